Background: an optimization exercise with open tools, aiming at small area and a short achievable clock period. Do not read the settings as production practice. Where RTL was checked, it was by simulation tests only, not by an equivalence proof against the original. Runs are listed by start time; runs that overlapped did not see each other's results, and the first one shown may already differ from the original design. Not every run is shown, and edits may drop behaviour that the tests do not exercise. For runs 6 to 8, 10, 11, 13 to 15 and 19 to 22, only the layout was checked, not whether the RTL still works. Power is estimated from default activity; no workload was simulated.

`config.mk`:
```
export PLATFORM = sky130hd
export DESIGN_NAME = cpu
export DESIGN_NICKNAME = cpu
export VERILOG_FILES = /design/flow/design.v
export SDC_FILE = /design/flow/constraint.sdc
export NUM_CORES = 4
export LEC_CHECK = 0
export CAP_MARGIN = 20
export CORE_MARGIN = 2
export CORE_UTILIZATION = 40
export SETUP_SLACK_MARGIN = 0.2
export SLEW_MARGIN = 20
```
`design.v`:
```
module signExtend(S, Q);
input [5:0] S;
output [7:0] Q;
assign Q = {S[5], S[5], S[5:0]};
endmodule
module two_to_one_mux(S0, S1, Q, select);
input [7:0] S0;
input [7:0] S1;
input select;
output [7:0] Q;
assign Q = (select == 0) ? S0 : S1;
endmodule
module control(OP, BSEL, CISEL, OSEL, SHIFT_LA, SHIFT_LR, LOGICAL_OP);  
input [2:0] OP;
output BSEL;
output CISEL;
output [1:0] OSEL;
output SHIFT_LA;
output SHIFT_LR;
output LOGICAL_OP;
wire q = (OP==3'b000 | OP ==3'b001);
wire w = (OP==3'b010 | OP==3'b011 | OP ==3'b100);
wire e = (OP==3'b101 | OP ==3'b110);
assign BSEL = OP[0];
assign CISEL = OP[0];
assign OSEL = (q ? 2'b00 : w ? 2'b01 : e ? 2'b10: q);
assign SHIFT_LA = (OP==3'b010);
assign SHIFT_LR = OP[1];
assign LOGICAL_OP = OP[0];
endmodule
module adder(A, B, CI, Y, C, V); 
  input [7:0] A;
  input [7:0] B;
  input CI;
  output  reg [7:0] Y;
  output reg C;
  output reg V;
  reg CI1;
  reg CI2;
  reg CI3;
  reg CI4;
  reg CI5;
  reg CI6;
  reg CI7;
  reg CI8;
always @(*)
	begin
		Y[0] = CI ^ A[0] ^ B[0];
		CI1 = (CI & A[0])|(CI & B[0])|(A[0] & B[0]);
		Y[1] = CI1^ A[1] ^ B[1];
		CI2 =(CI1 & A[1])|(CI1 & B[1])|(A[1] & B[1]);
		Y[2] =CI2 ^ A[2] ^ B[2];
		CI3 = (CI2 & A[2])|(CI2 & B[2])|(A[2] & B[2]);
		Y[3] = CI3 ^ A[3] ^ B[3];
		CI4 = (CI3 & A[3])|(CI3 & B[3])|(A[3] & B[3]);
		Y[4] = CI4 ^ A[4] ^ B[4];
		CI5 = (CI4 & A[4])|(CI4 & B[4])|(A[4] & B[4]);
		Y[5] = CI5 ^ A[5] ^ B[5];
		CI6 = (CI5 & A[5])|(CI5 & B[5])|(A[5] & B[5]);
		Y[6] = CI6 ^ A[6] ^ B[6];
		CI7 = (CI6 & A[6])|(CI6 & B[6])|(A[6] & B[6]);
		Y[7] = CI7 ^ A[7] ^ B[7];
		C = (CI7 & A[7])|(CI7 & B[7])|(A[7] & B[7]);
		V = (CI7==C) ? 0:1;
end
endmodule
module shifter(A, LA, LR, Y, C);
input [7:0] A;
input LA, LR;
output reg [7:0] Y;
output reg C;
   always @(*)
	begin
		if (LA==0 & LR==1)
			begin
			Y = {1'b0, A[7:1]};
			C = A[0];
			end
	else if (LA==0 & LR==0)
		begin
		Y = {A[6:0], 1'b0};
		C = A[7];
		end
	else
		begin
		Y = {A[7], A[7:1]};
		C = A[0];
		end
	end
endmodule
module logical(A, B, OP, Y);  
	input [7:0] A;
	input [7:0] B;
	input OP;
	output [7:0] Y;
	assign Y[0] = (~OP&(A[0]|B[0]))|(OP&(A[0]&B[0]));
	assign Y[1] = (~OP&(A[1]|B[1]))|(OP&(A[1]&B[1]));
	assign Y[2] = (~OP&(A[2]|B[2]))|(OP&(A[2]&B[2]));
	assign Y[3] = (~OP&(A[3]|B[3]))|(OP&(A[3]&B[3]));
	assign Y[4] = (~OP&(A[4]|B[4]))|(OP&(A[4]&B[4]));
	assign Y[5] = (~OP&(A[5]|B[5]))|(OP&(A[5]&B[5]));
	assign Y[6] = (~OP&(A[6]|B[6]))|(OP&(A[6]&B[6]));
	assign Y[7] = (~OP&(A[7]|B[7]))|(OP&(A[7]&B[7]));
endmodule
module alu(A, B, OP, Y, C, V, N, Z, BSEL, CSEL, OSEL, SHIFT_LA, SHIFT_LR, LOGICAL_OP, Y_ADD, Y_SHIFT, Y_LOG, C_ADD, C_SHIFT);
  input  [7:0]  A;
  input  [7:0]  B;
  input  [2:0]  OP;
  output [7:0]  Y;
  output [7:0]  Y_ADD;
  output [7:0]  Y_SHIFT;
  output [7:0]  Y_LOG;
  output        C;
  output C_ADD;
  output C_SHIFT;
  output        V;
  output        N;
  output        Z;
  output BSEL;
  output CSEL; 
  output [1:0] OSEL;
  output SHIFT_LA;
  output SHIFT_LR;
  output LOGICAL_OP;
adder add (
.A(A),
.B((BSEL) ? ~B : B),
.CI(CISEL),
.Y(Y_ADD),
.C(C_ADD),
.V(V)
);
shifter shift (
.A(A),
.LA(SHIFT_LA),
.LR(SHIFT_LR),
.Y(Y_SHIFT),
.C(C_SHIFT)
);
logical log (
.A(A),
.B(B),
.OP(LOGICAL_OP),
.Y(Y_LOG)
);
control con (
.OP(OP),
.BSEL(BSEL),
.CISEL(CISEL),
.OSEL(OSEL),
.SHIFT_LA(SHIFT_LA),
.SHIFT_LR(SHIFT_LR),
.LOGICAL_OP(LOGICAL_OP)
);
wire q = (OSEL == 2'b00);
wire w = (OSEL == 2'b01);
wire e = (OSEL == 2'b10);
assign Y = (q ? Y_ADD : w ? Y_SHIFT : e ? Y_LOG: Y_LOG);
assign C = (OSEL == 2'b00) ? C_ADD : (OSEL == 2'b01) ? C_SHIFT : 2'b0;
assign N = (Y[7:4] > 4'b0111);
assign Z = (Y[7:0]==8'b00000000);
endmodule
module registerFile(CLK, SA, SB, LD, DR, D_in, DataA, DataB, RESET);
input CLK;
input RESET;
input [2:0] SA;
input [2:0] SB;
input LD;
input [2:0] DR;
input [7:0] D_in;
output [7:0] DataA;
output [7:0] DataB;
reg [7:0] reg0, reg1, reg2, reg3, reg4, reg5, reg6, reg7;
assign DataA = (SA == 3'b0) ? reg0 :
					(SA == 3'b001) ? reg1 :
					(SA == 3'b010) ? reg2 :
					(SA == 3'b011) ? reg3 :
					(SA == 3'b100) ? reg4 :
					(SA == 3'b101) ? reg5 :
					(SA == 3'b110) ? reg6 :
					(SA == 3'b111) ? reg7 : 0;
assign DataB = (SB == 3'b0) ? reg0 :
					(SB == 3'b001) ? reg1 :
					(SB == 3'b010) ? reg2 :
					(SB == 3'b011) ? reg3 :
					(SB == 3'b100) ? reg4 :
					(SB == 3'b101) ? reg5 :
					(SB == 3'b110) ? reg6 :
					(SB == 3'b111) ? reg7 : 0;
always @(posedge CLK) begin
if(RESET) begin
reg0<=8'b0;
reg1<=8'b0;
reg2<=8'b0;
reg3<=8'b0;
reg4<=8'b0;
reg5<=8'b0;
reg6<=8'b0;
reg7<=8'b0;
end
else if(LD) begin
	case(DR)
		3'b000: reg0<=D_in;
		3'b001: reg1<=D_in;
		3'b010: reg2<=D_in;
		3'b011: reg3<=D_in;
		3'b100: reg4<=D_in;
		3'b101: reg5<=D_in;
		3'b110: reg6<=D_in;
		3'b111: reg7<=D_in;
	endcase
end
end
endmodule
module decoder(INST, DR, SA, SB, IMM, MB, FS, MD, LD, MW, BS, OFF, HALT);
input [15:0] INST;
output reg [2:0] DR;
output reg [2:0] SA;
output reg [2:0] SB;
output reg [5:0] IMM;
output reg [3:0] FS;
output reg [3:0] BS;
output reg [5:0] OFF;
output reg HALT;
output reg MB;
output reg MD;
output reg LD;
output reg MW;
always @(INST) begin
if(INST[15:12] == 4'b0000)begin
if(INST[2:0] == 3'b000)begin
	DR <= 3'b0;
	SA <= 3'b0;
	SB <= 3'b0;
	IMM <= 6'b0;
	FS <= 3'b0;
	MB <= 1'b0;
	OFF <= 6'b0;
	LD <= 1'b0;
	MW <= 1'b0;
	MD <= 1'b0;
	HALT<=1'b0;
	BS <= 3'b100;
end
else if(INST[2:0] == 3'b001)begin
	HALT <= 1'b1;
	DR <= 3'b0;
	SA <= 3'b0;
	SB <= 3'b0;
	OFF <= 6'b0;
	IMM <= 6'b0;
	FS <= 3'b0;
	MB <= 1'b0;
	LD <= 1'b0;
	MW <= 1'b0;
	MD <= 1'b0;
	BS <= 3'b100;
end
else begin
	DR <= 3'b0;
	SA <= 3'b0;
	SB <= 3'b0;
	OFF <= 6'b0;
	IMM <= 6'b0;
	FS <= 3'b0;
	MB <= 1'b0;
	LD <= 1'b0;
	MW <= 1'b0;
	MD <= 1'b0;
	BS <= 3'b100;
	HALT<=1'b0;
end
end	
else if(INST[15] == 0 && INST[14:12] != 3'b000)begin  
if(INST[15:12] == 4'b0010) begin
	IMM <= {INST[5:0]};
	DR <= 	INST[8:6];
	SA <= INST[11:9];
	SB <= 3'b0;
	MB <= 1'b1;
	LD <= 1'b1;
	MW <= 1'b0;
	BS <= 3'b100;
	OFF <= 6'b0;
	FS <= 3'b0;
	MD <= 1'b1;
	HALT<=1'b0;
end
else if(INST[15:12] == 4'b0100) begin
	IMM <= {INST[5:0]};
	DR <= 3'b0;
	SA <= INST[11:9];
	SB <= INST[8:6];
	MB <= 1'b1;
	OFF <= 6'b0;
	LD <= 1'b0;
	MW <= 1'b1;
	FS <= 3'b0;
	MD <= 1'b0;	
	BS <= 3'b100;
	HALT<=1'b0;
end
else if(INST[15:12] == 4'b0101) begin
	IMM <= INST[5:0];
	DR <= INST[8:6];
	SA <= INST[11:9];
	SB <= 3'b0;
	MB <= 1'b1;
	LD <= 1'b1;
	MW <= 1'b0;
	FS <= 3'b0;
	OFF <= 6'b0;
	BS <= 3'b100;
	HALT<=1'b0;
	MD <= 1'b0;
end
else if(INST[15:12] == 4'b0110) begin
	IMM <= {INST[5:0]};
	DR <= INST[8:6];
	SA <= INST[11:9];
	SB <= 3'b0;
	MB <= 1'b1;
	OFF <= 6'b0;
	LD <= 1'b1;
	MW <= 1'b0;
	FS <= 3'b101;
	MD <= 1'b0;
	BS <= 3'b100;
	HALT<=1'b0;
end
else if(INST[15:12] == 4'b0111) begin
	IMM <= {INST[5:0]};
	DR <= INST[8:6];
	SA <= INST[11:9];
	SB <= 3'b0;
	MB <= 1'b1;
	OFF <= 6'b0;
	LD <= 1'b1;
	MW <= 1'b0;
	FS <= 3'b110;
	MD <= 1'b0;
	BS <= 3'b100;
	HALT<=1'b0;
end	
else begin
	DR <= 3'b0;
	SA <= 3'b0;
	SB <= 3'b0;
	IMM <= 6'b0;
	FS <= 3'b0;
	MB <= 1'b0;
	OFF <= 6'b0;
	BS <= 3'b100;
	LD <= 1'b0;
	MW <= 1'b0;
	MD <= 1'b0;
	HALT<=1'b0;
end
end  
else if(INST[15:12] == 4'b1111) begin  
if(INST[2:0] == 3'b0)begin
	FS <= 3'b0;
	IMM <= 6'b0;
	DR <= INST[5:3];
	SA <= INST[11:9];
	SB <= INST[8:6];
	MB <= 1'b0;
	BS <= 3'b100;
	LD <= 1'b1;
	HALT<=1'b0;
	OFF <= 6'b0;
	MW <= 1'b0;
	MD <= 1'b0;
end
else if(INST[2:0] == 3'b001) begin
	FS <= 3'b001;
	IMM <= 6'b0;
	DR <= INST[5:3];
	SA <= INST[11:9];
	SB <= INST[8:6];
	MB <= 1'b0;
	OFF <= 6'b0;
	BS <= 3'b100;
	LD <= 1'b1;
	MW <= 1'b0;	
	MD <= 1'b0;
	HALT<=1'b0;
end
else if(INST[2:0] == 3'b010) begin
	FS <= 3'b010;
	IMM <= 6'b0;
	DR <= INST[5:3];
	SA <= INST[11:9];
	SB <= 3'b0;
	MB <= 1'b0;
	LD <= 1'b1;
	HALT<=1'b0;
	OFF <= 6'b0;
	MW <= 1'b0;
	BS <= 3'b100;
	MD <= 1'b0;
end
else if(INST[2:0] == 3'b011) begin
	FS <= 3'b011;
	IMM <= 6'b0;
	DR <= INST[5:3];
	SA <= INST[11:9];
	SB <= 3'b0;
	OFF <= 6'b0;
	MB <= 1'b0;
	BS <= 3'b100;
	LD <= 1'b1;
	HALT<=1'b0;
	MW <= 1'b0;
	MD <= 1'b0;
end
else if(INST[2:0] == 3'b100) begin
	FS <= 3'b100;
	IMM <= 6'b0;
	DR <= INST[5:3];
	SA <= INST[11:9];
	SB <= 3'b0;
	MB <= 1'b0;
	LD <= 1'b1;
	MW <= 1'b0;
	OFF <= 6'b0;
	HALT<=1'b0;
	BS <= 3'b100;
	MD <= 1'b0;
end
else if(INST[2:0] == 3'b101) begin
	FS <= 3'b101;
	DR <= INST[5:3];
	SA <= INST[11:9];
	SB <= INST[8:6];
	IMM <= 6'b0;
	OFF <= 6'b0;
	MB <= 1'b0;
	LD <= 1'b1;
	MW <= 1'b0;
	MD <= 1'b0;
	BS <= 3'b100;
	HALT<=1'b0;
end
else if(INST[2:0] == 3'b110) begin
	FS <= 3'b110;
	DR <= INST[5:3];
	SA <= INST[11:9];
	SB <= INST[8:6];
	IMM <= 6'b0;
	OFF <= 6'b0;
	MB <= 1'b0;
	LD <= 1'b1;
	MW <= 1'b0;
	MD <= 1'b0;
	BS <= 3'b100;
	HALT<=1'b0;
end
else begin
	DR <= 3'b0;
	SA <= 3'b0;
	SB <= 3'b0;
	IMM <= 6'b0;
	FS <= 3'b0;
	MB <= 1'b0;
	LD <= 1'b0;
	BS <= 3'b100;
	MW <= 1'b0;
	HALT<=1'b0;
	MD <= 1'b0;
	OFF <= 6'b0;
end
end  
else if(INST[15:14] == 2'b10) begin
if(INST[15:12] == 4'b1000) begin
	DR <= 3'b0;
	SA <= INST[11:9];
	SB <= INST[8:6];
	IMM <= 6'b0;
	FS<=3'b001;
	BS<=3'b0;
	HALT<=1'b0;
	MB<=1'b0;
	LD = 1'b0;
	MW = 1'b0;
	MD = 1'b0;
	OFF <= INST[5:0];
end
else if (INST[15:12] == 4'b1001) begin
	DR <= 3'b0;
	SA <= INST[11:9];
	SB <= INST[8:6];
	IMM <= 6'b0;
	FS<=3'b001;
	BS<=3'b001;
	HALT<=1'b0;
	MB<=1'b0;
	LD = 1'b0;
	MW = 1'b0;
	MD = 1'b0;
	OFF <= INST[5:0];
end
else if(INST[15:12] == 4'b1010) begin
	DR <= 3'b0;
	SA <= INST[11:9];
	SB <= 3'b0;
	IMM <= 6'b0;
	FS<=3'b001;
	BS<=3'b010;  
	HALT<=1'b0;
	MB<=1'b1;
	LD = 1'b0;
	MW = 1'b0;
	MD = 1'b0;
	OFF <= INST[5:0];
end
else if(INST[15:12] == 4'b1011) begin
	DR <= 3'b0;
	SA <= INST[11:9];
	SB <= 3'b0;
	IMM <= 6'b0;
	FS<=3'b001;
	BS<=3'b011;
	HALT<=1'b0;
	MB <=1'b1;
	LD = 1'b0;
	MW = 1'b0;
	MD = 1'b0;
	OFF <= INST[5:0];
end
else begin
	DR <= 3'b0;
	SA <= 3'b0;
	SB <= 3'b0;
	IMM <= 6'b0;
	FS <= 3'b0;
	BS <= 3'b0;
	HALT<=1'b0;
	MB <= 1'b0;
	LD <= 1'b0;
	MW <= 1'b0;
	MD <= 1'b0;
	OFF <= 6'b0;
end
end  
else begin
	DR <= 3'b0;
	SA <= 3'b0;
	SB <= 3'b0;
	IMM <= 6'b0;
	FS <= 3'b0;
	BS <= 3'b0;
	HALT<=1'b0;
	MB <= 1'b0;
	LD <= 1'b0;
	MW <= 1'b0;
	MD <= 1'b0;
	OFF <= 6'b0;
end
end 
endmodule
module cpu(CLK, RESET, EN_L, Iin, Din, PC, NextPC, DataA, DataB, DataC, DataD, MW);
  input         CLK;
  input         RESET;
  input         EN_L;
  input  [15:0] Iin;
  input  [7:0]  Din;
  output [7:0]  PC;
  output [7:0]  NextPC;
  output [7:0]  DataA;
  output [7:0]  DataB;
  output [7:0]  DataC;
  output [7:0]  DataD;
  output        MW;
  reg [7:0] PC;
  wire MW;
  wire [2:0] DR;
  wire [2:0] SA;
  wire [2:0] SB;
  wire [5:0] IMM;
  wire [8:0] IMMext;
  wire [2:0] FS;
  wire [2:0] BS;
  wire HALT, MB, MD, LD, H, Z, N, MP;  
  reg EN_LPrev;
  wire [5:0] OFF;
  wire [7:0] OFFext;
  wire [7:0] OFFshift;
  assign OFFshift = {OFFext[6:0], 1'b0};
  wire [7:0] MBResult;
  wire HaltCondition;
  assign HaltCondition = HALT & (!EN_L & EN_LPrev);
  assign MP = (BS == 3'b000) ? Z : (BS == 3'b001) ? ~Z : (BS == 3'b010) ? ~N : (BS == 3'b011) ? N : (BS == 3'b100) ? 1'b0:1'b0;
  always @(posedge CLK) begin
  EN_LPrev <= EN_L;
  if(RESET) PC <= 8'b0;
  else PC <= NextPC;
  end
  assign NextPC = (HaltCondition) ? PC : ((MP) ? (PC+2+OFFshift) : (PC+2));
	decoder decoder (
	.INST(Iin),
	.DR(DR),
	.SA(SA),
	.SB(SB),
	.IMM(IMM),
	.FS(FS),
	.BS(BS),
	.OFF(OFF),
	.HALT(HALT),
	.MB(MB),
	.MD(MD),
	.LD(LD),
	.MW(MW)
	);
	registerFile regFile (
	.CLK(CLK),
	.SA(SA),
	.SB(SB),
	.LD(LD),
	.DR(DR),
	.D_in(DataC),
	.DataA(DataA),
	.DataB(DataB),
	.RESET(RESET)
	);
	signExtend IMMExtend (
	.S(IMM),
	.Q(IMMext)
	);
	signExtend OFFextend(
	.S(OFF),
	.Q(OFFext)
	);
	two_to_one_mux MBMux(
	.S0(DataB),
	.S1(IMMext),
	.select(MB),
	.Q(MBResult)
	);
	alu alu(	
	.A(DataA),
	.B(MBResult),
	.OP(FS),
	.Y(DataD),
	.Z(Z),
	.N(N)
	);	
	two_to_one_mux MDmux (
	.S0(DataD),
	.S1(Din),
	.select(MD),
	.Q(DataC)
	);
endmodule
```
`run.sh`:
```
#!/bin/bash
# synth_recipe.tcl (not shown) runs the flow's synth.tcl, then flattens the netlist and writes it again
# the make line also repeats each setting of config.mk as NAME=value (left out here)
make -C /OpenROAD-flow-scripts/flow DESIGN_CONFIG=/design/flow/config.mk WORK_HOME=/design/flow/orfs CLKGATE_MAP_FILE= SYNTH_SCRIPT=/design/flow/synth_recipe.tcl finish
```
`constraint.sdc`:
```
create_clock -name core_clock -period 11.5 [get_ports {CLK}]
set_input_delay 2.3000 -clock core_clock [delete_from_list [all_inputs] [get_ports {CLK}]]
set_output_delay 2.3000 -clock core_clock [all_outputs]
set_load 0.01 [all_outputs]
```
==> results of run 1 <==
sequential cells by signal (all words and copies together), names as in the netlist:
register,flops
EN_LPrev,1
PC,7
regFile.reg0,8
regFile.reg1,8
regFile.reg2,8
regFile.reg3,8
regFile.reg4,8
regFile.reg5,8
regFile.reg6,8
regFile.reg7,8
per-stage QoR:
stage / worst slack [ps] / instance area, um2
floorplan: 544 / 5990
global placement: -213 / 7510
detailed placement: -298 / 7510
CTS: 99.7 / 7880
global route: 209 / 7960
finish: 505 / 7960
Yosys cell counts, types with 4 or more instances:
| library cell | number |
|---|---|
| nand3_1 | 16 |
| a21o_1 | 8 |
| o221ai_1 | 4 |
| dfxtp_1 | 72 |
| a22oi_1 | 8 |
| o32ai_1 | 4 |
| nor2b_1 | 14 |
| and2_1 | 16 |
| o31ai_1 | 4 |
| nand2b_1 | 12 |
| a221oi_1 | 6 |
| a31oi_1 | 14 |
| o2bb2ai_1 | 6 |
| mux2i_1 | 47 |
| o21a_1 | 7 |
| o22ai_1 | 13 |
| o21ai_0 | 27 |
| mux2_2 | 8 |
| a32oi_1 | 4 |
| o2111ai_1 | 4 |
| a21boi_0 | 5 |
| o32a_1 | 4 |
| ha_1 | 7 |
| a2bb2oi_1 | 4 |
| buf_1 | 8 |
| a211o_1 | 5 |
| inv_1 | 28 |
| clkbuf_1 | 32 |
| nor2_1 | 111 |
| o211ai_1 | 12 |
| fa_1 | 7 |
| buf_6 | 5 |
| a21oi_1 | 45 |
| and3_1 | 8 |
| a211oi_1 | 34 |
| buf_2 | 8 |
| nand2_1 | 58 |
| xnor2_1 | 17 |
| nor3_1 | 15 |
| or2_2 | 5 |
worst max-delay path, delay by kind of cell:
kind                     cells  cell delay [ps]
adder cells (fa/ha/maj)      6             2250
AO/OA/AOI/OAI                6             1430
buffers and inverters        5             1290
XOR/XNOR                     4              580
AND/OR/NAND/NOR              2              530
multiplexers                 1              290
final cells by class:
| cell class | count | share of cell area (%) |
|---|---|---|
| inverter | 30 | 1.41 |
| tap | 184 | 2.89 |
| clock buffer | 9 | 2.83 |
| multi-input combinational | 621 | 53.6 |
| clock inverter | 6 | 0.849 |
| sequential | 72 | 18.1 |
| timing repair buffer | 189 | 20.3 |
cell families after synthesis:
logic type	after synthesis	share of synthesized area, %
simple gates	279	22.7
compound gates	248	30.0
buf+inv	87	6.46
flops	72	24.1
mux	56	9.62
xor+xnor	20	2.93
fa+ha+maj	16	4.16
other cells	1	0.0627
repair_timing:
item                                    CTS  global route
hold buffers                              0             0
endpoints found under the setup margin    7             7
gates cloned                              0             0
pin swaps                                 7             4
resized for setup                        21            19
endpoints found under the hold margin     0             0
setup buffers                             3             3
how the worst max path moves through the flow:
| stage | from | end | slack (ps) | depth (start not counted) |
|---|---|---|---|---|
| global placement | Iin[15] | NextPC[3] | -210 | 26 |
| CTS | Iin[15] | NextPC[2] | 100 | 26 |
| global route | Iin[15] | NextPC[1] | 210 | 26 |
| detailed placement | Iin[14] | NextPC[2] | -300 | 27 |
| floorplan | Iin[13] | NextPC[4] | 540 | 25 |
| finish | Iin[7] | NextPC[3] | 510 | 24 |
routing by layer:
layer,up-vias,wire length [um],GRT usage (%)
li1,3139,-,-
met1,3225,10300,39.2
met2,262,11200,48.9
met3,42,1610,5.23
met4,0,675,10.9
met5,-,0,0
power groups by stage:
| stage | combinational [mW] | clock (mW) | sequential (mW) |
|---|---|---|---|
| floorplan | 0.220 | 0 | 0.274 |
| global placement | 0.412 | 0 | 0.276 |
| detailed placement | 0.415 | 0 | 0.276 |
| CTS | 0.418 | 0.291 | 0.271 |
| global route | 0.459 | 0.304 | 0.272 |
| finish | 0.431 | 0.288 | 0.271 |
==> run notes, run 1 <==
- Tmin final: 10,990 ps
- Total of max-cap violations: 0
- Synth Cell Area: 0.00598 mm2
- Post-synthesis instance total: 779
- Crit start category: primary input
- WS Path Type: in2out
- Hold Slack: 475 ps
- Setup_tns: 0 ps
- Design Power: 990 uW
- Non-Filler Instances: 1,111
- Final core utilization: 54.6%
- Warnings, synthesis: 10
- # fillers: 1,400
- # DRC: 0
- R2R Path End: PC[7]
- Combinational fraction of design power: 43.5%
- Vias per inst: 6.00
- Diodes inserted: 0
- Crit path cell chain: clkdlybuf4s50_1, buf_4, nor2b_1, buf_4, a221oi_1, o32a_1, o211ai_1, xnor2_1, fa_2, fa_2, fa_2, fa_2, fa_2, fa_2, xnor2_2, xnor2_1, xnor2_1, o211ai_1, nor4b_4, a22oi_1, o221a_2, buf_4, mux2_4, dlygate4sd2_1
- Slew headroom: 25.7%
- DRT Pass-1 Iters: 5
- H-tree Lvls: 3
- Commonest non-fill, non-tap cell in the layout: buf_4
- Die ar.: 0.0159 mm2
- Flop pwr share: 27.4%
- Tot GR Track Use: 29.8%
- Slowest Stage Delay on Critical Path: 470 ps
- WP data required: 9200 ps
- Multi-input logic area: 0.00426 mm2
- Chip Width: 126 um
- Fmax: 0.0910 GHz
- Crit-path max FO: 9
- Clk buf depth: 2
- Largest net degree at the start of global routing: 73
- Critical Path End Type: output pin
- Final nets: 964
- Post-DRT Antenna Nets: 0
- Int Pwr: 627 uW
- Clk_skew: 8.76 ps
- Max rail drop VDD: 0.0649 mV
- Reg2Reg Depth: 23
- Register Area: 0.00144 mm2
- CTS Buf Count: 9
- Vias: 6,668
- Placed Cells: 1,089
- First-pass GRT wire length: 37.0 mm
- DRT Wirelength: 23.8 mm
- # IOs: 76
- Worst hold path class: reg2reg
- Synth Register Bits: 72
- Arr. time, crit path: 8690 ps
- Worst reg-to-reg setup slack: 5530 ps
- Hold Crit Depth: 2
- Hold_sp: regFile.reg5[5]
- Worst skew pair latency: 350 ps
- RSZ-0062 raised after global routing: false
- # rows: 44
- Post-synth top area cell: dfxtp_1
- Clk pin slew, worst setup/hold paths: 60 ps
- P_sw: 363 uW
- RR Startpoint: regFile.reg5[1]
- Routed len/inst: 21.4 um
- Syn Area/Cell: 7.68 um2
- Synth cell types: 86
- CTS tree: done
- Power share of the clock group: 29.1%
- Crit share post-route: 95.6%
- HPWL Detailed: 18.6 mm
- Number of synthesized flops with an enable pin: 0
- Fin. max-slew vios: 0
- Share of cells above drive strength 1: 20.6%
- Core area: 0.0146 mm2
- Top cell by count, worst path: fa_2
- Vias in the first global route: 6,426
- Layout area overhead: 33.0%
- Synth async-reset ratio: 0%
- Switching Fraction: 36.7%
- Register area share after synthesis: 24.1%
- Top area cells in the synthesized netlist: dfxtp_1, mux2i_1, nor2_1
- PD cells: 124 mW/mm2
- Initial Utilization: 41.0%
- Clk sinks: 72
- Die height: 126 um
- Status: timing/DRC/antenna clean
- Worst slew pin tran: 1110 ps
- Initial antenna violation count: 0
- Leak Pwr: 3.10 nW
- Slowest-stage cell, CP: clkdlybuf4s50_1
- Hold Crit Endpoint: regFile.reg5[5]
- Final Setup Violations: 0
- Root buf cell: clkbuf_16
- Final GP Congestion: 0.963
- Most frequent cells in the layout: buf_4, nor2_1, dfxtp_1
- Port Buf Inserts: 73
- Final Hold Viols: 0
- Synth Flop Type: dfxtp_1
- DR iter-0 viols: 555
- Grt total ovfl: 0
- Synth top area share: 24.1%
==> run 2: changes to the inputs <==
--- a/design.v
+++ b/design.v
@@ -573,82 +573,80 @@
   output [7:0]  DataD;
   output        MW;
-  reg [7:0] PC;
-  wire MW;
-  wire [2:0] DR;
-  wire [2:0] SA;
-  wire [2:0] SB;
-  wire [5:0] IMM;
-  wire [8:0] IMMext;
-  wire [2:0] FS;
-  wire [2:0] BS;
-  wire HALT, MB, MD, LD, H, Z, N, MP;  
-  reg EN_LPrev;
-  wire [5:0] OFF;
-  wire [7:0] OFFext;
-  wire [7:0] OFFshift;
-  assign OFFshift = {OFFext[6:0], 1'b0};
-  wire [7:0] MBResult;
-  wire HaltCondition;
-  assign HaltCondition = HALT & (!EN_L & EN_LPrev);
-  assign MP = (BS == 3'b000) ? Z : (BS == 3'b001) ? ~Z : (BS == 3'b010) ? ~N : (BS == 3'b011) ? N : (BS == 3'b100) ? 1'b0:1'b0;
+  reg  [7:1] pc_q;
+  reg        EN_LPrev;
+  reg  [7:0] r0, r1, r2, r3, r4, r5, r6, r7;
+  wire [3:0] op = Iin[15:12];
+  wire [2:0] rs = Iin[11:9];
+  wire [2:0] rt = Iin[8:6];
+  wire [2:0] rd = Iin[5:3];
+  wire [2:0] fn = Iin[2:0];
+  wire [7:0] imm = {{2{Iin[5]}}, Iin[5:0]};
+  wire isR    = (op == 4'b1111) & (fn != 3'b111);
+  wire isLB   = (op == 4'b0010);
+  wire isSB   = (op == 4'b0100);
+  wire isIALU = (op[3:2] == 2'b01) & (op[1:0] != 2'b00);    
+  wire isBr   = (op[3:2] == 2'b10);
+  wire isHALT = (op == 4'b0000) & (fn == 3'b001);
+  wire useA   = isR | isLB | isSB | isIALU | isBr;          
+  wire [2:0] sa = useA ? rs : 3'b000;
+  reg  [7:0] A, B;
+  always @(*) begin
+    case (sa)
+      3'd0: A = r0; 3'd1: A = r1; 3'd2: A = r2; 3'd3: A = r3;
+      3'd4: A = r4; 3'd5: A = r5; 3'd6: A = r6; default: A = r7;
+    endcase
+    case (rt)
+      3'd0: B = r0; 3'd1: B = r1; 3'd2: B = r2; 3'd3: B = r3;
+      3'd4: B = r4; 3'd5: B = r5; 3'd6: B = r6; default: B = r7;
+    endcase
+  end
+  assign DataA = A;
+  assign DataB = B;
+  wire useImm = ~op[3];                        
+  wire [7:0] opB = useImm ? imm : B;
+  wire doSub  = isBr ? ~op[1] : (isR & (fn == 3'b001));    
+  wire [7:0] sum = A + (doSub ? ~opB : opB) + {7'b0, doSub};
+  wire doAnd  = isR ? (fn == 3'b101) : (op == 4'b0110);
+  wire doOr   = isR ? (fn == 3'b110) : (op == 4'b0111);
+  wire doSra  = isR & (fn == 3'b010);
+  wire doSrl  = isR & (fn == 3'b011);
+  wire doPass = isBr & op[1];                  
+  wire doAdd  = isLB | isSB | (op == 4'b0101) | (isR & fn[2:1] == 2'b00) | (isBr & ~op[1]);
+  reg [7:0] Y;
+  always @(*) begin
+    if (doAdd)       Y = sum;
+    else if (doAnd)  Y = A & opB;
+    else if (doOr)   Y = A | opB;
+    else if (doSra)  Y = {A[7], A[7:1]};
+    else if (doSrl)  Y = {1'b0, A[7:1]};
+    else if (doPass) Y = A;
+    else             Y = {A[6:0], 1'b0};
+  end
+  assign DataD = Y;
+  assign DataC = isLB ? Din : Y;
+  assign MW = isSB;
+  wire eq = (A == B);
+  wire taken = isBr & (op[1] ? (A[7] ^ ~op[0]) : (eq ^ op[0]));
+  wire halt = isHALT & ~EN_L & EN_LPrev;
+  wire [7:1] pc_inc = pc_q + 7'd1;
+  wire [7:1] pc_br  = pc_q + 7'd1 + {Iin[5], Iin[5:0]};
+  wire [7:1] npc = halt ? pc_q : (taken ? pc_br : pc_inc);
+  assign NextPC = {npc, 1'b0};
+  assign PC = {pc_q, 1'b0};
+  wire LD = isR | isLB | isIALU;
+  wire [2:0] DR = isR ? rd : rt;
   always @(posedge CLK) begin
-  EN_LPrev <= EN_L;
-  if(RESET) PC <= 8'b0;
-  else PC <= NextPC;
+    EN_LPrev <= EN_L;
+    if (RESET) pc_q <= 7'd0;
+    else       pc_q <= npc;
+    if (RESET) begin
+      r0 <= 8'd0; r1 <= 8'd0; r2 <= 8'd0; r3 <= 8'd0;
+      r4 <= 8'd0; r5 <= 8'd0; r6 <= 8'd0; r7 <= 8'd0;
+    end else if (LD) begin
+      case (DR)
+        3'd0: r0 <= DataC; 3'd1: r1 <= DataC; 3'd2: r2 <= DataC; 3'd3: r3 <= DataC;
+        3'd4: r4 <= DataC; 3'd5: r5 <= DataC; 3'd6: r6 <= DataC; default: r7 <= DataC;
+      endcase
+    end
   end
-  assign NextPC = (HaltCondition) ? PC : ((MP) ? (PC+2+OFFshift) : (PC+2));
-	decoder decoder (
-	.INST(Iin),
-	.DR(DR),
-	.SA(SA),
-	.SB(SB),
-	.IMM(IMM),
-	.FS(FS),
-	.BS(BS),
-	.OFF(OFF),
-	.HALT(HALT),
-	.MB(MB),
-	.MD(MD),
-	.LD(LD),
-	.MW(MW)
-	);
-	registerFile regFile (
-	.CLK(CLK),
-	.SA(SA),
-	.SB(SB),
-	.LD(LD),
-	.DR(DR),
-	.D_in(DataC),
-	.DataA(DataA),
-	.DataB(DataB),
-	.RESET(RESET)
-	);
-	signExtend IMMExtend (
-	.S(IMM),
-	.Q(IMMext)
-	);
-	signExtend OFFextend(
-	.S(OFF),
-	.Q(OFFext)
-	);
-	two_to_one_mux MBMux(
-	.S0(DataB),
-	.S1(IMMext),
-	.select(MB),
-	.Q(MBResult)
-	);
-	alu alu(	
-	.A(DataA),
-	.B(MBResult),
-	.OP(FS),
-	.Y(DataD),
-	.Z(Z),
-	.N(N)
-	);	
-	two_to_one_mux MDmux (
-	.S0(DataD),
-	.S1(Din),
-	.select(MD),
-	.Q(DataC)
-	);
 endmodule
==> run 2 against run 1 <==
Clock power rose by 6%. Cell area fell by 11%. Critical path type unchanged. Sequential share of layout area rose by 2.3 points. Setup slack improved by 990 ps. Via count fell by 12%. Clock skew fell by 1.5 ps. Global-route usage fell by 5.1 points. Synthesized cell count fell by 4.5%. Highest routed layer unchanged. Count of clock-buffer cells in the layout rose by 2. Critical path depth fell by 8. Hold slack improved by 18 ps.
==> run notes, run 2 <==
- Status: timing/DRC/antenna clean (unchanged)
- Final nets: 832 (was 964)
- Synth Register Bits: 72 (unchanged)
- Synth cell types: 84 (was 86)
- DRT Pass-1 Iters: 5 (unchanged)
- Syn Area/Cell: 8.02 um2 (was 7.68 um2)
- WS Path Type: in2out (unchanged)
- Number of synthesized flops with an enable pin: 0 (unchanged)
- Hold Buf Count CTS: 0 (unchanged)
- Most frequent cells after synthesis: nor2_1, dfxtp_1, mux2i_1 (was nor2_1, dfxtp_1, nand2_1)
- Die height: 126 um (about the same)
- Setup_tns: 0 ps (unchanged)
- Post-DRT Antenna Nets: 0 (unchanged)
- First-pass GRT wire length: 31.0 mm (was 37.0 mm)
- Crit-path max FO: 14 (was 9)
- DRT Wirelength: 19.9 mm (was 23.8 mm)
- Most common cell in the netlist: nor2_1 (unchanged)
- H-tree Lvls: 3 (unchanged)
- WP data required: 9200 ps (about the same)
- Top area cells in the synthesized netlist: dfxtp_1, mux2i_1, nor2_1 (unchanged)
- Slowest Stage Delay on Critical Path: 760 ps (was 470 ps)
- RSZ-0062 raised after global routing: false (unchanged)
- Port Buf Inserts: 73 (unchanged)
- Root buf cell: clkbuf_16 (unchanged)
- Die ar.: 0.0159 mm2 (about the same)
- Grt total ovfl: 0 (unchanged)
- Clk sinks: 72 (unchanged)
- Post-synthesis instance total: 744 (was 779)
- Tot GR Track Use: 24.6% (was 29.8%)
- Clk_skew: 7.31 ps (was 8.76 ps)
- Initial Utilization: 41.1% (was 41.0%)
- Final Setup Violations: 0 (unchanged)
- Critical Path End Type: output pin (unchanged)
- Core area: 0.0145 mm2 (was 0.0146 mm2)
- Slew headroom: 26.6% (was 25.7%)
- Leak Pwr: 2.60 nW (was 3.10 nW)
- Synth async-reset ratio: 0% (unchanged)
- Vias per inst: 5.98 (was 6.00)
- Share of cells above drive strength 1: 8.43% (was 20.6%)
- Synth top area share: 24.2% (was 24.1%)
- Vias: 5,850 (was 6,668)
- Post-CTS Resized: 0 (was 21)
- Crit start category: primary input (unchanged)
- CTS tree: done (unchanged)
- Initial antenna violation count: 0 (unchanged)
- CTS Buf Count: 9 (unchanged)
- Design Power: 816 uW (was 990 uW)
- Worst skew pair latency: 350 ps (about the same)
- Crit path cell chain: clkdlybuf4s50_1, nand4_1, nor2b_1, o22ai_4, a221oi_1, nor2_1, ha_1, a21o_1, a21o_1, a21o_1, a21oi_1, xnor2_1, and3_1, a21oi_1, o21ai_1, clkdlybuf4s50_1 (was clkdlybuf4s50_1, buf_4, nor2b_1, buf_4, a221oi_1, o32a_1, o211ai_1, xnor2_1, fa_2, fa_2, fa_2, fa_2, fa_2, fa_2, xnor2_2, xnor2_1, xnor2_1, o211ai_1, nor4b_4, a22oi_1, o221a_2, buf_4, mux2_4, dlygate4sd2_1)
- Total of max-cap violations: 0 (unchanged)
- Post-synth top area cell: dfxtp_1 (unchanged)
- Fmax: 0.100 GHz (was 0.0910 GHz)
- Synth Flop Type: dfxtp_1 (unchanged)
- Slowest-stage cell, CP: nor2b_1 (was clkdlybuf4s50_1)
- Most frequent cells in the layout: nor2_1, dfxtp_1, clkdlybuf4s50_1 (was buf_4, nor2_1, dfxtp_1)
- Max rail drop VDD: 0.0958 mV (was 0.0649 mV)
- Clk pin slew, worst setup/hold paths: 50 ps (was 60 ps)
- Tmin final: 10,000 ps (was 10,990 ps)
- # DRC: 0 (unchanged)
- Arr. time, crit path: 7700 ps (was 8690 ps)
- Worst reg-to-reg setup slack: 7320 ps (was 5530 ps)
- # fillers: 1,386 (was 1,400)
- Worst hold path class: reg2reg (unchanged)
- Synth Cell Area: 0.00597 mm2 (was 0.00598 mm2)
- Final Hold Viols: 0 (unchanged)
- Vias in the first global route: 5,505 (was 6,426)
- Crit share post-route: 87.0% (was 95.6%)
- Layout area overhead: 18.5% (was 33.0%)
- Final GP Congestion: 0.926 (was 0.963)
- Top cell by count, worst path: a21o_1 (was fa_2)
- # rows: 44 (unchanged)
- DR iter-0 viols: 587 (was 555)
- Clk buf depth: 2 (unchanged)
- Register area share after synthesis: 24.2% (was 24.1%)
- Fin. max-slew vios: 0 (unchanged)
- Post-CTS setup buffer count: 0 (was 3)
- Diodes inserted: 0 (unchanged)
- Worst slew pin tran: 1100 ps (was 1110 ps)
- PD cells: 115 mW/mm2 (was 124 mW/mm2)
- Commonest non-fill, non-tap cell in the layout: nor2_1 (was buf_4)
- Warnings, synthesis: 1 (was 10)
- Chip Width: 126 um (about the same)
- HPWL Detailed: 15.2 mm (was 18.6 mm)
- Largest net degree at the start of global routing: 75 (was 73)
- Routed len/inst: 20.3 um (was 21.4 um)
- # IOs: 76 (unchanged)
-- run 2: cell count changes after synthesis, sizes merged, moves of 9 or more --
cell | previous run | this run
a211oi | 34 | 24
clkbuf | 33 | 23
inv | 29 | 20
mux2i | 47 | 61
nand2b | 12 | 25
nor2 | 112 | 87
o21ai | 30 | 42
-- run 2: logic make-up after synthesis --
logic type                 count (synthesis)  share of synthesized area, %
adders and majority gates                 15                          3.40
DFF                                       72                          24.2
AOI/OAI and AO/OA                        225                          27.1
xor gates and xnor gates                  23                          3.61
muxes                                     77                          14.4
buffers and inverters                     65                          4.93
other                                      1                        0.0628
and+or+nand+nor                          266                          22.3
-- run 2: power breakdown --
part / switching (mW) / leakage (nW) / internal [mW]
Combinational: 0.139 / 1.87 / 0.108
Sequential: 0.00859 / 0.582 / 0.257
Clock: 0.109 / 0.152 / 0.195
-- run 2: worst paths after layout --
path,start,end,cells after the start
max,Iin[14],DataC[6],16
min,r2[5],r2[5],2
max reg2reg,r7[2],r3[5],14
min reg2reg,r2[5],r2[5],2
-- run 2: cell type report --
class	instances	area (um2)	area share, %
multi-input cells	608	4240	59.9
flip-flops and latches	72	1440	20.4
repair buffers	79	766	10.8
clock buffers	11	243	3.43
well taps	184	230	3.26
clock inverters	5	80.1	1.13
inverters	20	75.1	1.06
-- run 2: critical path, delay by kind of cell --
family                   cells  cell delay [ps]
buffers and inverters        2             1390
AO/OA/AOI/OAI                8             2140
XOR/XNOR                     1              140
adder cells (fa/ha/maj)      1              400
AND/OR/NAND/NOR              4             1320
-- run 2: per-layer routing --
layer | global-route usage (%) | vias up | part of all wire (%)
met1 | 34.3 | 2774 | 47
met3 | 3.99 | 18 | 5.0
met5 | 0 | - | 0
met4 | 6.72 | 0 | 1.3
met2 | 39.7 | 213 | 46
li1 | - | 2845 | -
-- run 2: per-stage QoR --
stage	std cells	hold WS [ps]	area, um2	setup WS [ps]	utilization (%)
detailed placement	963	485	6750	1610	46.5
finish	979	493	7070	1500	48.6
CTS	979	494	7080	1580	48.7
floorplan	745	452	5970	3630	-
global placement	963	481	6750	1730	46.5
global route	979	518	7070	1090	48.6
==> run 3: changes to the inputs <==
--- a/design.v
+++ b/design.v
@@ -589,43 +589,32 @@
   wire isHALT = (op == 4'b0000) & (fn == 3'b001);
   wire useA   = isR | isLB | isSB | isIALU | isBr;          
-  wire [2:0] sa = useA ? rs : 3'b000;
-  reg  [7:0] A, B;
-  always @(*) begin
-    case (sa)
-      3'd0: A = r0; 3'd1: A = r1; 3'd2: A = r2; 3'd3: A = r3;
-      3'd4: A = r4; 3'd5: A = r5; 3'd6: A = r6; default: A = r7;
-    endcase
-    case (rt)
-      3'd0: B = r0; 3'd1: B = r1; 3'd2: B = r2; 3'd3: B = r3;
-      3'd4: B = r4; 3'd5: B = r5; 3'd6: B = r6; default: B = r7;
-    endcase
-  end
-  assign DataA = A;
-  assign DataB = B;
+  wire [7:0] sa_oh = 8'd1 << rs;
+  wire [7:0] sb_oh = 8'd1 << rt;
+  wire [7:0] a = ({8{sa_oh[0]}} & r0) | ({8{sa_oh[1]}} & r1) | ({8{sa_oh[2]}} & r2) | ({8{sa_oh[3]}} & r3) |
+                 ({8{sa_oh[4]}} & r4) | ({8{sa_oh[5]}} & r5) | ({8{sa_oh[6]}} & r6) | ({8{sa_oh[7]}} & r7);
+  wire [7:0] b = ({8{sb_oh[0]}} & r0) | ({8{sb_oh[1]}} & r1) | ({8{sb_oh[2]}} & r2) | ({8{sb_oh[3]}} & r3) |
+                 ({8{sb_oh[4]}} & r4) | ({8{sb_oh[5]}} & r5) | ({8{sb_oh[6]}} & r6) | ({8{sb_oh[7]}} & r7);
+  assign DataA = useA ? a : r0;
+  assign DataB = b;
   wire useImm = ~op[3];                        
-  wire [7:0] opB = useImm ? imm : B;
+  wire [7:0] opB = useImm ? imm : b;
   wire doSub  = isBr ? ~op[1] : (isR & (fn == 3'b001));    
-  wire [7:0] sum = A + (doSub ? ~opB : opB) + {7'b0, doSub};
+  wire [7:0] sum = a + (doSub ? ~opB : opB) + {7'b0, doSub};
+  wire doAdd  = isLB | isSB | (op == 4'b0101) | (isR & fn[2:1] == 2'b00) | (isBr & ~op[1]);
   wire doAnd  = isR ? (fn == 3'b101) : (op == 4'b0110);
   wire doOr   = isR ? (fn == 3'b110) : (op == 4'b0111);
   wire doSra  = isR & (fn == 3'b010);
   wire doSrl  = isR & (fn == 3'b011);
+  wire doSll  = isR & (fn == 3'b100);
   wire doPass = isBr & op[1];                  
-  wire doAdd  = isLB | isSB | (op == 4'b0101) | (isR & fn[2:1] == 2'b00) | (isBr & ~op[1]);
-  reg [7:0] Y;
-  always @(*) begin
-    if (doAdd)       Y = sum;
-    else if (doAnd)  Y = A & opB;
-    else if (doOr)   Y = A | opB;
-    else if (doSra)  Y = {A[7], A[7:1]};
-    else if (doSrl)  Y = {1'b0, A[7:1]};
-    else if (doPass) Y = A;
-    else             Y = {A[6:0], 1'b0};
-  end
+  wire [7:0] Y = ({8{doAdd}} & sum) | ({8{doAnd}} & (a & opB)) | ({8{doOr}} & (a | opB)) |
+                 ({8{doSra}} & {a[7], a[7:1]}) | ({8{doSrl}} & {1'b0, a[7:1]}) |
+                 ({8{doSll}} & {a[6:0], 1'b0}) | ({8{doPass}} & a) |
+                 ({8{~useA}} & {r0[6:0], 1'b0});
   assign DataD = Y;
   assign DataC = isLB ? Din : Y;
   assign MW = isSB;
-  wire eq = (A == B);
-  wire taken = isBr & (op[1] ? (A[7] ^ ~op[0]) : (eq ^ op[0]));
+  wire eq = (a == b);
+  wire taken = isBr & (op[1] ? (a[7] ^ ~op[0]) : (eq ^ op[0]));
   wire halt = isHALT & ~EN_L & EN_LPrev;
   wire [7:1] pc_inc = pc_q + 7'd1;
@@ -636,17 +625,18 @@
   wire LD = isR | isLB | isIALU;
   wire [2:0] DR = isR ? rd : rt;
+  wire [7:0] wd = RESET ? 8'd0 : DataC;
+  wire [7:0] we = {8{RESET}} | ({8{LD}} & (8'd1 << DR));
   always @(posedge CLK) begin
     EN_LPrev <= EN_L;
     if (RESET) pc_q <= 7'd0;
     else       pc_q <= npc;
-    if (RESET) begin
-      r0 <= 8'd0; r1 <= 8'd0; r2 <= 8'd0; r3 <= 8'd0;
-      r4 <= 8'd0; r5 <= 8'd0; r6 <= 8'd0; r7 <= 8'd0;
-    end else if (LD) begin
-      case (DR)
-        3'd0: r0 <= DataC; 3'd1: r1 <= DataC; 3'd2: r2 <= DataC; 3'd3: r3 <= DataC;
-        3'd4: r4 <= DataC; 3'd5: r5 <= DataC; 3'd6: r6 <= DataC; default: r7 <= DataC;
-      endcase
-    end
+    if (we[0]) r0 <= wd;
+    if (we[1]) r1 <= wd;
+    if (we[2]) r2 <= wd;
+    if (we[3]) r3 <= wd;
+    if (we[4]) r4 <= wd;
+    if (we[5]) r5 <= wd;
+    if (we[6]) r6 <= wd;
+    if (we[7]) r7 <= wd;
   end
 endmodule
--- a/config.mk
+++ b/config.mk
@@ -9,4 +9,4 @@
 export CORE_MARGIN = 2
 export CORE_UTILIZATION = 40
-export SETUP_SLACK_MARGIN = 0.2
+export SETUP_SLACK_MARGIN = 3.5
 export SLEW_MARGIN = 20
==> run 3 against run 2 <==
Register-to-register slack gained 410 ps. Utilization grew 4.8 points. Area after synthesis shrank 13%. Critical endpoint is now DataC[1].
==> run notes, run 3 <==
- Diodes inserted: 0 (unchanged)
- Most common cell in the netlist: edfxtp_1 (was nor2_1)
- CTS tree: done (unchanged)
- Final instance area: 0.00678 mm2 (was 0.00707 mm2)
- Vias per inst: 5.75 (was 5.98)
- Combinational fraction of design power: 42.8% (was 30.2%)
- Placed Cells: 679 (was 963)
- Worst skew pair latency: 340 ps (was 350 ps)
- # IOs: 76 (unchanged)
- Syn Area/Cell: 11.5 um2 (was 8.02 um2)
- Clk_skew: 11.5 ps (was 7.31 ps)
- Share of cells above drive strength 1: 23.2% (was 8.43%)
- Slowest Stage Delay on Critical Path: 670 ps (was 760 ps)
- Synth cell types: 60 (was 84)
- Final GP Congestion: 0.908 (was 0.926)
- # rows: 41 (was 44)
- Final nets: 581 (was 832)
- Post-Synth XOR/XNOR Area: 4.70% (was 3.61%)
- Total of max-cap violations: 0 (unchanged)
- Setup_tns: 0 ps (unchanged)
- First-pass GRT wire length: 22.6 mm (was 31.0 mm)
- Tot GR Track Use: 21.2% (was 24.6%)
- Warnings, synthesis: 1 (unchanged)
- Register area share after synthesis: 39.9% (was 24.2%)
- Switching Fraction: 33.1% (was 31.4%)
- Multiplexer share of the synthesized area: 21.8% (was 14.4%)
- Crit path cell chain: buf_2, bufbuf_16, mux4_2, mux2i_4, a21oi_4, mux2i_4, fa_2, o22ai_1, a2111oi_1, a21oi_1, clkdlybuf4s50_1 (was clkdlybuf4s50_1, nand4_1, nor2b_1, o22ai_4, a221oi_1, nor2_1, ha_1, a21o_1, a21o_1, a21o_1, a21oi_1, xnor2_1, and3_1, a21oi_1, o21ai_1, clkdlybuf4s50_1)
- Initial antenna violation count: 0 (unchanged)
- Largest net degree at the start of global routing: 24 (was 75)
- Tmin final: 7980 ps (was 10,000 ps)
- Post-DRT Antenna Nets: 0 (unchanged)
- Layout area overhead: 29.8% (was 18.5%)
- P_sw: 373 uW (was 256 uW)
- Post-synth top area cell: edfxtp_1 (was dfxtp_1)
- Critical Path End Type: output pin (unchanged)
- Worst slew pin tran: 1080 ps (was 1100 ps)
- WS Path Type: in2out (unchanged)
- Fin. max-slew vios: 0 (unchanged)
- # DRC: 0 (unchanged)
- Int Pwr: 755 uW (was 560 uW)
- Synth Cell Area: 0.00522 mm2 (was 0.00597 mm2)
- Non-Filler Instances: 716 (was 979)
- Slowest-stage cell, CP: a2111oi_1 (was nor2b_1)
- Port Buf Inserts: 73 (unchanged)
- Most frequent cells after synthesis: edfxtp_1, nor2_1, mux4_2, o21ai_0 (was nor2_1, dfxtp_1, mux2i_1)
- HPWL Detailed: 10.6 mm (was 15.2 mm)
- Power share of the clock group: 24.8% (was 37.3%)
- Die ar.: 0.0140 mm2 (was 0.0159 mm2)
- Initial Utilization: 41.2% (was 41.1%)
- Leak Pwr: 2.61 nW (was 2.60 nW)
- Final Setup Violations: 0 (unchanged)
- Most frequent cells in the layout: edfxtp_1, clkdlybuf4s50_1, nor2_1 (was nor2_1, dfxtp_1, clkdlybuf4s50_1)
- Post-synthesis instance total: 455 (was 744)
- DR iter-0 viols: 368 (was 587)
- Vias in the first global route: 3,931 (was 5,505)
- Post-Synth Adder-Cell Area: 3.88% (was 3.40%)
- CTS Buf Count: 9 (unchanged)
- DRT Pass-1 Iters: 5 (unchanged)
- Root buf cell: clkbuf_16 (unchanged)
- Number of synthesized flops with an enable pin: 64 (was 0)
- Final Hold Viols: 0 (unchanged)
- Post-synthesis simple-gate area fraction: 10.8% (was 22.3%)
- PD cells: 166 mW/mm2 (was 115 mW/mm2)
- Commonest non-fill, non-tap cell in the layout: edfxtp_1 (was nor2_1)
- Chip Width: 118 um (was 126 um)
- Vias: 4,116 (was 5,850)
- Core area: 0.0127 mm2 (was 0.0145 mm2)
- WP data required: 9200 ps (about the same)
- Slew headroom: 27.6% (was 26.6%)
- Fmax: 0.125 GHz (was 0.100 GHz)
- Crit start category: primary input (unchanged)
- Cell area after placement: 0.00604 mm2 (was 0.00675 mm2)
- Synth Register Bits: 72 (unchanged)
- Crit-path max FO: 6 (was 14)
- Flop pwr share: 32.4% (was 32.5%)
- Grt total ovfl: 0 (unchanged)
- Synth top area share: 36.8% (was 24.2%)
- Synth Flop Type: edfxtp_1 (was dfxtp_1)
- Arr. time, crit path: 5680 ps (was 7700 ps)
- Routed len/inst: 20.7 um (was 20.3 um)
- Clk pin slew, worst setup/hold paths: 50 ps (about the same)
- Die height: 118 um (was 126 um)
- Clk sinks: 72 (unchanged)
- RSZ-0062 raised after global routing: true (was false)
- Top cell by count, worst path: mux2i_4 (was a21o_1)
- Top area cells in the synthesized netlist: edfxtp_1, mux4_2, xnor2_1 (was dfxtp_1, mux2i_1, nor2_1)
- Worst hold path class: reg2reg (unchanged)
- Synth async-reset ratio: 0% (unchanged)
- Max rail drop VDD: 0.0835 mV (was 0.0958 mV)
- Status: timing/DRC/antenna clean (unchanged)
- Crit share post-route: 69.4% (was 87.0%)
- DRT Wirelength: 14.8 mm (was 19.9 mm)
- H-tree Lvls: 3 (unchanged)
- Post-synthesis compound-gate area fraction: 14.0% (was 27.1%)
- Clk buf depth: 2 (unchanged)
- Largest family of logic cells by synthesized area: multiplexers (was compound AO/OA/AOI/OAI gates)
[run 3: cells by family after synthesis]
group,after synthesis
adders and majority gates,15
DFF,72
muxes,65
AOI/OAI and AO/OA,110
and+or+nand+nor,113
other,1
xor gates and xnor gates,28
buffers and inverters,51
[run 3: final timing paths]
check	startpoint	endpoint	slack, ps	cells past startpoint
hold reg to reg	pc_q[7]	pc_q[7]	510	2
setup reg to reg	r0[2]	r7[6]	7730	15
hold / removal	pc_q[7]	pc_q[7]	510	2
setup / recovery	Iin[8]	DataC[1]	3520	11
[run 3: per-stage QoR]
step / hold slack, ps / worst slack (ps) / power, mW / util (%)
finish: 511 / 3520 / 1.13 / 53.5
global route: 536 / 3390 / 1.18 / 53.5
CTS: 512 / 3500 / 1.12 / 52.7
detailed placement: 504 / 2150 / 0.806 / 47.7
global placement: 502 / 2170 / 0.803 / 47.7
floorplan: 531 / 3660 / 0.633 / -
[run 3: critical path: cells and delay by family]
kind,cells,cell delay [ps]
compound gates,4,1070
fa+ha+maj,1,560
buf+inv,3,980
mux,3,770
[run 3: power by group through the flow]
| stage | combinational [mW] | sequential (mW) | clock (mW) |
|---|---|---|---|
| after floorplan | 0.273 | 0.361 | 0 |
| after global placement | 0.435 | 0.368 | 0 |
| after detailed placement | 0.437 | 0.369 | 0 |
| after CTS | 0.468 | 0.364 | 0.283 |
| after global routing | 0.516 | 0.369 | 0.298 |
| final | 0.483 | 0.365 | 0.280 |
[run 3: repair_timing]
| item | 4_1_cts | 5_1_grt |
|---|---|---|
| gates resized for setup | 82 | 20 |
| hold buffers | 0 | 0 |
| buffers inserted | 13 | 5 |
| endpoints found under the setup margin | 22 | 14 |
| pin swaps | 5 | 4 |
| gates cloned | 2 | 0 |
[run 3: layout make-up]
cell class	instances	area (um2)
Inverter	25	93.8
Tap cell	172	215
Timing Repair Buffer	98	995
Fill cell	1095	5890
Multi-Input combinational cell	333	3090
Sequential cell	72	2080
Clock inverter	7	78.8
Clock buffer	9	225
[run 3: per-layer routing]
| layer | GRT usage (%) | routed length, um |
|---|---|---|
| met1 | 28.9 | 6570 |
| met3 | 3.67 | 755 |
| met4 | 6.17 | 337 |
| met5 | 0 | 0 |
| met2 | 34.6 | 7130 |
==> run 4: changes to the inputs <==
--- a/config.mk
+++ b/config.mk
@@ -9,4 +9,5 @@
 export CORE_MARGIN = 2
 export CORE_UTILIZATION = 40
-export SETUP_SLACK_MARGIN = 3.5
+export GPL_TIMING_DRIVEN = 0
+export SETUP_SLACK_MARGIN = 0.2
 export SLEW_MARGIN = 20
==> run 4 against run 3 <==
Utilization fell by 2.8 points. Synthesized cell count unchanged. Combinational power is 7.7% lower. Register-to-register slack got worse by 540 ps. Via count decreased by 0.61%. Area after synthesis stayed put. Sequential power barely moved. Maximum frequency shrank 12%. Critical path depth rose by 5. Hold slack gained 10 ps. Largest power group unchanged. Highest routed layer unchanged.
==> run notes, run 4 <==
- Initial antenna violation count: 0 (unchanged)
- RSZ-0062 raised after global routing: false (was true)
- Post-route setup slack: 2390 ps (was 3520 ps)
- Register Area: 0.00208 mm2 (unchanged)
- Int Pwr: 726 uW (was 755 uW)
- # IOs: 76 (unchanged)
- Post-CTS Resized: 0 (was 82)
- Hold_sp: pc_q[7] (unchanged)
- # rows: 41 (unchanged)
- Syn Area/Cell: 11.5 um2 (unchanged)
- Die height: 118 um (unchanged)
- Combinational fraction of design power: 41.4% (was 42.8%)
- Largest net degree at the start of global routing: 13 (was 24)
- Clk pin slew, worst setup/hold paths: 50 ps (about the same)
- Diodes inserted: 0 (unchanged)
- Post-place setup slack: 2350 ps (was 2150 ps)
- Power share of the clock group: 25.0% (was 24.8%)
- Fmax: 0.110 GHz (was 0.125 GHz)
- Worst skew pair latency: 330 ps (was 340 ps)
- Vias per inst: 5.75 (about the same)
- PD cells: 168 mW/mm2 (was 166 mW/mm2)
- Synth Flop Type: edfxtp_1 (unchanged)
- Clk_skew: 6.93 ps (was 11.5 ps)
- Clk buf depth: 2 (unchanged)
- Final core utilization: 50.7% (was 53.5%)
- DRT Pass-1 Iters: 6 (was 5)
- # DRC: 0 (unchanged)
- Synth Cell Area: 0.00522 mm2 (unchanged)
- Met1 wire length: 6.61 mm (was 6.57 mm)
- Synth top area share: 36.8% (unchanged)
- Layout area overhead: 23.0% (was 29.8%)
- Post-synthesis instance total: 455 (unchanged)
- Crit-path max FO: 9 (was 6)
- Hold Buf Count CTS: 0 (unchanged)
- H-tree Lvls: 3 (unchanged)
- Post-DRT Antenna Nets: 0 (unchanged)
- Hold Crit Endpoint: pc_q[7] (unchanged)
- Met2 WL: 7.00 mm (was 7.13 mm)
- Worst hold path class: reg2reg (unchanged)
- Grt total ovfl: 0 (unchanged)
- Post-CTS setup buffer count: 0 (was 13)
- Vias: 4,091 (was 4,116)
- Synth Register Bits: 72 (unchanged)
- Top area cells in the synthesized netlist: edfxtp_1, mux4_2, xnor2_1 (unchanged)
- Port Buf Inserts: 69 (was 73)
- Final nets: 578 (was 581)
- Commonest non-fill, non-tap cell in the layout: clkdlybuf4s50_1 (was edfxtp_1)
- CTS tree: done (unchanged)
- Fin. max-slew vios: 0 (unchanged)
- Hold Crit Depth: 2 (unchanged)
- Final Hold Viols: 0 (unchanged)
- Clk sinks: 72 (unchanged)
- Tot GR Track Use: 21.6% (was 21.2%)
- Core area: 0.0127 mm2 (unchanged)
- RR Startpoint: r0[4] (was r0[2])
- Setup_tns: 0 ps (unchanged)
- Slew headroom: 25.5% (was 27.6%)
- Warnings, synthesis: 1 (unchanged)
- Routed len/inst: 20.6 um (was 20.7 um)
- Most frequent cells in the layout: clkdlybuf4s50_1, edfxtp_1, nor2_1 (was edfxtp_1, clkdlybuf4s50_1, nor2_1)
- Status: timing/DRC/antenna clean (unchanged)
- Post-synth top area cell: edfxtp_1 (unchanged)
- Crit start category: primary input (unchanged)
- Most common cell in the netlist: edfxtp_1 (unchanged)
- Cell area after placement: 0.00613 mm2 (was 0.00604 mm2)
- Arr. time, crit path: 6810 ps (was 5680 ps)
- Met3 WL: 837 um (was 755 um)
- Final GP Congestion: 0.957 (was 0.908)
- Worst reg-to-reg setup slack: 7190 ps (was 7730 ps)
- Design Power: 1.08 mW (was 1.13 mW)
- Crit share post-route: 79.2% (was 69.4%)
- Leak Pwr: 2.44 nW (was 2.61 nW)
- HPWL Detailed: 11.1 mm (was 10.6 mm)
- DRT Wirelength: 14.6 mm (was 14.8 mm)
- Flop pwr share: 33.7% (was 32.4%)
- Die ar.: 0.0140 mm2 (unchanged)
- Synth cell types: 60 (unchanged)
- Most frequent cells after synthesis: edfxtp_1, nor2_1, mux4_2, o21ai_0 (unchanged)
- Synth async-reset ratio: 0% (unchanged)
- Multi-input logic area: 0.00289 mm2 (was 0.00309 mm2)
- Highest metal used: met4 (unchanged)
- Final instance area: 0.00642 mm2 (was 0.00678 mm2)
- Total of max-cap violations: 0 (unchanged)
- First-pass GRT wire length: 23.1 mm (was 22.6 mm)
- CTS Buf Count: 9 (unchanged)
- Non-Filler Instances: 712 (was 716)
- Hold Slack: 522 ps (was 511 ps)
- Max rail drop VDD: 0.107 mV (was 0.0835 mV)
- Reg2Reg Depth: 12 (was 15)
- Slowest Stage Delay on Critical Path: 660 ps (was 670 ps)
- Vias in the first global route: 4,067 (was 3,931)
- Initial Utilization: 41.2% (unchanged)
- Chip Width: 118 um (unchanged)
- Switching Fraction: 32.7% (was 33.1%)
- WP data required: 9200 ps (about the same)
- Crit path cell chain: clkdlybuf4s50_1, clkbuf_1, nor3b_1, a22o_1, clkbuf_1, xnor2_1, inv_1, fa_1, nor2b_1, o21ai_0, nand2b_1, xnor2_1, o22ai_1, a2111oi_0, a21oi_1, clkdlybuf4s50_1 (was buf_2, bufbuf_16, mux4_2, mux2i_4, a21oi_4, mux2i_4, fa_2, o22ai_1, a2111oi_1, a21oi_1, clkdlybuf4s50_1)
- Number of synthesized flops with an enable pin: 64 (unchanged)
- P_sw: 353 uW (was 373 uW)
- R2R Path End: r1[7] (was r7[6])
- Register area share after synthesis: 39.9% (unchanged)
- Share of cells above drive strength 1: 15.6% (was 23.2%)
- Placed Cells: 697 (was 679)
- Root buf cell: clkbuf_16 (unchanged)
- Tmin final: 9110 ps (was 7980 ps)
- Critical Path End Type: output pin (unchanged)
- Slowest-stage cell, CP: a2111oi_0 (was a2111oi_1)
- WS Path Type: in2out (unchanged)
- Final Setup Violations: 0 (unchanged)
- DR iter-0 viols: 462 (was 368)
- Worst slew pin tran: 1120 ps (was 1080 ps)
- # fillers: 1,155 (was 1,095)
-- run 4: cell counts after synthesis --
No cell type changed its count.
-- run 4: metal layers --
| layer | vias up | GRT usage [%] |
|---|---|---|
| li1 | 1894 | - |
| met1 | 2020 | 30.2 |
| met2 | 162 | 34.5 |
| met3 | 15 | 4.39 |
| met4 | 0 | 4.89 |
| met5 | - | 0 |
-- run 4: logic make-up after synthesis --
kind of cell | Yosys count | synth area share (%)
AO/OA/AOI/OAI | 110 | 14.0
buffers and inverters | 51 | 4.84
adder cells (fa/ha/maj) | 15 | 3.88
flip-flops | 72 | 39.9
other | 1 | 0.0718
multiplexers | 65 | 21.8
XOR/XNOR | 28 | 4.70
AND/OR/NAND/NOR | 113 | 10.8
-- run 4: power by group through the flow --
stage	Sequential [mW]	Clock, mW	Combinational, mW
floorplan	0.361	0	0.273
global placement	0.365	0	0.442
detailed placement	0.368	0	0.445
CTS	0.363	0.276	0.448
global route	0.369	0.285	0.484
finish	0.364	0.269	0.446
-- run 4: worst max path at each step --
stage / startpoint / endpoint / slack, ps / cells past startpoint
6_report: Iin[1] / DataC[4] / 2390 / 16
5_1_grt: Iin[1] / DataC[4] / 2010 / 16
3_5_place_dp: Iin[1] / DataC[4] / 2350 / 16
3_3_place_gp: Iin[1] / DataC[4] / 2370 / 16
2_1_floorplan: Iin[7] / DataC[6] / 3660 / 17
4_1_cts: Iin[1] / DataC[4] / 2320 / 16
-- run 4: critical path, delay by kind of cell --
family          cells  cell delay, ps
simple gates        3             660
xor+xnor            2             360
compound gates      5            1280
buf+inv             5            1790
fa+ha+maj           1             430
-- run 4: final cells by class --
class	instances	area share, %
Clock buffer	9	3.51
Clock inverter	6	0.955
Buffer	26	2.48
Multi-Input combinational cell	333	45.1
Inverter	25	1.46
Sequential cell	72	32.4
Tap cell	172	3.35
Timing Repair Buffer	69	10.8
==> run 5: changes to the inputs <==
--- a/config.mk
+++ b/config.mk
@@ -8,6 +8,6 @@
 export CAP_MARGIN = 20
 export CORE_MARGIN = 2
-export CORE_UTILIZATION = 40
-export GPL_TIMING_DRIVEN = 0
-export SETUP_SLACK_MARGIN = 0.2
+export CORE_UTILIZATION = 60
+export CTS_BUF_LIST = sky130_fd_sc_hd__clkbuf_4
+export SETUP_SLACK_MARGIN = 3.5
 export SLEW_MARGIN = 20
==> run 5 against run 4 <==
Still clean. Maximum frequency increased by 15%. Clock skew increased by 8.5 ps. First-iteration DRC count decreased by 37%. Sequential share of layout area decreased by 0.87 points. Cell area increased by 2.8%. Critical path type unchanged. Highest routed layer unchanged.
==> run notes, run 5 <==
- Synth Flop Type: edfxtp_1 (unchanged)
- Post-place setup slack: 2230 ps (was 2350 ps)
- Post-synthesis instance total: 455 (unchanged)
- Root buf cell: clkbuf_4 (was clkbuf_16)
- DRT Wirelength: 15.0 mm (was 14.6 mm)
- Int Pwr: 674 uW (was 726 uW)
- Total of max-cap violations: 0 (unchanged)
- Register area share after synthesis: 39.9% (unchanged)
- Max rail drop VDD: 0.130 mV (was 0.107 mV)
- Chip Width: 97.3 um (was 118 um)
- Clk sinks: 72 (unchanged)
- Most frequent cells in the layout: edfxtp_1, clkdlybuf4s50_1, nor2_1 (was clkdlybuf4s50_1, edfxtp_1, nor2_1)
- # IOs: 76 (unchanged)
- Final nets: 585 (was 578)
- H-tree Lvls: 3 (unchanged)
- Switching Fraction: 35.0% (was 32.7%)
- Number of synthesized flops with an enable pin: 64 (unchanged)
- Diodes inserted: 0 (unchanged)
- CTS tree: done (unchanged)
- Tmin final: 7900 ps (was 9110 ps)
- Commonest non-fill, non-tap cell in the layout: edfxtp_1 (was clkdlybuf4s50_1)
- Hold Slack: 537 ps (was 522 ps)
- Share of cells above drive strength 1: 24.7% (was 15.6%)
- Setup_tns: 0 ps (unchanged)
- Highest metal used: met4 (unchanged)
- Largest net degree at the start of global routing: 32 (was 13)
- Core area: 0.00859 mm2 (was 0.0127 mm2)
- Crit share post-route: 68.7% (was 79.2%)
- Post-DRT Antenna Nets: 0 (unchanged)
- First-pass GRT wire length: 23.3 mm (was 23.1 mm)
- Clk buf depth: 2 (unchanged)
- Most frequent cells after synthesis: edfxtp_1, nor2_1, mux4_2, o21ai_0 (unchanged)
- Die height: 97.3 um (was 118 um)
- Tot GR Track Use: 32.3% (was 21.6%)
- Initial antenna violation count: 0 (unchanged)
- Final Setup Violations: 0 (unchanged)
- Synth async-reset ratio: 0% (unchanged)
- Slew headroom: 27.9% (was 25.5%)
- WS Path Type: in2out (unchanged)
- Grt total ovfl: 0 (unchanged)
- # DRC: 0 (unchanged)
- Flop pwr share: 35.4% (was 33.7%)
- Met3 WL: 1.48 mm (was 837 um)
- Met1 wire length: 5.90 mm (was 6.61 mm)
- Synth Register Bits: 72 (unchanged)
- Synth cell types: 60 (unchanged)
- PD cells: 157 mW/mm2 (was 168 mW/mm2)
- Status: timing/DRC/antenna clean (unchanged)
- Synth Cell Area: 0.00522 mm2 (unchanged)
- Post-synth top area cell: edfxtp_1 (unchanged)
- Leak Pwr: 2.67 nW (was 2.44 nW)
- Arr. time, crit path: 5600 ps (was 6810 ps)
- Fin. max-slew vios: 0 (unchanged)
- Syn Area/Cell: 11.5 um2 (unchanged)
- Layout area overhead: 26.4% (was 23.0%)
- Final Hold Viols: 0 (unchanged)
- DR iter-0 viols: 292 (was 462)
- Top area cells in the synthesized netlist: edfxtp_1, mux4_2, xnor2_1 (unchanged)
- Most common cell in the netlist: edfxtp_1 (unchanged)
- Fmax: 0.127 GHz (was 0.110 GHz)
- Critical Path End Type: output pin (unchanged)
- Worst slew pin tran: 1080 ps (was 1120 ps)
- HPWL Detailed: 10.3 mm (was 11.1 mm)
- Initial Utilization: 60.7% (was 41.2%)
- # rows: 34 (was 41)
- Clk_skew: 15.4 ps (was 6.93 ps)
- Crit-path max FO: 5 (was 9)
- P_sw: 363 uW (was 353 uW)
- Vias in the first global route: 4,259 (was 4,067)
- Routed len/inst: 22.8 um (was 20.6 um)
- Combinational fraction of design power: 47.5% (was 41.4%)
- WP data required: 9200 ps (about the same)
- Post-route setup slack: 3600 ps (was 2390 ps)
- Met2 WL: 7.19 mm (was 7.00 mm)
- Port Buf Inserts: 73 (was 69)
- Hold Buf Count CTS: 0 (unchanged)
- Crit start category: primary input (unchanged)
- CTS Buf Count: 9 (unchanged)
- Vias per inst: 6.57 (was 5.75)
- DRT Pass-1 Iters: 5 (was 6)
- Worst hold path class: reg2reg (unchanged)
- Final core utilization: 76.8% (was 50.7%)
- Die ar.: 0.00946 mm2 (was 0.0140 mm2)
- Power share of the clock group: 17.1% (was 25.0%)
- Vias: 4,306 (was 4,091)
- Warnings, synthesis: 1 (unchanged)
- Synth top area share: 36.8% (unchanged)
- Worst skew pair latency: 410 ps (was 330 ps)
- Clk pin slew, worst setup/hold paths: 110 ps (was 50 ps)
- Final GP Congestion: 0.923 (was 0.957)
- RSZ-0062 raised after global routing: true (was false)
[run 5: power groups by stage]
stage | registers [mW] | clock network [mW] | logic (mW)
CTS | 0.364 | 0.178 | 0.475
detailed placement | 0.370 | 0 | 0.433
floorplan | 0.361 | 0 | 0.273
global route | 0.371 | 0.190 | 0.525
global placement | 0.365 | 0 | 0.427
finish | 0.367 | 0.177 | 0.493
[run 5: final timing paths]
check / slack (ps) / to / cells past startpoint / from
hold reg to reg: 540 / pc_q[7] / 2 / pc_q[7]
hold / removal: 540 / pc_q[7] / 2 / pc_q[7]
setup reg to reg: 7690 / r3[6] / 14 / r0[0]
setup / recovery: 3600 / DataD[5] / 14 / Iin[7]
[run 5: logic make-up after synthesis]
kind of cell    count (synthesis)  synth area share (%)
simple gates                  113                  10.8
compound gates                110                  14.0
flops                          72                  39.9
mux                            65                  21.8
buf+inv                        51                  4.84
xor+xnor                       28                  4.70
fa+ha+maj                      15                  3.88
other cells                     1                0.0718
[run 5: repair_timing]
| action | in CTS | in global routing |
|---|---|---|
| buffers inserted | 21 | 3 |
| gates resized for setup | 88 | 29 |
| cloned | 2 | 0 |
| endpoints found under the hold margin | 0 | 0 |
| endpoints found under the setup margin | 22 | 17 |
| pin swaps | 9 | 10 |
[run 5: final cells by class]
cell class | instances | area (um2)
Fill cell | 575 | 2000
Multi-Input combinational cell | 333 | 3120
Timing Repair Buffer | 102 | 1020
Inverter | 25 | 93.8
Sequential cell | 72 | 2080
Tap cell | 108 | 135
Clock buffer | 9 | 67.6
Clock inverter | 6 | 85.1
[run 5: metrics by stage]
stage	total power, mW	std cells	instance area (um2)
CTS	1.02	652	6490
global placement	0.792	614	5950
detailed placement	0.803	614	5950
global route	1.09	655	6600
finish	1.04	655	6600
floorplan	0.633	456	5220
[run 5: critical path, stage by stage]
cell             delay (ps)
buf_2                   130
bufbuf_16               280
buf_6                   130
mux4_2                  510
mux2_4                  330
a21oi_4                 180
xnor2_1                  90
ha_1                    360
buf_4                   160
buf_4                   120
nor2_1                  120
mux2i_1                  90
o2111ai_1               220
clkdlybuf4s50_1         580
[run 5: layer usage]
layer	GRT usage [%]	vias up
met3	6.76	37
met4	10.8	0
met1	43.7	2084
li1	-	1911
met2	52.7	274
met5	0	-
==> run 6: changes to the inputs <==
--- a/design.v
+++ b/design.v
@@ -608,10 +608,10 @@
   wire doSll  = isR & (fn == 3'b100);
   wire doPass = isBr & op[1];                  
-  wire [7:0] Y = ({8{doAdd}} & sum) | ({8{doAnd}} & (a & opB)) | ({8{doOr}} & (a | opB)) |
-                 ({8{doSra}} & {a[7], a[7:1]}) | ({8{doSrl}} & {1'b0, a[7:1]}) |
-                 ({8{doSll}} & {a[6:0], 1'b0}) | ({8{doPass}} & a) |
-                 ({8{~useA}} & {r0[6:0], 1'b0});
-  assign DataD = Y;
-  assign DataC = isLB ? Din : Y;
+  wire [7:0] other = ({8{doAnd}} & (a & opB)) | ({8{doOr}} & (a | opB)) |
+                     ({8{doSra}} & {a[7], a[7:1]}) | ({8{doSrl}} & {1'b0, a[7:1]}) |
+                     ({8{doSll}} & {a[6:0], 1'b0}) | ({8{doPass}} & a) |
+                     ({8{~useA}} & {r0[6:0], 1'b0});
+  assign DataD = doAdd ? sum : other;
+  assign DataC = (doAdd & ~isLB) ? sum : (isLB ? Din : other);
   assign MW = isSB;
   wire eq = (a == b);
==> flow/run.sh (new file) <==
#!/bin/bash
# The standard layout (standard.sh), with the input and output ports buffered by
# sky130_fd_sc_hd__buf_2 instead of the cell buffer_ports picks by default.
set -euo pipefail
export BUFFER_PORTS_ARGS="-buffer_cell sky130_fd_sc_hd__buf_2"
bash standard.sh > flow_make.log 2>&1
==> standard.sh (new file) <==
#!/bin/bash
# synth_recipe.tcl (not shown) runs the flow's synth.tcl, then flattens the netlist and writes it again
# the make line also repeats each setting of config.mk as NAME=value (left out here)
make -C /OpenROAD-flow-scripts/flow DESIGN_CONFIG=/design/flow/config.mk WORK_HOME=/design/flow/orfs CLKGATE_MAP_FILE= SYNTH_SCRIPT=/design/flow/synth_recipe.tcl "${@:-finish}"
--- a/config.mk
+++ b/config.mk
@@ -9,5 +9,5 @@
 export CORE_MARGIN = 2
 export CORE_UTILIZATION = 60
-export CTS_BUF_LIST = sky130_fd_sc_hd__clkbuf_4
-export SETUP_SLACK_MARGIN = 3.5
+export CTS_BUF_LIST = sky130_fd_sc_hd__clkbuf_8
+export SETUP_SLACK_MARGIN = 4.0
 export SLEW_MARGIN = 20
removed: run.sh
==> run 6 against run 5 <==
Hold slack better by 43 ps. Setup slack better by 180 ps. Wire length down 5.1%. Combinational power down 28%. Global-route usage down 2.2 points. Flip-flop and latch count unchanged. Via count down 0.72%. Sequential power down 5%. Cell area down 4.9%. Clock skew down 4.1 ps. Die area up 1.1%. Critical endpoint is now DataC[7].
==> run notes, run 6 <==
- Fin. max-slew vios: 0 (unchanged)
- Most frequent cells in the layout: buf_2, edfxtp_1, nand2_1 (was edfxtp_1, clkdlybuf4s50_1, nor2_1)
- Final Hold Viols: 0 (unchanged)
- Final core utilization: 72.6% (was 76.8%)
- Final Setup Violations: 0 (unchanged)
- Synth async-reset ratio: 0% (unchanged)
- Clk sinks: 72 (unchanged)
- PD cells: 148 mW/mm2 (was 157 mW/mm2)
- Top area cells in the synthesized netlist: edfxtp_1, mux4_2, mux4_1 (was edfxtp_1, mux4_2, xnor2_1)
- Reg2Reg Depth: 14 (unchanged)
- Vias: 4,275 (was 4,306)
- Hold Crit Depth: 2 (unchanged)
- Largest net degree at the start of global routing: 25 (was 32)
- Arr. time, crit path: 5430 ps (was 5600 ps)
- Synth cell types: 69 (was 60)
- Syn Area/Cell: 10.9 um2 (was 11.5 um2)
- Grt total ovfl: 0 (unchanged)
- Clk_skew: 11.3 ps (was 15.4 ps)
- # DRC: 0 (unchanged)
- Non-Filler Instances: 671 (was 655)
- Vias per inst: 6.37 (was 6.57)
- Most frequent cells after synthesis: edfxtp_1, nand2_1, nor2_1 (was edfxtp_1, nor2_1, mux4_2, o21ai_0)
- Crit start category: primary input (unchanged)
- RR Startpoint: r0[4] (was r0[0])
- Routed len/inst: 21.2 um (was 22.8 um)
- Post-synthesis instance total: 482 (was 455)
- Worst slew pin tran: 1080 ps (about the same)
- Post-synth top area cell: edfxtp_1 (unchanged)
- Fmax: 0.129 GHz (was 0.127 GHz)
- H-tree Lvls: 3 (unchanged)
- DRT Pass-1 Iters: 6 (was 5)
- Hold_sp: pc_q[5] (was pc_q[7])
- Final nets: 600 (was 585)
- Synth top area share: 36.4% (was 36.8%)
- Die height: 97.8 um (was 97.3 um)
- WS Path Type: in2out (unchanged)
- Synth Cell Area: 0.00528 mm2 (was 0.00522 mm2)
- # IOs: 76 (unchanged)
- Number of synthesized flops with an enable pin: 64 (unchanged)
- Chip Width: 97.8 um (was 97.3 um)
- Max rail drop VDD: 0.109 mV (was 0.130 mV)
- Warnings, synthesis: 1 (unchanged)
- Die ar.: 0.00956 mm2 (was 0.00946 mm2)
- CTS Buf Count: 9 (unchanged)
- R2R Path End: r1[7] (was r3[6])
- Worst reg-to-reg setup slack: 7300 ps (was 7690 ps)
- Worst skew pair latency: 350 ps (was 410 ps)
- Critical Path End Type: output pin (unchanged)
- Initial Utilization: 61.1% (was 60.7%)
- Clk pin slew, worst setup/hold paths: 80 ps (was 110 ps)
- Initial antenna violation count: 0 (unchanged)
- Synth Flop Type: edfxtp_1 (unchanged)
- Synth Register Bits: 72 (unchanged)
- Status: timing/DRC/antenna clean (unchanged)
- Leak Pwr: 2.61 nW (was 2.67 nW)
- Root buf cell: clkbuf_8 (was clkbuf_4)
- Diodes inserted: 0 (unchanged)
- CTS tree: done (unchanged)
- Port Buf Inserts: 73 (unchanged)
- Hold Crit Endpoint: pc_q[5] (was pc_q[7])
- Commonest non-fill, non-tap cell in the layout: buf_2 (was edfxtp_1)
- Slew headroom: 28.2% (was 27.9%)
- Layout area overhead: 18.9% (was 26.4%)
- Crit-path max FO: 8 (was 5)
- Placed Cells: 635 (was 614)
- First-pass GRT wire length: 22.3 mm (was 23.3 mm)
- Hold Buf Count CTS: 0 (unchanged)
- Tmin final: 7730 ps (was 7900 ps)
- Post-DRT Antenna Nets: 0 (unchanged)
- RSZ-0062 raised after global routing: true (unchanged)
- Vias in the first global route: 4,157 (was 4,259)
- Core area: 0.00864 mm2 (was 0.00859 mm2)
- Final GP Congestion: 0.893 (was 0.923)
- Worst hold path class: reg2reg (unchanged)
- Setup_tns: 0 ps (unchanged)
- HPWL Detailed: 10.2 mm (was 10.3 mm)
- Register area share after synthesis: 39.4% (was 39.9%)
- WP data required: 9200 ps (about the same)
- Share of cells above drive strength 1: 32.7% (was 24.7%)
- DRT Wirelength: 14.2 mm (was 15.0 mm)
- DR iter-0 viols: 249 (was 292)
- Tot GR Track Use: 30.1% (was 32.3%)
- Crit share post-route: 67.2% (was 68.7%)
- Most common cell in the netlist: edfxtp_1 (unchanged)
- Total of max-cap violations: 0 (unchanged)
- Clk buf depth: 2 (unchanged)
- # rows: 34 (unchanged)
==> run 6: layout make-up <==
class | count | area (um2)
multi-input cells | 361 | 3120
fillers | 657 | 2360
flip-flops and latches | 72 | 2080
repair buffers | 95 | 648
well taps | 108 | 135
clock buffers | 9 | 124
clock inverters | 6 | 93.8
inverters | 20 | 75.1
==> run 6: worst max-delay path, stage by stage <==
cell and delay [ps]:
buf_16 110, mux4_4 650, nand2b_4 110, nand2_4 50
mux2i_4 170, xor2_1 90, ha_1 340, o21a_1 130
nor2_1 50, a31oi_2 200, a21oi_2 90, maj3_2 340
xnor2_2 150, a221oi_4 360, a21oi_2 100, buf_2 160
==> run 6: worst max path at each step <==
| stage | from | end | slack (ps) |
|---|---|---|---|
| 2_1_floorplan | Iin[7] | DataC[6] | 4000 |
| 3_3_place_gp | Iin[7] | DataC[7] | 3190 |
| 3_5_place_dp | Iin[7] | DataC[7] | 3160 |
| 4_1_cts | Iin[7] | DataC[7] | 3790 |
| 5_1_grt | Iin[7] | DataC[7] | 3640 |
| 6_report | Iin[7] | DataC[7] | 3770 |
==> run 6: logic make-up (layout without fill, tap and decap cells) <==
family	after synthesis	in the layout	synth area share [%]
adders and majority gates	15	15	3.79
buffers and inverters	50	130	5.10
xor gates and xnor gates	31	31	5.14
DFF	72	72	39.4
other	1	2	0.0711
muxes	55	55	19.0
AOI/OAI and AO/OA	98	98	12.1
and+or+nand+nor	160	160	15.3
==> run 6: metrics by stage <==
stage	worst slack, ps	power [mW]	area, um2	hold WS (ps)
floorplan	4000	0.568	5310	563
finish	3770	0.929	6270	581
detailed placement	3160	0.658	5620	570
global placement	3190	0.652	5620	559
CTS	3790	0.904	6110	581
global route	3640	0.973	6270	599
==> run 6: what timing repair did <==
action | 4_1_cts | 5_1_grt
resized for setup | 27 | 26
pin swaps | 15 | 17
buffers inserted | 12 | 8
setup endpoints to repair | 16 | 13
gates cloned | 1 | 0
==> run 6: layer usage <==
layer | global-route usage (%) | wire, um | vias to the layer above
met1 | 41.1 | 5950 | 2082
met2 | 48.9 | 6930 | 212
met3 | 4.51 | 986 | 32
met5 | 0 | 0 | -
met4 | 12.3 | 337 | 0
li1 | - | - | 1949
==> run 6: report_power, final <==
part	internal, mW	switching [mW]	total, mW
clock network	0.122	0.101	0.223
registers	0.328	0.0211	0.349
logic	0.165	0.191	0.356
==> run 7: changes to the inputs <==
--- a/config.mk
+++ b/config.mk
@@ -10,4 +10,4 @@
 export CORE_UTILIZATION = 60
 export CTS_BUF_LIST = sky130_fd_sc_hd__clkbuf_8
-export SETUP_SLACK_MARGIN = 4.0
+export SETUP_SLACK_MARGIN = 3.0
 export SLEW_MARGIN = 20
==> run 7 against run 6 <==
Still clean. Final cell count down 3.0%. Via count down 3.8%. Area after synthesis unchanged. Flip-flop and latch count unchanged. Wire length down 4.5%. Sequential power about the same. Setup slack worse by 590 ps. Synthesized cell count unchanged. Critical path depth down 2. Critical endpoint unchanged. Largest power group is now registers.
==> run notes, run 7 <==
- Status: timing/DRC/antenna clean (unchanged)
- # rows: 34 (unchanged)
- Largest net degree at the start of global routing: 25 (unchanged)
- Slowest-stage cell, CP: o32a_1 (was mux4_4)
- Post-synthesis compound-gate area fraction: 12.1% (unchanged)
- Port Buf Inserts: 73 (unchanged)
- Initial Utilization: 61.1% (unchanged)
- DRT Pass-1 Iters: 4 (was 6)
- Most frequent cells in the layout: buf_2, edfxtp_1, nand2_1 (unchanged)
- Chip Width: 97.8 um (unchanged)
- Vias: 4,112 (was 4,275)
- Synth Flop Type: edfxtp_1 (unchanged)
- Fin. max-slew vios: 0 (unchanged)
- Most frequent cells after synthesis: edfxtp_1, nand2_1, nor2_1 (unchanged)
- Post-CTS setup buffer count: 0 (was 12)
- Routed len/inst: 20.8 um (was 21.2 um)
- Post-Synth Adder-Cell Area: 3.79% (unchanged)
- CTS tree: done (unchanged)
- Die ar.: 0.00956 mm2 (unchanged)
- P_sw: 294 uW (was 313 uW)
- Total of max-cap violations: 0 (unchanged)
- Vias in the first global route: 4,035 (was 4,157)
- Flop pwr share: 39.8% (was 37.6%)
- WS Path Type: in2out (unchanged)
- Clk sinks: 72 (unchanged)
- Grt total ovfl: 0 (unchanged)
- # IOs: 76 (unchanged)
- Register area share after synthesis: 39.4% (unchanged)
- Final Setup Violations: 0 (unchanged)
- Worst slew pin tran: 1100 ps (was 1080 ps)
- Final GP Congestion: 0.887 (was 0.893)
- Post-synthesis instance total: 482 (unchanged)
- Warnings, synthesis: 1 (unchanged)
- Fmax: 0.120 GHz (was 0.129 GHz)
- Final instance area: 0.00583 mm2 (was 0.00627 mm2)
- Placed Cells: 635 (unchanged)
- Synth cell types: 69 (unchanged)
- Slowest Stage Delay on Critical Path: 600 ps (was 650 ps)
- CTS Buf Count: 9 (unchanged)
- Syn Area/Cell: 10.9 um2 (unchanged)
- Max rail drop VDD: 0.117 mV (was 0.109 mV)
- Core area: 0.00864 mm2 (unchanged)
- Hold Slack: 592 ps (was 581 ps)
- RSZ-0062 raised after global routing: true (unchanged)
- Switching Fraction: 33.5% (was 33.7%)
- Most common cell in the netlist: edfxtp_1 (unchanged)
- H-tree Lvls: 3 (unchanged)
- Synth Register Bits: 72 (unchanged)
- Post-DRT Antenna Nets: 0 (unchanged)
- Non-Filler Instances: 651 (was 671)
- Post-CTS Resized: 0 (was 27)
- Tmin final: 8320 ps (was 7730 ps)
- Synth Cell Area: 0.00528 mm2 (unchanged)
- Diodes inserted: 0 (unchanged)
- Critical Path End Type: output pin (unchanged)
- Largest family of logic cells by synthesized area: multiplexers (unchanged)
- WP data required: 9200 ps (about the same)
- Crit start category: primary input (unchanged)
- Final nets: 579 (was 600)
- Clk buf depth: 2 (unchanged)
- Arr. time, crit path: 6020 ps (was 5430 ps)
- Synth async-reset ratio: 0% (unchanged)
- Worst hold path class: reg2reg (unchanged)
- Commonest non-fill, non-tap cell in the layout: buf_2 (unchanged)
- Crit share post-route: 72.3% (was 67.2%)
- Die height: 97.8 um (unchanged)
- Multiplexer share of the synthesized area: 19.0% (unchanged)
- DRT Wirelength: 13.6 mm (was 14.2 mm)
- Combinational fraction of design power: 34.5% (was 38.4%)
- Power share of the clock group: 25.7% (was 24.0%)
- Post-Synth XOR/XNOR Area: 5.14% (unchanged)
- PD cells: 150 mW/mm2 (was 148 mW/mm2)
- Final Hold Viols: 0 (unchanged)
- Root buf cell: clkbuf_8 (unchanged)
- Layout area overhead: 10.5% (was 18.9%)
- Synth top area share: 36.4% (unchanged)
- DR iter-0 viols: 206 (was 249)
- Slew headroom: 26.3% (was 28.2%)
- Post-synthesis simple-gate area fraction: 15.3% (unchanged)
- Initial antenna violation count: 0 (unchanged)
- Crit path cell chain: buf_2, nand4_1, o32a_1, xor2_1, ha_1, o21a_1, nor2_1, a31oi_1, a21oi_1, maj3_1, xnor2_1, a221oi_1, a21oi_1, buf_2 (was buf_16, mux4_4, nand2b_4, nand2_4, mux2i_4, xor2_1, ha_1, o21a_1, nor2_1, a31oi_2, a21oi_2, maj3_2, xnor2_2, a221oi_4, a21oi_2, buf_2)
- Crit-path max FO: 23 (was 8)
- Share of cells above drive strength 1: 24.9% (was 32.7%)
- Clk pin slew, worst setup/hold paths: 80 ps (about the same)
- Post-synth top area cell: edfxtp_1 (unchanged)
- Setup_tns: 0 ps (unchanged)
- Top area cells in the synthesized netlist: edfxtp_1, mux4_2, mux4_1 (unchanged)
- Leak Pwr: 2.44 nW (was 2.61 nW)
- Tot GR Track Use: 29.1% (was 30.1%)
- First-pass GRT wire length: 21.4 mm (was 22.3 mm)
- Hold Buf Count CTS: 0 (unchanged)
- HPWL Detailed: 9.91 mm (was 10.2 mm)
- # DRC: 0 (unchanged)
- Int Pwr: 583 uW (was 616 uW)
- Clk_skew: 10.5 ps (was 11.3 ps)
- Worst skew pair latency: 350 ps (about the same)
- Vias per inst: 6.32 (was 6.37)
- Cell area after placement: 0.00560 mm2 (was 0.00562 mm2)
- Number of synthesized flops with an enable pin: 64 (unchanged)
## run 7: cell counts after synthesis
Identical to the previous run, type by type.
## run 7: final cells by class
type                            instances  area (um2)
Fill cell                             695        2800
Tap cell                              108         135
Sequential cell                        72        2080
Inverter                               20        75.1
Clock buffer                            9         124
Multi-Input combinational cell        361        2950
Clock inverter                          7        96.3
Timing Repair Buffer                   74         375
## run 7: worst paths after layout
path              startpoint       end  slack, ps  cells past startpoint
setup / recovery     Iin[15]  DataC[7]       3180                     14
setup reg to reg       r0[4]     r3[7]       7080                     14
hold / removal       pc_q[5]   pc_q[5]        590                      2
hold reg to reg      pc_q[5]   pc_q[5]        590                      2
## run 7: critical path, delay by kind of cell
family	cells	cell delay, ps
buf+inv	2	540
xor+xnor	2	380
compound gates	6	1710
fa+ha+maj	2	740
simple gates	2	340
## run 7: power groups by stage
stage                     combinational [mW]  sequential (mW)  clock (mW)
after floorplan                        0.218            0.346           0
after global placement                 0.295            0.350           0
after detailed placement               0.298            0.354           0
after CTS                              0.300            0.349       0.230
after global routing                   0.332            0.353       0.237
final                                  0.302            0.349       0.225
## run 7: routing by layer
layer | share of wire [%] | up-vias | global-route usage, %
met1 | 42 | 1993 | 40.0
met3 | 7.2 | 30 | 4.29
met2 | 48 | 175 | 47.9
met5 | 0 | - | 0
met4 | 2.5 | 0 | 10.6
li1 | - | 1914 | -
## run 7: cells by family (layout without fill, tap and decap cells)
kind of cell / after synthesis / count (layout)
AO/OA/AOI/OAI: 98 / 98
buffers and inverters: 50 / 110
other: 1 / 2
adder cells (fa/ha/maj): 15 / 15
flip-flops: 72 / 72
XOR/XNOR: 31 / 31
multiplexers: 55 / 55
AND/OR/NAND/NOR: 160 / 160
## run 7: per-stage QoR
step           util [%]  setup slack, ps  total power, mW
2_1_floorplan         -             3850            0.564
4_1_cts            67.3             3030            0.878
3_5_place_dp       64.8             3050            0.653
6_report           67.5             3180            0.877
3_3_place_gp       64.8             3080            0.645
5_1_grt            67.5             2970            0.922
==> run 8: changes to the inputs <==
--- a/config.mk
+++ b/config.mk
@@ -10,4 +10,4 @@
 export CORE_UTILIZATION = 60
 export CTS_BUF_LIST = sky130_fd_sc_hd__clkbuf_8
-export SETUP_SLACK_MARGIN = 3.0
+export SETUP_SLACK_MARGIN = 3.5
 export SLEW_MARGIN = 20
==> run 8 against run 7 <==
Via count is 2.1% higher. Non-clock buffer count up 11. Area after synthesis did not move. Die area did not move. Final cell count increased by 1.7%. Sequential share of layout area decreased by 1.2 points. Flip-flop and latch count unchanged. Setup slack better by 430 ps. Clock skew grew 3.6 ps. Maximum frequency increased by 5.4%.
==> run notes, run 8 <==
- H-tree Lvls: 3 (unchanged)
- HPWL Detailed: 9.91 mm (unchanged)
- Post-synthesis instance total: 482 (unchanged)
- Port Buf Inserts: 73 (unchanged)
- Warnings, synthesis: 1 (unchanged)
- Root buf cell: clkbuf_8 (unchanged)
- Die ar.: 0.00956 mm2 (unchanged)
- WP data required: 9200 ps (about the same)
- PD cells: 148 mW/mm2 (was 150 mW/mm2)
- Critical Path End Type: output pin (unchanged)
- Reg2Reg Depth: 14 (unchanged)
- Most frequent cells in the layout: buf_2, edfxtp_1, nand2_1 (unchanged)
- Synth Register Bits: 72 (unchanged)
- Worst skew pair latency: 350 ps (about the same)
- CTS tree: done (unchanged)
- Largest net degree at the start of global routing: 25 (unchanged)
- Crit start category: primary input (unchanged)
- # DRC: 0 (unchanged)
- Top area cells in the synthesized netlist: edfxtp_1, mux4_2, mux4_1 (unchanged)
- Crit path cell chain: buf_4, nand4_1, o32a_4, xor2_2, buf_4, ha_1, o211ai_1, a31oi_1, a21oi_1, maj3_1, xnor2_1, a221oi_2, a21oi_1, buf_2 (was buf_2, nand4_1, o32a_1, xor2_1, ha_1, o21a_1, nor2_1, a31oi_1, a21oi_1, maj3_1, xnor2_1, a221oi_1, a21oi_1, buf_2)
- Vias: 4,200 (was 4,112)
- Vias in the first global route: 4,053 (was 4,035)
- Worst slew pin tran: 1140 ps (was 1100 ps)
- WS Path Type: in2out (unchanged)
- Crit-path max FO: 23 (unchanged)
- Arr. time, crit path: 5590 ps (was 6020 ps)
- Setup_tns: 0 ps (unchanged)
- # fillers: 668 (was 695)
- # IOs: 76 (unchanged)
- Vias per inst: 6.34 (was 6.32)
- Slew headroom: 24.2% (was 26.3%)
- CTS Buf Count: 9 (unchanged)
- Synth top area share: 36.4% (unchanged)
- Grt total ovfl: 0 (unchanged)
- Synth Flop Type: edfxtp_1 (unchanged)
- Final Hold Viols: 0 (unchanged)
- Status: timing/DRC/antenna clean (unchanged)
- Clk_skew: 14.2 ps (was 10.5 ps)
- Core area: 0.00864 mm2 (unchanged)
- Worst hold path class: reg2reg (unchanged)
- Clk sinks: 72 (unchanged)
- Final nets: 590 (was 579)
- Tmin final: 7890 ps (was 8320 ps)
- Synth cell types: 69 (unchanged)
- Tot GR Track Use: 29.2% (was 29.1%)
- Placed Cells: 635 (unchanged)
- Register area share after synthesis: 39.4% (unchanged)
- Slowest Stage Delay on Critical Path: 490 ps (was 600 ps)
- Fin. max-slew vios: 0 (unchanged)
- Final core utilization: 70.0% (was 67.5%)
- Non-Filler Instances: 662 (was 651)
- Max rail drop VDD: 0.117 mV (about the same)
- Syn Area/Cell: 10.9 um2 (unchanged)
- Chip Width: 97.8 um (unchanged)
- Post-synth top area cell: edfxtp_1 (unchanged)
- Total of max-cap violations: 0 (unchanged)
- Layout area overhead: 14.5% (was 10.5%)
- Commonest non-fill, non-tap cell in the layout: buf_2 (unchanged)
- Most common cell in the netlist: edfxtp_1 (unchanged)
- Final Setup Violations: 0 (unchanged)
- Hold Crit Depth: 2 (unchanged)
- Synth async-reset ratio: 0% (unchanged)
- DR iter-0 viols: 231 (was 206)
- Routed len/inst: 20.9 um (was 20.8 um)
- Fmax: 0.127 GHz (was 0.120 GHz)
- DRT Wirelength: 13.9 mm (was 13.6 mm)
- Initial Utilization: 61.1% (unchanged)
- Slowest-stage cell, CP: o32a_4 (was o32a_1)
- Final GP Congestion: 0.887 (unchanged)
- # rows: 34 (unchanged)
- Post-DRT Antenna Nets: 0 (unchanged)
- Leak Pwr: 2.51 nW (was 2.44 nW)
- Most frequent cells after synthesis: edfxtp_1, nand2_1, nor2_1 (unchanged)
- RSZ-0062 raised after global routing: false (was true)
- Share of cells above drive strength 1: 28.7% (was 24.9%)
- Clk pin slew, worst setup/hold paths: 80 ps (about the same)
- Synth Cell Area: 0.00528 mm2 (unchanged)
- Clk buf depth: 2 (unchanged)
- Diodes inserted: 0 (unchanged)
- Crit share post-route: 68.6% (was 72.3%)
- Number of synthesized flops with an enable pin: 64 (unchanged)
- Initial antenna violation count: 0 (unchanged)
- DRT Pass-1 Iters: 4 (unchanged)
- Design Power: 893 uW (was 877 uW)
- Die height: 97.8 um (unchanged)
- First-pass GRT wire length: 21.5 mm (was 21.4 mm)
==> run 8: cell counts after synthesis <==
No cell type changed its count.
==> run 8: timing repair <==
action                                  4_1_cts  5_1_grt
endpoints found under the setup margin       12        7
pin swaps                                     1        9
buffers inserted                              5        5
gates cloned                                  0        1
hold buffers                                  0        0
gates resized for setup                       9       21
==> run 8: worst max-delay path: cells and delay by family <==
kind                       cells  cell delay, ps
AOI/OAI and AO/OA              6            1490
adders and majority gates      2             650
buffers and inverters          3             580
xor gates and xnor gates       2             360
and+or+nand+nor                1             210
==> run 8: layer usage <==
layer | GRT usage [%] | wire [um] | vias to the layer above
met2 | 47.7 | 6850 | 167
li1 | - | - | 1937
met1 | 40.3 | 5850 | 2072
met3 | 4.29 | 881 | 24
met4 | 10.7 | 276 | 0
met5 | 0 | 0 | -
==> run 8: power by group <==
part           internal, mW  total, mW  switching (mW)
Combinational         0.144      0.320           0.176
Sequential            0.328      0.350          0.0216
Clock                 0.122      0.224           0.101
==> run 8: path summary, 6_finish.rpt <==
path                 from       end  slack (ps)
setup reg to reg    r0[4]     r3[7]        7210
setup / recovery  Iin[15]  DataC[7]        3610
hold / removal    pc_q[5]   pc_q[5]         590
hold reg to reg   pc_q[5]   pc_q[5]         590
==> run 8: kinds of logic after synthesis <==
group,synth area share [%]
buffers and inverters,5.10
and+or+nand+nor,15.3
muxes,19.0
AOI/OAI and AO/OA,12.1
xor gates and xnor gates,5.14
other,0.0711
DFF,39.4
adders and majority gates,3.79
==> run 8: metrics by stage <==
stage	setup slack (ps)	hold WS, ps	instance area [um2]
4_1_cts	3440	590	5880
5_1_grt	3470	634	6040
2_1_floorplan	3850	563	5280
6_report	3610	589	6040
3_3_place_gp	3080	562	5600
3_5_place_dp	3050	580	5600
==> run 8: cell type report <==
type / count / area, um2 / area share (%)
multi-input cells: 361 / 3020 / 49.9
inverters: 20 / 75.1 / 1.24
clock buffers: 9 / 124 / 2.05
clock inverters: 7 / 96.3 / 1.59
repair buffers: 85 / 513 / 8.49
flip-flops and latches: 72 / 2080 / 34.5
well taps: 108 / 135 / 2.24
==> run 9: changes to the inputs <==
--- a/design.v
+++ b/design.v
@@ -608,10 +608,10 @@
   wire doSll  = isR & (fn == 3'b100);
   wire doPass = isBr & op[1];                  
-  wire [7:0] other = ({8{doAnd}} & (a & opB)) | ({8{doOr}} & (a | opB)) |
-                     ({8{doSra}} & {a[7], a[7:1]}) | ({8{doSrl}} & {1'b0, a[7:1]}) |
-                     ({8{doSll}} & {a[6:0], 1'b0}) | ({8{doPass}} & a) |
-                     ({8{~useA}} & {r0[6:0], 1'b0});
-  assign DataD = doAdd ? sum : other;
-  assign DataC = (doAdd & ~isLB) ? sum : (isLB ? Din : other);
+  wire [7:0] Y = ({8{doAdd}} & sum) | ({8{doAnd}} & (a & opB)) | ({8{doOr}} & (a | opB)) |
+                 ({8{doSra}} & {a[7], a[7:1]}) | ({8{doSrl}} & {1'b0, a[7:1]}) |
+                 ({8{doSll}} & {a[6:0], 1'b0}) | ({8{doPass}} & a) |
+                 ({8{~useA}} & {r0[6:0], 1'b0});
+  assign DataD = Y;
+  assign DataC = isLB ? Din : Y;
   assign MW = isSB;
   wire eq = (a == b);
==> run 9 against run 8 <==
Largest power group is now combinational logic. Critical path type unchanged. Cell area decreased by 1.9%. Area after synthesis decreased by 1.1%. Via count decreased by 4.8%.
==> run notes, run 9 <==
- Most frequent cells in the layout: buf_2, edfxtp_1, nor2_1 (was buf_2, edfxtp_1, nand2_1)
- Switching Fraction: 35.7% (was 33.5%)
- RR Startpoint: r0[3] (was r0[4])
- Met2 WL: 6.38 mm (was 6.85 mm)
- Met1 wire length: 5.76 mm (was 5.85 mm)
- RSZ-0062 raised after global routing: false (unchanged)
- Hold Crit Endpoint: pc_q[7] (was pc_q[5])
- Layout area overhead: 13.5% (was 14.5%)
- Tmin final: 7830 ps (was 7890 ps)
- Combinational fraction of design power: 41.9% (was 35.8%)
- WS Path Type: in2out (unchanged)
- Most frequent cells after synthesis: edfxtp_1, nor2_1, mux4_2, o21ai_0 (was edfxtp_1, nand2_1, nor2_1)
- WP data required: 9200 ps (about the same)
- Most common cell in the netlist: edfxtp_1 (unchanged)
- Post-DRT Antenna Nets: 0 (unchanged)
- Top area cells in the synthesized netlist: edfxtp_1, mux4_2, xnor2_1 (was edfxtp_1, mux4_2, mux4_1)
- Synth Flop Type: edfxtp_1 (unchanged)
- Arr. time, crit path: 5530 ps (was 5590 ps)
- CTS tree: done (unchanged)
- R2R Path End: r7[6] (was r3[7])
- Slew headroom: 29.9% (was 24.2%)
- Max rail drop VDD: 0.114 mV (was 0.117 mV)
- Grt total ovfl: 0 (unchanged)
- Synth cell types: 60 (was 69)
- Clk_skew: 12.8 ps (was 14.2 ps)
- # IOs: 76 (unchanged)
- Synth Register Bits: 72 (unchanged)
- HPWL Detailed: 9.90 mm (was 9.91 mm)
- P_sw: 345 uW (was 299 uW)
- Die ar.: 0.00946 mm2 (was 0.00956 mm2)
- Reg2Reg Depth: 14 (unchanged)
- Core area: 0.00859 mm2 (was 0.00864 mm2)
- H-tree Lvls: 3 (unchanged)
- Crit start category: primary input (unchanged)
- First-pass GRT wire length: 20.6 mm (was 21.5 mm)
- # DRC: 0 (unchanged)
- Post-synthesis instance total: 455 (was 482)
- Clk pin slew, worst setup/hold paths: 80 ps (about the same)
- DRT Wirelength: 13.2 mm (was 13.9 mm)
- Hold Crit Depth: 2 (unchanged)
- Hold_sp: pc_q[7] (was pc_q[5])
- Crit share post-route: 68.1% (was 68.6%)
- Largest net degree at the start of global routing: 32 (was 25)
- Clk buf depth: 2 (unchanged)
- Worst skew pair latency: 340 ps (was 350 ps)
- Crit-path max FO: 18 (was 23)
- Chip Width: 97.3 um (was 97.8 um)
- Final nets: 559 (was 590)
- Worst slew pin tran: 1050 ps (was 1140 ps)
- Worst reg-to-reg setup slack: 7630 ps (was 7210 ps)
- Number of synthesized flops with an enable pin: 64 (unchanged)
- Highest metal used: met4 (unchanged)
- Leak Pwr: 2.40 nW (was 2.51 nW)
- Fin. max-slew vios: 0 (unchanged)
- Register Area: 0.00208 mm2 (unchanged)
- Commonest non-fill, non-tap cell in the layout: buf_2 (unchanged)
- Worst hold path class: reg2reg (unchanged)
- Total of max-cap violations: 0 (unchanged)
- # rows: 34 (unchanged)
- Multi-input logic area: 0.00298 mm2 (was 0.00302 mm2)
- Initial antenna violation count: 0 (unchanged)
- Met3 WL: 938 um (was 881 um)
- Routed len/inst: 21.0 um (was 20.9 um)
- Clk sinks: 72 (unchanged)
- DR iter-0 viols: 234 (was 231)
- Final GP Congestion: 0.905 (was 0.887)
- # fillers: 696 (was 668)
- Critical Path End Type: output pin (unchanged)
- Hold Slack: 520 ps (was 589 ps)
- Initial Utilization: 60.7% (was 61.1%)
- Final Hold Viols: 0 (unchanged)
- Synth top area share: 36.8% (was 36.4%)
- Int Pwr: 621 uW (was 594 uW)
- DRT Pass-1 Iters: 5 (was 4)
- Hold Buf Count CTS: 0 (unchanged)
- Share of cells above drive strength 1: 30.3% (was 28.7%)
- Diodes inserted: 0 (unchanged)
- CTS Buf Count: 9 (unchanged)
- Power share of the clock group: 20.5% (was 25.0%)
- Port Buf Inserts: 73 (unchanged)
- Warnings, synthesis: 1 (unchanged)
- Final Setup Violations: 0 (unchanged)
- Setup_tns: 0 ps (unchanged)
- Post-synth top area cell: edfxtp_1 (unchanged)
- Die height: 97.3 um (was 97.8 um)
- Vias in the first global route: 3,735 (was 4,053)
- PD cells: 163 mW/mm2 (was 148 mW/mm2)
- Synth Cell Area: 0.00522 mm2 (was 0.00528 mm2)
- Vias: 3,997 (was 4,200)
- Vias per inst: 6.34 (about the same)
- Flop pwr share: 37.6% (was 39.2%)
- Root buf cell: clkbuf_8 (unchanged)
- Syn Area/Cell: 11.5 um2 (was 10.9 um2)
- Fmax: 0.128 GHz (was 0.127 GHz)
- Register area share after synthesis: 39.9% (was 39.4%)
- Status: timing/DRC/antenna clean (unchanged)
- Synth async-reset ratio: 0% (unchanged)
- Tot GR Track Use: 28.0% (was 29.2%)
run 9: cell types whose count changed in the layout (fill, tap and decap cells not counted), sizes merged, moves of 5 or more:
cell / before / now
nand2b: 15 / 7
o22ai: 1 / 9
xor2: 21 / 9
mux2i: 11 / 22
inv: 20 / 27
nor2b: 15 / 10
nand2: 48 / 25
o21ai: 19 / 29
xnor2: 10 / 19
buf: 83 / 74
nor2: 39 / 34
run 9: kinds of logic (layout without fill, tap and decap cells):
group           after synthesis  after routing  synth area share [%]
simple gates                113            113                  10.8
compound gates              110            110                  14.0
flops                        72             72                  39.9
mux                          65             65                  21.8
buf+inv                      51            117                  4.84
xor+xnor                     28             28                  4.70
fa+ha+maj                    15             15                  3.88
other cells                   1              2                0.0718
run 9: worst max-delay path: stages:
cell and delay, ps:
buf_4 240, mux2_2 380, o22ai_1 310, nor2_1 190, mux2i_2 270, fa_2 270, nor2b_1 50, o21ai_1 110
nand2b_1 100, a21o_1 200, a21oi_2 150, xnor2_1 80, a2111o_1 420, mux2_2 290, buf_2 140
run 9: final cells by class:
cell class,count,share of cell area (%)
clock inverters,7,1.22
well taps,108,2.28
repair buffers,76,7.37
inverters,25,1.58
multi-input cells,333,50.3
flip-flops and latches,72,35.1
clock buffers,9,2.09
run 9: timing repair:
action	4_1_cts	5_1_grt
pin swaps	0	1
gates cloned	0	0
gates resized for setup	13	24
setup buffers	0	3
endpoints found under the setup margin	13	7
run 9: layer usage:
| metal | GRT usage (%) | up-vias |
|---|---|---|
| met5 | 0 | - |
| met4 | 5.13 | 0 |
| met3 | 4.96 | 10 |
| met2 | 45.7 | 148 |
| met1 | 40.6 | 1984 |
| li1 | - | 1855 |
run 9: how the worst max path moves through the flow:
stage / start / to / slack (ps) / cells after the start
global placement: Iin[7] / DataC[4] / 3110 / 16
detailed placement: Iin[7] / DataC[4] / 3070 / 16
CTS: Iin[7] / DataC[6] / 3500 / 16
floorplan: Iin[7] / DataC[6] / 3660 / 17
finish: Iin[11] / DataC[6] / 3670 / 15
global route: Iin[7] / DataC[6] / 3520 / 17
run 9: stage by stage:
| step | setup slack [ps] | util (%) | cell area [um2] | cells | total power, mW |
|---|---|---|---|---|---|
| CTS | 3500 | 67.5 | 5800 | 627 | 0.952 |
| detailed placement | 3070 | 64.8 | 5570 | 611 | 0.748 |
| finish | 3670 | 69.0 | 5930 | 630 | 0.967 |
| floorplan | 3660 | - | 5220 | 456 | 0.633 |
| global placement | 3110 | 64.8 | 5570 | 611 | 0.740 |
| global route | 3520 | 69.0 | 5930 | 630 | 1.02 |
run 9: power groups by stage:
stage / sequential (mW) / combinational (mW) / clock, mW
6_report: 0.364 / 0.405 / 0.198
5_1_grt: 0.368 / 0.440 / 0.213
4_1_cts: 0.363 / 0.386 / 0.204
3_5_place_dp: 0.369 / 0.380 / 0
3_3_place_gp: 0.364 / 0.376 / 0
2_1_floorplan: 0.361 / 0.273 / 0
==> run 10: changes to the inputs <==
--- a/design.v
+++ b/design.v
@@ -576,53 +576,27 @@
   reg        EN_LPrev;
   reg  [7:0] r0, r1, r2, r3, r4, r5, r6, r7;
-  wire [3:0] op = Iin[15:12];
-  wire [2:0] rs = Iin[11:9];
-  wire [2:0] rt = Iin[8:6];
-  wire [2:0] rd = Iin[5:3];
-  wire [2:0] fn = Iin[2:0];
-  wire [7:0] imm = {{2{Iin[5]}}, Iin[5:0]};
-  wire isR    = (op == 4'b1111) & (fn != 3'b111);
-  wire isLB   = (op == 4'b0010);
-  wire isSB   = (op == 4'b0100);
-  wire isIALU = (op[3:2] == 2'b01) & (op[1:0] != 2'b00);    
-  wire isBr   = (op[3:2] == 2'b10);
-  wire isHALT = (op == 4'b0000) & (fn == 3'b001);
-  wire useA   = isR | isLB | isSB | isIALU | isBr;          
-  wire [7:0] sa_oh = 8'd1 << rs;
-  wire [7:0] sb_oh = 8'd1 << rt;
-  wire [7:0] a = ({8{sa_oh[0]}} & r0) | ({8{sa_oh[1]}} & r1) | ({8{sa_oh[2]}} & r2) | ({8{sa_oh[3]}} & r3) |
-                 ({8{sa_oh[4]}} & r4) | ({8{sa_oh[5]}} & r5) | ({8{sa_oh[6]}} & r6) | ({8{sa_oh[7]}} & r7);
-  wire [7:0] b = ({8{sb_oh[0]}} & r0) | ({8{sb_oh[1]}} & r1) | ({8{sb_oh[2]}} & r2) | ({8{sb_oh[3]}} & r3) |
-                 ({8{sb_oh[4]}} & r4) | ({8{sb_oh[5]}} & r5) | ({8{sb_oh[6]}} & r6) | ({8{sb_oh[7]}} & r7);
+  wire useA, useImm, doSub, doAdd, doAnd, doOr, doSra, doSrl, doSll, doPass, isLB, isSB;
+  wire isBr, isHALT, LD;
+  wire [2:0] DR;
+  cpu_ctrl ctrl (.I(Iin), .useA(useA), .useImm(useImm), .doSub(doSub), .doAdd(doAdd), .doAnd(doAnd),
+             .doOr(doOr), .doSra(doSra), .doSrl(doSrl), .doSll(doSll), .doPass(doPass), .isLB(isLB),
+             .isSB(isSB), .isBr(isBr), .isHALT(isHALT), .LD(LD), .DR(DR));
+  wire [7:0] sa_oh, sb_oh;
+  wire [7:0] a, b;
+  cpu_dec3 dec_a (.s(Iin[11:9]), .y(sa_oh));
+  cpu_dec3 dec_b (.s(Iin[8:6]), .y(sb_oh));
+  cpu_rdport port_a (.sel(sa_oh), .r0(r0), .r1(r1), .r2(r2), .r3(r3), .r4(r4), .r5(r5), .r6(r6), .r7(r7), .y(a));
+  cpu_rdport port_b (.sel(sb_oh), .r0(r0), .r1(r1), .r2(r2), .r3(r3), .r4(r4), .r5(r5), .r6(r6), .r7(r7), .y(b));
   assign DataA = useA ? a : r0;
   assign DataB = b;
-  wire useImm = ~op[3];                        
-  wire [7:0] opB = useImm ? imm : b;
-  wire doSub  = isBr ? ~op[1] : (isR & (fn == 3'b001));    
-  wire [7:0] sum = a + (doSub ? ~opB : opB) + {7'b0, doSub};
-  wire doAdd  = isLB | isSB | (op == 4'b0101) | (isR & fn[2:1] == 2'b00) | (isBr & ~op[1]);
-  wire doAnd  = isR ? (fn == 3'b101) : (op == 4'b0110);
-  wire doOr   = isR ? (fn == 3'b110) : (op == 4'b0111);
-  wire doSra  = isR & (fn == 3'b010);
-  wire doSrl  = isR & (fn == 3'b011);
-  wire doSll  = isR & (fn == 3'b100);
-  wire doPass = isBr & op[1];                  
-  wire [7:0] Y = ({8{doAdd}} & sum) | ({8{doAnd}} & (a & opB)) | ({8{doOr}} & (a | opB)) |
-                 ({8{doSra}} & {a[7], a[7:1]}) | ({8{doSrl}} & {1'b0, a[7:1]}) |
-                 ({8{doSll}} & {a[6:0], 1'b0}) | ({8{doPass}} & a) |
-                 ({8{~useA}} & {r0[6:0], 1'b0});
-  assign DataD = Y;
-  assign DataC = isLB ? Din : Y;
+  cpu_alu alu (.a(a), .b(b), .imm(Iin[5:0]), .r0(r0), .Din(Din), .useA(useA), .useImm(useImm),
+           .doSub(doSub), .doAdd(doAdd), .doAnd(doAnd), .doOr(doOr), .doSra(doSra), .doSrl(doSrl),
+           .doSll(doSll), .doPass(doPass), .isLB(isLB), .D(DataD), .C(DataC));
   assign MW = isSB;
-  wire eq = (a == b);
-  wire taken = isBr & (op[1] ? (a[7] ^ ~op[0]) : (eq ^ op[0]));
   wire halt = isHALT & ~EN_L & EN_LPrev;
-  wire [7:1] pc_inc = pc_q + 7'd1;
-  wire [7:1] pc_br  = pc_q + 7'd1 + {Iin[5], Iin[5:0]};
-  wire [7:1] npc = halt ? pc_q : (taken ? pc_br : pc_inc);
+  wire [7:1] npc;
+  cpu_pc pcu (.pc(pc_q), .a(a), .b(b), .op(Iin[13:12]), .isBr(isBr), .halt(halt), .off(Iin[5:0]), .npc(npc));
   assign NextPC = {npc, 1'b0};
   assign PC = {pc_q, 1'b0};
-  wire LD = isR | isLB | isIALU;
-  wire [2:0] DR = isR ? rd : rt;
   wire [7:0] wd = RESET ? 8'd0 : DataC;
   wire [7:0] we = {8{RESET}} | ({8{LD}} & (8'd1 << DR));
@@ -641,2 +615,69 @@
   end
 endmodule
+module cpu_ctrl(I, useA, useImm, doSub, doAdd, doAnd, doOr, doSra, doSrl, doSll, doPass, isLB, isSB,
+            isBr, isHALT, LD, DR);
+  input  [15:0] I;
+  output useA, useImm, doSub, doAdd, doAnd, doOr, doSra, doSrl, doSll, doPass, isLB, isSB;
+  output isBr, isHALT, LD;
+  output [2:0] DR;
+  wire [3:0] op = I[15:12];
+  wire [2:0] fn = I[2:0];
+  wire isR    = (op == 4'b1111) & (fn != 3'b111);
+  assign isLB = (op == 4'b0010);
+  assign isSB = (op == 4'b0100);
+  wire isIALU = (op[3:2] == 2'b01) & (op[1:0] != 2'b00);    
+  assign isBr = (op[3:2] == 2'b10);
+  assign isHALT = (op == 4'b0000) & (fn == 3'b001);
+  assign useA   = isR | isLB | isSB | isIALU | isBr;        
+  assign useImm = ~op[3];                                   
+  assign doSub  = isBr ? ~op[1] : (isR & (fn == 3'b001));   
+  assign doAdd  = isLB | isSB | (op == 4'b0101) | (isR & fn[2:1] == 2'b00) | (isBr & ~op[1]);
+  assign doAnd  = isR ? (fn == 3'b101) : (op == 4'b0110);
+  assign doOr   = isR ? (fn == 3'b110) : (op == 4'b0111);
+  assign doSra  = isR & (fn == 3'b010);
+  assign doSrl  = isR & (fn == 3'b011);
+  assign doSll  = isR & (fn == 3'b100);
+  assign doPass = isBr & op[1];                             
+  assign LD = isR | isLB | isIALU;
+  assign DR = isR ? I[5:3] : I[8:6];
+endmodule
+module cpu_alu(a, b, imm, r0, Din, useA, useImm, doSub, doAdd, doAnd, doOr, doSra, doSrl, doSll, doPass,
+           isLB, D, C);
+  input  [7:0] a, b, r0, Din;
+  input  [5:0] imm;
+  input  useA, useImm, doSub, doAdd, doAnd, doOr, doSra, doSrl, doSll, doPass, isLB;
+  output [7:0] D, C;
+  wire [7:0] opB = useImm ? {{2{imm[5]}}, imm} : b;
+  wire [7:0] sum = a + (doSub ? ~opB : opB) + {7'b0, doSub};
+  wire [7:0] other = ({8{doAnd}} & (a & opB)) | ({8{doOr}} & (a | opB)) |
+                     ({8{doSra}} & {a[7], a[7:1]}) | ({8{doSrl}} & {1'b0, a[7:1]}) |
+                     ({8{doSll}} & {a[6:0], 1'b0}) | ({8{doPass}} & a) |
+                     ({8{~useA}} & {r0[6:0], 1'b0});
+  assign D = doAdd ? sum : other;
+  assign C = (doAdd & ~isLB) ? sum : (isLB ? Din : other);
+endmodule
+module cpu_pc(pc, a, b, op, isBr, halt, off, npc);
+  input  [7:1] pc;
+  input  [7:0] a, b;
+  input  [1:0] op;
+  input  isBr, halt;
+  input  [5:0] off;
+  output [7:1] npc;
+  wire eq = (a == b);
+  wire taken = isBr & (op[1] ? (a[7] ^ ~op[0]) : (eq ^ op[0]));
+  wire [7:1] pc_inc = pc + 7'd1;
+  wire [7:1] pc_br  = pc + 7'd1 + {off[5], off};
+  assign npc = halt ? pc : (taken ? pc_br : pc_inc);
+endmodule
+module cpu_dec3(s, y);
+  input  [2:0] s;
+  output [7:0] y;
+  assign y = 8'd1 << s;
+endmodule
+module cpu_rdport(sel, r0, r1, r2, r3, r4, r5, r6, r7, y);
+  input  [7:0] sel;
+  input  [7:0] r0, r1, r2, r3, r4, r5, r6, r7;
+  output [7:0] y;
+  assign y = ({8{sel[0]}} & r0) | ({8{sel[1]}} & r1) | ({8{sel[2]}} & r2) | ({8{sel[3]}} & r3) |
+             ({8{sel[4]}} & r4) | ({8{sel[5]}} & r5) | ({8{sel[6]}} & r6) | ({8{sel[7]}} & r7);
+endmodule
--- a/config.mk
+++ b/config.mk
@@ -12,2 +12,3 @@
 export SETUP_SLACK_MARGIN = 3.5
 export SLEW_MARGIN = 20
+export SYNTH_HIERARCHICAL = 1
==> run 10 against run 9 <==
Still clean on timing, DRC and antenna. Register-to-register slack worse by 120 ps. Synthesized cell count rose by 10%. Clock skew is 1.7 ps lower. Clock power rose by 15%. First-iteration DRC count grew 63%. Total power decreased by 6.9%. Sequential power shrank 3%. Critical path type unchanged.
==> run notes, run 10 <==
- Status: timing/DRC/antenna clean (unchanged)
- Layout area overhead: 12.1% (was 13.5%)
- WS Path Type: in2out (unchanged)
- Largest net degree at the start of global routing: 24 (was 32)
- Final core utilization: 69.1% (was 69.0%)
- CTS tree: done (unchanged)
- Clk sinks: 72 (unchanged)
- PD cells: 149 mW/mm2 (was 163 mW/mm2)
- Post-Synth Adder-Cell Area: 4.24% (was 3.88%)
- Fmax: 0.126 GHz (was 0.128 GHz)
- RR Startpoint: r0[4] (was r0[3])
- # IOs: 76 (unchanged)
- Post-DRT Antenna Nets: 0 (unchanged)
- H-tree Lvls: 3 (unchanged)
- Slew headroom: 26.9% (was 29.9%)
- Chip Width: 98.6 um (was 97.3 um)
- Synth async-reset ratio: 0% (unchanged)
- Launch point of the worst path: Iin[8] (was Iin[11])
- Hold Slack: 622 ps (was 520 ps)
- Tot GR Track Use: 31.2% (was 28.0%)
- Most frequent cells after synthesis: a22oi_1, edfxtp_1, a21oi_1 (was edfxtp_1, nor2_1, mux4_2, o21ai_0)
- Hold Crit Depth: 3 (was 2)
- Top cell by count, worst path: buf_2 (was mux2_2)
- Synth Register Bits: 72 (unchanged)
- Max rail drop VDD: 0.0824 mV (was 0.114 mV)
- # DRC: 0 (unchanged)
- Synth cell types: 77 (was 60)
- Tmin final: 7930 ps (was 7830 ps)
- # rows: 34 (unchanged)
- Reg2Reg Depth: 11 (was 14)
- Arr. time, crit path: 5630 ps (was 5530 ps)
- HPWL Detailed: 11.1 mm (was 9.90 mm)
- Die height: 98.6 um (was 97.3 um)
- Critical Path End Type: output pin (unchanged)
- Crit start category: primary input (unchanged)
- Multi-input logic area: 0.00304 mm2 (was 0.00298 mm2)
- Crit path cell chain: buf_2, and3b_2, a22oi_1, nand4_1, mux2i_4, o21ai_0, fa_1, a21o_1, a21oi_1, nor3b_1, a2111oi_2, mux2_2, buf_2 (was buf_4, mux2_2, o22ai_1, nor2_1, mux2i_2, fa_2, nor2b_1, o21ai_1, nand2b_1, a21o_1, a21oi_2, xnor2_1, a2111o_1, mux2_2, buf_2)
- Vias per inst: 6.73 (was 6.34)
- Synth Flop Type: edfxtp_1 (unchanged)
- Hold Buf Count CTS: 0 (unchanged)
- Post-synthesis instance total: 502 (was 455)
- First-pass GRT wire length: 23.7 mm (was 20.6 mm)
- Leak Pwr: 2.39 nW (was 2.40 nW)
- Slowest Stage Delay on Critical Path: 440 ps (was 420 ps)
- Multiplexer share of the synthesized area: 7.22% (was 21.8%)
- Core area: 0.00872 mm2 (was 0.00859 mm2)
- Hold_sp: pc_q[2] (was pc_q[7])
- Slowest-stage cell, CP: fa_1 (was a2111o_1)
- Setup_tns: 0 ps (unchanged)
- CTS Buf Count: 9 (unchanged)
- WP data required: 9200 ps (about the same)
- Routed len/inst: 22.2 um (was 21.0 um)
- Register Area: 0.00208 mm2 (unchanged)
- Clk_skew: 11.2 ps (was 12.8 ps)
- Fin. max-slew vios: 0 (unchanged)
- Top area cells in the synthesized netlist: edfxtp_1, a22oi_1, ha_1 (was edfxtp_1, mux4_2, xnor2_1)
- Port Buf Inserts: 73 (unchanged)
- DRT Pass-1 Iters: 6 (was 5)
- Register area share after synthesis: 38.7% (was 39.9%)
- Root buf cell: clkbuf_8 (unchanged)
- Share of cells above drive strength 1: 28.1% (was 30.3%)
- Design Power: 900 uW (was 967 uW)
- Grt total ovfl: 0 (unchanged)
- Die ar.: 0.00973 mm2 (was 0.00946 mm2)
- Initial Utilization: 61.6% (was 60.7%)
- Worst hold path class: reg2reg (unchanged)
- Synth top area share: 35.8% (was 36.8%)
- Clk buf depth: 2 (unchanged)
- Worst slew pin tran: 1080 ps (was 1050 ps)
- # fillers: 667 (was 696)
- Final GP Congestion: 0.907 (was 0.905)
- Worst skew pair latency: 340 ps (about the same)
- Total of max-cap violations: 0 (unchanged)
- Final nets: 604 (was 559)
- Post-Synth XOR/XNOR Area: 4.24% (was 4.70%)
- Commonest non-fill, non-tap cell in the layout: buf_2 (unchanged)
- Vias in the first global route: 4,395 (was 3,735)
- Synth Cell Area: 0.00537 mm2 (was 0.00522 mm2)
- Most common cell in the netlist: a22oi_1 (was edfxtp_1)
- Initial antenna violation count: 0 (unchanged)
- Warnings, synthesis: 7 (was 1)
- Diodes inserted: 0 (unchanged)
- Final Setup Violations: 0 (unchanged)
- Number of synthesized flops with an enable pin: 64 (unchanged)
- Largest family of logic cells by synthesized area: compound AO/OA/AOI/OAI gates (was multiplexers)
- Most frequent cells in the layout: buf_2, a22oi_1, edfxtp_1 (was buf_2, edfxtp_1, nor2_1)
- Post-synth top area cell: edfxtp_1 (unchanged)
- DRT Wirelength: 14.9 mm (was 13.2 mm)
- Vias: 4,526 (was 3,997)
- Final Hold Viols: 0 (unchanged)
- Crit-path max FO: 9 (was 18)
- Post-synthesis compound-gate area fraction: 22.3% (was 14.0%)
- DR iter-0 viols: 381 (was 234)
- Crit share post-route: 68.9% (was 68.1%)
- Post-synthesis simple-gate area fraction: 16.7% (was 10.8%)
- RSZ-0062 raised after global routing: true (was false)
- Clk pin slew, worst setup/hold paths: 90 ps (was 80 ps)
- Syn Area/Cell: 10.7 um2 (was 11.5 um2)
## run 10: metrics by stage
stage / setup slack (ps) / cells / cell area, um2
5_1_grt: 3340 / 673 / 6030
6_report: 3570 / 673 / 6030
2_1_floorplan: 4110 / 503 / 5380
4_1_cts: 3490 / 666 / 5890
3_5_place_dp: 3240 / 650 / 5640
3_3_place_gp: 3240 / 650 / 5630
## run 10: modules after synthesis (local to each module, per instance)
module,flip-flops and latches,times used
cpu,72,1
cpu_ctrl,0,1
cpu_dec3,0,2
cpu_pc,0,1
cpu_rdport,0,2
cpu_alu,0,1
## run 10: metal layers
metal	GRT usage, %	wire (um)	up-vias
li1	-	-	2088
met4	8.96	166	0
met5	0	0	-
met2	48.9	7140	239
met3	5.39	1290	12
met1	45.1	6320	2187
## run 10: path summary, 6_finish.rpt
| check | slack [ps] | endpoint |
|---|---|---|
| setup / recovery | 3570 | DataC[6] |
| hold / removal | 620 | pc_q[2] |
| setup reg to reg | 7510 | r1[7] |
| hold reg to reg | 620 | pc_q[2] |
## run 10: final cells by class
cell class / instances / share of cell area [%]
sequential: 72 / 34.6
timing repair buffer: 84 / 7.93
inverter: 18 / 1.12
clock inverter: 7 / 1.70
tap: 108 / 2.24
multi-input combinational: 375 / 50.4
clock buffer: 9 / 2.06
## run 10: where the power goes
group / leakage (nW) / internal [mW] / switching [mW] / total (mW)
sequential: 0.724 / 0.329 / 0.0231 / 0.352
clock: 0.110 / 0.124 / 0.104 / 0.228
combinational: 1.56 / 0.132 / 0.187 / 0.319
## run 10: critical path, delay by kind of cell
kind                       cells  cell delay (ps)
and+or+nand+nor                3              710
buffers and inverters          2              370
muxes                          2              570
adders and majority gates      1              440
AOI/OAI and AO/OA              5             1230
## run 10: timing repair
action	4_1_cts	5_1_grt
pin swaps	0	3
setup endpoints to repair	13	13
setup buffers	0	7
gates resized for setup	6	11
## run 10: cell families (layout without fill, tap and decap cells)
family / Yosys count / count (layout)
fa+ha+maj: 17 / 17
compound gates: 156 / 156
simple gates: 143 / 143
mux: 31 / 31
buf+inv: 56 / 118
flops: 72 / 72
xor+xnor: 26 / 26
other cells: 1 / 2
==> run 11: changes to the inputs <==
--- a/design.v
+++ b/design.v
@@ -576,25 +576,60 @@
   reg        EN_LPrev;
   reg  [7:0] r0, r1, r2, r3, r4, r5, r6, r7;
-  wire useA, useImm, doSub, doAdd, doAnd, doOr, doSra, doSrl, doSll, doPass, isLB, isSB;
-  wire isBr, isHALT, LD;
+  wire useA, useImm, doSub, doAdd, selC, isLB, isBr, isHALT, LD;
+  wire doAnd, doOr, doSra, doSrl, doSll, doPass;
   wire [2:0] DR;
-  cpu_ctrl ctrl (.I(Iin), .useA(useA), .useImm(useImm), .doSub(doSub), .doAdd(doAdd), .doAnd(doAnd),
-             .doOr(doOr), .doSra(doSra), .doSrl(doSrl), .doSll(doSll), .doPass(doPass), .isLB(isLB),
-             .isSB(isSB), .isBr(isBr), .isHALT(isHALT), .LD(LD), .DR(DR));
-  wire [7:0] sa_oh, sb_oh;
-  wire [7:0] a, b;
-  cpu_dec3 dec_a (.s(Iin[11:9]), .y(sa_oh));
-  cpu_dec3 dec_b (.s(Iin[8:6]), .y(sb_oh));
-  cpu_rdport port_a (.sel(sa_oh), .r0(r0), .r1(r1), .r2(r2), .r3(r3), .r4(r4), .r5(r5), .r6(r6), .r7(r7), .y(a));
-  cpu_rdport port_b (.sel(sb_oh), .r0(r0), .r1(r1), .r2(r2), .r3(r3), .r4(r4), .r5(r5), .r6(r6), .r7(r7), .y(b));
-  assign DataA = useA ? a : r0;
+  cpu_ctrl ctrl (.I(Iin), .useA(useA), .useImm(useImm), .doSub(doSub), .doAdd(doAdd), .selC(selC),
+                 .doAnd(doAnd), .doOr(doOr), .doSra(doSra), .doSrl(doSrl), .doSll(doSll),
+                 .doPass(doPass), .isLB(isLB), .isSB(MW), .isBr(isBr), .isHALT(isHALT), .LD(LD), .DR(DR));
+  wire [7:0] sa, sb, a, b, bm;
+  cpu_dec3 dec_a (.s(Iin[11:9]), .y(sa));
+  cpu_dec3 dec_b (.s(Iin[8:6]), .y(sb));
+  genvar i;
+  generate
+    for (i = 0; i < 8; i = i + 1) begin : rd
+      wire ta0, ta1, ta2, ta3, tb0, tb1, tb2, tb3;
+      g_a22oi pa0 (.a1(sa[0]), .a2(r0[i]), .b1(sa[1]), .b2(r1[i]), .y(ta0));
+      g_a22oi pa1 (.a1(sa[2]), .a2(r2[i]), .b1(sa[3]), .b2(r3[i]), .y(ta1));
+      g_a22oi pa2 (.a1(sa[4]), .a2(r4[i]), .b1(sa[5]), .b2(r5[i]), .y(ta2));
+      g_a22oi pa3 (.a1(sa[6]), .a2(r6[i]), .b1(sa[7]), .b2(r7[i]), .y(ta3));
+      g_nand4 na (.a(ta0), .b(ta1), .c(ta2), .d(ta3), .y(a[i]));
+      g_a22oi pb0 (.a1(sb[0]), .a2(r0[i]), .b1(sb[1]), .b2(r1[i]), .y(tb0));
+      g_a22oi pb1 (.a1(sb[2]), .a2(r2[i]), .b1(sb[3]), .b2(r3[i]), .y(tb1));
+      g_a22oi pb2 (.a1(sb[4]), .a2(r4[i]), .b1(sb[5]), .b2(r5[i]), .y(tb2));
+      g_a22oi pb3 (.a1(sb[6]), .a2(r6[i]), .b1(sb[7]), .b2(r7[i]), .y(tb3));
+      g_nand4 nb (.a(tb0), .b(tb1), .c(tb2), .d(tb3), .y(b[i]));
+      g_a41oi mb (.a1(tb0), .a2(tb1), .a3(tb2), .a4(tb3), .b1(useImm), .y(bm[i]));
+    end
+  endgenerate
   assign DataB = b;
-  cpu_alu alu (.a(a), .b(b), .imm(Iin[5:0]), .r0(r0), .Din(Din), .useA(useA), .useImm(useImm),
-           .doSub(doSub), .doAdd(doAdd), .doAnd(doAnd), .doOr(doOr), .doSra(doSra), .doSrl(doSrl),
-           .doSll(doSll), .doPass(doPass), .isLB(isLB), .D(DataD), .C(DataC));
-  assign MW = isSB;
+  cpu_mux8 amux (.s(useA), .d1(a), .d0(r0), .y(DataA));
+  wire [7:0] k, bx;
+  cpu_opk opk (.imm(Iin[5:0]), .useImm(useImm), .sub(doSub), .k(k));
+  generate
+    for (i = 0; i < 8; i = i + 1) begin : opb
+      g_xor2 x (.a(bm[i]), .b(k[i]), .y(bx[i]));
+    end
+  endgenerate
+  wire [7:0] sum;
+  cpu_add8 add (.a(a), .b(bx), .ci(doSub), .s(sum));
+  wire [7:0] nother, notherC;
+  cpu_other oth (.a(a), .b(bx), .r0(r0), .Din(Din), .useA(useA), .isLB(isLB), .doAnd(doAnd),
+                 .doOr(doOr), .doSra(doSra), .doSrl(doSrl), .doSll(doSll), .doPass(doPass),
+                 .nD(nother), .nC(notherC));
+  generate
+    for (i = 0; i < 8; i = i + 1) begin : res
+      wire sd, sc;
+      g_nand2 d0 (.a(sum[i]), .b(doAdd), .y(sd));
+      g_nand2 d1 (.a(sd), .b(nother[i]), .y(DataD[i]));
+      g_nand2 c0 (.a(sum[i]), .b(selC), .y(sc));
+      g_nand2 c1 (.a(sc), .b(notherC[i]), .y(DataC[i]));
+    end
+  endgenerate
   wire halt = isHALT & ~EN_L & EN_LPrev;
-  wire [7:1] npc;
-  cpu_pc pcu (.pc(pc_q), .a(a), .b(b), .op(Iin[13:12]), .isBr(isBr), .halt(halt), .off(Iin[5:0]), .npc(npc));
+  wire taken;
+  wire [7:1] pc_inc, pc_br, npc;
+  cpu_taken tk (.a(a), .b(b), .op(Iin[13:12]), .isBr(isBr), .taken(taken));
+  cpu_pcadd pa (.pc(pc_q), .off(Iin[5:0]), .inc(pc_inc), .br(pc_br));
+  cpu_pcsel ps (.pc(pc_q), .inc(pc_inc), .br(pc_br), .taken(taken), .halt(halt), .npc(npc));
   assign NextPC = {npc, 1'b0};
   assign PC = {pc_q, 1'b0};
@@ -615,9 +650,9 @@
   end
 endmodule
-module cpu_ctrl(I, useA, useImm, doSub, doAdd, doAnd, doOr, doSra, doSrl, doSll, doPass, isLB, isSB,
-            isBr, isHALT, LD, DR);
+module cpu_ctrl(I, useA, useImm, doSub, doAdd, selC, doAnd, doOr, doSra, doSrl, doSll, doPass,
+                isLB, isSB, isBr, isHALT, LD, DR);
   input  [15:0] I;
-  output useA, useImm, doSub, doAdd, doAnd, doOr, doSra, doSrl, doSll, doPass, isLB, isSB;
-  output isBr, isHALT, LD;
+  output useA, useImm, doSub, doAdd, selC, doAnd, doOr, doSra, doSrl, doSll, doPass;
+  output isLB, isSB, isBr, isHALT, LD;
   output [2:0] DR;
   wire [3:0] op = I[15:12];
@@ -633,4 +668,5 @@
   assign doSub  = isBr ? ~op[1] : (isR & (fn == 3'b001));   
   assign doAdd  = isLB | isSB | (op == 4'b0101) | (isR & fn[2:1] == 2'b00) | (isBr & ~op[1]);
+  assign selC   = doAdd & ~isLB;
   assign doAnd  = isR ? (fn == 3'b101) : (op == 4'b0110);
   assign doOr   = isR ? (fn == 3'b110) : (op == 4'b0111);
@@ -642,42 +678,84 @@
   assign DR = isR ? I[5:3] : I[8:6];
 endmodule
-module cpu_alu(a, b, imm, r0, Din, useA, useImm, doSub, doAdd, doAnd, doOr, doSra, doSrl, doSll, doPass,
-           isLB, D, C);
-  input  [7:0] a, b, r0, Din;
+module cpu_dec3(s, y);
+  input  [2:0] s;
+  output [7:0] y;
+  assign y = 8'd1 << s;
+endmodule
+module cpu_mux8(s, d1, d0, y);
+  input s;
+  input [7:0] d1, d0;
+  output [7:0] y;
+  assign y = s ? d1 : d0;
+endmodule
+module cpu_opk(imm, useImm, sub, k);
   input  [5:0] imm;
-  input  useA, useImm, doSub, doAdd, doAnd, doOr, doSra, doSrl, doSll, doPass, isLB;
-  output [7:0] D, C;
-  wire [7:0] opB = useImm ? {{2{imm[5]}}, imm} : b;
-  wire [7:0] sum = a + (doSub ? ~opB : opB) + {7'b0, doSub};
-  wire [7:0] other = ({8{doAnd}} & (a & opB)) | ({8{doOr}} & (a | opB)) |
-                     ({8{doSra}} & {a[7], a[7:1]}) | ({8{doSrl}} & {1'b0, a[7:1]}) |
-                     ({8{doSll}} & {a[6:0], 1'b0}) | ({8{doPass}} & a) |
-                     ({8{~useA}} & {r0[6:0], 1'b0});
-  assign D = doAdd ? sum : other;
-  assign C = (doAdd & ~isLB) ? sum : (isLB ? Din : other);
+  input  useImm, sub;
+  output [7:0] k;
+  assign k = useImm ? {{2{imm[5]}}, imm} : {8{sub}};
 endmodule
-module cpu_pc(pc, a, b, op, isBr, halt, off, npc);
-  input  [7:1] pc;
+module cpu_add8(a, b, ci, s);
+  input  [7:0] a, b;
+  input  ci;
+  output [7:0] s;
+  wire [8:0] t = {a, 1'b1} + {b, ci};
+  assign s = t[8:1];
+endmodule
+module cpu_other(a, b, r0, Din, useA, isLB, doAnd, doOr, doSra, doSrl, doSll, doPass, nD, nC);
+  input  [7:0] a, b, r0, Din;
+  input  useA, isLB, doAnd, doOr, doSra, doSrl, doSll, doPass;
+  output [7:0] nD, nC;
+  wire [7:0] o = ({8{doAnd}} & (a & b)) | ({8{doOr}} & (a | b)) |
+                 ({8{doSra}} & {a[7], a[7:1]}) | ({8{doSrl}} & {1'b0, a[7:1]}) |
+                 ({8{doSll}} & {a[6:0], 1'b0}) | ({8{doPass}} & a) |
+                 ({8{~useA}} & {r0[6:0], 1'b0});
+  assign nD = ~o;
+  assign nC = ~(isLB ? Din : o);
+endmodule
+module cpu_taken(a, b, op, isBr, taken);
   input  [7:0] a, b;
   input  [1:0] op;
-  input  isBr, halt;
-  input  [5:0] off;
-  output [7:1] npc;
+  input  isBr;
+  output taken;
   wire eq = (a == b);
-  wire taken = isBr & (op[1] ? (a[7] ^ ~op[0]) : (eq ^ op[0]));
-  wire [7:1] pc_inc = pc + 7'd1;
-  wire [7:1] pc_br  = pc + 7'd1 + {off[5], off};
-  assign npc = halt ? pc : (taken ? pc_br : pc_inc);
+  assign taken = isBr & (op[1] ? (a[7] ^ ~op[0]) : (eq ^ op[0]));
 endmodule
-module cpu_dec3(s, y);
-  input  [2:0] s;
-  output [7:0] y;
-  assign y = 8'd1 << s;
+module cpu_pcadd(pc, off, inc, br);
+  input  [7:1] pc;
+  input  [5:0] off;
+  output [7:1] inc, br;
+  assign inc = pc + 7'd1;
+  wire [7:0] t = {pc, 1'b1} + {off[5], off, 1'b1};
+  assign br = t[7:1];
+endmodule
+module cpu_pcsel(pc, inc, br, taken, halt, npc);
+  input  [7:1] pc, inc, br;
+  input  taken, halt;
+  output [7:1] npc;
+  assign npc = halt ? pc : (taken ? br : inc);
 endmodule
-module cpu_rdport(sel, r0, r1, r2, r3, r4, r5, r6, r7, y);
-  input  [7:0] sel;
-  input  [7:0] r0, r1, r2, r3, r4, r5, r6, r7;
-  output [7:0] y;
-  assign y = ({8{sel[0]}} & r0) | ({8{sel[1]}} & r1) | ({8{sel[2]}} & r2) | ({8{sel[3]}} & r3) |
-             ({8{sel[4]}} & r4) | ({8{sel[5]}} & r5) | ({8{sel[6]}} & r6) | ({8{sel[7]}} & r7);
+module g_nand2(a, b, y);
+  input a, b;
+  output y;
+  assign y = ~(a & b);
+endmodule
+module g_nand4(a, b, c, d, y);
+  input a, b, c, d;
+  output y;
+  assign y = ~(a & b & c & d);
+endmodule
+module g_xor2(a, b, y);
+  input a, b;
+  output y;
+  assign y = a ^ b;
+endmodule
+module g_a22oi(a1, a2, b1, b2, y);
+  input a1, a2, b1, b2;
+  output y;
+  assign y = ~((a1 & a2) | (b1 & b2));
+endmodule
+module g_a41oi(a1, a2, a3, a4, b1, y);
+  input a1, a2, a3, a4, b1;
+  output y;
+  assign y = ~((a1 & a2 & a3 & a4) | b1);
 endmodule
==> run 11 against run 10 <==
Flip-flop and latch count did not move. Total power rose by 6.4%. Die area rose by 7.2%. Area after synthesis rose by 7.5%. Final cell count rose by 11%. Synthesized cell count rose by 5.8%. Maximum frequency rose by 3.2%. Non-clock buffer count fell by 1. Sequential share of layout area fell by 2.6 points. Setup slack improved by 250 ps. Hold slack improved by 27 ps.
==> run notes, run 11 <==
- Leak Pwr: 2.48 nW (was 2.39 nW)
- Worst skew pair latency: 350 ps (was 340 ps)
- Tmin final: 7680 ps (was 7930 ps)
- Grt total ovfl: 0 (unchanged)
- Final GP Congestion: 0.916 (was 0.907)
- CP delay by family, top: compound AO/OA/AOI/OAI gates (unchanged)
- Crit-path max FO: 11 (was 9)
- Die ar.: 0.0104 mm2 (was 0.00973 mm2)
- Synth async-reset ratio: 0% (unchanged)
- First-pass GRT wire length: 24.7 mm (was 23.7 mm)
- CTS tree: done (unchanged)
- Number of synthesized flops with an enable pin: 64 (unchanged)
- Max rail drop VDD: 0.0927 mV (was 0.0824 mV)
- Crit start category: primary input (unchanged)
- Share of cells above drive strength 1: 36.6% (was 28.1%)
- Clk pin slew, worst setup/hold paths: 90 ps (about the same)
- Status: timing/DRC/antenna clean (unchanged)
- Most frequent cells in the layout: buf_2, a22oi_2, edfxtp_1 (was buf_2, a22oi_1, edfxtp_1)
- Chip Width: 102 um (was 98.6 um)
- Final nets: 653 (was 604)
- Vias per inst: 6.49 (was 6.73)
- Clk buf depth: 2 (unchanged)
- Post-synth top area cell: edfxtp_1 (unchanged)
- Fmax: 0.130 GHz (was 0.126 GHz)
- Syn Area/Cell: 10.9 um2 (was 10.7 um2)
- Final Setup Violations: 0 (unchanged)
- DRT Pass-1 Iters: 5 (was 6)
- Slowest-stage cell, CP: fa_1 (unchanged)
- Diodes inserted: 0 (unchanged)
- Vias: 4,825 (was 4,526)
- Clk sinks: 72 (unchanged)
- Synth Flop Type: edfxtp_1 (unchanged)
- Synth top area share: 33.3% (was 35.8%)
- Synth cell types: 71 (was 77)
- Crit path cell chain: buf_2, clkinvlp_4, nor2_1, o2bb2ai_1, mux2_4, xor2_1, fa_1, a21o_2, a21oi_2, o21ai_0, xor2_1, nand2_1, nand2_1, buf_2 (was buf_2, and3b_2, a22oi_1, nand4_1, mux2i_4, o21ai_0, fa_1, a21o_1, a21oi_1, nor3b_1, a2111oi_2, mux2_2, buf_2)
- H-tree Lvls: 3 (unchanged)
- # rows: 35 (was 34)
- RR Startpoint: r0[0] (was r0[4])
- Final Hold Viols: 0 (unchanged)
- Synth Register Bits: 72 (unchanged)
- Crit share post-route: 66.8% (was 68.9%)
- Tot GR Track Use: 31.4% (was 31.2%)
- CTS Buf Count: 9 (unchanged)
- Commonest non-fill, non-tap cell in the layout: buf_2 (unchanged)
- Post-DRT Antenna Nets: 0 (unchanged)
- Setup_tns: 0 ps (unchanged)
- DR iter-0 viols: 327 (was 381)
- # DRC: 0 (unchanged)
- Design Power: 957 uW (was 900 uW)
- CP Buf/Inv Count: 3 (was 2)
- Worst reg-to-reg setup slack: 7830 ps (was 7510 ps)
- Slew headroom: 30.2% (was 26.9%)
- Die height: 102 um (was 98.6 um)
- Layout area overhead: 12.6% (was 12.1%)
- Register area share after synthesis: 36.0% (was 38.7%)
- Critical Path End Type: output pin (unchanged)
- Arr. time, crit path: 5380 ps (was 5630 ps)
- Routed len/inst: 21.6 um (was 22.2 um)
- Slowest Stage Delay on Critical Path: 460 ps (was 440 ps)
- Total of max-cap violations: 0 (unchanged)
- Port Buf Inserts: 73 (unchanged)
- Worst slew pin tran: 1040 ps (was 1080 ps)
- Root buf cell: clkbuf_8 (unchanged)
- # IOs: 76 (unchanged)
- Hold_sp: pc_q[5] (was pc_q[2])
- Clk_skew: 16.5 ps (was 11.2 ps)
- RSZ-0062 raised after global routing: false (was true)
- DRT Wirelength: 16.1 mm (was 14.9 mm)
- Hold Buf Count CTS: 0 (unchanged)
- HPWL Detailed: 12.3 mm (was 11.1 mm)
- Initial antenna violation count: 0 (unchanged)
- Top area cells in the synthesized netlist: edfxtp_1, a22oi_2, nand2_1 (was edfxtp_1, a22oi_1, ha_1)
- WP data required: 9200 ps (about the same)
- Core area: 0.00928 mm2 (was 0.00872 mm2)
- Placed Cells: 727 (was 650)
- Post-synthesis instance total: 531 (was 502)
- Largest net degree at the start of global routing: 24 (unchanged)
- Worst hold path class: reg2reg (unchanged)
- WS Path Type: in2out (unchanged)
- Warnings, synthesis: 7 (unchanged)
- Fin. max-slew vios: 0 (unchanged)
- Vias in the first global route: 4,653 (was 4,395)
- Initial Utilization: 62.3% (was 61.6%)
- PD cells: 147 mW/mm2 (was 149 mW/mm2)
- Hold Slack: 648 ps (was 622 ps)
- Synth Cell Area: 0.00578 mm2 (was 0.00537 mm2)
- Most frequent cells after synthesis: a22oi_2, edfxtp_1, nand2_1 (was a22oi_1, edfxtp_1, a21oi_1)
- Launch point of the worst path: Iin[15] (was Iin[8])
- Non-Filler Instances: 744 (was 673)
run 11: final timing paths:
check	endpoint	cells after the start
worst min-delay path	pc_q[5]	3
worst max register to register	r1[7]	10
worst max-delay path	DataC[5]	14
worst min register to register	pc_q[5]	3
run 11: layout make-up:
type                    count  area (um2)
fillers                   730        2780
multi-input cells         430        3540
well taps                 129         161
repair buffers             83         440
inverters                  14        56.3
clock buffers               9         124
flip-flops and latches     72        2080
clock inverters             7         101
run 11: timing repair:
item	in CTS	in global routing
setup endpoints to repair	8	0
hold endpoints to repair	0	0
gates resized for setup	1	0
buffers inserted	1	0
run 11: where the power goes:
| group | total [mW] | switching, mW | internal [mW] | leakage, nW |
|---|---|---|---|---|
| combinational | 0.354 | 0.210 | 0.145 | 1.65 |
| clock | 0.232 | 0.108 | 0.124 | 0.107 |
| sequential | 0.370 | 0.0355 | 0.335 | 0.724 |
| total | 0.957 | 0.353 | 0.604 | 2.48 |
run 11: kinds of logic (layout without fill, tap and decap cells):
| family | count (synthesis) | after routing | synth area share (%) |
|---|---|---|---|
| DFF | 72 | 72 | 36.0 |
| muxes | 26 | 26 | 5.78 |
| and+or+nand+nor | 205 | 205 | 20.6 |
| xor gates and xnor gates | 29 | 29 | 4.52 |
| other | 1 | 2 | 0.0649 |
| AOI/OAI and AO/OA | 152 | 152 | 26.3 |
| adders and majority gates | 16 | 16 | 3.72 |
| buffers and inverters | 30 | 113 | 2.99 |
run 11: metal layers:
metal	GRT usage [%]	vias up	routed length, um
met2	51.9	237	7600
met3	6.70	40	1310
met1	40.9	2326	6650
met4	11.8	0	513
met5	0	-	0
li1	-	2222	-
run 11: per-module statistics from Yosys (local to each module, per instance), a selection:
module / cell area [um2] / cells / flip-flops and latches / times used
g_a22oi: 12.5 / 1 / 0 / 64
g_a41oi: 16.3 / 1 / 0 / 8
cpu_taken: 195 / 24 / 0 / 1
cpu_add8: 333 / 40 / 0 / 1
cpu: 2320 / 106 / 72 / 1
cpu_ctrl: 287 / 44 / 0 / 1
g_nand4: 6.26 / 1 / 0 / 16
cpu_other: 522 / 81 / 0 / 1
g_xor2: 8.76 / 1 / 0 / 8
cpu_pcsel: 150 / 23 / 0 / 1
cpu_opk: 116 / 9 / 0 / 1
cpu_mux8: 131 / 9 / 0 / 1
run 11: metrics by stage:
| stage | setup WS (ps) | utilization (%) | area, um2 |
|---|---|---|---|
| after floorplan | 4110 | - | 5780 |
| after global placement | 3360 | 67.5 | 6260 |
| after detailed placement | 3320 | 67.5 | 6270 |
| after CTS | 3840 | 70.0 | 6500 |
| after global routing | 3600 | 70.1 | 6510 |
| final | 3820 | 70.1 | 6510 |
run 11: worst min-delay path, cell delays in order, from the launching register on:
cell and delay, ps:
dfxtp_1 360, nand2_1 70, o21ai_1 60, nor2b_1 120
==> run 12: changes to the inputs <==
==> design.v: back to that of run 3 <==
==> flow/run.sh (replaced) <==
#!/bin/bash
# The standard layout (standard.sh), with the input and output ports buffered by
# sky130_fd_sc_hd__buf_1 instead of the cell buffer_ports picks by default.
set -euo pipefail
export BUFFER_PORTS_ARGS="-buffer_cell sky130_fd_sc_hd__buf_1"
bash standard.sh > flow_make.log 2>&1
--- a/config.mk
+++ b/config.mk
@@ -12,3 +12,2 @@
 export SETUP_SLACK_MARGIN = 3.5
 export SLEW_MARGIN = 20
-export SYNTH_HIERARCHICAL = 1
==> run 12 against run 11 <==
Setup slack got worse by 230 ps. Critical path type unchanged. Clock power decreased by 4%. Critical path depth increased by 4. Non-clock buffer count increased by 13.
==> run notes, run 12 <==
- Vias: 4,148 (was 4,825)
- Top area cells in the synthesized netlist: edfxtp_1, mux4_2, xnor2_1 (was edfxtp_1, a22oi_2, nand2_1)
- Final instance area: 0.00600 mm2 (was 0.00651 mm2)
- CTS Buf Count: 9 (unchanged)
- Die height: 97.3 um (was 102 um)
- Clk_skew: 14.1 ps (was 16.5 ps)
- Clk buf depth: 2 (unchanged)
- Synth Cell Area: 0.00522 mm2 (was 0.00578 mm2)
- Critical Path End Type: output pin (unchanged)
- Worst skew pair latency: 350 ps (about the same)
- Status: timing/DRC/antenna clean (unchanged)
- First-pass GRT wire length: 20.9 mm (was 24.7 mm)
- Die ar.: 0.00946 mm2 (was 0.0104 mm2)
- RSZ-0062 raised after global routing: true (was false)
- HPWL Detailed: 9.93 mm (was 12.3 mm)
- Worst hold path class: reg2reg (unchanged)
- Post-synthesis instance total: 455 (was 531)
- Warnings, synthesis: 1 (was 7)
- Max rail drop VDD: 0.129 mV (was 0.0927 mV)
- DRT Wirelength: 13.9 mm (was 16.1 mm)
- Total of max-cap violations: 0 (unchanged)
- Final Hold Viols: 0 (unchanged)
- Most frequent cells after synthesis: edfxtp_1, nor2_1, mux4_2, o21ai_0 (was a22oi_2, edfxtp_1, nand2_1)
- Synth cell types: 60 (was 71)
- Fin. max-slew vios: 0 (unchanged)
- Synth Register Bits: 72 (unchanged)
- Register area share after synthesis: 39.9% (was 36.0%)
- # fillers: 644 (was 730)
- Worst reg-to-reg setup slack: 7620 ps (was 7830 ps)
- Share of cells above drive strength 1: 20.0% (was 36.6%)
- R2R Path End: r2[7] (was r1[7])
- PD cells: 165 mW/mm2 (was 147 mW/mm2)
- Cell area after placement: 0.00553 mm2 (was 0.00627 mm2)
- Number of synthesized flops with an enable pin: 64 (unchanged)
- WS Path Type: in2out (unchanged)
- Synth async-reset ratio: 0% (unchanged)
- Hold Crit Endpoint: pc_q[7] (was pc_q[5])
- Hold Crit Depth: 2 (was 3)
- Diodes inserted: 0 (unchanged)
- CTS tree: done (unchanged)
- Largest net degree at the start of global routing: 32 (was 24)
- H-tree Lvls: 3 (unchanged)
- Final Setup Violations: 0 (unchanged)
- WP data required: 9200 ps (about the same)
- # IOs: 76 (unchanged)
- Crit start category: primary input (unchanged)
- Syn Area/Cell: 11.5 um2 (was 10.9 um2)
- Reg2Reg Depth: 12 (was 10)
- Initial antenna violation count: 0 (unchanged)
- Root buf cell: clkbuf_8 (unchanged)
- Commonest non-fill, non-tap cell in the layout: buf_1 (was buf_2)
- Post-DRT Antenna Nets: 0 (unchanged)
- Arr. time, crit path: 5610 ps (was 5380 ps)
- Slew headroom: 27.1% (was 30.2%)
- Routed len/inst: 21.4 um (was 21.6 um)
- Post-synth top area cell: edfxtp_1 (unchanged)
- DRT Pass-1 Iters: 5 (unchanged)
- Hold Buf Count CTS: 0 (unchanged)
- Final nets: 579 (was 653)
- Most frequent cells in the layout: buf_1, edfxtp_1, nor2_1 (was buf_2, a22oi_2, edfxtp_1)
- Final core utilization: 69.8% (was 70.1%)
- Layout area overhead: 15.0% (was 12.6%)
- Tot GR Track Use: 28.7% (was 31.4%)
- Vias in the first global route: 3,837 (was 4,653)
- Chip Width: 97.3 um (was 102 um)
- Vias per inst: 6.39 (was 6.49)
- Hold_sp: pc_q[7] (was pc_q[5])
- Core area: 0.00859 mm2 (was 0.00928 mm2)
- # rows: 34 (was 35)
- Port Buf Inserts: 73 (unchanged)
- Clk pin slew, worst setup/hold paths: 80 ps (was 90 ps)
- Tmin final: 7910 ps (was 7680 ps)
- Synth Flop Type: edfxtp_1 (unchanged)
- # DRC: 0 (unchanged)
- Crit-path max FO: 7 (was 11)
- Fmax: 0.126 GHz (was 0.130 GHz)
- Final GP Congestion: 0.867 (was 0.916)
- Most common cell in the netlist: edfxtp_1
- DR iter-0 viols: 297 (was 327)
- Crit share post-route: 68.8% (was 66.8%)
- Setup_tns: 0 ps (unchanged)
- RR Startpoint: r0[4] (was r0[0])
- Worst slew pin tran: 1090 ps (was 1040 ps)
- Clk sinks: 72 (unchanged)
- Synth top area share: 36.8% (was 33.3%)
- Grt total ovfl: 0 (unchanged)
- Initial Utilization: 60.7% (was 62.3%)
- Leak Pwr: 2.29 nW (was 2.48 nW)
==> run 12: cell count changes after synthesis, sizes merged, moves of 13 or more <==
cell / before / now
nor2b: 34 / 10
nand4: 19 / 4
a22oi: 64 / 3
nand2: 62 / 25
nor2: 12 / 34
mux4: 0 / 30
mux2i: 9 / 22
==> run 12: final cells by class <==
type,instances,area (um2),share of cell area (%)
clock inverters,6,93.8,1.56
well taps,108,135,2.25
flip-flops and latches,72,2080,34.7
repair buffers,96,485,8.09
inverters,25,93.8,1.56
clock buffers,9,124,2.06
multi-input cells,333,2990,49.8
==> run 12: logic make-up after synthesis <==
logic type	count (synthesis)	synth area share (%)
adder cells (fa/ha/maj)	15	3.88
AND/OR/NAND/NOR	113	10.8
XOR/XNOR	28	4.70
AO/OA/AOI/OAI	110	14.0
buffers and inverters	51	4.84
other	1	0.0718
multiplexers	65	21.8
flip-flops	72	39.9
==> run 12: repair_timing <==
item	in CTS	in global routing
resized for setup	11	18
pin swaps	0	1
buffers inserted	4	11
gates cloned	0	1
setup endpoints to repair	10	11
==> run 12: critical path, cell delays in order <==
cell and delay [ps]:
clkbuf_2 150, buf_12 150, mux4_2 550, mux2i_4 210, nand2_1 90, o21ai_2 110
xnor2_2 150, inv_1 80, fa_2 370, nor2b_1 120, o21ai_1 60, nand2b_1 110
a21o_1 140, a21oi_2 60, xnor2_1 120, a2111o_1 420, mux2_2 290, buf_1 130
==> run 12: layer usage <==
metal | GRT usage [%] | vias up | wire length (um)
met5 | 0 | - | 0
met4 | 8.44 | 0 | 406
met3 | 4.68 | 28 | 1320
met2 | 46.2 | 239 | 6560
met1 | 40.8 | 1980 | 5630
li1 | - | 1901 | -
==> run 12: per-stage QoR <==
| step | worst slack [ps] | power, mW | std cells | hold WS (ps) |
|---|---|---|---|---|
| 6_report | 3590 | 0.991 | 649 | 527 |
| 5_1_grt | 3420 | 1.04 | 649 | 550 |
| 4_1_cts | 3470 | 0.970 | 637 | 532 |
| 3_5_place_dp | 3170 | 0.740 | 618 | 518 |
| 3_3_place_gp | 3210 | 0.733 | 618 | 502 |
| 2_1_floorplan | 3660 | 0.633 | 456 | 531 |
==> run 12: worst max-delay path by stage <==
stage	startpoint	endpoint
3_3_place_gp	Iin[6]	DataC[6]
4_1_cts	Iin[7]	DataC[6]
5_1_grt	Iin[7]	DataC[6]
6_report	Iin[7]	DataC[6]
2_1_floorplan	Iin[7]	DataC[6]
3_5_place_dp	Iin[6]	DataC[6]
==> run 12: power by group <==
group / internal [mW] / leakage, nW / switching (mW) / total [mW]
logic: 0.174 / 1.46 / 0.227 / 0.402
clock network: 0.122 / 0.106 / 0.101 / 0.223
registers: 0.340 / 0.723 / 0.0253 / 0.366
==> run 13: changes to the inputs <==
--- a/design.v
+++ b/design.v
@@ -576,53 +576,56 @@
   reg        EN_LPrev;
   reg  [7:0] r0, r1, r2, r3, r4, r5, r6, r7;
-  wire [3:0] op = Iin[15:12];
-  wire [2:0] rs = Iin[11:9];
-  wire [2:0] rt = Iin[8:6];
-  wire [2:0] rd = Iin[5:3];
-  wire [2:0] fn = Iin[2:0];
-  wire [7:0] imm = {{2{Iin[5]}}, Iin[5:0]};
-  wire isR    = (op == 4'b1111) & (fn != 3'b111);
-  wire isLB   = (op == 4'b0010);
-  wire isSB   = (op == 4'b0100);
-  wire isIALU = (op[3:2] == 2'b01) & (op[1:0] != 2'b00);    
-  wire isBr   = (op[3:2] == 2'b10);
-  wire isHALT = (op == 4'b0000) & (fn == 3'b001);
-  wire useA   = isR | isLB | isSB | isIALU | isBr;          
-  wire [7:0] sa_oh = 8'd1 << rs;
-  wire [7:0] sb_oh = 8'd1 << rt;
-  wire [7:0] a = ({8{sa_oh[0]}} & r0) | ({8{sa_oh[1]}} & r1) | ({8{sa_oh[2]}} & r2) | ({8{sa_oh[3]}} & r3) |
-                 ({8{sa_oh[4]}} & r4) | ({8{sa_oh[5]}} & r5) | ({8{sa_oh[6]}} & r6) | ({8{sa_oh[7]}} & r7);
-  wire [7:0] b = ({8{sb_oh[0]}} & r0) | ({8{sb_oh[1]}} & r1) | ({8{sb_oh[2]}} & r2) | ({8{sb_oh[3]}} & r3) |
-                 ({8{sb_oh[4]}} & r4) | ({8{sb_oh[5]}} & r5) | ({8{sb_oh[6]}} & r6) | ({8{sb_oh[7]}} & r7);
-  assign DataA = useA ? a : r0;
+  wire useA, useImm, doSub, doAdd, selC, isLB, isBr, isHALT, LD;
+  wire doAnd, doOr, doRsh, doSra, doSll, doPass;
+  wire [2:0] DR;
+  wire [7:0] k;
+  cpu_ctrl ctrl (.I(Iin), .useA(useA), .useImm(useImm), .doSub(doSub), .doAdd(doAdd), .selC(selC),
+                 .doAnd(doAnd), .doOr(doOr), .doRsh(doRsh), .doSra(doSra), .doSll(doSll),
+                 .doPass(doPass), .isLB(isLB), .isSB(MW), .isBr(isBr), .isHALT(isHALT), .LD(LD),
+                 .DR(DR), .k(k));
+  wire [7:0] sa, sb, sm, a, b, bm;
+  cpu_dec3 dec_a (.s(Iin[11:9]), .y(sa));
+  cpu_dec3 dec_b (.s(Iin[8:6]), .y(sb));
+  cpu_dec3 dec_m (.s(Iin[8:6]), .y(sm));
+  genvar i;
+  generate
+    for (i = 0; i < 8; i = i + 1) begin : rd
+      wire [7:0] ri = {r7[i], r6[i], r5[i], r4[i], r3[i], r2[i], r1[i], r0[i]};
+      cpu_rd8  pa (.s(sa), .r(ri), .y(a[i]));
+      cpu_rd8  pb (.s(sb), .r(ri), .y(b[i]));
+      cpu_rd8m pm (.s(sm), .r(ri), .u(useImm), .y(bm[i]));
+    end
+  endgenerate
   assign DataB = b;
-  wire useImm = ~op[3];                        
-  wire [7:0] opB = useImm ? imm : b;
-  wire doSub  = isBr ? ~op[1] : (isR & (fn == 3'b001));    
-  wire [7:0] sum = a + (doSub ? ~opB : opB) + {7'b0, doSub};
-  wire doAdd  = isLB | isSB | (op == 4'b0101) | (isR & fn[2:1] == 2'b00) | (isBr & ~op[1]);
-  wire doAnd  = isR ? (fn == 3'b101) : (op == 4'b0110);
-  wire doOr   = isR ? (fn == 3'b110) : (op == 4'b0111);
-  wire doSra  = isR & (fn == 3'b010);
-  wire doSrl  = isR & (fn == 3'b011);
-  wire doSll  = isR & (fn == 3'b100);
-  wire doPass = isBr & op[1];                  
-  wire [7:0] Y = ({8{doAdd}} & sum) | ({8{doAnd}} & (a & opB)) | ({8{doOr}} & (a | opB)) |
-                 ({8{doSra}} & {a[7], a[7:1]}) | ({8{doSrl}} & {1'b0, a[7:1]}) |
-                 ({8{doSll}} & {a[6:0], 1'b0}) | ({8{doPass}} & a) |
-                 ({8{~useA}} & {r0[6:0], 1'b0});
-  assign DataD = Y;
-  assign DataC = isLB ? Din : Y;
-  assign MW = isSB;
-  wire eq = (a == b);
-  wire taken = isBr & (op[1] ? (a[7] ^ ~op[0]) : (eq ^ op[0]));
+  cpu_mux8 amux (.s(useA), .d1(a), .d0(r0), .y(DataA));
+  wire [7:0] sum;
+  cpu_add8 add (.a(a), .bm(bm), .k(k), .ci(doSub), .s(sum));
+  wire [7:0] nother, notherC;
+  generate
+    for (i = 0; i < 8; i = i + 1) begin : oth
+      cpu_oth1 o (.a(a[i]), .bm(bm[i]), .k(k[i]), .al(i > 0 ? a[i-1] : 1'b0),
+                  .ar(i < 7 ? a[i+1] : a[7]), .r0l(i > 0 ? r0[i-1] : 1'b0), .din(Din[i]),
+                  .useA(useA), .isLB(isLB), .doAnd(doAnd), .doOr(doOr),
+                  .doRsh(i < 7 ? doRsh : doSra), .doSll(doSll), .doPass(doPass),
+                  .nD(nother[i]), .nC(notherC[i]));
+    end
+  endgenerate
+  generate
+    for (i = 0; i < 8; i = i + 1) begin : res
+      wire sd, sc;
+      g_nand2 d0 (.a(sum[i]), .b(doAdd), .y(sd));
+      g_nand2 d1 (.a(sd), .b(nother[i]), .y(DataD[i]));
+      g_nand2 c0 (.a(sum[i]), .b(selC), .y(sc));
+      g_nand2 c1 (.a(sc), .b(notherC[i]), .y(DataC[i]));
+    end
+  endgenerate
   wire halt = isHALT & ~EN_L & EN_LPrev;
-  wire [7:1] pc_inc = pc_q + 7'd1;
-  wire [7:1] pc_br  = pc_q + 7'd1 + {Iin[5], Iin[5:0]};
-  wire [7:1] npc = halt ? pc_q : (taken ? pc_br : pc_inc);
+  wire taken;
+  wire [7:1] pc_inc, pc_br, npc;
+  cpu_taken tk (.a(a), .b(bm), .op(Iin[13:12]), .isBr(isBr), .taken(taken));
+  cpu_pcadd pa (.pc(pc_q), .off(Iin[5:0]), .inc(pc_inc), .br(pc_br));
+  cpu_pcsel ps (.pc(pc_q), .inc(pc_inc), .br(pc_br), .taken(taken), .halt(halt), .npc(npc));
   assign NextPC = {npc, 1'b0};
   assign PC = {pc_q, 1'b0};
-  wire LD = isR | isLB | isIALU;
-  wire [2:0] DR = isR ? rd : rt;
   wire [7:0] wd = RESET ? 8'd0 : DataC;
   wire [7:0] we = {8{RESET}} | ({8{LD}} & (8'd1 << DR));
@@ -641,2 +644,199 @@
   end
 endmodule
+module cpu_ctrl(I, useA, useImm, doSub, doAdd, selC, doAnd, doOr, doRsh, doSra, doSll, doPass,
+                isLB, isSB, isBr, isHALT, LD, DR, k);
+  input  [15:0] I;
+  output useA, useImm, doSub, doAdd, selC, doAnd, doOr, doRsh, doSra, doSll, doPass;
+  output isLB, isSB, isBr, isHALT, LD;
+  output [2:0] DR;
+  output [7:0] k;
+  wire [3:0] op = I[15:12];
+  wire [2:0] fn = I[2:0];
+  wire isR    = (op == 4'b1111) & (fn != 3'b111);
+  assign isLB = (op == 4'b0010);
+  assign isSB = (op == 4'b0100);
+  wire isIALU = (op[3:2] == 2'b01) & (op[1:0] != 2'b00);    
+  assign isBr = (op[3:2] == 2'b10);
+  assign isHALT = (op == 4'b0000) & (fn == 3'b001);
+  assign useA   = isR | isLB | isSB | isIALU | isBr;        
+  assign useImm = ~op[3];                                   
+  assign doSub  = (op[3:1] == 3'b100) | ((op == 4'b1111) & (fn == 3'b001));   
+  assign doAdd  = isLB | isSB | (op == 4'b0101) | (isR & fn[2:1] == 2'b00) | (isBr & ~op[1]);
+  assign selC   = doAdd & ~isLB;
+  assign doAnd  = isR ? (fn == 3'b101) : (op == 4'b0110);
+  assign doOr   = isR ? (fn == 3'b110) : (op == 4'b0111);
+  assign doSra  = isR & (fn == 3'b010);
+  assign doRsh  = isR & (fn[2:1] == 2'b01);                 
+  assign doSll  = isR & (fn == 3'b100);
+  assign doPass = isBr & op[1];                             
+  assign LD = isR | isLB | isIALU;
+  assign DR = isR ? I[5:3] : I[8:6];
+  assign k = ({8{useImm}} & {{2{I[5]}}, I[5:0]}) | {8{doSub}};
+endmodule
+module cpu_dec3(s, y);
+  input  [2:0] s;
+  output [7:0] y;
+  assign y = 8'd1 << s;
+endmodule
+module cpu_rd8(s, r, y);
+  input  [7:0] s, r;
+  output y;
+  assign y = |(s & r);
+endmodule
+module cpu_rd8m(s, r, u, y);
+  input  [7:0] s, r;
+  input  u;
+  output y;
+  assign y = |(s & r) & ~u;
+endmodule
+module cpu_mux8(s, d1, d0, y);
+  input s;
+  input [7:0] d1, d0;
+  output [7:0] y;
+  assign y = s ? d1 : d0;
+endmodule
+module cpu_oth1(a, bm, k, al, ar, r0l, din, useA, isLB, doAnd, doOr, doRsh, doSll, doPass, nD, nC);
+  input  a, bm, k, al, ar, r0l, din;
+  input  useA, isLB, doAnd, doOr, doRsh, doSll, doPass;
+  output nD, nC;
+  wire b = bm | k;                   
+  wire o = (doAnd & a & b) | (doOr & (a | b)) | (doRsh & ar) | (doSll & al) | (doPass & a) |
+           (~useA & r0l);
+  assign nD = ~o;
+  assign nC = ~(isLB ? din : o);
+endmodule
+module cpu_add8(a, bm, k, ci, s);
+  input  [7:0] a, bm, k;
+  input  ci;
+  output [7:0] s;
+  wire [7:0] b;
+  genvar j;
+  generate
+    for (j = 0; j < 8; j = j + 1) begin : ox
+      g_xor2 x (.a(bm[j]), .b(k[j]), .y(b[j]));
+    end
+  endgenerate
+  wire [6:0] ng, nt;
+  wire [7:0] p;
+  genvar i;
+  generate
+    for (i = 0; i < 7; i = i + 1) begin : l0
+      g_nand2 gg (.a(a[i]), .b(b[i]), .y(ng[i]));
+      g_nor2  gt (.a(a[i]), .b(b[i]), .y(nt[i]));
+    end
+    for (i = 0; i < 8; i = i + 1) begin : lp
+      g_xor2  gp (.a(a[i]), .b(b[i]), .y(p[i]));
+    end
+  endgenerate
+  wire nci;
+  g_inv  i_ci (.a(ci), .y(nci));
+  wire c1, G21, T21, G43, T43, G65, T65;
+  g_o21ai l1a (.a1(nt[0]), .a2(nci), .b1(ng[0]), .y(c1));
+  g_o21ai l1b (.a1(nt[2]), .a2(ng[1]), .b1(ng[2]), .y(G21));
+  g_nor2  l1c (.a(nt[2]), .b(nt[1]), .y(T21));
+  g_o21ai l1d (.a1(nt[4]), .a2(ng[3]), .b1(ng[4]), .y(G43));
+  g_nor2  l1e (.a(nt[4]), .b(nt[3]), .y(T43));
+  g_o21ai l1f (.a1(nt[6]), .a2(ng[5]), .b1(ng[6]), .y(G65));
+  g_nor2  l1g (.a(nt[6]), .b(nt[5]), .y(T65));
+  wire g1, t1, g5, t5;
+  g_inv i_g1 (.a(ng[1]), .y(g1));
+  g_inv i_t1 (.a(nt[1]), .y(t1));
+  g_inv i_g5 (.a(ng[5]), .y(g5));
+  g_inv i_t5 (.a(nt[5]), .y(t5));
+  wire nc2, nc3, nG53, nT53, nG63, nT63;
+  g_a21oi l2a (.a1(t1), .a2(c1), .b1(g1), .y(nc2));
+  g_a21oi l2b (.a1(T21), .a2(c1), .b1(G21), .y(nc3));
+  g_a21oi l2c (.a1(t5), .a2(G43), .b1(g5), .y(nG53));
+  g_nand2 l2d (.a(t5), .b(T43), .y(nT53));
+  g_a21oi l2e (.a1(T65), .a2(G43), .b1(G65), .y(nG63));
+  g_nand2 l2f (.a(T65), .b(T43), .y(nT63));
+  wire nG43, nT43;
+  g_inv i_G43 (.a(G43), .y(nG43));
+  g_inv i_T43 (.a(T43), .y(nT43));
+  wire c4, c5, c6, c7;
+  g_o21ai l3a (.a1(nt[3]), .a2(nc3), .b1(ng[3]), .y(c4));
+  g_o21ai l3b (.a1(nT43), .a2(nc3), .b1(nG43), .y(c5));
+  g_o21ai l3c (.a1(nT53), .a2(nc3), .b1(nG53), .y(c6));
+  g_o21ai l3d (.a1(nT63), .a2(nc3), .b1(nG63), .y(c7));
+  g_xor2  s0 (.a(p[0]), .b(ci), .y(s[0]));
+  g_xor2  s1 (.a(p[1]), .b(c1), .y(s[1]));
+  g_xnor2 s2 (.a(p[2]), .b(nc2), .y(s[2]));
+  g_xnor2 s3 (.a(p[3]), .b(nc3), .y(s[3]));
+  g_xor2  s4 (.a(p[4]), .b(c4), .y(s[4]));
+  g_xor2  s5 (.a(p[5]), .b(c5), .y(s[5]));
+  g_xor2  s6 (.a(p[6]), .b(c6), .y(s[6]));
+  g_xor2  s7 (.a(p[7]), .b(c7), .y(s[7]));
+endmodule
+module cpu_taken(a, b, op, isBr, taken);
+  input  [7:0] a, b;
+  input  [1:0] op;
+  input  isBr;
+  output taken;
+  wire eq = (a == b);
+  assign taken = isBr & (op[1] ? (a[7] ^ ~op[0]) : (eq ^ op[0]));
+endmodule
+module cpu_pcadd(pc, off, inc, br);
+  input  [7:1] pc;
+  input  [5:0] off;
+  output [7:1] inc, br;
+  assign inc = pc + 7'd1;
+  wire [7:0] t = {pc, 1'b1} + {off[5], off, 1'b1};
+  assign br = t[7:1];
+endmodule
+module cpu_pcsel(pc, inc, br, taken, halt, npc);
+  input  [7:1] pc, inc, br;
+  input  taken, halt;
+  output [7:1] npc;
+  wire [7:1] nt = halt ? pc : inc;
+  assign npc = taken ? br : nt;
+endmodule
+module g_nand2(a, b, y);
+  input a, b;
+  output y;
+  assign y = ~(a & b);
+endmodule
+module g_nand4(a, b, c, d, y);
+  input a, b, c, d;
+  output y;
+  assign y = ~(a & b & c & d);
+endmodule
+module g_xor2(a, b, y);
+  input a, b;
+  output y;
+  assign y = a ^ b;
+endmodule
+module g_a22oi(a1, a2, b1, b2, y);
+  input a1, a2, b1, b2;
+  output y;
+  assign y = ~((a1 & a2) | (b1 & b2));
+endmodule
+module g_a41oi(a1, a2, a3, a4, b1, y);
+  input a1, a2, a3, a4, b1;
+  output y;
+  assign y = ~((a1 & a2 & a3 & a4) | b1);
+endmodule
+module g_nor2(a, b, y);
+  input a, b;
+  output y;
+  assign y = ~(a | b);
+endmodule
+module g_inv(a, y);
+  input a;
+  output y;
+  assign y = ~a;
+endmodule
+module g_xnor2(a, b, y);
+  input a, b;
+  output y;
+  assign y = ~(a ^ b);
+endmodule
+module g_o21ai(a1, a2, b1, y);
+  input a1, a2, b1;
+  output y;
+  assign y = ~((a1 | a2) & b1);
+endmodule
+module g_a21oi(a1, a2, b1, y);
+  input a1, a2, b1;
+  output y;
+  assign y = ~((a1 & a2) | b1);
+endmodule
==> flow/run.sh (replaced) <==
#!/bin/bash
# The standard layout (standard.sh), with the input and output ports buffered by
# sky130_fd_sc_hd__buf_2 instead of the cell buffer_ports picks by default.
set -euo pipefail
export BUFFER_PORTS_ARGS="-buffer_cell sky130_fd_sc_hd__buf_2"
bash standard.sh > flow_make.log 2>&1
--- a/config.mk
+++ b/config.mk
@@ -10,4 +10,5 @@
 export CORE_UTILIZATION = 60
 export CTS_BUF_LIST = sky130_fd_sc_hd__clkbuf_8
-export SETUP_SLACK_MARGIN = 3.5
+export SETUP_SLACK_MARGIN = 4.0
 export SLEW_MARGIN = 20
+export SYNTH_HIERARCHICAL = 1
==> run 13 against run 12 <==
Highest routed layer unchanged. Register-to-register slack improved by 560 ps. Via count increased by 29%. Final cell count increased by 19%. Sequential power decreased by 2%. Combinational power decreased by about 20%. Clock skew decreased by 2.7 ps. Count of clock-buffer cells in the layout unchanged. First-iteration DRC count increased by 110%. Largest cell class unchanged. Clock power decreased by 9.9%. Utilization increased by 0.90 points.
==> run notes, run 13 <==
- Hold_sp: pc_q[1] (was pc_q[7])
- Chip Width: 100 um (was 97.3 um)
- # fillers: 719 (was 644)
- Crit-path max FO: 17 (was 7)
- Final Hold Viols: 0 (unchanged)
- RR Startpoint: r3[1] (was r0[4])
- DR iter-0 viols: 638 (was 297)
- Vias in the first global route: 4,863 (was 3,837)
- Tmin final: 7360 ps (was 7910 ps)
- Die ar.: 0.0101 mm2 (was 0.00946 mm2)
- Synth async-reset ratio: 0% (unchanged)
- PD cells: 137 mW/mm2 (was 165 mW/mm2)
- Arr. time, crit path: 5060 ps (was 5610 ps)
- DRT Pass-1 Iters: 6 (was 5)
- Layout area overhead: 15.8% (was 15.0%)
- Post-route setup slack: 4140 ps (was 3590 ps)
- Core area: 0.00911 mm2 (was 0.00859 mm2)
- Fmax: 0.136 GHz (was 0.126 GHz)
- # IOs: 76 (unchanged)
- Worst slew pin tran: 1130 ps (was 1090 ps)
- Fin. max-slew vios: 0 (unchanged)
- Post-DRT Antenna Nets: 0 (unchanged)
- Clk pin slew, worst setup/hold paths: 90 ps (was 80 ps)
- WP data required: 9200 ps (about the same)
- Multiplexer share of the synthesized area: 5.83% (was 21.8%)
- Root buf cell: clkbuf_8 (unchanged)
- Setup_tns: 0 ps (unchanged)
- Clk_skew: 11.4 ps (was 14.1 ps)
- Warnings, synthesis: 7 (was 1)
- Tot GR Track Use: 35.0% (was 28.7%)
- Most frequent cells after synthesis: a22oi_1, edfxtp_1, nand2_1 (was edfxtp_1, nor2_1, mux4_2, o21ai_0)
- Largest family of logic cells by synthesized area: compound AO/OA/AOI/OAI gates (was multiplexers)
- H-tree Lvls: 3 (unchanged)
- Clk sinks: 72 (unchanged)
- RSZ-0062 raised after global routing: true (unchanged)
- Total of max-cap violations: 0 (unchanged)
- Most frequent cells in the layout: a22oi_1, buf_2, edfxtp_1 (was buf_1, edfxtp_1, nor2_1)
- Slew headroom: 24.4% (was 27.1%)
- Most common cell in the netlist: a22oi_1 (was edfxtp_1)
- Vias per inst: 6.94 (was 6.39)
- Grt total ovfl: 0 (unchanged)
- Final Setup Violations: 0 (unchanged)
- Launch point of the worst path: Iin[6] (was Iin[7])
- Synth cell types: 68 (was 60)
- Max rail drop VDD: 0.117 mV (was 0.129 mV)
- Vias: 5,359 (was 4,148)
- Final core utilization: 70.7% (was 69.8%)
- Synth top area share: 34.5% (was 36.8%)
- Number of synthesized flops with an enable pin: 64 (unchanged)
- Initial antenna violation count: 0 (unchanged)
- Post-synth top area cell: edfxtp_1 (unchanged)
- Met1 wire length: 6.96 mm (was 5.63 mm)
- # rows: 35 (was 34)
- # DRC: 0 (unchanged)
- Register area share after synthesis: 37.4% (was 39.9%)
- Syn Area/Cell: 9.71 um2 (was 11.5 um2)
- Diodes inserted: 0 (unchanged)
- HPWL Detailed: 12.8 mm (was 9.93 mm)
- Synth Cell Area: 0.00556 mm2 (was 0.00522 mm2)
- Final nets: 691 (was 579)
- First-pass GRT wire length: 26.7 mm (was 20.9 mm)
- Critical Path End Type: output pin (unchanged)
- WS Path Type: in2out (unchanged)
- Highest metal used: met4 (unchanged)
- CTS tree: done (unchanged)
- Post-synthesis compound-gate area fraction: 25.3% (was 14.0%)
- Post-Synth XOR/XNOR Area: 6.12% (was 4.70%)
- Crit start category: primary input (unchanged)
- Cell area after placement: 0.00601 mm2 (was 0.00553 mm2)
- Commonest non-fill, non-tap cell in the layout: a22oi_1 (was buf_1)
- Synth Register Bits: 72 (unchanged)
- CTS Buf Count: 9 (unchanged)
- DRT Wirelength: 17.6 mm (was 13.9 mm)
- Routed len/inst: 22.9 um (was 21.4 um)
- Met2 WL: 8.08 mm (was 6.56 mm)
- Status: timing/DRC/antenna clean (unchanged)
- Die height: 100 um (was 97.3 um)
- Met3 WL: 2.05 mm (was 1.32 mm)
- Port Buf Inserts: 73 (unchanged)
- Worst hold path class: reg2reg (unchanged)
- Leak Pwr: 2.52 nW (was 2.29 nW)
- Post-synthesis simple-gate area fraction: 19.5% (was 10.8%)
- Post-synthesis instance total: 573 (was 455)
- Post-place setup slack: 3310 ps (was 3170 ps)
- Post-Synth Adder-Cell Area: 1.93% (was 3.88%)
- Worst skew pair latency: 360 ps (was 350 ps)
- Hold Slack: 746 ps (was 527 ps)
- Top area cells in the synthesized netlist: edfxtp_1, a22oi_1, xor2_1 (was edfxtp_1, mux4_2, xnor2_1)
- Final instance area: 0.00644 mm2 (was 0.00600 mm2)
- Final GP Congestion: 0.930 (was 0.867)
- Largest net degree at the start of global routing: 24 (was 32)
- Synth Flop Type: edfxtp_1 (unchanged)
- Clk buf depth: 2 (unchanged)
- Initial Utilization: 61.1% (was 60.7%)
- Crit share post-route: 64.0% (was 68.8%)
- Share of cells above drive strength 1: 25.4% (was 20.0%)
## run 13: kinds of logic (layout without fill, tap and decap cells)
kind of cell    after synthesis  after routing
compound gates              194            194
flops                        72             72
mux                          27             27
other cells                   1              4
buf+inv                      44            129
xor+xnor                     38             38
simple gates                189            189
fa+ha+maj                     8              8
## run 13: what timing repair did
| action | in CTS | in global routing |
|---|---|---|
| resized for setup | 13 | 15 |
| setup buffers | 4 | 0 |
| setup endpoints to repair | 21 | 15 |
| hold buffers | 0 | 0 |
## run 13: per-stage QoR
step / instances / total power [mW]
6_report: 772 / 0.880
3_3_place_gp: 751 / 0.663
4_1_cts: 772 / 0.867
5_1_grt: 772 / 0.916
3_5_place_dp: 752 / 0.669
2_1_floorplan: 576 / 0.563
## run 13: area by class of cell
class	instances	area (um2)	area share [%]
clock inverter	7	61.3	0.952
multi-input combinational	460	3450	53.5
inverter	32	120	1.86
clock buffer	9	124	1.92
tap	111	139	2.16
timing repair buffer	81	468	7.26
sequential	72	2080	32.3
## run 13: path summary, 6_finish.rpt
kind	to	slack (ps)	depth (start not counted)
worst min-delay path	pc_q[1]	750	3
worst min register to register	pc_q[1]	750	3
worst max register to register	r4[7]	8180	10
worst max-delay path	DataC[7]	4140	13
## run 13: layer usage
layer,up-vias,track usage (%)
met4,0,12.8
met2,376,54.4
met5,-,0
li1,2404,-
met3,52,6.82
met1,2527,48.9
## run 13: report_power, final
part	internal (mW)	switching [mW]	leakage, nW	total [mW]
registers	0.326	0.0330	0.726	0.359
logic	0.124	0.196	1.70	0.320
clock network	0.0829	0.118	0.0892	0.201
## run 13: worst max-delay path, stage by stage
cell,delay (ps)
clkbuf_4,210
nor3_4,450
a22oi_1,190
a41oi_2,260
xor2_1,320
nor2_1,100
o21ai_2,230
a21oi_2,140
o21ai_1,200
xor2_1,220
nand2_1,90
nand2_1,190
buf_2,160
## run 13: Yosys stat by module (local to each module, per instance), a selection
module	cell area, um2	flops+latches	cells	copies in the design
g_inv	3.75	0	1	7
cpu_oth1	53.8	0	8	8
cpu_rd8	36.3	0	5	16
cpu_pcadd	382	0	53	1
cpu_pcsel	150	0	23	1
g_nand2	3.75	0	1	41
g_xnor2	8.76	0	1	2
cpu_ctrl	369	0	56	1
g_nor2	3.75	0	1	10
g_xor2	8.76	0	1	22
==> run 14: changes to the inputs <==
--- a/config.mk
+++ b/config.mk
@@ -10,5 +10,5 @@
 export CORE_UTILIZATION = 60
 export CTS_BUF_LIST = sky130_fd_sc_hd__clkbuf_8
-export SETUP_SLACK_MARGIN = 4.0
+export SETUP_SLACK_MARGIN = 4.5
 export SLEW_MARGIN = 20
 export SYNTH_HIERARCHICAL = 1
==> run 14 against run 13 <==
Global-route usage is 1.9 points higher. Via count grew 8.7%. Clock skew about the same. Critical path type unchanged. Largest cell class unchanged. Largest power group is now combinational logic.
==> run notes, run 14 <==
- H-tree Lvls: 3 (unchanged)
- # DRC: 0 (unchanged)
- # rows: 35 (unchanged)
- Max rail drop VDD: 0.121 mV (was 0.117 mV)
- DRT Pass-1 Iters: 8 (was 6)
- Fin. max-slew vios: 0 (unchanged)
- Die ar.: 0.0101 mm2 (unchanged)
- Commonest non-fill, non-tap cell in the layout: a22oi_1 (unchanged)
- Layout area overhead: 31.2% (was 15.8%)
- Total of max-cap violations: 0 (unchanged)
- Share of cells above drive strength 1: 38.0% (was 25.4%)
- CTS tree: done (unchanged)
- # IOs: 76 (unchanged)
- Register area share after synthesis: 37.4% (unchanged)
- Synth cell types: 68 (unchanged)
- Final core utilization: 80.1% (was 70.7%)
- HPWL Detailed: 12.8 mm (unchanged)
- Number of synthesized flops with an enable pin: 64 (unchanged)
- Clk_skew: 11.6 ps (was 11.4 ps)
- PD cells: 131 mW/mm2 (was 137 mW/mm2)
- Final GP Congestion: 0.930 (unchanged)
- Vias in the first global route: 5,217 (was 4,863)
- Core area: 0.00911 mm2 (unchanged)
- Setup_tns: 0 ps (unchanged)
- Post-route setup slack: 4300 ps (was 4140 ps)
- Routed len/inst: 23.8 um (was 22.9 um)
- Initial Utilization: 61.1% (unchanged)
- Most common cell in the netlist: a22oi_1 (unchanged)
- Final nets: 744 (was 691)
- Post-DRT Antenna Nets: 0 (unchanged)
- Worst hold path class: reg2reg (unchanged)
- Vias per inst: 7.06 (was 6.94)
- Placed Cells: 752 (unchanged)
- Non-Filler Instances: 825 (was 772)
- Synth Flop Type: edfxtp_1 (unchanged)
- Synth async-reset ratio: 0% (unchanged)
- Reg2Reg Depth: 12 (was 10)
- Clk pin slew, worst setup/hold paths: 90 ps (about the same)
- Worst skew pair latency: 360 ps (about the same)
- Largest net degree at the start of global routing: 24 (unchanged)
- Crit start category: primary input (unchanged)
- Status: timing/DRC/antenna clean (unchanged)
- Post-place setup slack: 3310 ps (unchanged)
- Tot GR Track Use: 36.9% (was 35.0%)
- Die height: 100 um (unchanged)
- Final instance area: 0.00730 mm2 (was 0.00644 mm2)
- Chip Width: 100 um (unchanged)
- Cell area after placement: 0.00601 mm2 (unchanged)
- Crit-path max FO: 8 (was 17)
- RSZ-0062 raised after global routing: true (unchanged)
- Final Setup Violations: 0 (unchanged)
- Post-synthesis instance total: 573 (unchanged)
- WP data required: 9200 ps (about the same)
- Synth Register Bits: 72 (unchanged)
- DRT Wirelength: 19.7 mm (was 17.6 mm)
- Most frequent cells in the layout: a22oi_1, edfxtp_1, buf_2 (was a22oi_1, buf_2, edfxtp_1)
- Final Hold Viols: 0 (unchanged)
- Syn Area/Cell: 9.71 um2 (unchanged)
- Warnings, synthesis: 7 (unchanged)
- First-pass GRT wire length: 28.1 mm (was 26.7 mm)
- Vias: 5,827 (was 5,359)
- Diodes inserted: 0 (unchanged)
- Top area cells in the synthesized netlist: edfxtp_1, a22oi_1, xor2_1 (unchanged)
- Clk buf depth: 2 (unchanged)
- Fmax: 0.139 GHz (was 0.136 GHz)
- Grt total ovfl: 0 (unchanged)
- Post-synth top area cell: edfxtp_1 (unchanged)
- Root buf cell: clkbuf_8 (unchanged)
- Initial antenna violation count: 0 (unchanged)
- Leak Pwr: 2.89 nW (was 2.52 nW)
- Synth Cell Area: 0.00556 mm2 (unchanged)
- Slew headroom: 12.2% (was 24.4%)
- Synth top area share: 34.5% (unchanged)
- Crit share post-route: 62.6% (was 64.0%)
- Arr. time, crit path: 4900 ps (was 5060 ps)
- Most frequent cells after synthesis: a22oi_1, edfxtp_1, nand2_1 (unchanged)
- DR iter-0 viols: 740 (was 638)
- Tmin final: 7200 ps (was 7360 ps)
- Critical Path End Type: output pin (unchanged)
- # fillers: 567 (was 719)
- WS Path Type: in2out (unchanged)
- Port Buf Inserts: 73 (unchanged)
- Worst slew pin tran: 1310 ps (was 1130 ps)
- CTS Buf Count: 9 (unchanged)
- Clk sinks: 72 (unchanged)
- Hold Crit Depth: 3 (unchanged)
[run 14: cell counts after synthesis]
Identical to the previous run, type by type.
[run 14: metrics by stage]
step                hold slack [ps]  power [mW]
floorplan                       797       0.563
global placement                724       0.663
detailed placement              736       0.669
CTS                             765       0.903
global route                    836       0.991
finish                          785       0.956
[run 14: what timing repair did]
| item | 4_1_cts | 5_1_grt |
|---|---|---|
| pin swaps | 23 | 37 |
| setup endpoints to repair | 23 | 17 |
| setup buffers | 35 | 19 |
| gates cloned | 1 | 2 |
| gates resized for setup | 65 | 58 |
| hold buffers | 0 | 0 |
[run 14: logic make-up (layout without fill, tap and decap cells)]
family | after synthesis | after routing | share of synthesized area [%]
AO/OA/AOI/OAI | 194 | 194 | 25.3
flip-flops | 72 | 72 | 37.4
AND/OR/NAND/NOR | 189 | 189 | 19.5
buffers and inverters | 44 | 182 | 3.80
XOR/XNOR | 38 | 38 | 6.12
other | 1 | 4 | 0.0674
multiplexers | 27 | 27 | 5.83
adder cells (fa/ha/maj) | 8 | 8 | 1.93
[run 14: path summary, 6_finish.rpt]
path                              start        end  slack [ps]
worst max register to register    r0[2]      r4[7]        8300
worst min register to register  pc_q[1]    pc_q[1]         790
worst min-delay path            pc_q[1]    pc_q[1]         790
worst max-delay path             Iin[8]  NextPC[5]        4300
[run 14: metal layers]
layer | vias to the layer above | share of wire (%) | global-route usage [%]
li1 | 2512 | - | -
met1 | 2726 | 37 | 49.9
met2 | 462 | 46 | 57.7
met3 | 127 | 11 | 7.73
met4 | 0 | 5.8 | 15.4
met5 | - | 0 | 0
[run 14: cell type report]
class	count	area [um2]	share of cell area, %
multi-input cells	460	3770	51.7
clock inverters	7	61.3	0.840
inverters	32	123	1.68
flip-flops and latches	72	2080	28.5
clock buffers	9	124	1.70
repair buffers	134	996	13.7
well taps	111	139	1.90
[run 14: worst max-delay path, stage by stage]
cell	delay (ps)
buf_12	120
and3b_2	390
a22oi_2	140
a41oi_2	310
buf_4	200
xor2_4	80
nor4_4	360
a21oi_1	130
nand4b_1	330
buf_6	250
o21ai_2	140
buf_2	150
[run 14: where the power goes]
group          internal [mW]  switching (mW)  leakage [nW]
Combinational          0.169           0.228          2.08
Clock                 0.0829           0.114        0.0892
Sequential             0.326          0.0352         0.726
Total                  0.578           0.378          2.89
[run 14: Yosys stat by module, one instance, submodules excluded, excerpt]
module	flops+latches	times used	area [um2]
cpu_mux8	0	1	131
cpu_pcadd	0	1	382
g_xor2	0	22	8.76
cpu_pcsel	0	1	150
cpu_oth1	0	8	53.8
g_o21ai	0	8	5.00
cpu_rd8	0	16	36.3
cpu_dec3	0	3	65.1
g_nor2	0	10	3.75
cpu_ctrl	0	1	369
==> run 15: changes to the inputs <==
--- a/design.v
+++ b/design.v
@@ -577,15 +577,14 @@
   reg  [7:0] r0, r1, r2, r3, r4, r5, r6, r7;
   wire useA, useImm, doSub, doAdd, selC, isLB, isBr, isHALT, LD;
-  wire doAnd, doOr, doRsh, doSra, doSll, doPass;
+  wire doAnd, doOr, doRsh, doSra, doSll, doOP;
   wire [2:0] DR;
   wire [7:0] k;
   cpu_ctrl ctrl (.I(Iin), .useA(useA), .useImm(useImm), .doSub(doSub), .doAdd(doAdd), .selC(selC),
                  .doAnd(doAnd), .doOr(doOr), .doRsh(doRsh), .doSra(doSra), .doSll(doSll),
-                 .doPass(doPass), .isLB(isLB), .isSB(MW), .isBr(isBr), .isHALT(isHALT), .LD(LD),
+                 .doOP(doOP), .isLB(isLB), .isSB(MW), .isBr(isBr), .isHALT(isHALT), .LD(LD),
                  .DR(DR), .k(k));
-  wire [7:0] sa, sb, sm, a, b, bm;
+  wire [7:0] sa, sb, a, b, bm;
   cpu_dec3 dec_a (.s(Iin[11:9]), .y(sa));
   cpu_dec3 dec_b (.s(Iin[8:6]), .y(sb));
-  cpu_dec3 dec_m (.s(Iin[8:6]), .y(sm));
   genvar i;
   generate
@@ -593,19 +592,27 @@
       wire [7:0] ri = {r7[i], r6[i], r5[i], r4[i], r3[i], r2[i], r1[i], r0[i]};
       cpu_rd8  pa (.s(sa), .r(ri), .y(a[i]));
-      cpu_rd8  pb (.s(sb), .r(ri), .y(b[i]));
-      cpu_rd8m pm (.s(sm), .r(ri), .u(useImm), .y(bm[i]));
+      cpu_rd8m pb (.s(sb), .r(ri), .u(useImm), .y(b[i]), .ym(bm[i]));
     end
   endgenerate
   assign DataB = b;
-  cpu_mux8 amux (.s(useA), .d1(a), .d0(r0), .y(DataA));
-  wire [7:0] sum;
-  cpu_add8 add (.a(a), .bm(bm), .k(k), .ci(doSub), .s(sum));
+  wire nuseA;
+  g_inv iua (.a(useA), .y(nuseA));
+  generate
+    for (i = 0; i < 8; i = i + 1) begin : am
+      wire m1, m0;
+      g_nand2 n1 (.a(useA), .b(a[i]), .y(m1));
+      g_nand2 n0 (.a(nuseA), .b(r0[i]), .y(m0));
+      g_nand2 n2 (.a(m1), .b(m0), .y(DataA[i]));
+    end
+  endgenerate
+  wire [7:0] sum, bx;
+  cpu_add8 add (.a(a), .bm(bm), .k(k), .ci(doSub), .s(sum), .bx(bx));
   wire [7:0] nother, notherC;
   generate
     for (i = 0; i < 8; i = i + 1) begin : oth
-      cpu_oth1 o (.a(a[i]), .bm(bm[i]), .k(k[i]), .al(i > 0 ? a[i-1] : 1'b0),
+      cpu_oth1 o (.a(a[i]), .b(bx[i]), .al(i > 0 ? a[i-1] : 1'b0),
                   .ar(i < 7 ? a[i+1] : a[7]), .r0l(i > 0 ? r0[i-1] : 1'b0), .din(Din[i]),
-                  .useA(useA), .isLB(isLB), .doAnd(doAnd), .doOr(doOr),
-                  .doRsh(i < 7 ? doRsh : doSra), .doSll(doSll), .doPass(doPass),
+                  .nuseA(nuseA), .isLB(isLB), .doAnd(doAnd), .doOr(doOr), .doOP(doOP),
+                  .doRsh(i < 7 ? doRsh : doSra), .doSll(doSll),
                   .nD(nother[i]), .nC(notherC[i]));
     end
@@ -621,9 +628,26 @@
   endgenerate
   wire halt = isHALT & ~EN_L & EN_LPrev;
-  wire taken;
+  wire taken, ntaken;
   wire [7:1] pc_inc, pc_br, npc;
-  cpu_taken tk (.a(a), .b(bm), .op(Iin[13:12]), .isBr(isBr), .taken(taken));
-  cpu_pcadd pa (.pc(pc_q), .off(Iin[5:0]), .inc(pc_inc), .br(pc_br));
-  cpu_pcsel ps (.pc(pc_q), .inc(pc_inc), .br(pc_br), .taken(taken), .halt(halt), .npc(npc));
+  wire [7:0] eqb;
+  wire eq0, eq1;
+  generate
+    for (i = 0; i < 8; i = i + 1) begin : cmp
+      g_xnor2 x (.a(a[i]), .b(bm[i]), .y(eqb[i]));
+    end
+  endgenerate
+  g_nand4 e0 (.a(eqb[0]), .b(eqb[1]), .c(eqb[2]), .d(eqb[3]), .y(eq0));
+  g_nand4 e1 (.a(eqb[4]), .b(eqb[5]), .c(eqb[6]), .d(eqb[7]), .y(eq1));
+  cpu_taken tk (.neq0(eq0), .neq1(eq1), .a7(a[7]), .op(Iin[13:12]), .isBr(isBr), .taken(taken), .ntaken(ntaken));
+  cpu_pcinc pi (.pc(pc_q), .halt(halt), .inc(pc_inc));
+  cpu_pcbr  pb (.pc(pc_q), .off(Iin[5:0]), .br(pc_br));
+  generate
+    for (i = 1; i < 8; i = i + 1) begin : ps
+      wire m1, m0;
+      g_nand2 n1 (.a(taken), .b(pc_br[i]), .y(m1));
+      g_nand2 n0 (.a(ntaken), .b(pc_inc[i]), .y(m0));
+      g_nand2 n2 (.a(m1), .b(m0), .y(npc[i]));
+    end
+  endgenerate
   assign NextPC = {npc, 1'b0};
   assign PC = {pc_q, 1'b0};
@@ -644,8 +668,8 @@
   end
 endmodule
-module cpu_ctrl(I, useA, useImm, doSub, doAdd, selC, doAnd, doOr, doRsh, doSra, doSll, doPass,
+module cpu_ctrl(I, useA, useImm, doSub, doAdd, selC, doAnd, doOr, doRsh, doSra, doSll, doOP,
                 isLB, isSB, isBr, isHALT, LD, DR, k);
   input  [15:0] I;
-  output useA, useImm, doSub, doAdd, selC, doAnd, doOr, doRsh, doSra, doSll, doPass;
+  output useA, useImm, doSub, doAdd, selC, doAnd, doOr, doRsh, doSra, doSll, doOP;
   output isLB, isSB, isBr, isHALT, LD;
   output [2:0] DR;
@@ -669,5 +693,6 @@
   assign doRsh  = isR & (fn[2:1] == 2'b01);                 
   assign doSll  = isR & (fn == 3'b100);
-  assign doPass = isBr & op[1];                             
+  wire doPass   = isBr & op[1];                             
+  assign doOP   = doOr | doPass;
   assign LD = isR | isLB | isIALU;
   assign DR = isR ? I[5:3] : I[8:6];
@@ -684,31 +709,27 @@
   assign y = |(s & r);
 endmodule
-module cpu_rd8m(s, r, u, y);
+module cpu_rd8m(s, r, u, y, ym);
   input  [7:0] s, r;
   input  u;
-  output y;
-  assign y = |(s & r) & ~u;
-endmodule
-module cpu_mux8(s, d1, d0, y);
-  input s;
-  input [7:0] d1, d0;
-  output [7:0] y;
-  assign y = s ? d1 : d0;
-endmodule
-module cpu_oth1(a, bm, k, al, ar, r0l, din, useA, isLB, doAnd, doOr, doRsh, doSll, doPass, nD, nC);
-  input  a, bm, k, al, ar, r0l, din;
-  input  useA, isLB, doAnd, doOr, doRsh, doSll, doPass;
+  output y, ym;
+  wire t = |(s & r);
+  assign y = t;
+  assign ym = t & ~u;
+endmodule
+module cpu_oth1(a, b, al, ar, r0l, din, nuseA, isLB, doAnd, doOr, doOP, doRsh, doSll, nD, nC);
+  input  a, b, al, ar, r0l, din;
+  input  nuseA, isLB, doAnd, doOr, doOP, doRsh, doSll;
   output nD, nC;
-  wire b = bm | k;                   
-  wire o = (doAnd & a & b) | (doOr & (a | b)) | (doRsh & ar) | (doSll & al) | (doPass & a) |
-           (~useA & r0l);
+  wire x = (doAnd & b) | doOP;
+  wire o = (a & x) | (doOr & b) | (doRsh & ar) | (doSll & al) | (nuseA & r0l);
   assign nD = ~o;
-  assign nC = ~(isLB ? din : o);
+  assign nC = ~o & ~(isLB & din);
 endmodule
-module cpu_add8(a, bm, k, ci, s);
+module cpu_add8(a, bm, k, ci, s, bx);
   input  [7:0] a, bm, k;
   input  ci;
-  output [7:0] s;
+  output [7:0] s, bx;
   wire [7:0] b;
+  assign bx = b;
   genvar j;
   generate
@@ -768,26 +789,58 @@
   g_xor2  s7 (.a(p[7]), .b(c7), .y(s[7]));
 endmodule
-module cpu_taken(a, b, op, isBr, taken);
-  input  [7:0] a, b;
+module cpu_taken(neq0, neq1, a7, op, isBr, taken, ntaken);
+  input  neq0, neq1, a7;
   input  [1:0] op;
   input  isBr;
-  output taken;
-  wire eq = (a == b);
-  assign taken = isBr & (op[1] ? (a[7] ^ ~op[0]) : (eq ^ op[0]));
+  output taken, ntaken;
+  wire eq = ~(neq0 | neq1);
+  assign taken = isBr & (op[1] ? (a7 ^ ~op[0]) : (eq ^ op[0]));
+  assign ntaken = ~taken;
 endmodule
-module cpu_pcadd(pc, off, inc, br);
+module cpu_pcinc(pc, halt, inc);
+  input  [7:1] pc;
+  input  halt;
+  output [7:1] inc;
+  assign inc = pc + {6'd0, ~halt};
+endmodule
+module cpu_pcbr(pc, off, br);
   input  [7:1] pc;
   input  [5:0] off;
-  output [7:1] inc, br;
-  assign inc = pc + 7'd1;
-  wire [7:0] t = {pc, 1'b1} + {off[5], off, 1'b1};
-  assign br = t[7:1];
-endmodule
-module cpu_pcsel(pc, inc, br, taken, halt, npc);
-  input  [7:1] pc, inc, br;
-  input  taken, halt;
-  output [7:1] npc;
-  wire [7:1] nt = halt ? pc : inc;
-  assign npc = taken ? br : nt;
+  output [7:1] br;
+  wire [6:0] x = pc;
+  wire [6:0] y = {off[5], off};
+  wire [6:0] p;
+  wire [6:1] s;
+  genvar i;
+  generate
+    for (i = 1; i < 7; i = i + 1) begin : lp
+      g_xor2 gp (.a(x[i]), .b(y[i]), .y(p[i]));
+    end
+  endgenerate
+  g_xnor2 s0 (.a(x[0]), .b(y[0]), .y(br[1]));
+  wire nc1, ng1, nt1, ng3, nt3, ng5, nt5, g2, t2, g4, t4;
+  g_nor2  t0n (.a(x[0]), .b(y[0]), .y(nc1));    
+  g_nand2 g1n (.a(x[1]), .b(y[1]), .y(ng1));
+  g_nor2  t1n (.a(x[1]), .b(y[1]), .y(nt1));
+  g_and2  g2p (.a(x[2]), .b(y[2]), .y(g2));
+  g_or2   t2p (.a(x[2]), .b(y[2]), .y(t2));
+  g_nand2 g3n (.a(x[3]), .b(y[3]), .y(ng3));
+  g_nor2  t3n (.a(x[3]), .b(y[3]), .y(nt3));
+  g_and2  g4p (.a(x[4]), .b(y[4]), .y(g4));
+  g_or2   t4p (.a(x[4]), .b(y[4]), .y(t4));
+  g_nand2 g5n (.a(x[5]), .b(y[5]), .y(ng5));
+  g_nor2  t5n (.a(x[5]), .b(y[5]), .y(nt5));
+  wire c2, nc3, c4, nc5, c6;
+  g_o21ai k2 (.a1(nt1), .a2(nc1), .b1(ng1), .y(c2));
+  g_a21oi k3 (.a1(t2), .a2(c2), .b1(g2), .y(nc3));
+  g_o21ai k4 (.a1(nt3), .a2(nc3), .b1(ng3), .y(c4));
+  g_a21oi k5 (.a1(t4), .a2(c4), .b1(g4), .y(nc5));
+  g_o21ai k6 (.a1(nt5), .a2(nc5), .b1(ng5), .y(c6));
+  g_xnor2 s1 (.a(p[1]), .b(nc1), .y(br[2]));
+  g_xor2  s2 (.a(p[2]), .b(c2), .y(br[3]));
+  g_xnor2 s3 (.a(p[3]), .b(nc3), .y(br[4]));
+  g_xor2  s4 (.a(p[4]), .b(c4), .y(br[5]));
+  g_xnor2 s5 (.a(p[5]), .b(nc5), .y(br[6]));
+  g_xor2  s6 (.a(p[6]), .b(c6), .y(br[7]));
 endmodule
 module g_nand2(a, b, y);
@@ -841,2 +894,12 @@
   assign y = ~((a1 & a2) | b1);
 endmodule
+module g_and2(a, b, y);
+  input a, b;
+  output y;
+  assign y = a & b;
+endmodule
+module g_or2(a, b, y);
+  input a, b;
+  output y;
+  assign y = a | b;
+endmodule
--- a/config.mk
+++ b/config.mk
@@ -10,5 +10,5 @@
 export CORE_UTILIZATION = 60
 export CTS_BUF_LIST = sky130_fd_sc_hd__clkbuf_8
-export SETUP_SLACK_MARGIN = 4.5
+export SETUP_SLACK_MARGIN = 4.0
 export SLEW_MARGIN = 20
 export SYNTH_HIERARCHICAL = 1
==> run 15 against run 14 <==
Combinational power is about 20% lower. Die area is 5.1% lower. Synthesized cell count is 9.1% lower. Final cell count is 12% lower. Hold slack worse by 78 ps. Wire length is 27% lower. Maximum frequency is 0.95% lower. Global-route usage is 7.2 points lower. Sequential power hardly changed. Count of clock-buffer cells in the layout stayed put. Cell area is 16% lower.
==> run notes, run 15 <==
- Crit path cell chain: buf_2, nor3b_2, a22oi_1, nand4_1, xnor2_1, nand4_1, nor3_2, a21oi_2, mux2i_2, nand2_1, nand2_1, buf_2 (was buf_12, and3b_2, a22oi_2, a41oi_2, buf_4, xor2_4, nor4_4, a21oi_1, nand4b_1, buf_6, o21ai_2, buf_2)
- Worst reg-to-reg setup slack: 8310 ps (was 8300 ps)
- Grt total ovfl: 0 (unchanged)
- DRT Pass-1 Iters: 6 (was 8)
- Switching Fraction: 38.4% (was 39.5%)
- Synth cell types: 53 (was 68)
- Root buf cell: clkbuf_8 (unchanged)
- Met1 Use GR: 44.4% (was 49.9%)
- Grt met3 use: 4.82% (was 7.73%)
- RR Startpoint: r0[0] (was r0[2])
- Vias per inst: 6.35 (was 7.06)
- Register area share after synthesis: 39.5% (was 37.4%)
- Worst hold path class: reg2reg (unchanged)
- HPWL Detailed: 10.7 mm (was 12.8 mm)
- Vias in the first global route: 4,166 (was 5,217)
- Slowest Stage Delay on Critical Path: 540 ps (was 390 ps)
- Layout area overhead: 16.2% (was 31.2%)
- Final Setup Violations: 0 (unchanged)
- Fin. max-slew vios: 0 (unchanged)
- # DRC: 0 (unchanged)
- Leak Pwr: 2.50 nW (was 2.89 nW)
- Setup_tns: 0 ps (unchanged)
- Synth async-reset ratio: 0% (unchanged)
- Share of cells above drive strength 1: 34.9% (was 38.0%)
- Final Hold Viols: 0 (unchanged)
- Met2 Use GR: 44.9% (was 57.7%)
- Tmin final: 7270 ps (was 7200 ps)
- Warnings, synthesis: 7 (unchanged)
- Top area cells in the synthesized netlist: edfxtp_1, a22oi_2, nand2_1 (was edfxtp_1, a22oi_1, xor2_1)
- Tot GR Track Use: 29.6% (was 36.9%)
- Post-route setup slack: 4230 ps (was 4300 ps)
- # IOs: 76 (unchanged)
- Post-place setup slack: 3860 ps (was 3310 ps)
- First-pass GRT wire length: 22.4 mm (was 28.1 mm)
- Number of synthesized flops with an enable pin: 64 (unchanged)
- Clk_skew: 12.5 ps (was 11.6 ps)
- Vias: 4,617 (was 5,827)
- Most common cell in the netlist: nand2_1 (was a22oi_1)
- Hold_sp: pc_q[7] (was pc_q[1])
- Port Buf Inserts: 73 (unchanged)
- Final nets: 643 (was 744)
- Diodes inserted: 0 (unchanged)
- WP data required: 9200 ps (about the same)
- H-tree Lvls: 3 (unchanged)
- Placed Cells: 699 (was 752)
- Crit start category: primary input (unchanged)
- Initial Utilization: 61.0% (was 61.1%)
- PD cells: 143 mW/mm2 (was 131 mW/mm2)
- Gr busiest metal: met2 (unchanged)
- Launch point of the worst path: Iin[10] (was Iin[8])
- Status: timing/DRC/antenna clean (unchanged)
- Total of max-cap violations: 0 (unchanged)
- Chip Width: 97.7 um (was 100 um)
- Clk sinks: 72 (unchanged)
- Flop pwr share: 41.3% (was 37.8%)
- Worst slew pin tran: 1140 ps (was 1310 ps)
- DR iter-0 viols: 469 (was 740)
- Syn Area/Cell: 10.1 um2 (was 9.71 um2)
- CTS tree: done (unchanged)
- WS Path Type: in2out (unchanged)
- Crit share post-route: 63.2% (was 62.6%)
- Clk buf depth: 2 (unchanged)
- CTS Buf Count: 9 (unchanged)
- Non-Filler Instances: 727 (was 825)
- Synth Flop Type: edfxtp_1 (unchanged)
- Die height: 97.7 um (was 100 um)
- Initial antenna violation count: 0 (unchanged)
- Synth Cell Area: 0.00527 mm2 (was 0.00556 mm2)
- Clk pin slew, worst setup/hold paths: 90 ps (about the same)
- Max rail drop VDD: 0.124 mV (was 0.121 mV)
- Slew headroom: 23.8% (was 12.2%)
- Final GP Congestion: 0.925 (was 0.930)
- Most frequent cells after synthesis: nand2_1, edfxtp_1, a22oi_1, a22oi_2, xor2_1 (was a22oi_1, edfxtp_1, nand2_1)
- Routed len/inst: 19.7 um (was 23.8 um)
- Post-synth top area cell: edfxtp_1 (unchanged)
- RSZ-0062 raised after global routing: false (was true)
- Power share of the clock group: 22.5% (was 20.7%)
- Commonest non-fill, non-tap cell in the layout: nand2_1 (was a22oi_1)
- Largest net degree at the start of global routing: 24 (unchanged)
- # rows: 34 (was 35)
- Slowest-stage cell, CP: nor3b_2 (was and3b_2)
- Post-DRT Antenna Nets: 0 (unchanged)
- Fmax: 0.138 GHz (was 0.139 GHz)
- Post-synthesis instance total: 521 (was 573)
- Critical Path End Type: output pin (unchanged)
- Worst skew pair latency: 360 ps (about the same)
- Synth Register Bits: 72 (unchanged)
- Combinational fraction of design power: 36.2% (was 41.5%)
- Crit-path max FO: 9 (was 8)
- Most frequent cells in the layout: nand2_1, buf_2, edfxtp_1 (was a22oi_1, edfxtp_1, buf_2)
- Int Pwr: 538 uW (was 578 uW)
- DRT Wirelength: 14.3 mm (was 19.7 mm)
- P_sw: 335 uW (was 378 uW)
- Die ar.: 0.00954 mm2 (was 0.0101 mm2)
- Arr. time, crit path: 4970 ps (was 4900 ps)
- Synth top area share: 36.5% (was 34.5%)
- Core area: 0.00864 mm2 (was 0.00911 mm2)
## run 15: changes by cell type after synthesis, sizes merged, moves of 7 or more
cell,before,now
a221oi,0,8
nand2b,11,1
inv,32,14
mux2,19,4
nand2,56,108
xnor2,7,17
o2111a,8,0
a21o,2,9
nor3,14,6
a22oi,104,80
o21ai,34,19
## run 15: stage by stage
step	power, mW	hold slack, ps	instance area, um2	utilization, %
2_1_floorplan	0.564	792	5280	-
3_3_place_gp	0.653	696	5750	66.6
3_5_place_dp	0.660	698	5750	66.6
4_1_cts	0.856	717	5960	69.1
5_1_grt	0.920	770	6120	70.9
6_report	0.874	707	6120	70.9
## run 15: layout make-up
class	count	area [um2]
multi-input combinational	423	3130
fill	687	2510
sequential	72	2080
timing repair buffer	94	528
tap	108	135
clock buffer	9	124
clock inverter	7	70.1
inverter	14	52.6
## run 15: modules after synthesis, one instance, submodules excluded, excerpt
| module | times used | area (um2) | cells inside |
|---|---|---|---|
| g_nand2 | 89 | 3.75 | 1 |
| cpu_rd8m | 8 | 72.6 | 6 |
| cpu_dec3 | 2 | 65.1 | 8 |
| cpu_pcinc | 1 | 96.3 | 12 |
| g_or2 | 2 | 6.26 | 1 |
| g_and2 | 2 | 6.26 | 1 |
| cpu_ctrl | 1 | 418 | 65 |
| cpu_taken | 1 | 60.1 | 7 |
| g_xor2 | 31 | 8.76 | 1 |
| g_xnor2 | 14 | 8.76 | 1 |
| cpu | 1 | 2320 | 106 |
| cpu_oth1 | 8 | 52.6 | 6 |
## run 15: kinds of logic after synthesis
logic type                 after synthesis  synth area share [%]
AOI/OAI and AO/OA                      155                  27.8
DFF                                     72                  39.5
buffers and inverters                   29                  2.83
adders and majority gates                2                 0.475
other                                    1                0.0712
muxes                                    6                  1.31
xor gates and xnor gates                51                  8.48
and+or+nand+nor                        205                  19.5
## run 15: power by group through the flow
stage          clock network [mW]  logic (mW)  registers, mW
5_1_grt                     0.210       0.346          0.364
4_1_cts                     0.199       0.297          0.360
3_3_place_gp                    0       0.288          0.365
6_report                    0.197       0.316          0.361
2_1_floorplan                   0       0.208          0.356
3_5_place_dp                    0       0.295          0.365
## run 15: metal layers
layer  wire (um)  share of wire [%]  vias up
met5           0                  0        -
met4         194                1.4        0
met3        1000                7.0       20
met2        6600                 46      238
met1        6530                 46     2198
li1            -                  -     2161
## run 15: what timing repair did
item / CTS / global route
pin swaps: 0 / 6
hold buffers: 0 / 0
buffers inserted: 0 / 12
endpoints found under the hold margin: 0 / 0
gates resized for setup: 4 / 13
setup endpoints to repair: 9 / 17
## run 15: critical path: cells and delay by family
kind            cells  cell delay (ps)
xor+xnor            1              180
buf+inv             2              300
simple gates        6             1510
compound gates      2              260
mux                 1              420
## run 15: worst paths after layout
kind	endpoint	depth (start not counted)
worst min register to register	pc_q[7]	4
worst max-delay path	NextPC[2]	12
worst max register to register	r6[5]	10
worst min-delay path	pc_q[7]	4
==> run 16: changes to the inputs <==
--- a/design.v
+++ b/design.v
@@ -576,11 +576,11 @@
   reg        EN_LPrev;
   reg  [7:0] r0, r1, r2, r3, r4, r5, r6, r7;
-  wire useA, useImm, doSub, doAdd, selC, isLB, isBr, isHALT, LD;
-  wire doAnd, doOr, doRsh, doSra, doSll, doOP;
+  wire useA, zB, doSub, doAdd, selC, isLB, isBr, isHALT, LD;
+  wire doAnd, doOr, doRsh, doSra, doSll;
   wire [2:0] DR;
   wire [7:0] k;
-  cpu_ctrl ctrl (.I(Iin), .useA(useA), .useImm(useImm), .doSub(doSub), .doAdd(doAdd), .selC(selC),
+  cpu_ctrl ctrl (.I(Iin), .useA(useA), .zB(zB), .doSub(doSub), .doAdd(doAdd), .selC(selC),
                  .doAnd(doAnd), .doOr(doOr), .doRsh(doRsh), .doSra(doSra), .doSll(doSll),
-                 .doOP(doOP), .isLB(isLB), .isSB(MW), .isBr(isBr), .isHALT(isHALT), .LD(LD),
+                 .isLB(isLB), .isSB(MW), .isBr(isBr), .isHALT(isHALT), .LD(LD),
                  .DR(DR), .k(k));
   wire [7:0] sa, sb, a, b, bm;
@@ -592,5 +592,5 @@
       wire [7:0] ri = {r7[i], r6[i], r5[i], r4[i], r3[i], r2[i], r1[i], r0[i]};
       cpu_rd8  pa (.s(sa), .r(ri), .y(a[i]));
-      cpu_rd8m pb (.s(sb), .r(ri), .u(useImm), .y(b[i]), .ym(bm[i]));
+      cpu_rd8m pb (.s(sb), .r(ri), .u(zB), .y(b[i]), .ym(bm[i]));
     end
   endgenerate
@@ -606,12 +606,12 @@
     end
   endgenerate
-  wire [7:0] sum, bx;
-  cpu_add8 add (.a(a), .bm(bm), .k(k), .ci(doSub), .s(sum), .bx(bx));
+  wire [7:0] sum, ang, ant;
+  cpu_add8 add (.a(a), .bm(bm), .k(k), .ci(doSub), .s(sum), .ng(ang), .nt(ant));
   wire [7:0] nother, notherC;
   generate
     for (i = 0; i < 8; i = i + 1) begin : oth
-      cpu_oth1 o (.a(a[i]), .b(bx[i]), .al(i > 0 ? a[i-1] : 1'b0),
+      cpu_oth1 o (.ng(ang[i]), .nt(ant[i]), .al(i > 0 ? a[i-1] : 1'b0),
                   .ar(i < 7 ? a[i+1] : a[7]), .r0l(i > 0 ? r0[i-1] : 1'b0), .din(Din[i]),
-                  .nuseA(nuseA), .isLB(isLB), .doAnd(doAnd), .doOr(doOr), .doOP(doOP),
+                  .nuseA(nuseA), .isLB(isLB), .doAnd(doAnd), .doOr(doOr),
                   .doRsh(i < 7 ? doRsh : doSra), .doSll(doSll),
                   .nD(nother[i]), .nC(notherC[i]));
@@ -668,8 +668,8 @@
   end
 endmodule
-module cpu_ctrl(I, useA, useImm, doSub, doAdd, selC, doAnd, doOr, doRsh, doSra, doSll, doOP,
+module cpu_ctrl(I, useA, zB, doSub, doAdd, selC, doAnd, doOr, doRsh, doSra, doSll,
                 isLB, isSB, isBr, isHALT, LD, DR, k);
   input  [15:0] I;
-  output useA, useImm, doSub, doAdd, selC, doAnd, doOr, doRsh, doSra, doSll, doOP;
+  output useA, zB, doSub, doAdd, selC, doAnd, doOr, doRsh, doSra, doSll;
   output isLB, isSB, isBr, isHALT, LD;
   output [2:0] DR;
@@ -684,7 +684,7 @@
   assign isHALT = (op == 4'b0000) & (fn == 3'b001);
   assign useA   = isR | isLB | isSB | isIALU | isBr;        
-  assign useImm = ~op[3];                                   
+  wire useImm   = ~op[3];                                   
   assign doSub  = (op[3:1] == 3'b100) | ((op == 4'b1111) & (fn == 3'b001));   
-  assign doAdd  = isLB | isSB | (op == 4'b0101) | (isR & fn[2:1] == 2'b00) | (isBr & ~op[1]);
+  assign doAdd  = isLB | isSB | (op == 4'b0101) | (isR & fn[2:1] == 2'b00) | isBr;
   assign selC   = doAdd & ~isLB;
   assign doAnd  = isR ? (fn == 3'b101) : (op == 4'b0110);
@@ -693,6 +693,5 @@
   assign doRsh  = isR & (fn[2:1] == 2'b01);                 
   assign doSll  = isR & (fn == 3'b100);
-  wire doPass   = isBr & op[1];                             
-  assign doOP   = doOr | doPass;
+  assign zB     = useImm | (isBr & op[1]);
   assign LD = isR | isLB | isIALU;
   assign DR = isR ? I[5:3] : I[8:6];
@@ -717,19 +716,17 @@
   assign ym = t & ~u;
 endmodule
-module cpu_oth1(a, b, al, ar, r0l, din, nuseA, isLB, doAnd, doOr, doOP, doRsh, doSll, nD, nC);
-  input  a, b, al, ar, r0l, din;
-  input  nuseA, isLB, doAnd, doOr, doOP, doRsh, doSll;
+module cpu_oth1(ng, nt, al, ar, r0l, din, nuseA, isLB, doAnd, doOr, doRsh, doSll, nD, nC);
+  input  ng, nt, al, ar, r0l, din;
+  input  nuseA, isLB, doAnd, doOr, doRsh, doSll;
   output nD, nC;
-  wire x = (doAnd & b) | doOP;
-  wire o = (a & x) | (doOr & b) | (doRsh & ar) | (doSll & al) | (nuseA & r0l);
+  wire o = (doAnd & ~ng) | (doOr & ~nt) | (doRsh & ar) | (doSll & al) | (nuseA & r0l);
   assign nD = ~o;
   assign nC = ~o & ~(isLB & din);
 endmodule
-module cpu_add8(a, bm, k, ci, s, bx);
+module cpu_add8(a, bm, k, ci, s, ng, nt);
   input  [7:0] a, bm, k;
   input  ci;
-  output [7:0] s, bx;
+  output [7:0] s, ng, nt;
   wire [7:0] b;
-  assign bx = b;
   genvar j;
   generate
@@ -738,9 +735,8 @@
     end
   endgenerate
-  wire [6:0] ng, nt;
   wire [7:0] p;
   genvar i;
   generate
-    for (i = 0; i < 7; i = i + 1) begin : l0
+    for (i = 0; i < 8; i = i + 1) begin : l0
       g_nand2 gg (.a(a[i]), .b(b[i]), .y(ng[i]));
       g_nor2  gt (.a(a[i]), .b(b[i]), .y(nt[i]));
--- a/config.mk
+++ b/config.mk
@@ -10,5 +10,5 @@
 export CORE_UTILIZATION = 60
 export CTS_BUF_LIST = sky130_fd_sc_hd__clkbuf_8
-export SETUP_SLACK_MARGIN = 4.0
+export SETUP_SLACK_MARGIN = 3.7
 export SLEW_MARGIN = 20
 export SYNTH_HIERARCHICAL = 1
==> run 16 against run 15 <==
Critical endpoint is now NextPC[7]. Cell area shrank 3.2%. Highest routed layer unchanged. Wire length rose by 0.75%. Clock power increased by 9%. Maximum frequency shrank 1.6%. Register-to-register slack got worse by 60 ps. Critical path depth unchanged. Sequential power barely moved. Combinational power fell by 11%. Global-route usage is 0.99 points higher.
==> run notes, run 16 <==
- Clk buf depth: 2 (unchanged)
- Setup_tns: 0 ps (unchanged)
- Post-DRT Antenna Nets: 0 (unchanged)
- Max rail drop VDD: 0.133 mV (was 0.124 mV)
- RR Startpoint: r0[1] (was r0[0])
- Register area share after synthesis: 39.9% (was 39.5%)
- Routed len/inst: 20.0 um (was 19.7 um)
- Tmin final: 7390 ps (was 7270 ps)
- DR iter-0 viols: 482 (was 469)
- Hold Crit Depth: 4 (unchanged)
- Slew headroom: 35.5% (was 23.8%)
- Post-synthesis instance total: 529 (was 521)
- Worst reg-to-reg setup slack: 8250 ps (was 8310 ps)
- Vias: 4,622 (was 4,617)
- R2R Path End: r3[6] (was r6[5])
- Tot GR Track Use: 30.6% (was 29.6%)
- Synth async-reset ratio: 0% (unchanged)
- Layout area overhead: 13.7% (was 16.2%)
- Fmax: 0.135 GHz (was 0.138 GHz)
- Final nets: 639 (was 643)
- Status: timing/DRC/antenna clean (unchanged)
- Final Setup Violations: 0 (unchanged)
- Most frequent cells after synthesis: nand2_1, edfxtp_1, inv_1 (was nand2_1, edfxtp_1, a22oi_1, a22oi_2, xor2_1)
- Largest net degree at the start of global routing: 24 (unchanged)
- Arr. time, crit path: 5090 ps (was 4970 ps)
- Post-synth top area cell: edfxtp_1 (unchanged)
- HPWL Detailed: 10.9 mm (was 10.7 mm)
- Die height: 97.2 um (was 97.7 um)
- Top area cells in the synthesized netlist: edfxtp_1, a22oi_2, nand2_1 (unchanged)
- Clk pin slew, worst setup/hold paths: 80 ps (was 90 ps)
- WS Path Type: in2out (unchanged)
- Final instance area: 0.00593 mm2 (was 0.00612 mm2)
- Final Hold Viols: 0 (unchanged)
- Chip Width: 97.2 um (was 97.7 um)
- Vias per inst: 6.39 (was 6.35)
- Core area: 0.00855 mm2 (was 0.00864 mm2)
- Hold_sp: pc_q[7] (unchanged)
- Initial Utilization: 61.0% (about the same)
- Synth Cell Area: 0.00521 mm2 (was 0.00527 mm2)
- Most frequent cells in the layout: nand2_1, buf_2, edfxtp_1 (unchanged)
- Number of synthesized flops with an enable pin: 64 (unchanged)
- Clk sinks: 72 (unchanged)
- Cell area after placement: 0.00570 mm2 (was 0.00575 mm2)
- Syn Area/Cell: 9.85 um2 (was 10.1 um2)
- # IOs: 76 (unchanged)
- Initial antenna violation count: 0 (unchanged)
- Hold Crit Endpoint: pc_q[7] (unchanged)
- Crit share post-route: 64.2% (was 63.2%)
- CTS Buf Count: 9 (unchanged)
- Crit-path max FO: 10 (was 9)
- Synth top area share: 36.9% (was 36.5%)
- WP data required: 9200 ps (about the same)
- First-pass GRT wire length: 22.8 mm (was 22.4 mm)
- RSZ-0062 raised after global routing: false (unchanged)
- Post-CTS setup buffer count: 0 (unchanged)
- Worst hold path class: reg2reg (unchanged)
- Fin. max-slew vios: 0 (unchanged)
- Grt total ovfl: 0 (unchanged)
- Root buf cell: clkbuf_8 (unchanged)
- Clk_skew: 17.4 ps (was 12.5 ps)
- H-tree Lvls: 3 (unchanged)
- # fillers: 673 (was 687)
- CTS tree: done (unchanged)
- PD cells: 145 mW/mm2 (was 143 mW/mm2)
- Diodes inserted: 0 (unchanged)
- Crit start category: primary input (unchanged)
- Warnings, synthesis: 7 (unchanged)
- Synth Register Bits: 72 (unchanged)
- DRT Wirelength: 14.4 mm (was 14.3 mm)
- Total of max-cap violations: 0 (unchanged)
- Synth cell types: 57 (was 53)
- Hold Slack: 723 ps (was 707 ps)
- Most common cell in the netlist: nand2_1 (unchanged)
- Share of cells above drive strength 1: 27.8% (was 34.9%)
- Die ar.: 0.00945 mm2 (was 0.00954 mm2)
- Worst slew pin tran: 960 ps (was 1140 ps)
- Reg2Reg Depth: 10 (unchanged)
- Vias in the first global route: 4,262 (was 4,166)
- DRT Pass-1 Iters: 5 (was 6)
- Worst skew pair latency: 360 ps (about the same)
- Commonest non-fill, non-tap cell in the layout: nand2_1 (unchanged)
- Critical Path End Type: output pin (unchanged)
- Synth Flop Type: edfxtp_1 (unchanged)
- Port Buf Inserts: 73 (unchanged)
- Leak Pwr: 2.38 nW (was 2.50 nW)
- # rows: 34 (unchanged)
- Final GP Congestion: 0.983 (was 0.925)
- # DRC: 0 (unchanged)
## run 16: worst max-delay path, stage by stage
cell and delay, ps:
buf_2 140, nor3_2 550, a22oi_1 190, nand4_1 420
xnor2_1 180, nand4_1 170, nor3_2 220, a21oi_2 70
mux2i_1 510, nand2_1 120, nand2_1 90, buf_2 120
## run 16: kinds of logic (layout without fill, tap and decap cells)
kind of cell | count (synthesis) | after routing | share of synthesized area, %
simple gates | 212 | 212 | 20.6
compound gates | 138 | 138 | 25.2
flops | 72 | 72 | 39.9
xor+xnor | 50 | 50 | 8.40
buf+inv | 49 | 131 | 4.15
mux | 5 | 5 | 1.13
fa+ha+maj | 2 | 2 | 0.480
other cells | 1 | 5 | 0.0719
## run 16: how the worst max path moves through the flow
stage / from / to / slack [ps] / depth (start not counted)
after floorplan: Iin[6] / DataC[4] / 4260 / 11
after global placement: Iin[9] / NextPC[6] / 3940 / 12
after CTS: Iin[11] / NextPC[7] / 3870 / 12
after global routing: Iin[11] / NextPC[7] / 3830 / 12
after detailed placement: Iin[9] / NextPC[7] / 3860 / 12
final: Iin[9] / NextPC[7] / 4110 / 12
## run 16: Yosys stat by module (local to each module, per instance), a selection
module	flops+latches	cells inside	area, um2
cpu_dec3	0	8	65.1
cpu_pcinc	0	12	96.3
g_or2	0	1	6.26
g_xnor2	0	1	8.76
g_o21ai	0	1	5.00
g_nor2	0	1	3.75
cpu	72	106	2320
## run 16: area by class of cell
| class | instances | area, um2 | area share (%) |
|---|---|---|---|
| multi-input cells | 412 | 2960 | 49.9 |
| flip-flops and latches | 72 | 2080 | 35.1 |
| repair buffers | 79 | 410 | 6.92 |
| inverters | 36 | 135 | 2.28 |
| well taps | 108 | 135 | 2.28 |
| clock buffers | 9 | 124 | 2.09 |
| clock inverters | 7 | 86.3 | 1.46 |
## run 16: routing by layer
layer	GRT usage, %	wire length, um	share of wire [%]
met3	7.63	1310	9.0
met5	0	0	0
met4	10.8	301	2.1
met2	46.0	6460	45
met1	43.4	6370	44
## run 16: power breakdown
part           total (mW)  internal [mW]  switching, mW  leakage [nW]
clock               0.215          0.105          0.110         0.104
combinational       0.282          0.106          0.176          1.55
sequential          0.362          0.330         0.0318         0.724
total               0.859          0.541          0.318          2.38
## run 16: stage by stage
step / instances / utilization [%] / total power [mW] / setup slack (ps)
2_1_floorplan: 533 / - / 0.550 / 4260
3_3_place_gp: 707 / 66.6 / 0.637 / 3940
3_5_place_dp: 707 / 66.6 / 0.643 / 3860
4_1_cts: 723 / 69.1 / 0.857 / 3870
5_1_grt: 723 / 69.3 / 0.901 / 3830
6_report: 723 / 69.3 / 0.859 / 4110
## run 16: timing repair
item | 4_1_cts | 5_1_grt
resized for setup | 0 | 3
hold buffers | 0 | 0
endpoints found under the setup margin | 0 | 7
==> run 17: changes to the inputs <==
--- a/config.mk
+++ b/config.mk
@@ -10,5 +10,5 @@
 export CORE_UTILIZATION = 60
 export CTS_BUF_LIST = sky130_fd_sc_hd__clkbuf_8
-export SETUP_SLACK_MARGIN = 3.7
+export SETUP_SLACK_MARGIN = 4.0
 export SLEW_MARGIN = 20
 export SYNTH_HIERARCHICAL = 1
==> run 17 against run 16 <==
Largest power group unchanged. Utilization rose by 0.073 points. Final cell count did not move. Combinational power barely moved. Count of clock-buffer cells in the layout did not move. First-iteration DRC count fell by 1.0%. Clock skew barely moved. Sequential power barely moved. Clock power barely moved.
==> run notes, run 17 <==
- Worst hold path class: reg2reg (unchanged)
- Number of synthesized flops with an enable pin: 64 (unchanged)
- Slowest Stage Delay on Critical Path: 570 ps (was 550 ps)
- Routed len/inst: 19.9 um (was 20.0 um)
- H-tree Lvls: 3 (unchanged)
- Final Hold Viols: 0 (unchanged)
- Crit-path max FO: 10 (unchanged)
- Vias per inst: 6.38 (was 6.39)
- Critical Path End Type: output pin (unchanged)
- Slew headroom: 36.7% (was 35.5%)
- RSZ-0062 raised after global routing: true (was false)
- HPWL Detailed: 10.9 mm (unchanged)
- Crit start category: primary input (unchanged)
- Clk buf depth: 2 (unchanged)
- Syn Area/Cell: 9.85 um2 (unchanged)
- Tmin final: 7280 ps (was 7390 ps)
- Die ar.: 0.00945 mm2 (unchanged)
- Synth async-reset ratio: 0% (unchanged)
- Multi-input logic area: 0.00296 mm2 (about the same)
- Share of cells above drive strength 1: 28.1% (was 27.8%)
- Synth top area share: 36.9% (unchanged)
- Port Buf Inserts: 73 (unchanged)
- Initial antenna violation count: 0 (unchanged)
- Max rail drop VDD: 0.133 mV (about the same)
- Initial Utilization: 61.0% (unchanged)
- # IOs: 76 (unchanged)
- Synth Cell Area: 0.00521 mm2 (unchanged)
- Post-synthesis instance total: 529 (unchanged)
- Chip Width: 97.2 um (unchanged)
- PD cells: 145 mW/mm2 (about the same)
- Total of max-cap violations: 0 (unchanged)
- Grt total ovfl: 0 (unchanged)
- Diodes inserted: 0 (unchanged)
- Die height: 97.2 um (unchanged)
- Setup_tns: 0 ps (unchanged)
- # DRC: 0 (unchanged)
- Commonest non-fill, non-tap cell in the layout: nand2_1 (unchanged)
- Cell area after placement: 0.00570 mm2 (unchanged)
- Leak Pwr: 2.37 nW (was 2.38 nW)
- Synth cell types: 57 (unchanged)
- Layout area overhead: 13.9% (was 13.7%)
- Worst slew pin tran: 943 ps (was 960 ps)
- Final nets: 639 (unchanged)
- Register area share after synthesis: 39.9% (unchanged)
- Design Power: 859 uW (about the same)
- Synth Register Bits: 72 (unchanged)
- Largest net degree at the start of global routing: 24 (unchanged)
- Clk pin slew, worst setup/hold paths: 80 ps (about the same)
- Crit share post-route: 63.3% (was 64.2%)
- WS Path Type: in2out (unchanged)
- Tot GR Track Use: 30.5% (was 30.6%)
- Final GP Congestion: 0.983 (unchanged)
- Post-synth top area cell: edfxtp_1 (unchanged)
- Final Setup Violations: 0 (unchanged)
- Most frequent cells after synthesis: nand2_1, edfxtp_1, inv_1 (unchanged)
- Slowest-stage cell, CP: nor3b_2 (was nor3_2)
- Most common cell in the netlist: nand2_1 (unchanged)
- # fillers: 671 (was 673)
- Register Area: 0.00208 mm2 (unchanged)
- Worst skew pair latency: 360 ps (about the same)
- Top area cells in the synthesized netlist: edfxtp_1, a22oi_2, nand2_1 (unchanged)
- Final instance area: 0.00593 mm2 (about the same)
- Fin. max-slew vios: 0 (unchanged)
- Most frequent cells in the layout: nand2_1, buf_2, edfxtp_1 (unchanged)
- WP data required: 9200 ps (about the same)
- Fmax: 0.137 GHz (was 0.135 GHz)
- Vias: 4,616 (was 4,622)
- Post-DRT Antenna Nets: 0 (unchanged)
- CP Buf/Inv Count: 2 (unchanged)
- Root buf cell: clkbuf_8 (unchanged)
- Clk_skew: 17.9 ps (was 17.4 ps)
- First-pass GRT wire length: 22.8 mm (about the same)
- DR iter-0 viols: 477 (was 482)
- Final core utilization: 69.4% (was 69.3%)
- Crit path cell chain: buf_2, nor3b_2, a22oi_1, nand4_1, xnor2_1, nand4_1, nor3_2, a21oi_2, mux2i_2, nand2_1, nand2_1, buf_2 (was buf_2, nor3_2, a22oi_1, nand4_1, xnor2_1, nand4_1, nor3_2, a21oi_2, mux2i_1, nand2_1, nand2_1, buf_2)
- Hold Buf Count CTS: 0 (unchanged)
- Arr. time, crit path: 4980 ps (was 5090 ps)
- DRT Pass-1 Iters: 5 (unchanged)
- Vias in the first global route: 4,249 (was 4,262)
- Warnings, synthesis: 7 (unchanged)
- CTS tree: done (unchanged)
- DRT Wirelength: 14.4 mm (about the same)
- Clk sinks: 72 (unchanged)
- # rows: 34 (unchanged)
- Core area: 0.00855 mm2 (unchanged)
- CP delay by family, top: simple AND/OR/NAND/NOR gates (unchanged)
- CTS Buf Count: 9 (unchanged)
- Synth Flop Type: edfxtp_1 (unchanged)
- Status: timing/DRC/antenna clean (unchanged)
==> run 17: final cells by class <==
class | instances | area share, %
Clock buffer | 9 | 2.09
Clock inverter | 7 | 1.45
Inverter | 36 | 2.28
Multi-Input combinational cell | 412 | 49.9
Sequential cell | 72 | 35.1
Tap cell | 108 | 2.28
Timing Repair Buffer | 79 | 6.92
==> run 17: stage by stage <==
step / hold slack [ps] / worst slack [ps] / instances
after CTS: 730 / 4190 / 723
after global routing: 796 / 3980 / 723
final: 723 / 4220 / 723
after global placement: 698 / 3940 / 707
after floorplan: 792 / 4260 / 533
after detailed placement: 713 / 3860 / 707
==> run 17: tightest hold or removal path, cell delays in order, from the launching register on <==
cell and delay [ps]:
dfxtp_1 380, xnor2_1 80, nand2_1 50, nand2_1 50, nor2b_1 120
==> run 17: timing repair <==
item | 4_1_cts | 5_1_grt
cloned | 0 | 0
resized for setup | 4 | 2
setup endpoints to repair | 7 | 9
setup buffers | 0 | 0
==> run 17: final timing paths <==
check | from | to | slack, ps | cells past startpoint
worst min-delay path | pc_q[7] | pc_q[7] | 720 | 4
worst min register to register | pc_q[7] | pc_q[7] | 720 | 4
worst max-delay path | Iin[11] | NextPC[7] | 4220 | 12
worst max register to register | r0[1] | r1[7] | 8270 | 10
==> run 17: logic make-up (layout without fill, tap and decap cells) <==
| group | Yosys count | count (layout) | synth area share, % |
|---|---|---|---|
| AOI/OAI and AO/OA | 138 | 138 | 25.2 |
| xor gates and xnor gates | 50 | 50 | 8.40 |
| adders and majority gates | 2 | 2 | 0.480 |
| buffers and inverters | 49 | 131 | 4.15 |
| DFF | 72 | 72 | 39.9 |
| muxes | 5 | 5 | 1.13 |
| other | 1 | 5 | 0.0719 |
| and+or+nand+nor | 212 | 212 | 20.6 |
==> run 17: where the power goes <==
| part | switching [mW] | leakage (nW) | internal, mW | total (mW) |
|---|---|---|---|---|
| Clock | 0.110 | 0.104 | 0.105 | 0.215 |
| Sequential | 0.0316 | 0.724 | 0.330 | 0.362 |
| Combinational | 0.176 | 1.55 | 0.106 | 0.282 |
==> run 17: metal layers <==
| layer | GRT usage [%] | share of wire, % | vias up |
|---|---|---|---|
| met5 | 0 | 0 | - |
| met4 | 10.8 | 1.8 | 0 |
| met3 | 6.91 | 9.3 | 28 |
| met2 | 46.0 | 45 | 260 |
| met1 | 43.6 | 44 | 2173 |
| li1 | - | - | 2155 |
==> run 17: Yosys stat by module (local to each module, per instance), excerpt <==
module / area (um2) / cells inside
cpu: 2320 / 106
cpu_rd8m: 72.6 / 6
g_xor2: 8.76 / 1
g_nand4: 6.26 / 1
g_o21ai: 5.00 / 1
g_nor2: 3.75 / 1
g_nand2: 3.75 / 1
==> run 18: changes to the inputs <==
--- a/config.mk
+++ b/config.mk
@@ -10,5 +10,5 @@
 export CORE_UTILIZATION = 60
 export CTS_BUF_LIST = sky130_fd_sc_hd__clkbuf_8
-export SETUP_SLACK_MARGIN = 4.0
+export SETUP_SLACK_MARGIN = 4.3
 export SLEW_MARGIN = 20
 export SYNTH_HIERARCHICAL = 1
==> run 18 against run 17 <==
Still clean on timing, DRC and antenna. Synthesized cell count is the same. Global-route usage is essentially flat. Sequential power about the same. Total power increased by 3.8%. Die area is the same. Cell area is 6.4% higher. Critical path type unchanged.
==> run notes, run 18 <==
- Post-DRT Antenna Nets: 0 (unchanged)
- Status: timing/DRC/antenna clean (unchanged)
- Layout area overhead: 21.2% (was 13.9%)
- Switching Fraction: 37.0% (was 36.9%)
- H-tree Lvls: 3 (unchanged)
- Register area share after synthesis: 39.9% (unchanged)
- Final Setup Violations: 0 (unchanged)
- Fmax: 0.140 GHz (was 0.137 GHz)
- Register Area: 0.00208 mm2 (unchanged)
- Int Pwr: 562 uW (was 542 uW)
- Setup_tns: 0 ps (unchanged)
- Clk pin slew, worst setup/hold paths: 80 ps (about the same)
- Crit path cell chain: clkbuf_4, and3b_4, buf_12, a22oi_2, a41oi_4, xor2_2, nor2_1, nor2_2, a21oi_4, o21ai_1, xor2_1, nand2_1, nand2_1, buf_2 (was buf_2, nor3b_2, a22oi_1, nand4_1, xnor2_1, nand4_1, nor3_2, a21oi_2, mux2i_2, nand2_1, nand2_1, buf_2)
- Post-synthesis compound-gate area fraction: 25.2% (unchanged)
- Post-synthesis simple-gate area fraction: 20.6% (unchanged)
- Arr. time, crit path: 4830 ps (was 4980 ps)
- Post-synth top area cell: edfxtp_1 (unchanged)
- Initial antenna violation count: 0 (unchanged)
- Die height: 97.2 um (unchanged)
- Clk sinks: 72 (unchanged)
- Commonest non-fill, non-tap cell in the layout: nand2_1 (unchanged)
- WS Path Type: in2out (unchanged)
- First-pass GRT wire length: 22.7 mm (was 22.8 mm)
- Final instance area: 0.00632 mm2 (was 0.00593 mm2)
- Synth Flop Type: edfxtp_1 (unchanged)
- Syn Area/Cell: 9.85 um2 (unchanged)
- DRT Wirelength: 15.2 mm (was 14.4 mm)
- DR iter-0 viols: 567 (was 477)
- Synth Cell Area: 0.00521 mm2 (unchanged)
- WP data required: 9200 ps (about the same)
- Root buf cell: clkbuf_8 (unchanged)
- Leak Pwr: 2.56 nW (was 2.37 nW)
- Final nets: 667 (was 639)
- Port Buf Inserts: 73 (unchanged)
- Crit-path max FO: 9 (was 10)
- Crit share post-route: 62.0% (was 63.3%)
- P_sw: 330 uW (was 317 uW)
- Final GP Congestion: 0.980 (was 0.983)
- Clk_skew: 10.2 ps (was 17.9 ps)
- Vias: 4,876 (was 4,616)
- # rows: 34 (unchanged)
- Die ar.: 0.00945 mm2 (unchanged)
- Multi-input logic area: 0.00312 mm2 (was 0.00296 mm2)
- Crit start category: primary input (unchanged)
- Power share of the clock group: 24.1% (was 25.0%)
- Post-synthesis instance total: 529 (unchanged)
- Tot GR Track Use: 30.6% (was 30.5%)
- Slowest Stage Delay on Critical Path: 270 ps (was 570 ps)
- Chip Width: 97.2 um (unchanged)
- Diodes inserted: 0 (unchanged)
- Cell area after placement: 0.00570 mm2 (about the same)
- Most common cell in the netlist: nand2_1 (unchanged)
- Tmin final: 7130 ps (was 7280 ps)
- Synth async-reset ratio: 0% (unchanged)
- Routed len/inst: 20.2 um (was 19.9 um)
- # fillers: 649 (was 671)
- Hold Slack: 730 ps (was 723 ps)
- Initial Utilization: 61.0% (unchanged)
- Multiplexer share of the synthesized area: 1.13% (unchanged)
- Largest family of logic cells by synthesized area: compound AO/OA/AOI/OAI gates (unchanged)
- Synth Register Bits: 72 (unchanged)
- CTS tree: done (unchanged)
- Placed Cells: 706 (was 707)
- # DRC: 0 (unchanged)
- Core area: 0.00855 mm2 (unchanged)
- Post-Synth Adder-Cell Area: 0.480% (unchanged)
- Worst slew pin tran: 1040 ps (was 943 ps)
- Flop pwr share: 40.6% (was 42.1%)
- Vias in the first global route: 4,206 (was 4,249)
- Final Hold Viols: 0 (unchanged)
- Combinational fraction of design power: 35.3% (was 32.8%)
- CTS Buf Count: 9 (unchanged)
- Most frequent cells after synthesis: nand2_1, edfxtp_1, inv_1 (unchanged)
- DRT Pass-1 Iters: 6 (was 5)
- CP delay by family, top: compound AO/OA/AOI/OAI gates (was simple AND/OR/NAND/NOR gates)
- Share of cells above drive strength 1: 33.4% (was 28.1%)
- HPWL Detailed: 10.8 mm (was 10.9 mm)
- Slew headroom: 30.1% (was 36.7%)
- Synth top area share: 36.9% (unchanged)
- Warnings, synthesis: 7 (unchanged)
- Top cell by count, worst path: nand2_1
- Grt total ovfl: 0 (unchanged)
- Largest net degree at the start of global routing: 24 (unchanged)
- Most frequent cells in the layout: nand2_1, buf_2, edfxtp_1 (unchanged)
- Critical Path End Type: output pin (unchanged)
- CP Buf/Inv Count: 3 (was 2)
- Slowest-stage cell, CP: nor2_1 (was nor3b_2)
- Non-Filler Instances: 751 (was 723)
- Synth cell types: 57 (unchanged)
- Number of synthesized flops with an enable pin: 64 (unchanged)
- # IOs: 76 (unchanged)
- Worst hold path class: reg2reg (unchanged)
- Worst skew pair latency: 360 ps (about the same)
- PD cells: 141 mW/mm2 (was 145 mW/mm2)
- Post-Synth XOR/XNOR Area: 8.40% (unchanged)
- RSZ-0062 raised after global routing: false (was true)
- Max rail drop VDD: 0.106 mV (was 0.133 mV)
- Hold Buf Count CTS: 0 (unchanged)
- Total of max-cap violations: 0 (unchanged)
- Fin. max-slew vios: 0 (unchanged)
- Clk buf depth: 2 (unchanged)
- Vias per inst: 6.49 (was 6.38)
- Top area cells in the synthesized netlist: edfxtp_1, a22oi_2, nand2_1 (unchanged)
-- run 18: routing by layer --
metal / part of all wire [%] / global-route usage [%]
met1: 42 / 45.1
met2: 45 / 44.9
met3: 9.7 / 5.04
met4: 3.4 / 12.7
met5: 0 / 0
-- run 18: worst paths after layout --
check,from,depth (start not counted),slack [ps],to
max,Iin[8],14,4370,DataC[6]
min,pc_q[7],4,730,pc_q[7]
max reg2reg,r0[2],11,8320,r2[7]
min reg2reg,pc_q[7],4,730,pc_q[7]
-- run 18: area by class of cell --
class                   count  area share, %
clock inverters             7           1.35
clock buffers               9           1.96
well taps                 108           2.14
flip-flops and latches     72           33.0
multi-input cells         412           49.3
inverters                  36           2.14
repair buffers            107           10.1
-- run 18: kinds of logic (layout without fill, tap and decap cells) --
logic type      after synthesis  in the layout
flops                        72             72
fa+ha+maj                     2              2
mux                           5              5
compound gates              138            138
buf+inv                      49            159
xor+xnor                     50             50
simple gates                212            212
other cells                   1              5
-- run 18: per-stage QoR --
stage / power (mW) / util [%] / setup WS [ps]
after floorplan: 0.550 / - / 4340
after global placement: 0.638 / 66.6 / 3880
after detailed placement: 0.643 / 66.6 / 3800
after CTS: 0.859 / 69.8 / 4300
after global routing: 0.932 / 73.9 / 4240
final: 0.892 / 73.9 / 4370
-- run 18: power by group through the flow --
stage	Combinational, mW	Sequential [mW]	Clock, mW
floorplan	0.193	0.357	0
global placement	0.273	0.365	0
detailed placement	0.278	0.366	0
CTS	0.282	0.360	0.216
global route	0.341	0.365	0.226
finish	0.314	0.362	0.215
-- run 18: repair_timing --
action                                  in CTS  in global routing
endpoints found under the setup margin      21                 16
gates resized for setup                      9                 24
endpoints found under the hold margin        0                  0
pin swaps                                    1                 18
setup buffers                                3                 26
-- run 18: modules after synthesis, one instance, submodules excluded, a selection --
module / area [um2] / flops+latches / times used
g_nor2: 3.75 / 0 / 15
cpu_rd8: 36.3 / 0 / 8
cpu: 2320 / 72 / 1
cpu_dec3: 65.1 / 0 / 2
g_xor2: 8.76 / 0 / 31
cpu_pcinc: 96.3 / 0 / 1
-- run 18: tightest hold or removal path: stages, from the launching register on --
cell and delay, ps:
dfxtp_1 380, xnor2_1 90, nand2_1 50, nand2_1 50, nor2b_1 130
==> run 19: changes to the inputs <==
--- a/design.v
+++ b/design.v
@@ -592,5 +592,6 @@
       wire [7:0] ri = {r7[i], r6[i], r5[i], r4[i], r3[i], r2[i], r1[i], r0[i]};
       cpu_rd8  pa (.s(sa), .r(ri), .y(a[i]));
-      cpu_rd8m pb (.s(sb), .r(ri), .u(zB), .y(b[i]), .ym(bm[i]));
+      cpu_rd8  pb (.s(sb), .r(ri), .y(b[i]));
+      g_and2b  mb (.a_n(zB), .b(b[i]), .y(bm[i]));
     end
   endgenerate
@@ -634,5 +635,5 @@
   generate
     for (i = 0; i < 8; i = i + 1) begin : cmp
-      g_xnor2 x (.a(a[i]), .b(bm[i]), .y(eqb[i]));
+      g_xnor2 x (.a(a[i]), .b(b[i]), .y(eqb[i]));
     end
   endgenerate
@@ -708,12 +709,4 @@
   assign y = |(s & r);
 endmodule
-module cpu_rd8m(s, r, u, y, ym);
-  input  [7:0] s, r;
-  input  u;
-  output y, ym;
-  wire t = |(s & r);
-  assign y = t;
-  assign ym = t & ~u;
-endmodule
 module cpu_oth1(ng, nt, al, ar, r0l, din, nuseA, isLB, doAnd, doOr, doRsh, doSll, nD, nC);
   input  ng, nt, al, ar, r0l, din;
@@ -900,2 +893,7 @@
   assign y = a | b;
 endmodule
+module g_and2b(a_n, b, y);
+  input a_n, b;
+  output y;
+  assign y = ~a_n & b;
+endmodule
--- a/config.mk
+++ b/config.mk
@@ -10,5 +10,5 @@
 export CORE_UTILIZATION = 60
 export CTS_BUF_LIST = sky130_fd_sc_hd__clkbuf_8
-export SETUP_SLACK_MARGIN = 4.3
+export SETUP_SLACK_MARGIN = 4.0
 export SLEW_MARGIN = 20
 export SYNTH_HIERARCHICAL = 1
==> run 19 against run 18 <==
Final cell count down 3.7%. Clock skew up 1.0 ps. Hold slack worse by 3.3 ps. Cell area down 7.3%. Combinational power down 6.7%. Global-route usage up 0.38 points. Total power down 5.4%. Critical endpoint is now DataC[7]. Largest cell class unchanged. Highest routed layer unchanged.
==> run notes, run 19 <==
- Status: timing/DRC/antenna clean (unchanged)
- Core area: 0.00818 mm2 (was 0.00855 mm2)
- Crit start category: primary input (unchanged)
- Most common cell in the netlist: nand2_1 (unchanged)
- Largest net degree at the start of global routing: 24 (unchanged)
- Vias per inst: 6.24 (was 6.49)
- Clk sinks: 72 (unchanged)
- DRT Pass-1 Iters: 6 (unchanged)
- Post-synthesis instance total: 529 (unchanged)
- Leak Pwr: 2.43 nW (was 2.56 nW)
- Routed len/inst: 18.9 um (was 20.2 um)
- Synth async-reset ratio: 0% (unchanged)
- Diodes inserted: 0 (unchanged)
- Post-Synth XOR/XNOR Area: 8.70% (was 8.40%)
- Chip Width: 95.6 um (was 97.2 um)
- Total of max-cap violations: 0 (unchanged)
- Clk pin slew, worst setup/hold paths: 80 ps (about the same)
- Die height: 95.6 um (was 97.2 um)
- Synth Flop Type: edfxtp_1 (unchanged)
- Post-place setup slack: 3680 ps (was 3800 ps)
- Slowest Stage Delay on Critical Path: 330 ps (was 270 ps)
- Hold Slack: 727 ps (was 730 ps)
- Commonest non-fill, non-tap cell in the layout: nand2_1 (unchanged)
- Port Buf Inserts: 73 (unchanged)
- Tmin final: 7360 ps (was 7130 ps)
- Vias in the first global route: 4,048 (was 4,206)
- Fmax: 0.136 GHz (was 0.140 GHz)
- Vias: 4,509 (was 4,876)
- Worst skew pair latency: 350 ps (was 360 ps)
- Slowest-stage cell, CP: and3b_2 (was nor2_1)
- Post-route setup slack: 4140 ps (was 4370 ps)
- Layout area overhead: 16.4% (was 21.2%)
- CTS Buf Count: 9 (unchanged)
- First-pass GRT wire length: 21.3 mm (was 22.7 mm)
- RSZ-0062 raised after global routing: false (unchanged)
- Post-synthesis compound-gate area fraction: 20.3% (was 25.2%)
- Worst slew pin tran: 896 ps (was 1040 ps)
- Hold Buf Count CTS: 0 (unchanged)
- Initial antenna violation count: 0 (unchanged)
- Synth cell types: 55 (was 57)
- Initial Utilization: 61.6% (was 61.0%)
- Cell area after placement: 0.00548 mm2 (was 0.00570 mm2)
- Final nets: 642 (was 667)
- # rows: 33 (was 34)
- Share of cells above drive strength 1: 24.6% (was 33.4%)
- CTS tree: done (unchanged)
- Setup_tns: 0 ps (unchanged)
- H-tree Lvls: 3 (unchanged)
- Multiplexer share of the synthesized area: 1.17% (was 1.13%)
- Final Setup Violations: 0 (unchanged)
- Crit share post-route: 64.0% (was 62.0%)
- HPWL Detailed: 10.2 mm (was 10.8 mm)
- Final instance area: 0.00586 mm2 (was 0.00632 mm2)
- Synth top area share: 38.2% (was 36.9%)
- Grt total ovfl: 0 (unchanged)
- Warnings, synthesis: 7 (unchanged)
- Max rail drop VDD: 0.132 mV (was 0.106 mV)
- PD cells: 144 mW/mm2 (was 141 mW/mm2)
- Critical Path End Type: output pin (unchanged)
- Number of synthesized flops with an enable pin: 64 (unchanged)
- Post-DRT Antenna Nets: 0 (unchanged)
- # DRC: 0 (unchanged)
- Top area cells in the synthesized netlist: edfxtp_1, a22oi_1, nand2_1 (was edfxtp_1, a22oi_2, nand2_1)
- Clk_skew: 11.2 ps (was 10.2 ps)
- Fin. max-slew vios: 0 (unchanged)
- DR iter-0 viols: 417 (was 567)
- Synth Cell Area: 0.00503 mm2 (was 0.00521 mm2)
- Arr. time, crit path: 5060 ps (was 4830 ps)
- Crit path cell chain: buf_2, and3b_2, a22oi_1, nand4_1, nor2b_4, xor2_1, nor2_1, o21ai_1, a21oi_4, o21ai_1, xor2_1, nand2_1, nand2_1, buf_2 (was clkbuf_4, and3b_4, buf_12, a22oi_2, a41oi_4, xor2_2, nor2_1, nor2_2, a21oi_4, o21ai_1, xor2_1, nand2_1, nand2_1, buf_2)
- Most frequent cells in the layout: nand2_1, buf_2, edfxtp_1 (unchanged)
- Post-synthesis simple-gate area fraction: 23.5% (was 20.6%)
- WP data required: 9200 ps (about the same)
- Final core utilization: 71.7% (was 73.9%)
- Largest family of logic cells by synthesized area: simple AND/OR/NAND/NOR gates (was compound AO/OA/AOI/OAI gates)
- Post-synth top area cell: edfxtp_1 (unchanged)
- Tot GR Track Use: 31.0% (was 30.6%)
- Post-Synth Adder-Cell Area: 0.497% (was 0.480%)
- Worst hold path class: reg2reg (unchanged)
- Syn Area/Cell: 9.51 um2 (was 9.85 um2)
- Root buf cell: clkbuf_8 (unchanged)
- Most frequent cells after synthesis: nand2_1, a22oi_1, edfxtp_1 (was nand2_1, edfxtp_1, inv_1)
- Register area share after synthesis: 41.4% (was 39.9%)
- # IOs: 76 (unchanged)
- Die ar.: 0.00914 mm2 (was 0.00945 mm2)
- Final GP Congestion: 0.974 (was 0.980)
- WS Path Type: in2out (unchanged)
- Final Hold Viols: 0 (unchanged)
- Slew headroom: 39.8% (was 30.1%)
- Crit-path max FO: 9 (unchanged)
- Clk buf depth: 2 (unchanged)
- DRT Wirelength: 13.7 mm (was 15.2 mm)
- Synth Register Bits: 72 (unchanged)
run 19: cell types whose count changed after synthesis:
cell	previous run	this run
a22oi_2	32	0
a41oi_2	8	0
a22oi_1	32	64
nor2b_4	1	9
run 19: what timing repair did:
action | 4_1_cts | 5_1_grt
endpoints found under the setup margin | 19 | 18
pin swaps | 0 | 7
buffers inserted | 0 | 7
resized for setup | 8 | 15
run 19: area by class of cell:
cell class / count / area [um2]
Timing Repair Buffer: 82 / 435
Clock buffer: 9 / 124
Fill cell: 625 / 2320
Multi-Input combinational cell: 412 / 2880
Tap cell: 105 / 131
Sequential cell: 72 / 2080
Clock inverter: 7 / 71.3
Inverter: 36 / 135
run 19: critical path: cells and delay by family:
| family | cells | cell delay [ps] |
|---|---|---|
| xor gates and xnor gates | 2 | 460 |
| AOI/OAI and AO/OA | 4 | 770 |
| and+or+nand+nor | 6 | 1130 |
| buffers and inverters | 2 | 390 |
run 19: cells by family (layout without fill, tap and decap cells):
| group | Yosys count | in the layout |
|---|---|---|
| AND/OR/NAND/NOR | 220 | 220 |
| AO/OA/AOI/OAI | 130 | 130 |
| flip-flops | 72 | 72 |
| XOR/XNOR | 50 | 50 |
| buffers and inverters | 49 | 134 |
| multiplexers | 5 | 5 |
| adder cells (fa/ha/maj) | 2 | 2 |
| other | 1 | 5 |
run 19: per-layer routing:
layer / vias to the layer above / wire, um / global-route usage [%]
met5: - / 0 / 0
met1: 2127 / 5960 / 43.8
li1: 2127 / - / -
met3: 22 / 1090 / 4.90
met2: 233 / 6410 / 49.1
met4: 0 / 195 / 9.40
run 19: modules after synthesis, one instance, submodules excluded, a selection:
module     area (um2)  cells
cpu              2320    106
cpu_ctrl          405     63
cpu_pcinc        96.3     12
cpu_dec3         65.1      8
cpu_oth1         46.3      7
cpu_rd8          36.3      5
g_a21oi          8.76      1
g_xor2           8.76      1
g_xnor2          8.76      1
g_or2            6.26      1
g_and2           6.26      1
g_nand4          6.26      1
g_inv            3.75      1
run 19: power breakdown:
| part | leakage (nW) | total, mW | internal, mW | switching (mW) |
|---|---|---|---|---|
| Sequential | 0.724 | 0.352 | 0.330 | 0.0227 |
| Clock | 0.0970 | 0.198 | 0.100 | 0.0979 |
| Combinational | 1.61 | 0.293 | 0.114 | 0.180 |
run 19: final timing paths:
kind	startpoint	end	slack, ps	cells past startpoint
setup reg to reg	r0[2]	r3[7]	8190	12
hold / removal	pc_q[1]	pc_q[1]	730	4
setup / recovery	Iin[8]	DataC[7]	4140	14
hold reg to reg	pc_q[1]	pc_q[1]	730	4
run 19: stage by stage:
| step | cells | power, mW |
|---|---|---|
| after floorplan | 533 | 0.544 |
| after global placement | 700 | 0.625 |
| after detailed placement | 700 | 0.633 |
| after CTS | 716 | 0.830 |
| after global routing | 723 | 0.889 |
| final | 723 | 0.844 |
==> run 20: changes to the inputs <==
--- a/config.mk
+++ b/config.mk
@@ -9,5 +9,5 @@
 export CORE_MARGIN = 2
 export CORE_UTILIZATION = 60
-export CTS_BUF_LIST = sky130_fd_sc_hd__clkbuf_8
+export CTS_BUF_LIST = sky130_fd_sc_hd__clkbuf_4 sky130_fd_sc_hd__clkbuf_8
 export SETUP_SLACK_MARGIN = 4.0
 export SLEW_MARGIN = 20
==> run 20 against run 19 <==
Hold slack improved by 3.4 ps. Critical path depth stayed put. Wire length decreased by 1.0%. Global-route usage decreased by 0.32 points. Register-to-register slack is essentially flat. Count of clock-buffer cells in the layout is 1 higher. Synthesized cell count unchanged. Die area unchanged. Maximum frequency up 0.12%. Critical endpoint unchanged. Largest cell class unchanged. Largest power group unchanged. Highest routed layer unchanged.
==> run notes, run 20 <==
- Flop pwr share: 41.7% (was 41.8%)
- Hold_sp: pc_q[1] (unchanged)
- # IOs: 76 (unchanged)
- Die height: 95.6 um (unchanged)
- CTS Buf Count: 9 (unchanged)
- RSZ-0062 raised after global routing: false (unchanged)
- Highest metal used: met4 (unchanged)
- Critical Path End Type: output pin (unchanged)
- Tmin final: 7350 ps (was 7360 ps)
- Syn Area/Cell: 9.51 um2 (unchanged)
- WS Path Type: in2out (unchanged)
- DRT Pass-1 Iters: 6 (unchanged)
- Post-place setup slack: 3680 ps (unchanged)
- Status: timing/DRC/antenna clean (unchanged)
- Crit start category: primary input (unchanged)
- Worst skew pair latency: 350 ps (about the same)
- Vias in the first global route: 4,072 (was 4,048)
- Non-Filler Instances: 724 (was 723)
- Grt total ovfl: 0 (unchanged)
- Power share of the clock group: 23.6% (was 23.5%)
- Met3 WL: 1.05 mm (was 1.09 mm)
- Register Area: 0.00208 mm2 (unchanged)
- Cell area after placement: 0.00548 mm2 (unchanged)
- Arr. time, crit path: 5050 ps (was 5060 ps)
- Most frequent cells after synthesis: nand2_1, a22oi_1, edfxtp_1 (unchanged)
- Clk buf depth: 2 (unchanged)
- Clk_skew: 7.30 ps (was 11.2 ps)
- Worst slew pin tran: 909 ps (was 896 ps)
- Placed Cells: 700 (unchanged)
- Layout area overhead: 16.1% (was 16.4%)
- Final nets: 643 (was 642)
- Post-synth top area cell: edfxtp_1 (unchanged)
- CTS tree: done (unchanged)
- Launch point of the worst path: Iin[8] (unchanged)
- PD cells: 145 mW/mm2 (was 144 mW/mm2)
- Post-DRT Antenna Nets: 0 (unchanged)
- Fin. max-slew vios: 0 (unchanged)
- Most common cell in the netlist: nand2_1 (unchanged)
- Max rail drop VDD: 0.132 mV (about the same)
- Hold Slack: 730 ps (was 727 ps)
- DR iter-0 viols: 402 (was 417)
- Routed len/inst: 18.7 um (was 18.9 um)
- Vias per inst: 6.23 (was 6.24)
- Chip Width: 95.6 um (unchanged)
- Share of cells above drive strength 1: 24.4% (was 24.6%)
- Worst reg-to-reg setup slack: 8190 ps (about the same)
- Hold Crit Endpoint: pc_q[1] (unchanged)
- Crit share post-route: 64.0% (about the same)
- Final Hold Viols: 0 (unchanged)
- Port Buf Inserts: 73 (unchanged)
- R2R Path End: r3[7] (unchanged)
- Post-synthesis instance total: 529 (unchanged)
- Setup_tns: 0 ps (unchanged)
- Final core utilization: 71.4% (was 71.7%)
- RR Startpoint: r0[2] (unchanged)
- Initial antenna violation count: 0 (unchanged)
- Design Power: 844 uW (about the same)
- Fmax: 0.136 GHz (about the same)
- Int Pwr: 547 uW (was 543 uW)
- Final instance area: 0.00584 mm2 (was 0.00586 mm2)
- Met1 wire length: 5.95 mm (was 5.96 mm)
- Post-route setup slack: 4150 ps (was 4140 ps)
- # DRC: 0 (unchanged)
- Most frequent cells in the layout: nand2_1, buf_2, a22oi_1, edfxtp_1, inv_1 (was nand2_1, buf_2, edfxtp_1)
- Die ar.: 0.00914 mm2 (unchanged)
- Multi-input logic area: 0.00285 mm2 (was 0.00288 mm2)
- Total of max-cap violations: 0 (unchanged)
- Reg2Reg Depth: 12 (unchanged)
- Worst hold path class: reg2reg (unchanged)
- DRT Wirelength: 13.5 mm (was 13.7 mm)
- HPWL Detailed: 10.2 mm (unchanged)
- Synth top area share: 38.2% (unchanged)
- H-tree Lvls: 3 (unchanged)
- Hold Crit Depth: 4 (unchanged)
- Leak Pwr: 2.43 nW (about the same)
- WP data required: 9200 ps (about the same)
- Clk pin slew, worst setup/hold paths: 80 ps (about the same)
- P_sw: 298 uW (was 300 uW)
- Synth Register Bits: 72 (unchanged)
- # rows: 33 (unchanged)
- Number of synthesized flops with an enable pin: 64 (unchanged)
- Top area cells in the synthesized netlist: edfxtp_1, a22oi_1, nand2_1 (unchanged)
- Largest net degree at the start of global routing: 24 (unchanged)
- Root buf cell: clkbuf_8 (unchanged)
- Synth async-reset ratio: 0% (unchanged)
- Vias: 4,508 (was 4,509)
- Final Setup Violations: 0 (unchanged)
- Synth cell types: 55 (unchanged)
- Commonest non-fill, non-tap cell in the layout: nand2_1 (unchanged)
- Clk sinks: 72 (unchanged)
- # fillers: 634 (was 625)
- Core area: 0.00818 mm2 (unchanged)
- Warnings, synthesis: 7 (unchanged)
- Switching Fraction: 35.3% (was 35.6%)
- Final GP Congestion: 0.974 (unchanged)
- Crit-path max FO: 9 (unchanged)
- Tot GR Track Use: 30.6% (was 31.0%)
- First-pass GRT wire length: 21.2 mm (was 21.3 mm)
- Slew headroom: 38.9% (was 39.8%)
- Register area share after synthesis: 41.4% (unchanged)
- Met2 WL: 6.30 mm (was 6.41 mm)
- Combinational fraction of design power: 34.7% (was 34.8%)
- Initial Utilization: 61.6% (unchanged)
- Synth Flop Type: edfxtp_1 (unchanged)
- Synth Cell Area: 0.00503 mm2 (unchanged)
- Diodes inserted: 0 (unchanged)
-- run 20: worst max-delay path by stage --
stage | to | cells after the start | slack, ps
global route | DataD[6] | 14 | 3980
finish | DataC[7] | 14 | 4150
floorplan | DataC[4] | 12 | 4570
global placement | DataC[7] | 14 | 3870
CTS | DataC[7] | 14 | 4010
detailed placement | DataC[7] | 14 | 3680
-- run 20: final cells by class --
class / instances / area share [%]
Sequential cell: 72 / 35.6
Timing Repair Buffer: 83 / 7.54
Multi-Input combinational cell: 412 / 48.8
Inverter: 36 / 2.31
Clock inverter: 6 / 1.16
Clock buffer: 10 / 2.25
Tap cell: 105 / 2.25
-- run 20: modules after synthesis (local to each module, per instance), excerpt --
module | flops+latches | cells | copies in the design | cell area [um2]
cpu_ctrl | 0 | 63 | 1 | 405
cpu_dec3 | 0 | 8 | 2 | 65.1
cpu_taken | 0 | 7 | 1 | 60.1
cpu_oth1 | 0 | 7 | 8 | 46.3
g_and2b | 0 | 1 | 8 | 13.8
g_nand4 | 0 | 1 | 2 | 6.26
g_o21ai | 0 | 1 | 11 | 5.00
-- run 20: power groups by stage --
| stage | Combinational [mW] | Sequential (mW) | Clock, mW |
|---|---|---|---|
| finish | 0.293 | 0.352 | 0.199 |
| global route | 0.322 | 0.356 | 0.213 |
| CTS | 0.278 | 0.351 | 0.202 |
| detailed placement | 0.276 | 0.357 | 0 |
| global placement | 0.270 | 0.355 | 0 |
| floorplan | 0.193 | 0.351 | 0 |
-- run 20: timing repair --
item	in CTS	in global routing
pin swaps	0	5
hold buffers	0	0
setup endpoints to repair	19	18
gates resized for setup	8	10
hold endpoints to repair	0	0
buffers inserted	0	8
-- run 20: kinds of logic (layout without fill, tap and decap cells) --
family / Yosys count / count (layout) / share of synthesized area (%)
xor+xnor: 50 / 50 / 8.70
buf+inv: 49 / 135 / 4.30
compound gates: 130 / 130 / 20.3
fa+ha+maj: 2 / 2 / 0.497
simple gates: 220 / 220 / 23.5
flops: 72 / 72 / 41.4
mux: 5 / 5 / 1.17
other cells: 1 / 5 / 0.0745
-- run 20: worst max-delay path, stage by stage --
cell and delay, ps:
buf_2 240, and3b_2 320, a22oi_1 260, nand4_1 290
nor2b_4 220, xor2_1 280, nor2_1 130, nor2_1 250
nand2_1 80, o21ai_1 150, xor2_1 220, nand2_1 90
nand2_1 100, buf_2 130
-- run 20: per-layer routing --
metal	up-vias	GRT usage [%]
met5	-	0
met4	0	8.45
met3	32	4.43
met2	232	48.9
met1	2113	43.8
li1	2131	-
==> run 21: changes to the inputs <==
--- a/design.v
+++ b/design.v
@@ -576,9 +576,9 @@
   reg        EN_LPrev;
   reg  [7:0] r0, r1, r2, r3, r4, r5, r6, r7;
-  wire useA, zB, doSub, doAdd, selC, isLB, isBr, isHALT, LD;
+  wire useA, zB, doSub, doAdd, selC, isLB, isLBc, isBr, isHALT, LD;
   wire doAnd, doOr, doRsh, doSra, doSll;
   wire [2:0] DR;
   wire [7:0] k;
-  cpu_ctrl ctrl (.I(Iin), .useA(useA), .zB(zB), .doSub(doSub), .doAdd(doAdd), .selC(selC),
+  cpu_ctrl ctrl (.I(Iin), .RESET(RESET), .isLBc(isLBc), .useA(useA), .zB(zB), .doSub(doSub), .doAdd(doAdd), .selC(selC),
                  .doAnd(doAnd), .doOr(doOr), .doRsh(doRsh), .doSra(doSra), .doSll(doSll),
                  .isLB(isLB), .isSB(MW), .isBr(isBr), .isHALT(isHALT), .LD(LD),
@@ -612,7 +612,7 @@
   generate
     for (i = 0; i < 8; i = i + 1) begin : oth
-      cpu_oth1 o (.ng(ang[i]), .nt(ant[i]), .al(i > 0 ? a[i-1] : 1'b0),
-                  .ar(i < 7 ? a[i+1] : a[7]), .r0l(i > 0 ? r0[i-1] : 1'b0), .din(Din[i]),
-                  .nuseA(nuseA), .isLB(isLB), .doAnd(doAnd), .doOr(doOr),
+      cpu_oth1 o (.ng(ang[i]), .nt(ant[i]), .al(i > 0 ? DataA[i-1] : 1'b0),
+                  .ar(i < 7 ? DataA[i+1] : DataA[7]), .din(Din[i]),
+                  .isLB(isLBc), .doAnd(doAnd), .doOr(doOr),
                   .doRsh(i < 7 ? doRsh : doSra), .doSll(doSll),
                   .nD(nother[i]), .nC(notherC[i]));
@@ -640,5 +640,5 @@
   g_nand4 e0 (.a(eqb[0]), .b(eqb[1]), .c(eqb[2]), .d(eqb[3]), .y(eq0));
   g_nand4 e1 (.a(eqb[4]), .b(eqb[5]), .c(eqb[6]), .d(eqb[7]), .y(eq1));
-  cpu_taken tk (.neq0(eq0), .neq1(eq1), .a7(a[7]), .op(Iin[13:12]), .isBr(isBr), .taken(taken), .ntaken(ntaken));
+  cpu_taken tk (.neq0(eq0), .neq1(eq1), .a7(a[7]), .op(Iin[13:12]), .isBr(isBr), .RESET(RESET), .taken(taken), .ntaken(ntaken));
   cpu_pcinc pi (.pc(pc_q), .halt(halt), .inc(pc_inc));
   cpu_pcbr  pb (.pc(pc_q), .off(Iin[5:0]), .br(pc_br));
@@ -653,23 +653,23 @@
   assign NextPC = {npc, 1'b0};
   assign PC = {pc_q, 1'b0};
-  wire [7:0] wd = RESET ? 8'd0 : DataC;
   wire [7:0] we = {8{RESET}} | ({8{LD}} & (8'd1 << DR));
   always @(posedge CLK) begin
     EN_LPrev <= EN_L;
-    if (RESET) pc_q <= 7'd0;
-    else       pc_q <= npc;
-    if (we[0]) r0 <= wd;
-    if (we[1]) r1 <= wd;
-    if (we[2]) r2 <= wd;
-    if (we[3]) r3 <= wd;
-    if (we[4]) r4 <= wd;
-    if (we[5]) r5 <= wd;
-    if (we[6]) r6 <= wd;
-    if (we[7]) r7 <= wd;
+    pc_q <= npc;                   
+    if (we[0]) r0 <= DataC;
+    if (we[1]) r1 <= DataC;
+    if (we[2]) r2 <= DataC;
+    if (we[3]) r3 <= DataC;
+    if (we[4]) r4 <= DataC;
+    if (we[5]) r5 <= DataC;
+    if (we[6]) r6 <= DataC;
+    if (we[7]) r7 <= DataC;
   end
 endmodule
-module cpu_ctrl(I, useA, zB, doSub, doAdd, selC, doAnd, doOr, doRsh, doSra, doSll,
+module cpu_ctrl(I, RESET, isLBc, useA, zB, doSub, doAdd, selC, doAnd, doOr, doRsh, doSra, doSll,
                 isLB, isSB, isBr, isHALT, LD, DR, k);
   input  [15:0] I;
+  input  RESET;
+  output isLBc;
   output useA, zB, doSub, doAdd, selC, doAnd, doOr, doRsh, doSra, doSll;
   output isLB, isSB, isBr, isHALT, LD;
@@ -688,10 +688,12 @@
   assign doSub  = (op[3:1] == 3'b100) | ((op == 4'b1111) & (fn == 3'b001));   
   assign doAdd  = isLB | isSB | (op == 4'b0101) | (isR & fn[2:1] == 2'b00) | isBr;
-  assign selC   = doAdd & ~isLB;
-  assign doAnd  = isR ? (fn == 3'b101) : (op == 4'b0110);
-  assign doOr   = isR ? (fn == 3'b110) : (op == 4'b0111);
-  assign doSra  = isR & (fn == 3'b010);
-  assign doRsh  = isR & (fn[2:1] == 2'b01);                 
-  assign doSll  = isR & (fn == 3'b100);
+  wire run = ~RESET;
+  assign selC   = doAdd & ~isLB & run;
+  assign isLBc  = isLB & run;
+  assign doAnd  = (isR ? (fn == 3'b101) : (op == 4'b0110)) & run;
+  assign doOr   = (isR ? (fn == 3'b110) : (op == 4'b0111)) & run;
+  assign doSra  = isR & (fn == 3'b010) & run;
+  assign doRsh  = isR & (fn[2:1] == 2'b01) & run;           
+  assign doSll  = ((isR & (fn == 3'b100)) | ~useA) & run;   
   assign zB     = useImm | (isBr & op[1]);
   assign LD = isR | isLB | isIALU;
@@ -709,9 +711,9 @@
   assign y = |(s & r);
 endmodule
-module cpu_oth1(ng, nt, al, ar, r0l, din, nuseA, isLB, doAnd, doOr, doRsh, doSll, nD, nC);
-  input  ng, nt, al, ar, r0l, din;
-  input  nuseA, isLB, doAnd, doOr, doRsh, doSll;
+module cpu_oth1(ng, nt, al, ar, din, isLB, doAnd, doOr, doRsh, doSll, nD, nC);
+  input  ng, nt, al, ar, din;
+  input  isLB, doAnd, doOr, doRsh, doSll;
   output nD, nC;
-  wire o = (doAnd & ~ng) | (doOr & ~nt) | (doRsh & ar) | (doSll & al) | (nuseA & r0l);
+  wire o = (doAnd & ~ng) | (doOr & ~nt) | (doRsh & ar) | (doSll & al);
   assign nD = ~o;
   assign nC = ~o & ~(isLB & din);
@@ -778,12 +780,13 @@
   g_xor2  s7 (.a(p[7]), .b(c7), .y(s[7]));
 endmodule
-module cpu_taken(neq0, neq1, a7, op, isBr, taken, ntaken);
+module cpu_taken(neq0, neq1, a7, op, isBr, RESET, taken, ntaken);
   input  neq0, neq1, a7;
   input  [1:0] op;
-  input  isBr;
+  input  isBr, RESET;
   output taken, ntaken;
   wire eq = ~(neq0 | neq1);
-  assign taken = isBr & (op[1] ? (a7 ^ ~op[0]) : (eq ^ op[0]));
-  assign ntaken = ~taken;
+  wire t = isBr & (op[1] ? (a7 ^ ~op[0]) : (eq ^ op[0]));
+  assign taken = t & ~RESET;
+  assign ntaken = ~t & ~RESET;
 endmodule
 module cpu_pcinc(pc, halt, inc);
--- a/config.mk
+++ b/config.mk
@@ -9,5 +9,5 @@
 export CORE_MARGIN = 2
 export CORE_UTILIZATION = 60
-export CTS_BUF_LIST = sky130_fd_sc_hd__clkbuf_4 sky130_fd_sc_hd__clkbuf_8
+export CTS_BUF_LIST = sky130_fd_sc_hd__clkbuf_8
 export SETUP_SLACK_MARGIN = 4.0
 export SLEW_MARGIN = 20
==> run 21 against run 20 <==
Wire length is 5.8% higher. Maximum frequency is 0.35% lower. Sequential share of layout area is 0.80 points lower. Critical path depth is 1 higher. Die area is 1.8% lower. Final cell count is 2.9% lower. Clock power is 15% higher. Highest routed layer unchanged.
==> run notes, run 21 <==
- CTS Buf Count: 9 (unchanged)
- Synth Flop Type: edfxtp_1 (unchanged)
- # IOs: 76 (unchanged)
- Slowest-stage cell, CP: nor3_1 (was and3b_2)
- Crit-path max FO: 9 (unchanged)
- Synth Cell Area: 0.00494 mm2 (was 0.00503 mm2)
- Crit path cell chain: buf_2, nor3b_4, buf_4, a22oi_1, nand4_1, buf_4, xnor2_1, nand4_1, nor3_1, o21ai_0, a31oi_2, buf_4, nand2_1, nand2_1, buf_2 (was buf_2, and3b_2, a22oi_1, nand4_1, nor2b_4, xor2_1, nor2_1, nor2_1, nand2_1, o21ai_1, xor2_1, nand2_1, nand2_1, buf_2)
- Worst reg-to-reg setup slack: 8770 ps (was 8190 ps)
- Diodes inserted: 0 (unchanged)
- Flop pwr share: 41.0% (was 41.7%)
- Post-DRT Antenna Nets: 0 (unchanged)
- Commonest non-fill, non-tap cell in the layout: nand2_1 (unchanged)
- Crit share post-route: 64.2% (was 64.0%)
- Critical Path End Type: output pin (unchanged)
- Total of max-cap violations: 0 (unchanged)
- P_sw: 320 uW (was 298 uW)
- Warnings, synthesis: 7 (unchanged)
- Clk_skew: 19.0 ps (was 7.30 ps)
- Post-synth top area cell: edfxtp_1 (unchanged)
- Worst hold path class: reg2reg (unchanged)
- Final nets: 622 (was 643)
- Top area cells in the synthesized netlist: edfxtp_1, a22oi_1, nand2_1 (unchanged)
- Die ar.: 0.00897 mm2 (was 0.00914 mm2)
- Power share of the clock group: 25.4% (was 23.6%)
- CP delay by family, top: simple AND/OR/NAND/NOR gates (unchanged)
- Synth Register Bits: 72 (unchanged)
- Combinational fraction of design power: 33.6% (was 34.7%)
- HPWL Detailed: 10.1 mm (was 10.2 mm)
- Root buf cell: clkbuf_8 (unchanged)
- Core area: 0.00809 mm2 (was 0.00818 mm2)
- Most common cell in the netlist: nand2_1 (unchanged)
- # rows: 33 (unchanged)
- Share of cells above drive strength 1: 29.9% (was 24.4%)
- Top cell by count, worst path: buf_4 (was nand2_1)
- Routed len/inst: 20.3 um (was 18.7 um)
- Post-synthesis instance total: 498 (was 529)
- Int Pwr: 580 uW (was 547 uW)
- Vias: 4,511 (was 4,508)
- Tmin final: 7380 ps (was 7350 ps)
- Final core utilization: 73.8% (was 71.4%)
- Initial antenna violation count: 0 (unchanged)
- Max rail drop VDD: 0.0904 mV (was 0.132 mV)
- Register area share after synthesis: 42.1% (was 41.4%)
- # DRC: 0 (unchanged)
- Port Buf Inserts: 73 (unchanged)
- DRT Pass-1 Iters: 5 (was 6)
- DR iter-0 viols: 460 (was 402)
- Switching Fraction: 35.5% (was 35.3%)
- CP Buf/Inv Count: 5 (was 2)
- First-pass GRT wire length: 21.6 mm (was 21.2 mm)
- Design Power: 899 uW (was 844 uW)
- Synth async-reset ratio: 0% (unchanged)
- Number of synthesized flops with an enable pin: 64 (unchanged)
- RSZ-0062 raised after global routing: false (unchanged)
- Tot GR Track Use: 31.8% (was 30.6%)
- Grt total ovfl: 0 (unchanged)
- WS Path Type: in2out (unchanged)
- Die height: 94.7 um (was 95.6 um)
- Vias in the first global route: 4,186 (was 4,072)
- Layout area overhead: 20.9% (was 16.1%)
- Final Hold Viols: 0 (unchanged)
- Vias per inst: 6.42 (was 6.23)
- Largest net degree at the start of global routing: 17 (was 24)
- Crit start category: primary input (unchanged)
- Most frequent cells in the layout: nand2_1, buf_2, a22oi_1, edfxtp_1, xor2_1 (was nand2_1, buf_2, a22oi_1, edfxtp_1, inv_1)
- Synth top area share: 38.9% (was 38.2%)
- Clk sinks: 72 (unchanged)
- Synth cell types: 49 (was 55)
- WP data required: 9200 ps (about the same)
- Slew headroom: 38.2% (was 38.9%)
- Slowest Stage Delay on Critical Path: 340 ps (was 320 ps)
- Clk pin slew, worst setup/hold paths: 90 ps (was 80 ps)
- Status: timing/DRC/antenna clean (unchanged)
- PD cells: 151 mW/mm2 (was 145 mW/mm2)
- Most frequent cells after synthesis: nand2_1, a22oi_1, edfxtp_1 (unchanged)
- CTS tree: done (unchanged)
- Worst skew pair latency: 350 ps (about the same)
- Fmax: 0.135 GHz (was 0.136 GHz)
- Clk buf depth: 2 (unchanged)
- H-tree Lvls: 3 (unchanged)
- Final GP Congestion: 0.947 (was 0.974)
- Hold Slack: 624 ps (was 730 ps)
- Syn Area/Cell: 9.92 um2 (was 9.51 um2)
- Setup_tns: 0 ps (unchanged)
- Chip Width: 94.7 um (was 95.6 um)
- Fin. max-slew vios: 0 (unchanged)
- Worst slew pin tran: 919 ps (was 909 ps)
- Final Setup Violations: 0 (unchanged)
- DRT Wirelength: 14.3 mm (was 13.5 mm)
- Initial Utilization: 61.0% (was 61.6%)
- Arr. time, crit path: 5080 ps (was 5050 ps)
- Leak Pwr: 2.51 nW (was 2.43 nW)
[run 21: worst paths after layout]
kind	startpoint	endpoint	cells after the start
min	pc_q[7]	pc_q[7]	3
max	Iin[8]	NextPC[7]	15
min reg2reg	pc_q[7]	pc_q[7]	3
max reg2reg	r0[1]	r7[7]	11
[run 21: worst register-to-register path, stage by stage (launching register included)]
cell and delay [ps]:
edfxtp_1 440, a22oi_1 270, nand4_1 270, nor2b_4 220
xor2_2 210, nand2_1 150, o21ai_2 210, a21oi_4 60
o21ai_1 180, xor2_1 230, nand2_1 120, nand2_4 190
[run 21: cell families after synthesis]
group	share of synthesized area (%)
buf+inv	2.68
compound gates	22.1
simple gates	23.6
fa+ha+maj	0.507
xor+xnor	8.87
flops	42.1
other cells	0.0759
[run 21: per-layer routing]
metal  wire length, um  vias up  global-route usage, %
li1                  -     2051                      -
met1              5510     2122                   41.9
met2              6890      284                   52.3
met3              1320       54                   5.03
met4               581        0                   13.2
met5                 0        -                      0
[run 21: final cells by class]
cell class,count,area (um2)
clock buffer,9,124
clock inverter,7,101
fill,589,2120
inverter,19,71.3
multi-input combinational,400,2960
sequential,72,2080
tap,105,131
timing repair buffer,91,503
[run 21: metrics by stage]
| stage | setup slack [ps] | area (um2) | instances |
|---|---|---|---|
| global route | 3940 | 5970 | 703 |
| finish | 4120 | 5970 | 703 |
| floorplan | 4270 | 4950 | 500 |
| global placement | 3530 | 5410 | 672 |
| CTS | 3940 | 5770 | 695 |
| detailed placement | 3420 | 5410 | 672 |
[run 21: power by group through the flow]
stage | Clock, mW | Combinational [mW] | Sequential (mW)
floorplan | 0 | 0.187 | 0.364
global placement | 0 | 0.267 | 0.370
detailed placement | 0 | 0.272 | 0.371
CTS | 0.228 | 0.277 | 0.366
global route | 0.239 | 0.328 | 0.372
finish | 0.228 | 0.302 | 0.369
[run 21: repair_timing]
item,CTS,global route
endpoints found under the setup margin,21,18
gates cloned,0,0
gates resized for setup,16,29
buffers inserted,7,8
pin swaps,0,8
hold buffers,0,0
[run 21: per-module statistics from Yosys, one instance, submodules excluded, a selection]
module     flops+latches  cells
g_and2b                0      1
g_o21ai                0      1
cpu_rd8                0      5
g_or2                  0      1
g_inv                  0      1
g_nor2                 0      1
g_nand4                0      1
cpu                   72     90
cpu_taken              0      6
cpu_ctrl               0     65
g_and2                 0      1
==> run 22: changes to the inputs <==
==> design.v: back to that of run 19 <==
--- a/config.mk
+++ b/config.mk
@@ -8,5 +8,5 @@
 export CAP_MARGIN = 20
 export CORE_MARGIN = 2
-export CORE_UTILIZATION = 60
+export CORE_UTILIZATION = 70
 export CTS_BUF_LIST = sky130_fd_sc_hd__clkbuf_8
 export SETUP_SLACK_MARGIN = 4.0
==> run 22 against run 21 <==
Maximum frequency is 0.40% lower. Flip-flop and latch count stayed put. Synthesized cell count is 6.2% higher. Sequential share of layout area is 0.18 points higher. Critical path depth stayed put. Register-to-register slack worse by 800 ps. Cell area is 0.52% lower. Final cell count is 3.7% higher. Area after synthesis is 1.9% higher. Sequential power is 4% lower. Hold slack better by 130 ps. Critical endpoint is now DataC[7].
==> run notes, run 22 <==
- Layout area overhead: 18.1% (was 20.9%)
- Vias in the first global route: 4,331 (was 4,186)
- Status: timing/DRC/antenna clean (unchanged)
- Setup_tns: 0 ps (unchanged)
- Warnings, synthesis: 7 (unchanged)
- Total of max-cap violations: 0 (unchanged)
- Root buf cell: clkbuf_8 (unchanged)
- First-pass GRT wire length: 22.3 mm (was 21.6 mm)
- CP Depth: 15 (unchanged)
- Crit share post-route: 64.4% (was 64.2%)
- Commonest non-fill, non-tap cell in the layout: nand2_1 (unchanged)
- CP Buf/Inv Count: 3 (was 5)
- Synth cell types: 55 (was 49)
- DRT Pass-1 Iters: 8 (was 5)
- Worst hold path class: reg2reg (unchanged)
- Synth Flop Type: edfxtp_1 (unchanged)
- CTS Buf Count: 9 (unchanged)
- Synth async-reset ratio: 0% (unchanged)
- Register area share after synthesis: 41.4% (was 42.1%)
- HPWL Detailed: 10.2 mm (was 10.1 mm)
- # IOs: 76 (unchanged)
- Die ar.: 0.00788 mm2 (was 0.00897 mm2)
- Routed len/inst: 21.6 um (was 20.3 um)
- Worst skew pair latency: 350 ps (about the same)
- Placed Cells: 691 (was 672)
- Top area cells in the synthesized netlist: edfxtp_1, a22oi_1, nand2_1 (unchanged)
- Syn Area/Cell: 9.51 um2 (was 9.92 um2)
- CP delay by family, top: simple AND/OR/NAND/NOR gates (unchanged)
- Clk buf depth: 2 (unchanged)
- H-tree Lvls: 3 (unchanged)
- Fmax: 0.135 GHz (about the same)
- Slowest-stage cell, CP: and3b_2 (was nor3_1)
- Hold Crit Depth: 4 (was 3)
- Clk_skew: 8.26 ps (was 19.0 ps)
- Non-Filler Instances: 729 (was 703)
- Core area: 0.00687 mm2 (was 0.00809 mm2)
- Initial Utilization: 73.3% (was 61.0%)
- Post-place setup slack: 3710 ps (was 3420 ps)
- Tmin final: 7410 ps (was 7380 ps)
- # DRC: 0 (unchanged)
- Largest net degree at the start of global routing: 24 (was 17)
- Diodes inserted: 0 (unchanged)
- Most common cell in the netlist: nand2_1 (unchanged)
- WP data required: 9200 ps (about the same)
- RSZ-0062 raised after global routing: false (unchanged)
- Synth Cell Area: 0.00503 mm2 (was 0.00494 mm2)
- Leak Pwr: 2.49 nW (was 2.51 nW)
- Die height: 88.8 um (was 94.7 um)
- Clk pin slew, worst setup/hold paths: 80 ps (was 90 ps)
- Port Buf Inserts: 73 (unchanged)
- Final Setup Violations: 0 (unchanged)
- Post-DRT Antenna Nets: 0 (unchanged)
- Max rail drop VDD: 0.134 mV (was 0.0904 mV)
- Post-synthesis instance total: 529 (was 498)
- Synth Register Bits: 72 (unchanged)
- # rows: 30 (was 33)
- Chip Width: 88.8 um (was 94.7 um)
- Final core utilization: 86.5% (was 73.8%)
- Initial antenna violation count: 0 (unchanged)
- Slew headroom: 33.8% (was 38.2%)
- Crit path cell chain: buf_2, and3b_2, a22oi_1, nand4_1, nor2b_4, xor2_2, nor2_1, o21ai_2, a21oi_2, buf_4, o21ai_1, xor2_1, nand2_1, nand2_1, buf_2 (was buf_2, nor3b_4, buf_4, a22oi_1, nand4_1, buf_4, xnor2_1, nand4_1, nor3_1, o21ai_0, a31oi_2, buf_4, nand2_1, nand2_1, buf_2)
- Critical Path End Type: output pin (unchanged)
- Fin. max-slew vios: 0 (unchanged)
- Grt total ovfl: 0 (unchanged)
- Synth top area share: 38.2% (was 38.9%)
- Most frequent cells after synthesis: nand2_1, a22oi_1, edfxtp_1 (unchanged)
- Arr. time, crit path: 5110 ps (was 5080 ps)
- Vias per inst: 6.90 (was 6.42)
- DR iter-0 viols: 659 (was 460)
- Slowest Stage Delay on Critical Path: 320 ps (was 340 ps)
- Final GP Congestion: 0.917 (was 0.947)
- Crit-path max FO: 9 (unchanged)
- Share of cells above drive strength 1: 26.5% (was 29.9%)
- DRT Wirelength: 15.7 mm (was 14.3 mm)
- CTS tree: done (unchanged)
- Post-route setup slack: 4090 ps (was 4120 ps)
- Post-synth top area cell: edfxtp_1 (unchanged)
- PD cells: 145 mW/mm2 (was 151 mW/mm2)
- Worst slew pin tran: 985 ps (was 919 ps)
- Clk sinks: 72 (unchanged)
- Reg2Reg Depth: 13 (was 11)
- Tot GR Track Use: 37.8% (was 31.8%)
- Hold Buf Count CTS: 0 (unchanged)
- Crit start category: primary input (unchanged)
- Most frequent cells in the layout: nand2_1, buf_2, a22oi_1, edfxtp_1, inv_1 (was nand2_1, buf_2, a22oi_1, edfxtp_1, xor2_1)
- Number of synthesized flops with an enable pin: 64 (unchanged)
- WS Path Type: in2out (unchanged)
- Vias: 5,032 (was 4,511)
- Final Hold Viols: 0 (unchanged)
- Final nets: 657 (was 622)
run 22: final timing paths:
kind	startpoint	endpoint	slack, ps
max	Iin[8]	DataC[7]	4090
min	pc_q[7]	pc_q[7]	750
max reg2reg	r0[1]	r6[5]	7970
min reg2reg	pc_q[7]	pc_q[7]	750
run 22: per-stage QoR:
stage          hold slack (ps)  instance area [um2]  total power [mW]
6_report                   754                 5940             0.863
5_1_grt                    818                 5940             0.898
4_1_cts                    754                 5700             0.819
3_5_place_dp               707                 5470             0.633
3_3_place_gp               698                 5470             0.622
2_1_floorplan              792                 5050             0.544
run 22: logic make-up (layout without fill, tap and decap cells):
kind of cell	after synthesis	in the layout	synth area share, %
AOI/OAI and AO/OA	130	130	20.3
muxes	5	5	1.17
xor gates and xnor gates	50	50	8.70
adders and majority gates	2	2	0.497
DFF	72	72	41.4
other	1	5	0.0745
and+or+nand+nor	220	220	23.5
buffers and inverters	49	149	4.30
run 22: routing by layer:
layer / GRT usage [%] / share of wire [%] / vias up
met4: 16.9 / 5.6 / 0
met5: 0 / 0 / -
li1: - / - / 2174
met2: 60.3 / 47 / 459
met1: 51.7 / 36 / 2291
met3: 5.04 / 12 / 108
run 22: layout make-up:
| class | instances | area (um2) |
|---|---|---|
| clock buffer | 9 | 124 |
| clock inverter | 7 | 60.1 |
| fill | 378 | 926 |
| inverter | 36 | 135 |
| multi-input combinational | 412 | 2880 |
| sequential | 72 | 2080 |
| tap | 96 | 120 |
| timing repair buffer | 97 | 546 |
run 22: tightest hold or removal path: stages (launching register included):
cell and delay, ps:
dfxtp_1 350, xnor2_1 140, nand2_1 60, nand2_1 50
nor2b_1 120
run 22: report_power, final:
part | internal (mW) | switching (mW) | total (mW)
sequential | 0.330 | 0.0262 | 0.356
clock | 0.0819 | 0.107 | 0.189
combinational | 0.123 | 0.194 | 0.317
total | 0.535 | 0.328 | 0.863
run 22: per-module statistics from Yosys (local to each module, per instance), a selection:
module | copies in the design | cell area, um2 | flops+latches
g_and2b | 8 | 13.8 | 0
g_nand4 | 2 | 6.26 | 0
g_inv | 8 | 3.75 | 0
cpu_taken | 1 | 60.1 | 0
g_a21oi | 6 | 8.76 | 0
cpu_rd8 | 16 | 36.3 | 0
cpu | 1 | 2320 | 72
g_o21ai | 11 | 5.00 | 0
g_and2 | 2 | 6.26 | 0
g_nand2 | 90 | 3.75 | 0
g_xor2 | 31 | 8.76 | 0
g_or2 | 2 | 6.26 | 0
cpu_dec3 | 2 | 65.1 | 0
cpu_oth1 | 8 | 46.3 | 0
g_nor2 | 15 | 3.75 | 0
run 22: what timing repair did:
action                                  4_1_cts  5_1_grt
gates resized for setup                       9       12
endpoints found under the setup margin       19       17
pin swaps                                     0       11
setup buffers                                 0       22
==> run 23: changes to the inputs <==
--- a/design.v
+++ b/design.v
@@ -576,13 +576,13 @@
   reg        EN_LPrev;
   reg  [7:0] r0, r1, r2, r3, r4, r5, r6, r7;
-  wire useA, zB, doSub, doAdd, selC, isLB, isBr, isHALT, LD;
-  wire doAnd, doOr, doRsh, doSra, doSll;
+  wire useA, useB, doSub, doAdd, selC, isLB, isLBc, isBr, isHALT, LD;
+  wire ndoAnd, ndoOr, doRsh, doSra, doSll;
   wire [2:0] DR;
   wire [7:0] k;
-  cpu_ctrl ctrl (.I(Iin), .useA(useA), .zB(zB), .doSub(doSub), .doAdd(doAdd), .selC(selC),
-                 .doAnd(doAnd), .doOr(doOr), .doRsh(doRsh), .doSra(doSra), .doSll(doSll),
+  cpu_ctrl ctrl (.I(Iin), .RESET(RESET), .isLBc(isLBc), .useA(useA), .useB(useB), .doSub(doSub), .doAdd(doAdd), .selC(selC),
+                 .ndoAnd(ndoAnd), .ndoOr(ndoOr), .doRsh(doRsh), .doSra(doSra), .doSll(doSll),
                  .isLB(isLB), .isSB(MW), .isBr(isBr), .isHALT(isHALT), .LD(LD),
                  .DR(DR), .k(k));
-  wire [7:0] sa, sb, a, b, bm;
+  wire [7:0] sa, sb, a, b;
   cpu_dec3 dec_a (.s(Iin[11:9]), .y(sa));
   cpu_dec3 dec_b (.s(Iin[8:6]), .y(sb));
@@ -593,5 +593,4 @@
       cpu_rd8  pa (.s(sa), .r(ri), .y(a[i]));
       cpu_rd8  pb (.s(sb), .r(ri), .y(b[i]));
-      g_and2b  mb (.a_n(zB), .b(b[i]), .y(bm[i]));
     end
   endgenerate
@@ -608,11 +607,12 @@
   endgenerate
   wire [7:0] sum, ang, ant;
-  cpu_add8 add (.a(a), .bm(bm), .k(k), .ci(doSub), .s(sum), .ng(ang), .nt(ant));
+  wire [7:0] ap;
+  cpu_add8 add (.a(a), .b(b), .useB(useB), .k(k), .ci(doSub), .s(sum), .ng(ang), .nt(ant), .p(ap));
   wire [7:0] nother, notherC;
   generate
     for (i = 0; i < 8; i = i + 1) begin : oth
-      cpu_oth1 o (.ng(ang[i]), .nt(ant[i]), .al(i > 0 ? a[i-1] : 1'b0),
-                  .ar(i < 7 ? a[i+1] : a[7]), .r0l(i > 0 ? r0[i-1] : 1'b0), .din(Din[i]),
-                  .nuseA(nuseA), .isLB(isLB), .doAnd(doAnd), .doOr(doOr),
+      cpu_oth1 o (.ng(ang[i]), .nt(ant[i]), .al(i > 0 ? DataA[i-1] : 1'b0),
+                  .ar(i < 7 ? DataA[i+1] : DataA[7]), .din(Din[i]),
+                  .isLB(isLBc), .ndoAnd(ndoAnd), .ndoOr(ndoOr),
                   .doRsh(i < 7 ? doRsh : doSra), .doSll(doSll),
                   .nD(nother[i]), .nC(notherC[i]));
@@ -631,14 +631,8 @@
   wire taken, ntaken;
   wire [7:1] pc_inc, pc_br, npc;
-  wire [7:0] eqb;
   wire eq0, eq1;
-  generate
-    for (i = 0; i < 8; i = i + 1) begin : cmp
-      g_xnor2 x (.a(a[i]), .b(b[i]), .y(eqb[i]));
-    end
-  endgenerate
-  g_nand4 e0 (.a(eqb[0]), .b(eqb[1]), .c(eqb[2]), .d(eqb[3]), .y(eq0));
-  g_nand4 e1 (.a(eqb[4]), .b(eqb[5]), .c(eqb[6]), .d(eqb[7]), .y(eq1));
-  cpu_taken tk (.neq0(eq0), .neq1(eq1), .a7(a[7]), .op(Iin[13:12]), .isBr(isBr), .taken(taken), .ntaken(ntaken));
+  g_nand4 e0 (.a(ap[0]), .b(ap[1]), .c(ap[2]), .d(ap[3]), .y(eq0));
+  g_nand4 e1 (.a(ap[4]), .b(ap[5]), .c(ap[6]), .d(ap[7]), .y(eq1));
+  cpu_taken tk (.neq0(eq0), .neq1(eq1), .a7(a[7]), .op(Iin[13:12]), .isBr(isBr), .RESET(RESET), .taken(taken), .ntaken(ntaken));
   cpu_pcinc pi (.pc(pc_q), .halt(halt), .inc(pc_inc));
   cpu_pcbr  pb (.pc(pc_q), .off(Iin[5:0]), .br(pc_br));
@@ -653,24 +647,24 @@
   assign NextPC = {npc, 1'b0};
   assign PC = {pc_q, 1'b0};
-  wire [7:0] wd = RESET ? 8'd0 : DataC;
   wire [7:0] we = {8{RESET}} | ({8{LD}} & (8'd1 << DR));
   always @(posedge CLK) begin
     EN_LPrev <= EN_L;
-    if (RESET) pc_q <= 7'd0;
-    else       pc_q <= npc;
-    if (we[0]) r0 <= wd;
-    if (we[1]) r1 <= wd;
-    if (we[2]) r2 <= wd;
-    if (we[3]) r3 <= wd;
-    if (we[4]) r4 <= wd;
-    if (we[5]) r5 <= wd;
-    if (we[6]) r6 <= wd;
-    if (we[7]) r7 <= wd;
+    pc_q <= npc;                   
+    if (we[0]) r0 <= DataC;
+    if (we[1]) r1 <= DataC;
+    if (we[2]) r2 <= DataC;
+    if (we[3]) r3 <= DataC;
+    if (we[4]) r4 <= DataC;
+    if (we[5]) r5 <= DataC;
+    if (we[6]) r6 <= DataC;
+    if (we[7]) r7 <= DataC;
   end
 endmodule
-module cpu_ctrl(I, useA, zB, doSub, doAdd, selC, doAnd, doOr, doRsh, doSra, doSll,
+module cpu_ctrl(I, RESET, isLBc, useA, useB, doSub, doAdd, selC, ndoAnd, ndoOr, doRsh, doSra, doSll,
                 isLB, isSB, isBr, isHALT, LD, DR, k);
   input  [15:0] I;
-  output useA, zB, doSub, doAdd, selC, doAnd, doOr, doRsh, doSra, doSll;
+  input  RESET;
+  output isLBc;
+  output useA, useB, doSub, doAdd, selC, ndoAnd, ndoOr, doRsh, doSra, doSll;
   output isLB, isSB, isBr, isHALT, LD;
   output [2:0] DR;
@@ -688,11 +682,13 @@
   assign doSub  = (op[3:1] == 3'b100) | ((op == 4'b1111) & (fn == 3'b001));   
   assign doAdd  = isLB | isSB | (op == 4'b0101) | (isR & fn[2:1] == 2'b00) | isBr;
-  assign selC   = doAdd & ~isLB;
-  assign doAnd  = isR ? (fn == 3'b101) : (op == 4'b0110);
-  assign doOr   = isR ? (fn == 3'b110) : (op == 4'b0111);
-  assign doSra  = isR & (fn == 3'b010);
-  assign doRsh  = isR & (fn[2:1] == 2'b01);                 
-  assign doSll  = isR & (fn == 3'b100);
-  assign zB     = useImm | (isBr & op[1]);
+  wire run = ~RESET;
+  assign selC   = doAdd & ~isLB & run;
+  assign isLBc  = isLB & run;
+  assign ndoAnd = ~((isR ? (fn == 3'b101) : (op == 4'b0110)) & run);
+  assign ndoOr  = ~((isR ? (fn == 3'b110) : (op == 4'b0111)) & run);
+  assign doSra  = isR & (fn == 3'b010) & run;
+  assign doRsh  = isR & (fn[2:1] == 2'b01) & run;           
+  assign doSll  = ((isR & (fn == 3'b100)) | ~useA) & run;   
+  assign useB   = ~(useImm | (isBr & op[1]));
   assign LD = isR | isLB | isIALU;
   assign DR = isR ? I[5:3] : I[8:6];
@@ -709,32 +705,33 @@
   assign y = |(s & r);
 endmodule
-module cpu_oth1(ng, nt, al, ar, r0l, din, nuseA, isLB, doAnd, doOr, doRsh, doSll, nD, nC);
-  input  ng, nt, al, ar, r0l, din;
-  input  nuseA, isLB, doAnd, doOr, doRsh, doSll;
+module cpu_oth1(ng, nt, al, ar, din, isLB, ndoAnd, ndoOr, doRsh, doSll, nD, nC);
+  input  ng, nt, al, ar, din;
+  input  isLB, ndoAnd, ndoOr, doRsh, doSll;
   output nD, nC;
-  wire o = (doAnd & ~ng) | (doOr & ~nt) | (doRsh & ar) | (doSll & al) | (nuseA & r0l);
-  assign nD = ~o;
-  assign nC = ~o & ~(isLB & din);
-endmodule
-module cpu_add8(a, bm, k, ci, s, ng, nt);
-  input  [7:0] a, bm, k;
-  input  ci;
-  output [7:0] s, ng, nt;
-  wire [7:0] b;
+  wire no = (ng | ndoAnd) & (nt | ndoOr) & ~((doRsh & ar) | (doSll & al));
+  assign nD = no;
+  assign nC = no & ~(isLB & din);
+endmodule
+module cpu_add8(a, b, useB, k, ci, s, ng, nt, p);
+  input  [7:0] a, b, k;
+  input  useB, ci;
+  output [7:0] s, ng, nt, p;
+  wire [7:0] bx;
   genvar j;
   generate
     for (j = 0; j < 8; j = j + 1) begin : ox
-      g_xor2 x (.a(bm[j]), .b(k[j]), .y(b[j]));
+      wire nbm;
+      g_nand2 m (.a(b[j]), .b(useB), .y(nbm));
+      g_xnor2 x (.a(nbm), .b(k[j]), .y(bx[j]));
     end
   endgenerate
-  wire [7:0] p;
   genvar i;
   generate
     for (i = 0; i < 8; i = i + 1) begin : l0
-      g_nand2 gg (.a(a[i]), .b(b[i]), .y(ng[i]));
-      g_nor2  gt (.a(a[i]), .b(b[i]), .y(nt[i]));
+      g_nand2 gg (.a(a[i]), .b(bx[i]), .y(ng[i]));
+      g_nor2  gt (.a(a[i]), .b(bx[i]), .y(nt[i]));
     end
     for (i = 0; i < 8; i = i + 1) begin : lp
-      g_xor2  gp (.a(a[i]), .b(b[i]), .y(p[i]));
+      g_xor2  gp (.a(a[i]), .b(bx[i]), .y(p[i]));
     end
   endgenerate
@@ -778,12 +775,13 @@
   g_xor2  s7 (.a(p[7]), .b(c7), .y(s[7]));
 endmodule
-module cpu_taken(neq0, neq1, a7, op, isBr, taken, ntaken);
+module cpu_taken(neq0, neq1, a7, op, isBr, RESET, taken, ntaken);
   input  neq0, neq1, a7;
   input  [1:0] op;
-  input  isBr;
+  input  isBr, RESET;
   output taken, ntaken;
   wire eq = ~(neq0 | neq1);
-  assign taken = isBr & (op[1] ? (a7 ^ ~op[0]) : (eq ^ op[0]));
-  assign ntaken = ~taken;
+  wire t = isBr & (op[1] ? (a7 ^ ~op[0]) : (eq ^ op[0]));
+  assign taken = t & ~RESET;
+  assign ntaken = ~t & ~RESET;
 endmodule
 module cpu_pcinc(pc, halt, inc);
--- a/config.mk
+++ b/config.mk
@@ -8,7 +8,7 @@
 export CAP_MARGIN = 20
 export CORE_MARGIN = 2
-export CORE_UTILIZATION = 70
+export CORE_UTILIZATION = 60
 export CTS_BUF_LIST = sky130_fd_sc_hd__clkbuf_8
-export SETUP_SLACK_MARGIN = 4.0
+export SETUP_SLACK_MARGIN = 4.2
 export SLEW_MARGIN = 20
 export SYNTH_HIERARCHICAL = 1
==> run 23 against run 22 <==
Still clean. Register-to-register slack improved by 870 ps. Global-route usage decreased by 5.1 points. First-iteration DRC count shrank 6.8%. Sequential share of layout area rose by 0.081 points. Sequential power up 4%. Cell area decreased by 0.23%. Critical endpoint is now NextPC[5].
==> run notes, run 23 <==
- Post-DRT Antenna Nets: 0 (unchanged)
- # rows: 31 (was 30)
- Crit share post-route: 63.5% (was 64.4%)
- # IOs: 76 (unchanged)
- Root buf cell: clkbuf_8 (unchanged)
- First-pass GRT wire length: 21.2 mm (was 22.3 mm)
- Total of max-cap violations: 0 (unchanged)
- Worst skew pair latency: 360 ps (was 350 ps)
- Most frequent cells after synthesis: nand2_1, a22oi_1, edfxtp_1 (unchanged)
- Most common cell in the netlist: nand2_1 (unchanged)
- HPWL Detailed: 9.76 mm (was 10.2 mm)
- DRT Wirelength: 15.0 mm (was 15.7 mm)
- Layout area overhead: 28.6% (was 18.1%)
- Synth Register Bits: 72 (unchanged)
- Chip Width: 91.7 um (was 88.8 um)
- Die height: 91.7 um (was 88.8 um)
- Fin. max-slew vios: 0 (unchanged)
- RSZ-0062 raised after global routing: true (was false)
- WS Path Type: in2out (unchanged)
- Hold Slack: 622 ps (was 754 ps)
- H-tree Lvls: 3 (unchanged)
- CP Buf/Inv Count: 3 (unchanged)
- Power share of the clock group: 24.7% (was 21.9%)
- Clk pin slew, worst setup/hold paths: 80 ps (about the same)
- CTS Buf Count: 9 (unchanged)
- Switching Fraction: 35.6% (was 38.0%)
- DRT Pass-1 Iters: 16 (was 8)
- Crit-path max FO: 10 (was 9)
- Flop pwr share: 40.7% (was 41.3%)
- Diodes inserted: 0 (unchanged)
- Warnings, synthesis: 7 (unchanged)
- CTS tree: done (unchanged)
- P_sw: 326 uW (was 328 uW)
- Register area share after synthesis: 45.2% (was 41.4%)
- Final Hold Viols: 0 (unchanged)
- Arr. time, crit path: 5010 ps (was 5110 ps)
- Top cell by count, worst path: nand2_1
- Final Setup Violations: 0 (unchanged)
- Clk buf depth: 2 (unchanged)
- Final GP Congestion: 0.945 (was 0.917)
- Slowest-stage cell, CP: a21oi_2 (was and3b_2)
- Synth Cell Area: 0.00461 mm2 (was 0.00503 mm2)
- Int Pwr: 590 uW (was 535 uW)
- Leak Pwr: 2.55 nW (was 2.49 nW)
- Final nets: 626 (was 657)
- Vias in the first global route: 4,203 (was 4,331)
- Critical Path End Type: output pin (unchanged)
- Core area: 0.00733 mm2 (was 0.00687 mm2)
- Worst slew pin tran: 966 ps (was 985 ps)
- Clk sinks: 72 (unchanged)
- Slew headroom: 35.1% (was 33.8%)
- Share of cells above drive strength 1: 33.2% (was 26.5%)
- Initial Utilization: 62.9% (was 73.3%)
- Tmin final: 7310 ps (was 7410 ps)
- Most frequent cells in the layout: nand2_1, buf_2, edfxtp_1 (was nand2_1, buf_2, a22oi_1, edfxtp_1, inv_1)
- Commonest non-fill, non-tap cell in the layout: nand2_1 (unchanged)
- Synth Flop Type: edfxtp_1 (unchanged)
- Syn Area/Cell: 9.47 um2 (was 9.51 um2)
- # DRC: 0 (unchanged)
- WP data required: 9200 ps (about the same)
- CP delay by family, top: simple AND/OR/NAND/NOR gates (unchanged)
- Highest metal used: met4 (unchanged)
- Vias: 4,717 (was 5,032)
- Post-synthesis instance total: 487 (was 529)
- Die ar.: 0.00840 mm2 (was 0.00788 mm2)
- Initial antenna violation count: 0 (unchanged)
- Top area cells in the synthesized netlist: edfxtp_1, a22oi_1, nand2_1 (unchanged)
- Number of synthesized flops with an enable pin: 64 (unchanged)
- Routed len/inst: 21.4 um (was 21.6 um)
- Setup_tns: 0 ps (unchanged)
- Port Buf Inserts: 73 (unchanged)
- Crit start category: primary input (unchanged)
- Met2 WL: 7.30 mm (was 7.34 mm)
- Worst hold path class: reg2reg (unchanged)
- Synth top area share: 41.7% (was 38.2%)
- Tot GR Track Use: 32.6% (was 37.8%)
- PD cells: 154 mW/mm2 (was 145 mW/mm2)
- Clk_skew: 15.0 ps (was 8.26 ps)
- Grt total ovfl: 0 (unchanged)
- Vias per inst: 6.73 (was 6.90)
- Largest net degree at the start of global routing: 16 (was 24)
- Synth async-reset ratio: 0% (unchanged)
- Combinational fraction of design power: 34.6% (was 36.8%)
- Synth cell types: 48 (was 55)
- Max rail drop VDD: 0.115 mV (was 0.134 mV)
- Met3 WL: 1.64 mm (was 1.83 mm)
- Fmax: 0.137 GHz (was 0.135 GHz)
- DR iter-0 viols: 614 (was 659)
- Status: timing/DRC/antenna clean (unchanged)
- Crit path cell chain: clkbuf_4, inv_1, a21oi_2, nand2_1, xnor2_2, xor2_2, nand4_1, nor3_2, or3_4, and4b_2, nand2_1, nand2_1, buf_2 (was buf_2, and3b_2, a22oi_1, nand4_1, nor2b_4, xor2_2, nor2_1, o21ai_2, a21oi_2, buf_4, o21ai_1, xor2_1, nand2_1, nand2_1, buf_2)
- Post-synth top area cell: edfxtp_1 (unchanged)
- Met1 wire length: 5.36 mm (was 5.67 mm)
- Slowest Stage Delay on Critical Path: 440 ps (was 320 ps)
run 23: repair_timing:
action                                  4_1_cts  5_1_grt
hold buffers                                  0        0
buffers inserted                             10       20
cloned                                        0        1
resized for setup                            25       61
endpoints found under the setup margin       22       18
pin swaps                                     6       30
run 23: modules after synthesis (local to each module, per instance), excerpt:
module,area [um2],flip-flops and latches,times used,cells
cpu_dec3,65.1,0,2,8
cpu_oth1,31.3,0,8,4
g_a21oi,8.76,0,6,1
g_or2,6.26,0,2,1
g_inv,3.75,0,8,1
g_nand2,3.75,0,98,1
run 23: path summary, 6_finish.rpt:
check | depth (start not counted) | slack (ps) | startpoint | endpoint
worst min-delay path | 3 | 620 | pc_q[1] | pc_q[1]
worst max register to register | 11 | 8840 | r0[7] | pc_q[5]
worst min register to register | 3 | 620 | pc_q[1] | pc_q[1]
worst max-delay path | 13 | 4190 | Iin[14] | NextPC[5]
run 23: tightest hold or removal path: stages (launching register included):
cell and delay, ps:
dfxtp_1 390, xnor2_1 80, nand2_1 50, nand2_1 60
run 23: final cells by class:
class / instances / area, um2
Fill cell: 434 / 1400
Clock inverter: 7 / 95.1
Multi-Input combinational cell: 388 / 2730
Timing Repair Buffer: 106 / 704
Clock buffer: 9 / 124
Tap cell: 99 / 124
Sequential cell: 72 / 2080
Inverter: 20 / 75.1
run 23: layer usage:
layer / GRT usage [%] / vias up
li1: - / 2051
met1: 41.3 / 2166
met2: 55.8 / 410
met3: 5.26 / 90
met4: 13.4 / 0
met5: 0 / -
run 23: cell families (layout without fill, tap and decap cells):
kind of cell    after synthesis  in the layout  synth area share, %
other cells                   1              3               0.0813
buf+inv                      29            142                 2.99
xor+xnor                     42             42                 7.98
simple gates                205            205                 21.4
fa+ha+maj                     2              2                0.543
flops                        72             72                 45.2
compound gates              136            136                 21.8
run 23: stage by stage:
step	std cells	power, mW	setup WS, ps	util (%)	instance area [um2]
after global routing	701	0.951	4080	80.9	5930
after global placement	654	0.614	3470	69.0	5060
final	701	0.915	4190	80.9	5930
after detailed placement	654	0.621	3340	69.0	5060
after floorplan	489	0.531	4470	-	4620
after CTS	680	0.856	4210	74.7	5480
run 23: power by group through the flow:
stage          logic [mW]  clock network, mW  registers [mW]
3_3_place_gp        0.243                  0           0.371
3_5_place_dp        0.248                  0           0.373
2_1_floorplan       0.167                  0           0.364
6_report            0.317              0.226           0.372
4_1_cts             0.265              0.224           0.367
5_1_grt             0.339              0.237           0.375
==> run 24: changes to the inputs <==
--- a/config.mk
+++ b/config.mk
@@ -10,5 +10,5 @@
 export CORE_UTILIZATION = 60
 export CTS_BUF_LIST = sky130_fd_sc_hd__clkbuf_8
-export SETUP_SLACK_MARGIN = 4.2
+export SETUP_SLACK_MARGIN = 4.0
 export SLEW_MARGIN = 20
 export SYNTH_HIERARCHICAL = 1
==> run 24 against run 23 <==
Still clean on timing, DRC and antenna. Total power fell by 4.9%. Synthesized cell count did not move. Hold slack improved by 0.51 ps. Count of clock-buffer cells in the layout did not move. Critical path type unchanged.
==> run notes, run 24 <==
- Status: timing/DRC/antenna clean (unchanged)
- RR Startpoint: r0[0] (was r0[7])
- Tot GR Track Use: 32.6% (about the same)
- Non-Filler Instances: 679 (was 701)
- Post-Synth Adder-Cell Area: 0.543% (unchanged)
- Die height: 91.7 um (unchanged)
- DRT Pass-1 Iters: 6 (was 16)
- Initial Utilization: 62.9% (unchanged)
- Multiplexer share of the synthesized area: 0% (unchanged)
- # IOs: 76 (unchanged)
- # DRC: 0 (unchanged)
- Post-synthesis simple-gate area fraction: 21.4% (unchanged)
- Largest family of logic cells by synthesized area: compound AO/OA/AOI/OAI gates (unchanged)
- Register area share after synthesis: 45.2% (unchanged)
- Final nets: 604 (was 626)
- # rows: 31 (unchanged)
- Syn Area/Cell: 9.47 um2 (unchanged)
- Leak Pwr: 2.40 nW (was 2.55 nW)
- Post-place setup slack: 3340 ps (unchanged)
- DR iter-0 viols: 427 (was 614)
- Worst hold path class: reg2reg (unchanged)
- Synth top area share: 41.7% (unchanged)
- Fmax: 0.136 GHz (was 0.137 GHz)
- Post-DRT Antenna Nets: 0 (unchanged)
- Arr. time, crit path: 5060 ps (was 5010 ps)
- Post-route setup slack: 4140 ps (was 4190 ps)
- Share of cells above drive strength 1: 27.1% (was 33.2%)
- Crit-path max FO: 9 (was 10)
- Diodes inserted: 0 (unchanged)
- CTS Buf Count: 9 (unchanged)
- Chip Width: 91.7 um (unchanged)
- Commonest non-fill, non-tap cell in the layout: nand2_1 (unchanged)
- CP delay by family, top: simple AND/OR/NAND/NOR gates (unchanged)
- Hold_sp: pc_q[1] (unchanged)
- Grt total ovfl: 0 (unchanged)
- Clk_skew: 15.8 ps (was 15.0 ps)
- Final Hold Viols: 0 (unchanged)
- RSZ-0062 raised after global routing: false (was true)
- Vias: 4,517 (was 4,717)
- Worst skew pair latency: 360 ps (about the same)
- Layout area overhead: 21.5% (was 28.6%)
- Launch point of the worst path: Iin[8] (was Iin[14])
- Root buf cell: clkbuf_8 (unchanged)
- Final Setup Violations: 0 (unchanged)
- Post-Synth XOR/XNOR Area: 7.98% (unchanged)
- Warnings, synthesis: 7 (unchanged)
- CTS tree: done (unchanged)
- Number of synthesized flops with an enable pin: 64 (unchanged)
- Post-synthesis instance total: 487 (unchanged)
- Final GP Congestion: 0.945 (unchanged)
- Slowest-stage cell, CP: and3b_2 (was a21oi_2)
- Multi-input logic area: 0.00261 mm2 (was 0.00273 mm2)
- Tmin final: 7360 ps (was 7310 ps)
- Clk buf depth: 2 (unchanged)
- Clk pin slew, worst setup/hold paths: 80 ps (about the same)
- Synth cell types: 48 (unchanged)
- Synth Cell Area: 0.00461 mm2 (unchanged)
- Slowest Stage Delay on Critical Path: 310 ps (was 440 ps)
- Core area: 0.00733 mm2 (unchanged)
- Hold Buf Count CTS: 0 (unchanged)
- Crit share post-route: 64.0% (was 63.5%)
- Total of max-cap violations: 0 (unchanged)
- First-pass GRT wire length: 21.2 mm (about the same)
- Placed Cells: 654 (unchanged)
- H-tree Lvls: 3 (unchanged)
- Post-synthesis compound-gate area fraction: 21.8% (unchanged)
- Top area cells in the synthesized netlist: edfxtp_1, a22oi_1, nand2_1 (unchanged)
- WS Path Type: in2out (unchanged)
- Synth Register Bits: 72 (unchanged)
- Crit start category: primary input (unchanged)
- Vias in the first global route: 4,195 (was 4,203)
- Register Area: 0.00208 mm2 (unchanged)
- CP Buf/Inv Count: 3 (unchanged)
- Max rail drop VDD: 0.103 mV (was 0.115 mV)
- PD cells: 155 mW/mm2 (was 154 mW/mm2)
- Die ar.: 0.00840 mm2 (unchanged)
- Critical Path End Type: output pin (unchanged)
- Top cell by count, worst path: nand2_1 (unchanged)
- Most frequent cells after synthesis: nand2_1, a22oi_1, edfxtp_1 (unchanged)
- Setup_tns: 0 ps (unchanged)
- Worst slew pin tran: 1010 ps (was 966 ps)
- Most common cell in the netlist: nand2_1 (unchanged)
- Synth async-reset ratio: 0% (unchanged)
- # fillers: 489 (was 434)
- DRT Wirelength: 14.0 mm (was 15.0 mm)
- Vias per inst: 6.65 (was 6.73)
- Port Buf Inserts: 73 (unchanged)
- Slew headroom: 32.3% (was 35.1%)
- Clk sinks: 72 (unchanged)
- Synth Flop Type: edfxtp_1 (unchanged)
- Fin. max-slew vios: 0 (unchanged)
- Largest net degree at the start of global routing: 16 (unchanged)
- Crit path cell chain: clkbuf_4, and3b_2, a22oi_1, nand4_1, nand2_1, xnor2_2, xor2_1, nand4_1, nor3_2, o21ai_0, a31oi_2, buf_4, nand2_1, nand2_1, buf_2 (was clkbuf_4, inv_1, a21oi_2, nand2_1, xnor2_2, xor2_2, nand4_1, nor3_2, or3_4, and4b_2, nand2_1, nand2_1, buf_2)
- HPWL Detailed: 9.76 mm (unchanged)
- Design Power: 870 uW (was 915 uW)
- Initial antenna violation count: 0 (unchanged)
- Most frequent cells in the layout: nand2_1, buf_2, edfxtp_1 (unchanged)
- WP data required: 9200 ps (about the same)
- Post-synth top area cell: edfxtp_1 (unchanged)
- Routed len/inst: 20.6 um (was 21.4 um)
==> run 24: cell counts after synthesis <==
No cell type changed its count.
==> run 24: cell families (layout without fill, tap and decap cells) <==
group	Yosys count	count (layout)
simple gates	205	205
buf+inv	29	120
flops	72	72
compound gates	136	136
xor+xnor	42	42
other cells	1	3
fa+ha+maj	2	2
==> run 24: per-stage QoR <==
stage          utilization, %  instance area, um2  hold slack, ps
6_report                 76.4                5600             623
3_5_place_dp             69.0                5060             609
3_3_place_gp             69.0                5060             594
5_1_grt                  76.4                5600             658
2_1_floorplan               -                4620             679
4_1_cts                  73.5                5390             627
==> run 24: worst register-to-register path, delay by kind of cell, from the launching register on <==
| kind | cells | cell delay [ps] |
|---|---|---|
| DFF | 1 | 440 |
| xor gates and xnor gates | 2 | 390 |
| AOI/OAI and AO/OA | 4 | 780 |
| and+or+nand+nor | 5 | 830 |
==> run 24: power breakdown <==
group	internal, mW	switching [mW]
sequential	0.340	0.0298
combinational	0.100	0.175
clock	0.123	0.102
total	0.563	0.307
==> run 24: layout make-up <==
| cell class | instances | share of cell area [%] |
|---|---|---|
| Clock buffer | 9 | 2.21 |
| Clock inverter | 7 | 1.70 |
| Timing Repair Buffer | 84 | 8.89 |
| Inverter | 20 | 1.34 |
| Sequential cell | 72 | 37.2 |
| Tap cell | 99 | 2.21 |
| Multi-Input combinational cell | 388 | 46.5 |
==> run 24: final timing paths <==
kind	end	slack, ps	cells past startpoint
setup / recovery	NextPC[5]	4140	15
hold / removal	pc_q[1]	620	3
setup reg to reg	r6[4]	8850	11
hold reg to reg	pc_q[1]	620	3
==> run 24: timing repair <==
action,in CTS,in global routing
setup endpoints to repair,19,13
resized for setup,18,29
buffers inserted,1,8
pin swaps,2,10
==> run 24: layer usage <==
layer	track usage (%)	wire length [um]	vias to the layer above
li1	-	-	2004
met2	55.5	6780	336
met1	40.9	5220	2118
met4	14.4	555	0
met5	0	0	-
met3	5.42	1430	59
==> run 24: modules after synthesis (local to each module, per instance), a selection <==
module | flip-flops and latches | cells | area, um2 | copies in the design
g_xor2 | 0 | 1 | 8.76 | 23
g_xnor2 | 0 | 1 | 8.76 | 14
g_o21ai | 0 | 1 | 5.00 | 11
g_nand4 | 0 | 1 | 6.26 | 2
cpu_oth1 | 0 | 4 | 31.3 | 8
cpu_taken | 0 | 6 | 46.3 | 1
cpu_rd8 | 0 | 5 | 36.3 | 16
g_nand2 | 0 | 1 | 3.75 | 98
g_nor2 | 0 | 1 | 3.75 | 15
==> run 25: changes to the inputs <==
--- a/config.mk
+++ b/config.mk
@@ -10,5 +10,5 @@
 export CORE_UTILIZATION = 60
 export CTS_BUF_LIST = sky130_fd_sc_hd__clkbuf_8
-export SETUP_SLACK_MARGIN = 4.0
+export SETUP_SLACK_MARGIN = 3.7
 export SLEW_MARGIN = 20
 export SYNTH_HIERARCHICAL = 1
==> run 25 against run 24 <==
Synthesized cell count stayed put. Combinational power is 6% lower. Sequential share of layout area is 1.4 points higher. Area after synthesis stayed put. Register-to-register slack worse by 140 ps. Clock power hardly changed. Hold slack worse by 3.1 ps. Critical path depth is 1 lower.
==> run notes, run 25 <==
- Synth Flop Type: edfxtp_1 (unchanged)
- Die height: 91.7 um (unchanged)
- Register Area: 0.00208 mm2 (unchanged)
- Most frequent cells in the layout: nand2_1, buf_2, a22oi_1, edfxtp_1, nor2_1 (was nand2_1, buf_2, edfxtp_1)
- Synth Cell Area: 0.00461 mm2 (unchanged)
- CTS tree: done (unchanged)
- Non-Filler Instances: 674 (was 679)
- RSZ-0062 raised after global routing: false (unchanged)
- Vias in the first global route: 4,114 (was 4,195)
- Final GP Congestion: 0.945 (unchanged)
- Multi-input logic area: 0.00248 mm2 (was 0.00261 mm2)
- Synth top area share: 41.7% (unchanged)
- Max rail drop VDD: 0.102 mV (was 0.103 mV)
- Largest family of logic cells by synthesized area: compound AO/OA/AOI/OAI gates (unchanged)
- Worst Setup EP: NextPC[5] (unchanged)
- Power share of the clock group: 26.4% (was 25.8%)
- Port Buf Inserts: 73 (unchanged)
- Post-Synth XOR/XNOR Area: 7.98% (unchanged)
- Critical Path End Type: output pin (unchanged)
- Fmax: 0.131 GHz (was 0.136 GHz)
- Final core utilization: 73.7% (was 76.4%)
- First-pass GRT wire length: 20.6 mm (was 21.2 mm)
- Top area cells in the synthesized netlist: edfxtp_1, a22oi_1, nand2_1 (unchanged)
- Post-synth top area cell: edfxtp_1 (unchanged)
- R2R Path End: pc_q[5] (was r6[4])
- Vias: 4,470 (was 4,517)
- Worst hold path class: reg2reg (unchanged)
- Worst slew pin tran: 978 ps (was 1010 ps)
- Die ar.: 0.00840 mm2 (unchanged)
- DRT Pass-1 Iters: 6 (unchanged)
- # rows: 31 (unchanged)
- Most common cell in the netlist: nand2_1 (unchanged)
- Post-Synth Adder-Cell Area: 0.543% (unchanged)
- Final Hold Viols: 0 (unchanged)
- WS Path Type: in2out (unchanged)
- Root buf cell: clkbuf_8 (unchanged)
- Tmin final: 7620 ps (was 7360 ps)
- Initial antenna violation count: 0 (unchanged)
- Fin. max-slew vios: 0 (unchanged)
- Design Power: 851 uW (was 870 uW)
- Synth cell types: 48 (unchanged)
- Share of cells above drive strength 1: 23.8% (was 27.1%)
- Warnings, synthesis: 7 (unchanged)
- Total of max-cap violations: 0 (unchanged)
- P_sw: 298 uW (was 307 uW)
- Final nets: 599 (was 604)
- Syn Area/Cell: 9.47 um2 (unchanged)
- Core area: 0.00733 mm2 (unchanged)
- Switching Fraction: 35.0% (was 35.3%)
- Number of synthesized flops with an enable pin: 64 (unchanged)
- Leak Pwr: 2.30 nW (was 2.40 nW)
- Slew headroom: 34.3% (was 32.3%)
- Crit share post-route: 66.2% (was 64.0%)
- Chip Width: 91.7 um (unchanged)
- Synth Register Bits: 72 (unchanged)
- Worst reg-to-reg setup slack: 8710 ps (was 8850 ps)
- # IOs: 76 (unchanged)
- DR iter-0 viols: 427 (unchanged)
- Worst skew pair latency: 360 ps (about the same)
- Layout area overhead: 17.2% (was 21.5%)
- Clk pin slew, worst setup/hold paths: 80 ps (about the same)
- DRT Wirelength: 13.4 mm (was 14.0 mm)
- Post-DRT Antenna Nets: 0 (unchanged)
- Setup_tns: 0 ps (unchanged)
- Diodes inserted: 0 (unchanged)
- CTS Buf Count: 9 (unchanged)
- Tot GR Track Use: 31.5% (was 32.6%)
- Crit start category: primary input (unchanged)
- Combinational fraction of design power: 30.3% (was 31.6%)
- Clk buf depth: 2 (unchanged)
- Arr. time, crit path: 5320 ps (was 5060 ps)
- # DRC: 0 (unchanged)
- PD cells: 157 mW/mm2 (was 155 mW/mm2)
- Int Pwr: 553 uW (was 563 uW)
- Multiplexer share of the synthesized area: 0% (unchanged)
- Commonest non-fill, non-tap cell in the layout: nand2_1 (unchanged)
- WP data required: 9200 ps (about the same)
- Largest net degree at the start of global routing: 16 (unchanged)
- H-tree Lvls: 3 (unchanged)
- Post-synthesis instance total: 487 (unchanged)
- Vias per inst: 6.63 (was 6.65)
- Final Setup Violations: 0 (unchanged)
- Clk sinks: 72 (unchanged)
- Routed len/inst: 19.8 um (was 20.6 um)
- Status: timing/DRC/antenna clean (unchanged)
- Initial Utilization: 62.9% (unchanged)
- Most frequent cells after synthesis: nand2_1, a22oi_1, edfxtp_1 (unchanged)
- Clk_skew: 14.8 ps (was 15.8 ps)
- Register area share after synthesis: 45.2% (unchanged)
- Flop pwr share: 43.4% (was 42.5%)
- Crit-path max FO: 9 (unchanged)
- # fillers: 534 (was 489)
- Post-synthesis simple-gate area fraction: 21.4% (unchanged)
- Launch point of the worst path: Iin[8] (unchanged)
- Placed Cells: 654 (unchanged)
- HPWL Detailed: 9.76 mm (unchanged)
- Reg2Reg Depth: 9 (was 11)
- Post-synthesis compound-gate area fraction: 21.8% (unchanged)
- Synth async-reset ratio: 0% (unchanged)
- RR Startpoint: r0[7] (was r0[0])
- Grt total ovfl: 0 (unchanged)
==> run 25: cell counts after synthesis <==
No cell type changed its count.
==> run 25: metal layers <==
metal / vias to the layer above / wire (um) / global-route usage (%) / share of wire (%)
li1: 1996 / - / - / -
met1: 2096 / 5140 / 40.3 / 38
met2: 318 / 6360 / 54.0 / 48
met3: 60 / 1310 / 4.19 / 9.8
met4: 0 / 561 / 13.3 / 4.2
met5: - / 0 / 0 / 0
==> run 25: stage by stage <==
stage / cell area (um2) / setup slack, ps / hold WS, ps
final: 5400 / 3880 / 620
after global routing: 5400 / 3710 / 658
after CTS: 5330 / 3810 / 627
after detailed placement: 5060 / 3340 / 609
after global placement: 5060 / 3470 / 594
after floorplan: 4620 / 4470 / 679
==> run 25: kinds of logic (layout without fill, tap and decap cells) <==
| family | Yosys count | in the layout |
|---|---|---|
| AOI/OAI and AO/OA | 136 | 136 |
| xor gates and xnor gates | 42 | 42 |
| adders and majority gates | 2 | 2 |
| buffers and inverters | 29 | 115 |
| DFF | 72 | 72 |
| other | 1 | 3 |
| and+or+nand+nor | 205 | 205 |
==> run 25: how the worst min path moves through the flow <==
stage	endpoint	depth (start not counted)	slack, ps	startpoint
2_1_floorplan	pc_q[1]	3	680	pc_q[1]
3_3_place_gp	pc_q[7]	3	590	pc_q[7]
3_5_place_dp	pc_q[1]	3	610	pc_q[1]
4_1_cts	pc_q[7]	3	630	pc_q[7]
5_1_grt	pc_q[1]	3	660	pc_q[1]
6_report	pc_q[1]	3	620	pc_q[1]
==> run 25: power groups by stage <==
stage	combinational [mW]	clock (mW)	sequential [mW]
after floorplan	0.167	0	0.364
after global placement	0.243	0	0.371
after detailed placement	0.248	0	0.373
after CTS	0.251	0.224	0.367
after global routing	0.282	0.235	0.373
final	0.258	0.224	0.369
==> run 25: worst max-delay path: stages <==
cell	delay [ps]
buf_2	230
and3b_2	320
a22oi_1	290
nand4_1	200
nand2_1	130
xnor2_1	180
xor2_1	280
nand4_1	170
nor3_1	320
or3_1	190
and4b_1	370
nand2_1	100
nand2_1	90
buf_2	130
==> run 25: per-module statistics from Yosys, one instance, submodules excluded, excerpt <==
module,times used,flip-flops and latches,cells
g_xor2,23,0,1
g_xnor2,14,0,1
g_or2,2,0,1
cpu_rd8,16,0,5
g_a21oi,6,0,1
g_nand4,2,0,1
g_nand2,98,0,1
cpu_dec3,2,0,8
cpu_pcinc,1,0,12
cpu_oth1,8,0,4
g_inv,8,0,1
==> run 25: what timing repair did <==
action | in CTS | in global routing
buffers inserted | 0 | 4
gates resized for setup | 9 | 8
hold endpoints to repair | 0 | 0
pin swaps | 0 | 1
hold buffers | 0 | 0
cloned | 0 | 0
endpoints found under the setup margin | 11 | 11
==> run 25: area by class of cell <==
class,count,area share [%]
clock buffer,9,2.29
clock inverter,7,1.76
inverter,20,1.39
multi-input combinational,388,45.9
sequential,72,38.5
tap,99,2.29
timing repair buffer,79,7.83
==> run 26: changes to the inputs <==
==> flow/run.sh (replaced) <==
#!/bin/bash
# The standard layout (standard.sh), with two changes: the input and output ports are
# buffered by sky130_fd_sc_hd__buf_2 instead of the cell buffer_ports picks by default, and
# clock tree synthesis inserts no dummy loads and clusters up to 24 sinks per buffer.
set -euo pipefail
export BUFFER_PORTS_ARGS="-buffer_cell sky130_fd_sc_hd__buf_2"
export CTS_ARGS="-sink_clustering_enable -repair_clock_nets -buf_list sky130_fd_sc_hd__clkbuf_8 -dont_use_dummy_load -sink_clustering_size 24 -sink_clustering_max_diameter 100"
bash standard.sh > flow_make.log 2>&1
--- a/config.mk
+++ b/config.mk
@@ -10,5 +10,5 @@
 export CORE_UTILIZATION = 60
 export CTS_BUF_LIST = sky130_fd_sc_hd__clkbuf_8
-export SETUP_SLACK_MARGIN = 3.7
+export SETUP_SLACK_MARGIN = 4.0
 export SLEW_MARGIN = 20
 export SYNTH_HIERARCHICAL = 1
==> run 26 against run 25 <==
Still clean. Sequential share of layout area shrank 0.51 points. Utilization grew 0.99 points. Global-route usage about the same. Register-to-register slack better by 150 ps. Combinational power grew 7%. Via count decreased by 0.76%. Clock power shrank 32%. Sequential power about the same. Count of clock-buffer cells in the layout unchanged. Critical path depth stayed put. Critical path type unchanged. Largest cell class unchanged. Largest power group unchanged.
==> run notes, run 26 <==
- RR Startpoint: r0[2] (was r0[7])
- Chip Width: 91.7 um (unchanged)
- Setup_tns: 0 ps (unchanged)
- Worst skew pair latency: 360 ps (about the same)
- DRT Wirelength: 13.5 mm (was 13.4 mm)
- Most frequent cells in the layout: nand2_1, buf_2, a22oi_1, edfxtp_1, nor2_1 (unchanged)
- Non-Filler Instances: 674 (unchanged)
- Grt total ovfl: 0 (unchanged)
- Arr. time, crit path: 5040 ps (was 5320 ps)
- Multiplexer share of the synthesized area: 0% (unchanged)
- Port Buf Inserts: 73 (unchanged)
- Slew headroom: 33.5% (was 34.3%)
- Commonest non-fill, non-tap cell in the layout: nand2_1 (unchanged)
- HPWL Detailed: 9.76 mm (unchanged)
- CTS Buf Count: 9 (unchanged)
- # DRC: 0 (unchanged)
- Post-synthesis instance total: 487 (unchanged)
- Synth top area share: 41.7% (unchanged)
- Diodes inserted: 0 (unchanged)
- Synth Flop Type: edfxtp_1 (unchanged)
- DR iter-0 viols: 490 (was 427)
- Synth Register Bits: 72 (unchanged)
- Final nets: 606 (was 599)
- Hold Crit Depth: 3 (unchanged)
- Warnings, synthesis: 7 (unchanged)
- WS Path Type: in2out (unchanged)
- Largest net degree at the start of global routing: 16 (unchanged)
- H-tree Lvls: 3 (unchanged)
- Core area: 0.00733 mm2 (unchanged)
- Crit share post-route: 63.8% (was 66.2%)
- Final GP Congestion: 0.945 (unchanged)
- Routed len/inst: 20.0 um (was 19.8 um)
- Status: timing/DRC/antenna clean (unchanged)
- Fmax: 0.136 GHz (was 0.131 GHz)
- Final Hold Viols: 0 (unchanged)
- Post-place setup slack: 3340 ps (unchanged)
- Tmin final: 7340 ps (was 7620 ps)
- Die ar.: 0.00840 mm2 (unchanged)
- Tot GR Track Use: 31.5% (about the same)
- # IOs: 76 (unchanged)
- Post-synthesis simple-gate area fraction: 21.4% (unchanged)
- Root buf cell: clkbuf_8 (unchanged)
- CTS tree: done (unchanged)
- Hold Buf Count CTS: 0 (unchanged)
- Vias in the first global route: 4,163 (was 4,114)
- Layout area overhead: 18.8% (was 17.2%)
- Clk buf depth: 2 (unchanged)
- Synth cell types: 48 (unchanged)
- Post-Synth Adder-Cell Area: 0.543% (unchanged)
- Clk pin slew, worst setup/hold paths: 50 ps (was 80 ps)
- R2R Path End: r2[4] (was pc_q[5])
- Slowest Stage Delay on Critical Path: 330 ps (was 370 ps)
- # rows: 31 (unchanged)
- Crit start category: primary input (unchanged)
- Placed Cells: 654 (unchanged)
- CP Buf/Inv Count: 2 (unchanged)
- Largest family of logic cells by synthesized area: compound AO/OA/AOI/OAI gates (unchanged)
- Worst slew pin tran: 990 ps (was 978 ps)
- Die height: 91.7 um (unchanged)
- Post-synthesis compound-gate area fraction: 21.8% (unchanged)
- Register area share after synthesis: 45.2% (unchanged)
- Initial antenna violation count: 0 (unchanged)
- Total of max-cap violations: 0 (unchanged)
- Slowest-stage cell, CP: and4b_2 (was and4b_1)
- Crit path cell chain: clkbuf_4, and3b_2, a22oi_1, nand4_1, nand2_1, xnor2_2, xor2_1, nand4_1, nor3_2, or3_1, and4b_2, nand2_1, nand2_1, buf_2 (was buf_2, and3b_2, a22oi_1, nand4_1, nand2_1, xnor2_1, xor2_1, nand4_1, nor3_1, or3_1, and4b_1, nand2_1, nand2_1, buf_2)
- Vias per inst: 6.58 (was 6.63)
- Final Setup Violations: 0 (unchanged)
- Hold Crit Endpoint: pc_q[1] (unchanged)
- Reg2Reg Depth: 11 (was 9)
- Top area cells in the synthesized netlist: edfxtp_1, a22oi_1, nand2_1 (unchanged)
- Number of synthesized flops with an enable pin: 64 (unchanged)
- Synth Cell Area: 0.00461 mm2 (unchanged)
- CP delay by family, top: simple AND/OR/NAND/NOR gates (unchanged)
- Clk_skew: 26.1 ps (was 14.8 ps)
- Clk sinks: 72 (unchanged)
- RSZ-0062 raised after global routing: true (was false)
- Syn Area/Cell: 9.47 um2 (unchanged)
- Share of cells above drive strength 1: 26.3% (was 23.8%)
- Most frequent cells after synthesis: nand2_1, a22oi_1, edfxtp_1 (unchanged)
- Design Power: 796 uW (was 851 uW)
- First-pass GRT wire length: 20.7 mm (was 20.6 mm)
- Initial Utilization: 62.9% (unchanged)
- Post-Synth XOR/XNOR Area: 7.98% (unchanged)
- Worst reg-to-reg setup slack: 8860 ps (was 8710 ps)
- Leak Pwr: 2.35 nW (was 2.30 nW)
- Post-route setup slack: 4160 ps (was 3880 ps)
- Most common cell in the netlist: nand2_1 (unchanged)
- Fin. max-slew vios: 0 (unchanged)
- Crit-path max FO: 9 (unchanged)
- Post-DRT Antenna Nets: 0 (unchanged)
- Synth async-reset ratio: 0% (unchanged)
- Post-synth top area cell: edfxtp_1 (unchanged)
- CP Depth: 14 (unchanged)
- Top cell by count, worst path: nand2_1 (unchanged)
- Vias: 4,436 (was 4,470)
- PD cells: 145 mW/mm2 (was 157 mW/mm2)
- Critical Path End Type: output pin (unchanged)
- Max rail drop VDD: 0.0891 mV (was 0.102 mV)
- Hold_sp: pc_q[1] (unchanged)
- DRT Pass-1 Iters: 8 (was 6)
- Worst hold path class: reg2reg (unchanged)
- WP data required: 9200 ps (about the same)
[run 26: per-stage QoR]
stage / area, um2 / hold WS, ps / util (%)
final: 5480 / 619 / 74.7
after global routing: 5480 / 655 / 74.7
after CTS: 5290 / 624 / 72.2
after detailed placement: 5060 / 609 / 69.0
after global placement: 5060 / 594 / 69.0
after floorplan: 4620 / 679 / -
[run 26: final cells by class]
class	count	area [um2]
Clock buffer	9	124
Fill cell	516	1850
Inverter	20	75.1
Multi-Input combinational cell	388	2580
Sequential cell	72	2080
Tap cell	99	124
Timing Repair Buffer	86	495
[run 26: repair_timing]
action                     4_1_cts  5_1_grt
gates resized for setup         18       19
pin swaps                        2        7
setup endpoints to repair       19       13
setup buffers                    1       10
[run 26: modules after synthesis (local to each module, per instance), a selection]
| module | cells inside | area [um2] | copies in the design |
|---|---|---|---|
| cpu | 90 | 2210 | 1 |
| cpu_pcinc | 12 | 96.3 | 1 |
| cpu_dec3 | 8 | 65.1 | 2 |
| cpu_taken | 6 | 46.3 | 1 |
| cpu_rd8 | 5 | 36.3 | 16 |
| cpu_oth1 | 4 | 31.3 | 8 |
| g_xnor2 | 1 | 8.76 | 14 |
| g_xor2 | 1 | 8.76 | 23 |
| g_a21oi | 1 | 8.76 | 6 |
| g_and2 | 1 | 6.26 | 2 |
| g_nand4 | 1 | 6.26 | 2 |
| g_o21ai | 1 | 5.00 | 11 |
| g_nor2 | 1 | 3.75 | 15 |
| g_nand2 | 1 | 3.75 | 98 |
| g_inv | 1 | 3.75 | 8 |
[run 26: worst max-delay path by stage]
stage,slack (ps),to,start
6_report,4160,NextPC[5],Iin[8]
5_1_grt,3920,NextPC[7],Iin[6]
4_1_cts,4030,NextPC[6],Iin[8]
3_5_place_dp,3340,NextPC[5],Iin[7]
3_3_place_gp,3470,NextPC[1],Iin[7]
2_1_floorplan,4470,NextPC[1],Iin[6]
[run 26: logic make-up after synthesis]
logic type / count (synthesis)
and+or+nand+nor: 205
AOI/OAI and AO/OA: 136
DFF: 72
xor gates and xnor gates: 42
buffers and inverters: 29
adders and majority gates: 2
other: 1
[run 26: power by group]
group / total [mW] / switching (mW) / internal (mW)
logic: 0.275 / 0.174 / 0.100
registers: 0.369 / 0.0283 / 0.341
clock network: 0.152 / 0.0826 / 0.0698
total: 0.796 / 0.285 / 0.511
[run 26: tightest hold or removal path, cell delays in order, from the launching register on]
cell	delay, ps
dfxtp_1	380
xnor2_1	80
nand2_1	50
nand2_1	60
[run 26: layer usage]
layer	GRT usage [%]	wire [um]	vias to the layer above	part of all wire, %
li1	-	-	2004	-
met1	40.2	5280	2081	39
met2	52.6	6600	310	49
met3	4.77	1210	41	9.0
met4	15.5	381	0	2.8
met5	0	0	-	0
==> run 27: changes to the inputs <==
==> flow/run.sh (replaced) <==
#!/bin/bash
# The standard layout (standard.sh), with two changes: the input and output ports are
# buffered by sky130_fd_sc_hd__buf_2 instead of the cell buffer_ports picks by default, and
# clock tree synthesis inserts no dummy loads.
set -euo pipefail
export BUFFER_PORTS_ARGS="-buffer_cell sky130_fd_sc_hd__buf_2"
export CTS_ARGS="-sink_clustering_enable -repair_clock_nets -buf_list sky130_fd_sc_hd__clkbuf_8 -dont_use_dummy_load"
bash standard.sh > flow_make.log 2>&1
==> run 27 against run 26 <==
Still clean on timing, DRC and antenna. Sequential power barely moved. Maximum frequency did not move. Area after synthesis did not move. Clock skew did not move. Register-to-register slack barely moved. Critical path type unchanged. Largest power group unchanged.
==> run notes, run 27 <==
- Hold Slack: 619 ps (unchanged)
- Fmax: 0.136 GHz (unchanged)
- Crit share post-route: 63.8% (unchanged)
- Synth cell types: 48 (unchanged)
- DRT Wirelength: 13.5 mm (unchanged)
- Warnings, synthesis: 7 (unchanged)
- Most frequent cells in the layout: nand2_1, buf_2, a22oi_1, edfxtp_1, nor2_1 (unchanged)
- Worst slew pin tran: 990 ps (unchanged)
- Synth Cell Area: 0.00461 mm2 (unchanged)
- Commonest non-fill, non-tap cell in the layout: nand2_1 (unchanged)
- Multi-input logic area: 0.00258 mm2 (unchanged)
- Layout area overhead: 18.8% (unchanged)
- # rows: 31 (unchanged)
- Number of synthesized flops with an enable pin: 64 (unchanged)
- Critical Path End Type: output pin (unchanged)
- Vias: 4,436 (unchanged)
- Synth Flop Type: edfxtp_1 (unchanged)
- Register area share after synthesis: 45.2% (unchanged)
- Vias per inst: 6.58 (unchanged)
- Post-DRT Antenna Nets: 0 (unchanged)
- WS Path Type: in2out (unchanged)
- Slew headroom: 33.5% (unchanged)
- Core area: 0.00733 mm2 (unchanged)
- Syn Area/Cell: 9.47 um2 (unchanged)
- WP data required: 9200 ps (about the same)
- Post-synth top area cell: edfxtp_1 (unchanged)
- DRT Pass-1 Iters: 8 (unchanged)
- Most common cell in the netlist: nand2_1 (unchanged)
- Grt total ovfl: 0 (unchanged)
- Root buf cell: clkbuf_8 (unchanged)
- Vias in the first global route: 4,163 (unchanged)
- Largest net degree at the start of global routing: 16 (unchanged)
- Most frequent cells after synthesis: nand2_1, a22oi_1, edfxtp_1 (unchanged)
- # fillers: 516 (unchanged)
- Final Hold Viols: 0 (unchanged)
- First-pass GRT wire length: 20.7 mm (unchanged)
- PD cells: 145 mW/mm2 (unchanged)
- Max rail drop VDD: 0.0891 mV (unchanged)
- Worst skew pair latency: 360 ps (about the same)
- Setup_tns: 0 ps (unchanged)
- Final Setup Violations: 0 (unchanged)
- Crit start category: primary input (unchanged)
- Synth async-reset ratio: 0% (unchanged)
- Post-synthesis instance total: 487 (unchanged)
- CTS tree: done (unchanged)
- Hold Buf Count CTS: 0 (unchanged)
- RSZ-0062 raised after global routing: true (unchanged)
- Final core utilization: 74.7% (unchanged)
- # IOs: 76 (unchanged)
- Final nets: 606 (unchanged)
- Crit-path max FO: 9 (unchanged)
- DR iter-0 viols: 490 (unchanged)
- Leak Pwr: 2.35 nW (unchanged)
- Chip Width: 91.7 um (unchanged)
- Cell area after placement: 0.00506 mm2 (unchanged)
- Port Buf Inserts: 73 (unchanged)
- Initial Utilization: 62.9% (unchanged)
- Diodes inserted: 0 (unchanged)
- Fin. max-slew vios: 0 (unchanged)
- Final instance area: 0.00548 mm2 (unchanged)
- CTS Buf Count: 9 (unchanged)
- Total of max-cap violations: 0 (unchanged)
- Non-Filler Instances: 674 (unchanged)
- Die height: 91.7 um (unchanged)
- Clk buf depth: 2 (unchanged)
- Worst hold path class: reg2reg (unchanged)
- Routed len/inst: 20.0 um (unchanged)
- Status: timing/DRC/antenna clean (unchanged)
- Final GP Congestion: 0.945 (unchanged)
- Placed Cells: 654 (unchanged)
- Clk_skew: 26.1 ps (unchanged)
- Tot GR Track Use: 31.5% (unchanged)
- Share of cells above drive strength 1: 26.3% (unchanged)
- Synth top area share: 41.7% (unchanged)
- HPWL Detailed: 9.76 mm (unchanged)
- Register Area: 0.00208 mm2 (unchanged)
- H-tree Lvls: 3 (unchanged)
- Clk pin slew, worst setup/hold paths: 50 ps (about the same)
- Synth Register Bits: 72 (unchanged)
- Clk sinks: 72 (unchanged)
- # DRC: 0 (unchanged)
- Arr. time, crit path: 5040 ps (about the same)
- Initial antenna violation count: 0 (unchanged)
- Tmin final: 7340 ps (unchanged)
- Die ar.: 0.00840 mm2 (unchanged)
- Top area cells in the synthesized netlist: edfxtp_1, a22oi_1, nand2_1 (unchanged)
run 27: cell counts after synthesis:
Identical to the previous run, type by type.
run 27: metal layers:
| metal | wire length [um] | track usage [%] | up-vias |
|---|---|---|---|
| li1 | - | - | 2004 |
| met2 | 6600 | 52.6 | 310 |
| met1 | 5280 | 40.2 | 2081 |
| met5 | 0 | 0 | - |
| met4 | 381 | 15.5 | 0 |
| met3 | 1210 | 4.77 | 41 |
run 27: where the power goes:
group / internal [mW] / switching (mW)
clock network: 0.0698 / 0.0826
registers: 0.341 / 0.0283
logic: 0.100 / 0.174
total: 0.511 / 0.285
run 27: final cells by class:
class / count / share of cell area [%]
multi-input cells: 388 / 47.0
inverters: 20 / 1.37
clock buffers: 9 / 2.26
repair buffers: 86 / 9.05
well taps: 99 / 2.26
flip-flops and latches: 72 / 38.0
run 27: Yosys stat by module, one instance, submodules excluded, a selection:
| module | cells inside | area, um2 | flip-flops and latches |
|---|---|---|---|
| g_nand2 | 1 | 3.75 | 0 |
| g_or2 | 1 | 6.26 | 0 |
| cpu_ctrl | 70 | 370 | 0 |
| cpu_rd8 | 5 | 36.3 | 0 |
| g_inv | 1 | 3.75 | 0 |
| cpu_taken | 6 | 46.3 | 0 |
run 27: worst paths after layout:
check	endpoint	from	cells after the start	slack (ps)
setup / recovery	NextPC[5]	Iin[8]	14	4160
hold / removal	pc_q[1]	pc_q[1]	3	620
setup reg to reg	r2[4]	r0[2]	11	8860
hold reg to reg	pc_q[1]	pc_q[1]	3	620
run 27: what timing repair did:
action                     4_1_cts  5_1_grt
resized for setup               18       19
buffers inserted                 1       10
setup endpoints to repair       19       13
gates cloned                     0        0
pin swaps                        2        7
run 27: metrics by stage:
step	total power [mW]	setup slack [ps]
floorplan	0.531	4470
global placement	0.614	3470
detailed placement	0.621	3340
CTS	0.772	4030
global route	0.834	3920
finish	0.796	4160
run 27: worst max-delay path, stage by stage:
cell	delay, ps
clkbuf_4	200
and3b_2	310
a22oi_1	320
nand4_1	190
nand2_1	140
xnor2_2	140
xor2_1	260
nand4_1	160
nor3_2	210
or3_1	170
and4b_2	330
nand2_1	80
nand2_1	90
buf_2	130
run 27: kinds of logic after synthesis:
kind of cell               count (synthesis)  share of synthesized area (%)
and+or+nand+nor                          205                           21.4
adders and majority gates                  2                          0.543
xor gates and xnor gates                  42                           7.98
DFF                                       72                           45.2
other                                      1                         0.0813
buffers and inverters                     29                           2.99
AOI/OAI and AO/OA                        136                           21.8
==> run 28: changes to the inputs <==
==> flow/run.sh (replaced) <==
#!/bin/bash
# The standard layout (standard.sh), with two changes: the input and output ports are
# buffered by
# clock tree synthesis inserts no dummy loads.
set -euo pipefail
export BUFFER_PORTS_ARGS="-buffer_cell sky130_fd_sc_hd__buf_1"
export CTS_ARGS="-sink_clustering_enable -repair_clock_nets -buf_list sky130_fd_sc_hd__clkbuf_8 -dont_use_dummy_load"
bash standard.sh > flow_make.log 2>&1
==> run 28 against run 27 <==
Count of clock-buffer cells in the layout did not move. Largest power group unchanged. Wire length rose by 2.6%. Critical path type unchanged. Largest cell class unchanged. Highest routed layer unchanged. Clock power barely moved. Sequential share of layout area fell by 0.74 points. Critical path depth did not move. Critical endpoint is now NextPC[2].
==> run notes, run 28 <==
- Slew headroom: 28.4% (was 33.5%)
- Fmax: 0.135 GHz (was 0.136 GHz)
- R2R Path End: pc_q[2] (was r2[4])
- CP delay by family, top: simple AND/OR/NAND/NOR gates (unchanged)
- Total of max-cap violations: 0 (unchanged)
- Warnings, synthesis: 7 (unchanged)
- Most frequent cells in the layout: nand2_1, edfxtp_1, a22oi_1 (was nand2_1, buf_2, a22oi_1, edfxtp_1, nor2_1)
- Vias in the first global route: 4,101 (was 4,163)
- Top cell by count, worst path: nand2_1 (unchanged)
- Synth cell types: 48 (unchanged)
- Reg2Reg Depth: 11 (unchanged)
- Final Hold Viols: 0 (unchanged)
- Critical Path End Type: output pin (unchanged)
- Syn Area/Cell: 9.47 um2 (unchanged)
- Status: timing/DRC/antenna clean (unchanged)
- Clk sinks: 72 (unchanged)
- Arr. time, crit path: 5090 ps (was 5040 ps)
- CP Depth: 14 (unchanged)
- Synth Register Bits: 72 (unchanged)
- Final nets: 617 (was 606)
- WP data required: 9200 ps (about the same)
- Worst skew pair latency: 360 ps (about the same)
- Post-DRT Antenna Nets: 0 (unchanged)
- Crit start category: primary input (unchanged)
- Synth async-reset ratio: 0% (unchanged)
- Synth top area share: 41.7% (unchanged)
- Root buf cell: clkbuf_8 (unchanged)
- Final Setup Violations: 0 (unchanged)
- Most common cell in the netlist: nand2_1 (unchanged)
- Chip Width: 91.7 um (unchanged)
- Worst Setup EP: NextPC[2] (was NextPC[5])
- WS Path Type: in2out (unchanged)
- Layout area overhead: 21.1% (was 18.8%)
- First-pass GRT wire length: 20.8 mm (was 20.7 mm)
- # IOs: 76 (unchanged)
- Max rail drop VDD: 0.0849 mV (was 0.0891 mV)
- Most frequent cells after synthesis: nand2_1, a22oi_1, edfxtp_1 (unchanged)
- Design Power: 803 uW (was 796 uW)
- # fillers: 523 (was 516)
- DRT Wirelength: 13.8 mm (was 13.5 mm)
- Setup_tns: 0 ps (unchanged)
- Vias per inst: 6.56 (was 6.58)
- Synth Cell Area: 0.00461 mm2 (unchanged)
- Register area share after synthesis: 45.2% (unchanged)
- PD cells: 144 mW/mm2 (was 145 mW/mm2)
- Crit share post-route: 64.2% (was 63.8%)
- Diodes inserted: 0 (unchanged)
- Placed Cells: 654 (unchanged)
- Clk_skew: 37.6 ps (was 26.1 ps)
- Share of cells above drive strength 1: 19.1% (was 26.3%)
- Routed len/inst: 20.2 um (was 20.0 um)
- Crit-path max FO: 9 (unchanged)
- Launch point of the worst path: Iin[7] (was Iin[8])
- HPWL Detailed: 9.89 mm (was 9.76 mm)
- Post-synthesis instance total: 487 (unchanged)
- DR iter-0 viols: 429 (was 490)
- Slowest-stage cell, CP: and4b_2 (unchanged)
- Initial antenna violation count: 0 (unchanged)
- Largest net degree at the start of global routing: 17 (was 16)
- # DRC: 0 (unchanged)
- H-tree Lvls: 3 (unchanged)
- Fin. max-slew vios: 0 (unchanged)
- Slowest Stage Delay on Critical Path: 320 ps (was 330 ps)
- Grt total ovfl: 0 (unchanged)
- CTS Buf Count: 9 (unchanged)
- Core area: 0.00733 mm2 (unchanged)
- Clk buf depth: 2 (unchanged)
- Post-synth top area cell: edfxtp_1 (unchanged)
- Leak Pwr: 2.24 nW (was 2.35 nW)
- CP Buf/Inv Count: 2 (unchanged)
- Hold_sp: pc_q[1] (unchanged)
- Top area cells in the synthesized netlist: edfxtp_1, a22oi_1, nand2_1 (unchanged)
- Final GP Congestion: 0.929 (was 0.945)
- Tmin final: 7390 ps (was 7340 ps)
- Commonest non-fill, non-tap cell in the layout: nand2_1 (unchanged)
- Clk pin slew, worst setup/hold paths: 50 ps (about the same)
- Worst hold path class: reg2reg (unchanged)
- Number of synthesized flops with an enable pin: 64 (unchanged)
- DRT Pass-1 Iters: 9 (was 8)
- Synth Flop Type: edfxtp_1 (unchanged)
- Worst slew pin tran: 1060 ps (was 990 ps)
- RSZ-0062 raised after global routing: true (unchanged)
- Die height: 91.7 um (unchanged)
- RR Startpoint: r0[7] (was r0[2])
- Port Buf Inserts: 73 (unchanged)
- Vias: 4,492 (was 4,436)
- Die ar.: 0.00840 mm2 (unchanged)
- Non-Filler Instances: 685 (was 674)
- # rows: 31 (unchanged)
- Initial Utilization: 62.9% (unchanged)
- Crit path cell chain: clkbuf_4, and3b_2, a22oi_1, nand4_1, nand2_1, xnor2_2, xor2_1, nand4_1, nor3_4, or3_4, and4b_2, nand2_1, nand2_1, buf_1 (was clkbuf_4, and3b_2, a22oi_1, nand4_1, nand2_1, xnor2_2, xor2_1, nand4_1, nor3_2, or3_1, and4b_2, nand2_1, nand2_1, buf_2)
- Tot GR Track Use: 31.8% (was 31.5%)
- CTS tree: done (unchanged)
- Worst reg-to-reg setup slack: 8870 ps (was 8860 ps)
## run 28: cell families (layout without fill, tap and decap cells)
logic type	count (synthesis)	in the layout	share of synthesized area (%)
xor+xnor	42	42	7.98
simple gates	205	205	21.4
fa+ha+maj	2	2	0.543
compound gates	136	136	21.8
other cells	1	3	0.0813
buf+inv	29	126	2.99
flops	72	72	45.2
## run 28: cell type report
type	count	area (um2)	share of cell area [%]
inverter	20	75.1	1.34
multi-input combinational	388	2680	47.9
tap	99	124	2.22
sequential	72	2080	37.3
clock buffer	9	124	2.22
timing repair buffer	97	505	9.05
## run 28: report_power, final
group | internal, mW | switching (mW)
Clock | 0.0697 | 0.0832
Combinational | 0.100 | 0.182
Sequential | 0.340 | 0.0268
## run 28: stage by stage
step	cell area (um2)	utilization (%)	hold WS, ps	worst slack [ps]
after detailed placement	4970	67.8	610	3150
after global placement	4970	67.8	600	3320
after floorplan	4620	-	679	4470
after global routing	5590	76.2	675	3930
after CTS	5280	72.0	627	4000
final	5590	76.2	628	4110
## run 28: tightest hold or removal path, stage by stage (launching register included)
cell and delay, ps:
dfxtp_1 380, xnor2_1 80, nand2_1 50, nand2_1 60
## run 28: per-module statistics from Yosys, one instance, submodules excluded, excerpt
module / flops+latches / times used / cells / area, um2
cpu: 72 / 1 / 90 / 2210
cpu_pcinc: 0 / 1 / 12 / 96.3
cpu_rd8: 0 / 16 / 5 / 36.3
g_a21oi: 0 / 6 / 1 / 8.76
g_inv: 0 / 8 / 1 / 3.75
g_o21ai: 0 / 11 / 1 / 5.00
g_or2: 0 / 2 / 1 / 6.26
g_xnor2: 0 / 14 / 1 / 8.76
g_xor2: 0 / 23 / 1 / 8.76
## run 28: how the worst min path moves through the flow
| stage | depth (start not counted) | endpoint | slack [ps] |
|---|---|---|---|
| after detailed placement | 3 | pc_q[1] | 610 |
| after global placement | 3 | pc_q[7] | 600 |
| after CTS | 3 | pc_q[7] | 630 |
| after global routing | 3 | pc_q[1] | 670 |
| final | 3 | pc_q[1] | 630 |
| after floorplan | 3 | pc_q[1] | 680 |
## run 28: what timing repair did
action                                  in CTS  in global routing
buffers inserted                             7                 15
pin swaps                                    4                 22
gates resized for setup                     31                 42
hold buffers                                 0                  0
endpoints found under the setup margin      21                 17
## run 28: routing by layer
metal / track usage, % / up-vias / part of all wire [%]
met3: 4.03 / 44 / 9.5
met2: 53.2 / 290 / 49
li1: - / 2024 / -
met1: 42.3 / 2134 / 39
met5: 0 / - / 0
met4: 11.9 / 0 / 3.2
==> run 29: changes to the inputs <==
--- a/design.v
+++ b/design.v
@@ -619,4 +619,5 @@
     end
   endgenerate
+  wire [7:0] wdat;
   generate
     for (i = 0; i < 8; i = i + 1) begin : res
@@ -626,4 +627,5 @@
       g_nand2 c0 (.a(sum[i]), .b(selC), .y(sc));
       g_nand2 c1 (.a(sc), .b(notherC[i]), .y(DataC[i]));
+      g_nand2 w1 (.a(sc), .b(notherC[i]), .y(wdat[i]));
     end
   endgenerate
@@ -634,5 +636,15 @@
   g_nand4 e0 (.a(ap[0]), .b(ap[1]), .c(ap[2]), .d(ap[3]), .y(eq0));
   g_nand4 e1 (.a(ap[4]), .b(ap[5]), .c(ap[6]), .d(ap[7]), .y(eq1));
-  cpu_taken tk (.neq0(eq0), .neq1(eq1), .a7(a[7]), .op(Iin[13:12]), .isBr(isBr), .RESET(RESET), .taken(taken), .ntaken(ntaken));
+  wire tx, ty, ntx, nty, eq, neq, m0, m1, m2, m3;
+  cpu_taken tk (.a7(a[7]), .op(Iin[13:12]), .isBr(isBr), .RESET(RESET), .tx(tx), .ty(ty),
+                .ntx(ntx), .nty(nty));
+  g_nor2  te (.a(eq0), .b(eq1), .y(eq));
+  g_or2   tn (.a(eq0), .b(eq1), .y(neq));
+  g_nand2 t0 (.a(eq), .b(tx), .y(m0));
+  g_nand2 t1 (.a(neq), .b(ty), .y(m1));
+  g_nand2 t2 (.a(m0), .b(m1), .y(taken));
+  g_nand2 t3 (.a(eq), .b(ntx), .y(m2));
+  g_nand2 t4 (.a(neq), .b(nty), .y(m3));
+  g_nand2 t5 (.a(m2), .b(m3), .y(ntaken));
   cpu_pcinc pi (.pc(pc_q), .halt(halt), .inc(pc_inc));
   cpu_pcbr  pb (.pc(pc_q), .off(Iin[5:0]), .br(pc_br));
@@ -651,12 +663,12 @@
     EN_LPrev <= EN_L;
     pc_q <= npc;                   
-    if (we[0]) r0 <= DataC;
-    if (we[1]) r1 <= DataC;
-    if (we[2]) r2 <= DataC;
-    if (we[3]) r3 <= DataC;
-    if (we[4]) r4 <= DataC;
-    if (we[5]) r5 <= DataC;
-    if (we[6]) r6 <= DataC;
-    if (we[7]) r7 <= DataC;
+    if (we[0]) r0 <= wdat;
+    if (we[1]) r1 <= wdat;
+    if (we[2]) r2 <= wdat;
+    if (we[3]) r3 <= wdat;
+    if (we[4]) r4 <= wdat;
+    if (we[5]) r5 <= wdat;
+    if (we[6]) r6 <= wdat;
+    if (we[7]) r7 <= wdat;
   end
 endmodule
@@ -775,13 +787,15 @@
   g_xor2  s7 (.a(p[7]), .b(c7), .y(s[7]));
 endmodule
-module cpu_taken(neq0, neq1, a7, op, isBr, RESET, taken, ntaken);
-  input  neq0, neq1, a7;
+module cpu_taken(a7, op, isBr, RESET, tx, ty, ntx, nty);
+  input  a7;
   input  [1:0] op;
   input  isBr, RESET;
-  output taken, ntaken;
-  wire eq = ~(neq0 | neq1);
-  wire t = isBr & (op[1] ? (a7 ^ ~op[0]) : (eq ^ op[0]));
-  assign taken = t & ~RESET;
-  assign ntaken = ~t & ~RESET;
+  output tx, ty, ntx, nty;
+  wire run = isBr & ~RESET;
+  wire sgn = a7 ^ ~op[0];                    
+  assign tx = run & (op[1] ? sgn : ~op[0]);   
+  assign ty = run & (op[1] ? sgn : op[0]);    
+  assign ntx = ~RESET & ~tx;
+  assign nty = ~RESET & ~ty;
 endmodule
 module cpu_pcinc(pc, halt, inc);
==> flow/run.sh (replaced) <==
#!/bin/bash
# The standard layout (standard.sh), with two changes: the input and output ports are
# buffered by sky130_fd_sc_hd__buf_2 instead of the cell buffer_ports picks by default, and
# clock tree synthesis inserts no dummy loads.
set -euo pipefail
export BUFFER_PORTS_ARGS="-buffer_cell sky130_fd_sc_hd__buf_2"
export CTS_ARGS="-sink_clustering_enable -repair_clock_nets -buf_list sky130_fd_sc_hd__clkbuf_8 -dont_use_dummy_load"
bash standard.sh > flow_make.log 2>&1
==> run 29 against run 28 <==
Count of clock-buffer cells in the layout did not move. First-iteration DRC count rose by 2.6%. Flip-flop and latch count did not move. Clock power barely moved. Total power fell by 0.54%. Wire length rose by 2.3%. Maximum frequency rose by 0.32%. Setup slack improved by 24 ps. Sequential power barely moved.
==> run notes, run 29 <==
- Status: timing/DRC/antenna clean (unchanged)
- Synth Register Bits: 72 (unchanged)
- CTS Buf Count: 9 (unchanged)
- WS Path Type: in2out (unchanged)
- H-tree Lvls: 3 (unchanged)
- Crit share post-route: 64.0% (was 64.2%)
- Vias: 4,510 (was 4,492)
- Final Setup Violations: 0 (unchanged)
- Clk buf depth: 2 (unchanged)
- Worst slew pin tran: 938 ps (was 1060 ps)
- Hold_sp: pc_q[1] (unchanged)
- Syn Area/Cell: 9.27 um2 (was 9.47 um2)
- DRT Pass-1 Iters: 5 (was 9)
- RR Startpoint: r0[3] (was r0[7])
- Most frequent cells after synthesis: nand2_1, a22oi_1, edfxtp_1 (unchanged)
- RSZ-0062 raised after global routing: true (unchanged)
- Hold Crit Depth: 3 (unchanged)
- Final Hold Viols: 0 (unchanged)
- Crit-path max FO: 9 (unchanged)
- Clk sinks: 72 (unchanged)
- Post-synth top area cell: edfxtp_1 (unchanged)
- Routed len/inst: 20.5 um (was 20.2 um)
- Vias per inst: 6.53 (was 6.56)
- Synth async-reset ratio: 0% (unchanged)
- Synth Cell Area: 0.00470 mm2 (was 0.00461 mm2)
- Commonest non-fill, non-tap cell in the layout: nand2_1 (unchanged)
- PD cells: 146 mW/mm2 (was 144 mW/mm2)
- Most common cell in the netlist: nand2_1 (unchanged)
- Total of max-cap violations: 0 (unchanged)
- Crit path cell chain: buf_2, nor3b_4, buf_12, a22oi_1, nand4_1, nand2_1, xnor2_1, xor2_1, nand4_1, or2_1, nand2_1, nand2_1, nand2_1, nand2_1, buf_2 (was clkbuf_4, and3b_2, a22oi_1, nand4_1, nand2_1, xnor2_2, xor2_1, nand4_1, nor3_4, or3_4, and4b_2, nand2_1, nand2_1, buf_1)
- Cell area after placement: 0.00516 mm2 (was 0.00497 mm2)
- Top area cells in the synthesized netlist: edfxtp_1, a22oi_1, nand2_1 (unchanged)
- Setup_tns: 0 ps (unchanged)
- Crit start category: primary input (unchanged)
- Largest net degree at the start of global routing: 17 (unchanged)
- Hold Crit Endpoint: pc_q[1] (unchanged)
- Max rail drop VDD: 0.0849 mV (about the same)
- Initial Utilization: 61.5% (was 62.9%)
- Clk_skew: 23.9 ps (was 37.6 ps)
- Chip Width: 92.5 um (was 91.7 um)
- Slowest Stage Delay on Critical Path: 340 ps (was 320 ps)
- Clk pin slew, worst setup/hold paths: 60 ps (was 50 ps)
- Synth top area share: 40.9% (was 41.7%)
- Die height: 92.5 um (was 91.7 um)
- Reg2Reg Depth: 11 (unchanged)
- # DRC: 0 (unchanged)
- Port Buf Inserts: 73 (unchanged)
- Final GP Congestion: 0.939 (was 0.929)
- Final instance area: 0.00546 mm2 (was 0.00559 mm2)
- DR iter-0 viols: 440 (was 429)
- Initial antenna violation count: 0 (unchanged)
- Arr. time, crit path: 5060 ps (was 5090 ps)
- Share of cells above drive strength 1: 22.6% (was 19.1%)
- Grt total ovfl: 0 (unchanged)
- Fin. max-slew vios: 0 (unchanged)
- R2R Path End: r0[5] (was pc_q[2])
- First-pass GRT wire length: 21.5 mm (was 20.8 mm)
- Fmax: 0.136 GHz (was 0.135 GHz)
- Vias in the first global route: 4,239 (was 4,101)
- Tot GR Track Use: 33.3% (was 31.8%)
- Synth Flop Type: edfxtp_1 (unchanged)
- Diodes inserted: 0 (unchanged)
- # rows: 32 (was 31)
- Leak Pwr: 2.37 nW (was 2.24 nW)
- Layout area overhead: 16.3% (was 21.1%)
- Slew headroom: 36.8% (was 28.4%)
- Warnings, synthesis: 7 (unchanged)
- Root buf cell: clkbuf_8 (unchanged)
- Tmin final: 7360 ps (was 7390 ps)
- Number of synthesized flops with an enable pin: 64 (unchanged)
- HPWL Detailed: 10.6 mm (was 9.89 mm)
- Die ar.: 0.00856 mm2 (was 0.00840 mm2)
- Critical Path End Type: output pin (unchanged)
- Core area: 0.00765 mm2 (was 0.00733 mm2)
- Worst skew pair latency: 360 ps (about the same)
- Worst hold path class: reg2reg (unchanged)
- Synth cell types: 47 (was 48)
- Worst reg-to-reg setup slack: 8700 ps (was 8870 ps)
- Most frequent cells in the layout: nand2_1, buf_2, a22oi_1, edfxtp_1, nor2_1 (was nand2_1, edfxtp_1, a22oi_1)
- Register area share after synthesis: 44.3% (was 45.2%)
- Launch point of the worst path: Iin[8] (was Iin[7])
- DRT Wirelength: 14.1 mm (was 13.8 mm)
- Post-DRT Antenna Nets: 0 (unchanged)
- Final nets: 620 (was 617)
- Top cell by count, worst path: nand2_1 (unchanged)
- Post-synthesis instance total: 507 (was 487)
- CTS tree: done (unchanged)
- Slowest-stage cell, CP: xnor2_1 (was and4b_2)
- WP data required: 9200 ps (about the same)
- # IOs: 76 (unchanged)
## run 29: per-layer routing
metal  GRT usage, %  vias to the layer above  part of all wire (%)
li1               -                     2045                     -
met5              0                        -                     0
met2           54.7                      284                    50
met4           13.3                        0                   2.9
met1           42.3                     2136                    38
met3           8.14                       45                   9.3
## run 29: cells by family after synthesis
logic type,synth area share (%)
adder cells (fa/ha/maj),0.532
XOR/XNOR,8.20
AO/OA/AOI/OAI,21.6
buffers and inverters,3.01
flip-flops,44.3
other,0.0798
AND/OR/NAND/NOR,22.3
## run 29: per-module statistics from Yosys, one instance, submodules excluded, excerpt
module     cells  area (um2)  times used
cpu_ctrl      70         370           1
cpu_dec3       8        65.1           2
cpu_rd8        5        36.3          16
cpu_taken     10        72.6           1
g_inv          1        3.75           8
g_nand2        1        3.75         112
g_nand4        1        6.26           2
g_nor2         1        3.75          16
g_o21ai        1        5.00          11
g_or2          1        6.26           3
## run 29: cell type report
class / count / area, um2
well taps: 102 / 128
repair buffers: 80 / 468
inverters: 21 / 78.8
fillers: 581 / 2180
flip-flops and latches: 72 / 2080
clock buffers: 9 / 124
multi-input cells: 407 / 2580
## run 29: critical path: cells and delay by family
family | cells | cell delay, ps
compound gates | 1 | 90
xor+xnor | 2 | 650
buf+inv | 3 | 530
simple gates | 9 | 1500
## run 29: how the worst max path moves through the flow
stage	to	slack, ps	cells past startpoint
3_3_place_gp	DataC[7]	3750	14
3_5_place_dp	DataC[5]	3580	14
5_1_grt	NextPC[3]	3940	12
2_1_floorplan	DataC[4]	4630	12
4_1_cts	NextPC[3]	4010	14
6_report	NextPC[3]	4140	15
## run 29: report_power, final
| part | total [mW] | internal [mW] | switching, mW |
|---|---|---|---|
| clock network | 0.156 | 0.0699 | 0.0863 |
| registers | 0.368 | 0.341 | 0.0267 |
| logic | 0.275 | 0.0950 | 0.180 |
## run 29: timing repair
item                       4_1_cts  5_1_grt
gates resized for setup          9       10
setup endpoints to repair       21       15
hold buffers                     0        0
buffers inserted                 0        4
pin swaps                        0        2
## run 29: through the flow
step           hold slack, ps  instances  total power, mW  setup slack, ps  utilization [%]
3_5_place_dp              600        678            0.635             3580             67.5
6_report                  610        691            0.798             4140             71.4
5_1_grt                   692        691            0.837             3940             71.4
3_3_place_gp              599        678            0.627             3750             67.5
4_1_cts                   615        687            0.789             4010             69.7
2_1_floorplan             679        509            0.539             4630                -
==> run 30: changes to the inputs <==
--- a/config.mk
+++ b/config.mk
@@ -10,5 +10,5 @@
 export CORE_UTILIZATION = 60
 export CTS_BUF_LIST = sky130_fd_sc_hd__clkbuf_8
-export SETUP_SLACK_MARGIN = 4.0
+export SETUP_SLACK_MARGIN = 4.3
 export SLEW_MARGIN = 20
 export SYNTH_HIERARCHICAL = 1
==> run 30 against run 29 <==
Sequential power barely moved. Synthesized cell count is the same. Area after synthesis did not move. Still clean. Maximum frequency rose by 3.2%. Clock skew shrank 1.8 ps. Register-to-register slack improved by 60 ps. Die area is the same. Count of clock-buffer cells in the layout did not move.
==> run notes, run 30 <==
- Status: timing/DRC/antenna clean (unchanged)
- Hold_sp: pc_q[1] (unchanged)
- Worst skew pair latency: 360 ps (about the same)
- Vias in the first global route: 4,363 (was 4,239)
- Worst reg-to-reg setup slack: 8760 ps (was 8700 ps)
- Synth Cell Area: 0.00470 mm2 (unchanged)
- Clk sinks: 72 (unchanged)
- Slew headroom: 34.5% (was 36.8%)
- Vias per inst: 6.57 (was 6.53)
- Cell area after placement: 0.00516 mm2 (unchanged)
- Commonest non-fill, non-tap cell in the layout: nand2_1 (unchanged)
- Core area: 0.00765 mm2 (unchanged)
- Switching Fraction: 36.9% (was 36.7%)
- Diodes inserted: 0 (unchanged)
- Power share of the clock group: 18.7% (was 19.6%)
- WP data required: 9200 ps (about the same)
- Critical Path End Type: output pin (unchanged)
- Synth top area share: 40.9% (unchanged)
- Crit-path max FO: 9 (unchanged)
- R2R Path End: r4[4] (was r0[5])
- Clk_skew: 22.0 ps (was 23.9 ps)
- Register area share after synthesis: 44.3% (unchanged)
- Die ar.: 0.00856 mm2 (unchanged)
- Worst slew pin tran: 973 ps (was 938 ps)
- Combinational fraction of design power: 36.9% (was 34.4%)
- Tmin final: 7140 ps (was 7360 ps)
- RSZ-0062 raised after global routing: true (unchanged)
- Clk pin slew, worst setup/hold paths: 60 ps (about the same)
- Hold Slack: 608 ps (was 610 ps)
- Initial antenna violation count: 0 (unchanged)
- Number of synthesized flops with an enable pin: 64 (unchanged)
- WS Path Type: in2out (unchanged)
- Register Area: 0.00208 mm2 (unchanged)
- Max rail drop VDD: 0.0939 mV (was 0.0849 mV)
- Final GP Congestion: 0.939 (unchanged)
- PD cells: 144 mW/mm2 (was 146 mW/mm2)
- Crit start category: primary input (unchanged)
- Layout area overhead: 22.4% (was 16.3%)
- RR Startpoint: r3[0] (was r0[3])
- CTS Buf Count: 9 (unchanged)
- Hold Crit Endpoint: pc_q[1] (unchanged)
- DRT Wirelength: 14.5 mm (was 14.1 mm)
- # fillers: 558 (was 581)
- P_sw: 306 uW (was 293 uW)
- Total of max-cap violations: 0 (unchanged)
- # rows: 32 (unchanged)
- Grt total ovfl: 0 (unchanged)
- Fmax: 0.140 GHz (was 0.136 GHz)
- Most frequent cells after synthesis: nand2_1, a22oi_1, edfxtp_1 (unchanged)
- Launch point of the worst path: Iin[8] (unchanged)
- Clk buf depth: 2 (unchanged)
- Final Setup Violations: 0 (unchanged)
- Worst hold path class: reg2reg (unchanged)
- Crit share post-route: 62.1% (was 64.0%)
- Top area cells in the synthesized netlist: edfxtp_1, a22oi_1, nand2_1 (unchanged)
- Hold Crit Depth: 3 (unchanged)
- Post-DRT Antenna Nets: 0 (unchanged)
- DR iter-0 viols: 440 (unchanged)
- DRT Pass-1 Iters: 6 (was 5)
- Warnings, synthesis: 7 (unchanged)
- Flop pwr share: 44.4% (was 46.0%)
- # DRC: 0 (unchanged)
- Initial Utilization: 61.5% (unchanged)
- H-tree Lvls: 3 (unchanged)
- Arr. time, crit path: 4840 ps (was 5060 ps)
- CTS tree: done (unchanged)
- Root buf cell: clkbuf_8 (unchanged)
- Vias: 4,642 (was 4,510)
- Fin. max-slew vios: 0 (unchanged)
- Synth Register Bits: 72 (unchanged)
- Synth Flop Type: edfxtp_1 (unchanged)
- Post-synth top area cell: edfxtp_1 (unchanged)
- Synth async-reset ratio: 0% (unchanged)
- Synth cell types: 47 (unchanged)
- Die height: 92.5 um (unchanged)
- Setup_tns: 0 ps (unchanged)
- Routed len/inst: 20.6 um (was 20.5 um)
- Final instance area: 0.00575 mm2 (was 0.00546 mm2)
- Syn Area/Cell: 9.27 um2 (unchanged)
- Design Power: 831 uW (was 798 uW)
- Int Pwr: 525 uW (was 506 uW)
- Reg2Reg Depth: 11 (unchanged)
- Post-synthesis instance total: 507 (unchanged)
- Largest net degree at the start of global routing: 17 (unchanged)
- Post-route setup slack: 4360 ps (was 4140 ps)
- Port Buf Inserts: 73 (unchanged)
- Multi-input logic area: 0.00276 mm2 (was 0.00258 mm2)
- Share of cells above drive strength 1: 29.8% (was 22.6%)
- Tot GR Track Use: 33.9% (was 33.3%)
- Final nets: 636 (was 620)
- Final Hold Viols: 0 (unchanged)
- HPWL Detailed: 10.6 mm (unchanged)
- Chip Width: 92.5 um (unchanged)
- First-pass GRT wire length: 21.9 mm (was 21.5 mm)
- Most frequent cells in the layout: nand2_1, buf_2, edfxtp_1 (was nand2_1, buf_2, a22oi_1, edfxtp_1, nor2_1)
- # IOs: 76 (unchanged)
- Most common cell in the netlist: nand2_1 (unchanged)
- Leak Pwr: 2.51 nW (was 2.37 nW)
- Post-place setup slack: 3580 ps (unchanged)
[run 30: cell counts after synthesis]
Identical to the previous run, type by type.
[run 30: power by group through the flow]
stage	Sequential (mW)	Combinational (mW)	Clock, mW
floorplan	0.365	0.174	0
global placement	0.369	0.258	0
detailed placement	0.372	0.263	0
CTS	0.366	0.275	0.156
global route	0.374	0.329	0.169
finish	0.369	0.306	0.156
[run 30: worst max-delay path by stage]
stage	to	depth (start not counted)
floorplan	DataC[4]	12
global placement	DataC[7]	14
detailed placement	DataC[5]	14
CTS	NextPC[3]	14
global route	NextPC[1]	15
finish	NextPC[5]	14
[run 30: stage by stage]
stage                     cells  utilization [%]
after floorplan             509                -
after CTS                   694             71.5
final                       707             75.2
after detailed placement    678             67.5
after global routing        707             75.2
after global placement      678             67.5
[run 30: timing repair]
item / CTS / global route
endpoints found under the setup margin: 23 / 15
gates resized for setup: 21 / 39
pin swaps: 3 / 18
buffers inserted: 7 / 13
hold buffers: 0 / 0
[run 30: per-layer routing]
layer  routed length, um  vias to the layer above  part of all wire [%]  GRT usage [%]
li1                    -                     2075                     -              -
met1                5470                     2206                    38           42.8
met2                7070                      302                    49           55.3
met3                1340                       59                   9.2           8.14
met4                 660                        0                   4.5           15.5
met5                   0                        -                     0              0
[run 30: logic make-up after synthesis]
kind of cell	after synthesis	share of synthesized area, %
simple gates	222	22.3
compound gates	136	21.6
flops	72	44.3
xor+xnor	44	8.20
buf+inv	30	3.01
fa+ha+maj	2	0.532
other cells	1	0.0798
[run 30: cell type report]
type	count	area share (%)
flip-flops and latches	72	36.2
inverters	21	1.37
clock buffers	9	2.15
well taps	102	2.22
repair buffers	96	10.1
multi-input cells	407	48.0
[run 30: critical path: stages]
cell,delay [ps]
clkbuf_4,190
and3b_2,320
a22oi_1,260
nand4_1,210
nand2_1,170
xnor2_2,160
xor2_1,240
nand4_1,190
or2_1,300
nand2_1,130
nand2_4,90
nand2_1,70
nand2_1,70
buf_2,140
[run 30: modules after synthesis (local to each module, per instance), excerpt]
module	cell area, um2	flops+latches	cells
cpu	2210	72	90
cpu_ctrl	370	0	70
cpu_pcinc	96.3	0	12
cpu_dec3	65.1	0	8
cpu_oth1	31.3	0	4
g_xor2	8.76	0	1
g_a21oi	8.76	0	1
g_xnor2	8.76	0	1
g_or2	6.26	0	1
g_and2	6.26	0	1
g_o21ai	5.00	0	1
g_inv	3.75	0	1
g_nand2	3.75	0	1
g_nor2	3.75	0	1
==> run 31: changes to the inputs <==
--- a/config.mk
+++ b/config.mk
@@ -10,5 +10,6 @@
 export CORE_UTILIZATION = 60
 export CTS_BUF_LIST = sky130_fd_sc_hd__clkbuf_8
-export SETUP_SLACK_MARGIN = 4.3
+export GPL_TIMING_DRIVEN = 0
+export SETUP_SLACK_MARGIN = 4.0
 export SLEW_MARGIN = 20
 export SYNTH_HIERARCHICAL = 1
==> run 31 against run 30 <==
Largest power group unchanged. Clock power about the same. Total power down 5.2%. Synthesized cell count unchanged. Cell area down 4.7%. Highest routed layer unchanged. Count of clock-buffer cells in the layout unchanged. Utilization down 3.6 points. Still clean. Register-to-register slack better by 30 ps. Sequential share of layout area up 1.8 points. Clock skew up 15 ps. Sequential power about the same.
==> run notes, run 31 <==
- Tot GR Track Use: 31.2% (was 33.9%)
- Layout area overhead: 16.6% (was 22.4%)
- Initial antenna violation count: 0 (unchanged)
- Synth Flop Type: edfxtp_1 (unchanged)
- Worst skew pair latency: 360 ps (about the same)
- Fin. max-slew vios: 0 (unchanged)
- First-pass GRT wire length: 20.4 mm (was 21.9 mm)
- Synth cell types: 47 (unchanged)
- Crit share post-route: 63.8% (was 62.1%)
- Chip Width: 92.5 um (unchanged)
- Die ar.: 0.00856 mm2 (unchanged)
- Synth Register Bits: 72 (unchanged)
- Clk_skew: 37.4 ps (was 22.0 ps)
- Clk sinks: 72 (unchanged)
- RSZ-0062 raised after global routing: false (was true)
- Port Buf Inserts: 72 (was 73)
- DRT Pass-1 Iters: 5 (was 6)
- Largest net degree at the start of global routing: 16 (was 17)
- Final nets: 627 (was 636)
- Vias in the first global route: 4,126 (was 4,363)
- Top area cells in the synthesized netlist: edfxtp_1, a22oi_1, nand2_1 (unchanged)
- CTS tree: done (unchanged)
- RR Startpoint: r0[0] (was r3[0])
- Final GP Congestion: 0.878 (was 0.939)
- Number of synthesized flops with an enable pin: 64 (unchanged)
- Grt total ovfl: 0 (unchanged)
- Clk buf depth: 2 (unchanged)
- Setup_tns: 0 ps (unchanged)
- Post-DRT Antenna Nets: 0 (unchanged)
- Register area share after synthesis: 44.3% (unchanged)
- Commonest non-fill, non-tap cell in the layout: nand2_1 (unchanged)
- Final Setup Violations: 0 (unchanged)
- CTS Buf Count: 9 (unchanged)
- HPWL Detailed: 10.2 mm (was 10.6 mm)
- # DRC: 0 (unchanged)
- Crit start category: primary input (unchanged)
- Total of max-cap violations: 0 (unchanged)
- Synth top area share: 40.9% (unchanged)
- R2R Path End: r4[7] (was r4[4])
- Synth async-reset ratio: 0% (unchanged)
- Die height: 92.5 um (unchanged)
- Most common cell in the netlist: nand2_1 (unchanged)
- Most frequent cells in the layout: nand2_1, buf_2, a22oi_1, edfxtp_1, nor2_1 (was nand2_1, buf_2, edfxtp_1)
- WS Path Type: in2out (unchanged)
- Hold Crit Endpoint: pc_q[1] (unchanged)
- DR iter-0 viols: 368 (was 440)
- Tmin final: 7340 ps (was 7140 ps)
- # fillers: 600 (was 558)
- Vias: 4,468 (was 4,642)
- Crit-path max FO: 9 (unchanged)
- Initial Utilization: 61.5% (unchanged)
- Post-place setup slack: 3680 ps (was 3580 ps)
- Hold Crit Depth: 3 (unchanged)
- Synth Cell Area: 0.00470 mm2 (unchanged)
- Share of cells above drive strength 1: 23.7% (was 29.8%)
- Hold_sp: pc_q[1] (unchanged)
- Root buf cell: clkbuf_8 (unchanged)
- Hold Slack: 612 ps (was 608 ps)
- Post-synth top area cell: edfxtp_1 (unchanged)
- Post-synthesis instance total: 507 (unchanged)
- Reg2Reg Depth: 11 (unchanged)
- Critical Path End Type: output pin (unchanged)
- Vias per inst: 6.40 (was 6.57)
- Core area: 0.00765 mm2 (unchanged)
- H-tree Lvls: 3 (unchanged)
- Warnings, synthesis: 7 (unchanged)
- Hold Buf Count CTS: 0 (unchanged)
- WP data required: 9200 ps (about the same)
- Syn Area/Cell: 9.27 um2 (unchanged)
- # rows: 32 (unchanged)
- DRT Wirelength: 13.2 mm (was 14.5 mm)
- Status: timing/DRC/antenna clean (unchanged)
- PD cells: 144 mW/mm2 (about the same)
- Fmax: 0.136 GHz (was 0.140 GHz)
- # IOs: 76 (unchanged)
- Worst reg-to-reg setup slack: 8790 ps (was 8760 ps)
- Diodes inserted: 0 (unchanged)
- Clk pin slew, worst setup/hold paths: 60 ps (about the same)
- Leak Pwr: 2.38 nW (was 2.51 nW)
- Worst slew pin tran: 1090 ps (was 973 ps)
- Post-route setup slack: 4160 ps (was 4360 ps)
- Max rail drop VDD: 0.0748 mV (was 0.0939 mV)
- Arr. time, crit path: 5040 ps (was 4840 ps)
- Most frequent cells after synthesis: nand2_1, a22oi_1, edfxtp_1 (unchanged)
- Final Hold Viols: 0 (unchanged)
- Design Power: 788 uW (was 831 uW)
- Worst hold path class: reg2reg (unchanged)
- Final core utilization: 71.6% (was 75.2%)
- Slew headroom: 26.5% (was 34.5%)
- Routed len/inst: 19.0 um (was 20.6 um)
[run 31: cell counts after synthesis]
No cell type changed its count.
[run 31: through the flow]
| step | instance area (um2) | std cells |
|---|---|---|
| final | 5480 | 698 |
| after global routing | 5480 | 698 |
| after CTS | 5370 | 693 |
| after detailed placement | 5210 | 684 |
| after global placement | 5190 | 683 |
| after floorplan | 4710 | 509 |
[run 31: per-layer routing]
| metal | GRT usage (%) | share of wire [%] | vias up |
|---|---|---|---|
| li1 | - | - | 2054 |
| met1 | 39.9 | 40 | 2151 |
| met2 | 53.4 | 49 | 231 |
| met3 | 5.13 | 8.4 | 32 |
| met4 | 11.4 | 2.4 | 0 |
| met5 | 0 | 0 | - |
[run 31: what timing repair did]
| action | CTS | global route |
|---|---|---|
| pin swaps | 0 | 1 |
| buffers inserted | 0 | 5 |
| endpoints found under the setup margin | 19 | 17 |
| gates resized for setup | 7 | 11 |
[run 31: worst max path at each step]
stage | endpoint | from | slack [ps]
after floorplan | DataC[4] | Iin[6] | 4630
after global placement | NextPC[5] | Iin[7] | 3720
after detailed placement | NextPC[3] | Iin[7] | 3680
after CTS | NextPC[3] | Iin[12] | 4050
after global routing | NextPC[3] | Iin[8] | 4030
final | NextPC[3] | Iin[6] | 4160
[run 31: kinds of logic (layout without fill, tap and decap cells)]
group,count (synthesis),in the layout,synth area share (%)
simple gates,222,222,22.3
flops,72,72,44.3
compound gates,136,136,21.6
buf+inv,30,117,3.01
fa+ha+maj,2,2,0.532
other cells,1,3,0.0798
xor+xnor,44,44,8.20
[run 31: per-module statistics from Yosys (local to each module, per instance), a selection]
| module | area, um2 | flops+latches | cells | copies in the design |
|---|---|---|---|---|
| g_a21oi | 8.76 | 0 | 1 | 6 |
| g_nand2 | 3.75 | 0 | 1 | 112 |
| cpu_ctrl | 370 | 0 | 70 | 1 |
| cpu | 2210 | 72 | 90 | 1 |
| g_nand4 | 6.26 | 0 | 1 | 2 |
| cpu_pcinc | 96.3 | 0 | 12 | 1 |
[run 31: power by group]
group | total [mW] | switching, mW | internal [mW]
sequential | 0.366 | 0.0255 | 0.341
combinational | 0.269 | 0.174 | 0.0953
clock | 0.153 | 0.0829 | 0.0697
total | 0.788 | 0.282 | 0.506
[run 31: layout make-up]
type                            count  area [um2]  area share, %
Sequential cell                    72        2080           38.0
Clock buffer                        9         124           2.26
Buffer                              9        62.6           1.14
Timing Repair Buffer               78         418           7.63
Tap cell                          102         128           2.33
Multi-Input combinational cell    407        2590           47.2
Inverter                           21        78.8           1.44
[run 31: worst max-delay path, stage by stage]
cell and delay (ps):
buf_2 240, nor3b_4 260, buf_4 190, a22oi_1 90, nand4_1 140, nand2_1 80
xnor2_1 330, xor2_1 290, nand4_1 190, or2_1 280, nand2_1 70, nand2_1 210
nand2_1 150, nand2_1 70, buf_2 140
==> run 32: changes to the inputs <==
--- a/flow/run.sh
+++ b/flow/run.sh
@@ -5,4 +5,4 @@
 set -euo pipefail
 export BUFFER_PORTS_ARGS="-buffer_cell sky130_fd_sc_hd__buf_2"
-export CTS_ARGS="-sink_clustering_enable -repair_clock_nets -buf_list sky130_fd_sc_hd__clkbuf_8 -dont_use_dummy_load"
+export CTS_ARGS="-sink_clustering_enable -repair_clock_nets -root_buf sky130_fd_sc_hd__clkbuf_8 -buf_list sky130_fd_sc_hd__clkbuf_4 -dont_use_dummy_load"
 bash standard.sh > flow_make.log 2>&1
--- a/config.mk
+++ b/config.mk
@@ -10,5 +10,4 @@
 export CORE_UTILIZATION = 60
 export CTS_BUF_LIST = sky130_fd_sc_hd__clkbuf_8
-export GPL_TIMING_DRIVEN = 0
 export SETUP_SLACK_MARGIN = 4.0
 export SLEW_MARGIN = 20
==> run 32 against run 31 <==
Critical path depth did not move. Sequential share of layout area rose by 0.10 points. Highest routed layer unchanged. Still clean. Critical endpoint unchanged. Final cell count fell by 1.0%.
==> run notes, run 32 <==
- Synth Register Bits: 72 (unchanged)
- Synth Flop Type: edfxtp_1 (unchanged)
- Worst hold path class: reg2reg (unchanged)
- Clk_skew: 23.9 ps (was 37.4 ps)
- Clk buf depth: 2 (unchanged)
- Die ar.: 0.00856 mm2 (unchanged)
- # rows: 32 (unchanged)
- Max rail drop VDD: 0.0849 mV (was 0.0748 mV)
- Slowest Stage Delay on Critical Path: 340 ps (was 330 ps)
- DR iter-0 viols: 440 (was 368)
- Crit-path max FO: 9 (unchanged)
- HPWL Detailed: 10.6 mm (was 10.2 mm)
- Final Hold Viols: 0 (unchanged)
- Warnings, synthesis: 7 (unchanged)
- Layout area overhead: 16.3% (was 16.6%)
- Number of synthesized flops with an enable pin: 64 (unchanged)
- DRT Wirelength: 14.1 mm (was 13.2 mm)
- WS Path Type: in2out (unchanged)
- Tmin final: 7360 ps (was 7340 ps)
- WP data required: 9200 ps (about the same)
- Largest net degree at the start of global routing: 17 (was 16)
- First-pass GRT wire length: 21.5 mm (was 20.4 mm)
- CTS tree: done (unchanged)
- P_sw: 293 uW (was 282 uW)
- Top cell by count, worst path: nand2_1 (unchanged)
- Top area cells in the synthesized netlist: edfxtp_1, a22oi_1, nand2_1 (unchanged)
- H-tree Lvls: 3 (unchanged)
- Synth cell types: 47 (unchanged)
- Initial Utilization: 61.5% (unchanged)
- Post-route setup slack: 4140 ps (was 4160 ps)
- Int Pwr: 506 uW (about the same)
- Synth top area share: 40.9% (unchanged)
- Commonest non-fill, non-tap cell in the layout: nand2_1 (unchanged)
- Vias: 4,510 (was 4,468)
- # DRC: 0 (unchanged)
- Most common cell in the netlist: nand2_1 (unchanged)
- Leak Pwr: 2.37 nW (was 2.38 nW)
- Slowest-stage cell, CP: xnor2_1 (unchanged)
- Die height: 92.5 um (unchanged)
- Post-DRT Antenna Nets: 0 (unchanged)
- Crit path cell chain: buf_2, nor3b_4, buf_12, a22oi_1, nand4_1, nand2_1, xnor2_1, xor2_1, nand4_1, or2_1, nand2_1, nand2_1, nand2_1, nand2_1, buf_2 (was buf_2, nor3b_4, buf_4, a22oi_1, nand4_1, nand2_1, xnor2_1, xor2_1, nand4_1, or2_1, nand2_1, nand2_1, nand2_1, nand2_1, buf_2)
- Synth async-reset ratio: 0% (unchanged)
- Final nets: 620 (was 627)
- Crit start category: primary input (unchanged)
- Most frequent cells after synthesis: nand2_1, a22oi_1, edfxtp_1 (unchanged)
- Hold Crit Depth: 3 (unchanged)
- Worst skew pair latency: 360 ps (about the same)
- Grt total ovfl: 0 (unchanged)
- Switching Fraction: 36.7% (was 35.8%)
- Total of max-cap violations: 0 (unchanged)
- Power share of the clock group: 19.6% (was 19.4%)
- Worst slew pin tran: 938 ps (was 1090 ps)
- Vias per inst: 6.53 (was 6.40)
- PD cells: 146 mW/mm2 (was 144 mW/mm2)
- Most frequent cells in the layout: nand2_1, buf_2, a22oi_1, edfxtp_1, nor2_1 (unchanged)
- CTS Buf Count: 9 (unchanged)
- Final GP Congestion: 0.939 (was 0.878)
- Port Buf Inserts: 73 (was 72)
- Register area share after synthesis: 44.3% (unchanged)
- Tot GR Track Use: 33.3% (was 31.2%)
- Post-synthesis instance total: 507 (unchanged)
- Fmax: 0.136 GHz (about the same)
- Post-place setup slack: 3580 ps (was 3680 ps)
- Root buf cell: clkbuf_8 (unchanged)
- Reg2Reg Depth: 11 (unchanged)
- Clk sinks: 72 (unchanged)
- Worst reg-to-reg setup slack: 8700 ps (was 8790 ps)
- Final Setup Violations: 0 (unchanged)
- Post-synth top area cell: edfxtp_1 (unchanged)
- Combinational fraction of design power: 34.4% (was 34.1%)
- R2R Path End: r0[5] (was r4[7])
- RSZ-0062 raised after global routing: true (was false)
- Synth Cell Area: 0.00470 mm2 (unchanged)
- Crit share post-route: 64.0% (was 63.8%)
- Hold_sp: pc_q[1] (unchanged)
- Setup_tns: 0 ps (unchanged)
- Hold Buf Count CTS: 0 (unchanged)
- Chip Width: 92.5 um (unchanged)
- Flop pwr share: 46.0% (was 46.5%)
- Critical Path End Type: output pin (unchanged)
- # IOs: 76 (unchanged)
- Fin. max-slew vios: 0 (unchanged)
- RR Startpoint: r0[3] (was r0[0])
- Hold Crit Endpoint: pc_q[1] (unchanged)
- Diodes inserted: 0 (unchanged)
- Arr. time, crit path: 5060 ps (was 5040 ps)
- Clk pin slew, worst setup/hold paths: 60 ps (about the same)
- Initial antenna violation count: 0 (unchanged)
- Share of cells above drive strength 1: 22.6% (was 23.7%)
- Routed len/inst: 20.5 um (was 19.0 um)
- Slew headroom: 36.8% (was 26.5%)
- Vias in the first global route: 4,239 (was 4,126)
- Syn Area/Cell: 9.27 um2 (unchanged)
- Launch point of the worst path: Iin[8] (was Iin[6])
- Status: timing/DRC/antenna clean (unchanged)
- Core area: 0.00765 mm2 (unchanged)
- DRT Pass-1 Iters: 5 (unchanged)
## run 32: worst max path at each step
stage	to	slack, ps	cells past startpoint
after floorplan	DataC[4]	4630	12
after global placement	DataC[7]	3750	14
after detailed placement	DataC[5]	3580	14
after CTS	NextPC[3]	4010	14
after global routing	NextPC[3]	3940	12
final	NextPC[3]	4140	15
## run 32: worst max-delay path, delay by kind of cell
family                 cells  cell delay, ps
buffers and inverters      3             530
AND/OR/NAND/NOR            9            1500
AO/OA/AOI/OAI              1              90
XOR/XNOR                   2             650
## run 32: layer usage
| layer | routed length, um | track usage [%] |
|---|---|---|
| met5 | 0 | 0 |
| met4 | 408 | 13.3 |
| met3 | 1320 | 8.14 |
| met2 | 7020 | 54.7 |
| met1 | 5390 | 42.3 |
## run 32: through the flow
step / total power, mW / util [%] / hold slack (ps) / cells / cell area [um2]
final: 0.798 / 71.4 / 610 / 691 / 5460
after global routing: 0.837 / 71.4 / 692 / 691 / 5460
after CTS: 0.789 / 69.7 / 615 / 687 / 5330
after detailed placement: 0.635 / 67.5 / 600 / 678 / 5160
after global placement: 0.627 / 67.5 / 599 / 678 / 5160
after floorplan: 0.539 / - / 679 / 509 / 4710
## run 32: final cells by class
cell class / instances / area [um2]
Inverter: 21 / 78.8
Timing Repair Buffer: 80 / 468
Fill cell: 581 / 2180
Tap cell: 102 / 128
Multi-Input combinational cell: 407 / 2580
Clock buffer: 9 / 124
Sequential cell: 72 / 2080
## run 32: logic make-up after synthesis
group / after synthesis / share of synthesized area, %
flip-flops: 72 / 44.3
buffers and inverters: 30 / 3.01
AO/OA/AOI/OAI: 136 / 21.6
XOR/XNOR: 44 / 8.20
adder cells (fa/ha/maj): 2 / 0.532
AND/OR/NAND/NOR: 222 / 22.3
other: 1 / 0.0798
## run 32: power by group through the flow
stage                     clock, mW  sequential (mW)  combinational (mW)
after detailed placement          0            0.372               0.263
final                         0.156            0.368               0.275
after floorplan                   0            0.365               0.174
after CTS                     0.156            0.366               0.266
after global routing          0.168            0.372               0.298
after global placement            0            0.369               0.258
## run 32: Yosys stat by module (local to each module, per instance), a selection
module | cells inside | area, um2 | times used
g_xor2 | 1 | 8.76 | 23
cpu_dec3 | 8 | 65.1 | 2
cpu_rd8 | 5 | 36.3 | 16
g_and2 | 1 | 6.26 | 2
g_nor2 | 1 | 3.75 | 16
g_o21ai | 1 | 5.00 | 11
cpu_ctrl | 70 | 370 | 1
cpu_oth1 | 4 | 31.3 | 8
g_xnor2 | 1 | 8.76 | 14
cpu_taken | 10 | 72.6 | 1
g_nand2 | 1 | 3.75 | 112
g_a21oi | 1 | 8.76 | 6
g_inv | 1 | 3.75 | 8
g_or2 | 1 | 6.26 | 3
cpu | 90 | 2210 | 1
g_nand4 | 1 | 6.26 | 2
## run 32: timing repair
action | 4_1_cts | 5_1_grt
endpoints found under the setup margin | 21 | 15
pin swaps | 0 | 2
setup buffers | 0 | 4
resized for setup | 9 | 10
==> run 33: changes to the inputs <==
--- a/flow/run.sh
+++ b/flow/run.sh
@@ -5,4 +5,4 @@
 set -euo pipefail
 export BUFFER_PORTS_ARGS="-buffer_cell sky130_fd_sc_hd__buf_2"
-export CTS_ARGS="-sink_clustering_enable -repair_clock_nets -root_buf sky130_fd_sc_hd__clkbuf_8 -buf_list sky130_fd_sc_hd__clkbuf_4 -dont_use_dummy_load"
+export CTS_ARGS="-sink_clustering_enable -repair_clock_nets -buf_list sky130_fd_sc_hd__clkbuf_8 -dont_use_dummy_load"
 bash standard.sh > flow_make.log 2>&1
--- a/config.mk
+++ b/config.mk
@@ -8,5 +8,5 @@
 export CAP_MARGIN = 20
 export CORE_MARGIN = 2
-export CORE_UTILIZATION = 60
+export CORE_UTILIZATION = 52
 export CTS_BUF_LIST = sky130_fd_sc_hd__clkbuf_8
 export SETUP_SLACK_MARGIN = 4.0
==> run 33 against run 32 <==
Clock skew increased by 4.8 ps. Area after synthesis unchanged. Hold slack better by 12 ps.
==> run notes, run 33 <==
- First-pass GRT wire length: 21.8 mm (was 21.5 mm)
- Most frequent cells after synthesis: nand2_1, a22oi_1, edfxtp_1 (unchanged)
- Total of max-cap violations: 0 (unchanged)
- Multiplexer share of the synthesized area: 0% (unchanged)
- PD cells: 145 mW/mm2 (was 146 mW/mm2)
- Slew headroom: 27.3% (was 36.8%)
- Arr. time, crit path: 5040 ps (was 5060 ps)
- Top cell by count, worst path: nand2_1 (unchanged)
- Slowest Stage Delay on Critical Path: 320 ps (was 340 ps)
- Core area: 0.00876 mm2 (was 0.00765 mm2)
- Post-Synth Adder-Cell Area: 0.532% (unchanged)
- Final core utilization: 62.4% (was 71.4%)
- Largest net degree at the start of global routing: 17 (unchanged)
- Share of cells above drive strength 1: 23.7% (was 22.6%)
- Max rail drop VDD: 0.0755 mV (was 0.0849 mV)
- Worst slew pin tran: 1080 ps (was 938 ps)
- Post-synthesis simple-gate area fraction: 22.3% (unchanged)
- Grt total ovfl: 0 (unchanged)
- Placed Cells: 686 (was 678)
- Clk pin slew, worst setup/hold paths: 60 ps (about the same)
- Status: timing/DRC/antenna clean (unchanged)
- Post-Synth XOR/XNOR Area: 8.20% (unchanged)
- Crit share post-route: 63.8% (was 64.0%)
- Synth Flop Type: edfxtp_1 (unchanged)
- R2R Path End: r6[7] (was r0[5])
- Commonest non-fill, non-tap cell in the layout: nand2_1 (unchanged)
- Top area cells in the synthesized netlist: edfxtp_1, a22oi_1, nand2_1 (unchanged)
- Vias: 4,379 (was 4,510)
- Routed len/inst: 19.6 um (was 20.5 um)
- Root buf cell: clkbuf_8 (unchanged)
- Tmin final: 7340 ps (was 7360 ps)
- Setup_tns: 0 ps (unchanged)
- Crit start category: primary input (unchanged)
- Non-Filler Instances: 703 (was 691)
- Most frequent cells in the layout: nand2_1, buf_2, a22oi_1, edfxtp_1, nor2_1 (unchanged)
- Warnings, synthesis: 7 (unchanged)
- Worst skew pair latency: 340 ps (was 360 ps)
- Die ar.: 0.00981 mm2 (was 0.00856 mm2)
- Chip Width: 99.1 um (was 92.5 um)
- Crit path cell chain: buf_2, nor3b_4, buf_2, a22oi_1, nand4_1, nand2_1, xnor2_1, xor2_1, nand4_1, or2_1, nand2_1, nand2_1, nand2_1, nand2_1, buf_2 (was buf_2, nor3b_4, buf_12, a22oi_1, nand4_1, nand2_1, xnor2_1, xor2_1, nand4_1, or2_1, nand2_1, nand2_1, nand2_1, nand2_1, buf_2)
- Post-synthesis compound-gate area fraction: 21.6% (unchanged)
- WP data required: 9200 ps (about the same)
- Leak Pwr: 2.40 nW (was 2.37 nW)
- Clk_skew: 28.7 ps (was 23.9 ps)
- # rows: 34 (was 32)
- Fmax: 0.136 GHz (about the same)
- Clk buf depth: 2 (unchanged)
- RR Startpoint: r0[0] (was r0[3])
- Final nets: 626 (was 620)
- # DRC: 0 (unchanged)
- Launch point of the worst path: Iin[7] (was Iin[8])
- DR iter-0 viols: 294 (was 440)
- Hold_sp: pc_q[1] (unchanged)
- DRT Pass-1 Iters: 5 (unchanged)
- Crit-path max FO: 9 (unchanged)
- Critical Path End Type: output pin (unchanged)
- Initial antenna violation count: 0 (unchanged)
- DRT Wirelength: 13.8 mm (was 14.1 mm)
- Hold Crit Depth: 3 (unchanged)
- # IOs: 76 (unchanged)
- Layout area overhead: 16.4% (was 16.3%)
- Most common cell in the netlist: nand2_1 (unchanged)
- Largest family of logic cells by synthesized area: simple AND/OR/NAND/NOR gates (unchanged)
- CTS tree: done (unchanged)
- Final Hold Viols: 0 (unchanged)
- Final GP Congestion: 0.934 (was 0.939)
- H-tree Lvls: 3 (unchanged)
- Post-synthesis instance total: 507 (unchanged)
- Initial Utilization: 53.6% (was 61.5%)
- Worst hold path class: reg2reg (unchanged)
- HPWL Detailed: 10.7 mm (was 10.6 mm)
- RSZ-0062 raised after global routing: false (was true)
- Synth async-reset ratio: 0% (unchanged)
- Register area share after synthesis: 44.3% (unchanged)
- Diodes inserted: 0 (unchanged)
- Fin. max-slew vios: 0 (unchanged)
- Clk sinks: 72 (unchanged)
- Reg2Reg Depth: 11 (unchanged)
- Die height: 99.1 um (was 92.5 um)
- Final Setup Violations: 0 (unchanged)
- Hold Crit Endpoint: pc_q[1] (unchanged)
- CP delay by family, top: simple AND/OR/NAND/NOR gates (unchanged)
- Post-DRT Antenna Nets: 0 (unchanged)
- Worst reg-to-reg setup slack: 8800 ps (was 8700 ps)
- Synth Register Bits: 72 (unchanged)
- Slowest-stage cell, CP: nor3b_4 (was xnor2_1)
- Synth top area share: 40.9% (unchanged)
- Synth cell types: 47 (unchanged)
- Post-synth top area cell: edfxtp_1 (unchanged)
- WS Path Type: in2out (unchanged)
- Tot GR Track Use: 28.4% (was 33.3%)
- Syn Area/Cell: 9.27 um2 (unchanged)
- Vias in the first global route: 4,291 (was 4,239)
- Port Buf Inserts: 73 (unchanged)
- CTS Buf Count: 9 (unchanged)
- CP Buf/Inv Count: 3 (unchanged)
- Synth Cell Area: 0.00470 mm2 (unchanged)
- Vias per inst: 6.23 (was 6.53)
- Number of synthesized flops with an enable pin: 64 (unchanged)
-- run 33: cell counts after synthesis --
Identical to the previous run, type by type.
-- run 33: worst register-to-register path, delay by kind of cell (launching register included) --
kind / cells / cell delay (ps)
AOI/OAI and AO/OA: 4 / 780
and+or+nand+nor: 5 / 860
DFF: 1 / 430
xor gates and xnor gates: 2 / 410
-- run 33: worst max-delay path by stage --
stage                      endpoint  depth (start not counted)
after detailed placement  NextPC[3]                         14
after CTS                 NextPC[3]                         14
after floorplan            DataC[4]                         12
final                     NextPC[5]                         15
after global routing      NextPC[4]                         15
after global placement     DataC[7]                         14
-- run 33: modules after synthesis (local to each module, per instance), excerpt --
module	area, um2	copies in the design
g_xnor2	8.76	14
g_nand2	3.75	112
cpu	2210	1
cpu_rd8	36.3	16
g_nor2	3.75	16
cpu_taken	72.6	1
g_a21oi	8.76	6
cpu_ctrl	370	1
-- run 33: repair_timing --
action	in CTS	in global routing
pin swaps	0	6
buffers inserted	0	7
setup endpoints to repair	19	18
resized for setup	5	15
hold buffers	0	0
gates cloned	0	0
-- run 33: logic make-up (layout without fill, tap and decap cells) --
kind of cell | Yosys count | count (layout)
AND/OR/NAND/NOR | 222 | 222
buffers and inverters | 30 | 116
AO/OA/AOI/OAI | 136 | 136
adder cells (fa/ha/maj) | 2 | 2
flip-flops | 72 | 72
other | 1 | 3
XOR/XNOR | 44 | 44
-- run 33: layout make-up --
cell class	count	area, um2
repair buffers	86	458
well taps	108	135
flip-flops and latches	72	2080
clock buffers	9	124
inverters	21	78.8
fillers	785	3290
multi-input cells	407	2590
-- run 33: report_power, final --
group | switching (mW) | internal, mW
registers | 0.0260 | 0.341
logic | 0.177 | 0.0976
clock network | 0.0828 | 0.0699
-- run 33: routing by layer --
metal	vias to the layer above	GRT usage, %	share of wire [%]
met5	-	0	0
li1	2055	-	-
met3	31	4.96	7.8
met2	220	45.1	47
met4	0	11.6	2.4
met1	2073	38.7	42
-- run 33: through the flow --
step / area (um2) / worst slack [ps] / power (mW) / hold slack, ps
4_1_cts: 5330 / 4030 / 0.785 / 621
3_3_place_gp: 5170 / 3690 / 0.630 / 599
6_report: 5470 / 4160 / 0.794 / 622
5_1_grt: 5470 / 3970 / 0.839 / 656
3_5_place_dp: 5180 / 3660 / 0.634 / 607
2_1_floorplan: 4710 / 4630 / 0.539 / 679
==> run 34: changes to the inputs <==
--- a/config.mk
+++ b/config.mk
@@ -8,7 +8,7 @@
 export CAP_MARGIN = 20
 export CORE_MARGIN = 2
-export CORE_UTILIZATION = 52
+export CORE_UTILIZATION = 60
 export CTS_BUF_LIST = sky130_fd_sc_hd__clkbuf_8
-export SETUP_SLACK_MARGIN = 4.0
+export SETUP_SLACK_MARGIN = 3.85
 export SLEW_MARGIN = 20
 export SYNTH_HIERARCHICAL = 1
==> run 34 against run 33 <==
Final cell count down 1.8%. Global-route usage up 4.9 points. Still clean. Sequential share of layout area up 0.37 points. First-iteration DRC count grew 64%. Total power rose by 0.16%. Combinational power barely moved. Largest cell class unchanged. Hold slack got worse by 12 ps. Utilization grew 8.4 points.
==> run notes, run 34 <==
- Status: timing/DRC/antenna clean (unchanged)
- Final instance area: 0.00542 mm2 (was 0.00547 mm2)
- RSZ-0062 raised after global routing: false (unchanged)
- Chip Width: 92.5 um (was 99.1 um)
- Grt met3 use: 8.14% (was 4.96%)
- Root buf cell: clkbuf_8 (unchanged)
- Diodes inserted: 0 (unchanged)
- Crit-path max FO: 9 (unchanged)
- Reg2Reg Depth: 11 (unchanged)
- Critical Path End Type: output pin (unchanged)
- Die ar.: 0.00856 mm2 (was 0.00981 mm2)
- Arr. time, crit path: 5100 ps (was 5040 ps)
- R2R Path End: r0[5] (was r6[7])
- Synth async-reset ratio: 0% (unchanged)
- CTS Buf Count: 9 (unchanged)
- Max rail drop VDD: 0.0846 mV (was 0.0755 mV)
- Total of max-cap violations: 0 (unchanged)
- CTS tree: done (unchanged)
- Core area: 0.00765 mm2 (was 0.00876 mm2)
- Worst skew pair latency: 360 ps (was 340 ps)
- Met1 Use GR: 42.4% (was 38.7%)
- First-pass GRT wire length: 21.5 mm (was 21.8 mm)
- Vias: 4,487 (was 4,379)
- Post-place setup slack: 3580 ps (was 3660 ps)
- Commonest non-fill, non-tap cell in the layout: nand2_1 (unchanged)
- Most frequent cells in the layout: nand2_1, buf_2, a22oi_1, edfxtp_1, nor2_1 (unchanged)
- DR iter-0 viols: 483 (was 294)
- Largest net degree at the start of global routing: 17 (unchanged)
- # IOs: 76 (unchanged)
- Post-synthesis instance total: 507 (unchanged)
- Tot GR Track Use: 33.3% (was 28.4%)
- Number of synthesized flops with an enable pin: 64 (unchanged)
- Final nets: 619 (was 626)
- Warnings, synthesis: 7 (unchanged)
- Synth Cell Area: 0.00470 mm2 (unchanged)
- Hold_sp: pc_q[1] (unchanged)
- Most frequent cells after synthesis: nand2_1, a22oi_1, edfxtp_1 (unchanged)
- DRT Wirelength: 14.1 mm (was 13.8 mm)
- Grt total ovfl: 0 (unchanged)
- DRT Pass-1 Iters: 6 (was 5)
- Setup_tns: 0 ps (unchanged)
- Launch point of the worst path: Iin[8] (was Iin[7])
- Final GP Congestion: 0.939 (was 0.934)
- WS Path Type: in2out (unchanged)
- Top cell by count, worst path: nand2_1 (unchanged)
- Slowest-stage cell, CP: o21ai_1 (was nor3b_4)
- Clk sinks: 72 (unchanged)
- # rows: 32 (was 34)
- WP data required: 9200 ps (about the same)
- Worst hold path class: reg2reg (unchanged)
- Syn Area/Cell: 9.27 um2 (unchanged)
- Clk_skew: 23.3 ps (was 28.7 ps)
- Crit start category: primary input (unchanged)
- Switching Fraction: 36.5% (was 36.0%)
- Power share of the clock group: 19.5% (was 19.2%)
- Worst reg-to-reg setup slack: 8560 ps (was 8800 ps)
- Synth cell types: 47 (unchanged)
- # DRC: 0 (unchanged)
- Most common cell in the netlist: nand2_1 (unchanged)
- Die height: 92.5 um (was 99.1 um)
- Post-route setup slack: 4100 ps (was 4160 ps)
- Combinational fraction of design power: 34.2% (was 34.6%)
- Crit path cell chain: buf_2, and3b_2, a22oi_1, nand4_1, nand2_1, xnor2_1, nor2_1, o21ai_1, a21oi_2, o21ai_1, xor2_1, nand2_1, nand2_1, buf_2 (was buf_2, nor3b_4, buf_2, a22oi_1, nand4_1, nand2_1, xnor2_1, xor2_1, nand4_1, or2_1, nand2_1, nand2_1, nand2_1, nand2_1, buf_2)
- Flop pwr share: 46.2% (about the same)
- Routed len/inst: 20.4 um (was 19.6 um)
- Register area share after synthesis: 44.3% (unchanged)
- Share of cells above drive strength 1: 21.9% (was 23.7%)
- Worst slew pin tran: 927 ps (was 1080 ps)
- P_sw: 291 uW (was 285 uW)
- RR Startpoint: r3[0] (was r0[0])
- Met2 Use GR: 54.3% (was 45.1%)
- Vias per inst: 6.50 (was 6.23)
- Initial Utilization: 61.5% (was 53.6%)
- Slowest Stage Delay on Critical Path: 350 ps (was 320 ps)
- Design Power: 795 uW (was 794 uW)
- Clk buf depth: 2 (unchanged)
- Vias in the first global route: 4,236 (was 4,291)
- Post-DRT Antenna Nets: 0 (unchanged)
- Int Pwr: 504 uW (was 508 uW)
- PD cells: 147 mW/mm2 (was 145 mW/mm2)
- Fmax: 0.135 GHz (was 0.136 GHz)
- Post-synth top area cell: edfxtp_1 (unchanged)
- Top area cells in the synthesized netlist: edfxtp_1, a22oi_1, nand2_1 (unchanged)
- Fin. max-slew vios: 0 (unchanged)
- Final Hold Viols: 0 (unchanged)
- Cell area after placement: 0.00516 mm2 (was 0.00518 mm2)
- Worst Setup EP: DataC[5] (was NextPC[5])
- Synth Flop Type: edfxtp_1 (unchanged)
- Initial antenna violation count: 0 (unchanged)
- Slew headroom: 37.6% (was 27.3%)
- Leak Pwr: 2.34 nW (was 2.40 nW)
- Gr busiest metal: met2 (unchanged)
- Crit share post-route: 64.3% (was 63.8%)
- Clk pin slew, worst setup/hold paths: 60 ps (about the same)
- Tmin final: 7400 ps (was 7340 ps)
- HPWL Detailed: 10.6 mm (was 10.7 mm)
- Synth Register Bits: 72 (unchanged)
- Synth top area share: 40.9% (unchanged)
- H-tree Lvls: 3 (unchanged)
- Final Setup Violations: 0 (unchanged)
- Port Buf Inserts: 73 (unchanged)
- Layout area overhead: 15.3% (was 16.4%)
-- run 34: cell counts after synthesis --
Identical to the previous run, type by type.
-- run 34: layout make-up --
class / count / area [um2]
fill: 590 / 2230
tap: 102 / 128
clock buffer: 9 / 124
sequential: 72 / 2080
inverter: 21 / 78.8
multi-input combinational: 407 / 2560
timing repair buffer: 79 / 448
-- run 34: worst min-delay path by stage --
stage	to	cells past startpoint
2_1_floorplan	pc_q[1]	3
3_3_place_gp	pc_q[1]	3
3_5_place_dp	pc_q[1]	3
4_1_cts	pc_q[1]	3
5_1_grt	pc_q[7]	3
6_report	pc_q[1]	3
-- run 34: cells by family after synthesis --
family                     after synthesis  share of synthesized area, %
buffers and inverters                   30                          3.01
DFF                                     72                          44.3
other                                    1                        0.0798
AOI/OAI and AO/OA                      136                          21.6
and+or+nand+nor                        222                          22.3
xor gates and xnor gates                44                          8.20
adders and majority gates                2                         0.532
-- run 34: routing by layer --
layer | vias up | share of wire, %
met5 | - | 0
li1 | 2039 | -
met4 | 0 | 3.3
met3 | 48 | 10
met1 | 2112 | 38
met2 | 288 | 49
-- run 34: repair_timing --
| action | 4_1_cts | 5_1_grt |
|---|---|---|
| setup buffers | 0 | 3 |
| setup endpoints to repair | 17 | 15 |
| gates resized for setup | 4 | 7 |
| hold buffers | 0 | 0 |
| pin swaps | 0 | 1 |
-- run 34: stage by stage --
step           utilization [%]  hold slack (ps)  instances
3_5_place_dp              67.5              600        678
3_3_place_gp              67.5              599        678
4_1_cts                   69.4              615        687
5_1_grt                   70.8              692        690
2_1_floorplan                -              679        509
6_report                  70.8              610        690
-- run 34: critical path: cells and delay by family --
family	cells	cell delay (ps)
compound gates	4	1060
simple gates	6	930
xor+xnor	2	460
buf+inv	2	350
-- run 34: power groups by stage --
stage                     clock network [mW]  registers (mW)  logic, mW
final                                  0.155           0.367      0.272
after global routing                   0.168           0.372      0.295
after CTS                              0.156           0.366      0.265
after detailed placement                   0           0.372      0.263
after global placement                     0           0.369      0.258
after floorplan                            0           0.365      0.174
-- run 34: Yosys stat by module, one instance, submodules excluded, a selection --
module	area (um2)	cells	times used
cpu_dec3	65.1	8	2
cpu	2210	90	1
g_xor2	8.76	1	23
cpu_pcinc	96.3	12	1
g_or2	6.26	1	3
g_inv	3.75	1	8
g_and2	6.26	1	2
g_o21ai	5.00	1	11
cpu_rd8	36.3	5	16
g_xnor2	8.76	1	14
cpu_ctrl	370	70	1
g_nand4	6.26	1	2

[separate check: timing with driven ports]
In the flow no input, the clock included, has a driving cell. The finished layouts below were timed again as built, in two steps.
Step 1: set_driving_cell puts a clkbuf_16 on CLK and a buf_2 on each other input, an assumption about the parent block.
Step 2 times the ports against the registers' clock, not the clock port: input delays grow and output delays shrink by t, the midpoint of the rising clock arrivals with the driver on.
Slacks: ideal / step 1 / step 2; pairs: ideal / step 1.
| run | shift t [ns] | slack for setup (ns) | worst setup path at the end | latest minus earliest clock arrival (ns) | worst register clock-pin slew, ns |
|---|---|---|---|---|---|
| run 1 | 0.390 | 0.505 / 0.480 / 0.480 | input to output | 0.009 / 0.008 | 0.07 / 0.07 |
| run 2 | 0.386 | 1.498 / 1.465 / 1.465 | input to output | 0.007 / 0.007 | 0.06 / 0.06 |
| run 3 | 0.367 | 3.517 / 3.490 / 3.490 | input to output | 0.011 / 0.011 | 0.06 / 0.06 |
| run 4 | 0.366 | 2.391 / 2.368 / 2.368 | input to output | 0.007 / 0.007 | 0.06 / 0.06 |
| run 5 | 0.429 | 3.595 / 3.555 / 3.555 | input to output | 0.016 / 0.016 | 0.12 / 0.12 |
| run 6 | 0.381 | 3.775 / 3.631 / 3.631 | input to output | 0.011 / 0.012 | 0.08 / 0.08 |
| run 7 | 0.375 | 3.183 / 3.161 / 3.161 | input to output | 0.011 / 0.010 | 0.08 / 0.08 |
| run 8 | 0.377 | 3.610 / 3.483 / 3.483 | input to output | 0.014 / 0.014 | 0.09 / 0.09 |
| run 9 | 0.365 | 3.670 / 3.622 / 3.622 | input to output | 0.013 / 0.013 | 0.09 / 0.09 |
| run 10 | 0.369 | 3.571 / 3.551 / 3.551 | input to output | 0.011 / 0.011 | 0.09 / 0.09 |
| run 11 | 0.378 | 3.817 / 3.787 / 3.787 | input to output | 0.016 / 0.017 | 0.09 / 0.09 |
| run 12 | 0.379 | 3.587 / 3.561 / 3.561 | input to output | 0.014 / 0.014 | 0.09 / 0.09 |
| run 13 | 0.393 | 4.137 / 4.115 / 4.115 | input to output | 0.011 / 0.011 | 0.09 / 0.09 |
| run 14 | 0.388 | 4.303 / 4.213 / 4.213 | input to output | 0.011 / 0.012 | 0.10 / 0.10 |
| run 15 | 0.379 | 4.234 / 4.213 / 4.213 | input to output | 0.012 / 0.012 | 0.09 / 0.09 |
| run 16 | 0.388 | 4.112 / 4.080 / 4.080 | input to output | 0.017 / 0.017 | 0.09 / 0.09 |
| run 17 | 0.385 | 4.215 / 4.183 / 4.183 | input to output | 0.018 / 0.017 | 0.09 / 0.09 |
| run 18 | 0.385 | 4.367 / 4.345 / 4.345 | input to output | 0.010 / 0.010 | 0.09 / 0.09 |
| run 19 | 0.374 | 4.136 / 4.107 / 4.107 | input to output | 0.011 / 0.012 | 0.08 / 0.08 |
| run 20 | 0.374 | 4.145 / 4.115 / 4.115 | input to output | 0.008 / 0.008 | 0.08 / 0.08 |
| run 21 | 0.372 | 4.119 / 4.099 / 4.099 | input to output | 0.019 / 0.020 | 0.09 / 0.09 |
| run 22 | 0.379 | 4.089 / 4.054 / 4.054 | input to output | 0.008 / 0.008 | 0.09 / 0.09 |
| run 23 | 0.384 | 4.192 / 4.110 / 4.110 | input to output | 0.015 / 0.015 | 0.09 / 0.09 |
| run 24 | 0.387 | 4.142 / 4.108 / 4.108 | input to output | 0.016 / 0.016 | 0.09 / 0.09 |
| run 25 | 0.387 | 3.884 / 3.851 / 3.851 | input to output | 0.015 / 0.015 | 0.09 / 0.09 |
| run 26 | 0.376 | 4.163 / 4.129 / 4.129 | input to output | 0.026 / 0.026 | 0.09 / 0.09 |
| run 27 | 0.376 | 4.163 / 4.129 / 4.129 | input to output | 0.026 / 0.026 | 0.09 / 0.09 |
| run 28 | 0.378 | 4.112 / 4.077 / 4.077 | input to output | 0.038 / 0.038 | 0.09 / 0.09 |
| run 29 | 0.378 | 4.136 / 4.113 / 4.113 | input to output | 0.024 / 0.024 | 0.09 / 0.09 |
| run 30 | 0.380 | 4.364 / 4.338 / 4.338 | input to output | 0.022 / 0.022 | 0.08 / 0.08 |
| run 31 | 0.369 | 4.161 / 4.141 / 4.141 | input to output | 0.038 / 0.038 | 0.09 / 0.09 |
| run 32 | 0.378 | 4.136 / 4.113 / 4.113 | input to output | 0.024 / 0.024 | 0.09 / 0.09 |
| run 33 | 0.358 | 4.164 / 4.141 / 4.141 | input to output | 0.028 / 0.029 | 0.09 / 0.09 |
| run 34 | 0.381 | 4.103 / 4.079 / 4.079 | input to output | 0.023 / 0.023 | 0.08 / 0.08 |
After both steps every run listed still meets setup and hold. For run 6, which loses most, drivers alone change the setup slack by -0.144 ns; drivers and shift together by -0.144 ns.
